What follows belongs to an exercise in optimizing a design on an open flow for small area, a short achievable clock period and few clock cycles per item; a production flow would make more cautious choices. At most, simulation tests tie the RTL to the original design; equivalence was not proved. The runs stand in the order in which they began. Some may have run side by side, so a run need not build on the results above it, and the first need not be the original design. The series may have gaps, and a smaller design here may also do less where the tests do not look. Only the layout flow was run in runs 2 to 6, 11 to 16, 20 and 21; the RTL was not checked for function there. Power figures rest on the tool's default switching activity, not on a simulated workload.

==> design.v <==
module bit_population_counter #(
  parameter WIDTH = 128,
  parameter SLICE = 6
)(
  input                               clk_i,
  input                               srst_i,
  input        [(WIDTH-1):0]          data_i,
  input                               data_val_i,
  output logic [$clog2(WIDTH):0]      data_o,
  output logic                        data_val_o
);
  localparam                                          SLICE_CNT     = (WIDTH + SLICE - 1) / SLICE;
  localparam                                          LOG_SLICE_CNT = $clog2(SLICE_CNT);
  logic [WIDTH-1:0][$clog2(WIDTH):0]                  cnt_low_level;
  logic [LOG_SLICE_CNT:0][WIDTH-1:0][$clog2(WIDTH):0] cnt;
  logic [LOG_SLICE_CNT+1:0] valid_delay;
  assign data_val_o = valid_delay[LOG_SLICE_CNT+1];
  function automatic integer level_size( input integer level );
    integer size;
    size = SLICE_CNT;
    for( int top_level_ind = 1; top_level_ind <= level; top_level_ind++ )
      size = (size + 1) / 2;
    level_size = size;
  endfunction
  always_ff @( posedge clk_i )
    begin
      for( int top_level_ind = 1; top_level_ind <= LOG_SLICE_CNT; top_level_ind++ )
        begin
          for( int i = 0; i < level_size(top_level_ind); i++ )
            begin
              if( i * 2 + 1 < level_size(top_level_ind - 1) )
                cnt[top_level_ind][i] <= cnt[top_level_ind - 1][i * 2 + 1] + cnt[top_level_ind - 1][i * 2];
              else
                cnt[top_level_ind][i] <= cnt[top_level_ind - 1][i * 2];
            end
        end
    end
  always_ff @( posedge clk_i )
    begin
      cnt[0] <= cnt_low_level;
    end
  always_comb
    begin
      cnt_low_level = '0;
      for( int i = 0; i < SLICE_CNT; i++ )
      begin
        cnt_low_level[i] = '0;
        for( int j = 0; j < SLICE && i * SLICE + j < WIDTH; j++ )
          cnt_low_level[i] = cnt_low_level[i] + data_i[i * SLICE + j];
      end
    end
  always_ff @( posedge clk_i )
    data_o <= cnt[LOG_SLICE_CNT][0];
  always_ff @( posedge clk_i )
    if( srst_i )
      valid_delay <= '0;
    else
      valid_delay <= {valid_delay[LOG_SLICE_CNT:0],data_val_i};
endmodule
==> run.sh <==
#!/bin/bash
# synth_recipe.tcl (not shown) runs the flow's synth.tcl, then flattens the netlist and writes it again
# the make line also repeats each setting of config.mk as NAME=value (left out here)
make -C /OpenROAD-flow-scripts/flow DESIGN_CONFIG=/design/flow/config.mk WORK_HOME=/design/flow/orfs CLKGATE_MAP_FILE= SYNTH_SCRIPT=/design/flow/synth_recipe.tcl finish
==> config.mk <==
export PLATFORM = sky130hd
export DESIGN_NAME = bit_population_counter
export DESIGN_NICKNAME = bit_population_counter
export VERILOG_FILES = /design/flow/design.v
export SDC_FILE = /design/flow/constraint.sdc
export NUM_CORES = 4
export LEC_CHECK = 0
export CAP_MARGIN = 20
export CORE_MARGIN = 2
export CORE_UTILIZATION = 40
export SLEW_MARGIN = 20
==> constraint.sdc <==
create_clock -name core_clock -period 2.5 [get_ports {clk_i}]
set_input_delay 0.5000 -clock core_clock [delete_from_list [all_inputs] [get_ports {clk_i}]]
set_output_delay 0.5000 -clock core_clock [all_outputs]
set_load 0.01 [all_outputs]
==> metrics.md, run 1 <==
| Metric | Value |
|---|---|
| Final setup vio count | 0 |
| Drt drc | 0 |
| Share of cells above drive strength 1 | ~3.7% |
| Post-route cell area | 10840 um^2 |
| Grt ovf | 0 |
| Ant diodes | 0 |
| Mapped Cells | 702 |
| Seq/Total Area, Yosys | between 40% and 50% |
| Instance count on the critical path | 7 |
| H-tree levels | 4 |
| Chip height | 149.4 um |
| DR WL met2 | a little over 5000 um |
| Hold_buf cts | 0 |
| Root Buffer | clkbuf_16 |
| FMAX | between 400 and 500 MHz |
| Internal reg-to-reg setup slack | 0.76 ns |
| Final period util | between 90% and 100% |
| Final Hold Vio Count | 0 |
| Most frequent cell on the critical path | fa_1 |
| CP cell instances | clkdlybuf4s50_1, fa_1, inv_1, fa_1, inv_1, ha_1, fa_1 |
| Cts repair resizes | 0 |
| Area Overhead vs Synth | 28.23% |
| RSZ-0062 raised after global routing | false |
| Startpoint Class | input port |
| Die Area | 22320 um^2 |
| Post-synth top area share | 45.45% |
| Starting Density | 40.49% |
| Worst EP required | 2.79 ns |
| Nets@finish | roughly 1200 |
| Worst-margin pin slew | 0.2500 ns |
| Hpwl dp | 8971 um |
| I/O pin cnt | 140 |
| M1 WL | between 5000 and 6000 um |
| Detailed-route via count | 4677 |
| Worst skew pair latency | 0.41 ns |
| Fin crit period | roughly 2.4 ns |
| Critical Path End | cnt[113]$_DFF_P_ |
| Synth cell types | 20 |
| Placed Area | between 10000 and 15000 um^2 |
| Pwr Total | 12310 uW |
| Status | complete, no violations |
| CTS tree | yes |
| Path depth of the worst reg2reg path | 6 |
| Pin count of the biggest net entering global routing | 18 |
| Max incr delay on CP | about 0.55 ns |
| PortBufs | 139 |
| Skew final | ~0.006 ns |
| Mean Syn Cell Area | 12.05 um^2 |
| Die Wd | roughly 150 um |
| Worst hold-check path type | register to register |
| Pre-antenna DRT Iters | 4 |
| Crit path max fanout | 1 |
| Met3 wire length | 547 um |
| Max-cap violation count | 0 |
| Rel. slew slack | a little over four fifths |
| Reg2reg end | cnt[5126]$_DFF_P_ |
| Critical Path AT | 2.67 ns |
| Core box area | 20890 um^2 |
| Slowest stage cell, crit path | fa_1 |
| P per Cell Area | 1135 nW/um^2 |
| First-pass GRT wire length | 20010 um |
| Reg clk slew, reported paths | 0.07 ns |
| Yosys reg bits | 192 |
| Yosys top cell by area | dfxtp_1 |
| CTS Buf Count | 17 |
| GRT Overall Usage | 11.23% |
| Vias in the first global route | 4911 |
| CP Capture Type | register |
| TritonCTS Sinks | approximately 190 |
| Final wirelength | 10820 um |
| Yosys warns | 1 |
| Initial drt markers | 82 |
| Placer's final routability congestion estimate | 0.7596 |
| Crit path kind | input port to register |
| Top cells by area, synth | dfxtp_1 (45%), fa_1 (20%), ha_1 (15%) |
| Max layer used | met4 |
| RR Startpoint | cnt[4096]$_DFF_P_ |
| DR WL/cell | roughly 9.4 um |
| Top delay family on crit path | adder cells |
| Post-CTS Setup Bufs | 0 |
| Worst Setup SP | data_i[84] |
| DRT antenna net count | 0 |
| WP buf/inv | 3 |
| WHS | 0.3264 ns |
| FP Rows | 53 |
| Max clock buf depth | 2 |
| Vias/cell | 4.074 |
| Lkg Pwr | 0.005381 uW |
| Post-synth net total | 1017 |
| Worst VDD drop | 0.4903 mV |
| Count of pins over their slew limit | 0 |
| Mapped cell area | 8457 um^2 |
| Antenna violations before repair | 0 |
-- worst min path at each step --
stage	from	endpoint	slack, ns	depth (start not counted)
detailed placement	cnt[3089]$_DFF_P_	cnt[4105]$_DFF_P_	0.31	0
CTS	cnt[3089]$_DFF_P_	cnt[4105]$_DFF_P_	0.33	0
global placement	cnt[5127]$_DFF_P_	data_o[7]$_DFF_P_	0.31	0
global route	cnt[5122]$_DFF_P_	data_o[2]$_DFF_P_	0.33	0
finish	cnt[5127]$_DFF_P_	data_o[7]$_DFF_P_	0.33	0
floorplan	cnt[1104]$_DFF_P_	cnt[2088]$_DFF_P_	0.31	0
-- layout by cell type, fill, tap and decap left out, types with 2 or more instances in the layout --
cell / synthesis / layout
dfxtp_1: 192 / 192
inv_1: 182 / 182
clkdlybuf4s50_1: 0 / 139
ha_1: 100 / 100
fa_1: 84 / 84
a21o_1: 35 / 35
xnor2_1: 26 / 26
a21oi_1: 17 / 17
clkbuf_16: 0 / 17
nor2b_1: 15 / 15
o21ai_0: 13 / 13
xor2_1: 10 / 10
nand2b_1: 7 / 7
nor2_1: 6 / 6
a211oi_1: 6 / 6
inv_6: 0 / 4
bufinv_16: 0 / 4
o21bai_1: 2 / 2
nand2_1: 2 / 2
clkinv_4: 0 / 2
clkbuf_8: 0 / 2
clkinvlp_4: 0 / 2
-- state kept, by name (all words and copies together), names as in the netlist --
register / count
cnt: 177
data_o: 8
valid_delay: 7
-- worst reg2reg max path: stages (launching register included) --
cell	delay, ns
dfxtp_1	0.30
ha_1	0.21
fa_1	0.43
a211oi_1	0.29
o21bai_1	0.13
a21oi_1	0.18
xnor2_1	0.13
-- final cells by class --
cell class | count | area [um^2]
clock buffer | 19 | 452.9
inverter | 182 | 683.2
sequential | 192 | 3844
timing repair buffer | 139 | 1391
multi-input combinational | 328 | 3930
clock inverter | 13 | 198.9
fill | 1894 | 10040
tap | 275 | 344.1
-- through the flow --
| step | setup WS, ns | setup TNS (ns) | std cells | util [%] |
|---|---|---|---|---|
| floorplan | 0.2240 | 0 | 702 | - |
| global placement | -0.2756 | -9.209 | 1116 | 48.79 |
| detailed placement | -0.3383 | -10.21 | 1116 | 48.79 |
| CTS | 0.1206 | 0 | 1148 | 51.91 |
| global route | 0.07600 | 0 | 1148 | 51.91 |
| finish | 0.1182 | 0 | 1148 | 51.91 |
-- kinds of logic after synthesis --
logic type      count (synthesis)  synth area share [%]
compound gates                 77                 6.007
xor+xnor                       36                 3.728
fa+ha+maj                     184                 34.68
buf+inv                       182                 8.078
flops                         192                 45.45
simple gates                   31                 2.057
-- where the power goes --
group	leakage [uW]	switching (uW)	total, uW	internal (uW)
registers	0.00161	511	4960	4450
logic	0.00345	2090	4460	2370
clock network	0.000313	1140	2890	1750
-- cell usage after synthesis --
| master | count |
|---|---|
| nor2b_1 | 15 |
| dfxtp_1 | 192 |
| a21oi_1 | 17 |
| fa_1 | 84 |
| inv_1 | 182 |
| o21bai_1 | 2 |
| and2_1 | 1 |
| xor2_1 | 10 |
| o21a_1 | 1 |
| a22o_1 | 1 |
| xnor2_1 | 26 |
| a21o_1 | 35 |
| a311o_1 | 1 |
| o21ai_0 | 13 |
| o31a_1 | 1 |
| nor2_1 | 6 |
| a211oi_1 | 6 |
| ha_1 | 100 |
| nand2_1 | 2 |
| nand2b_1 | 7 |
-- routing by layer --
metal | GRT usage, % | up-vias
met5 | 0 | -
met4 | 2.857 | 0
met3 | 4.343 | 4
met2 | 18.65 | 82
met1 | 13.71 | 2140
li1 | - | 2451
Testbench counts, summed over its fixed seeds: cycles 8,056, items 8,000.
==> run 2: changes to the inputs <==
==> design.v (replaced) <==
module pc_fa ( input a, input b, input c, output s, output co );
  assign s  = a ^ b ^ c;
  assign co = (a & b) | (a & c) | (b & c);
endmodule
module pc_ha ( input a, input b, output s, output co );
  assign s  = a ^ b;
  assign co = a & b;
endmodule
module bit_population_counter #(
  parameter WIDTH = 128,
  parameter SLICE = 6
)(
  input                               clk_i,
  input                               srst_i,
  input        [(WIDTH-1):0]          data_i,
  input                               data_val_i,
  output logic [$clog2(WIDTH):0]      data_o,
  output logic                        data_val_o
);
  logic s1;
  logic c2;
  logic s3;
  logic c4;
  logic s5;
  logic c6;
  logic s7;
  logic c8;
  logic s9;
  logic c10;
  logic s11;
  logic c12;
  logic s13;
  logic c14;
  logic s15;
  logic c16;
  logic s17;
  logic c18;
  logic s19;
  logic c20;
  logic s21;
  logic c22;
  logic s23;
  logic c24;
  logic s25;
  logic c26;
  logic s27;
  logic c28;
  logic s29;
  logic c30;
  logic s31;
  logic c32;
  logic s33;
  logic c34;
  logic s35;
  logic c36;
  logic s37;
  logic c38;
  logic s39;
  logic c40;
  logic s41;
  logic c42;
  logic s43;
  logic c44;
  logic s45;
  logic c46;
  logic s47;
  logic c48;
  logic s49;
  logic c50;
  logic s51;
  logic c52;
  logic s53;
  logic c54;
  logic s55;
  logic c56;
  logic s57;
  logic c58;
  logic s59;
  logic c60;
  logic s61;
  logic c62;
  logic s63;
  logic c64;
  logic s65;
  logic c66;
  logic s67;
  logic c68;
  logic s69;
  logic c70;
  logic s71;
  logic c72;
  logic s73;
  logic c74;
  logic s75;
  logic c76;
  logic s77;
  logic c78;
  logic s79;
  logic c80;
  logic s81;
  logic c82;
  logic s83;
  logic c84;
  logic s85;
  logic c86;
  logic s87;
  logic c88;
  logic s89;
  logic c90;
  logic s91;
  logic c92;
  logic s93;
  logic c94;
  logic s95;
  logic c96;
  logic s97;
  logic c98;
  logic s99;
  logic c100;
  logic s101;
  logic c102;
  logic s103;
  logic c104;
  logic s105;
  logic c106;
  logic s107;
  logic c108;
  logic s109;
  logic c110;
  logic s111;
  logic c112;
  logic s113;
  logic c114;
  logic s115;
  logic c116;
  logic s117;
  logic c118;
  logic s119;
  logic c120;
  logic s121;
  logic c122;
  logic s123;
  logic c124;
  logic s125;
  logic c126;
  logic s127;
  logic c128;
  logic s129;
  logic c130;
  logic s131;
  logic c132;
  logic s133;
  logic c134;
  logic s135;
  logic c136;
  logic s137;
  logic c138;
  logic s139;
  logic c140;
  logic s141;
  logic c142;
  logic s143;
  logic c144;
  logic s145;
  logic c146;
  logic s147;
  logic c148;
  logic s149;
  logic c150;
  logic s151;
  logic c152;
  logic s153;
  logic c154;
  logic s155;
  logic c156;
  logic s157;
  logic c158;
  logic s159;
  logic c160;
  logic s161;
  logic c162;
  logic s163;
  logic c164;
  logic s165;
  logic c166;
  logic s167;
  logic c168;
  logic s169;
  logic c170;
  logic s171;
  logic c172;
  logic s173;
  logic c174;
  logic s175;
  logic c176;
  logic s177;
  logic c178;
  logic s179;
  logic c180;
  logic s181;
  logic c182;
  logic s183;
  logic c184;
  logic s185;
  logic c186;
  logic s187;
  logic c188;
  logic s189;
  logic c190;
  logic s191;
  logic c192;
  logic s193;
  logic c194;
  logic s195;
  logic c196;
  logic s197;
  logic c198;
  logic s199;
  logic c200;
  logic s201;
  logic c202;
  logic s203;
  logic c204;
  logic s205;
  logic c206;
  logic s207;
  logic c208;
  logic s209;
  logic c210;
  logic s211;
  logic c212;
  logic s213;
  logic c214;
  logic s215;
  logic c216;
  logic s217;
  logic c218;
  logic s219;
  logic c220;
  logic s221;
  logic c222;
  logic s223;
  logic c224;
  logic s225;
  logic c226;
  logic s227;
  logic c228;
  logic s229;
  logic c230;
  logic s231;
  logic c232;
  logic s233;
  logic c234;
  logic s235;
  logic c236;
  logic s237;
  logic c238;
  logic s239;
  logic c240;
  logic s241;
  logic c242;
  logic s243;
  logic c244;
  logic s245;
  logic c246;
  logic s247;
  logic c248;
  logic s249;
  logic c250;
  logic s251;
  logic c252;
  logic s253;
  logic c254;
  logic r1_data_i_99;
  logic r1_data_i_9;
  logic r1_s1;
  logic r1_s11;
  logic r1_s13;
  logic r1_s15;
  logic r1_s17;
  logic r1_s19;
  logic r1_s21;
  logic r1_s23;
  logic r1_s25;
  logic r1_s27;
  logic r1_s29;
  logic r1_s3;
  logic r1_s31;
  logic r1_s33;
  logic r1_s35;
  logic r1_s37;
  logic r1_s39;
  logic r1_s41;
  logic r1_s43;
  logic r1_s45;
  logic r1_s47;
  logic r1_s49;
  logic r1_s5;
  logic r1_s51;
  logic r1_s53;
  logic r1_s55;
  logic r1_s57;
  logic r1_s59;
  logic r1_s61;
  logic r1_s63;
  logic r1_s65;
  logic r1_s67;
  logic r1_s69;
  logic r1_s7;
  logic r1_s71;
  logic r1_s73;
  logic r1_s75;
  logic r1_s77;
  logic r1_s79;
  logic r1_s81;
  logic r1_s83;
  logic r1_s9;
  logic r1_c10;
  logic r1_c12;
  logic r1_c14;
  logic r1_c16;
  logic r1_c18;
  logic r1_c2;
  logic r1_c20;
  logic r1_c22;
  logic r1_c24;
  logic r1_c26;
  logic r1_c28;
  logic r1_c30;
  logic r1_c32;
  logic r1_c34;
  logic r1_c36;
  logic r1_c38;
  logic r1_c4;
  logic r1_c40;
  logic r1_c42;
  logic r1_c44;
  logic r1_c46;
  logic r1_c48;
  logic r1_c50;
  logic r1_c52;
  logic r1_c54;
  logic r1_c56;
  logic r1_c58;
  logic r1_c6;
  logic r1_c60;
  logic r1_c62;
  logic r1_c64;
  logic r1_c66;
  logic r1_c68;
  logic r1_c70;
  logic r1_c72;
  logic r1_c74;
  logic r1_c76;
  logic r1_c78;
  logic r1_c8;
  logic r1_c80;
  logic r1_c82;
  logic r1_c84;
  logic r2_s99;
  logic r2_s113;
  logic r2_s115;
  logic r2_s117;
  logic r2_s119;
  logic r2_s121;
  logic r2_s149;
  logic r2_c114;
  logic r2_c116;
  logic r2_c118;
  logic r2_c120;
  logic r2_c122;
  logic r2_s151;
  logic r2_s153;
  logic r2_s155;
  logic r2_s157;
  logic r2_s159;
  logic r2_s161;
  logic r2_s163;
  logic r2_s165;
  logic r2_s167;
  logic r2_c148;
  logic r2_c150;
  logic r2_c152;
  logic r2_c154;
  logic r2_c156;
  logic r2_c158;
  logic r2_c160;
  logic r2_c162;
  logic r2_c164;
  logic r2_c166;
  logic r2_c168;
  logic r2_s169;
  logic r2_s171;
  logic r2_s173;
  logic r2_s175;
  logic r2_c170;
  logic r2_c172;
  logic r2_c174;
  logic r2_c176;
  logic r3_s181;
  logic r3_s191;
  logic r3_c182;
  logic r3_s193;
  logic r3_s195;
  logic r3_s205;
  logic r3_c194;
  logic r3_c196;
  logic r3_s207;
  logic r3_s209;
  logic r3_s211;
  logic r3_s213;
  logic r3_c208;
  logic r3_c210;
  logic r3_c212;
  logic r3_s215;
  logic r3_s217;
  logic r3_c214;
  logic r3_c216;
  logic r3_c218;
  logic r4_r3_s181;
  logic r4_s221;
  logic r4_c222;
  logic r4_s227;
  logic r4_s231;
  logic r4_c228;
  logic r4_s233;
  logic r4_c234;
  logic r4_s237;
  logic r4_c236;
  logic r4_c238;
  logic r5_r4_r3_s181;
  logic r5_r4_s221;
  logic r5_s239;
  logic r5_s243;
  logic r5_c244;
  logic r5_s245;
  logic r5_r4_c236;
  logic r5_r4_c238;
  logic r5_c246;
  logic r6_r5_r4_r3_s181;
  logic r6_r5_r4_s221;
  logic r6_r5_s239;
  logic r6_r5_s243;
  logic r6_s247;
  logic r6_s251;
  logic r6_c250;
  logic r6_c252;
  pc_fa u_s1 ( .a(data_i[0]), .b(data_i[100]), .c(data_i[101]), .s(s1), .co(c2) );
  pc_fa u_s3 ( .a(data_i[102]), .b(data_i[103]), .c(data_i[104]), .s(s3), .co(c4) );
  pc_fa u_s5 ( .a(data_i[105]), .b(data_i[106]), .c(data_i[107]), .s(s5), .co(c6) );
  pc_fa u_s7 ( .a(data_i[108]), .b(data_i[109]), .c(data_i[10]), .s(s7), .co(c8) );
  pc_fa u_s9 ( .a(data_i[110]), .b(data_i[111]), .c(data_i[112]), .s(s9), .co(c10) );
  pc_fa u_s11 ( .a(data_i[113]), .b(data_i[114]), .c(data_i[115]), .s(s11), .co(c12) );
  pc_fa u_s13 ( .a(data_i[116]), .b(data_i[117]), .c(data_i[118]), .s(s13), .co(c14) );
  pc_fa u_s15 ( .a(data_i[119]), .b(data_i[11]), .c(data_i[120]), .s(s15), .co(c16) );
  pc_fa u_s17 ( .a(data_i[121]), .b(data_i[122]), .c(data_i[123]), .s(s17), .co(c18) );
  pc_fa u_s19 ( .a(data_i[124]), .b(data_i[125]), .c(data_i[126]), .s(s19), .co(c20) );
  pc_fa u_s21 ( .a(data_i[127]), .b(data_i[12]), .c(data_i[13]), .s(s21), .co(c22) );
  pc_fa u_s23 ( .a(data_i[14]), .b(data_i[15]), .c(data_i[16]), .s(s23), .co(c24) );
  pc_fa u_s25 ( .a(data_i[17]), .b(data_i[18]), .c(data_i[19]), .s(s25), .co(c26) );
  pc_fa u_s27 ( .a(data_i[1]), .b(data_i[20]), .c(data_i[21]), .s(s27), .co(c28) );
  pc_fa u_s29 ( .a(data_i[22]), .b(data_i[23]), .c(data_i[24]), .s(s29), .co(c30) );
  pc_fa u_s31 ( .a(data_i[25]), .b(data_i[26]), .c(data_i[27]), .s(s31), .co(c32) );
  pc_fa u_s33 ( .a(data_i[28]), .b(data_i[29]), .c(data_i[2]), .s(s33), .co(c34) );
  pc_fa u_s35 ( .a(data_i[30]), .b(data_i[31]), .c(data_i[32]), .s(s35), .co(c36) );
  pc_fa u_s37 ( .a(data_i[33]), .b(data_i[34]), .c(data_i[35]), .s(s37), .co(c38) );
  pc_fa u_s39 ( .a(data_i[36]), .b(data_i[37]), .c(data_i[38]), .s(s39), .co(c40) );
  pc_fa u_s41 ( .a(data_i[39]), .b(data_i[3]), .c(data_i[40]), .s(s41), .co(c42) );
  pc_fa u_s43 ( .a(data_i[41]), .b(data_i[42]), .c(data_i[43]), .s(s43), .co(c44) );
  pc_fa u_s45 ( .a(data_i[44]), .b(data_i[45]), .c(data_i[46]), .s(s45), .co(c46) );
  pc_fa u_s47 ( .a(data_i[47]), .b(data_i[48]), .c(data_i[49]), .s(s47), .co(c48) );
  pc_fa u_s49 ( .a(data_i[4]), .b(data_i[50]), .c(data_i[51]), .s(s49), .co(c50) );
  pc_fa u_s51 ( .a(data_i[52]), .b(data_i[53]), .c(data_i[54]), .s(s51), .co(c52) );
  pc_fa u_s53 ( .a(data_i[55]), .b(data_i[56]), .c(data_i[57]), .s(s53), .co(c54) );
  pc_fa u_s55 ( .a(data_i[58]), .b(data_i[59]), .c(data_i[5]), .s(s55), .co(c56) );
  pc_fa u_s57 ( .a(data_i[60]), .b(data_i[61]), .c(data_i[62]), .s(s57), .co(c58) );
  pc_fa u_s59 ( .a(data_i[63]), .b(data_i[64]), .c(data_i[65]), .s(s59), .co(c60) );
  pc_fa u_s61 ( .a(data_i[66]), .b(data_i[67]), .c(data_i[68]), .s(s61), .co(c62) );
  pc_fa u_s63 ( .a(data_i[69]), .b(data_i[6]), .c(data_i[70]), .s(s63), .co(c64) );
  pc_fa u_s65 ( .a(data_i[71]), .b(data_i[72]), .c(data_i[73]), .s(s65), .co(c66) );
  pc_fa u_s67 ( .a(data_i[74]), .b(data_i[75]), .c(data_i[76]), .s(s67), .co(c68) );
  pc_fa u_s69 ( .a(data_i[77]), .b(data_i[78]), .c(data_i[79]), .s(s69), .co(c70) );
  pc_fa u_s71 ( .a(data_i[7]), .b(data_i[80]), .c(data_i[81]), .s(s71), .co(c72) );
  pc_fa u_s73 ( .a(data_i[82]), .b(data_i[83]), .c(data_i[84]), .s(s73), .co(c74) );
  pc_fa u_s75 ( .a(data_i[85]), .b(data_i[86]), .c(data_i[87]), .s(s75), .co(c76) );
  pc_fa u_s77 ( .a(data_i[88]), .b(data_i[89]), .c(data_i[8]), .s(s77), .co(c78) );
  pc_fa u_s79 ( .a(data_i[90]), .b(data_i[91]), .c(data_i[92]), .s(s79), .co(c80) );
  pc_fa u_s81 ( .a(data_i[93]), .b(data_i[94]), .c(data_i[95]), .s(s81), .co(c82) );
  pc_fa u_s83 ( .a(data_i[96]), .b(data_i[97]), .c(data_i[98]), .s(s83), .co(c84) );
  pc_fa u_s85 ( .a(r1_data_i_9), .b(r1_data_i_99), .c(r1_s1), .s(s85), .co(c86) );
  pc_fa u_s87 ( .a(r1_s11), .b(r1_s13), .c(r1_s15), .s(s87), .co(c88) );
  pc_fa u_s89 ( .a(r1_s17), .b(r1_s19), .c(r1_s21), .s(s89), .co(c90) );
  pc_fa u_s91 ( .a(r1_s23), .b(r1_s25), .c(r1_s27), .s(s91), .co(c92) );
  pc_fa u_s93 ( .a(r1_s29), .b(r1_s3), .c(r1_s31), .s(s93), .co(c94) );
  pc_fa u_s95 ( .a(r1_s33), .b(r1_s35), .c(r1_s37), .s(s95), .co(c96) );
  pc_fa u_s97 ( .a(r1_s39), .b(r1_s41), .c(r1_s43), .s(s97), .co(c98) );
  pc_fa u_s99 ( .a(r1_s45), .b(r1_s47), .c(r1_s49), .s(s99), .co(c100) );
  pc_fa u_s101 ( .a(r1_s5), .b(r1_s51), .c(r1_s53), .s(s101), .co(c102) );
  pc_fa u_s103 ( .a(r1_s55), .b(r1_s57), .c(r1_s59), .s(s103), .co(c104) );
  pc_fa u_s105 ( .a(r1_s61), .b(r1_s63), .c(r1_s65), .s(s105), .co(c106) );
  pc_fa u_s107 ( .a(r1_s67), .b(r1_s69), .c(r1_s7), .s(s107), .co(c108) );
  pc_fa u_s109 ( .a(r1_s71), .b(r1_s73), .c(r1_s75), .s(s109), .co(c110) );
  pc_fa u_s111 ( .a(r1_s77), .b(r1_s79), .c(r1_s81), .s(s111), .co(c112) );
  pc_fa u_s113 ( .a(r1_s83), .b(r1_s9), .c(s101), .s(s113), .co(c114) );
  pc_fa u_s115 ( .a(s103), .b(s105), .c(s107), .s(s115), .co(c116) );
  pc_fa u_s117 ( .a(s109), .b(s111), .c(s85), .s(s117), .co(c118) );
  pc_fa u_s119 ( .a(s87), .b(s89), .c(s91), .s(s119), .co(c120) );
  pc_fa u_s121 ( .a(s93), .b(s95), .c(s97), .s(s121), .co(c122) );
  pc_fa u_s123 ( .a(r1_c10), .b(r1_c12), .c(r1_c14), .s(s123), .co(c124) );
  pc_fa u_s125 ( .a(r1_c16), .b(r1_c18), .c(r1_c2), .s(s125), .co(c126) );
  pc_fa u_s127 ( .a(r1_c20), .b(r1_c22), .c(r1_c24), .s(s127), .co(c128) );
  pc_fa u_s129 ( .a(r1_c26), .b(r1_c28), .c(r1_c30), .s(s129), .co(c130) );
  pc_fa u_s131 ( .a(r1_c32), .b(r1_c34), .c(r1_c36), .s(s131), .co(c132) );
  pc_fa u_s133 ( .a(r1_c38), .b(r1_c4), .c(r1_c40), .s(s133), .co(c134) );
  pc_fa u_s135 ( .a(r1_c42), .b(r1_c44), .c(r1_c46), .s(s135), .co(c136) );
  pc_fa u_s137 ( .a(r1_c48), .b(r1_c50), .c(r1_c52), .s(s137), .co(c138) );
  pc_fa u_s139 ( .a(r1_c54), .b(r1_c56), .c(r1_c58), .s(s139), .co(c140) );
  pc_fa u_s141 ( .a(r1_c6), .b(r1_c60), .c(r1_c62), .s(s141), .co(c142) );
  pc_fa u_s143 ( .a(r1_c64), .b(r1_c66), .c(r1_c68), .s(s143), .co(c144) );
  pc_fa u_s145 ( .a(r1_c70), .b(r1_c72), .c(r1_c74), .s(s145), .co(c146) );
  pc_fa u_s147 ( .a(r1_c76), .b(r1_c78), .c(r1_c8), .s(s147), .co(c148) );
  pc_fa u_s149 ( .a(r1_c80), .b(r1_c82), .c(r1_c84), .s(s149), .co(c150) );
  pc_fa u_s151 ( .a(c100), .b(c102), .c(c104), .s(s151), .co(c152) );
  pc_fa u_s153 ( .a(c106), .b(c108), .c(c110), .s(s153), .co(c154) );
  pc_fa u_s155 ( .a(c112), .b(c86), .c(c88), .s(s155), .co(c156) );
  pc_fa u_s157 ( .a(c90), .b(c92), .c(c94), .s(s157), .co(c158) );
  pc_fa u_s159 ( .a(c96), .b(c98), .c(s123), .s(s159), .co(c160) );
  pc_fa u_s161 ( .a(s125), .b(s127), .c(s129), .s(s161), .co(c162) );
  pc_fa u_s163 ( .a(s131), .b(s133), .c(s135), .s(s163), .co(c164) );
  pc_fa u_s165 ( .a(s137), .b(s139), .c(s141), .s(s165), .co(c166) );
  pc_fa u_s167 ( .a(s143), .b(s145), .c(s147), .s(s167), .co(c168) );
  pc_fa u_s169 ( .a(c124), .b(c126), .c(c128), .s(s169), .co(c170) );
  pc_fa u_s171 ( .a(c130), .b(c132), .c(c134), .s(s171), .co(c172) );
  pc_fa u_s173 ( .a(c136), .b(c138), .c(c140), .s(s173), .co(c174) );
  pc_fa u_s175 ( .a(c142), .b(c144), .c(c146), .s(s175), .co(c176) );
  pc_fa u_s177 ( .a(r2_s113), .b(r2_s115), .c(r2_s117), .s(s177), .co(c178) );
  pc_fa u_s179 ( .a(r2_s119), .b(r2_s121), .c(r2_s99), .s(s179), .co(c180) );
  pc_ha u_s181 ( .a(s177), .b(s179), .s(s181), .co(c182) );
  pc_fa u_s183 ( .a(r2_c114), .b(r2_c116), .c(r2_c118), .s(s183), .co(c184) );
  pc_fa u_s185 ( .a(r2_c120), .b(r2_c122), .c(r2_s149), .s(s185), .co(c186) );
  pc_fa u_s187 ( .a(r2_s151), .b(r2_s153), .c(r2_s155), .s(s187), .co(c188) );
  pc_fa u_s189 ( .a(r2_s157), .b(r2_s159), .c(r2_s161), .s(s189), .co(c190) );
  pc_fa u_s191 ( .a(r2_s163), .b(r2_s165), .c(r2_s167), .s(s191), .co(c192) );
  pc_fa u_s193 ( .a(c178), .b(c180), .c(s183), .s(s193), .co(c194) );
  pc_fa u_s195 ( .a(s185), .b(s187), .c(s189), .s(s195), .co(c196) );
  pc_fa u_s197 ( .a(r2_c148), .b(r2_c150), .c(r2_c152), .s(s197), .co(c198) );
  pc_fa u_s199 ( .a(r2_c154), .b(r2_c156), .c(r2_c158), .s(s199), .co(c200) );
  pc_fa u_s201 ( .a(r2_c160), .b(r2_c162), .c(r2_c164), .s(s201), .co(c202) );
  pc_fa u_s203 ( .a(r2_c166), .b(r2_c168), .c(r2_s169), .s(s203), .co(c204) );
  pc_fa u_s205 ( .a(r2_s171), .b(r2_s173), .c(r2_s175), .s(s205), .co(c206) );
  pc_fa u_s207 ( .a(c184), .b(c186), .c(c188), .s(s207), .co(c208) );
  pc_fa u_s209 ( .a(c190), .b(c192), .c(s197), .s(s209), .co(c210) );
  pc_fa u_s211 ( .a(s199), .b(s201), .c(s203), .s(s211), .co(c212) );
  pc_fa u_s213 ( .a(r2_c170), .b(r2_c172), .c(r2_c174), .s(s213), .co(c214) );
  pc_fa u_s215 ( .a(r2_c176), .b(c198), .c(c200), .s(s215), .co(c216) );
  pc_fa u_s217 ( .a(c202), .b(c204), .c(c206), .s(s217), .co(c218) );
  pc_fa u_s219 ( .a(r3_c182), .b(r3_s191), .c(r3_s193), .s(s219), .co(c220) );
  pc_ha u_s221 ( .a(r3_s195), .b(s219), .s(s221), .co(c222) );
  pc_fa u_s223 ( .a(r3_c194), .b(r3_c196), .c(r3_s205), .s(s223), .co(c224) );
  pc_fa u_s225 ( .a(r3_s207), .b(r3_s209), .c(r3_s211), .s(s225), .co(c226) );
  pc_fa u_s227 ( .a(c220), .b(s223), .c(s225), .s(s227), .co(c228) );
  pc_fa u_s229 ( .a(r3_c208), .b(r3_c210), .c(r3_c212), .s(s229), .co(c230) );
  pc_fa u_s231 ( .a(r3_s213), .b(r3_s215), .c(r3_s217), .s(s231), .co(c232) );
  pc_fa u_s233 ( .a(c224), .b(c226), .c(s229), .s(s233), .co(c234) );
  pc_fa u_s235 ( .a(r3_c214), .b(r3_c216), .c(r3_c218), .s(s235), .co(c236) );
  pc_fa u_s237 ( .a(c230), .b(c232), .c(s235), .s(s237), .co(c238) );
  pc_ha u_s239 ( .a(r4_c222), .b(r4_s227), .s(s239), .co(c240) );
  pc_fa u_s241 ( .a(r4_c228), .b(r4_s231), .c(r4_s233), .s(s241), .co(c242) );
  pc_ha u_s243 ( .a(c240), .b(s241), .s(s243), .co(c244) );
  pc_fa u_s245 ( .a(r4_c234), .b(r4_s237), .c(c242), .s(s245), .co(c246) );
  pc_ha u_s247 ( .a(r5_c244), .b(r5_s245), .s(s247), .co(c248) );
  pc_fa u_s249 ( .a(r5_c246), .b(r5_r4_c236), .c(r5_r4_c238), .s(s249), .co(c250) );
  pc_ha u_s251 ( .a(c248), .b(s249), .s(s251), .co(c252) );
  pc_ha u_s253 ( .a(r6_c250), .b(r6_c252), .s(s253), .co(c254) );
  always_ff @( posedge clk_i )
    begin
      r1_data_i_99 <= data_i[99];
      r1_data_i_9 <= data_i[9];
      r1_s1 <= s1;
      r1_s11 <= s11;
      r1_s13 <= s13;
      r1_s15 <= s15;
      r1_s17 <= s17;
      r1_s19 <= s19;
      r1_s21 <= s21;
      r1_s23 <= s23;
      r1_s25 <= s25;
      r1_s27 <= s27;
      r1_s29 <= s29;
      r1_s3 <= s3;
      r1_s31 <= s31;
      r1_s33 <= s33;
      r1_s35 <= s35;
      r1_s37 <= s37;
      r1_s39 <= s39;
      r1_s41 <= s41;
      r1_s43 <= s43;
      r1_s45 <= s45;
      r1_s47 <= s47;
      r1_s49 <= s49;
      r1_s5 <= s5;
      r1_s51 <= s51;
      r1_s53 <= s53;
      r1_s55 <= s55;
      r1_s57 <= s57;
      r1_s59 <= s59;
      r1_s61 <= s61;
      r1_s63 <= s63;
      r1_s65 <= s65;
      r1_s67 <= s67;
      r1_s69 <= s69;
      r1_s7 <= s7;
      r1_s71 <= s71;
      r1_s73 <= s73;
      r1_s75 <= s75;
      r1_s77 <= s77;
      r1_s79 <= s79;
      r1_s81 <= s81;
      r1_s83 <= s83;
      r1_s9 <= s9;
      r1_c10 <= c10;
      r1_c12 <= c12;
      r1_c14 <= c14;
      r1_c16 <= c16;
      r1_c18 <= c18;
      r1_c2 <= c2;
      r1_c20 <= c20;
      r1_c22 <= c22;
      r1_c24 <= c24;
      r1_c26 <= c26;
      r1_c28 <= c28;
      r1_c30 <= c30;
      r1_c32 <= c32;
      r1_c34 <= c34;
      r1_c36 <= c36;
      r1_c38 <= c38;
      r1_c4 <= c4;
      r1_c40 <= c40;
      r1_c42 <= c42;
      r1_c44 <= c44;
      r1_c46 <= c46;
      r1_c48 <= c48;
      r1_c50 <= c50;
      r1_c52 <= c52;
      r1_c54 <= c54;
      r1_c56 <= c56;
      r1_c58 <= c58;
      r1_c6 <= c6;
      r1_c60 <= c60;
      r1_c62 <= c62;
      r1_c64 <= c64;
      r1_c66 <= c66;
      r1_c68 <= c68;
      r1_c70 <= c70;
      r1_c72 <= c72;
      r1_c74 <= c74;
      r1_c76 <= c76;
      r1_c78 <= c78;
      r1_c8 <= c8;
      r1_c80 <= c80;
      r1_c82 <= c82;
      r1_c84 <= c84;
    end
  always_ff @( posedge clk_i )
    begin
      r2_s99 <= s99;
      r2_s113 <= s113;
      r2_s115 <= s115;
      r2_s117 <= s117;
      r2_s119 <= s119;
      r2_s121 <= s121;
      r2_s149 <= s149;
      r2_c114 <= c114;
      r2_c116 <= c116;
      r2_c118 <= c118;
      r2_c120 <= c120;
      r2_c122 <= c122;
      r2_s151 <= s151;
      r2_s153 <= s153;
      r2_s155 <= s155;
      r2_s157 <= s157;
      r2_s159 <= s159;
      r2_s161 <= s161;
      r2_s163 <= s163;
      r2_s165 <= s165;
      r2_s167 <= s167;
      r2_c148 <= c148;
      r2_c150 <= c150;
      r2_c152 <= c152;
      r2_c154 <= c154;
      r2_c156 <= c156;
      r2_c158 <= c158;
      r2_c160 <= c160;
      r2_c162 <= c162;
      r2_c164 <= c164;
      r2_c166 <= c166;
      r2_c168 <= c168;
      r2_s169 <= s169;
      r2_s171 <= s171;
      r2_s173 <= s173;
      r2_s175 <= s175;
      r2_c170 <= c170;
      r2_c172 <= c172;
      r2_c174 <= c174;
      r2_c176 <= c176;
    end
  always_ff @( posedge clk_i )
    begin
      r3_s181 <= s181;
      r3_s191 <= s191;
      r3_c182 <= c182;
      r3_s193 <= s193;
      r3_s195 <= s195;
      r3_s205 <= s205;
      r3_c194 <= c194;
      r3_c196 <= c196;
      r3_s207 <= s207;
      r3_s209 <= s209;
      r3_s211 <= s211;
      r3_s213 <= s213;
      r3_c208 <= c208;
      r3_c210 <= c210;
      r3_c212 <= c212;
      r3_s215 <= s215;
      r3_s217 <= s217;
      r3_c214 <= c214;
      r3_c216 <= c216;
      r3_c218 <= c218;
    end
  always_ff @( posedge clk_i )
    begin
      r4_r3_s181 <= r3_s181;
      r4_s221 <= s221;
      r4_c222 <= c222;
      r4_s227 <= s227;
      r4_s231 <= s231;
      r4_c228 <= c228;
      r4_s233 <= s233;
      r4_c234 <= c234;
      r4_s237 <= s237;
      r4_c236 <= c236;
      r4_c238 <= c238;
    end
  always_ff @( posedge clk_i )
    begin
      r5_r4_r3_s181 <= r4_r3_s181;
      r5_r4_s221 <= r4_s221;
      r5_s239 <= s239;
      r5_s243 <= s243;
      r5_c244 <= c244;
      r5_s245 <= s245;
      r5_r4_c236 <= r4_c236;
      r5_r4_c238 <= r4_c238;
      r5_c246 <= c246;
    end
  always_ff @( posedge clk_i )
    begin
      r6_r5_r4_r3_s181 <= r5_r4_r3_s181;
      r6_r5_r4_s221 <= r5_r4_s221;
      r6_r5_s239 <= r5_s239;
      r6_r5_s243 <= r5_s243;
      r6_s247 <= s247;
      r6_s251 <= s251;
      r6_c250 <= c250;
      r6_c252 <= c252;
    end
  always_ff @( posedge clk_i )
    data_o <= {c254, s253, r6_s251, r6_s247, r6_r5_s243, r6_r5_s239, r6_r5_r4_s221, r6_r5_r4_r3_s181};
  logic [6:0] valid_delay;
  assign data_val_o = valid_delay[6];
  always_ff @( posedge clk_i )
    if( srst_i )
      valid_delay <= '0;
    else
      valid_delay <= {valid_delay[5:0], data_val_i};
endmodule
--- a/config.mk
+++ b/config.mk
@@ -10,2 +10,5 @@
 export CORE_UTILIZATION = 40
+export SETUP_SLACK_MARGIN = 1.1
 export SLEW_MARGIN = 20
+export SYNTH_HIERARCHICAL = 1
+export SYNTH_MINIMUM_KEEP_SIZE = 0
==> run 2 against run 1 <==
Still clean; synthesized area shrank 25%; critical path depth shrank 5; via count shrank 40%; sequential share of layout area grew 8.8 points; global-route usage grew 2.2 points; final cell count shrank 39%; largest power group unchanged.
==> metrics.md, run 2 <==
| Metric | Value |
|---|---|
| DP Cell Count | just under 700 |
| Pre-antenna DRT Iters | 3 |
| Drt drc | 0 |
| Core box area | 15310 um^2 |
| Area Overhead vs Synth | 36.17% |
| Yosys top cell by area | dfxtp_1 |
| Hold Startpoint | r5_r4_r3_s181$_DFF_P_ |
| RR Startpoint | r1_s37$_DFF_P_ |
| Ant diodes | 0 |
| Mapped Cells | 323 |
| Slowest stage cell, crit path | fa_2 |
| Status | complete, no violations |
| Non-filler cells, final | approximately 700 |
| Lkg Pwr | roughly 0.0034 uW |
| Rel. slew slack | 85.81% |
| Mean Syn Cell Area | 19.56 um^2 |
| Critical Path AT | between 1.5 and 2 ns |
| EDFF count, synth | 0 |
| Setup TNS | 0 ns |
| RSZ-0062 raised after global routing | true |
| Nets@finish | 739 |
| Worst skew pair latency | 0.42 ns |
| GRT Overall Usage | 13.42% |
| Most numerous cell in the Yosys netlist | dfxtp_1 |
| Post-synth top area share | between 50% and 60% |
| CP cell instances | fa_1, fa_2 |
| Worst hold-check path type | register to register |
| CP Capture Type | register |
| Hold_buf cts | 0 |
| FP Rows | 45 |
| Commonest cells after routing, fill and taps aside | dfxtp_1 (172), clkdlybuf4s50_1 (130), fa_1 (99), fa_2 (21) |
| Max clock buf depth | 2 |
| Worst VDD drop | between 0.7 and 0.8 mV |
| Antenna violations before repair | 0 |
| Detailed-route via count | between 2000 and 3000 |
| Final setup vio count | 0 |
| PortBufs | 139 |
| Synth cell types | 4 |
| H-tree levels | 4 |
| Crit path max fanout | 1 |
| Top flop regs | data_o x8, valid_delay x7 |
| Skew final | 0.005968 ns |
| Grt ovf | 0 |
| Main synth FF type | dfxtp_1 |
| Vias/cell | 3.965 |
| P per Cell Area | 1062 nW/um^2 |
| Placer's final routability congestion estimate | ~0.71 |
| Chip height | 129.7 um |
| Fin crit period | ~1.5 ns |
| Path depth of the worst reg2reg path | 2 |
| Final period util | 59.57% |
| Die Area | approximately 17000 um^2 |
| TritonCTS Sinks | 189 |
| Max-cap violation count | 0 |
| CTS tree | yes |
| Seq/Total Area, Yosys | about three fifths |
| Post-CTS Setup Bufs | 0 |
| Final Hold Vio Count | 0 |
| Startpoint Class | register |
| Top delay family on crit path | adder cells |
| Worst Setup SP | r1_s37$_DFF_P_ |
| I/O pin cnt | 140 |
| Pwr Total | 9136 uW |
| FMAX | 671.5 MHz |
| Worst EP required | 2.86 ns |
| Root Buffer | clkbuf_16 |
| Hold Path Depth | 0 |
| Hpwl dp | 8185 um |
| Top cells by count, synth | dfxtp_1 (189), fa_1 (120), ha_1 (7), nor2b_1 (7) |
| Pin count of the biggest net entering global routing | 17 |
| Crit path kind | register to register |
| Ys async rst share | 0% |
| Vias in the first global route | 3332 |
| DRT antenna net count | 0 |
| Share of cells above drive strength 1 | 15.18% |
| Final wirelength | 9768 um |
| Die Wd | 129.7 um |
| Top cells by area, synth | dfxtp_1 (60%), fa_1 (38%), ha_1 (1.4%) |
| Count of pins over their slew limit | 0 |
| Max incr delay on CP | 0.60 ns |
| Post-synth net total | 581 |
| Commonest non-fill, non-tap cell in the layout | dfxtp_1 |
| Reg clk slew, reported paths | around 0.06 ns |
| Final Core Density | 56.17% |
| Number of fill cells | 1222 |
| Yosys reg bits | approximately 190 |
| Yosys warns | 7 |
| DR WL/cell | around 14 um |
| WHS | 0.3234 ns |
| Initial drt markers | 61 |
| Instance count on the critical path | 2 |
| Max reg flops | 8 |
| Starting Density | 41.25% |
| WP buf/inv | 0 |
| CTS Buf Count | 17 |
| Most flops, register | data_o |
| Worst-margin pin slew | 0.2122 ns |
| First-pass GRT wire length | 15990 um |
| Mapped cell area | 6317 um^2 |
run 2: cell types whose count changed in the layout (fill, tap and decap cells not counted), sizes merged, moves of 9 or more:
cell           change
xor2              -10
a21oi             -17
buf                +9
xnor2             -26
a21o              -35
clkdlybuf4s50      -9
fa                +36
inv              -187
o21ai             -13
ha                -93
run 2: path summary, 6_finish.rpt:
path / slack, ns / end
setup / recovery: 1.01 / r2_s121$_DFF_P_
hold / removal: 0.32 / r6_r5_r4_r3_s181$_DFF_P_
setup reg to reg: 1.01 / r2_s121$_DFF_P_
hold reg to reg: 0.32 / r6_r5_r4_r3_s181$_DFF_P_
run 2: area by class of cell:
class	instances	area (um^2)	area share, %
clock inverters	5	77.57	0.9018
multi-input cells	134	2586	30.07
clock buffers	27	523.0	6.080
well taps	211	264.0	3.069
flip-flops and latches	189	3805	44.23
repair buffers	139	1346	15.65
run 2: cells by family (layout without fill, tap and decap cells):
group / count (synthesis) / count (layout) / synth area share (%)
simple gates: 7 / 7 / 0.6932
buf+inv: 0 / 171 / 0
fa+ha+maj: 127 / 127 / 39.41
flops: 189 / 189 / 59.89
run 2: per-module statistics from Yosys, one instance, submodules excluded:
module	cells	flip-flops and latches	times used	cell area [um^2]
bit_population_counter	196	189	1	3827
pc_fa	1	0	120	20.02
pc_ha	1	0	7	12.51
run 2: what timing repair did:
item,in CTS,in global routing
endpoints found under the setup margin,33,34
pin swaps,24,15
cloned,0,0
resized for setup,45,29
run 2: routing by layer:
layer / track usage (%) / up-vias / part of all wire (%)
li1: - / 1307 / -
met1: 16.02 / 1402 / 41
met2: 21.93 / 71 / 53
met3: 4.542 / 15 / 4.7
met4: 6.452 / 0 / 2.0
met5: 0 / - / 0
run 2: where the power goes:
part / switching [uW] / total, uW / internal, uW / leakage, uW
Sequential: 434 / 4450 / 4010 / 0.00159
Combinational: 929 / 2040 / 1110 / 0.00148
Clock: 1020 / 2650 / 1630 / 0.000294
run 2: per-stage QoR:
step           cell area (um^2)  setup slack [ns]
2_1_floorplan              6317             1.117
3_3_place_gp               7973            0.9244
4_1_cts                    8553             1.008
6_report                   8602             1.011
3_5_place_dp               7973            0.9132
5_1_grt                    8602            0.9693
==> run 3: changes to the inputs <==
==> design.v (replaced) <==
module pc_fa ( input a, input b, input c, output s, output co );
  assign s  = a ^ b ^ c;
  assign co = (a & b) | (a & c) | (b & c);
endmodule
module pc_ha ( input a, input b, output s, output co );
  assign s  = a ^ b;
  assign co = a & b;
endmodule
module bit_population_counter #(
  parameter WIDTH = 128,
  parameter SLICE = 6
)(
  input                               clk_i,
  input                               srst_i,
  input        [(WIDTH-1):0]          data_i,
  input                               data_val_i,
  output logic [$clog2(WIDTH):0]      data_o,
  output logic                        data_val_o
);
  logic s1;
  logic c2;
  logic s3;
  logic c4;
  logic s5;
  logic c6;
  logic s7;
  logic c8;
  logic s9;
  logic c10;
  logic s11;
  logic c12;
  logic s13;
  logic c14;
  logic s15;
  logic c16;
  logic s17;
  logic c18;
  logic s19;
  logic c20;
  logic s21;
  logic c22;
  logic s23;
  logic c24;
  logic s25;
  logic c26;
  logic s27;
  logic c28;
  logic s29;
  logic c30;
  logic s31;
  logic c32;
  logic s33;
  logic c34;
  logic s35;
  logic c36;
  logic s37;
  logic c38;
  logic s39;
  logic c40;
  logic s41;
  logic c42;
  logic s43;
  logic c44;
  logic s45;
  logic c46;
  logic s47;
  logic c48;
  logic s49;
  logic c50;
  logic s51;
  logic c52;
  logic s53;
  logic c54;
  logic s55;
  logic c56;
  logic s57;
  logic c58;
  logic s59;
  logic c60;
  logic s61;
  logic c62;
  logic s63;
  logic c64;
  logic s65;
  logic c66;
  logic s67;
  logic c68;
  logic s69;
  logic c70;
  logic s71;
  logic c72;
  logic s73;
  logic c74;
  logic s75;
  logic c76;
  logic s77;
  logic c78;
  logic s79;
  logic c80;
  logic s81;
  logic c82;
  logic s83;
  logic c84;
  logic s85;
  logic c86;
  logic s87;
  logic c88;
  logic s89;
  logic c90;
  logic s91;
  logic c92;
  logic s93;
  logic c94;
  logic s95;
  logic c96;
  logic s97;
  logic c98;
  logic s99;
  logic c100;
  logic s101;
  logic c102;
  logic s103;
  logic c104;
  logic s105;
  logic c106;
  logic s107;
  logic c108;
  logic s109;
  logic c110;
  logic s111;
  logic c112;
  logic s113;
  logic c114;
  logic s115;
  logic c116;
  logic s117;
  logic c118;
  logic s119;
  logic c120;
  logic s121;
  logic c122;
  logic s123;
  logic c124;
  logic s125;
  logic c126;
  logic s127;
  logic c128;
  logic s129;
  logic c130;
  logic s131;
  logic c132;
  logic s133;
  logic c134;
  logic s135;
  logic c136;
  logic s137;
  logic c138;
  logic s139;
  logic c140;
  logic s141;
  logic c142;
  logic s143;
  logic c144;
  logic s145;
  logic c146;
  logic s147;
  logic c148;
  logic s149;
  logic c150;
  logic s151;
  logic c152;
  logic s153;
  logic c154;
  logic s155;
  logic c156;
  logic s157;
  logic c158;
  logic s159;
  logic c160;
  logic s161;
  logic c162;
  logic s163;
  logic c164;
  logic s165;
  logic c166;
  logic s167;
  logic c168;
  logic s169;
  logic c170;
  logic s171;
  logic c172;
  logic s173;
  logic c174;
  logic s175;
  logic c176;
  logic s177;
  logic c178;
  logic s179;
  logic c180;
  logic s181;
  logic c182;
  logic s183;
  logic c184;
  logic s185;
  logic c186;
  logic s187;
  logic c188;
  logic s189;
  logic c190;
  logic s191;
  logic c192;
  logic s193;
  logic c194;
  logic s195;
  logic c196;
  logic s197;
  logic c198;
  logic s199;
  logic c200;
  logic s201;
  logic c202;
  logic s203;
  logic c204;
  logic s205;
  logic c206;
  logic s207;
  logic c208;
  logic s209;
  logic c210;
  logic s211;
  logic c212;
  logic s213;
  logic c214;
  logic s215;
  logic c216;
  logic s217;
  logic c218;
  logic s219;
  logic c220;
  logic s221;
  logic c222;
  logic s223;
  logic c224;
  logic s225;
  logic c226;
  logic s227;
  logic c228;
  logic s229;
  logic c230;
  logic s231;
  logic c232;
  logic s233;
  logic c234;
  logic s235;
  logic c236;
  logic s237;
  logic c238;
  logic s239;
  logic c240;
  logic s241;
  logic c242;
  logic s243;
  logic c244;
  logic s245;
  logic c246;
  logic s247;
  logic c248;
  logic s249;
  logic c250;
  logic s251;
  logic c252;
  logic s253;
  logic c254;
  logic r1_s99;
  logic r1_s113;
  logic r1_s115;
  logic r1_s117;
  logic r1_s119;
  logic r1_s121;
  logic r1_s149;
  logic r1_c114;
  logic r1_c116;
  logic r1_c118;
  logic r1_c120;
  logic r1_c122;
  logic r1_s151;
  logic r1_s153;
  logic r1_s155;
  logic r1_s157;
  logic r1_s159;
  logic r1_s161;
  logic r1_s163;
  logic r1_s165;
  logic r1_s167;
  logic r1_c148;
  logic r1_c150;
  logic r1_c152;
  logic r1_c154;
  logic r1_c156;
  logic r1_c158;
  logic r1_c160;
  logic r1_c162;
  logic r1_c164;
  logic r1_c166;
  logic r1_c168;
  logic r1_s169;
  logic r1_s171;
  logic r1_s173;
  logic r1_s175;
  logic r1_c170;
  logic r1_c172;
  logic r1_c174;
  logic r1_c176;
  logic r2_s181;
  logic r2_s199;
  logic r2_c198;
  logic r2_s217;
  logic r2_s219;
  logic r2_c200;
  logic r2_c218;
  logic r2_c220;
  logic r2_s227;
  logic r2_s229;
  logic r2_c228;
  logic r2_c230;
  logic r2_s231;
  logic r2_c232;
  logic r3_r2_s181;
  logic r3_r2_s199;
  logic r3_s235;
  logic r3_s241;
  logic r3_s247;
  logic r3_r2_c232;
  logic r3_c244;
  logic r3_c246;
  logic r3_c248;
  pc_fa u_s1 ( .a(data_i[0]), .b(data_i[100]), .c(data_i[101]), .s(s1), .co(c2) );
  pc_fa u_s3 ( .a(data_i[102]), .b(data_i[103]), .c(data_i[104]), .s(s3), .co(c4) );
  pc_fa u_s5 ( .a(data_i[105]), .b(data_i[106]), .c(data_i[107]), .s(s5), .co(c6) );
  pc_fa u_s7 ( .a(data_i[108]), .b(data_i[109]), .c(data_i[10]), .s(s7), .co(c8) );
  pc_fa u_s9 ( .a(data_i[110]), .b(data_i[111]), .c(data_i[112]), .s(s9), .co(c10) );
  pc_fa u_s11 ( .a(data_i[113]), .b(data_i[114]), .c(data_i[115]), .s(s11), .co(c12) );
  pc_fa u_s13 ( .a(data_i[116]), .b(data_i[117]), .c(data_i[118]), .s(s13), .co(c14) );
  pc_fa u_s15 ( .a(data_i[119]), .b(data_i[11]), .c(data_i[120]), .s(s15), .co(c16) );
  pc_fa u_s17 ( .a(data_i[121]), .b(data_i[122]), .c(data_i[123]), .s(s17), .co(c18) );
  pc_fa u_s19 ( .a(data_i[124]), .b(data_i[125]), .c(data_i[126]), .s(s19), .co(c20) );
  pc_fa u_s21 ( .a(data_i[127]), .b(data_i[12]), .c(data_i[13]), .s(s21), .co(c22) );
  pc_fa u_s23 ( .a(data_i[14]), .b(data_i[15]), .c(data_i[16]), .s(s23), .co(c24) );
  pc_fa u_s25 ( .a(data_i[17]), .b(data_i[18]), .c(data_i[19]), .s(s25), .co(c26) );
  pc_fa u_s27 ( .a(data_i[1]), .b(data_i[20]), .c(data_i[21]), .s(s27), .co(c28) );
  pc_fa u_s29 ( .a(data_i[22]), .b(data_i[23]), .c(data_i[24]), .s(s29), .co(c30) );
  pc_fa u_s31 ( .a(data_i[25]), .b(data_i[26]), .c(data_i[27]), .s(s31), .co(c32) );
  pc_fa u_s33 ( .a(data_i[28]), .b(data_i[29]), .c(data_i[2]), .s(s33), .co(c34) );
  pc_fa u_s35 ( .a(data_i[30]), .b(data_i[31]), .c(data_i[32]), .s(s35), .co(c36) );
  pc_fa u_s37 ( .a(data_i[33]), .b(data_i[34]), .c(data_i[35]), .s(s37), .co(c38) );
  pc_fa u_s39 ( .a(data_i[36]), .b(data_i[37]), .c(data_i[38]), .s(s39), .co(c40) );
  pc_fa u_s41 ( .a(data_i[39]), .b(data_i[3]), .c(data_i[40]), .s(s41), .co(c42) );
  pc_fa u_s43 ( .a(data_i[41]), .b(data_i[42]), .c(data_i[43]), .s(s43), .co(c44) );
  pc_fa u_s45 ( .a(data_i[44]), .b(data_i[45]), .c(data_i[46]), .s(s45), .co(c46) );
  pc_fa u_s47 ( .a(data_i[47]), .b(data_i[48]), .c(data_i[49]), .s(s47), .co(c48) );
  pc_fa u_s49 ( .a(data_i[4]), .b(data_i[50]), .c(data_i[51]), .s(s49), .co(c50) );
  pc_fa u_s51 ( .a(data_i[52]), .b(data_i[53]), .c(data_i[54]), .s(s51), .co(c52) );
  pc_fa u_s53 ( .a(data_i[55]), .b(data_i[56]), .c(data_i[57]), .s(s53), .co(c54) );
  pc_fa u_s55 ( .a(data_i[58]), .b(data_i[59]), .c(data_i[5]), .s(s55), .co(c56) );
  pc_fa u_s57 ( .a(data_i[60]), .b(data_i[61]), .c(data_i[62]), .s(s57), .co(c58) );
  pc_fa u_s59 ( .a(data_i[63]), .b(data_i[64]), .c(data_i[65]), .s(s59), .co(c60) );
  pc_fa u_s61 ( .a(data_i[66]), .b(data_i[67]), .c(data_i[68]), .s(s61), .co(c62) );
  pc_fa u_s63 ( .a(data_i[69]), .b(data_i[6]), .c(data_i[70]), .s(s63), .co(c64) );
  pc_fa u_s65 ( .a(data_i[71]), .b(data_i[72]), .c(data_i[73]), .s(s65), .co(c66) );
  pc_fa u_s67 ( .a(data_i[74]), .b(data_i[75]), .c(data_i[76]), .s(s67), .co(c68) );
  pc_fa u_s69 ( .a(data_i[77]), .b(data_i[78]), .c(data_i[79]), .s(s69), .co(c70) );
  pc_fa u_s71 ( .a(data_i[7]), .b(data_i[80]), .c(data_i[81]), .s(s71), .co(c72) );
  pc_fa u_s73 ( .a(data_i[82]), .b(data_i[83]), .c(data_i[84]), .s(s73), .co(c74) );
  pc_fa u_s75 ( .a(data_i[85]), .b(data_i[86]), .c(data_i[87]), .s(s75), .co(c76) );
  pc_fa u_s77 ( .a(data_i[88]), .b(data_i[89]), .c(data_i[8]), .s(s77), .co(c78) );
  pc_fa u_s79 ( .a(data_i[90]), .b(data_i[91]), .c(data_i[92]), .s(s79), .co(c80) );
  pc_fa u_s81 ( .a(data_i[93]), .b(data_i[94]), .c(data_i[95]), .s(s81), .co(c82) );
  pc_fa u_s83 ( .a(data_i[96]), .b(data_i[97]), .c(data_i[98]), .s(s83), .co(c84) );
  pc_fa u_s85 ( .a(data_i[99]), .b(data_i[9]), .c(s1), .s(s85), .co(c86) );
  pc_fa u_s87 ( .a(s11), .b(s13), .c(s15), .s(s87), .co(c88) );
  pc_fa u_s89 ( .a(s17), .b(s19), .c(s21), .s(s89), .co(c90) );
  pc_fa u_s91 ( .a(s23), .b(s25), .c(s27), .s(s91), .co(c92) );
  pc_fa u_s93 ( .a(s29), .b(s3), .c(s31), .s(s93), .co(c94) );
  pc_fa u_s95 ( .a(s33), .b(s35), .c(s37), .s(s95), .co(c96) );
  pc_fa u_s97 ( .a(s39), .b(s41), .c(s43), .s(s97), .co(c98) );
  pc_fa u_s99 ( .a(s45), .b(s47), .c(s49), .s(s99), .co(c100) );
  pc_fa u_s101 ( .a(s5), .b(s51), .c(s53), .s(s101), .co(c102) );
  pc_fa u_s103 ( .a(s55), .b(s57), .c(s59), .s(s103), .co(c104) );
  pc_fa u_s105 ( .a(s61), .b(s63), .c(s65), .s(s105), .co(c106) );
  pc_fa u_s107 ( .a(s67), .b(s69), .c(s7), .s(s107), .co(c108) );
  pc_fa u_s109 ( .a(s71), .b(s73), .c(s75), .s(s109), .co(c110) );
  pc_fa u_s111 ( .a(s77), .b(s79), .c(s81), .s(s111), .co(c112) );
  pc_fa u_s113 ( .a(s83), .b(s9), .c(s101), .s(s113), .co(c114) );
  pc_fa u_s115 ( .a(s103), .b(s105), .c(s107), .s(s115), .co(c116) );
  pc_fa u_s117 ( .a(s109), .b(s111), .c(s85), .s(s117), .co(c118) );
  pc_fa u_s119 ( .a(s87), .b(s89), .c(s91), .s(s119), .co(c120) );
  pc_fa u_s121 ( .a(s93), .b(s95), .c(s97), .s(s121), .co(c122) );
  pc_fa u_s123 ( .a(c10), .b(c12), .c(c14), .s(s123), .co(c124) );
  pc_fa u_s125 ( .a(c16), .b(c18), .c(c2), .s(s125), .co(c126) );
  pc_fa u_s127 ( .a(c20), .b(c22), .c(c24), .s(s127), .co(c128) );
  pc_fa u_s129 ( .a(c26), .b(c28), .c(c30), .s(s129), .co(c130) );
  pc_fa u_s131 ( .a(c32), .b(c34), .c(c36), .s(s131), .co(c132) );
  pc_fa u_s133 ( .a(c38), .b(c4), .c(c40), .s(s133), .co(c134) );
  pc_fa u_s135 ( .a(c42), .b(c44), .c(c46), .s(s135), .co(c136) );
  pc_fa u_s137 ( .a(c48), .b(c50), .c(c52), .s(s137), .co(c138) );
  pc_fa u_s139 ( .a(c54), .b(c56), .c(c58), .s(s139), .co(c140) );
  pc_fa u_s141 ( .a(c6), .b(c60), .c(c62), .s(s141), .co(c142) );
  pc_fa u_s143 ( .a(c64), .b(c66), .c(c68), .s(s143), .co(c144) );
  pc_fa u_s145 ( .a(c70), .b(c72), .c(c74), .s(s145), .co(c146) );
  pc_fa u_s147 ( .a(c76), .b(c78), .c(c8), .s(s147), .co(c148) );
  pc_fa u_s149 ( .a(c80), .b(c82), .c(c84), .s(s149), .co(c150) );
  pc_fa u_s151 ( .a(c100), .b(c102), .c(c104), .s(s151), .co(c152) );
  pc_fa u_s153 ( .a(c106), .b(c108), .c(c110), .s(s153), .co(c154) );
  pc_fa u_s155 ( .a(c112), .b(c86), .c(c88), .s(s155), .co(c156) );
  pc_fa u_s157 ( .a(c90), .b(c92), .c(c94), .s(s157), .co(c158) );
  pc_fa u_s159 ( .a(c96), .b(c98), .c(s123), .s(s159), .co(c160) );
  pc_fa u_s161 ( .a(s125), .b(s127), .c(s129), .s(s161), .co(c162) );
  pc_fa u_s163 ( .a(s131), .b(s133), .c(s135), .s(s163), .co(c164) );
  pc_fa u_s165 ( .a(s137), .b(s139), .c(s141), .s(s165), .co(c166) );
  pc_fa u_s167 ( .a(s143), .b(s145), .c(s147), .s(s167), .co(c168) );
  pc_fa u_s169 ( .a(c124), .b(c126), .c(c128), .s(s169), .co(c170) );
  pc_fa u_s171 ( .a(c130), .b(c132), .c(c134), .s(s171), .co(c172) );
  pc_fa u_s173 ( .a(c136), .b(c138), .c(c140), .s(s173), .co(c174) );
  pc_fa u_s175 ( .a(c142), .b(c144), .c(c146), .s(s175), .co(c176) );
  pc_fa u_s177 ( .a(r1_s113), .b(r1_s115), .c(r1_s117), .s(s177), .co(c178) );
  pc_fa u_s179 ( .a(r1_s119), .b(r1_s121), .c(r1_s99), .s(s179), .co(c180) );
  pc_ha u_s181 ( .a(s177), .b(s179), .s(s181), .co(c182) );
  pc_fa u_s183 ( .a(r1_c114), .b(r1_c116), .c(r1_c118), .s(s183), .co(c184) );
  pc_fa u_s185 ( .a(r1_c120), .b(r1_c122), .c(r1_s149), .s(s185), .co(c186) );
  pc_fa u_s187 ( .a(r1_s151), .b(r1_s153), .c(r1_s155), .s(s187), .co(c188) );
  pc_fa u_s189 ( .a(r1_s157), .b(r1_s159), .c(r1_s161), .s(s189), .co(c190) );
  pc_fa u_s191 ( .a(r1_s163), .b(r1_s165), .c(r1_s167), .s(s191), .co(c192) );
  pc_fa u_s193 ( .a(c178), .b(c180), .c(s183), .s(s193), .co(c194) );
  pc_fa u_s195 ( .a(s185), .b(s187), .c(s189), .s(s195), .co(c196) );
  pc_fa u_s197 ( .a(s191), .b(c182), .c(s193), .s(s197), .co(c198) );
  pc_ha u_s199 ( .a(s195), .b(s197), .s(s199), .co(c200) );
  pc_fa u_s201 ( .a(r1_c148), .b(r1_c150), .c(r1_c152), .s(s201), .co(c202) );
  pc_fa u_s203 ( .a(r1_c154), .b(r1_c156), .c(r1_c158), .s(s203), .co(c204) );
  pc_fa u_s205 ( .a(r1_c160), .b(r1_c162), .c(r1_c164), .s(s205), .co(c206) );
  pc_fa u_s207 ( .a(r1_c166), .b(r1_c168), .c(r1_s169), .s(s207), .co(c208) );
  pc_fa u_s209 ( .a(r1_s171), .b(r1_s173), .c(r1_s175), .s(s209), .co(c210) );
  pc_fa u_s211 ( .a(c184), .b(c186), .c(c188), .s(s211), .co(c212) );
  pc_fa u_s213 ( .a(c190), .b(c192), .c(s201), .s(s213), .co(c214) );
  pc_fa u_s215 ( .a(s203), .b(s205), .c(s207), .s(s215), .co(c216) );
  pc_fa u_s217 ( .a(s209), .b(c194), .c(c196), .s(s217), .co(c218) );
  pc_fa u_s219 ( .a(s211), .b(s213), .c(s215), .s(s219), .co(c220) );
  pc_fa u_s221 ( .a(r1_c170), .b(r1_c172), .c(r1_c174), .s(s221), .co(c222) );
  pc_fa u_s223 ( .a(r1_c176), .b(c202), .c(c204), .s(s223), .co(c224) );
  pc_fa u_s225 ( .a(c206), .b(c208), .c(c210), .s(s225), .co(c226) );
  pc_fa u_s227 ( .a(s221), .b(c212), .c(c214), .s(s227), .co(c228) );
  pc_fa u_s229 ( .a(c216), .b(s223), .c(s225), .s(s229), .co(c230) );
  pc_fa u_s231 ( .a(c222), .b(c224), .c(c226), .s(s231), .co(c232) );
  pc_fa u_s233 ( .a(r2_c198), .b(r2_c200), .c(r2_s217), .s(s233), .co(c234) );
  pc_ha u_s235 ( .a(r2_s219), .b(s233), .s(s235), .co(c236) );
  pc_fa u_s237 ( .a(r2_c218), .b(r2_c220), .c(r2_s227), .s(s237), .co(c238) );
  pc_fa u_s239 ( .a(r2_s229), .b(c234), .c(s237), .s(s239), .co(c240) );
  pc_ha u_s241 ( .a(c236), .b(s239), .s(s241), .co(c242) );
  pc_fa u_s243 ( .a(r2_c228), .b(r2_c230), .c(r2_s231), .s(s243), .co(c244) );
  pc_fa u_s245 ( .a(c238), .b(s243), .c(c240), .s(s245), .co(c246) );
  pc_ha u_s247 ( .a(c242), .b(s245), .s(s247), .co(c248) );
  pc_fa u_s249 ( .a(r3_c244), .b(r3_c246), .c(r3_c248), .s(s249), .co(c250) );
  pc_ha u_s251 ( .a(r3_r2_c232), .b(s249), .s(s251), .co(c252) );
  pc_ha u_s253 ( .a(c250), .b(c252), .s(s253), .co(c254) );
  always_ff @( posedge clk_i )
    begin
      r1_s99 <= s99;
      r1_s113 <= s113;
      r1_s115 <= s115;
      r1_s117 <= s117;
      r1_s119 <= s119;
      r1_s121 <= s121;
      r1_s149 <= s149;
      r1_c114 <= c114;
      r1_c116 <= c116;
      r1_c118 <= c118;
      r1_c120 <= c120;
      r1_c122 <= c122;
      r1_s151 <= s151;
      r1_s153 <= s153;
      r1_s155 <= s155;
      r1_s157 <= s157;
      r1_s159 <= s159;
      r1_s161 <= s161;
      r1_s163 <= s163;
      r1_s165 <= s165;
      r1_s167 <= s167;
      r1_c148 <= c148;
      r1_c150 <= c150;
      r1_c152 <= c152;
      r1_c154 <= c154;
      r1_c156 <= c156;
      r1_c158 <= c158;
      r1_c160 <= c160;
      r1_c162 <= c162;
      r1_c164 <= c164;
      r1_c166 <= c166;
      r1_c168 <= c168;
      r1_s169 <= s169;
      r1_s171 <= s171;
      r1_s173 <= s173;
      r1_s175 <= s175;
      r1_c170 <= c170;
      r1_c172 <= c172;
      r1_c174 <= c174;
      r1_c176 <= c176;
    end
  always_ff @( posedge clk_i )
    begin
      r2_s181 <= s181;
      r2_s199 <= s199;
      r2_c198 <= c198;
      r2_s217 <= s217;
      r2_s219 <= s219;
      r2_c200 <= c200;
      r2_c218 <= c218;
      r2_c220 <= c220;
      r2_s227 <= s227;
      r2_s229 <= s229;
      r2_c228 <= c228;
      r2_c230 <= c230;
      r2_s231 <= s231;
      r2_c232 <= c232;
    end
  always_ff @( posedge clk_i )
    begin
      r3_r2_s181 <= r2_s181;
      r3_r2_s199 <= r2_s199;
      r3_s235 <= s235;
      r3_s241 <= s241;
      r3_s247 <= s247;
      r3_r2_c232 <= r2_c232;
      r3_c244 <= c244;
      r3_c246 <= c246;
      r3_c248 <= c248;
    end
  always_ff @( posedge clk_i )
    data_o <= {c254, s253, s251, r3_s247, r3_s241, r3_s235, r3_r2_s199, r3_r2_s181};
  logic [3:0] valid_delay;
  assign data_val_o = valid_delay[3];
  always_ff @( posedge clk_i )
    if( srst_i )
      valid_delay <= '0;
    else
      valid_delay <= {valid_delay[2:0], data_val_i};
endmodule
--- a/config.mk
+++ b/config.mk
@@ -10,3 +10,2 @@
 export CORE_UTILIZATION = 40
-export SETUP_SLACK_MARGIN = 1.1
 export SLEW_MARGIN = 20
==> run 3 against run 2 <==
Still clean; global-route usage rose by 2.5 points; final cell count fell by 30%; fmax fell by 35%; utilization rose by 3.2 points; flip-flop and latch count fell by 114; first-iteration DRC count fell by 13%; sequential share of layout area fell by 18 points; via count fell by 25%; clock-buffer cell count fell by 17; critical path type is now input port to register; critical endpoint is now r1_s115$_DFF_P_; highest routed layer unchanged.
==> metrics.md, run 3 <==
| Metric | Value |
|---|---|
| Status | complete, no violations |
| Max clock buf depth | 2 |
| H-tree levels | 3 |
| Mean Syn Cell Area | 19.50 um^2 |
| EDFF count, synth | 0 |
| Crit path max fanout | 1 |
| Pin count of the biggest net entering global routing | 15 |
| Ant diodes | 0 |
| FP Rows | 36 |
| TritonCTS Sinks | 75 |
| GRT Overall Usage | 15.94% |
| Area Overhead vs Synth | 44.58% |
| Startpoint Class | input port |
| Sequential Power Share | a little over a third |
| RSZ-0062 raised after global routing | false |
| Yosys warns | 7 |
| Most frequent cell on the critical path | fa_1 |
| DR WL/cell | 15.52 um |
| Commonest non-fill, non-tap cell in the layout | clkdlybuf4s50_1 |
| Rel. slew slack | between 80 and 90% |
| Top flop regs | data_o x8, valid_delay x4 |
| Hold_buf cts | 0 |
| Worst EP required | around 2.7 ns |
| Drt drc | 0 |
| Share of cells above drive strength 1 | 4.432% |
| Grt ovf | 0 |
| Combinational fraction of design power | 47.0% |
| Pwr Total | roughly 5900 uW |
| Crit path kind | input port to register |
| Placer's final routability congestion estimate | 0.7261 |
| Final wirelength | roughly 7700 um |
| Die Area | 10860 um^2 |
| Synth cell types | 4 |
| Max reg flops | 8 |
| Root Buffer | clkbuf_8 |
| Vias in the first global route | 2626 |
| Lkg Pwr | 0.002238 uW |
| Starting Density | 41.09% |
| First-pass GRT wire length | 12940 um |
| Internal reg-to-reg setup slack | approximately 0.36 ns |
| Worst-margin pin slew | between 0.2 and 0.25 ns |
| P per Cell Area | slightly above 1000 nW/um^2 |
| Critical Path AT | 2.50 ns |
| Max-cap violation count | 0 |
| Antenna violations before repair | 0 |
| Sw power | 2011 uW |
| Pre-antenna DRT Iters | 4 |
| Ys async rst share | 0% |
| Reg clk slew, reported paths | 0.08 ns |
| Final period util | 91.60% |
| Yosys top cell by area | fa_1 |
| CTS tree | yes |
| Mapped Cells | 206 |
| Clock share of power | 17.7% |
| I/O pin cnt | 140 |
| Top cells by count, synth | fa_1 (120), dfxtp_1 (75), ha_1 (7) |
| Post-synth top area share | 59.81% |
| Path depth of the worst reg2reg path | 4 |
| Most numerous cell in the Yosys netlist | fa_1 |
| Post-CTS Setup Bufs | 0 |
| Seq/Total Area, Yosys | 37.38% |
| PortBufs | around 140 |
| Die Wd | 104.2 um |
| Max incr delay on CP | 0.63 ns |
| Placed Area | ~5600 um^2 |
| Detailed-route via count | around 2100 |
| Hold Startpoint | r3_s247$_DFF_P_ |
| Worst VDD drop | 0.5626 mV |
| Core box area | between 9000 and 10000 um^2 |
| Critical Path End | r1_s115$_DFF_P_ |
| Post-synth net total | about 460 |
| Mapped cell area | about 4000 um^2 |
| Vias/cell | 4.247 |
| Chip height | ~100 um |
| Cts repair resizes | 0 |
| Reg2reg end | r2_s199$_DFF_P_ |
| Top cells by area, synth | fa_1 (60%), dfxtp_1 (37%), ha_1 (2.2%) |
| Hpwl dp | between 7000 and 8000 um |
| Yosys reg bits | between 70 and 80 |
| Worst hold-check path type | register to register |
| Setup TNS | 0 ns |
| Count of pins over their slew limit | 0 |
| CP Capture Type | register |
| Net Sw Frac | approximately 34% |
| Post-route cell area | ~5800 um^2 |
| CTS Buf Count | 9 |
| Commonest cells after routing, fill and taps aside | clkdlybuf4s50_1 (139), fa_1 (120), dfxtp_1 (75), clkbuf_8 (10), ha_1 (7) |
| RR Startpoint | r1_s113$_DFF_P_ |
| Main synth FF type | dfxtp_1 |
| Hold Path Depth | 0 |
| Skew final | 0.009089 ns |
| FMAX | about 440 MHz |
| Worst skew pair latency | 0.34 ns |
| CP cell instances | clkdlybuf4s50_1, fa_1, fa_1, fa_1 |
| Worst Setup SP | data_i[66] |
| Initial drt markers | 53 |
| Final Hold Vio Count | 0 |
| Nets@finish | 614 |
| P_int | ~3900 uW |
| Most flops, register | data_o |
| Slowest stage cell, crit path | fa_1 |
| DRT antenna net count | 0 |
| Final setup vio count | 0 |
| Fin crit period | 2.290 ns |
run 3: worst min-delay path by stage:
| stage | slack, ns | end |
|---|---|---|
| after floorplan | 0.31 | data_o[0]$_DFF_P_ |
| after global placement | 0.31 | r3_r2_s181$_DFF_P_ |
| after detailed placement | 0.31 | r3_r2_s199$_DFF_P_ |
| after CTS | 0.33 | data_o[1]$_DFF_P_ |
| after global routing | 0.34 | data_o[0]$_DFF_P_ |
| final | 0.33 | data_o[4]$_DFF_P_ |
run 3: metrics by stage:
step                      instances  worst slack, ns  utilization [%]  hold WS, ns
after floorplan                 206           0.4029                -       0.3096
after global placement          478          -0.1264            57.03       0.3115
after detailed placement        478          -0.1544            57.03       0.3121
after CTS                       494           0.2146            59.41       0.3291
after global routing            494           0.1850            59.41       0.3393
final                           494           0.2101            59.41       0.3263
run 3: power by group through the flow:
stage               logic, uW  clock network [uW]  registers (uW)
floorplan                1710                   0            2090
global placement         2800                   0            2130
detailed placement       2860                   0            2140
CTS                      2890                1080            2110
global route             3420                1130            2150
finish                   2780                1050            2100
run 3: area by class of cell:
cell class | instances | area [um^2]
fill | 797 | 3968
tap | 133 | 166.4
clock buffer | 10 | 137.6
clock inverter | 6 | 95.09
sequential | 75 | 1501
multi-input combinational | 131 | 2515
timing repair buffer | 139 | 1391
run 3: worst max-delay path: cells and delay by family:
family,cells,cell delay (ns)
fa+ha+maj,3,1.58
buf+inv,1,0.43
run 3: logic make-up after synthesis:
kind of cell,after synthesis,synth area share (%)
adder cells (fa/ha/maj),127,61.99
flip-flops,75,37.38
AND/OR/NAND/NOR,4,0.6230
run 3: modules after synthesis (local to each module, per instance):
| module | copies in the design | cells | area, um^2 |
|---|---|---|---|
| pc_fa | 120 | 1 | 20.02 |
| pc_ha | 7 | 1 | 12.51 |
| bit_population_counter | 1 | 79 | 1526 |
run 3: per-layer routing:
metal  vias up  share of wire (%)  track usage [%]
met3        10                4.2            2.820
met1      1090                 42            21.10
met5         -                  0                0
li1        930                  -                -
met2        68                 52            26.97
met4         0                1.2            4.923
==> run 4: changes to the inputs <==
==> design.v: back to that of run 2 <==
--- a/config.mk
+++ b/config.mk
@@ -10,2 +10,6 @@
 export CORE_UTILIZATION = 40
+export CTS_BUF_LIST = sky130_fd_sc_hd__clkbuf_4 sky130_fd_sc_hd__clkbuf_8
+export CTS_CLUSTER_DIAMETER = 100
+export CTS_CLUSTER_SIZE = 30
+export SETUP_SLACK_MARGIN = 1.1
 export SLEW_MARGIN = 20
==> run 4 against run 3 <==
Register-to-register slack better by 0.64 ns; largest power group is now registers; wire length grew 26%; critical path type is now register to register; non-clock buffer count is the same.
==> metrics.md, run 4 <==
| Metric | Value |
|---|---|
| Worst VDD drop | 0.4658 mV |
| TritonCTS Sinks | between 150 and 200 |
| Critical Path AT | 1.88 ns |
| Skew final | 0.006888 ns |
| WP buf/inv | 0 |
| PortBufs | 139 |
| FMAX | 668.3 MHz |
| Core box area | 15310 um^2 |
| Grt ovf | 0 |
| Die Area | 16810 um^2 |
| Post-CTS Setup Bufs | 0 |
| Synth cell types | 4 |
| Yosys reg bits | ~190 |
| CTS tree | yes |
| Ys async rst share | 0% |
| Antenna violations before repair | 0 |
| H-tree levels | 4 |
| Crit path max fanout | 1 |
| Worst EP required | 2.88 ns |
| RSZ-0062 raised after global routing | true |
| Setup TNS | 0 ns |
| Starting Density | 41.25% |
| Ant diodes | 0 |
| Commonest non-fill, non-tap cell in the layout | dfxtp_1 |
| Top delay family on crit path | adder cells |
| Nets@finish | around 740 |
| FP Rows | 45 |
| DR WL/cell | between 10 and 15 um |
| Top flop regs | data_o x8, valid_delay x7 |
| Lkg Pwr | 0.003298 uW |
| Max clock buf depth | 2 |
| Detailed-route via count | between 2000 and 3000 |
| Post-synth net total | between 500 and 600 |
| First-pass GRT wire length | 15930 um |
| Worst setup margin | between 1 and 1.5 ns |
| I/O pin cnt | 140 |
| Worst skew pair latency | roughly 0.45 ns |
| Commonest cells after routing, fill and taps aside | dfxtp_1 (168), clkdlybuf4s50_1 (130), fa_1 (100), clkbuf_8 (23), dfxtp_2 (21) |
| EDFF count, synth | 0 |
| GRT Overall Usage | 13.27% |
| Worst-margin pin slew | 0.2122 ns |
| Placer's final routability congestion estimate | around 0.71 |
| Root Buffer | clkbuf_8 |
| Chip height | 129.7 um |
| Number of fill cells | roughly 1200 |
| Main synth FF type | dfxtp_1 |
| Final period util | 59.85% |
| Max incr delay on CP | 0.60 ns |
| Mapped Cells | 323 |
| Mapped cell area | 6317 um^2 |
| Final setup vio count | 0 |
| Initial drt markers | 65 |
| Final Core Density | 55.11% |
| Most flops, register | data_o |
| CP Capture Type | register |
| Most numerous cell in the Yosys netlist | dfxtp_1 |
| Max-cap violation count | 0 |
| Yosys warns | 7 |
| Drt drc | 0 |
| CTS Buf Count | 17 |
| Pwr Total | 8527 uW |
| Die Wd | 129.7 um |
| Crit path kind | register to register |
| Slowest stage cell, crit path | fa_2 |
| Mean Syn Cell Area | 19.56 um^2 |
| Rel. slew slack | 85.81% |
| Yosys top cell by area | dfxtp_1 |
| Final wirelength | 9661 um |
| Reg clk slew, reported paths | 0.08 ns |
| Top cells by count, synth | dfxtp_1 (189), fa_1 (120), ha_1 (7), nor2b_1 (7) |
| Status | complete, no violations |
| Top cells by area, synth | dfxtp_1 (60%), fa_1 (38%), ha_1 (1.4%) |
| DRT antenna net count | 0 |
| Pre-CTS setup slack | approximately 0.91 ns |
| Post-synth top area share | 59.89% |
| Count of pins over their slew limit | 0 |
| Startpoint Class | register |
| Fin crit period | 1.496 ns |
| P per Cell Area | just over 1000 nW/um^2 |
| Vias in the first global route | 3311 |
| Pre-antenna DRT Iters | 4 |
| Area Overhead vs Synth | 33.61% |
| Vias/cell | slightly below 4 |
| Worst hold-check path type | register to register |
| Seq/Total Area, Yosys | 59.89% |
| Final Hold Vio Count | 0 |
| CP cell instances | fa_1, fa_2 |
| Pin count of the biggest net entering global routing | 17 |
| Max reg flops | 8 |
| Share of cells above drive strength 1 | 16.60% |
| Hpwl dp | 8185 um |
run 4: changes by cell type in the layout (fill, tap and decap cells not counted), moves of 3 or more:
| cell | delta |
|---|---|
| buf_2 | +7 |
| clkbuf_4 | +4 |
| clkbuf_8 | +13 |
| clkdlybuf4s50_1 | -9 |
| dfxtp_1 | +93 |
| dfxtp_2 | +21 |
| fa_1 | -20 |
| fa_2 | +20 |
| nor2b_1 | +3 |
run 4: final timing paths:
kind	start	endpoint	slack, ns	depth (start not counted)
worst max register to register	r1_s37$_DFF_P_	r2_s121$_DFF_P_	1.00	2
worst min register to register	r5_r4_r3_s181$_DFF_P_	r6_r5_r4_r3_s181$_DFF_P_	0.32	0
worst max-delay path	r1_s37$_DFF_P_	r2_s121$_DFF_P_	1.00	2
worst min-delay path	r5_r4_r3_s181$_DFF_P_	r6_r5_r4_r3_s181$_DFF_P_	0.32	0
run 4: routing by layer:
metal	global-route usage [%]	part of all wire, %
met4	5.503	1.6
met2	21.87	53
met1	16.03	40
met3	4.542	4.7
met5	0	0
run 4: cell families after synthesis:
logic type | after synthesis | synth area share, %
DFF | 189 | 59.89
adders and majority gates | 127 | 39.41
and+or+nand+nor | 7 | 0.6932
run 4: per-module statistics from Yosys, one instance, submodules excluded:
module,flops+latches,area (um^2),cells inside
bit_population_counter,189,3827,196
pc_ha,0,12.51,1
pc_fa,0,20.02,1
run 4: area by class of cell:
type	instances	area (um^2)	area share [%]
Timing Repair Buffer	139	1359	16.10
Clock inverter	5	77.57	0.9191
Sequential cell	189	3810	45.14
Clock buffer	27	346.6	4.106
Multi-Input combinational cell	134	2584	30.61
Tap cell	211	264.0	3.128
run 4: power breakdown:
group | switching (uW) | internal, uW
registers | 436 | 4010
clock network | 936 | 1090
logic | 932 | 1120
total | 2300 | 6220
run 4: metrics by stage:
stage,instance area (um^2),cells,hold slack (ns)
6_report,8441,705,0.3246
5_1_grt,8441,705,0.3278
4_1_cts,8379,705,0.3314
3_5_place_dp,7973,673,0.3154
3_3_place_gp,7973,673,0.3100
2_1_floorplan,6317,323,0.3096
run 4: timing repair:
item	CTS	global route
hold buffers	0	0
resized for setup	52	27
endpoints found under the setup margin	38	41
hold endpoints to repair	0	0
pin swaps	26	14
==> run 5: changes to the inputs <==
==> design.v (replaced) <==
module pc_fa ( input a, input b, input c, output s, output co );
  assign s  = a ^ b ^ c;
  assign co = (a & b) | (a & c) | (b & c);
endmodule
module pc_ha ( input a, input b, output s, output co );
  assign s  = a ^ b;
  assign co = a & b;
endmodule
module bit_population_counter #(
  parameter WIDTH = 128,
  parameter SLICE = 6
)(
  input                               clk_i,
  input                               srst_i,
  input        [(WIDTH-1):0]          data_i,
  input                               data_val_i,
  output logic [$clog2(WIDTH):0]      data_o,
  output logic                        data_val_o
);
  logic s1;
  logic c2;
  logic s3;
  logic c4;
  logic s5;
  logic c6;
  logic s7;
  logic c8;
  logic s9;
  logic c10;
  logic s11;
  logic c12;
  logic s13;
  logic c14;
  logic s15;
  logic c16;
  logic s17;
  logic c18;
  logic s19;
  logic c20;
  logic s21;
  logic c22;
  logic s23;
  logic c24;
  logic s25;
  logic c26;
  logic s27;
  logic c28;
  logic s29;
  logic c30;
  logic s31;
  logic c32;
  logic s33;
  logic c34;
  logic s35;
  logic c36;
  logic s37;
  logic c38;
  logic s39;
  logic c40;
  logic s41;
  logic c42;
  logic s43;
  logic c44;
  logic s45;
  logic c46;
  logic s47;
  logic c48;
  logic s49;
  logic c50;
  logic s51;
  logic c52;
  logic s53;
  logic c54;
  logic s55;
  logic c56;
  logic s57;
  logic c58;
  logic s59;
  logic c60;
  logic s61;
  logic c62;
  logic s63;
  logic c64;
  logic s65;
  logic c66;
  logic s67;
  logic c68;
  logic s69;
  logic c70;
  logic s71;
  logic c72;
  logic s73;
  logic c74;
  logic s75;
  logic c76;
  logic s77;
  logic c78;
  logic s79;
  logic c80;
  logic s81;
  logic c82;
  logic s83;
  logic c84;
  logic s85;
  logic c86;
  logic s87;
  logic c88;
  logic s89;
  logic c90;
  logic s91;
  logic c92;
  logic s93;
  logic c94;
  logic s95;
  logic c96;
  logic s97;
  logic c98;
  logic s99;
  logic c100;
  logic s101;
  logic c102;
  logic s103;
  logic c104;
  logic s105;
  logic c106;
  logic s107;
  logic c108;
  logic s109;
  logic c110;
  logic s111;
  logic c112;
  logic s113;
  logic c114;
  logic s115;
  logic c116;
  logic s117;
  logic c118;
  logic s119;
  logic c120;
  logic s121;
  logic c122;
  logic s123;
  logic c124;
  logic s125;
  logic c126;
  logic s127;
  logic c128;
  logic s129;
  logic c130;
  logic s131;
  logic c132;
  logic s133;
  logic c134;
  logic s135;
  logic c136;
  logic s137;
  logic c138;
  logic s139;
  logic c140;
  logic s141;
  logic c142;
  logic s143;
  logic c144;
  logic s145;
  logic c146;
  logic s147;
  logic c148;
  logic s149;
  logic c150;
  logic s151;
  logic c152;
  logic s153;
  logic c154;
  logic s155;
  logic c156;
  logic s157;
  logic c158;
  logic s159;
  logic c160;
  logic s161;
  logic c162;
  logic s163;
  logic c164;
  logic s165;
  logic c166;
  logic s167;
  logic c168;
  logic s169;
  logic c170;
  logic s171;
  logic c172;
  logic s173;
  logic c174;
  logic s175;
  logic c176;
  logic s177;
  logic c178;
  logic s179;
  logic c180;
  logic s181;
  logic c182;
  logic s183;
  logic c184;
  logic s185;
  logic c186;
  logic s187;
  logic c188;
  logic s189;
  logic c190;
  logic s191;
  logic c192;
  logic s193;
  logic c194;
  logic s195;
  logic c196;
  logic s197;
  logic c198;
  logic s199;
  logic c200;
  logic s201;
  logic c202;
  logic s203;
  logic c204;
  logic s205;
  logic c206;
  logic s207;
  logic c208;
  logic s209;
  logic c210;
  logic s211;
  logic c212;
  logic s213;
  logic c214;
  logic s215;
  logic c216;
  logic s217;
  logic c218;
  logic r1_s99;
  logic r1_s113;
  logic r1_s115;
  logic r1_s117;
  logic r1_s119;
  logic r1_s121;
  logic r1_s149;
  logic r1_c114;
  logic r1_c116;
  logic r1_c118;
  logic r1_c120;
  logic r1_c122;
  logic r1_s151;
  logic r1_s153;
  logic r1_s155;
  logic r1_s157;
  logic r1_s159;
  logic r1_s161;
  logic r1_s163;
  logic r1_s165;
  logic r1_s167;
  logic r1_c148;
  logic r1_c150;
  logic r1_c152;
  logic r1_c154;
  logic r1_c156;
  logic r1_c158;
  logic r1_c160;
  logic r1_c162;
  logic r1_c164;
  logic r1_c166;
  logic r1_c168;
  logic r1_s169;
  logic r1_s171;
  logic r1_s173;
  logic r1_s175;
  logic r1_c170;
  logic r1_c172;
  logic r1_c174;
  logic r1_c176;
  logic r2_s181;
  logic r2_s191;
  logic r2_c182;
  logic r2_s193;
  logic r2_s195;
  logic r2_s205;
  logic r2_c194;
  logic r2_c196;
  logic r2_s207;
  logic r2_s209;
  logic r2_s211;
  logic r2_s213;
  logic r2_c208;
  logic r2_c210;
  logic r2_c212;
  logic r2_s215;
  logic r2_s217;
  logic r2_c214;
  logic r2_c216;
  logic r2_c218;
  pc_fa u_s1 ( .a(data_i[0]), .b(data_i[100]), .c(data_i[101]), .s(s1), .co(c2) );
  pc_fa u_s3 ( .a(data_i[102]), .b(data_i[103]), .c(data_i[104]), .s(s3), .co(c4) );
  pc_fa u_s5 ( .a(data_i[105]), .b(data_i[106]), .c(data_i[107]), .s(s5), .co(c6) );
  pc_fa u_s7 ( .a(data_i[108]), .b(data_i[109]), .c(data_i[10]), .s(s7), .co(c8) );
  pc_fa u_s9 ( .a(data_i[110]), .b(data_i[111]), .c(data_i[112]), .s(s9), .co(c10) );
  pc_fa u_s11 ( .a(data_i[113]), .b(data_i[114]), .c(data_i[115]), .s(s11), .co(c12) );
  pc_fa u_s13 ( .a(data_i[116]), .b(data_i[117]), .c(data_i[118]), .s(s13), .co(c14) );
  pc_fa u_s15 ( .a(data_i[119]), .b(data_i[11]), .c(data_i[120]), .s(s15), .co(c16) );
  pc_fa u_s17 ( .a(data_i[121]), .b(data_i[122]), .c(data_i[123]), .s(s17), .co(c18) );
  pc_fa u_s19 ( .a(data_i[124]), .b(data_i[125]), .c(data_i[126]), .s(s19), .co(c20) );
  pc_fa u_s21 ( .a(data_i[127]), .b(data_i[12]), .c(data_i[13]), .s(s21), .co(c22) );
  pc_fa u_s23 ( .a(data_i[14]), .b(data_i[15]), .c(data_i[16]), .s(s23), .co(c24) );
  pc_fa u_s25 ( .a(data_i[17]), .b(data_i[18]), .c(data_i[19]), .s(s25), .co(c26) );
  pc_fa u_s27 ( .a(data_i[1]), .b(data_i[20]), .c(data_i[21]), .s(s27), .co(c28) );
  pc_fa u_s29 ( .a(data_i[22]), .b(data_i[23]), .c(data_i[24]), .s(s29), .co(c30) );
  pc_fa u_s31 ( .a(data_i[25]), .b(data_i[26]), .c(data_i[27]), .s(s31), .co(c32) );
  pc_fa u_s33 ( .a(data_i[28]), .b(data_i[29]), .c(data_i[2]), .s(s33), .co(c34) );
  pc_fa u_s35 ( .a(data_i[30]), .b(data_i[31]), .c(data_i[32]), .s(s35), .co(c36) );
  pc_fa u_s37 ( .a(data_i[33]), .b(data_i[34]), .c(data_i[35]), .s(s37), .co(c38) );
  pc_fa u_s39 ( .a(data_i[36]), .b(data_i[37]), .c(data_i[38]), .s(s39), .co(c40) );
  pc_fa u_s41 ( .a(data_i[39]), .b(data_i[3]), .c(data_i[40]), .s(s41), .co(c42) );
  pc_fa u_s43 ( .a(data_i[41]), .b(data_i[42]), .c(data_i[43]), .s(s43), .co(c44) );
  pc_fa u_s45 ( .a(data_i[44]), .b(data_i[45]), .c(data_i[46]), .s(s45), .co(c46) );
  pc_fa u_s47 ( .a(data_i[47]), .b(data_i[48]), .c(data_i[49]), .s(s47), .co(c48) );
  pc_fa u_s49 ( .a(data_i[4]), .b(data_i[50]), .c(data_i[51]), .s(s49), .co(c50) );
  pc_fa u_s51 ( .a(data_i[52]), .b(data_i[53]), .c(data_i[54]), .s(s51), .co(c52) );
  pc_fa u_s53 ( .a(data_i[55]), .b(data_i[56]), .c(data_i[57]), .s(s53), .co(c54) );
  pc_fa u_s55 ( .a(data_i[58]), .b(data_i[59]), .c(data_i[5]), .s(s55), .co(c56) );
  pc_fa u_s57 ( .a(data_i[60]), .b(data_i[61]), .c(data_i[62]), .s(s57), .co(c58) );
  pc_fa u_s59 ( .a(data_i[63]), .b(data_i[64]), .c(data_i[65]), .s(s59), .co(c60) );
  pc_fa u_s61 ( .a(data_i[66]), .b(data_i[67]), .c(data_i[68]), .s(s61), .co(c62) );
  pc_fa u_s63 ( .a(data_i[69]), .b(data_i[6]), .c(data_i[70]), .s(s63), .co(c64) );
  pc_fa u_s65 ( .a(data_i[71]), .b(data_i[72]), .c(data_i[73]), .s(s65), .co(c66) );
  pc_fa u_s67 ( .a(data_i[74]), .b(data_i[75]), .c(data_i[76]), .s(s67), .co(c68) );
  pc_fa u_s69 ( .a(data_i[77]), .b(data_i[78]), .c(data_i[79]), .s(s69), .co(c70) );
  pc_fa u_s71 ( .a(data_i[7]), .b(data_i[80]), .c(data_i[81]), .s(s71), .co(c72) );
  pc_fa u_s73 ( .a(data_i[82]), .b(data_i[83]), .c(data_i[84]), .s(s73), .co(c74) );
  pc_fa u_s75 ( .a(data_i[85]), .b(data_i[86]), .c(data_i[87]), .s(s75), .co(c76) );
  pc_fa u_s77 ( .a(data_i[88]), .b(data_i[89]), .c(data_i[8]), .s(s77), .co(c78) );
  pc_fa u_s79 ( .a(data_i[90]), .b(data_i[91]), .c(data_i[92]), .s(s79), .co(c80) );
  pc_fa u_s81 ( .a(data_i[93]), .b(data_i[94]), .c(data_i[95]), .s(s81), .co(c82) );
  pc_fa u_s83 ( .a(data_i[96]), .b(data_i[97]), .c(data_i[98]), .s(s83), .co(c84) );
  pc_fa u_s85 ( .a(data_i[99]), .b(data_i[9]), .c(s1), .s(s85), .co(c86) );
  pc_fa u_s87 ( .a(s11), .b(s13), .c(s15), .s(s87), .co(c88) );
  pc_fa u_s89 ( .a(s17), .b(s19), .c(s21), .s(s89), .co(c90) );
  pc_fa u_s91 ( .a(s23), .b(s25), .c(s27), .s(s91), .co(c92) );
  pc_fa u_s93 ( .a(s29), .b(s3), .c(s31), .s(s93), .co(c94) );
  pc_fa u_s95 ( .a(s33), .b(s35), .c(s37), .s(s95), .co(c96) );
  pc_fa u_s97 ( .a(s39), .b(s41), .c(s43), .s(s97), .co(c98) );
  pc_fa u_s99 ( .a(s45), .b(s47), .c(s49), .s(s99), .co(c100) );
  pc_fa u_s101 ( .a(s5), .b(s51), .c(s53), .s(s101), .co(c102) );
  pc_fa u_s103 ( .a(s55), .b(s57), .c(s59), .s(s103), .co(c104) );
  pc_fa u_s105 ( .a(s61), .b(s63), .c(s65), .s(s105), .co(c106) );
  pc_fa u_s107 ( .a(s67), .b(s69), .c(s7), .s(s107), .co(c108) );
  pc_fa u_s109 ( .a(s71), .b(s73), .c(s75), .s(s109), .co(c110) );
  pc_fa u_s111 ( .a(s77), .b(s79), .c(s81), .s(s111), .co(c112) );
  pc_fa u_s113 ( .a(s83), .b(s9), .c(s101), .s(s113), .co(c114) );
  pc_fa u_s115 ( .a(s103), .b(s105), .c(s107), .s(s115), .co(c116) );
  pc_fa u_s117 ( .a(s109), .b(s111), .c(s85), .s(s117), .co(c118) );
  pc_fa u_s119 ( .a(s87), .b(s89), .c(s91), .s(s119), .co(c120) );
  pc_fa u_s121 ( .a(s93), .b(s95), .c(s97), .s(s121), .co(c122) );
  pc_fa u_s123 ( .a(c10), .b(c12), .c(c14), .s(s123), .co(c124) );
  pc_fa u_s125 ( .a(c16), .b(c18), .c(c2), .s(s125), .co(c126) );
  pc_fa u_s127 ( .a(c20), .b(c22), .c(c24), .s(s127), .co(c128) );
  pc_fa u_s129 ( .a(c26), .b(c28), .c(c30), .s(s129), .co(c130) );
  pc_fa u_s131 ( .a(c32), .b(c34), .c(c36), .s(s131), .co(c132) );
  pc_fa u_s133 ( .a(c38), .b(c4), .c(c40), .s(s133), .co(c134) );
  pc_fa u_s135 ( .a(c42), .b(c44), .c(c46), .s(s135), .co(c136) );
  pc_fa u_s137 ( .a(c48), .b(c50), .c(c52), .s(s137), .co(c138) );
  pc_fa u_s139 ( .a(c54), .b(c56), .c(c58), .s(s139), .co(c140) );
  pc_fa u_s141 ( .a(c6), .b(c60), .c(c62), .s(s141), .co(c142) );
  pc_fa u_s143 ( .a(c64), .b(c66), .c(c68), .s(s143), .co(c144) );
  pc_fa u_s145 ( .a(c70), .b(c72), .c(c74), .s(s145), .co(c146) );
  pc_fa u_s147 ( .a(c76), .b(c78), .c(c8), .s(s147), .co(c148) );
  pc_fa u_s149 ( .a(c80), .b(c82), .c(c84), .s(s149), .co(c150) );
  pc_fa u_s151 ( .a(c100), .b(c102), .c(c104), .s(s151), .co(c152) );
  pc_fa u_s153 ( .a(c106), .b(c108), .c(c110), .s(s153), .co(c154) );
  pc_fa u_s155 ( .a(c112), .b(c86), .c(c88), .s(s155), .co(c156) );
  pc_fa u_s157 ( .a(c90), .b(c92), .c(c94), .s(s157), .co(c158) );
  pc_fa u_s159 ( .a(c96), .b(c98), .c(s123), .s(s159), .co(c160) );
  pc_fa u_s161 ( .a(s125), .b(s127), .c(s129), .s(s161), .co(c162) );
  pc_fa u_s163 ( .a(s131), .b(s133), .c(s135), .s(s163), .co(c164) );
  pc_fa u_s165 ( .a(s137), .b(s139), .c(s141), .s(s165), .co(c166) );
  pc_fa u_s167 ( .a(s143), .b(s145), .c(s147), .s(s167), .co(c168) );
  pc_fa u_s169 ( .a(c124), .b(c126), .c(c128), .s(s169), .co(c170) );
  pc_fa u_s171 ( .a(c130), .b(c132), .c(c134), .s(s171), .co(c172) );
  pc_fa u_s173 ( .a(c136), .b(c138), .c(c140), .s(s173), .co(c174) );
  pc_fa u_s175 ( .a(c142), .b(c144), .c(c146), .s(s175), .co(c176) );
  pc_fa u_s177 ( .a(r1_s113), .b(r1_s115), .c(r1_s117), .s(s177), .co(c178) );
  pc_fa u_s179 ( .a(r1_s119), .b(r1_s121), .c(r1_s99), .s(s179), .co(c180) );
  pc_ha u_s181 ( .a(s177), .b(s179), .s(s181), .co(c182) );
  pc_fa u_s183 ( .a(r1_c114), .b(r1_c116), .c(r1_c118), .s(s183), .co(c184) );
  pc_fa u_s185 ( .a(r1_c120), .b(r1_c122), .c(r1_s149), .s(s185), .co(c186) );
  pc_fa u_s187 ( .a(r1_s151), .b(r1_s153), .c(r1_s155), .s(s187), .co(c188) );
  pc_fa u_s189 ( .a(r1_s157), .b(r1_s159), .c(r1_s161), .s(s189), .co(c190) );
  pc_fa u_s191 ( .a(r1_s163), .b(r1_s165), .c(r1_s167), .s(s191), .co(c192) );
  pc_fa u_s193 ( .a(c178), .b(c180), .c(s183), .s(s193), .co(c194) );
  pc_fa u_s195 ( .a(s185), .b(s187), .c(s189), .s(s195), .co(c196) );
  pc_fa u_s197 ( .a(r1_c148), .b(r1_c150), .c(r1_c152), .s(s197), .co(c198) );
  pc_fa u_s199 ( .a(r1_c154), .b(r1_c156), .c(r1_c158), .s(s199), .co(c200) );
  pc_fa u_s201 ( .a(r1_c160), .b(r1_c162), .c(r1_c164), .s(s201), .co(c202) );
  pc_fa u_s203 ( .a(r1_c166), .b(r1_c168), .c(r1_s169), .s(s203), .co(c204) );
  pc_fa u_s205 ( .a(r1_s171), .b(r1_s173), .c(r1_s175), .s(s205), .co(c206) );
  pc_fa u_s207 ( .a(c184), .b(c186), .c(c188), .s(s207), .co(c208) );
  pc_fa u_s209 ( .a(c190), .b(c192), .c(s197), .s(s209), .co(c210) );
  pc_fa u_s211 ( .a(s199), .b(s201), .c(s203), .s(s211), .co(c212) );
  pc_fa u_s213 ( .a(r1_c170), .b(r1_c172), .c(r1_c174), .s(s213), .co(c214) );
  pc_fa u_s215 ( .a(r1_c176), .b(c198), .c(c200), .s(s215), .co(c216) );
  pc_fa u_s217 ( .a(c202), .b(c204), .c(c206), .s(s217), .co(c218) );
  logic [7:0] sum_last;
  assign sum_last = 8'(r2_s181)
                  + (8'(r2_s191) << 1)
                  + (8'(r2_c182) << 1)
                  + (8'(r2_s193) << 1)
                  + (8'(r2_s195) << 1)
                  + (8'(r2_s205) << 2)
                  + (8'(r2_c194) << 2)
                  + (8'(r2_c196) << 2)
                  + (8'(r2_s207) << 2)
                  + (8'(r2_s209) << 2)
                  + (8'(r2_s211) << 2)
                  + (8'(r2_s213) << 3)
                  + (8'(r2_c208) << 3)
                  + (8'(r2_c210) << 3)
                  + (8'(r2_c212) << 3)
                  + (8'(r2_s215) << 3)
                  + (8'(r2_s217) << 3)
                  + (8'(r2_c214) << 4)
                  + (8'(r2_c216) << 4)
                  + (8'(r2_c218) << 4);
  always_ff @( posedge clk_i )
    begin
      r1_s99 <= s99;
      r1_s113 <= s113;
      r1_s115 <= s115;
      r1_s117 <= s117;
      r1_s119 <= s119;
      r1_s121 <= s121;
      r1_s149 <= s149;
      r1_c114 <= c114;
      r1_c116 <= c116;
      r1_c118 <= c118;
      r1_c120 <= c120;
      r1_c122 <= c122;
      r1_s151 <= s151;
      r1_s153 <= s153;
      r1_s155 <= s155;
      r1_s157 <= s157;
      r1_s159 <= s159;
      r1_s161 <= s161;
      r1_s163 <= s163;
      r1_s165 <= s165;
      r1_s167 <= s167;
      r1_c148 <= c148;
      r1_c150 <= c150;
      r1_c152 <= c152;
      r1_c154 <= c154;
      r1_c156 <= c156;
      r1_c158 <= c158;
      r1_c160 <= c160;
      r1_c162 <= c162;
      r1_c164 <= c164;
      r1_c166 <= c166;
      r1_c168 <= c168;
      r1_s169 <= s169;
      r1_s171 <= s171;
      r1_s173 <= s173;
      r1_s175 <= s175;
      r1_c170 <= c170;
      r1_c172 <= c172;
      r1_c174 <= c174;
      r1_c176 <= c176;
    end
  always_ff @( posedge clk_i )
    begin
      r2_s181 <= s181;
      r2_s191 <= s191;
      r2_c182 <= c182;
      r2_s193 <= s193;
      r2_s195 <= s195;
      r2_s205 <= s205;
      r2_c194 <= c194;
      r2_c196 <= c196;
      r2_s207 <= s207;
      r2_s209 <= s209;
      r2_s211 <= s211;
      r2_s213 <= s213;
      r2_c208 <= c208;
      r2_c210 <= c210;
      r2_c212 <= c212;
      r2_s215 <= s215;
      r2_s217 <= s217;
      r2_c214 <= c214;
      r2_c216 <= c216;
      r2_c218 <= c218;
    end
  always_ff @( posedge clk_i )
    data_o <= {sum_last[7], sum_last[6], sum_last[5], sum_last[4], sum_last[3], sum_last[2], sum_last[1], sum_last[0]};
  logic [2:0] valid_delay;
  assign data_val_o = valid_delay[2];
  always_ff @( posedge clk_i )
    if( srst_i )
      valid_delay <= '0;
    else
      valid_delay <= {valid_delay[1:0], data_val_i};
endmodule
==> flow/run.sh (new file) <==
#!/bin/bash
# The standard layout (bash standard.sh), with the smallest buffer,
# sky130_fd_sc_hd__buf_1, on every input and output port; the resizer may
# still upsize it where timing needs. Each tool's output goes to its own log.
set -o pipefail
export BUFFER_PORTS_ARGS="-buffer_cell sky130_fd_sc_hd__buf_1"
bash standard.sh > standard.log 2>&1
==> standard.sh (new file) <==
#!/bin/bash
# synth_recipe.tcl (not shown) runs the flow's synth.tcl, then flattens the netlist and writes it again
# the make line also repeats each setting of config.mk as NAME=value (left out here)
make -C /OpenROAD-flow-scripts/flow DESIGN_CONFIG=/design/flow/config.mk WORK_HOME=/design/flow/orfs CLKGATE_MAP_FILE= SYNTH_SCRIPT=/design/flow/synth_recipe.tcl "${@:-finish}"
--- a/config.mk
+++ b/config.mk
@@ -10,6 +10,3 @@
 export CORE_UTILIZATION = 40
-export CTS_BUF_LIST = sky130_fd_sc_hd__clkbuf_4 sky130_fd_sc_hd__clkbuf_8
-export CTS_CLUSTER_DIAMETER = 100
-export CTS_CLUSTER_SIZE = 30
-export SETUP_SLACK_MARGIN = 1.1
+export SETUP_SLACK_MARGIN = 0.55
 export SLEW_MARGIN = 20
removed: run.sh
==> run 5 against run 4 <==
Now fails the layout checks on setup timing; via count is 22% lower; synthesized cell count fell by 28%; sequential share of layout area decreased by 17 points; flip-flop and latch count fell by 118; sequential power decreased by 55%; worst setup slack lost 1.2 ns; critical endpoint is now data_o[4]$_DFF_P_.
==> metrics.md, run 5 <==
| Metric | Value |
|---|---|
| Grt ovf | 0 |
| Final period util | 108.2% |
| Fin crit period | ~2.7 ns |
| Main synth FF type | dfxtp_1 |
| Most numerous cell in the Yosys netlist | fa_1 |
| H-tree levels | 3 |
| RR Startpoint | r2_c210$_DFF_P_ |
| CP cell instances | inv_2, fa_1, inv_1, fa_2, fa_1, ha_4, inv_2, fa_2, inv_1 |
| Final setup vio count | 4 |
| First-pass GRT wire length | 12230 um |
| CP Capture Type | register |
| P per Cell Area | 1308 nW/um^2 |
| Top flop regs | data_o x8, valid_delay x3 |
| DRT antenna net count | 0 |
| Rel. slew slack | ~89% |
| Lkg Pwr | roughly 0.0019 uW |
| WP buf/inv | 4 |
| DR WL/cell | 13.88 um |
| Placer's final routability congestion estimate | 0.7805 |
| Pre-antenna DRT Iters | 2 |
| CTS tree | yes |
| Post-synth net total | roughly 490 |
| Crit path max fanout | 2 |
| Starting Density | 41.42% |
| Reg clk slew, reported paths | 0.07 ns |
| GRT Overall Usage | 15.00% |
| Reg2reg end | data_o[4]$_DFF_P_ |
| Adder-Cell Fraction of Synth Area | 61.03% |
| Max reg flops | 8 |
| Crit path kind | register to register |
| TritonCTS Sinks | 71 |
| Top cells by area, synth | fa_1 (59%), dfxtp_1 (35%), ha_1 (2.5%) |
| Die Area | 10990 um^2 |
| Slowest stage cell, crit path | fa_1 |
| Instance count on the critical path | 9 |
| Most flops, register | data_o |
| Multi-input gate area | ~2700 um^2 |
| Critical Path End | data_o[4]$_DFF_P_ |
| Vias/cell | 4.155 |
| Simple-gate portion of the synthesized area | 0.6152% |
| Count of pins over their slew limit | 0 |
| Mean Syn Cell Area | 17.46 um^2 |
| Initial drt markers | 29 |
| Pwr Total | ~6700 uW |
| Detailed-route via count | roughly 2200 |
| RSZ-0062 raised after global routing | true |
| Startpoint Class | register |
| Worst EP required | 2.74 ns |
| Mux cell area share after synthesis | 0% |
| I/O pin cnt | 140 |
| Mapped cell area | 4068 um^2 |
| Final wirelength | between 7000 and 8000 um |
| Nets@finish | 642 |
| Vias in the first global route | between 2000 and 3000 |
| Chip height | 104.8 um |
| Worst Setup SP | r2_c210$_DFF_P_ |
| Layout Check Fails | setup timing |
| FMAX | 369.5 MHz |
| Root Buffer | clkbuf_8 |
| Pin count of the biggest net entering global routing | 11 |
| Die Wd | 104.8 um |
| Yosys top cell by area | fa_1 |
| Critical Path AT | 2.94 ns |
| Hold Path Depth | 0 |
| Synth cell types | 9 |
| Max incr delay on CP | roughly 0.55 ns |
| Largest family of logic cells by synthesized area | adder cells |
| Yosys reg bits | 71 |
| Hpwl dp | about 6700 um |
| Commonest cells after routing, fill and taps aside | buf_1 (136), fa_1 (72), dfxtp_1 (69), fa_2 (47), inv_1 (22) |
| Worst skew pair latency | roughly 0.33 ns |
| Max clock buf depth | 2 |
| Post-synth top area share | roughly three fifths |
| Synth Area in Compound Gates | less than 1% |
| Worst hold-check path type | register to register |
| Worst-margin pin slew | 0.1626 ns |
| Skew final | 0.006503 ns |
| PortBufs | 139 |
| Drt drc | 0 |
| Ant diodes | 0 |
| Final Core Density | 51.89% |
| Yosys warns | 7 |
| EDFF count, synth | 0 |
| Area Overhead vs Synth | 25.25% |
| Seq/Total Area, Yosys | 34.94% |
| Worst VDD drop | 0.8772 mV |
| Core box area | 9819 um^2 |
| Ys async rst share | 0% |
| Share of cells above drive strength 1 | 18.30% |
| Final Hold Vio Count | 0 |
| Antenna violations before repair | 0 |
| Reg area | approximately 1400 um^2 |
| Mapped Cells | 233 |
| Max-cap violation count | 0 |
| XOR/XNOR Fraction of Synth Area | less than 1% |
| Top delay family on crit path | adder cells |
| Commonest non-fill, non-tap cell in the layout | buf_1 |
| Status | finished with violations |
| Number of fill cells | 882 |
| CTS Buf Count | 9 |
| Path depth of the worst reg2reg path | 9 |
| Top cells by count, synth | fa_1 (119), dfxtp_1 (71), inv_1 (26) |
| FP Rows | 36 |
| Worst setup margin | -0.2060 ns |
| Internal reg-to-reg setup slack | -0.21 ns |
run 5: per-stage QoR:
stage	hold slack [ns]	cells	setup TNS, ns	cell area [um^2]	setup WS, ns
floorplan	0.3096	233	-0.5120	4193	-0.1952
global placement	0.3132	505	-0.6801	4881	-0.2232
detailed placement	0.3245	505	-0.8658	4881	-0.2607
CTS	0.3400	521	-0.7071	5074	-0.2105
global route	0.3481	521	-1.168	5095	-0.3216
finish	0.3336	521	-0.6618	5095	-0.2060
run 5: metal layers:
metal	track usage, %	vias to the layer above	share of wire [%]
met5	0	-	0
met4	3.143	0	0.75
met3	3.805	5	4.7
met2	28.20	64	56
met1	17.13	1107	39
li1	-	989	-
run 5: final cells by class:
| type | instances | share of cell area (%) |
|---|---|---|
| Clock buffer | 15 | 3.463 |
| Inverter | 26 | 1.916 |
| Multi-Input combinational cell | 136 | 52.58 |
| Sequential cell | 71 | 27.95 |
| Tap cell | 133 | 3.266 |
| Timing Repair Buffer | 140 | 10.83 |
run 5: modules after synthesis, one instance, submodules excluded:
module                  area [um^2]  cells  times used
pc_ha                         12.51      1           1
bit_population_counter         1893    124           1
pc_fa                         20.02      1         108
run 5: repair_timing:
action | CTS | global route
gates resized for setup | 4 | 9
pin swaps | 17 | 18
hold buffers | 0 | 0
endpoints found under the setup margin | 7 | 9
buffers inserted | 1 | 0
run 5: how the worst min path moves through the flow:
stage	start	end	slack [ns]
floorplan	r2_s181$_DFF_P_	data_o[0]$_DFF_P_	0.31
global placement	r2_s181$_DFF_P_	data_o[0]$_DFF_P_	0.31
detailed placement	r2_s181$_DFF_P_	data_o[0]$_DFF_P_	0.32
CTS	r2_s181$_DFF_P_	data_o[0]$_DFF_P_	0.34
finish	r2_s181$_DFF_P_	data_o[0]$_DFF_P_	0.33
global route	r2_s181$_DFF_P_	data_o[0]$_DFF_P_	0.35
run 5: power by group:
part           switching (uW)  internal [uW]
Sequential                247           1750
Clock                     368            438
Combinational            1950           1910
Total                    2560           4100
run 5: kinds of logic (layout without fill, tap and decap cells):
logic type      after synthesis  count (layout)
compound gates                3               3
fa+ha+maj                   127             127
flops                        71              71
buf+inv                      26             181
xor+xnor                      2               2
simple gates                  4               4
==> run 6: changes to the inputs <==
--- a/design.v
+++ b/design.v
@@ -237,3 +237,44 @@
   logic c218;
+  logic s219;
+  logic c220;
+  logic s221;
+  logic c222;
+  logic s223;
+  logic c224;
+  logic s225;
+  logic c226;
+  logic s227;
+  logic c228;
+  logic s229;
+  logic c230;
+  logic r1_s83;
+  logic r1_s9;
+  logic r1_s101;
+  logic r1_s103;
+  logic r1_s105;
+  logic r1_s107;
+  logic r1_s109;
+  logic r1_s111;
+  logic r1_s85;
+  logic r1_s87;
+  logic r1_s89;
+  logic r1_s91;
+  logic r1_s93;
+  logic r1_s95;
+  logic r1_s97;
   logic r1_s99;
+  logic r1_c100;
+  logic r1_c102;
+  logic r1_c104;
+  logic r1_c106;
+  logic r1_c108;
+  logic r1_c110;
+  logic r1_c112;
+  logic r1_c86;
+  logic r1_c88;
+  logic r1_c90;
+  logic r1_c92;
+  logic r1_c94;
+  logic r1_c96;
+  logic r1_c98;
   logic r1_s113;
@@ -243,3 +284,11 @@
   logic r1_s121;
-  logic r1_s149;
+  logic r1_s123;
+  logic r1_s125;
+  logic r1_s127;
+  logic r1_s129;
+  logic r1_s131;
+  logic r1_s133;
+  logic r1_s135;
+  logic r1_s137;
+  logic r1_s139;
   logic r1_c114;
@@ -249,50 +298,52 @@
   logic r1_c122;
-  logic r1_s151;
-  logic r1_s153;
-  logic r1_s155;
-  logic r1_s157;
-  logic r1_s159;
-  logic r1_s161;
-  logic r1_s163;
-  logic r1_s165;
-  logic r1_s167;
-  logic r1_c148;
-  logic r1_c150;
-  logic r1_c152;
-  logic r1_c154;
-  logic r1_c156;
-  logic r1_c158;
-  logic r1_c160;
-  logic r1_c162;
-  logic r1_c164;
-  logic r1_c166;
-  logic r1_c168;
-  logic r1_s169;
-  logic r1_s171;
-  logic r1_s173;
-  logic r1_s175;
-  logic r1_c170;
-  logic r1_c172;
-  logic r1_c174;
-  logic r1_c176;
+  logic r1_c124;
+  logic r1_c126;
+  logic r1_c128;
+  logic r1_c130;
+  logic r1_c132;
+  logic r1_c134;
+  logic r1_c136;
+  logic r1_c138;
+  logic r1_c140;
+  logic r2_s151;
+  logic r2_s153;
+  logic r2_c152;
+  logic r2_c154;
+  logic r2_s173;
+  logic r2_s175;
+  logic r2_s177;
+  logic r2_s179;
   logic r2_s181;
-  logic r2_s191;
+  logic r2_c174;
+  logic r2_c176;
+  logic r2_c178;
+  logic r2_c180;
   logic r2_c182;
+  logic r2_s191;
   logic r2_s193;
   logic r2_s195;
-  logic r2_s205;
+  logic r2_s197;
+  logic r2_s199;
+  logic r2_c190;
+  logic r2_c192;
   logic r2_c194;
   logic r2_c196;
-  logic r2_s207;
-  logic r2_s209;
-  logic r2_s211;
-  logic r2_s213;
-  logic r2_c208;
-  logic r2_c210;
-  logic r2_c212;
-  logic r2_s215;
-  logic r2_s217;
-  logic r2_c214;
-  logic r2_c216;
-  logic r2_c218;
+  logic r2_c198;
+  logic r2_c200;
+  logic r2_s201;
+  logic r2_c202;
+  logic r3_s203;
+  logic r3_s207;
+  logic r3_s209;
+  logic r3_c210;
+  logic r3_s217;
+  logic r3_s219;
+  logic r3_c218;
+  logic r3_c220;
+  logic r3_s225;
+  logic r3_s227;
+  logic r3_c226;
+  logic r3_c228;
+  logic r3_s229;
+  logic r3_c230;
   pc_fa u_s1 ( .a(data_i[0]), .b(data_i[100]), .c(data_i[101]), .s(s1), .co(c2) );
@@ -353,79 +404,108 @@
   pc_fa u_s111 ( .a(s77), .b(s79), .c(s81), .s(s111), .co(c112) );
-  pc_fa u_s113 ( .a(s83), .b(s9), .c(s101), .s(s113), .co(c114) );
-  pc_fa u_s115 ( .a(s103), .b(s105), .c(s107), .s(s115), .co(c116) );
-  pc_fa u_s117 ( .a(s109), .b(s111), .c(s85), .s(s117), .co(c118) );
-  pc_fa u_s119 ( .a(s87), .b(s89), .c(s91), .s(s119), .co(c120) );
-  pc_fa u_s121 ( .a(s93), .b(s95), .c(s97), .s(s121), .co(c122) );
-  pc_fa u_s123 ( .a(c10), .b(c12), .c(c14), .s(s123), .co(c124) );
-  pc_fa u_s125 ( .a(c16), .b(c18), .c(c2), .s(s125), .co(c126) );
-  pc_fa u_s127 ( .a(c20), .b(c22), .c(c24), .s(s127), .co(c128) );
-  pc_fa u_s129 ( .a(c26), .b(c28), .c(c30), .s(s129), .co(c130) );
-  pc_fa u_s131 ( .a(c32), .b(c34), .c(c36), .s(s131), .co(c132) );
-  pc_fa u_s133 ( .a(c38), .b(c4), .c(c40), .s(s133), .co(c134) );
-  pc_fa u_s135 ( .a(c42), .b(c44), .c(c46), .s(s135), .co(c136) );
-  pc_fa u_s137 ( .a(c48), .b(c50), .c(c52), .s(s137), .co(c138) );
-  pc_fa u_s139 ( .a(c54), .b(c56), .c(c58), .s(s139), .co(c140) );
-  pc_fa u_s141 ( .a(c6), .b(c60), .c(c62), .s(s141), .co(c142) );
-  pc_fa u_s143 ( .a(c64), .b(c66), .c(c68), .s(s143), .co(c144) );
-  pc_fa u_s145 ( .a(c70), .b(c72), .c(c74), .s(s145), .co(c146) );
-  pc_fa u_s147 ( .a(c76), .b(c78), .c(c8), .s(s147), .co(c148) );
-  pc_fa u_s149 ( .a(c80), .b(c82), .c(c84), .s(s149), .co(c150) );
-  pc_fa u_s151 ( .a(c100), .b(c102), .c(c104), .s(s151), .co(c152) );
-  pc_fa u_s153 ( .a(c106), .b(c108), .c(c110), .s(s153), .co(c154) );
-  pc_fa u_s155 ( .a(c112), .b(c86), .c(c88), .s(s155), .co(c156) );
-  pc_fa u_s157 ( .a(c90), .b(c92), .c(c94), .s(s157), .co(c158) );
-  pc_fa u_s159 ( .a(c96), .b(c98), .c(s123), .s(s159), .co(c160) );
-  pc_fa u_s161 ( .a(s125), .b(s127), .c(s129), .s(s161), .co(c162) );
-  pc_fa u_s163 ( .a(s131), .b(s133), .c(s135), .s(s163), .co(c164) );
-  pc_fa u_s165 ( .a(s137), .b(s139), .c(s141), .s(s165), .co(c166) );
-  pc_fa u_s167 ( .a(s143), .b(s145), .c(s147), .s(s167), .co(c168) );
-  pc_fa u_s169 ( .a(c124), .b(c126), .c(c128), .s(s169), .co(c170) );
-  pc_fa u_s171 ( .a(c130), .b(c132), .c(c134), .s(s171), .co(c172) );
-  pc_fa u_s173 ( .a(c136), .b(c138), .c(c140), .s(s173), .co(c174) );
-  pc_fa u_s175 ( .a(c142), .b(c144), .c(c146), .s(s175), .co(c176) );
-  pc_fa u_s177 ( .a(r1_s113), .b(r1_s115), .c(r1_s117), .s(s177), .co(c178) );
-  pc_fa u_s179 ( .a(r1_s119), .b(r1_s121), .c(r1_s99), .s(s179), .co(c180) );
-  pc_ha u_s181 ( .a(s177), .b(s179), .s(s181), .co(c182) );
+  pc_fa u_s113 ( .a(c10), .b(c12), .c(c14), .s(s113), .co(c114) );
+  pc_fa u_s115 ( .a(c16), .b(c18), .c(c2), .s(s115), .co(c116) );
+  pc_fa u_s117 ( .a(c20), .b(c22), .c(c24), .s(s117), .co(c118) );
+  pc_fa u_s119 ( .a(c26), .b(c28), .c(c30), .s(s119), .co(c120) );
+  pc_fa u_s121 ( .a(c32), .b(c34), .c(c36), .s(s121), .co(c122) );
+  pc_fa u_s123 ( .a(c38), .b(c4), .c(c40), .s(s123), .co(c124) );
+  pc_fa u_s125 ( .a(c42), .b(c44), .c(c46), .s(s125), .co(c126) );
+  pc_fa u_s127 ( .a(c48), .b(c50), .c(c52), .s(s127), .co(c128) );
+  pc_fa u_s129 ( .a(c54), .b(c56), .c(c58), .s(s129), .co(c130) );
+  pc_fa u_s131 ( .a(c6), .b(c60), .c(c62), .s(s131), .co(c132) );
+  pc_fa u_s133 ( .a(c64), .b(c66), .c(c68), .s(s133), .co(c134) );
+  pc_fa u_s135 ( .a(c70), .b(c72), .c(c74), .s(s135), .co(c136) );
+  pc_fa u_s137 ( .a(c76), .b(c78), .c(c8), .s(s137), .co(c138) );
+  pc_fa u_s139 ( .a(c80), .b(c82), .c(c84), .s(s139), .co(c140) );
+  pc_fa u_s141 ( .a(r1_s101), .b(r1_s103), .c(r1_s105), .s(s141), .co(c142) );
+  pc_fa u_s143 ( .a(r1_s107), .b(r1_s109), .c(r1_s111), .s(s143), .co(c144) );
+  pc_fa u_s145 ( .a(r1_s83), .b(r1_s85), .c(r1_s87), .s(s145), .co(c146) );
+  pc_fa u_s147 ( .a(r1_s89), .b(r1_s9), .c(r1_s91), .s(s147), .co(c148) );
+  pc_fa u_s149 ( .a(r1_s93), .b(r1_s95), .c(r1_s97), .s(s149), .co(c150) );
+  pc_fa u_s151 ( .a(r1_s99), .b(s141), .c(s143), .s(s151), .co(c152) );
+  pc_fa u_s153 ( .a(s145), .b(s147), .c(s149), .s(s153), .co(c154) );
+  pc_fa u_s155 ( .a(r1_c100), .b(r1_c102), .c(r1_c104), .s(s155), .co(c156) );
+  pc_fa u_s157 ( .a(r1_c106), .b(r1_c108), .c(r1_c110), .s(s157), .co(c158) );
+  pc_fa u_s159 ( .a(r1_c112), .b(r1_c86), .c(r1_c88), .s(s159), .co(c160) );
+  pc_fa u_s161 ( .a(r1_c90), .b(r1_c92), .c(r1_c94), .s(s161), .co(c162) );
+  pc_fa u_s163 ( .a(r1_c96), .b(r1_c98), .c(r1_s113), .s(s163), .co(c164) );
+  pc_fa u_s165 ( .a(r1_s115), .b(r1_s117), .c(r1_s119), .s(s165), .co(c166) );
+  pc_fa u_s167 ( .a(r1_s121), .b(r1_s123), .c(r1_s125), .s(s167), .co(c168) );
+  pc_fa u_s169 ( .a(r1_s127), .b(r1_s129), .c(r1_s131), .s(s169), .co(c170) );
+  pc_fa u_s171 ( .a(r1_s133), .b(r1_s135), .c(r1_s137), .s(s171), .co(c172) );
+  pc_fa u_s173 ( .a(r1_s139), .b(c142), .c(c144), .s(s173), .co(c174) );
+  pc_fa u_s175 ( .a(c146), .b(c148), .c(c150), .s(s175), .co(c176) );
+  pc_fa u_s177 ( .a(s155), .b(s157), .c(s159), .s(s177), .co(c178) );
+  pc_fa u_s179 ( .a(s161), .b(s163), .c(s165), .s(s179), .co(c180) );
+  pc_fa u_s181 ( .a(s167), .b(s169), .c(s171), .s(s181), .co(c182) );
   pc_fa u_s183 ( .a(r1_c114), .b(r1_c116), .c(r1_c118), .s(s183), .co(c184) );
-  pc_fa u_s185 ( .a(r1_c120), .b(r1_c122), .c(r1_s149), .s(s185), .co(c186) );
-  pc_fa u_s187 ( .a(r1_s151), .b(r1_s153), .c(r1_s155), .s(s187), .co(c188) );
-  pc_fa u_s189 ( .a(r1_s157), .b(r1_s159), .c(r1_s161), .s(s189), .co(c190) );
-  pc_fa u_s191 ( .a(r1_s163), .b(r1_s165), .c(r1_s167), .s(s191), .co(c192) );
-  pc_fa u_s193 ( .a(c178), .b(c180), .c(s183), .s(s193), .co(c194) );
-  pc_fa u_s195 ( .a(s185), .b(s187), .c(s189), .s(s195), .co(c196) );
-  pc_fa u_s197 ( .a(r1_c148), .b(r1_c150), .c(r1_c152), .s(s197), .co(c198) );
-  pc_fa u_s199 ( .a(r1_c154), .b(r1_c156), .c(r1_c158), .s(s199), .co(c200) );
-  pc_fa u_s201 ( .a(r1_c160), .b(r1_c162), .c(r1_c164), .s(s201), .co(c202) );
-  pc_fa u_s203 ( .a(r1_c166), .b(r1_c168), .c(r1_s169), .s(s203), .co(c204) );
-  pc_fa u_s205 ( .a(r1_s171), .b(r1_s173), .c(r1_s175), .s(s205), .co(c206) );
-  pc_fa u_s207 ( .a(c184), .b(c186), .c(c188), .s(s207), .co(c208) );
-  pc_fa u_s209 ( .a(c190), .b(c192), .c(s197), .s(s209), .co(c210) );
-  pc_fa u_s211 ( .a(s199), .b(s201), .c(s203), .s(s211), .co(c212) );
-  pc_fa u_s213 ( .a(r1_c170), .b(r1_c172), .c(r1_c174), .s(s213), .co(c214) );
-  pc_fa u_s215 ( .a(r1_c176), .b(c198), .c(c200), .s(s215), .co(c216) );
-  pc_fa u_s217 ( .a(c202), .b(c204), .c(c206), .s(s217), .co(c218) );
+  pc_fa u_s185 ( .a(r1_c120), .b(r1_c122), .c(r1_c124), .s(s185), .co(c186) );
+  pc_fa u_s187 ( .a(r1_c126), .b(r1_c128), .c(r1_c130), .s(s187), .co(c188) );
+  pc_fa u_s189 ( .a(r1_c132), .b(r1_c134), .c(r1_c136), .s(s189), .co(c190) );
+  pc_fa u_s191 ( .a(r1_c138), .b(r1_c140), .c(c156), .s(s191), .co(c192) );
+  pc_fa u_s193 ( .a(c158), .b(c160), .c(c162), .s(s193), .co(c194) );
+  pc_fa u_s195 ( .a(c164), .b(c166), .c(c168), .s(s195), .co(c196) );
+  pc_fa u_s197 ( .a(c170), .b(c172), .c(s183), .s(s197), .co(c198) );
+  pc_fa u_s199 ( .a(s185), .b(s187), .c(s189), .s(s199), .co(c200) );
+  pc_fa u_s201 ( .a(c184), .b(c186), .c(c188), .s(s201), .co(c202) );
+  pc_ha u_s203 ( .a(r2_s151), .b(r2_s153), .s(s203), .co(c204) );
+  pc_fa u_s205 ( .a(r2_c152), .b(r2_c154), .c(r2_s173), .s(s205), .co(c206) );
+  pc_fa u_s207 ( .a(r2_s175), .b(r2_s177), .c(r2_s179), .s(s207), .co(c208) );
+  pc_fa u_s209 ( .a(r2_s181), .b(c204), .c(s205), .s(s209), .co(c210) );
+  pc_fa u_s211 ( .a(r2_c174), .b(r2_c176), .c(r2_c178), .s(s211), .co(c212) );
+  pc_fa u_s213 ( .a(r2_c180), .b(r2_c182), .c(r2_s191), .s(s213), .co(c214) );
+  pc_fa u_s215 ( .a(r2_s193), .b(r2_s195), .c(r2_s197), .s(s215), .co(c216) );
+  pc_fa u_s217 ( .a(r2_s199), .b(c206), .c(c208), .s(s217), .co(c218) );
+  pc_fa u_s219 ( .a(s211), .b(s213), .c(s215), .s(s219), .co(c220) );
+  pc_fa u_s221 ( .a(r2_c190), .b(r2_c192), .c(r2_c194), .s(s221), .co(c222) );
+  pc_fa u_s223 ( .a(r2_c196), .b(r2_c198), .c(r2_c200), .s(s223), .co(c224) );
+  pc_fa u_s225 ( .a(r2_s201), .b(c212), .c(c214), .s(s225), .co(c226) );
+  pc_fa u_s227 ( .a(c216), .b(s221), .c(s223), .s(s227), .co(c228) );
+  pc_fa u_s229 ( .a(r2_c202), .b(c222), .c(c224), .s(s229), .co(c230) );
   logic [7:0] sum_last;
-  assign sum_last = 8'(r2_s181)
-                  + (8'(r2_s191) << 1)
-                  + (8'(r2_c182) << 1)
-                  + (8'(r2_s193) << 1)
-                  + (8'(r2_s195) << 1)
-                  + (8'(r2_s205) << 2)
-                  + (8'(r2_c194) << 2)
-                  + (8'(r2_c196) << 2)
-                  + (8'(r2_s207) << 2)
-                  + (8'(r2_s209) << 2)
-                  + (8'(r2_s211) << 2)
-                  + (8'(r2_s213) << 3)
-                  + (8'(r2_c208) << 3)
-                  + (8'(r2_c210) << 3)
-                  + (8'(r2_c212) << 3)
-                  + (8'(r2_s215) << 3)
-                  + (8'(r2_s217) << 3)
-                  + (8'(r2_c214) << 4)
-                  + (8'(r2_c216) << 4)
-                  + (8'(r2_c218) << 4);
+  assign sum_last = 8'(r3_s203)
+                  + (8'(r3_s207) << 1)
+                  + (8'(r3_s209) << 1)
+                  + (8'(r3_c210) << 2)
+                  + (8'(r3_s217) << 2)
+                  + (8'(r3_s219) << 2)
+                  + (8'(r3_c218) << 3)
+                  + (8'(r3_c220) << 3)
+                  + (8'(r3_s225) << 3)
+                  + (8'(r3_s227) << 3)
+                  + (8'(r3_c226) << 4)
+                  + (8'(r3_c228) << 4)
+                  + (8'(r3_s229) << 4)
+                  + (8'(r3_c230) << 5);
   always_ff @( posedge clk_i )
     begin
+      r1_s83 <= s83;
+      r1_s9 <= s9;
+      r1_s101 <= s101;
+      r1_s103 <= s103;
+      r1_s105 <= s105;
+      r1_s107 <= s107;
+      r1_s109 <= s109;
+      r1_s111 <= s111;
+      r1_s85 <= s85;
+      r1_s87 <= s87;
+      r1_s89 <= s89;
+      r1_s91 <= s91;
+      r1_s93 <= s93;
+      r1_s95 <= s95;
+      r1_s97 <= s97;
       r1_s99 <= s99;
+      r1_c100 <= c100;
+      r1_c102 <= c102;
+      r1_c104 <= c104;
+      r1_c106 <= c106;
+      r1_c108 <= c108;
+      r1_c110 <= c110;
+      r1_c112 <= c112;
+      r1_c86 <= c86;
+      r1_c88 <= c88;
+      r1_c90 <= c90;
+      r1_c92 <= c92;
+      r1_c94 <= c94;
+      r1_c96 <= c96;
+      r1_c98 <= c98;
       r1_s113 <= s113;
@@ -435,3 +515,11 @@
       r1_s121 <= s121;
-      r1_s149 <= s149;
+      r1_s123 <= s123;
+      r1_s125 <= s125;
+      r1_s127 <= s127;
+      r1_s129 <= s129;
+      r1_s131 <= s131;
+      r1_s133 <= s133;
+      r1_s135 <= s135;
+      r1_s137 <= s137;
+      r1_s139 <= s139;
       r1_c114 <= c114;
@@ -441,30 +529,11 @@
       r1_c122 <= c122;
-      r1_s151 <= s151;
-      r1_s153 <= s153;
-      r1_s155 <= s155;
-      r1_s157 <= s157;
-      r1_s159 <= s159;
-      r1_s161 <= s161;
-      r1_s163 <= s163;
-      r1_s165 <= s165;
-      r1_s167 <= s167;
-      r1_c148 <= c148;
-      r1_c150 <= c150;
-      r1_c152 <= c152;
-      r1_c154 <= c154;
-      r1_c156 <= c156;
-      r1_c158 <= c158;
-      r1_c160 <= c160;
-      r1_c162 <= c162;
-      r1_c164 <= c164;
-      r1_c166 <= c166;
-      r1_c168 <= c168;
-      r1_s169 <= s169;
-      r1_s171 <= s171;
-      r1_s173 <= s173;
-      r1_s175 <= s175;
-      r1_c170 <= c170;
-      r1_c172 <= c172;
-      r1_c174 <= c174;
-      r1_c176 <= c176;
+      r1_c124 <= c124;
+      r1_c126 <= c126;
+      r1_c128 <= c128;
+      r1_c130 <= c130;
+      r1_c132 <= c132;
+      r1_c134 <= c134;
+      r1_c136 <= c136;
+      r1_c138 <= c138;
+      r1_c140 <= c140;
     end
@@ -472,22 +541,46 @@
     begin
+      r2_s151 <= s151;
+      r2_s153 <= s153;
+      r2_c152 <= c152;
+      r2_c154 <= c154;
+      r2_s173 <= s173;
+      r2_s175 <= s175;
+      r2_s177 <= s177;
+      r2_s179 <= s179;
       r2_s181 <= s181;
-      r2_s191 <= s191;
+      r2_c174 <= c174;
+      r2_c176 <= c176;
+      r2_c178 <= c178;
+      r2_c180 <= c180;
       r2_c182 <= c182;
+      r2_s191 <= s191;
       r2_s193 <= s193;
       r2_s195 <= s195;
-      r2_s205 <= s205;
+      r2_s197 <= s197;
+      r2_s199 <= s199;
+      r2_c190 <= c190;
+      r2_c192 <= c192;
       r2_c194 <= c194;
       r2_c196 <= c196;
-      r2_s207 <= s207;
-      r2_s209 <= s209;
-      r2_s211 <= s211;
-      r2_s213 <= s213;
-      r2_c208 <= c208;
-      r2_c210 <= c210;
-      r2_c212 <= c212;
-      r2_s215 <= s215;
-      r2_s217 <= s217;
-      r2_c214 <= c214;
-      r2_c216 <= c216;
-      r2_c218 <= c218;
+      r2_c198 <= c198;
+      r2_c200 <= c200;
+      r2_s201 <= s201;
+      r2_c202 <= c202;
+    end
+  always_ff @( posedge clk_i )
+    begin
+      r3_s203 <= s203;
+      r3_s207 <= s207;
+      r3_s209 <= s209;
+      r3_c210 <= c210;
+      r3_s217 <= s217;
+      r3_s219 <= s219;
+      r3_c218 <= c218;
+      r3_c220 <= c220;
+      r3_s225 <= s225;
+      r3_s227 <= s227;
+      r3_c226 <= c226;
+      r3_c228 <= c228;
+      r3_s229 <= s229;
+      r3_c230 <= c230;
     end
@@ -495,4 +588,4 @@
     data_o <= {sum_last[7], sum_last[6], sum_last[5], sum_last[4], sum_last[3], sum_last[2], sum_last[1], sum_last[0]};
-  logic [2:0] valid_delay;
-  assign data_val_o = valid_delay[2];
+  logic [3:0] valid_delay;
+  assign data_val_o = valid_delay[3];
   always_ff @( posedge clk_i )
@@ -501,3 +594,3 @@
     else
-      valid_delay <= {valid_delay[1:0], data_val_i};
+      valid_delay <= {valid_delay[2:0], data_val_i};
 endmodule
--- a/config.mk
+++ b/config.mk
@@ -10,3 +10,3 @@
 export CORE_UTILIZATION = 40
-export SETUP_SLACK_MARGIN = 0.55
+export SETUP_SLACK_MARGIN = 1.0
 export SLEW_MARGIN = 20
==> run 6 against run 5 <==
The run now finishes clean; clock skew rose by 0.0043 ns; cell area rose by 17%; hold slack improved by 0.0038 ns; final cell count rose by 7.5%; worst setup slack improved by 0.53 ns; synthesized area rose by 18%; via count rose by 9.5%; largest cell class unchanged; highest routed layer unchanged.
==> metrics.md, run 6 <==
| Metric | Value |
|---|---|
| Share of cells above drive strength 1 | 14.04% |
| CTS Buf Count | 9 |
| H-tree levels | 3 |
| Vias/cell | 4.232 |
| Root Buffer | clkbuf_16 |
| Status | complete, no violations |
| Path depth of the worst reg2reg path | 8 |
| GRT Overall Usage | 12.88% |
| Initial drt markers | 52 |
| Lkg Pwr | about 0.0022 uW |
| Hold_buf cts | 0 |
| Final Core Density | 50.04% |
| CTS tree | yes |
| Skew final | between 0.01 and 0.015 ns |
| Crit path max fanout | 2 |
| PortBufs | 139 |
| RR Startpoint | r3_c218$_DFF_P_ |
| Final wirelength | 7372 um |
| EDFF count, synth | 0 |
| Most frequent cell on the critical path | fa_2 |
| Core box area | between 10000 and 15000 um^2 |
| Critical Path AT | 2.41 ns |
| DR WL/cell | between 10 and 15 um |
| Ant diodes | 0 |
| Post-CTS Setup Bufs | 0 |
| I/O pin cnt | 140 |
| CP Capture Type | register |
| Internal reg-to-reg setup slack | 0.32 ns |
| Max-cap violation count | 0 |
| Worst skew pair latency | ~0.34 ns |
| WHS | 0.3374 ns |
| Final Hold Vio Count | 0 |
| Commonest cells after routing, fill and taps aside | buf_1 (139), dfxtp_1 (110), fa_1 (83), fa_2 (36) |
| Ys async rst share | 0% |
| Count of pins over their slew limit | 0 |
| Setup TNS | 0 ns |
| Top cells by count, synth | fa_1 (119), dfxtp_1 (111), inv_1 (10) |
| Mapped cell area | slightly below 5000 um^2 |
| Max incr delay on CP | around 0.52 ns |
| FMAX | 459.4 MHz |
| DRT antenna net count | 0 |
| Commonest non-fill, non-tap cell in the layout | buf_1 |
| Hpwl dp | 6516 um |
| Post-synth net total | just over 500 |
| Rel. slew slack | 88.69% |
| Starting Density | 40.57% |
| Final setup vio count | 0 |
| Most flops, register | data_o |
| Chip height | between 100 and 150 um |
| Pin count of the biggest net entering global routing | 19 |
| Max reg flops | 8 |
| Startpoint Class | register |
| CP cell instances | inv_2, fa_1, inv_1, fa_2, ha_4, fa_2, a21oi_2, nor2b_1 |
| Non-filler cells, final | 560 |
| Area Overhead vs Synth | 23.35% |
| DP Cell Count | 544 |
| Crit path kind | register to register |
| FP Rows | 40 |
| Grt ovf | 0 |
| P per Cell Area | 1176 nW/um^2 |
| Placer's final routability congestion estimate | 0.7238 |
| Reg clk slew, reported paths | 0.07 ns |
| Fin crit period | 2.177 ns |
| Slowest stage cell, crit path | fa_1 |
| Yosys top cell by area | fa_1 |
| Mapped Cells | 258 |
| Max clock buf depth | 2 |
| Post-synth top area share | 49.51% |
| Final period util | 87.08% |
| Antenna violations before repair | 0 |
| Synth cell types | 10 |
| Seq/Total Area, Yosys | 46.18% |
| Vias in the first global route | about 2700 |
| Drt drc | 0 |
| Nets@finish | approximately 670 |
| Yosys warns | 7 |
| Mean Syn Cell Area | approximately 19 um^2 |
| RSZ-0062 raised after global routing | true |
| Worst Setup SP | r3_c218$_DFF_P_ |
| Most numerous cell in the Yosys netlist | fa_1 |
| Pre-antenna DRT Iters | 3 |
| Hold Startpoint | r3_s203$_DFF_P_ |
| Top flop regs | data_o x8, valid_delay x4 |
| Main synth FF type | dfxtp_1 |
| TritonCTS Sinks | 111 |
| Detailed-route via count | about 2400 |
| Die Area | 12920 um^2 |
| Yosys reg bits | 111 |
| Worst EP required | around 2.7 ns |
| Die Wd | approximately 110 um |
| Pwr Total | 6978 uW |
| Top cells by area, synth | fa_1 (50%), dfxtp_1 (46%), ha_1 (2.1%) |
| Worst hold-check path type | register to register |
| Worst-margin pin slew | 0.1697 ns |
| First-pass GRT wire length | ~12000 um |
| Critical Path End | data_o[7]$_DFF_P_ |
| Reg2reg end | data_o[7]$_DFF_P_ |
| Worst VDD drop | 0.5382 mV |
==> run 6: changes by cell type in the layout (fill, tap and decap cells not counted), moves of 3 or more <==
cell and delta:
clkbuf_8 -12, fa_1 +11, dfxtp_1 +41, clkbuf_16 +9
inv_1 -13, fa_2 -11, inv_6 +3, buf_6 -3
inv_2 -3, buf_1 +3
==> run 6: power by group <==
group	leakage, uW	internal (uW)	total, uW	switching, uW
sequential	0.000935	2530	2840	316
combinational	0.00115	1350	2730	1370
clock	0.000148	785	1410	625
==> run 6: modules after synthesis (local to each module, per instance) <==
module | area (um^2) | flip-flops and latches | copies in the design
bit_population_counter | 2517 | 111 | 1
pc_fa | 20.02 | 0 | 114
pc_ha | 12.51 | 0 | 1
==> run 6: timing repair <==
item | CTS | global route
resized for setup | 1 | 2
endpoints found under the setup margin | 6 | 8
pin swaps | 4 | 2
==> run 6: cell type report <==
cell class                 instances  area [um^2]
clock buffer                      10        229.0
clock inverter                     6        66.31
fill                            1025         5926
inverter                          10        37.54
multi-input combinational        137         2674
sequential                       111         2223
tap                              147        183.9
timing repair buffer             139        521.8
==> run 6: stage by stage <==
step	area (um^2)	worst slack [ns]
after floorplan	4931	0.3921
after global placement	5637	0.3711
after detailed placement	5637	0.3153
after CTS	5934	0.3040
after global routing	5936	0.2313
final	5936	0.3231
==> run 6: worst min path at each step <==
stage,endpoint,slack (ns),depth (start not counted)
finish,data_o[0]$_DFF_P_,0.34,0
global route,data_o[0]$_DFF_P_,0.36,0
floorplan,data_o[0]$_DFF_P_,0.31,0
detailed placement,data_o[0]$_DFF_P_,0.32,0
global placement,data_o[0]$_DFF_P_,0.32,0
CTS,data_o[0]$_DFF_P_,0.34,0
==> run 6: layer usage <==
layer | global-route usage [%] | vias up | share of wire (%)
li1 | - | 1081 | -
met1 | 15.50 | 1217 | 40
met2 | 22.59 | 65 | 55
met3 | 3.241 | 7 | 4.5
met4 | 4.634 | 0 | 1.3
met5 | 0 | - | 0
==> run 6: critical path: cells and delay by family (launching register included) <==
family / cells / cell delay (ns)
AOI/OAI and AO/OA: 1 / 0.13
buffers and inverters: 2 / 0.08
adders and majority gates: 4 / 1.49
DFF: 1 / 0.32
and+or+nand+nor: 1 / 0.05
==> run 6: cell families (layout without fill, tap and decap cells) <==
family / count (synthesis) / in the layout / synth area share (%)
adder cells (fa/ha/maj): 127 / 127 / 51.59
flip-flops: 111 / 111 / 46.18
buffers and inverters: 10 / 165 / 0.7801
AND/OR/NAND/NOR: 5 / 5 / 0.6500
AO/OA/AOI/OAI: 3 / 3 / 0.4420
XOR/XNOR: 2 / 2 / 0.3641
==> run 7: changes to the inputs <==
--- a/design.v
+++ b/design.v
@@ -249,2 +249,26 @@
   logic c230;
+  logic s231;
+  logic c232;
+  logic s233;
+  logic c234;
+  logic s235;
+  logic c236;
+  logic s237;
+  logic c238;
+  logic s239;
+  logic c240;
+  logic s241;
+  logic c242;
+  logic s243;
+  logic c244;
+  logic s245;
+  logic c246;
+  logic s247;
+  logic c248;
+  logic s249;
+  logic c250;
+  logic s251;
+  logic c252;
+  logic s253;
+  logic c254;
   logic r1_s83;
@@ -348,2 +372,20 @@
   logic r3_c230;
+  logic r4_r3_s203;
+  logic r4_s231;
+  logic r4_s235;
+  logic r4_c236;
+  logic r4_s239;
+  logic r4_c238;
+  logic r4_s241;
+  logic r4_c240;
+  logic r4_r3_c230;
+  logic r4_c242;
+  logic r5_r4_r3_s203;
+  logic r5_r4_s231;
+  logic r5_r4_s235;
+  logic r5_s243;
+  logic r5_s247;
+  logic r5_c248;
+  logic r5_s249;
+  logic r5_c250;
   pc_fa u_s1 ( .a(data_i[0]), .b(data_i[100]), .c(data_i[101]), .s(s1), .co(c2) );
@@ -463,17 +505,14 @@
   pc_fa u_s229 ( .a(r2_c202), .b(c222), .c(c224), .s(s229), .co(c230) );
-  logic [7:0] sum_last;
-  assign sum_last = 8'(r3_s203)
-                  + (8'(r3_s207) << 1)
-                  + (8'(r3_s209) << 1)
-                  + (8'(r3_c210) << 2)
-                  + (8'(r3_s217) << 2)
-                  + (8'(r3_s219) << 2)
-                  + (8'(r3_c218) << 3)
-                  + (8'(r3_c220) << 3)
-                  + (8'(r3_s225) << 3)
-                  + (8'(r3_s227) << 3)
-                  + (8'(r3_c226) << 4)
-                  + (8'(r3_c228) << 4)
-                  + (8'(r3_s229) << 4)
-                  + (8'(r3_c230) << 5);
+  pc_ha u_s231 ( .a(r3_s207), .b(r3_s209), .s(s231), .co(c232) );
+  pc_fa u_s233 ( .a(r3_c210), .b(r3_s217), .c(r3_s219), .s(s233), .co(c234) );
+  pc_ha u_s235 ( .a(c232), .b(s233), .s(s235), .co(c236) );
+  pc_fa u_s237 ( .a(r3_c218), .b(r3_c220), .c(r3_s225), .s(s237), .co(c238) );
+  pc_fa u_s239 ( .a(r3_s227), .b(c234), .c(s237), .s(s239), .co(c240) );
+  pc_fa u_s241 ( .a(r3_c226), .b(r3_c228), .c(r3_s229), .s(s241), .co(c242) );
+  pc_ha u_s243 ( .a(r4_c236), .b(r4_s239), .s(s243), .co(c244) );
+  pc_fa u_s245 ( .a(r4_c238), .b(r4_c240), .c(r4_s241), .s(s245), .co(c246) );
+  pc_ha u_s247 ( .a(c244), .b(s245), .s(s247), .co(c248) );
+  pc_fa u_s249 ( .a(r4_c242), .b(r4_r3_c230), .c(c246), .s(s249), .co(c250) );
+  pc_ha u_s251 ( .a(r5_c248), .b(r5_s249), .s(s251), .co(c252) );
+  pc_ha u_s253 ( .a(r5_c250), .b(c252), .s(s253), .co(c254) );
   always_ff @( posedge clk_i )
@@ -587,5 +626,29 @@
   always_ff @( posedge clk_i )
-    data_o <= {sum_last[7], sum_last[6], sum_last[5], sum_last[4], sum_last[3], sum_last[2], sum_last[1], sum_last[0]};
-  logic [3:0] valid_delay;
-  assign data_val_o = valid_delay[3];
+    begin
+      r4_r3_s203 <= r3_s203;
+      r4_s231 <= s231;
+      r4_s235 <= s235;
+      r4_c236 <= c236;
+      r4_s239 <= s239;
+      r4_c238 <= c238;
+      r4_s241 <= s241;
+      r4_c240 <= c240;
+      r4_r3_c230 <= r3_c230;
+      r4_c242 <= c242;
+    end
+  always_ff @( posedge clk_i )
+    begin
+      r5_r4_r3_s203 <= r4_r3_s203;
+      r5_r4_s231 <= r4_s231;
+      r5_r4_s235 <= r4_s235;
+      r5_s243 <= s243;
+      r5_s247 <= s247;
+      r5_c248 <= c248;
+      r5_s249 <= s249;
+      r5_c250 <= c250;
+    end
+  always_ff @( posedge clk_i )
+    data_o <= {c254, s253, s251, r5_s247, r5_s243, r5_r4_s235, r5_r4_s231, r5_r4_r3_s203};
+  logic [5:0] valid_delay;
+  assign data_val_o = valid_delay[5];
   always_ff @( posedge clk_i )
@@ -594,3 +657,3 @@
     else
-      valid_delay <= {valid_delay[2:0], data_val_i};
+      valid_delay <= {valid_delay[4:0], data_val_i};
 endmodule
--- a/config.mk
+++ b/config.mk
@@ -10,3 +10,3 @@
 export CORE_UTILIZATION = 40
-export SETUP_SLACK_MARGIN = 1.0
+export SETUP_SLACK_MARGIN = 1.1
 export SLEW_MARGIN = 20
==> run 7 against run 6 <==
Die area grew 6.8%; global-route usage is 0.30 points higher; highest routed layer unchanged; worst setup slack improved by 0.69 ns; critical endpoint is now r2_s153$_DFF_P_; combinational power fell by 25%.
==> metrics.md, run 7 <==
| Metric | Value |
|---|---|
| Status | complete, no violations |
| Ant diodes | 0 |
| Non-filler cells, final | 607 |
| Critical Path AT | 1.77 ns |
| Slowest stage cell, crit path | fa_2 |
| Vias in the first global route | 2986 |
| Fin crit period | ~1.5 ns |
| Root Buffer | clkbuf_16 |
| Final Hold Vio Count | 0 |
| GRT Overall Usage | 13.18% |
| WHS | around 0.32 ns |
| Pin count of the biggest net entering global routing | 17 |
| Pre-antenna DRT Iters | 4 |
| CP cell instances | fa_2, fa_2 |
| Most flops, register | data_o |
| Main synth FF type | dfxtp_1 |
| Max-cap violation count | 0 |
| Count of pins over their slew limit | 0 |
| Skew final | 0.006923 ns |
| Antenna violations before repair | 0 |
| Grt ovf | 0 |
| Rel. slew slack | 86.01% |
| Crit path max fanout | 1 |
| Die Wd | 117.5 um |
| Chip height | 117.5 um |
| TritonCTS Sinks | 131 |
| Max incr delay on CP | 0.61 ns |
| H-tree levels | 4 |
| Worst hold-check path type | register to register |
| Placer's final routability congestion estimate | 0.7354 |
| EDFF count, synth | 0 |
| Mapped cell area | 5150 um^2 |
| Top delay family on crit path | adder cells |
| Mapped Cells | 264 |
| RR Startpoint | r1_s95$_DFF_P_ |
| Reg clk slew, reported paths | 0.06 ns |
| First-pass GRT wire length | 13660 um |
| DRT antenna net count | 0 |
| Final wirelength | 7969 um |
| Worst EP required | 2.78 ns |
| Final period util | roughly three fifths |
| Die Area | 13800 um^2 |
| Hpwl dp | 6824 um |
| Worst-margin pin slew | 0.2098 ns |
| Initial drt markers | 65 |
| Seq/Total Area, Yosys | a little over 50% |
| Internal reg-to-reg setup slack | slightly above 1 ns |
| Startpoint Class | register |
| FP Rows | 41 |
| Core box area | 12620 um^2 |
| Starting Density | roughly 41% |
| Ys async rst share | 0% |
| Number of fill cells | ~1100 |
| Mean Syn Cell Area | 19.51 um^2 |
| FMAX | 671.9 MHz |
| Nets@finish | 680 |
| Crit path kind | register to register |
| Setup TNS | 0 ns |
| Worst skew pair latency | 0.40 ns |
| I/O pin cnt | 140 |
| Post-synth top area share | around 51% |
| Worst Setup SP | r1_s95$_DFF_P_ |
| Vias/cell | 4.064 |
| Top cells by count, synth | dfxtp_1 (131), fa_1 (120), ha_1 (7) |
| Most frequent cell on the critical path | fa_2 |
| CTS tree | yes |
| Yosys reg bits | ~130 |
| Max clock buf depth | 2 |
| DP Cell Count | 575 |
| Worst VDD drop | 0.6342 mV |
| CP Capture Type | register |
| Top flop regs | data_o x8, valid_delay x6 |
| Share of cells above drive strength 1 | 26.21% |
| Detailed-route via count | 2467 |
| Yosys warns | 7 |
| Final Core Density | 53.38% |
| Commonest cells after routing, fill and taps aside | buf_1 (137), dfxtp_1 (119), fa_2 (69), fa_1 (51), clkbuf_16 (17) |
| Final setup vio count | 0 |
| Drt drc | 0 |
| PortBufs | around 140 |
| WP buf/inv | 0 |
| Most numerous cell in the Yosys netlist | dfxtp_1 |
| Post-synth net total | 522 |
| Synth cell types | 4 |
| Yosys top cell by area | dfxtp_1 |
| CTS Buf Count | 17 |
| Lkg Pwr | between 0.002 and 0.0025 uW |
| DR WL/cell | 13.13 um |
| P per Cell Area | 1206 nW/um^2 |
| Max reg flops | 8 |
| RSZ-0062 raised after global routing | true |
| Commonest non-fill, non-tap cell in the layout | buf_1 |
| Hold_buf cts | 0 |
| Top cells by area, synth | dfxtp_1 (51%), fa_1 (47%), ha_1 (1.7%) |
| Area Overhead vs Synth | 30.81% |
| Post-CTS Setup Bufs | 0 |
| Hold Startpoint | r3_c230$_DFF_P_ |
## run 7: worst paths after layout
path	cells past startpoint	endpoint
setup / recovery	2	r2_s153$_DFF_P_
hold / removal	0	r4_r3_c230$_DFF_P_
setup reg to reg	2	r2_s153$_DFF_P_
hold reg to reg	0	r4_r3_c230$_DFF_P_
## run 7: layout make-up
| cell class | count | area, um^2 | share of cell area, % |
|---|---|---|---|
| Tap cell | 172 | 215.2 | 3.195 |
| Multi-Input combinational cell | 133 | 2700 | 40.08 |
| Timing Repair Buffer | 139 | 524.3 | 7.782 |
| Sequential cell | 131 | 2638 | 39.15 |
| Clock inverter | 12 | 202.7 | 3.009 |
| Clock buffer | 20 | 456.7 | 6.779 |
## run 7: Yosys stat by module, one instance, submodules excluded
module / cells / flops+latches
pc_fa: 1 / 0
pc_ha: 1 / 0
bit_population_counter: 137 / 131
## run 7: per-layer routing
metal / track usage [%] / share of wire [%]
met3: 4.651 / 5.0
met2: 23.10 / 55
met1: 14.74 / 39
met5: 0 / 0
met4: 5.120 / 1.3
## run 7: cells by family after synthesis
logic type / after synthesis / synth area share [%]
fa+ha+maj: 127 / 48.35
flops: 131 / 50.92
simple gates: 6 / 0.7289
## run 7: per-stage QoR
stage                     total power, uW  area, um^2  worst slack [ns]
final                                8124        6736             1.012
after global routing                 8842        6736            0.9812
after CTS                            8253        6694            0.9851
after detailed placement             5498        6027            0.7479
after global placement               5392        6027            0.7747
after floorplan                      4549        5290            0.9153
## run 7: where the power goes
part | leakage [uW] | total [uW] | internal, uW | switching (uW)
sequential | 0.00110 | 3390 | 3000 | 390
clock | 0.000309 | 2690 | 1820 | 863
combinational | 0.00106 | 2050 | 1040 | 1010
total | 0.00248 | 8120 | 5860 | 2260
## run 7: timing repair
action | CTS | global route
resized for setup | 5 | 22
hold endpoints to repair | 0 | 0
pin swaps | 16 | 21
setup endpoints to repair | 12 | 26
## run 7: worst register-to-register path: cells and delay by family, from the launching register on
family / cells / cell delay [ns]
adder cells (fa/ha/maj): 2 / 1.05
flip-flops: 1 / 0.32
Testbench counts for the RTL of run 7, summed over its fixed seeds: cycles 8,048, items 8,000.
==> run 8: changes to the inputs <==
--- a/config.mk
+++ b/config.mk
@@ -10,2 +10,5 @@
 export CORE_UTILIZATION = 40
+export CTS_BUF_LIST = sky130_fd_sc_hd__clkbuf_8
+export CTS_CLUSTER_DIAMETER = 60
+export CTS_CLUSTER_SIZE = 24
 export SETUP_SLACK_MARGIN = 1.1
==> run 8 against run 7 <==
Clock skew is 0.0044 ns higher; non-clock buffer count stayed put; clock power is 25% lower; flip-flop and latch count stayed put; via count is 0.41% lower; fmax is 0.17% lower; still clean on timing, DRC and antenna; clock-buffer cell count is 1 lower; critical endpoint is now r2_s181$_DFF_P_; sequential power hardly changed; die area stayed put; critical path type unchanged; global-route usage is 0.15 points lower; total power is 8.4% lower; largest cell class unchanged.
==> metrics.md, run 8 <==
| Metric | Value |
|---|---|
| Worst hold-check path type | input port to register |
| I/O pin cnt | 140 |
| H-tree levels | 4 |
| Vias in the first global route | 2955 |
| Top flop regs | data_o x8, valid_delay x6 |
| GRT Overall Usage | 13.03% |
| Die Area | about 14000 um^2 |
| Final Hold Vio Count | 0 |
| Largest family of logic cells by synthesized area | adder cells |
| Root Buffer | clkbuf_8 |
| Startpoint Class | register |
| Mapped cell area | 5150 um^2 |
| Most numerous cell in the Yosys netlist | dfxtp_1 |
| Yosys warns | 7 |
| XOR/XNOR Fraction of Synth Area | 0% |
| Simple-gate portion of the synthesized area | less than 1% |
| Clock share of power | 27.0% |
| First-pass GRT wire length | about 14000 um |
| Post-synth top area share | 50.92% |
| Reg clk slew, reported paths | 0.07 ns |
| WHS | 0.3132 ns |
| Final period util | 59.64% |
| P per Cell Area | about 1100 nW/um^2 |
| Top cells by count, synth | dfxtp_1 (131), fa_1 (120), ha_1 (7) |
| Worst EP required | 2.85 ns |
| Max-cap violation count | 0 |
| Ant diodes | 0 |
| Ys async rst share | 0% |
| Detailed-route via count | approximately 2500 |
| Skew final | approximately 0.011 ns |
| Worst VDD drop | 0.3992 mV |
| CP cell instances | fa_1, fa_2 |
| Mapped Cells | 264 |
| Crit path max fanout | 1 |
| Share of cells above drive strength 1 | between 20% and 30% |
| Yosys reg bits | 131 |
| Main synth FF type | dfxtp_1 |
| CTS Buf Count | 17 |
| Seq/Total Area, Yosys | 50.92% |
| Setup TNS | 0 ns |
| Critical Path AT | 1.85 ns |
| FMAX | 670.7 MHz |
| Reg2reg end | r2_s181$_DFF_P_ |
| Post-CTS Setup Bufs | 0 |
| Mean Syn Cell Area | 19.51 um^2 |
| Worst skew pair latency | approximately 0.42 ns |
| Top cells by area, synth | dfxtp_1 (51%), fa_1 (47%), ha_1 (1.7%) |
| Synth Area in Compound Gates | 0% |
| Slowest stage cell, crit path | fa_2 |
| Hold endpoint | valid_delay[0]$_SDFF_PP0_ |
| Grt ovf | 0 |
| Sw power | 2167 uW |
| Rel. slew slack | 86.01% |
| Synth cell types | 4 |
| Max incr delay on CP | 0.58 ns |
| TritonCTS Sinks | 131 |
| Hold Startpoint | data_val_i |
| Path depth of the worst reg2reg path | 2 |
| Antenna violations before repair | 0 |
| Count of pins over their slew limit | 0 |
| PortBufs | 139 |
| RR Startpoint | r1_s133$_DFF_P_ |
| Placer's final routability congestion estimate | 0.7354 |
| Core box area | 12620 um^2 |
| DRT antenna net count | 0 |
| Commonest cells after routing, fill and taps aside | buf_1 (130), dfxtp_1 (121), fa_2 (68), fa_1 (52), clkbuf_8 (19) |
| Yosys top cell by area | dfxtp_1 |
| Final Core Density | about half |
| Post-route cell area | ~6600 um^2 |
| Worst-margin pin slew | 0.2098 ns |
| Pin count of the biggest net entering global routing | 17 |
| CP Capture Type | register |
| Hold Path Depth | 2 |
| Sequential Power Share | about 46% |
| Drt drc | 0 |
| Post-synth net total | 522 |
| Pre-antenna DRT Iters | 4 |
| Die Wd | 117.5 um |
| Starting Density | 40.81% |
| DR WL/cell | 13.02 um |
| Number of fill cells | roughly 1100 |
| Hpwl dp | 6824 um |
| Adder-Cell Fraction of Synth Area | between 40% and 50% |
| Chip height | 117.5 um |
| Max reg flops | 8 |
| Hold_buf cts | 0 |
| Initial drt markers | 79 |
| Internal reg-to-reg setup slack | slightly above 1 ns |
| Status | complete, no violations |
| Lkg Pwr | 0.002418 uW |
| Crit path kind | register to register |
| Final setup vio count | 0 |
| P_int | 5277 uW |
| Most flops, register | data_o |
| Nets@finish | 680 |
| Mux cell area share after synthesis | 0% |
| Commonest non-fill, non-tap cell in the layout | buf_1 |
| FP Rows | 41 |
| Area Overhead vs Synth | 27.28% |
| Placed Area | approximately 6000 um^2 |
| RSZ-0062 raised after global routing | true |
| EDFF count, synth | 0 |
| Net Sw Frac | roughly 29% |
| Final wirelength | 7901 um |
| Max clock buf depth | 2 |
| Vias/cell | 4.048 |
| CTS tree | yes |
| Fin crit period | 1.491 ns |
| Combinational fraction of design power | 27.5% |
==> run 8: worst max-delay path by stage <==
stage                     from         endpoint  slack [ns]
2_1_floorplan       data_i[52]  r1_s101$_DFF_P_        0.92
3_3_place_gp        data_i[69]  r1_s105$_DFF_P_        0.77
3_5_place_dp        data_i[77]  r1_s107$_DFF_P_        0.75
4_1_cts        r1_s107$_DFF_P_  r2_s151$_DFF_P_        0.98
5_1_grt        r1_c102$_DFF_P_  r2_s177$_DFF_P_        0.98
6_report       r1_s133$_DFF_P_  r2_s181$_DFF_P_        1.01
==> run 8: kinds of logic after synthesis <==
| logic type | after synthesis |
|---|---|
| adders and majority gates | 127 |
| DFF | 131 |
| and+or+nand+nor | 6 |
==> run 8: metrics by stage <==
| step | setup WS [ns] | power (uW) | cells |
|---|---|---|---|
| floorplan | 0.9153 | 4549 | 264 |
| global placement | 0.7747 | 5392 | 575 |
| detailed placement | 0.7479 | 5498 | 575 |
| CTS | 0.9850 | 7554 | 607 |
| global route | 0.9774 | 8150 | 607 |
| finish | 1.009 | 7445 | 607 |
==> run 8: timing repair <==
action,CTS,global route
setup endpoints to repair,19,29
resized for setup,9,26
pin swaps,12,8
==> run 8: worst max-delay path, delay by kind of cell (launching register included) <==
| kind | cells | cell delay, ns |
|---|---|---|
| adder cells (fa/ha/maj) | 2 | 1.11 |
| flip-flops | 1 | 0.32 |
==> run 8: per-module statistics from Yosys (local to each module, per instance) <==
module / flip-flops and latches / cells inside
bit_population_counter: 131 / 137
pc_fa: 0 / 1
pc_ha: 0 / 1
==> run 8: layout make-up <==
type / instances / area [um^2] / area share [%]
multi-input cells: 133 / 2698 / 41.15
flip-flops and latches: 131 / 2635 / 40.20
repair buffers: 139 / 539.3 / 8.227
clock buffers: 19 / 261.5 / 3.989
well taps: 172 / 215.2 / 3.283
clock inverters: 13 / 206.4 / 3.149
==> run 8: routing by layer <==
metal | vias to the layer above | global-route usage (%) | routed length [um]
met4 | 0 | 7.154 | 106
met5 | - | 0 | 0
li1 | 1126 | - | -
met1 | 1242 | 14.63 | 3074
met3 | 11 | 3.198 | 417
met2 | 78 | 22.81 | 4303
==> run 8: power by group through the flow <==
stage	sequential [uW]	clock [uW]	combinational [uW]
floorplan	3360	0	1190
global placement	3410	0	1980
detailed placement	3420	0	2070
CTS	3390	2070	2100
global route	3480	2170	2500
finish	3380	2010	2050
==> run 9: changes to the inputs <==
==> flow/run.sh (replaced) <==
#!/bin/bash
# The standard layout (bash standard.sh), with the smallest buffer,
# sky130_fd_sc_hd__buf_1, on every input and output port (the resizer may
# still upsize it where timing needs), and clock tree synthesis without
# dummy loads. Each tool's output goes to its own log.
set -o pipefail
export BUFFER_PORTS_ARGS="-buffer_cell sky130_fd_sc_hd__buf_1"
export CTS_ARGS="-sink_clustering_enable -repair_clock_nets -dont_use_dummy_load -sink_clustering_size 24 -sink_clustering_max_diameter 60 -buf_list sky130_fd_sc_hd__clkbuf_8"
bash standard.sh > standard.log 2>&1
==> run 9 against run 8 <==
Highest routed layer unchanged; register-to-register slack is essentially flat; first-iteration DRC count is 14% lower; non-clock buffer count stayed put; wire length decreased by 1.1%; sequential share of layout area grew 1.5 points; die area unchanged; still clean on timing, DRC and antenna; synthesized cell count unchanged; largest cell class unchanged.
==> metrics.md, run 9 <==
| Metric | Value |
|---|---|
| First-pass GRT wire length | 13300 um |
| Fin crit period | 1.500 ns |
| Die Wd | 117.5 um |
| Synth cell types | 4 |
| FP Rows | 41 |
| Worst hold-check path type | register to register |
| Nets@finish | 680 |
| Vias in the first global route | 2898 |
| Worst VDD drop | approximately 0.42 mV |
| Crit path kind | register to register |
| Worst EP required | 2.76 ns |
| Worst setup margin | 1.000 ns |
| Yosys warns | 7 |
| Hold Startpoint | r3_c230$_DFF_P_ |
| Crit path max fanout | 1 |
| Ant diodes | 0 |
| Ys async rst share | 0% |
| Antenna violations before repair | 0 |
| Top cells by area, synth | dfxtp_1 (51%), fa_1 (47%), ha_1 (1.7%) |
| DR WL/cell | 13.19 um |
| Hold_buf cts | 0 |
| Worst Setup SP | r1_c104$_DFF_P_ |
| CP Capture Type | register |
| Number of fill cells | 1093 |
| Worst-margin pin slew | 0.2098 ns |
| Final wirelength | 7811 um |
| Count of pins over their slew limit | 0 |
| CTS Buf Count | 17 |
| Chip height | 117.5 um |
| TritonCTS Sinks | around 130 |
| Core box area | 12620 um^2 |
| Mean Syn Cell Area | between 15 and 20 um^2 |
| Top flop regs | data_o x8, valid_delay x6 |
| Startpoint Class | register |
| Max clock buf depth | 2 |
| Reg2reg end | r2_s177$_DFF_P_ |
| Internal reg-to-reg setup slack | 1.00 ns |
| Max reg flops | 8 |
| Worst skew pair latency | 0.41 ns |
| Multi-input gate area | 2700 um^2 |
| Skew final | 0.02347 ns |
| Lkg Pwr | 0.002307 uW |
| Post-synth top area share | 50.92% |
| Starting Density | 40.81% |
| Mapped cell area | 5150 um^2 |
| Reg area | between 2000 and 3000 um^2 |
| Commonest non-fill, non-tap cell in the layout | buf_1 |
| Pre-CTS setup slack | 0.7479 ns |
| Critical Path End | r2_s177$_DFF_P_ |
| Die Area | 13800 um^2 |
| Pre-antenna DRT Iters | 3 |
| Rel. slew slack | 86.01% |
| Pin count of the biggest net entering global routing | 17 |
| Commonest cells after routing, fill and taps aside | buf_1 (131), dfxtp_1 (120), fa_2 (69), fa_1 (51), clkbuf_8 (17) |
| Area Overhead vs Synth | 22.67% |
| Drt drc | 0 |
| Top cells by count, synth | dfxtp_1 (131), fa_1 (120), ha_1 (7) |
| Status | complete, no violations |
| Final Hold Vio Count | 0 |
| Yosys top cell by area | dfxtp_1 |
| RR Startpoint | r1_c104$_DFF_P_ |
| Placer's final routability congestion estimate | 0.7354 |
| Vias/cell | between 4 and 5 |
| P per Cell Area | 1052 nW/um^2 |
| RSZ-0062 raised after global routing | true |
| Path depth of the worst reg2reg path | 2 |
| EDFF count, synth | 0 |
| Seq/Total Area, Yosys | 50.92% |
| CTS tree | yes |
| Hpwl dp | 6824 um |
| I/O pin cnt | 140 |
| Detailed-route via count | 2430 |
| Mapped Cells | 264 |
| Most numerous cell in the Yosys netlist | dfxtp_1 |
| Share of cells above drive strength 1 | 25.00% |
| Setup TNS | 0 ns |
| Main synth FF type | dfxtp_1 |
| DRT antenna net count | 0 |
| Root Buffer | clkbuf_8 |
| Final setup vio count | 0 |
| Reg clk slew, reported paths | about 0.070 ns |
| Post-synth net total | 522 |
| Post-CTS Setup Bufs | 0 |
| Grt ovf | 0 |
| Critical Path AT | 1.76 ns |
| PortBufs | 139 |
| Final period util | between 50% and 60% |
| WHS | 0.3178 ns |
| Max-cap violation count | 0 |
| Most flops, register | data_o |
| FMAX | 666.8 MHz |
| GRT Overall Usage | between 10% and 20% |
| Initial drt markers | between 60 and 70 |
| Yosys reg bits | 131 |
| H-tree levels | 4 |
-- run 9: stage by stage --
step / power [uW] / area, um^2 / instances / utilization, %
finish: 6645 / 6317 / 592 / 50.06
detailed placement: 5498 / 6027 / 575 / 47.76
global placement: 5392 / 6027 / 575 / 47.76
floorplan: 4549 / 5290 / 264 / -
CTS: 6741 / 6269 / 592 / 49.67
global route: 7352 / 6317 / 592 / 50.06
-- run 9: layer usage --
layer | track usage (%) | wire length (um)
met5 | 0 | 0
met4 | 5.572 | 122
met3 | 4.360 | 409
met2 | 22.40 | 4218
met1 | 14.33 | 3060
-- run 9: logic make-up (layout without fill, tap and decap cells) --
kind of cell	count (synthesis)	after routing	synth area share (%)
simple gates	6	6	0.7289
fa+ha+maj	127	127	48.35
flops	131	131	50.92
buf+inv	0	156	0
-- run 9: Yosys stat by module (local to each module, per instance) --
module | copies in the design | area (um^2) | flip-flops and latches | cells inside
pc_fa | 120 | 20.02 | 0 | 1
bit_population_counter | 1 | 2660 | 131 | 137
pc_ha | 7 | 12.51 | 0 | 1
-- run 9: final cells by class --
| type | count | area share (%) |
|---|---|---|
| clock buffer | 17 | 3.704 |
| multi-input combinational | 133 | 42.74 |
| sequential | 131 | 41.73 |
| tap | 172 | 3.407 |
| timing repair buffer | 139 | 8.418 |
-- run 9: worst min-delay path by stage --
stage / cells after the start / slack [ns] / endpoint
6_report: 0 / 0.32 / r4_r3_c230$_DFF_P_
5_1_grt: 2 / 0.30 / valid_delay[0]$_SDFF_PP0_
4_1_cts: 2 / 0.29 / valid_delay[0]$_SDFF_PP0_
3_5_place_dp: 0 / 0.31 / r4_r3_c230$_DFF_P_
3_3_place_gp: 0 / 0.31 / r5_r4_s235$_DFF_P_
2_1_floorplan: 0 / 0.31 / data_o[0]$_DFF_P_
-- run 9: where the power goes --
part | leakage [uW] | switching [uW] | internal [uW]
logic | 0.00108 | 998 | 1050
registers | 0.00110 | 390 | 3000
clock network | 0.000122 | 618 | 597
total | 0.00231 | 2010 | 4640
-- run 9: critical path: stages, from the launching register on --
cell and delay (ns):
dfxtp_2 0.32, fa_1 0.58, fa_1 0.45
-- run 9: what timing repair did --
action	4_1_cts	5_1_grt
endpoints found under the hold margin	0	0
pin swaps	11	16
setup endpoints to repair	16	31
gates resized for setup	5	27
==> run 10: changes to the inputs <==
--- a/flow/run.sh
+++ b/flow/run.sh
@@ -7,3 +7,3 @@
 export BUFFER_PORTS_ARGS="-buffer_cell sky130_fd_sc_hd__buf_1"
-export CTS_ARGS="-sink_clustering_enable -repair_clock_nets -dont_use_dummy_load -sink_clustering_size 24 -sink_clustering_max_diameter 60 -buf_list sky130_fd_sc_hd__clkbuf_8"
+export CTS_ARGS="-sink_clustering_enable -repair_clock_nets -dont_use_dummy_load -sink_clustering_size 40 -sink_clustering_max_diameter 120 -buf_list sky130_fd_sc_hd__clkbuf_8"
 bash standard.sh > standard.log 2>&1
==> run 10 against run 9 <==
Die area did not move; combinational power barely moved; flip-flop and latch count did not move; hold slack did not move; worst setup slack did not move; critical endpoint unchanged; highest routed layer unchanged.
==> metrics.md, run 10 <==
| Metric | Value |
|---|---|
| Commonest cells after routing, fill and taps aside | buf_1 (131), dfxtp_1 (120), fa_2 (69), fa_1 (51), clkbuf_8 (17) |
| CP Capture Type | register |
| PortBufs | 139 |
| Mux cell area share after synthesis | 0% |
| Largest family of logic cells by synthesized area | adder cells |
| Pin count of the biggest net entering global routing | 17 |
| Combinational fraction of design power | around 31% |
| DR WL/cell | 13.19 um |
| Final Core Density | 50.06% |
| CP cell instances | fa_1, fa_1 |
| Detailed-route via count | 2430 |
| Worst setup margin | 1.000 ns |
| Vias/cell | 4.105 |
| Placer's final routability congestion estimate | 0.7354 |
| Adder-Cell Fraction of Synth Area | 48.35% |
| Non-filler cells, final | 592 |
| Net Sw Frac | 30.20% |
| Number of fill cells | approximately 1100 |
| Most numerous cell in the Yosys netlist | dfxtp_1 |
| Die Area | 13800 um^2 |
| Mean Syn Cell Area | 19.51 um^2 |
| Slowest stage cell, crit path | fa_1 |
| Area Overhead vs Synth | 22.67% |
| Critical Path AT | 1.76 ns |
| Synth cell types | 4 |
| TritonCTS Sinks | 131 |
| Ant diodes | 0 |
| Root Buffer | clkbuf_8 |
| CTS tree | yes |
| Placed Area | around 6000 um^2 |
| Skew final | 0.02347 ns |
| Seq/Total Area, Yosys | 50.92% |
| Core box area | 12620 um^2 |
| Drt drc | 0 |
| Simple-gate portion of the synthesized area | 0.7289% |
| Fin crit period | between 1 and 1.5 ns |
| FMAX | about 670 MHz |
| Chip height | about 120 um |
| Antenna violations before repair | 0 |
| Hold_buf cts | 0 |
| Final setup vio count | 0 |
| DP Cell Count | around 580 |
| GRT Overall Usage | between 10% and 20% |
| EDFF count, synth | 0 |
| Worst VDD drop | 0.4250 mV |
| Mapped cell area | 5150 um^2 |
| Post-synth net total | 522 |
| Yosys top cell by area | dfxtp_1 |
| Worst-margin pin slew | 0.2098 ns |
| Hold endpoint | r4_r3_c230$_DFF_P_ |
| Pre-CTS setup slack | between 0.7 and 0.8 ns |
| Setup TNS | 0 ns |
| Worst EP required | between 2 and 3 ns |
| Final Hold Vio Count | 0 |
| Lkg Pwr | 0.002307 uW |
| Grt ovf | 0 |
| Max incr delay on CP | 0.58 ns |
| Max reg flops | 8 |
| Reg2reg end | r2_s177$_DFF_P_ |
| Ys async rst share | 0% |
| Path depth of the worst reg2reg path | 2 |
| H-tree levels | 4 |
| FP Rows | between 40 and 50 |
| Post-route cell area | 6317 um^2 |
| Max clock buf depth | 2 |
| Yosys warns | 7 |
| Main synth FF type | dfxtp_1 |
| Hold Startpoint | r3_c230$_DFF_P_ |
| Mapped Cells | roughly 260 |
| Worst hold-check path type | register to register |
| Sequential Power Share | 50.9% |
| P_int | 4638 uW |
| Internal reg-to-reg setup slack | 1.00 ns |
| Vias in the first global route | 2898 |
| I/O pin cnt | 140 |
| Initial drt markers | 68 |
| Worst Setup SP | r1_c104$_DFF_P_ |
| Worst skew pair latency | approximately 0.41 ns |
| Reg clk slew, reported paths | 0.07 ns |
| Clock share of power | 18.3% |
| Nets@finish | 680 |
| Top cells by area, synth | dfxtp_1 (51%), fa_1 (47%), ha_1 (1.7%) |
| XOR/XNOR Fraction of Synth Area | 0% |
| Starting Density | 40.81% |
| Startpoint Class | register |
| Most frequent cell on the critical path | fa_1 |
| Hold Path Depth | 0 |
| Final wirelength | 7811 um |
| RSZ-0062 raised after global routing | true |
| Commonest non-fill, non-tap cell in the layout | buf_1 |
| First-pass GRT wire length | 13300 um |
| DRT antenna net count | 0 |
| Most flops, register | data_o |
| CTS Buf Count | 17 |
| Yosys reg bits | 131 |
| Multi-input gate area | 2700 um^2 |
| Max-cap violation count | 0 |
| Sw power | 2006 uW |
| P per Cell Area | roughly 1100 nW/um^2 |
| Top flop regs | data_o x8, valid_delay x6 |
| Crit path kind | register to register |
| Pre-antenna DRT Iters | 3 |
| Final period util | 59.99% |
| Synth Area in Compound Gates | 0% |
| Rel. slew slack | between 80% and 90% |
| Share of cells above drive strength 1 | 25.00% |
| Die Wd | approximately 120 um |
| Reg area | about 2600 um^2 |
| Hpwl dp | 6824 um |
| Count of pins over their slew limit | 0 |
| Post-synth top area share | 50.92% |
| RR Startpoint | r1_c104$_DFF_P_ |
| Status | complete, no violations |
| Top cells by count, synth | dfxtp_1 (131), fa_1 (120), ha_1 (7) |
| Crit path max fanout | 1 |
==> run 10: cell counts after synthesis <==
No cell type changed its count.
==> run 10: critical path: cells and delay by family (launching register included) <==
kind / cells / cell delay [ns]
flip-flops: 1 / 0.32
adder cells (fa/ha/maj): 2 / 1.03
==> run 10: stage by stage <==
step | hold WS [ns] | total power (uW)
finish | 0.3178 | 6645
global route | 0.3044 | 7352
CTS | 0.2947 | 6741
detailed placement | 0.3121 | 5498
global placement | 0.3106 | 5392
floorplan | 0.3096 | 4549
==> run 10: repair_timing <==
item,CTS,global route
pin swaps,11,16
setup buffers,0,0
gates resized for setup,5,27
endpoints found under the setup margin,16,31
==> run 10: logic make-up (layout without fill, tap and decap cells) <==
kind of cell,after synthesis,count (layout)
flops,131,131
buf+inv,0,156
fa+ha+maj,127,127
simple gates,6,6
==> run 10: per-module statistics from Yosys, one instance, submodules excluded <==
module,flip-flops and latches,cell area [um^2],cells inside
pc_fa,0,20.02,1
pc_ha,0,12.51,1
bit_population_counter,131,2660,137
==> run 10: metal layers <==
layer  up-vias  GRT usage, %  part of all wire [%]
met5         -             0                     0
met4         0         5.572                   1.6
met3        10         4.360                   5.2
met2        79         22.40                    54
met1      1229         14.33                    39
li1       1112             -                     -
==> run 10: worst max-delay path by stage <==
stage                            endpoint  slack (ns)  depth (start not counted)
after detailed placement  r1_s107$_DFF_P_        0.75                          3
final                     r2_s177$_DFF_P_        1.00                          2
after global placement    r1_s105$_DFF_P_        0.77                          3
after global routing      r2_s177$_DFF_P_        0.96                          2
after CTS                 r2_s177$_DFF_P_        0.98                          2
after floorplan           r1_s101$_DFF_P_        0.92                          2
==> run 10: power groups by stage <==
stage / combinational, uW / clock [uW] / sequential [uW]
2_1_floorplan: 1190 / 0 / 3360
3_5_place_dp: 2070 / 0 / 3420
5_1_grt: 2510 / 1360 / 3480
3_3_place_gp: 1980 / 0 / 3410
6_report: 2040 / 1220 / 3390
4_1_cts: 2090 / 1270 / 3390
==> run 10: area by class of cell <==
class	count	area share (%)
Clock buffer	17	3.704
Multi-Input combinational cell	133	42.74
Sequential cell	131	41.73
Tap cell	172	3.407
Timing Repair Buffer	139	8.418
==> run 11: changes to the inputs <==
--- a/design.v
+++ b/design.v
@@ -275,2 +275,3 @@
   logic r1_s9;
+  logic r1_s85;
   logic r1_s101;
@@ -281,3 +282,2 @@
   logic r1_s111;
-  logic r1_s85;
   logic r1_s87;
@@ -289,2 +289,3 @@
   logic r1_s99;
+  logic r1_c86;
   logic r1_c100;
@@ -296,3 +297,2 @@
   logic r1_c112;
-  logic r1_c86;
   logic r1_c88;
@@ -334,4 +334,4 @@
   logic r2_c152;
-  logic r2_c154;
   logic r2_s173;
+  logic r2_c154;
   logic r2_s175;
@@ -342,2 +342,3 @@
   logic r2_c176;
+  logic r2_s191;
   logic r2_c178;
@@ -345,3 +346,2 @@
   logic r2_c182;
-  logic r2_s191;
   logic r2_s193;
@@ -365,4 +365,4 @@
   logic r3_c218;
-  logic r3_c220;
   logic r3_s225;
+  logic r3_c220;
   logic r3_s227;
@@ -390,2 +390,10 @@
   logic r5_c250;
+  logic r6_r5_r4_r3_s203;
+  logic r6_r5_r4_s231;
+  logic r6_r5_r4_s235;
+  logic r6_r5_s243;
+  logic r6_r5_s247;
+  logic r6_s251;
+  logic r6_s253;
+  logic r6_c254;
   pc_fa u_s1 ( .a(data_i[0]), .b(data_i[100]), .c(data_i[101]), .s(s1), .co(c2) );
@@ -521,2 +529,3 @@
       r1_s9 <= s9;
+      r1_s85 <= s85;
       r1_s101 <= s101;
@@ -527,3 +536,2 @@
       r1_s111 <= s111;
-      r1_s85 <= s85;
       r1_s87 <= s87;
@@ -535,2 +543,3 @@
       r1_s99 <= s99;
+      r1_c86 <= c86;
       r1_c100 <= c100;
@@ -542,3 +551,2 @@
       r1_c112 <= c112;
-      r1_c86 <= c86;
       r1_c88 <= c88;
@@ -583,4 +591,4 @@
       r2_c152 <= c152;
-      r2_c154 <= c154;
       r2_s173 <= s173;
+      r2_c154 <= c154;
       r2_s175 <= s175;
@@ -591,2 +599,3 @@
       r2_c176 <= c176;
+      r2_s191 <= s191;
       r2_c178 <= c178;
@@ -594,3 +603,2 @@
       r2_c182 <= c182;
-      r2_s191 <= s191;
       r2_s193 <= s193;
@@ -617,4 +625,4 @@
       r3_c218 <= c218;
-      r3_c220 <= c220;
       r3_s225 <= s225;
+      r3_c220 <= c220;
       r3_s227 <= s227;
@@ -650,5 +658,16 @@
   always_ff @( posedge clk_i )
-    data_o <= {c254, s253, s251, r5_s247, r5_s243, r5_r4_s235, r5_r4_s231, r5_r4_r3_s203};
-  logic [5:0] valid_delay;
-  assign data_val_o = valid_delay[5];
+    begin
+      r6_r5_r4_r3_s203 <= r5_r4_r3_s203;
+      r6_r5_r4_s231 <= r5_r4_s231;
+      r6_r5_r4_s235 <= r5_r4_s235;
+      r6_r5_s243 <= r5_s243;
+      r6_r5_s247 <= r5_s247;
+      r6_s251 <= s251;
+      r6_s253 <= s253;
+      r6_c254 <= c254;
+    end
+  always_ff @( posedge clk_i )
+    data_o <= {r6_c254, r6_s253, r6_s251, r6_r5_s247, r6_r5_s243, r6_r5_r4_s235, r6_r5_r4_s231, r6_r5_r4_r3_s203};
+  logic [6:0] valid_delay;
+  assign data_val_o = valid_delay[6];
   always_ff @( posedge clk_i )
@@ -657,3 +676,3 @@
     else
-      valid_delay <= {valid_delay[4:0], data_val_i};
+      valid_delay <= {valid_delay[5:0], data_val_i};
 endmodule
--- a/flow/run.sh
+++ b/flow/run.sh
@@ -7,3 +7,3 @@
 export BUFFER_PORTS_ARGS="-buffer_cell sky130_fd_sc_hd__buf_1"
-export CTS_ARGS="-sink_clustering_enable -repair_clock_nets -dont_use_dummy_load -sink_clustering_size 40 -sink_clustering_max_diameter 120 -buf_list sky130_fd_sc_hd__clkbuf_8"
+export CTS_ARGS="-sink_clustering_enable -repair_clock_nets -dont_use_dummy_load -buf_list sky130_fd_sc_hd__clkbuf_8"
 bash standard.sh > standard.log 2>&1
--- a/config.mk
+++ b/config.mk
@@ -10,6 +10,3 @@
 export CORE_UTILIZATION = 40
-export CTS_BUF_LIST = sky130_fd_sc_hd__clkbuf_8
-export CTS_CLUSTER_DIAMETER = 60
-export CTS_CLUSTER_SIZE = 24
-export SETUP_SLACK_MARGIN = 1.1
+export SETUP_SLACK_MARGIN = 1.05
 export SLEW_MARGIN = 20
==> run 11 against run 10 <==
Still clean; worst setup slack better by 0.024 ns; synthesized area grew 3.6%; utilization fell by 1.1 points; cell area grew 1.9%; clock-buffer cell count unchanged; total power up 2.6%; sequential share of layout area is 2.0 points higher; clock skew is 0.00064 ns lower; first-iteration DRC count grew 29%; die area is 3.5% higher; global-route usage fell by 0.15 points; hold slack lost 0.022 ns; critical path type unchanged.
==> metrics.md, run 11 <==
| Metric | Value |
|---|---|
| Status | complete, no violations |
| Worst EP required | 2.78 ns |
| Worst VDD drop | 0.4463 mV |
| PortBufs | 139 |
| Mean Syn Cell Area | 19.48 um^2 |
| FMAX | 677.6 MHz |
| Synth cell types | 4 |
| Crit path kind | register to register |
| Hpwl dp | 6818 um |
| Antenna violations before repair | 0 |
| Nets@finish | 690 |
| Post-synth net total | 532 |
| Count of pins over their slew limit | 0 |
| CTS Buf Count | 17 |
| Final period util | about three fifths |
| Grt ovf | 0 |
| Post-synth top area share | 52.52% |
| RSZ-0062 raised after global routing | true |
| Worst-margin pin slew | 0.2692 ns |
| Lkg Pwr | 0.002383 uW |
| First-pass GRT wire length | 13310 um |
| Worst setup margin | just over 1 ns |
| Final Hold Vio Count | 0 |
| Area Overhead vs Synth | 20.61% |
| Initial drt markers | 88 |
| Non-filler cells, final | 606 |
| Placer's final routability congestion estimate | 0.7418 |
| Final Core Density | 48.99% |
| Worst skew pair latency | 0.43 ns |
| Top cells by area, synth | dfxtp_1 (53%), fa_1 (45%), ha_1 (1.6%) |
| Pre-antenna DRT Iters | 4 |
| Hold_buf cts | 0 |
| Top flop regs | data_o x8, valid_delay x7 |
| Share of cells above drive strength 1 | between 10% and 20% |
| Skew final | 0.02283 ns |
| Seq/Total Area, Yosys | 52.52% |
| FP Rows | 42 |
| Max reg flops | 8 |
| Fin crit period | around 1.5 ns |
| Reg clk slew, reported paths | 0.08 ns |
| Ys async rst share | 0% |
| EDFF count, synth | 0 |
| Chip height | between 100 and 150 um |
| Final wirelength | 7883 um |
| Setup TNS | 0 ns |
| Mapped cell area | 5336 um^2 |
| Commonest cells after routing, fill and taps aside | buf_1 (138), dfxtp_1 (132), fa_1 (75), fa_2 (45), clkbuf_8 (17) |
| Core box area | around 13000 um^2 |
| Most flops, register | data_o |
| Root Buffer | clkbuf_8 |
| Die Wd | 119.5 um |
| GRT Overall Usage | 12.70% |
| Yosys top cell by area | dfxtp_1 |
| Max clock buf depth | 2 |
| DP Cell Count | 589 |
| Rel. slew slack | 82.05% |
| Number of fill cells | approximately 1200 |
| Commonest non-fill, non-tap cell in the layout | buf_1 |
| Pwr Total | between 6000 and 7000 uW |
| Detailed-route via count | 2483 |
| Vias in the first global route | roughly 2900 |
| Starting Density | around two fifths |
| Crit path max fanout | 1 |
| Vias/cell | 4.097 |
| Yosys warns | 7 |
| CP Capture Type | register |
| H-tree levels | 4 |
| Yosys reg bits | 140 |
| Startpoint Class | register |
| Final setup vio count | 0 |
| Drt drc | 0 |
| P per Cell Area | between 1000 and 1500 nW/um^2 |
| Most numerous cell in the Yosys netlist | dfxtp_1 |
| Die Area | 14280 um^2 |
| DR WL/cell | 13.01 um |
| I/O pin cnt | 140 |
| Main synth FF type | dfxtp_1 |
| Pin count of the biggest net entering global routing | 17 |
| Ant diodes | 0 |
| Top cells by count, synth | dfxtp_1 (140), fa_1 (120), ha_1 (7), nor2b_1 (7) |
| CTS tree | yes |
| TritonCTS Sinks | 140 |
| Worst hold-check path type | input port to register |
| DRT antenna net count | 0 |
| Critical Path AT | 1.75 ns |
| Max-cap violation count | 0 |
| Mapped Cells | about 270 |
| Pre-CTS setup slack | 0.7411 ns |
[run 11: changes by cell type after synthesis]
| cell | delta |
|---|---|
| dfxtp_1 | +9 |
| nor2b_1 | +1 |
[run 11: cell families after synthesis]
family                     Yosys count  synth area share (%)
adders and majority gates          127                 46.66
and+or+nand+nor                      7                0.8206
DFF                                140                 52.52
[run 11: final timing paths]
kind	from	to	cells past startpoint	slack (ns)
setup / recovery	r1_c110$_DFF_P_	r2_s177$_DFF_P_	2	1.02
hold / removal	data_val_i	valid_delay[0]$_SDFF_PP0_	2	0.30
setup reg to reg	r1_c110$_DFF_P_	r2_s177$_DFF_P_	2	1.02
hold reg to reg	r6_r5_s243$_DFF_P_	data_o[3]$_DFF_P_	0	0.32
[run 11: routing by layer]
layer,GRT usage (%),up-vias,share of wire (%)
li1,-,1142,-
met1,14.16,1245,38
met2,22.04,80,55
met3,4.230,16,5.3
met4,5.809,0,2.2
met5,0,-,0
[run 11: repair_timing]
action	CTS	global route
gates resized for setup	4	8
setup endpoints to repair	6	11
setup buffers	0	0
pin swaps	11	10
[run 11: area by class of cell]
type                       count  area [um^2]  area share (%)
clock buffer                  17        234.0           3.635
multi-input combinational    134         2646           41.12
sequential                   140         2813           43.70
tap                          176        220.2           3.421
timing repair buffer         139        523.0           8.126
[run 11: worst max-delay path: stages, from the launching register on]
cell and delay (ns):
dfxtp_2 0.33, fa_1 0.56, fa_1 0.44
[run 11: metrics by stage]
step | hold slack [ns] | area [um^2]
6_report | 0.2953 | 6436
5_1_grt | 0.2773 | 6436
2_1_floorplan | 0.3096 | 5441
3_5_place_dp | 0.3128 | 6183
4_1_cts | 0.2703 | 6424
3_3_place_gp | 0.3102 | 6183
[run 11: per-module statistics from Yosys (local to each module, per instance)]
module / times used / flops+latches / area, um^2
bit_population_counter: 1 / 140 / 2846
pc_fa: 120 / 0 / 20.02
pc_ha: 7 / 0 / 12.51
[run 11: power by group]
part	leakage (uW)	switching, uW	internal [uW]
Combinational	0.00108	988	990
Sequential	0.00118	386	3190
Clock	0.000122	661	598
Total	0.00238	2030	4780
==> run 12: changes to the inputs <==
--- a/design.v
+++ b/design.v
@@ -331,8 +331,18 @@
   logic r1_c140;
+  logic r2_s145;
+  logic r2_s147;
+  logic r2_s149;
   logic r2_s151;
   logic r2_s153;
+  logic r2_s155;
+  logic r2_s157;
+  logic r2_s159;
+  logic r2_s161;
+  logic r2_s163;
+  logic r2_s165;
+  logic r2_s167;
+  logic r2_s169;
   logic r2_c152;
+  logic r2_s171;
   logic r2_s173;
-  logic r2_c154;
-  logic r2_s175;
   logic r2_s177;
@@ -340,60 +350,60 @@
   logic r2_s181;
+  logic r2_c172;
   logic r2_c174;
-  logic r2_c176;
-  logic r2_s191;
-  logic r2_c178;
-  logic r2_c180;
+  logic r2_s183;
+  logic r2_s185;
+  logic r2_s187;
+  logic r2_s189;
   logic r2_c182;
-  logic r2_s193;
-  logic r2_s195;
-  logic r2_s197;
-  logic r2_s199;
+  logic r2_c184;
+  logic r2_c186;
+  logic r2_c188;
   logic r2_c190;
+  logic r2_s191;
   logic r2_c192;
-  logic r2_c194;
-  logic r2_c196;
-  logic r2_c198;
-  logic r2_c200;
-  logic r2_s201;
-  logic r2_c202;
+  logic r3_s195;
+  logic r3_s201;
   logic r3_s203;
-  logic r3_s207;
-  logic r3_s209;
-  logic r3_c210;
+  logic r3_c196;
+  logic r3_s205;
+  logic r3_s211;
+  logic r3_c206;
+  logic r3_s213;
+  logic r3_s215;
   logic r3_s217;
   logic r3_s219;
-  logic r3_c218;
-  logic r3_s225;
-  logic r3_c220;
-  logic r3_s227;
-  logic r3_c226;
-  logic r3_c228;
-  logic r3_s229;
-  logic r3_c230;
-  logic r4_r3_s203;
+  logic r3_c214;
+  logic r3_c216;
+  logic r3_s221;
+  logic r3_c222;
+  logic r3_s223;
+  logic r3_c224;
+  logic r4_r3_s195;
+  logic r4_s227;
+  logic r4_c228;
   logic r4_s231;
+  logic r4_s233;
   logic r4_s235;
+  logic r4_c232;
   logic r4_c236;
-  logic r4_s239;
+  logic r4_s237;
+  logic r4_r3_c224;
   logic r4_c238;
-  logic r4_s241;
-  logic r4_c240;
-  logic r4_r3_c230;
-  logic r4_c242;
-  logic r5_r4_r3_s203;
-  logic r5_r4_s231;
-  logic r5_r4_s235;
+  logic r5_r4_r3_s195;
+  logic r5_r4_s227;
+  logic r5_s239;
   logic r5_s243;
-  logic r5_s247;
-  logic r5_c248;
-  logic r5_s249;
-  logic r5_c250;
-  logic r6_r5_r4_r3_s203;
-  logic r6_r5_r4_s231;
-  logic r6_r5_r4_s235;
+  logic r5_c244;
+  logic r5_s245;
+  logic r5_r4_c238;
+  logic r5_r4_r3_c224;
+  logic r5_c246;
+  logic r6_r5_r4_r3_s195;
+  logic r6_r5_r4_s227;
+  logic r6_r5_s239;
   logic r6_r5_s243;
-  logic r6_r5_s247;
+  logic r6_s247;
   logic r6_s251;
-  logic r6_s253;
-  logic r6_c254;
+  logic r6_c250;
+  logic r6_c252;
   pc_fa u_s1 ( .a(data_i[0]), .b(data_i[100]), .c(data_i[101]), .s(s1), .co(c2) );
@@ -474,53 +484,53 @@
   pc_fa u_s151 ( .a(r1_s99), .b(s141), .c(s143), .s(s151), .co(c152) );
-  pc_fa u_s153 ( .a(s145), .b(s147), .c(s149), .s(s153), .co(c154) );
-  pc_fa u_s155 ( .a(r1_c100), .b(r1_c102), .c(r1_c104), .s(s155), .co(c156) );
-  pc_fa u_s157 ( .a(r1_c106), .b(r1_c108), .c(r1_c110), .s(s157), .co(c158) );
-  pc_fa u_s159 ( .a(r1_c112), .b(r1_c86), .c(r1_c88), .s(s159), .co(c160) );
-  pc_fa u_s161 ( .a(r1_c90), .b(r1_c92), .c(r1_c94), .s(s161), .co(c162) );
-  pc_fa u_s163 ( .a(r1_c96), .b(r1_c98), .c(r1_s113), .s(s163), .co(c164) );
-  pc_fa u_s165 ( .a(r1_s115), .b(r1_s117), .c(r1_s119), .s(s165), .co(c166) );
-  pc_fa u_s167 ( .a(r1_s121), .b(r1_s123), .c(r1_s125), .s(s167), .co(c168) );
-  pc_fa u_s169 ( .a(r1_s127), .b(r1_s129), .c(r1_s131), .s(s169), .co(c170) );
-  pc_fa u_s171 ( .a(r1_s133), .b(r1_s135), .c(r1_s137), .s(s171), .co(c172) );
-  pc_fa u_s173 ( .a(r1_s139), .b(c142), .c(c144), .s(s173), .co(c174) );
-  pc_fa u_s175 ( .a(c146), .b(c148), .c(c150), .s(s175), .co(c176) );
-  pc_fa u_s177 ( .a(s155), .b(s157), .c(s159), .s(s177), .co(c178) );
-  pc_fa u_s179 ( .a(s161), .b(s163), .c(s165), .s(s179), .co(c180) );
-  pc_fa u_s181 ( .a(s167), .b(s169), .c(s171), .s(s181), .co(c182) );
-  pc_fa u_s183 ( .a(r1_c114), .b(r1_c116), .c(r1_c118), .s(s183), .co(c184) );
-  pc_fa u_s185 ( .a(r1_c120), .b(r1_c122), .c(r1_c124), .s(s185), .co(c186) );
-  pc_fa u_s187 ( .a(r1_c126), .b(r1_c128), .c(r1_c130), .s(s187), .co(c188) );
-  pc_fa u_s189 ( .a(r1_c132), .b(r1_c134), .c(r1_c136), .s(s189), .co(c190) );
-  pc_fa u_s191 ( .a(r1_c138), .b(r1_c140), .c(c156), .s(s191), .co(c192) );
-  pc_fa u_s193 ( .a(c158), .b(c160), .c(c162), .s(s193), .co(c194) );
-  pc_fa u_s195 ( .a(c164), .b(c166), .c(c168), .s(s195), .co(c196) );
-  pc_fa u_s197 ( .a(c170), .b(c172), .c(s183), .s(s197), .co(c198) );
-  pc_fa u_s199 ( .a(s185), .b(s187), .c(s189), .s(s199), .co(c200) );
-  pc_fa u_s201 ( .a(c184), .b(c186), .c(c188), .s(s201), .co(c202) );
-  pc_ha u_s203 ( .a(r2_s151), .b(r2_s153), .s(s203), .co(c204) );
-  pc_fa u_s205 ( .a(r2_c152), .b(r2_c154), .c(r2_s173), .s(s205), .co(c206) );
-  pc_fa u_s207 ( .a(r2_s175), .b(r2_s177), .c(r2_s179), .s(s207), .co(c208) );
-  pc_fa u_s209 ( .a(r2_s181), .b(c204), .c(s205), .s(s209), .co(c210) );
-  pc_fa u_s211 ( .a(r2_c174), .b(r2_c176), .c(r2_c178), .s(s211), .co(c212) );
-  pc_fa u_s213 ( .a(r2_c180), .b(r2_c182), .c(r2_s191), .s(s213), .co(c214) );
-  pc_fa u_s215 ( .a(r2_s193), .b(r2_s195), .c(r2_s197), .s(s215), .co(c216) );
-  pc_fa u_s217 ( .a(r2_s199), .b(c206), .c(c208), .s(s217), .co(c218) );
-  pc_fa u_s219 ( .a(s211), .b(s213), .c(s215), .s(s219), .co(c220) );
-  pc_fa u_s221 ( .a(r2_c190), .b(r2_c192), .c(r2_c194), .s(s221), .co(c222) );
-  pc_fa u_s223 ( .a(r2_c196), .b(r2_c198), .c(r2_c200), .s(s223), .co(c224) );
-  pc_fa u_s225 ( .a(r2_s201), .b(c212), .c(c214), .s(s225), .co(c226) );
-  pc_fa u_s227 ( .a(c216), .b(s221), .c(s223), .s(s227), .co(c228) );
-  pc_fa u_s229 ( .a(r2_c202), .b(c222), .c(c224), .s(s229), .co(c230) );
-  pc_ha u_s231 ( .a(r3_s207), .b(r3_s209), .s(s231), .co(c232) );
-  pc_fa u_s233 ( .a(r3_c210), .b(r3_s217), .c(r3_s219), .s(s233), .co(c234) );
-  pc_ha u_s235 ( .a(c232), .b(s233), .s(s235), .co(c236) );
-  pc_fa u_s237 ( .a(r3_c218), .b(r3_c220), .c(r3_s225), .s(s237), .co(c238) );
-  pc_fa u_s239 ( .a(r3_s227), .b(c234), .c(s237), .s(s239), .co(c240) );
-  pc_fa u_s241 ( .a(r3_c226), .b(r3_c228), .c(r3_s229), .s(s241), .co(c242) );
-  pc_ha u_s243 ( .a(r4_c236), .b(r4_s239), .s(s243), .co(c244) );
-  pc_fa u_s245 ( .a(r4_c238), .b(r4_c240), .c(r4_s241), .s(s245), .co(c246) );
-  pc_ha u_s247 ( .a(c244), .b(s245), .s(s247), .co(c248) );
-  pc_fa u_s249 ( .a(r4_c242), .b(r4_r3_c230), .c(c246), .s(s249), .co(c250) );
-  pc_ha u_s251 ( .a(r5_c248), .b(r5_s249), .s(s251), .co(c252) );
-  pc_ha u_s253 ( .a(r5_c250), .b(c252), .s(s253), .co(c254) );
+  pc_fa u_s153 ( .a(r1_c100), .b(r1_c102), .c(r1_c104), .s(s153), .co(c154) );
+  pc_fa u_s155 ( .a(r1_c106), .b(r1_c108), .c(r1_c110), .s(s155), .co(c156) );
+  pc_fa u_s157 ( .a(r1_c112), .b(r1_c86), .c(r1_c88), .s(s157), .co(c158) );
+  pc_fa u_s159 ( .a(r1_c90), .b(r1_c92), .c(r1_c94), .s(s159), .co(c160) );
+  pc_fa u_s161 ( .a(r1_c96), .b(r1_c98), .c(r1_s113), .s(s161), .co(c162) );
+  pc_fa u_s163 ( .a(r1_s115), .b(r1_s117), .c(r1_s119), .s(s163), .co(c164) );
+  pc_fa u_s165 ( .a(r1_s121), .b(r1_s123), .c(r1_s125), .s(s165), .co(c166) );
+  pc_fa u_s167 ( .a(r1_s127), .b(r1_s129), .c(r1_s131), .s(s167), .co(c168) );
+  pc_fa u_s169 ( .a(r1_s133), .b(r1_s135), .c(r1_s137), .s(s169), .co(c170) );
+  pc_fa u_s171 ( .a(r1_s139), .b(c142), .c(c144), .s(s171), .co(c172) );
+  pc_fa u_s173 ( .a(c146), .b(c148), .c(c150), .s(s173), .co(c174) );
+  pc_fa u_s175 ( .a(r1_c114), .b(r1_c116), .c(r1_c118), .s(s175), .co(c176) );
+  pc_fa u_s177 ( .a(r1_c120), .b(r1_c122), .c(r1_c124), .s(s177), .co(c178) );
+  pc_fa u_s179 ( .a(r1_c126), .b(r1_c128), .c(r1_c130), .s(s179), .co(c180) );
+  pc_fa u_s181 ( .a(r1_c132), .b(r1_c134), .c(r1_c136), .s(s181), .co(c182) );
+  pc_fa u_s183 ( .a(r1_c138), .b(r1_c140), .c(c154), .s(s183), .co(c184) );
+  pc_fa u_s185 ( .a(c156), .b(c158), .c(c160), .s(s185), .co(c186) );
+  pc_fa u_s187 ( .a(c162), .b(c164), .c(c166), .s(s187), .co(c188) );
+  pc_fa u_s189 ( .a(c168), .b(c170), .c(s175), .s(s189), .co(c190) );
+  pc_fa u_s191 ( .a(c176), .b(c178), .c(c180), .s(s191), .co(c192) );
+  pc_fa u_s193 ( .a(r2_s145), .b(r2_s147), .c(r2_s149), .s(s193), .co(c194) );
+  pc_ha u_s195 ( .a(r2_s151), .b(s193), .s(s195), .co(c196) );
+  pc_fa u_s197 ( .a(r2_c152), .b(r2_s153), .c(r2_s155), .s(s197), .co(c198) );
+  pc_fa u_s199 ( .a(r2_s157), .b(r2_s159), .c(r2_s161), .s(s199), .co(c200) );
+  pc_fa u_s201 ( .a(r2_s163), .b(r2_s165), .c(r2_s167), .s(s201), .co(c202) );
+  pc_fa u_s203 ( .a(r2_s169), .b(r2_s171), .c(r2_s173), .s(s203), .co(c204) );
+  pc_fa u_s205 ( .a(c194), .b(s197), .c(s199), .s(s205), .co(c206) );
+  pc_fa u_s207 ( .a(r2_c172), .b(r2_c174), .c(r2_s177), .s(s207), .co(c208) );
+  pc_fa u_s209 ( .a(r2_s179), .b(r2_s181), .c(r2_s183), .s(s209), .co(c210) );
+  pc_fa u_s211 ( .a(r2_s185), .b(r2_s187), .c(r2_s189), .s(s211), .co(c212) );
+  pc_fa u_s213 ( .a(c198), .b(c200), .c(c202), .s(s213), .co(c214) );
+  pc_fa u_s215 ( .a(c204), .b(s207), .c(s209), .s(s215), .co(c216) );
+  pc_fa u_s217 ( .a(r2_c182), .b(r2_c184), .c(r2_c186), .s(s217), .co(c218) );
+  pc_fa u_s219 ( .a(r2_c188), .b(r2_c190), .c(r2_s191), .s(s219), .co(c220) );
+  pc_fa u_s221 ( .a(c208), .b(c210), .c(c212), .s(s221), .co(c222) );
+  pc_fa u_s223 ( .a(r2_c192), .b(c218), .c(c220), .s(s223), .co(c224) );
+  pc_fa u_s225 ( .a(r3_c196), .b(r3_s201), .c(r3_s203), .s(s225), .co(c226) );
+  pc_ha u_s227 ( .a(r3_s205), .b(s225), .s(s227), .co(c228) );
+  pc_fa u_s229 ( .a(r3_c206), .b(r3_s211), .c(r3_s213), .s(s229), .co(c230) );
+  pc_fa u_s231 ( .a(r3_s215), .b(c226), .c(s229), .s(s231), .co(c232) );
+  pc_fa u_s233 ( .a(r3_c214), .b(r3_c216), .c(r3_s217), .s(s233), .co(c234) );
+  pc_fa u_s235 ( .a(r3_s219), .b(r3_s221), .c(c230), .s(s235), .co(c236) );
+  pc_fa u_s237 ( .a(r3_c222), .b(r3_s223), .c(c234), .s(s237), .co(c238) );
+  pc_ha u_s239 ( .a(r4_c228), .b(r4_s231), .s(s239), .co(c240) );
+  pc_fa u_s241 ( .a(r4_c232), .b(r4_s233), .c(r4_s235), .s(s241), .co(c242) );
+  pc_ha u_s243 ( .a(c240), .b(s241), .s(s243), .co(c244) );
+  pc_fa u_s245 ( .a(r4_c236), .b(r4_s237), .c(c242), .s(s245), .co(c246) );
+  pc_ha u_s247 ( .a(r5_c244), .b(r5_s245), .s(s247), .co(c248) );
+  pc_fa u_s249 ( .a(r5_c246), .b(r5_r4_c238), .c(r5_r4_r3_c224), .s(s249), .co(c250) );
+  pc_ha u_s251 ( .a(c248), .b(s249), .s(s251), .co(c252) );
+  pc_ha u_s253 ( .a(r6_c250), .b(r6_c252), .s(s253), .co(c254) );
   always_ff @( posedge clk_i )
@@ -588,8 +598,18 @@
     begin
+      r2_s145 <= s145;
+      r2_s147 <= s147;
+      r2_s149 <= s149;
       r2_s151 <= s151;
       r2_s153 <= s153;
+      r2_s155 <= s155;
+      r2_s157 <= s157;
+      r2_s159 <= s159;
+      r2_s161 <= s161;
+      r2_s163 <= s163;
+      r2_s165 <= s165;
+      r2_s167 <= s167;
+      r2_s169 <= s169;
       r2_c152 <= c152;
+      r2_s171 <= s171;
       r2_s173 <= s173;
-      r2_c154 <= c154;
-      r2_s175 <= s175;
       r2_s177 <= s177;
@@ -597,20 +617,15 @@
       r2_s181 <= s181;
+      r2_c172 <= c172;
       r2_c174 <= c174;
-      r2_c176 <= c176;
-      r2_s191 <= s191;
-      r2_c178 <= c178;
-      r2_c180 <= c180;
+      r2_s183 <= s183;
+      r2_s185 <= s185;
+      r2_s187 <= s187;
+      r2_s189 <= s189;
       r2_c182 <= c182;
-      r2_s193 <= s193;
-      r2_s195 <= s195;
-      r2_s197 <= s197;
-      r2_s199 <= s199;
+      r2_c184 <= c184;
+      r2_c186 <= c186;
+      r2_c188 <= c188;
       r2_c190 <= c190;
+      r2_s191 <= s191;
       r2_c192 <= c192;
-      r2_c194 <= c194;
-      r2_c196 <= c196;
-      r2_c198 <= c198;
-      r2_c200 <= c200;
-      r2_s201 <= s201;
-      r2_c202 <= c202;
     end
@@ -618,16 +633,19 @@
     begin
+      r3_s195 <= s195;
+      r3_s201 <= s201;
       r3_s203 <= s203;
-      r3_s207 <= s207;
-      r3_s209 <= s209;
-      r3_c210 <= c210;
+      r3_c196 <= c196;
+      r3_s205 <= s205;
+      r3_s211 <= s211;
+      r3_c206 <= c206;
+      r3_s213 <= s213;
+      r3_s215 <= s215;
       r3_s217 <= s217;
       r3_s219 <= s219;
-      r3_c218 <= c218;
-      r3_s225 <= s225;
-      r3_c220 <= c220;
-      r3_s227 <= s227;
-      r3_c226 <= c226;
-      r3_c228 <= c228;
-      r3_s229 <= s229;
-      r3_c230 <= c230;
+      r3_c214 <= c214;
+      r3_c216 <= c216;
+      r3_s221 <= s221;
+      r3_c222 <= c222;
+      r3_s223 <= s223;
+      r3_c224 <= c224;
     end
@@ -635,12 +653,13 @@
     begin
-      r4_r3_s203 <= r3_s203;
+      r4_r3_s195 <= r3_s195;
+      r4_s227 <= s227;
+      r4_c228 <= c228;
       r4_s231 <= s231;
+      r4_s233 <= s233;
       r4_s235 <= s235;
+      r4_c232 <= c232;
       r4_c236 <= c236;
-      r4_s239 <= s239;
+      r4_s237 <= s237;
+      r4_r3_c224 <= r3_c224;
       r4_c238 <= c238;
-      r4_s241 <= s241;
-      r4_c240 <= c240;
-      r4_r3_c230 <= r3_c230;
-      r4_c242 <= c242;
     end
@@ -648,10 +667,11 @@
     begin
-      r5_r4_r3_s203 <= r4_r3_s203;
-      r5_r4_s231 <= r4_s231;
-      r5_r4_s235 <= r4_s235;
+      r5_r4_r3_s195 <= r4_r3_s195;
+      r5_r4_s227 <= r4_s227;
+      r5_s239 <= s239;
       r5_s243 <= s243;
-      r5_s247 <= s247;
-      r5_c248 <= c248;
-      r5_s249 <= s249;
-      r5_c250 <= c250;
+      r5_c244 <= c244;
+      r5_s245 <= s245;
+      r5_r4_c238 <= r4_c238;
+      r5_r4_r3_c224 <= r4_r3_c224;
+      r5_c246 <= c246;
     end
@@ -659,13 +679,13 @@
     begin
-      r6_r5_r4_r3_s203 <= r5_r4_r3_s203;
-      r6_r5_r4_s231 <= r5_r4_s231;
-      r6_r5_r4_s235 <= r5_r4_s235;
+      r6_r5_r4_r3_s195 <= r5_r4_r3_s195;
+      r6_r5_r4_s227 <= r5_r4_s227;
+      r6_r5_s239 <= r5_s239;
       r6_r5_s243 <= r5_s243;
-      r6_r5_s247 <= r5_s247;
+      r6_s247 <= s247;
       r6_s251 <= s251;
-      r6_s253 <= s253;
-      r6_c254 <= c254;
+      r6_c250 <= c250;
+      r6_c252 <= c252;
     end
   always_ff @( posedge clk_i )
-    data_o <= {r6_c254, r6_s253, r6_s251, r6_r5_s247, r6_r5_s243, r6_r5_r4_s235, r6_r5_r4_s231, r6_r5_r4_r3_s203};
+    data_o <= {c254, s253, r6_s251, r6_s247, r6_r5_s243, r6_r5_s239, r6_r5_r4_s227, r6_r5_r4_r3_s195};
   logic [6:0] valid_delay;
--- a/config.mk
+++ b/config.mk
@@ -10,3 +10,3 @@
 export CORE_UTILIZATION = 40
-export SETUP_SLACK_MARGIN = 1.05
+export SETUP_SLACK_MARGIN = 1.1
 export SLEW_MARGIN = 20
==> run 12 against run 11 <==
Largest cell class unchanged; register-to-register slack gained 0.03 ns; critical path type unchanged; combinational power is 9% lower; critical endpoint is now r3_s205$_DFF_P_; global-route usage barely moved.
==> metrics.md, run 12 <==
| Metric | Value |
|---|---|
| WHS | 0.3190 ns |
| DP Cell Count | ~600 |
| DR WL met2 | about 4300 um |
| Post-synth top area share | 54.24% |
| Status | complete, no violations |
| Detailed-route via count | between 2000 and 3000 |
| Crit path kind | register to register |
| Vias in the first global route | 3004 |
| CTS tree | yes |
| Synth cell types | 4 |
| Worst-margin pin slew | around 0.26 ns |
| Root Buffer | clkbuf_8 |
| Top delay family on crit path | adder cells |
| Pre-CTS setup slack | 0.7240 ns |
| Worst skew pair latency | 0.42 ns |
| Worst Setup SP | r2_s157$_DFF_P_ |
| Max reg flops | 8 |
| Post-route cell area | 6696 um^2 |
| Worst hold-check path type | register to register |
| Placed Area | 6419 um^2 |
| Pre-antenna DRT Iters | 5 |
| Antenna violations before repair | 0 |
| Met3 wire length | 457 um |
| Post-synth net total | about 540 |
| DR WL/cell | 13.06 um |
| Area Overhead vs Synth | 20.95% |
| Drt drc | 0 |
| Slowest stage cell, crit path | fa_2 |
| Vias/cell | 4.065 |
| Count of pins over their slew limit | 0 |
| Reg clk slew, reported paths | 0.07 ns |
| Yosys reg bits | 150 |
| Worst setup margin | around 1.1 ns |
| TritonCTS Sinks | 150 |
| CTS Buf Count | 17 |
| Non-filler cells, final | 616 |
| Hold Startpoint | r6_s247$_DFF_P_ |
| GRT Overall Usage | 12.66% |
| H-tree levels | 4 |
| Max-cap violation count | 0 |
| Max layer used | met4 |
| Yosys warns | 7 |
| M1 WL | 3152 um |
| Worst VDD drop | 0.3728 mV |
| Starting Density | 41.32% |
| Rel. slew slack | 82.98% |
| Share of cells above drive strength 1 | 22.05% |
| Mean Syn Cell Area | between 15 and 20 um^2 |
| FMAX | around 690 MHz |
| Chip height | about 120 um |
| RSZ-0062 raised after global routing | true |
| Worst EP required | 2.79 ns |
| EDFF count, synth | 0 |
| Fin crit period | 1.448 ns |
| Most flops, register | data_o |
| Hpwl dp | 6946 um |
| Pin count of the biggest net entering global routing | 17 |
| Max clock buf depth | 2 |
| Seq/Total Area, Yosys | 54.24% |
| Nets@finish | 700 |
| I/O pin cnt | 140 |
| Ys async rst share | 0% |
| Max incr delay on CP | 0.59 ns |
| Mapped Cells | 284 |
| Yosys top cell by area | dfxtp_1 |
| PortBufs | 139 |
| Commonest cells after routing, fill and taps aside | dfxtp_1 (145), buf_1 (131), fa_2 (67), fa_1 (53), clkbuf_8 (17) |
| Final Hold Vio Count | 0 |
| Die Wd | 121.7 um |
| Commonest non-fill, non-tap cell in the layout | dfxtp_1 |
| Final setup vio count | 0 |
| Initial drt markers | 70 |
| DRT antenna net count | 0 |
| First-pass GRT wire length | 13730 um |
| RR Startpoint | r2_s157$_DFF_P_ |
| Post-CTS Setup Bufs | 0 |
| Final wirelength | a little over 8000 um |
| Mapped cell area | 5537 um^2 |
| Skew final | 0.01494 ns |
| Final period util | 57.93% |
| Top cells by count, synth | dfxtp_1 (150), fa_1 (120), ha_1 (7), nor2b_1 (7) |
| Placer's final routability congestion estimate | 0.7272 |
| Main synth FF type | dfxtp_1 |
| Die Area | 14800 um^2 |
| Setup TNS | 0 ns |
| CP Capture Type | register |
| Critical Path AT | 1.74 ns |
| Core box area | 13400 um^2 |
| Lkg Pwr | 0.002473 uW |
| WP buf/inv | 0 |
| CP cell instances | fa_2, fa_1 |
| Startpoint Class | register |
| P per Cell Area | 1043 nW/um^2 |
| Ant diodes | 0 |
| Top flop regs | data_o x8, valid_delay x7 |
| Grt ovf | 0 |
| Crit path max fanout | 1 |
| Top cells by area, synth | dfxtp_1 (54%), fa_1 (43%), ha_1 (1.6%) |
| FP Rows | 42 |
| Most numerous cell in the Yosys netlist | dfxtp_1 |
==> run 12: worst reg2reg max path, stage by stage (launching register included) <==
cell     delay, ns
dfxtp_2       0.33
fa_2          0.59
fa_1          0.41
==> run 12: layer usage <==
metal,vias up,GRT usage (%)
met5,-,0
met4,0,3.879
met3,8,4.494
met2,79,21.95
met1,1245,14.83
li1,1172,-
==> run 12: where the power goes <==
part	leakage (uW)	internal [uW]	switching [uW]
clock	0.000122	599	696
sequential	0.00126	3440	451
combinational	0.00109	926	877
total	0.00247	4960	2020
==> run 12: path summary, 6_finish.rpt <==
kind                            end  slack (ns)  depth (start not counted)
setup / recovery    r3_s205$_DFF_P_        1.05                          2
setup reg to reg    r3_s205$_DFF_P_        1.05                          2
hold / removal    data_o[4]$_DFF_P_        0.32                          0
hold reg to reg   data_o[4]$_DFF_P_        0.32                          0
==> run 12: modules after synthesis, one instance, submodules excluded <==
module | times used | cell area [um^2] | flip-flops and latches | cells
bit_population_counter | 1 | 3047 | 150 | 157
pc_fa | 120 | 20.02 | 0 | 1
pc_ha | 7 | 12.51 | 0 | 1
==> run 12: logic make-up after synthesis <==
family | Yosys count | share of synthesized area [%]
adder cells (fa/ha/maj) | 127 | 44.97
flip-flops | 150 | 54.24
AND/OR/NAND/NOR | 7 | 0.7909
==> run 12: layout make-up <==
| cell class | count | area, um^2 |
|---|---|---|
| Tap cell | 176 | 220.2 |
| Fill cell | 1156 | 6704 |
| Clock buffer | 17 | 234.0 |
| Timing Repair Buffer | 139 | 531.8 |
| Multi-Input combinational cell | 134 | 2701 |
| Sequential cell | 150 | 3009 |
==> run 12: repair_timing <==
action / CTS / global route
pin swaps: 6 / 4
endpoints found under the setup margin: 12 / 18
hold buffers: 0 / 0
gates resized for setup: 10 / 14
==> run 12: stage by stage <==
stage          total power (uW)  utilization [%]
5_1_grt                    7683            49.97
4_1_cts                    7110            49.78
2_1_floorplan              4941                -
6_report                   6984            49.97
3_3_place_gp               5749            47.90
3_5_place_dp               5790            47.90
==> run 13: changes to the inputs <==
==> design.v (replaced) <==
module pc_fa ( input a, input b, input c, output s, output co );
  assign s  = a ^ b ^ c;
  assign co = (a & b) | (a & c) | (b & c);
endmodule
module pc_ha ( input a, input b, output s, output co );
  assign s  = a ^ b;
  assign co = a & b;
endmodule
module bit_population_counter #(
  parameter WIDTH = 128,
  parameter SLICE = 6
)(
  input                               clk_i,
  input                               srst_i,
  input        [(WIDTH-1):0]          data_i,
  input                               data_val_i,
  output logic [$clog2(WIDTH):0]      data_o,
  output logic                        data_val_o
);
  logic s1;
  logic c2;
  logic s3;
  logic c4;
  logic s5;
  logic c6;
  logic s7;
  logic c8;
  logic s9;
  logic c10;
  logic s11;
  logic c12;
  logic s13;
  logic c14;
  logic s15;
  logic c16;
  logic s17;
  logic c18;
  logic s19;
  logic c20;
  logic s21;
  logic c22;
  logic s23;
  logic c24;
  logic s25;
  logic c26;
  logic s27;
  logic c28;
  logic s29;
  logic c30;
  logic s31;
  logic c32;
  logic s33;
  logic c34;
  logic s35;
  logic c36;
  logic s37;
  logic c38;
  logic s39;
  logic c40;
  logic s41;
  logic c42;
  logic s43;
  logic c44;
  logic s45;
  logic c46;
  logic s47;
  logic c48;
  logic s49;
  logic c50;
  logic s51;
  logic c52;
  logic s53;
  logic c54;
  logic s55;
  logic c56;
  logic s57;
  logic c58;
  logic s59;
  logic c60;
  logic s61;
  logic c62;
  logic s63;
  logic c64;
  logic s65;
  logic c66;
  logic s67;
  logic c68;
  logic s69;
  logic c70;
  logic s71;
  logic c72;
  logic s73;
  logic c74;
  logic s75;
  logic c76;
  logic s77;
  logic c78;
  logic s79;
  logic c80;
  logic s81;
  logic c82;
  logic s83;
  logic c84;
  logic s85;
  logic c86;
  logic s87;
  logic c88;
  logic s89;
  logic c90;
  logic s91;
  logic c92;
  logic s93;
  logic c94;
  logic s95;
  logic c96;
  logic s97;
  logic c98;
  logic s99;
  logic c100;
  logic s101;
  logic c102;
  logic s103;
  logic c104;
  logic s105;
  logic c106;
  logic s107;
  logic c108;
  logic s109;
  logic c110;
  logic s111;
  logic c112;
  logic s113;
  logic c114;
  logic s115;
  logic c116;
  logic s117;
  logic c118;
  logic s119;
  logic c120;
  logic s121;
  logic c122;
  logic s123;
  logic c124;
  logic s125;
  logic c126;
  logic s127;
  logic c128;
  logic s129;
  logic c130;
  logic s131;
  logic c132;
  logic s133;
  logic c134;
  logic s135;
  logic c136;
  logic s137;
  logic c138;
  logic s139;
  logic c140;
  logic s141;
  logic c142;
  logic s143;
  logic c144;
  logic s145;
  logic c146;
  logic s147;
  logic c148;
  logic s149;
  logic c150;
  logic s151;
  logic c152;
  logic s153;
  logic c154;
  logic s155;
  logic c156;
  logic s157;
  logic c158;
  logic s159;
  logic c160;
  logic s161;
  logic c162;
  logic s163;
  logic c164;
  logic s165;
  logic c166;
  logic s167;
  logic c168;
  logic s169;
  logic c170;
  logic s171;
  logic c172;
  logic s173;
  logic c174;
  logic s175;
  logic c176;
  logic s177;
  logic c178;
  logic s179;
  logic c180;
  logic s181;
  logic c182;
  logic s183;
  logic c184;
  logic s185;
  logic c186;
  logic s187;
  logic c188;
  logic s189;
  logic c190;
  logic s191;
  logic c192;
  logic s193;
  logic c194;
  logic s195;
  logic c196;
  logic s197;
  logic c198;
  logic s199;
  logic c200;
  logic s201;
  logic c202;
  logic s203;
  logic c204;
  logic s205;
  logic c206;
  logic s207;
  logic c208;
  logic s209;
  logic c210;
  logic s211;
  logic c212;
  logic s213;
  logic c214;
  logic s215;
  logic c216;
  logic s217;
  logic c218;
  logic s219;
  logic c220;
  logic s221;
  logic c222;
  logic s223;
  logic c224;
  logic s225;
  logic c226;
  logic s227;
  logic c228;
  logic s229;
  logic c230;
  logic s231;
  logic c232;
  logic s233;
  logic c234;
  logic s235;
  logic c236;
  logic s237;
  logic c238;
  logic s239;
  logic c240;
  logic s241;
  logic c242;
  logic s243;
  logic c244;
  logic s245;
  logic c246;
  logic s247;
  logic c248;
  logic s249;
  logic c250;
  logic s251;
  logic c252;
  logic s253;
  logic c254;
  logic r1_s99;
  logic r1_s113;
  logic r1_s115;
  logic r1_s117;
  logic r1_s119;
  logic r1_s121;
  logic r1_s149;
  logic r1_c114;
  logic r1_s151;
  logic r1_c116;
  logic r1_c118;
  logic r1_c120;
  logic r1_c122;
  logic r1_s153;
  logic r1_s155;
  logic r1_s157;
  logic r1_s159;
  logic r1_s161;
  logic r1_s163;
  logic r1_s165;
  logic r1_s167;
  logic r1_c148;
  logic r1_c150;
  logic r1_c152;
  logic r1_c154;
  logic r1_c156;
  logic r1_c158;
  logic r1_c160;
  logic r1_c162;
  logic r1_c164;
  logic r1_c166;
  logic r1_c168;
  logic r1_s169;
  logic r1_s171;
  logic r1_s173;
  logic r1_s175;
  logic r1_c170;
  logic r1_c172;
  logic r1_c174;
  logic r1_c176;
  logic r2_s181;
  logic r2_s195;
  logic r2_s197;
  logic r2_c198;
  logic r2_s215;
  logic r2_s217;
  logic r2_c216;
  logic r2_s225;
  logic r2_c218;
  logic r2_s227;
  logic r2_c226;
  logic r2_s229;
  logic r2_c228;
  logic r2_c230;
  logic r3_r2_s181;
  logic r3_s231;
  logic r3_s235;
  logic r3_s241;
  logic r3_c242;
  logic r3_s245;
  logic r3_r2_c230;
  logic r3_c244;
  logic r3_c246;
  logic r4_r3_r2_s181;
  logic r4_r3_s231;
  logic r4_r3_s235;
  logic r4_r3_s241;
  logic r4_s247;
  logic r4_s251;
  logic r4_s253;
  logic r4_c254;
  pc_fa u_s1 ( .a(data_i[0]), .b(data_i[100]), .c(data_i[101]), .s(s1), .co(c2) );
  pc_fa u_s3 ( .a(data_i[102]), .b(data_i[103]), .c(data_i[104]), .s(s3), .co(c4) );
  pc_fa u_s5 ( .a(data_i[105]), .b(data_i[106]), .c(data_i[107]), .s(s5), .co(c6) );
  pc_fa u_s7 ( .a(data_i[108]), .b(data_i[109]), .c(data_i[10]), .s(s7), .co(c8) );
  pc_fa u_s9 ( .a(data_i[110]), .b(data_i[111]), .c(data_i[112]), .s(s9), .co(c10) );
  pc_fa u_s11 ( .a(data_i[113]), .b(data_i[114]), .c(data_i[115]), .s(s11), .co(c12) );
  pc_fa u_s13 ( .a(data_i[116]), .b(data_i[117]), .c(data_i[118]), .s(s13), .co(c14) );
  pc_fa u_s15 ( .a(data_i[119]), .b(data_i[11]), .c(data_i[120]), .s(s15), .co(c16) );
  pc_fa u_s17 ( .a(data_i[121]), .b(data_i[122]), .c(data_i[123]), .s(s17), .co(c18) );
  pc_fa u_s19 ( .a(data_i[124]), .b(data_i[125]), .c(data_i[126]), .s(s19), .co(c20) );
  pc_fa u_s21 ( .a(data_i[127]), .b(data_i[12]), .c(data_i[13]), .s(s21), .co(c22) );
  pc_fa u_s23 ( .a(data_i[14]), .b(data_i[15]), .c(data_i[16]), .s(s23), .co(c24) );
  pc_fa u_s25 ( .a(data_i[17]), .b(data_i[18]), .c(data_i[19]), .s(s25), .co(c26) );
  pc_fa u_s27 ( .a(data_i[1]), .b(data_i[20]), .c(data_i[21]), .s(s27), .co(c28) );
  pc_fa u_s29 ( .a(data_i[22]), .b(data_i[23]), .c(data_i[24]), .s(s29), .co(c30) );
  pc_fa u_s31 ( .a(data_i[25]), .b(data_i[26]), .c(data_i[27]), .s(s31), .co(c32) );
  pc_fa u_s33 ( .a(data_i[28]), .b(data_i[29]), .c(data_i[2]), .s(s33), .co(c34) );
  pc_fa u_s35 ( .a(data_i[30]), .b(data_i[31]), .c(data_i[32]), .s(s35), .co(c36) );
  pc_fa u_s37 ( .a(data_i[33]), .b(data_i[34]), .c(data_i[35]), .s(s37), .co(c38) );
  pc_fa u_s39 ( .a(data_i[36]), .b(data_i[37]), .c(data_i[38]), .s(s39), .co(c40) );
  pc_fa u_s41 ( .a(data_i[39]), .b(data_i[3]), .c(data_i[40]), .s(s41), .co(c42) );
  pc_fa u_s43 ( .a(data_i[41]), .b(data_i[42]), .c(data_i[43]), .s(s43), .co(c44) );
  pc_fa u_s45 ( .a(data_i[44]), .b(data_i[45]), .c(data_i[46]), .s(s45), .co(c46) );
  pc_fa u_s47 ( .a(data_i[47]), .b(data_i[48]), .c(data_i[49]), .s(s47), .co(c48) );
  pc_fa u_s49 ( .a(data_i[4]), .b(data_i[50]), .c(data_i[51]), .s(s49), .co(c50) );
  pc_fa u_s51 ( .a(data_i[52]), .b(data_i[53]), .c(data_i[54]), .s(s51), .co(c52) );
  pc_fa u_s53 ( .a(data_i[55]), .b(data_i[56]), .c(data_i[57]), .s(s53), .co(c54) );
  pc_fa u_s55 ( .a(data_i[58]), .b(data_i[59]), .c(data_i[5]), .s(s55), .co(c56) );
  pc_fa u_s57 ( .a(data_i[60]), .b(data_i[61]), .c(data_i[62]), .s(s57), .co(c58) );
  pc_fa u_s59 ( .a(data_i[63]), .b(data_i[64]), .c(data_i[65]), .s(s59), .co(c60) );
  pc_fa u_s61 ( .a(data_i[66]), .b(data_i[67]), .c(data_i[68]), .s(s61), .co(c62) );
  pc_fa u_s63 ( .a(data_i[69]), .b(data_i[6]), .c(data_i[70]), .s(s63), .co(c64) );
  pc_fa u_s65 ( .a(data_i[71]), .b(data_i[72]), .c(data_i[73]), .s(s65), .co(c66) );
  pc_fa u_s67 ( .a(data_i[74]), .b(data_i[75]), .c(data_i[76]), .s(s67), .co(c68) );
  pc_fa u_s69 ( .a(data_i[77]), .b(data_i[78]), .c(data_i[79]), .s(s69), .co(c70) );
  pc_fa u_s71 ( .a(data_i[7]), .b(data_i[80]), .c(data_i[81]), .s(s71), .co(c72) );
  pc_fa u_s73 ( .a(data_i[82]), .b(data_i[83]), .c(data_i[84]), .s(s73), .co(c74) );
  pc_fa u_s75 ( .a(data_i[85]), .b(data_i[86]), .c(data_i[87]), .s(s75), .co(c76) );
  pc_fa u_s77 ( .a(data_i[88]), .b(data_i[89]), .c(data_i[8]), .s(s77), .co(c78) );
  pc_fa u_s79 ( .a(data_i[90]), .b(data_i[91]), .c(data_i[92]), .s(s79), .co(c80) );
  pc_fa u_s81 ( .a(data_i[93]), .b(data_i[94]), .c(data_i[95]), .s(s81), .co(c82) );
  pc_fa u_s83 ( .a(data_i[96]), .b(data_i[97]), .c(data_i[98]), .s(s83), .co(c84) );
  pc_fa u_s85 ( .a(data_i[99]), .b(data_i[9]), .c(s1), .s(s85), .co(c86) );
  pc_fa u_s87 ( .a(s11), .b(s13), .c(s15), .s(s87), .co(c88) );
  pc_fa u_s89 ( .a(s17), .b(s19), .c(s21), .s(s89), .co(c90) );
  pc_fa u_s91 ( .a(s23), .b(s25), .c(s27), .s(s91), .co(c92) );
  pc_fa u_s93 ( .a(s29), .b(s3), .c(s31), .s(s93), .co(c94) );
  pc_fa u_s95 ( .a(s33), .b(s35), .c(s37), .s(s95), .co(c96) );
  pc_fa u_s97 ( .a(s39), .b(s41), .c(s43), .s(s97), .co(c98) );
  pc_fa u_s99 ( .a(s45), .b(s47), .c(s49), .s(s99), .co(c100) );
  pc_fa u_s101 ( .a(s5), .b(s51), .c(s53), .s(s101), .co(c102) );
  pc_fa u_s103 ( .a(s55), .b(s57), .c(s59), .s(s103), .co(c104) );
  pc_fa u_s105 ( .a(s61), .b(s63), .c(s65), .s(s105), .co(c106) );
  pc_fa u_s107 ( .a(s67), .b(s69), .c(s7), .s(s107), .co(c108) );
  pc_fa u_s109 ( .a(s71), .b(s73), .c(s75), .s(s109), .co(c110) );
  pc_fa u_s111 ( .a(s77), .b(s79), .c(s81), .s(s111), .co(c112) );
  pc_fa u_s113 ( .a(s83), .b(s9), .c(s85), .s(s113), .co(c114) );
  pc_fa u_s115 ( .a(s101), .b(s103), .c(s105), .s(s115), .co(c116) );
  pc_fa u_s117 ( .a(s107), .b(s109), .c(s111), .s(s117), .co(c118) );
  pc_fa u_s119 ( .a(s87), .b(s89), .c(s91), .s(s119), .co(c120) );
  pc_fa u_s121 ( .a(s93), .b(s95), .c(s97), .s(s121), .co(c122) );
  pc_fa u_s123 ( .a(c10), .b(c12), .c(c14), .s(s123), .co(c124) );
  pc_fa u_s125 ( .a(c16), .b(c18), .c(c2), .s(s125), .co(c126) );
  pc_fa u_s127 ( .a(c20), .b(c22), .c(c24), .s(s127), .co(c128) );
  pc_fa u_s129 ( .a(c26), .b(c28), .c(c30), .s(s129), .co(c130) );
  pc_fa u_s131 ( .a(c32), .b(c34), .c(c36), .s(s131), .co(c132) );
  pc_fa u_s133 ( .a(c38), .b(c4), .c(c40), .s(s133), .co(c134) );
  pc_fa u_s135 ( .a(c42), .b(c44), .c(c46), .s(s135), .co(c136) );
  pc_fa u_s137 ( .a(c48), .b(c50), .c(c52), .s(s137), .co(c138) );
  pc_fa u_s139 ( .a(c54), .b(c56), .c(c58), .s(s139), .co(c140) );
  pc_fa u_s141 ( .a(c6), .b(c60), .c(c62), .s(s141), .co(c142) );
  pc_fa u_s143 ( .a(c64), .b(c66), .c(c68), .s(s143), .co(c144) );
  pc_fa u_s145 ( .a(c70), .b(c72), .c(c74), .s(s145), .co(c146) );
  pc_fa u_s147 ( .a(c76), .b(c78), .c(c8), .s(s147), .co(c148) );
  pc_fa u_s149 ( .a(c80), .b(c82), .c(c84), .s(s149), .co(c150) );
  pc_fa u_s151 ( .a(c86), .b(c100), .c(c102), .s(s151), .co(c152) );
  pc_fa u_s153 ( .a(c104), .b(c106), .c(c108), .s(s153), .co(c154) );
  pc_fa u_s155 ( .a(c110), .b(c112), .c(c88), .s(s155), .co(c156) );
  pc_fa u_s157 ( .a(c90), .b(c92), .c(c94), .s(s157), .co(c158) );
  pc_fa u_s159 ( .a(c96), .b(c98), .c(s123), .s(s159), .co(c160) );
  pc_fa u_s161 ( .a(s125), .b(s127), .c(s129), .s(s161), .co(c162) );
  pc_fa u_s163 ( .a(s131), .b(s133), .c(s135), .s(s163), .co(c164) );
  pc_fa u_s165 ( .a(s137), .b(s139), .c(s141), .s(s165), .co(c166) );
  pc_fa u_s167 ( .a(s143), .b(s145), .c(s147), .s(s167), .co(c168) );
  pc_fa u_s169 ( .a(c124), .b(c126), .c(c128), .s(s169), .co(c170) );
  pc_fa u_s171 ( .a(c130), .b(c132), .c(c134), .s(s171), .co(c172) );
  pc_fa u_s173 ( .a(c136), .b(c138), .c(c140), .s(s173), .co(c174) );
  pc_fa u_s175 ( .a(c142), .b(c144), .c(c146), .s(s175), .co(c176) );
  pc_fa u_s177 ( .a(r1_s113), .b(r1_s115), .c(r1_s117), .s(s177), .co(c178) );
  pc_fa u_s179 ( .a(r1_s119), .b(r1_s121), .c(r1_s99), .s(s179), .co(c180) );
  pc_ha u_s181 ( .a(s177), .b(s179), .s(s181), .co(c182) );
  pc_fa u_s183 ( .a(r1_c114), .b(r1_c116), .c(r1_c118), .s(s183), .co(c184) );
  pc_fa u_s185 ( .a(r1_c120), .b(r1_c122), .c(r1_s149), .s(s185), .co(c186) );
  pc_fa u_s187 ( .a(r1_s151), .b(r1_s153), .c(r1_s155), .s(s187), .co(c188) );
  pc_fa u_s189 ( .a(r1_s157), .b(r1_s159), .c(r1_s161), .s(s189), .co(c190) );
  pc_fa u_s191 ( .a(r1_s163), .b(r1_s165), .c(r1_s167), .s(s191), .co(c192) );
  pc_fa u_s193 ( .a(c178), .b(c180), .c(s183), .s(s193), .co(c194) );
  pc_fa u_s195 ( .a(s185), .b(s187), .c(s189), .s(s195), .co(c196) );
  pc_fa u_s197 ( .a(s191), .b(c182), .c(s193), .s(s197), .co(c198) );
  pc_fa u_s199 ( .a(r1_c148), .b(r1_c150), .c(r1_c152), .s(s199), .co(c200) );
  pc_fa u_s201 ( .a(r1_c154), .b(r1_c156), .c(r1_c158), .s(s201), .co(c202) );
  pc_fa u_s203 ( .a(r1_c160), .b(r1_c162), .c(r1_c164), .s(s203), .co(c204) );
  pc_fa u_s205 ( .a(r1_c166), .b(r1_c168), .c(r1_s169), .s(s205), .co(c206) );
  pc_fa u_s207 ( .a(r1_s171), .b(r1_s173), .c(r1_s175), .s(s207), .co(c208) );
  pc_fa u_s209 ( .a(c184), .b(c186), .c(c188), .s(s209), .co(c210) );
  pc_fa u_s211 ( .a(c190), .b(c192), .c(s199), .s(s211), .co(c212) );
  pc_fa u_s213 ( .a(s201), .b(s203), .c(s205), .s(s213), .co(c214) );
  pc_fa u_s215 ( .a(s207), .b(c194), .c(c196), .s(s215), .co(c216) );
  pc_fa u_s217 ( .a(s209), .b(s211), .c(s213), .s(s217), .co(c218) );
  pc_fa u_s219 ( .a(r1_c170), .b(r1_c172), .c(r1_c174), .s(s219), .co(c220) );
  pc_fa u_s221 ( .a(r1_c176), .b(c200), .c(c202), .s(s221), .co(c222) );
  pc_fa u_s223 ( .a(c204), .b(c206), .c(c208), .s(s223), .co(c224) );
  pc_fa u_s225 ( .a(s219), .b(c210), .c(c212), .s(s225), .co(c226) );
  pc_fa u_s227 ( .a(s221), .b(c214), .c(s223), .s(s227), .co(c228) );
  pc_fa u_s229 ( .a(c220), .b(c222), .c(c224), .s(s229), .co(c230) );
  pc_ha u_s231 ( .a(r2_s195), .b(r2_s197), .s(s231), .co(c232) );
  pc_fa u_s233 ( .a(r2_c198), .b(r2_s215), .c(r2_s217), .s(s233), .co(c234) );
  pc_ha u_s235 ( .a(c232), .b(s233), .s(s235), .co(c236) );
  pc_fa u_s237 ( .a(r2_c216), .b(r2_c218), .c(r2_s225), .s(s237), .co(c238) );
  pc_fa u_s239 ( .a(r2_s227), .b(c234), .c(s237), .s(s239), .co(c240) );
  pc_ha u_s241 ( .a(c236), .b(s239), .s(s241), .co(c242) );
  pc_fa u_s243 ( .a(r2_c226), .b(r2_c228), .c(r2_s229), .s(s243), .co(c244) );
  pc_fa u_s245 ( .a(c238), .b(s243), .c(c240), .s(s245), .co(c246) );
  pc_ha u_s247 ( .a(r3_c242), .b(r3_s245), .s(s247), .co(c248) );
  pc_fa u_s249 ( .a(r3_c244), .b(r3_c246), .c(r3_r2_c230), .s(s249), .co(c250) );
  pc_ha u_s251 ( .a(c248), .b(s249), .s(s251), .co(c252) );
  pc_ha u_s253 ( .a(c250), .b(c252), .s(s253), .co(c254) );
  always_ff @( posedge clk_i )
    begin
      r1_s99 <= s99;
      r1_s113 <= s113;
      r1_s115 <= s115;
      r1_s117 <= s117;
      r1_s119 <= s119;
      r1_s121 <= s121;
      r1_s149 <= s149;
      r1_c114 <= c114;
      r1_s151 <= s151;
      r1_c116 <= c116;
      r1_c118 <= c118;
      r1_c120 <= c120;
      r1_c122 <= c122;
      r1_s153 <= s153;
      r1_s155 <= s155;
      r1_s157 <= s157;
      r1_s159 <= s159;
      r1_s161 <= s161;
      r1_s163 <= s163;
      r1_s165 <= s165;
      r1_s167 <= s167;
      r1_c148 <= c148;
      r1_c150 <= c150;
      r1_c152 <= c152;
      r1_c154 <= c154;
      r1_c156 <= c156;
      r1_c158 <= c158;
      r1_c160 <= c160;
      r1_c162 <= c162;
      r1_c164 <= c164;
      r1_c166 <= c166;
      r1_c168 <= c168;
      r1_s169 <= s169;
      r1_s171 <= s171;
      r1_s173 <= s173;
      r1_s175 <= s175;
      r1_c170 <= c170;
      r1_c172 <= c172;
      r1_c174 <= c174;
      r1_c176 <= c176;
    end
  always_ff @( posedge clk_i )
    begin
      r2_s181 <= s181;
      r2_s195 <= s195;
      r2_s197 <= s197;
      r2_c198 <= c198;
      r2_s215 <= s215;
      r2_s217 <= s217;
      r2_c216 <= c216;
      r2_s225 <= s225;
      r2_c218 <= c218;
      r2_s227 <= s227;
      r2_c226 <= c226;
      r2_s229 <= s229;
      r2_c228 <= c228;
      r2_c230 <= c230;
    end
  always_ff @( posedge clk_i )
    begin
      r3_r2_s181 <= r2_s181;
      r3_s231 <= s231;
      r3_s235 <= s235;
      r3_s241 <= s241;
      r3_c242 <= c242;
      r3_s245 <= s245;
      r3_r2_c230 <= r2_c230;
      r3_c244 <= c244;
      r3_c246 <= c246;
    end
  always_ff @( posedge clk_i )
    begin
      r4_r3_r2_s181 <= r3_r2_s181;
      r4_r3_s231 <= r3_s231;
      r4_r3_s235 <= r3_s235;
      r4_r3_s241 <= r3_s241;
      r4_s247 <= s247;
      r4_s251 <= s251;
      r4_s253 <= s253;
      r4_c254 <= c254;
    end
  always_ff @( posedge clk_i )
    data_o <= {r4_c254, r4_s253, r4_s251, r4_s247, r4_r3_s241, r4_r3_s235, r4_r3_s231, r4_r3_r2_s181};
  logic [4:0] valid_delay;
  assign data_val_o = valid_delay[4];
  always_ff @( posedge clk_i )
    if( srst_i )
      valid_delay <= '0;
    else
      valid_delay <= {valid_delay[3:0], data_val_i};
endmodule
--- a/config.mk
+++ b/config.mk
@@ -10,3 +10,3 @@
 export CORE_UTILIZATION = 40
-export SETUP_SLACK_MARGIN = 1.1
+export SETUP_SLACK_MARGIN = 0.6
 export SLEW_MARGIN = 20
==> run 13 against run 12 <==
Combinational power grew 29%; final cell count fell by 19%; global-route usage up 0.64 points; total power decreased by 24%; worst setup slack worse by 0.48 ns; first-iteration DRC count down 19%; fmax down 25%; sequential power down 41%; register-to-register slack lost 0.48 ns; non-clock buffer count stayed put; die area is 23% lower; clock-buffer cell count is 8 lower.
==> metrics.md, run 13 <==
| Metric | Value |
|---|---|
| Status | complete, no violations |
| Mux cell area share after synthesis | 0% |
| Final Core Density | 50.32% |
| Hold Path Depth | 0 |
| TritonCTS Sinks | 84 |
| Final wirelength | 6623 um |
| Max-cap violation count | 0 |
| Pin count of the biggest net entering global routing | 14 |
| RSZ-0062 raised after global routing | true |
| Mean Syn Cell Area | 19.46 um^2 |
| Area Overhead vs Synth | 23.04% |
| Chip height | about 110 um |
| Core box area | 10280 um^2 |
| Non-filler cells, final | 500 |
| Placer's final routability congestion estimate | about 0.75 |
| CTS Buf Count | 9 |
| Largest family of logic cells by synthesized area | adder cells |
| Die Area | roughly 11000 um^2 |
| Final period util | 77.15% |
| Commonest cells after routing, fill and taps aside | buf_1 (134), dfxtp_1 (83), fa_1 (72), fa_2 (48), clkbuf_8 (9) |
| Placed Area | approximately 5000 um^2 |
| Simple-gate portion of the synthesized area | 0.7443% |
| Post-synth net total | between 400 and 500 |
| EDFF count, synth | 0 |
| Setup TNS | 0 ns |
| Worst VDD drop | 0.4109 mV |
| Vias/cell | 4.220 |
| RR Startpoint | r1_c166$_DFF_P_ |
| Crit path max fanout | 1 |
| Pre-antenna DRT Iters | 4 |
| Worst-margin pin slew | 0.1847 ns |
| Ant diodes | 0 |
| Top cells by count, synth | fa_1 (120), dfxtp_1 (84), ha_1 (7) |
| Post-CTS Setup Bufs | 0 |
| Starting Density | roughly two fifths |
| Synth cell types | 4 |
| Path depth of the worst reg2reg path | 3 |
| Hold_buf cts | 0 |
| Yosys top cell by area | fa_1 |
| DR WL/cell | 13.25 um |
| Crit path kind | register to register |
| Count of pins over their slew limit | 0 |
| Nets@finish | 624 |
| Internal reg-to-reg setup slack | 0.57 ns |
| P per Cell Area | 1032 nW/um^2 |
| FP Rows | 37 |
| Max reg flops | 8 |
| Reg2reg end | r2_s217$_DFF_P_ |
| Mapped Cells | 216 |
| FMAX | 518.4 MHz |
| Post-route cell area | 5171 um^2 |
| First-pass GRT wire length | 11290 um |
| Final setup vio count | 0 |
| Final Hold Vio Count | 0 |
| Initial drt markers | 57 |
| Hold Startpoint | r3_r2_s181$_DFF_P_ |
| Main synth FF type | dfxtp_1 |
| PortBufs | 139 |
| Skew final | 0.01362 ns |
| Commonest non-fill, non-tap cell in the layout | buf_1 |
| Reg clk slew, reported paths | 0.07 ns |
| CP Capture Type | register |
| DRT antenna net count | 0 |
| WHS | 0.3145 ns |
| GRT Overall Usage | 13.30% |
| Worst skew pair latency | 0.34 ns |
| Antenna violations before repair | 0 |
| Most flops, register | data_o |
| Grt ovf | 0 |
| DP Cell Count | 491 |
| Die Wd | approximately 110 um |
| Adder-Cell Fraction of Synth Area | 59.24% |
| XOR/XNOR Fraction of Synth Area | 0% |
| Most numerous cell in the Yosys netlist | fa_1 |
| Mapped cell area | 4203 um^2 |
| Share of cells above drive strength 1 | 17.31% |
| Drt drc | 0 |
| Worst EP required | 2.71 ns |
| Critical Path AT | 2.14 ns |
| H-tree levels | 3 |
| Ys async rst share | 0% |
| Vias in the first global route | 2487 |
| Post-synth top area share | a little under three fifths |
| Top cells by area, synth | fa_1 (57%), dfxtp_1 (40%), ha_1 (2.1%) |
| Seq/Total Area, Yosys | 40.01% |
| Detailed-route via count | 2110 |
| Yosys warns | 7 |
| Max clock buf depth | 2 |
| Fin crit period | 1.929 ns |
| I/O pin cnt | between 100 and 150 |
| Top flop regs | data_o x8, valid_delay x5 |
| Root Buffer | clkbuf_8 |
| Synth Area in Compound Gates | 0% |
| Hold endpoint | r4_r3_r2_s181$_DFF_P_ |
| Lkg Pwr | 0.001866 uW |
| Startpoint Class | register |
| Yosys reg bits | 84 |
| Worst hold-check path type | register to register |
| CTS tree | yes |
| Rel. slew slack | 87.69% |
-- run 13: cell types whose count changed in the layout (fill, tap and decap cells not counted), sizes merged --
cell,delta
dfxtp,-66
clkbuf,-12
buf,+4
nor2b,-2
-- run 13: worst max path at each step --
stage | from | endpoint | slack, ns
detailed placement | data_i[29] | r1_s121$_DFF_P_ | 0.25
CTS | r1_c154$_DFF_P_ | r2_s217$_DFF_P_ | 0.56
global route | r1_c166$_DFF_P_ | r2_s217$_DFF_P_ | 0.52
global placement | data_i[113] | r1_s119$_DFF_P_ | 0.28
floorplan | data_i[113] | r1_s119$_DFF_P_ | 0.40
finish | r1_c166$_DFF_P_ | r2_s217$_DFF_P_ | 0.57
-- run 13: modules after synthesis, one instance, submodules excluded --
module / copies in the design / cells / cell area [um^2] / flops+latches
pc_fa: 120 / 1 / 20.02 / 0
bit_population_counter: 1 / 89 / 1713 / 84
pc_ha: 7 / 1 / 12.51 / 0
-- run 13: where the power goes --
group          switching (uW)  internal [uW]  leakage [uW]  total (uW)
clock                     378            321     0.0000647         699
combinational            1160           1180       0.00110        2330
sequential                276           2030      0.000706        2300
total                    1810           3530       0.00187        5340
-- run 13: critical path, stage by stage (launching register included) --
cell,delay [ns]
dfxtp_1,0.32
fa_1,0.50
fa_1,0.57
fa_1,0.41
-- run 13: cell type report --
type                       instances  area [um^2]
fill                             899         5106
multi-input combinational        132         2641
sequential                        84         1683
timing repair buffer             139        553.0
tap                              136        170.2
clock buffer                       9        123.9
-- run 13: cells by family (layout without fill, tap and decap cells) --
kind of cell | Yosys count | after routing
fa+ha+maj | 127 | 127
buf+inv | 0 | 148
flops | 84 | 84
simple gates | 5 | 5
-- run 13: timing repair --
| action | 4_1_cts | 5_1_grt |
|---|---|---|
| cloned | 0 | 0 |
| pin swaps | 0 | 18 |
| endpoints found under the hold margin | 0 | 0 |
| endpoints found under the setup margin | 1 | 6 |
| gates resized for setup | 0 | 15 |
-- run 13: per-layer routing --
metal | wire length (um) | global-route usage [%] | up-vias
li1 | - | - | 953
met2 | 3643 | 23.40 | 76
met1 | 2513 | 15.81 | 1072
met5 | 0 | 0 | -
met4 | 86 | 3.618 | 0
met3 | 380 | 4.169 | 9
-- run 13: stage by stage --
step                      total power [uW]  worst slack, ns
after floorplan                       3888           0.4029
after global placement                4680           0.2765
after detailed placement              4756           0.2483
after CTS                             5470           0.5636
after global routing                  6048           0.5174
final                                 5339           0.5712
==> run 14: changes to the inputs <==
==> design.v: back to that of run 11 <==
--- a/config.mk
+++ b/config.mk
@@ -10,3 +10,3 @@
 export CORE_UTILIZATION = 40
-export SETUP_SLACK_MARGIN = 0.6
+export SETUP_SLACK_MARGIN = 1.15
 export SLEW_MARGIN = 20
==> run 14 against run 13 <==
Utilization shrank 0.42 points; sequential share of layout area up 11 points; total power is 30% higher; die area grew 26%; cell area up 27%; register-to-register slack gained 0.46 ns; synthesized cell count grew 27%; largest cell class is now registers; combinational power shrank 12%; flip-flop and latch count grew 56; highest routed layer unchanged; first-iteration DRC count rose by 67%; still clean; clock power rose by 82%; hold slack got worse by 0.015 ns.
==> metrics.md, run 14 <==
| Metric | Value |
|---|---|
| Status | complete, no violations |
| Ys async rst share | 0% |
| Startpoint Class | register |
| Share of cells above drive strength 1 | 28.84% |
| Number of fill cells | 1121 |
| Top cells by area, synth | dfxtp_1 (53%), fa_1 (45%), ha_1 (1.6%) |
| DRT antenna net count | 0 |
| Combinational fraction of design power | 29.7% |
| Top cells by count, synth | dfxtp_1 (140), fa_1 (120), ha_1 (7), nor2b_1 (7) |
| Core box area | 13140 um^2 |
| Post-CTS Setup Bufs | 0 |
| XOR/XNOR Fraction of Synth Area | 0% |
| Top flop regs | data_o x8, valid_delay x7 |
| Top delay family on crit path | adder cells |
| Seq/Total Area, Yosys | 52.52% |
| Instance count on the critical path | 2 |
| FP Rows | 42 |
| H-tree levels | 4 |
| CP Capture Type | register |
| Mapped cell area | roughly 5300 um^2 |
| Initial drt markers | 95 |
| Worst VDD drop | 0.4565 mV |
| Mapped Cells | 274 |
| Critical Path AT | around 1.8 ns |
| Antenna violations before repair | 0 |
| Max clock buf depth | 2 |
| Mean Syn Cell Area | 19.48 um^2 |
| RSZ-0062 raised after global routing | true |
| Die Wd | 119.5 um |
| Post-synth net total | around 530 |
| WP buf/inv | 0 |
| Reg2reg end | r2_s177$_DFF_P_ |
| Count of pins over their slew limit | 0 |
| Nets@finish | 690 |
| Chip height | 119.5 um |
| P_int | 4878 uW |
| Detailed-route via count | 2454 |
| Largest family of logic cells by synthesized area | adder cells |
| Yosys warns | 7 |
| Synth Area in Compound Gates | 0% |
| TritonCTS Sinks | between 100 and 150 |
| Final setup vio count | 0 |
| P per Cell Area | 1059 nW/um^2 |
| Sw power | 2062 uW |
| EDFF count, synth | 0 |
| Root Buffer | clkbuf_8 |
| Commonest cells after routing, fill and taps aside | buf_1 (130), dfxtp_1 (119), fa_2 (77), fa_1 (43), dfxtp_2 (21) |
| Drt drc | 0 |
| Post-synth top area share | 52.52% |
| Commonest non-fill, non-tap cell in the layout | buf_1 |
| DR WL/cell | roughly 13 um |
| Grt ovf | 0 |
| Sequential Power Share | 52.1% |
| Vias/cell | 4.050 |
| Worst-margin pin slew | 0.2649 ns |
| Slowest stage cell, crit path | fa_2 |
| Final Hold Vio Count | 0 |
| Yosys reg bits | 140 |
| PortBufs | approximately 140 |
| GRT Overall Usage | 13.02% |
| Max-cap violation count | 0 |
| Worst Setup SP | r1_c108$_DFF_P_ |
| Reg clk slew, reported paths | 0.08 ns |
| Worst hold-check path type | input port to register |
| Yosys top cell by area | dfxtp_1 |
| Ant diodes | 0 |
| Most flops, register | data_o |
| Mux cell area share after synthesis | 0% |
| Synth cell types | 4 |
| Max reg flops | 8 |
| Worst EP required | 2.78 ns |
| CTS tree | yes |
| Die Area | ~14000 um^2 |
| Net Sw Frac | between 20% and 30% |
| Max incr delay on CP | 0.57 ns |
| Final period util | 58.93% |
| Hpwl dp | 6891 um |
| I/O pin cnt | 140 |
| Skew final | 0.02306 ns |
| Path depth of the worst reg2reg path | 2 |
| Critical Path End | r2_s177$_DFF_P_ |
| RR Startpoint | r1_c108$_DFF_P_ |
| Final Core Density | between 40% and 50% |
| Worst skew pair latency | 0.42 ns |
| Clock share of power | 18.2% |
| Most numerous cell in the Yosys netlist | dfxtp_1 |
| Area Overhead vs Synth | 22.84% |
| First-pass GRT wire length | 13580 um |
| Vias in the first global route | 2949 |
| Rel. slew slack | 82.34% |
| Final wirelength | 8045 um |
| Pre-antenna DRT Iters | 4 |
| Internal reg-to-reg setup slack | 1.03 ns |
| Starting Density | 40.62% |
| Simple-gate portion of the synthesized area | less than 1% |
| CP cell instances | fa_2, fa_1 |
| FMAX | 678.8 MHz |
| Main synth FF type | dfxtp_1 |
| Hold_buf cts | 0 |
| Fin crit period | 1.473 ns |
| Lkg Pwr | between 0.002 and 0.0025 uW |
| Crit path kind | register to register |
| Placer's final routability congestion estimate | 0.7685 |
| Crit path max fanout | 1 |
| CTS Buf Count | 17 |
| Setup TNS | 0 ns |
| Adder-Cell Fraction of Synth Area | between 40% and 50% |
| Pin count of the biggest net entering global routing | 17 |
==> run 14: cell types whose count changed in the layout (fill, tap and decap cells not counted), sizes merged <==
cell	before	now
clkbuf	10	17
buf	138	139
nor2b	5	7
dfxtp	84	140
==> run 14: per-module statistics from Yosys (local to each module, per instance) <==
module	times used	cell area [um^2]	cells
bit_population_counter	1	2846	147
pc_fa	120	20.02	1
pc_ha	7	12.51	1
==> run 14: cell families after synthesis <==
group | count (synthesis)
simple gates | 7
flops | 140
fa+ha+maj | 127
==> run 14: how the worst min path moves through the flow <==
| stage | start | cells past startpoint | slack (ns) | to |
|---|---|---|---|---|
| detailed placement | r6_s251$_DFF_P_ | 0 | 0.31 | data_o[5]$_DFF_P_ |
| CTS | data_val_i | 2 | 0.28 | valid_delay[0]$_SDFF_PP0_ |
| global placement | r6_r5_s247$_DFF_P_ | 0 | 0.31 | data_o[4]$_DFF_P_ |
| global route | data_val_i | 2 | 0.29 | valid_delay[0]$_SDFF_PP0_ |
| floorplan | r6_r5_r4_r3_s203$_DFF_P_ | 0 | 0.31 | data_o[0]$_DFF_P_ |
| finish | data_val_i | 2 | 0.30 | valid_delay[0]$_SDFF_PP0_ |
==> run 14: power groups by stage <==
stage          Sequential, uW  Clock (uW)  Combinational (uW)
6_report                 3620        1270                2060
5_1_grt                  3720        1410                2500
4_1_cts                  3620        1310                2120
3_5_place_dp             3640           0                2050
3_3_place_gp             3620           0                1980
2_1_floorplan            3570           0                1190
==> run 14: area by class of cell <==
class                   count  area (um^2)  area share (%)
flip-flops and latches    140         2829           43.16
multi-input cells         134         2726           41.59
repair buffers            139        545.5           8.322
clock buffers              17        234.0           3.569
well taps                 176        220.2           3.359
==> run 14: worst reg2reg max path: stages, from the launching register on <==
cell	delay (ns)
dfxtp_2	0.33
fa_2	0.57
fa_1	0.43
==> run 14: per-layer routing <==
layer	up-vias	global-route usage (%)	routed length, um
met2	88	22.29	4281
li1	1142	-	-
met3	19	4.753	460
met1	1205	14.55	3086
met4	0	5.882	217
met5	-	0	0
==> run 14: what timing repair did <==
item                       CTS  global route
setup endpoints to repair   37            35
pin swaps                   16            13
gates resized for setup     32            21
==> run 14: per-stage QoR <==
step / total power [uW] / cell area, um^2 / setup slack (ns) / hold WS (ns) / std cells
after floorplan: 4764 / 5477 / 0.9153 / 0.3096 / 274
after global placement: 5598 / 6218 / 0.7655 / 0.3100 / 589
after detailed placement: 5692 / 6218 / 0.7468 / 0.3121 / 589
after CTS: 7047 / 6506 / 1.005 / 0.2841 / 606
after global routing: 7629 / 6555 / 0.9973 / 0.2876 / 606
final: 6940 / 6555 / 1.027 / 0.2998 / 606
==> run 15: changes to the inputs <==
--- a/design.v
+++ b/design.v
@@ -382,18 +382,2 @@
   logic r4_c242;
-  logic r5_r4_r3_s203;
-  logic r5_r4_s231;
-  logic r5_r4_s235;
-  logic r5_s243;
-  logic r5_s247;
-  logic r5_c248;
-  logic r5_s249;
-  logic r5_c250;
-  logic r6_r5_r4_r3_s203;
-  logic r6_r5_r4_s231;
-  logic r6_r5_r4_s235;
-  logic r6_r5_s243;
-  logic r6_r5_s247;
-  logic r6_s251;
-  logic r6_s253;
-  logic r6_c254;
   pc_fa u_s1 ( .a(data_i[0]), .b(data_i[100]), .c(data_i[101]), .s(s1), .co(c2) );
@@ -523,4 +507,4 @@
   pc_fa u_s249 ( .a(r4_c242), .b(r4_r3_c230), .c(c246), .s(s249), .co(c250) );
-  pc_ha u_s251 ( .a(r5_c248), .b(r5_s249), .s(s251), .co(c252) );
-  pc_ha u_s253 ( .a(r5_c250), .b(c252), .s(s253), .co(c254) );
+  pc_ha u_s251 ( .a(c248), .b(s249), .s(s251), .co(c252) );
+  pc_ha u_s253 ( .a(c250), .b(c252), .s(s253), .co(c254) );
   always_ff @( posedge clk_i )
@@ -647,27 +631,5 @@
   always_ff @( posedge clk_i )
-    begin
-      r5_r4_r3_s203 <= r4_r3_s203;
-      r5_r4_s231 <= r4_s231;
-      r5_r4_s235 <= r4_s235;
-      r5_s243 <= s243;
-      r5_s247 <= s247;
-      r5_c248 <= c248;
-      r5_s249 <= s249;
-      r5_c250 <= c250;
-    end
-  always_ff @( posedge clk_i )
-    begin
-      r6_r5_r4_r3_s203 <= r5_r4_r3_s203;
-      r6_r5_r4_s231 <= r5_r4_s231;
-      r6_r5_r4_s235 <= r5_r4_s235;
-      r6_r5_s243 <= r5_s243;
-      r6_r5_s247 <= r5_s247;
-      r6_s251 <= s251;
-      r6_s253 <= s253;
-      r6_c254 <= c254;
-    end
-  always_ff @( posedge clk_i )
-    data_o <= {r6_c254, r6_s253, r6_s251, r6_r5_s247, r6_r5_s243, r6_r5_r4_s235, r6_r5_r4_s231, r6_r5_r4_r3_s203};
-  logic [6:0] valid_delay;
-  assign data_val_o = valid_delay[6];
+    data_o <= {c254, s253, s251, s247, s243, r4_s235, r4_s231, r4_r3_s203};
+  logic [4:0] valid_delay;
+  assign data_val_o = valid_delay[4];
   always_ff @( posedge clk_i )
@@ -676,3 +638,3 @@
     else
-      valid_delay <= {valid_delay[5:0], data_val_i};
+      valid_delay <= {valid_delay[3:0], data_val_i};
 endmodule
--- a/config.mk
+++ b/config.mk
@@ -10,3 +10,3 @@
 export CORE_UTILIZATION = 40
-export SETUP_SLACK_MARGIN = 1.15
+export SETUP_SLACK_MARGIN = 1.1
 export SLEW_MARGIN = 20
==> run 15 against run 14 <==
Still clean; combinational power fell by 2%; sequential power fell by 12%; synthesized cell count fell by 7.3%; die area fell by 6.8%.
==> metrics.md, run 15 <==
| Metric | Value |
|---|---|
| Post-CTS Setup Bufs | 0 |
| Core box area | 12060 um^2 |
| Area Overhead vs Synth | 24.40% |
| Die Area | 13320 um^2 |
| Post-synth top area share | about half |
| Worst EP required | 2.80 ns |
| Starting Density | a little over 40% |
| Initial drt markers | between 50 and 60 |
| Final wirelength | 7579 um |
| Synth cell types | 4 |
| Yosys warns | 7 |
| Root Buffer | clkbuf_8 |
| GR Layer Usage met2 | 22.11% |
| Top flop regs | data_o x8, valid_delay x5 |
| Fin crit period | 1.654 ns |
| Nets@finish | 670 |
| First-pass GRT wire length | 12550 um |
| PortBufs | 139 |
| Mean Syn Cell Area | between 15 and 20 um^2 |
| Die Wd | around 120 um |
| Worst hold-check path type | input port to register |
| Drt drc | 0 |
| Detailed-route via count | 2343 |
| Met1 usage | 15.04% |
| Max incr delay on CP | 0.48 ns |
| H-tree levels | 4 |
| Reg2reg end | data_o[6]$_DFF_P_ |
| Most flops, register | data_o |
| Startpoint Class | register |
| Reg clk slew, reported paths | 0.07 ns |
| Hold_buf cts | 0 |
| Main synth FF type | dfxtp_1 |
| Count of pins over their slew limit | 0 |
| Path depth of the worst reg2reg path | 4 |
| Yosys reg bits | 122 |
| Global-route met3 utilization | 4.217% |
| Placer's final routability congestion estimate | 0.7806 |
| P per Cell Area | approximately 1000 nW/um^2 |
| RSZ-0062 raised after global routing | true |
| Grt ovf | 0 |
| Crit path max fanout | 1 |
| Yosys top cell by area | dfxtp_1 |
| EDFF count, synth | 0 |
| FP Rows | 40 |
| RR Startpoint | r4_c238$_DFF_P_ |
| Pin count of the biggest net entering global routing | 17 |
| Final setup vio count | 0 |
| Hold Path Depth | 2 |
| Most numerous cell in the Yosys netlist | dfxtp_1 |
| Hold endpoint | valid_delay[0]$_SDFF_PP0_ |
| Max reg flops | 8 |
| Antenna violations before repair | 0 |
| Multi-input gate area | 2736 um^2 |
| Rel. slew slack | around 88% |
| Lkg Pwr | 0.002221 uW |
| Hold Startpoint | data_val_i |
| Max-cap violation count | 0 |
| Top cells by count, synth | dfxtp_1 (122), fa_1 (120), ha_1 (7) |
| Post-route cell area | 6175 um^2 |
| Worst skew pair latency | 0.41 ns |
| Chip height | 115.4 um |
| Post-synth net total | just over 500 |
| Mapped Cells | 254 |
| Reg area | ~2500 um^2 |
| Mapped cell area | 4964 um^2 |
| Ant diodes | 0 |
| Status | complete, no violations |
| Ys async rst share | 0% |
| Global routing's busiest layer | met2 |
| CTS tree | yes |
| FMAX | 604.5 MHz |
| TritonCTS Sinks | roughly 120 |
| CP cell instances | fa_2, fa_1, ha_4, ha_4 |
| Pre-antenna DRT Iters | 4 |
| Vias in the first global route | 2811 |
| Slowest stage cell, crit path | fa_1 |
| Worst VDD drop | approximately 0.44 mV |
| Commonest non-fill, non-tap cell in the layout | buf_1 |
| Placed Area | between 5000 and 6000 um^2 |
| Vias/cell | 4.054 |
| Share of cells above drive strength 1 | between 20% and 30% |
| Commonest cells after routing, fill and taps aside | buf_1 (132), dfxtp_1 (110), fa_2 (76), fa_1 (44), clkbuf_8 (17) |
| Final Hold Vio Count | 0 |
| Skew final | roughly 0.018 ns |
| CTS Buf Count | 17 |
| Internal reg-to-reg setup slack | between 0.8 and 0.9 ns |
| CP Capture Type | register |
| DRT antenna net count | 0 |
| I/O pin cnt | 140 |
| Worst-margin pin slew | between 0.15 and 0.2 ns |
| Most frequent cell on the critical path | ha_4 |
| Max clock buf depth | 2 |
| Top cells by area, synth | dfxtp_1 (49%), fa_1 (48%), ha_1 (1.8%) |
| Seq/Total Area, Yosys | about half |
| Critical Path AT | 1.95 ns |
| Setup TNS | 0 ns |
| DR WL/cell | around 13 um |
| Hpwl dp | around 6600 um |
| GRT Overall Usage | 13.03% |
| Final period util | 66.17% |
| Pwr Total | 6367 uW |
| Number of fill cells | 1033 |
| Crit path kind | register to register |
==> run 15: stage by stage <==
step | setup slack [ns] | instances | hold slack (ns) | utilization, %
after floorplan | 0.8473 | 254 | 0.3096 | -
after global placement | 0.7129 | 561 | 0.3104 | 48.71
after detailed placement | 0.7126 | 561 | 0.3143 | 48.71
after CTS | 0.8100 | 578 | 0.2919 | 50.72
after global routing | 0.8214 | 578 | 0.2830 | 51.19
final | 0.8458 | 578 | 0.3211 | 51.19
==> run 15: routing by layer <==
| metal | part of all wire (%) | vias up |
|---|---|---|
| met5 | 0 | - |
| met4 | 1.1 | 0 |
| met3 | 5.0 | 4 |
| met2 | 55 | 72 |
| met1 | 39 | 1185 |
| li1 | - | 1082 |
==> run 15: cell families (layout without fill, tap and decap cells) <==
group | count (synthesis) | count (layout) | share of synthesized area (%)
fa+ha+maj | 127 | 127 | 50.16
flops | 122 | 122 | 49.21
simple gates | 5 | 5 | 0.6302
buf+inv | 0 | 156 | 0
==> run 15: how the worst max path moves through the flow <==
stage                          from                end  slack, ns  depth (start not counted)
finish              r4_c238$_DFF_P_  data_o[6]$_DFF_P_       0.85                          4
global route        r4_c238$_DFF_P_  data_o[6]$_DFF_P_       0.82                          4
CTS                 r4_c238$_DFF_P_  data_o[6]$_DFF_P_       0.81                          4
detailed placement       data_i[47]     r1_s99$_DFF_P_       0.71                          3
global placement         data_i[47]     r1_s99$_DFF_P_       0.71                          3
floorplan           r4_c238$_DFF_P_  data_o[6]$_DFF_P_       0.85                          4
==> run 15: per-module statistics from Yosys (local to each module, per instance) <==
module                  times used  cell area [um^2]  cells inside
bit_population_counter           1              2474           127
pc_fa                          120             20.02             1
pc_ha                            7             12.51             1
==> run 15: cell type report <==
class	instances	area share (%)
clock buffers	17	3.789
multi-input cells	132	44.32
flip-flops and latches	122	39.80
well taps	168	3.404
repair buffers	139	8.693
==> run 15: critical path: cells and delay by family (launching register included) <==
family	cells	cell delay [ns]
DFF	1	0.32
adders and majority gates	4	1.24
==> run 15: power by group <==
group | leakage, uW | internal, uW | switching [uW]
registers | 0.00103 | 2790 | 374
logic | 0.00107 | 1030 | 995
clock network | 0.000122 | 595 | 585
==> run 15: repair_timing <==
action,4_1_cts,5_1_grt
pin swaps,20,12
setup endpoints to repair,18,27
resized for setup,6,25
==> run 16: changes to the inputs <==
==> design.v (replaced) <==
module pc_fa ( input a, input b, input c, output s, output co );
  assign s  = a ^ b ^ c;
  assign co = (a & b) | (a & c) | (b & c);
endmodule
module pc_ha ( input a, input b, output s, output co );
  assign s  = a ^ b;
  assign co = a & b;
endmodule
module bit_population_counter #(
  parameter WIDTH = 128,
  parameter SLICE = 6
)(
  input                               clk_i,
  input                               srst_i,
  input        [(WIDTH-1):0]          data_i,
  input                               data_val_i,
  output logic [$clog2(WIDTH):0]      data_o,
  output logic                        data_val_o
);
  logic s1;
  logic c2;
  logic s3;
  logic c4;
  logic s5;
  logic c6;
  logic s7;
  logic c8;
  logic s9;
  logic c10;
  logic s11;
  logic c12;
  logic s13;
  logic c14;
  logic s15;
  logic c16;
  logic s17;
  logic c18;
  logic s19;
  logic c20;
  logic s21;
  logic c22;
  logic s23;
  logic c24;
  logic s25;
  logic c26;
  logic s27;
  logic c28;
  logic s29;
  logic c30;
  logic s31;
  logic c32;
  logic s33;
  logic c34;
  logic s35;
  logic c36;
  logic s37;
  logic c38;
  logic s39;
  logic c40;
  logic s41;
  logic c42;
  logic s43;
  logic c44;
  logic s45;
  logic c46;
  logic s47;
  logic c48;
  logic s49;
  logic c50;
  logic s51;
  logic c52;
  logic s53;
  logic c54;
  logic s55;
  logic c56;
  logic s57;
  logic c58;
  logic s59;
  logic c60;
  logic s61;
  logic c62;
  logic s63;
  logic c64;
  logic s65;
  logic c66;
  logic s67;
  logic c68;
  logic s69;
  logic c70;
  logic s71;
  logic c72;
  logic s73;
  logic c74;
  logic s75;
  logic c76;
  logic s77;
  logic c78;
  logic s79;
  logic c80;
  logic s81;
  logic c82;
  logic s83;
  logic c84;
  logic s85;
  logic c86;
  logic s87;
  logic c88;
  logic s89;
  logic c90;
  logic s91;
  logic c92;
  logic s93;
  logic c94;
  logic s95;
  logic c96;
  logic s97;
  logic c98;
  logic s99;
  logic c100;
  logic s101;
  logic c102;
  logic s103;
  logic c104;
  logic s105;
  logic c106;
  logic s107;
  logic c108;
  logic s109;
  logic c110;
  logic s111;
  logic c112;
  logic s113;
  logic c114;
  logic s115;
  logic c116;
  logic s117;
  logic c118;
  logic s119;
  logic c120;
  logic s121;
  logic c122;
  logic s123;
  logic c124;
  logic s125;
  logic c126;
  logic s127;
  logic c128;
  logic s129;
  logic c130;
  logic s131;
  logic c132;
  logic s133;
  logic c134;
  logic s135;
  logic c136;
  logic s137;
  logic c138;
  logic s139;
  logic c140;
  logic s141;
  logic c142;
  logic s143;
  logic c144;
  logic s145;
  logic c146;
  logic s147;
  logic c148;
  logic s149;
  logic c150;
  logic s151;
  logic c152;
  logic s153;
  logic c154;
  logic s155;
  logic c156;
  logic s157;
  logic c158;
  logic s159;
  logic c160;
  logic s161;
  logic c162;
  logic s163;
  logic c164;
  logic s165;
  logic c166;
  logic s167;
  logic c168;
  logic s169;
  logic c170;
  logic s171;
  logic c172;
  logic s173;
  logic c174;
  logic s175;
  logic c176;
  logic s177;
  logic c178;
  logic s179;
  logic c180;
  logic s181;
  logic c182;
  logic s183;
  logic c184;
  logic s185;
  logic c186;
  logic s187;
  logic c188;
  logic s189;
  logic c190;
  logic s191;
  logic c192;
  logic s193;
  logic c194;
  logic s195;
  logic c196;
  logic s197;
  logic c198;
  logic s199;
  logic c200;
  logic s201;
  logic c202;
  logic s203;
  logic c204;
  logic s205;
  logic c206;
  logic s207;
  logic c208;
  logic s209;
  logic c210;
  logic s211;
  logic c212;
  logic s213;
  logic c214;
  logic s215;
  logic c216;
  logic s217;
  logic c218;
  logic s219;
  logic c220;
  logic s221;
  logic c222;
  logic s223;
  logic c224;
  logic s225;
  logic c226;
  logic s227;
  logic c228;
  logic s229;
  logic c230;
  logic s231;
  logic c232;
  logic s233;
  logic c234;
  logic s235;
  logic c236;
  logic s237;
  logic c238;
  logic s239;
  logic c240;
  logic s241;
  logic c242;
  logic s243;
  logic c244;
  logic s245;
  logic c246;
  logic s247;
  logic c248;
  logic s249;
  logic c250;
  logic s251;
  logic c252;
  logic s253;
  logic c254;
  logic r1_s99;
  logic r1_s113;
  logic r1_s115;
  logic r1_s117;
  logic r1_s119;
  logic r1_s121;
  logic r1_s149;
  logic r1_c114;
  logic r1_s151;
  logic r1_c116;
  logic r1_c118;
  logic r1_c120;
  logic r1_c122;
  logic r1_s153;
  logic r1_s155;
  logic r1_s157;
  logic r1_s159;
  logic r1_s161;
  logic r1_s163;
  logic r1_s165;
  logic r1_s167;
  logic r1_c148;
  logic r1_c150;
  logic r1_c152;
  logic r1_c154;
  logic r1_c156;
  logic r1_c158;
  logic r1_c160;
  logic r1_c162;
  logic r1_c164;
  logic r1_c166;
  logic r1_c168;
  logic r1_s169;
  logic r1_s171;
  logic r1_s173;
  logic r1_s175;
  logic r1_c170;
  logic r1_c172;
  logic r1_c174;
  logic r1_c176;
  logic r2_s181;
  logic r2_s195;
  logic r2_s197;
  logic r2_c198;
  logic r2_s215;
  logic r2_s217;
  logic r2_c216;
  logic r2_s225;
  logic r2_c218;
  logic r2_s227;
  logic r2_c226;
  logic r2_s229;
  logic r2_c228;
  logic r2_c230;
  logic r3_r2_s181;
  logic r3_s231;
  logic r3_s235;
  logic r3_s241;
  logic r3_c242;
  logic r3_s245;
  logic r3_r2_c230;
  logic r3_c244;
  logic r3_c246;
  pc_fa u_s1 ( .a(data_i[0]), .b(data_i[100]), .c(data_i[101]), .s(s1), .co(c2) );
  pc_fa u_s3 ( .a(data_i[102]), .b(data_i[103]), .c(data_i[104]), .s(s3), .co(c4) );
  pc_fa u_s5 ( .a(data_i[105]), .b(data_i[106]), .c(data_i[107]), .s(s5), .co(c6) );
  pc_fa u_s7 ( .a(data_i[108]), .b(data_i[109]), .c(data_i[10]), .s(s7), .co(c8) );
  pc_fa u_s9 ( .a(data_i[110]), .b(data_i[111]), .c(data_i[112]), .s(s9), .co(c10) );
  pc_fa u_s11 ( .a(data_i[113]), .b(data_i[114]), .c(data_i[115]), .s(s11), .co(c12) );
  pc_fa u_s13 ( .a(data_i[116]), .b(data_i[117]), .c(data_i[118]), .s(s13), .co(c14) );
  pc_fa u_s15 ( .a(data_i[119]), .b(data_i[11]), .c(data_i[120]), .s(s15), .co(c16) );
  pc_fa u_s17 ( .a(data_i[121]), .b(data_i[122]), .c(data_i[123]), .s(s17), .co(c18) );
  pc_fa u_s19 ( .a(data_i[124]), .b(data_i[125]), .c(data_i[126]), .s(s19), .co(c20) );
  pc_fa u_s21 ( .a(data_i[127]), .b(data_i[12]), .c(data_i[13]), .s(s21), .co(c22) );
  pc_fa u_s23 ( .a(data_i[14]), .b(data_i[15]), .c(data_i[16]), .s(s23), .co(c24) );
  pc_fa u_s25 ( .a(data_i[17]), .b(data_i[18]), .c(data_i[19]), .s(s25), .co(c26) );
  pc_fa u_s27 ( .a(data_i[1]), .b(data_i[20]), .c(data_i[21]), .s(s27), .co(c28) );
  pc_fa u_s29 ( .a(data_i[22]), .b(data_i[23]), .c(data_i[24]), .s(s29), .co(c30) );
  pc_fa u_s31 ( .a(data_i[25]), .b(data_i[26]), .c(data_i[27]), .s(s31), .co(c32) );
  pc_fa u_s33 ( .a(data_i[28]), .b(data_i[29]), .c(data_i[2]), .s(s33), .co(c34) );
  pc_fa u_s35 ( .a(data_i[30]), .b(data_i[31]), .c(data_i[32]), .s(s35), .co(c36) );
  pc_fa u_s37 ( .a(data_i[33]), .b(data_i[34]), .c(data_i[35]), .s(s37), .co(c38) );
  pc_fa u_s39 ( .a(data_i[36]), .b(data_i[37]), .c(data_i[38]), .s(s39), .co(c40) );
  pc_fa u_s41 ( .a(data_i[39]), .b(data_i[3]), .c(data_i[40]), .s(s41), .co(c42) );
  pc_fa u_s43 ( .a(data_i[41]), .b(data_i[42]), .c(data_i[43]), .s(s43), .co(c44) );
  pc_fa u_s45 ( .a(data_i[44]), .b(data_i[45]), .c(data_i[46]), .s(s45), .co(c46) );
  pc_fa u_s47 ( .a(data_i[47]), .b(data_i[48]), .c(data_i[49]), .s(s47), .co(c48) );
  pc_fa u_s49 ( .a(data_i[4]), .b(data_i[50]), .c(data_i[51]), .s(s49), .co(c50) );
  pc_fa u_s51 ( .a(data_i[52]), .b(data_i[53]), .c(data_i[54]), .s(s51), .co(c52) );
  pc_fa u_s53 ( .a(data_i[55]), .b(data_i[56]), .c(data_i[57]), .s(s53), .co(c54) );
  pc_fa u_s55 ( .a(data_i[58]), .b(data_i[59]), .c(data_i[5]), .s(s55), .co(c56) );
  pc_fa u_s57 ( .a(data_i[60]), .b(data_i[61]), .c(data_i[62]), .s(s57), .co(c58) );
  pc_fa u_s59 ( .a(data_i[63]), .b(data_i[64]), .c(data_i[65]), .s(s59), .co(c60) );
  pc_fa u_s61 ( .a(data_i[66]), .b(data_i[67]), .c(data_i[68]), .s(s61), .co(c62) );
  pc_fa u_s63 ( .a(data_i[69]), .b(data_i[6]), .c(data_i[70]), .s(s63), .co(c64) );
  pc_fa u_s65 ( .a(data_i[71]), .b(data_i[72]), .c(data_i[73]), .s(s65), .co(c66) );
  pc_fa u_s67 ( .a(data_i[74]), .b(data_i[75]), .c(data_i[76]), .s(s67), .co(c68) );
  pc_fa u_s69 ( .a(data_i[77]), .b(data_i[78]), .c(data_i[79]), .s(s69), .co(c70) );
  pc_fa u_s71 ( .a(data_i[7]), .b(data_i[80]), .c(data_i[81]), .s(s71), .co(c72) );
  pc_fa u_s73 ( .a(data_i[82]), .b(data_i[83]), .c(data_i[84]), .s(s73), .co(c74) );
  pc_fa u_s75 ( .a(data_i[85]), .b(data_i[86]), .c(data_i[87]), .s(s75), .co(c76) );
  pc_fa u_s77 ( .a(data_i[88]), .b(data_i[89]), .c(data_i[8]), .s(s77), .co(c78) );
  pc_fa u_s79 ( .a(data_i[90]), .b(data_i[91]), .c(data_i[92]), .s(s79), .co(c80) );
  pc_fa u_s81 ( .a(data_i[93]), .b(data_i[94]), .c(data_i[95]), .s(s81), .co(c82) );
  pc_fa u_s83 ( .a(data_i[96]), .b(data_i[97]), .c(data_i[98]), .s(s83), .co(c84) );
  pc_fa u_s85 ( .a(data_i[99]), .b(data_i[9]), .c(s1), .s(s85), .co(c86) );
  pc_fa u_s87 ( .a(s11), .b(s13), .c(s15), .s(s87), .co(c88) );
  pc_fa u_s89 ( .a(s17), .b(s19), .c(s21), .s(s89), .co(c90) );
  pc_fa u_s91 ( .a(s23), .b(s25), .c(s27), .s(s91), .co(c92) );
  pc_fa u_s93 ( .a(s29), .b(s3), .c(s31), .s(s93), .co(c94) );
  pc_fa u_s95 ( .a(s33), .b(s35), .c(s37), .s(s95), .co(c96) );
  pc_fa u_s97 ( .a(s39), .b(s41), .c(s43), .s(s97), .co(c98) );
  pc_fa u_s99 ( .a(s45), .b(s47), .c(s49), .s(s99), .co(c100) );
  pc_fa u_s101 ( .a(s5), .b(s51), .c(s53), .s(s101), .co(c102) );
  pc_fa u_s103 ( .a(s55), .b(s57), .c(s59), .s(s103), .co(c104) );
  pc_fa u_s105 ( .a(s61), .b(s63), .c(s65), .s(s105), .co(c106) );
  pc_fa u_s107 ( .a(s67), .b(s69), .c(s7), .s(s107), .co(c108) );
  pc_fa u_s109 ( .a(s71), .b(s73), .c(s75), .s(s109), .co(c110) );
  pc_fa u_s111 ( .a(s77), .b(s79), .c(s81), .s(s111), .co(c112) );
  pc_fa u_s113 ( .a(s83), .b(s9), .c(s85), .s(s113), .co(c114) );
  pc_fa u_s115 ( .a(s101), .b(s103), .c(s105), .s(s115), .co(c116) );
  pc_fa u_s117 ( .a(s107), .b(s109), .c(s111), .s(s117), .co(c118) );
  pc_fa u_s119 ( .a(s87), .b(s89), .c(s91), .s(s119), .co(c120) );
  pc_fa u_s121 ( .a(s93), .b(s95), .c(s97), .s(s121), .co(c122) );
  pc_fa u_s123 ( .a(c10), .b(c12), .c(c14), .s(s123), .co(c124) );
  pc_fa u_s125 ( .a(c16), .b(c18), .c(c2), .s(s125), .co(c126) );
  pc_fa u_s127 ( .a(c20), .b(c22), .c(c24), .s(s127), .co(c128) );
  pc_fa u_s129 ( .a(c26), .b(c28), .c(c30), .s(s129), .co(c130) );
  pc_fa u_s131 ( .a(c32), .b(c34), .c(c36), .s(s131), .co(c132) );
  pc_fa u_s133 ( .a(c38), .b(c4), .c(c40), .s(s133), .co(c134) );
  pc_fa u_s135 ( .a(c42), .b(c44), .c(c46), .s(s135), .co(c136) );
  pc_fa u_s137 ( .a(c48), .b(c50), .c(c52), .s(s137), .co(c138) );
  pc_fa u_s139 ( .a(c54), .b(c56), .c(c58), .s(s139), .co(c140) );
  pc_fa u_s141 ( .a(c6), .b(c60), .c(c62), .s(s141), .co(c142) );
  pc_fa u_s143 ( .a(c64), .b(c66), .c(c68), .s(s143), .co(c144) );
  pc_fa u_s145 ( .a(c70), .b(c72), .c(c74), .s(s145), .co(c146) );
  pc_fa u_s147 ( .a(c76), .b(c78), .c(c8), .s(s147), .co(c148) );
  pc_fa u_s149 ( .a(c80), .b(c82), .c(c84), .s(s149), .co(c150) );
  pc_fa u_s151 ( .a(c86), .b(c100), .c(c102), .s(s151), .co(c152) );
  pc_fa u_s153 ( .a(c104), .b(c106), .c(c108), .s(s153), .co(c154) );
  pc_fa u_s155 ( .a(c110), .b(c112), .c(c88), .s(s155), .co(c156) );
  pc_fa u_s157 ( .a(c90), .b(c92), .c(c94), .s(s157), .co(c158) );
  pc_fa u_s159 ( .a(c96), .b(c98), .c(s123), .s(s159), .co(c160) );
  pc_fa u_s161 ( .a(s125), .b(s127), .c(s129), .s(s161), .co(c162) );
  pc_fa u_s163 ( .a(s131), .b(s133), .c(s135), .s(s163), .co(c164) );
  pc_fa u_s165 ( .a(s137), .b(s139), .c(s141), .s(s165), .co(c166) );
  pc_fa u_s167 ( .a(s143), .b(s145), .c(s147), .s(s167), .co(c168) );
  pc_fa u_s169 ( .a(c124), .b(c126), .c(c128), .s(s169), .co(c170) );
  pc_fa u_s171 ( .a(c130), .b(c132), .c(c134), .s(s171), .co(c172) );
  pc_fa u_s173 ( .a(c136), .b(c138), .c(c140), .s(s173), .co(c174) );
  pc_fa u_s175 ( .a(c142), .b(c144), .c(c146), .s(s175), .co(c176) );
  pc_fa u_s177 ( .a(r1_s113), .b(r1_s115), .c(r1_s117), .s(s177), .co(c178) );
  pc_fa u_s179 ( .a(r1_s119), .b(r1_s121), .c(r1_s99), .s(s179), .co(c180) );
  pc_ha u_s181 ( .a(s177), .b(s179), .s(s181), .co(c182) );
  pc_fa u_s183 ( .a(r1_c114), .b(r1_c116), .c(r1_c118), .s(s183), .co(c184) );
  pc_fa u_s185 ( .a(r1_c120), .b(r1_c122), .c(r1_s149), .s(s185), .co(c186) );
  pc_fa u_s187 ( .a(r1_s151), .b(r1_s153), .c(r1_s155), .s(s187), .co(c188) );
  pc_fa u_s189 ( .a(r1_s157), .b(r1_s159), .c(r1_s161), .s(s189), .co(c190) );
  pc_fa u_s191 ( .a(r1_s163), .b(r1_s165), .c(r1_s167), .s(s191), .co(c192) );
  pc_fa u_s193 ( .a(c178), .b(c180), .c(s183), .s(s193), .co(c194) );
  pc_fa u_s195 ( .a(s185), .b(s187), .c(s189), .s(s195), .co(c196) );
  pc_fa u_s197 ( .a(s191), .b(c182), .c(s193), .s(s197), .co(c198) );
  pc_fa u_s199 ( .a(r1_c148), .b(r1_c150), .c(r1_c152), .s(s199), .co(c200) );
  pc_fa u_s201 ( .a(r1_c154), .b(r1_c156), .c(r1_c158), .s(s201), .co(c202) );
  pc_fa u_s203 ( .a(r1_c160), .b(r1_c162), .c(r1_c164), .s(s203), .co(c204) );
  pc_fa u_s205 ( .a(r1_c166), .b(r1_c168), .c(r1_s169), .s(s205), .co(c206) );
  pc_fa u_s207 ( .a(r1_s171), .b(r1_s173), .c(r1_s175), .s(s207), .co(c208) );
  pc_fa u_s209 ( .a(c184), .b(c186), .c(c188), .s(s209), .co(c210) );
  pc_fa u_s211 ( .a(c190), .b(c192), .c(s199), .s(s211), .co(c212) );
  pc_fa u_s213 ( .a(s201), .b(s203), .c(s205), .s(s213), .co(c214) );
  pc_fa u_s215 ( .a(s207), .b(c194), .c(c196), .s(s215), .co(c216) );
  pc_fa u_s217 ( .a(s209), .b(s211), .c(s213), .s(s217), .co(c218) );
  pc_fa u_s219 ( .a(r1_c170), .b(r1_c172), .c(r1_c174), .s(s219), .co(c220) );
  pc_fa u_s221 ( .a(r1_c176), .b(c200), .c(c202), .s(s221), .co(c222) );
  pc_fa u_s223 ( .a(c204), .b(c206), .c(c208), .s(s223), .co(c224) );
  pc_fa u_s225 ( .a(s219), .b(c210), .c(c212), .s(s225), .co(c226) );
  pc_fa u_s227 ( .a(s221), .b(c214), .c(s223), .s(s227), .co(c228) );
  pc_fa u_s229 ( .a(c220), .b(c222), .c(c224), .s(s229), .co(c230) );
  pc_ha u_s231 ( .a(r2_s195), .b(r2_s197), .s(s231), .co(c232) );
  pc_fa u_s233 ( .a(r2_c198), .b(r2_s215), .c(r2_s217), .s(s233), .co(c234) );
  pc_ha u_s235 ( .a(c232), .b(s233), .s(s235), .co(c236) );
  pc_fa u_s237 ( .a(r2_c216), .b(r2_c218), .c(r2_s225), .s(s237), .co(c238) );
  pc_fa u_s239 ( .a(r2_s227), .b(c234), .c(s237), .s(s239), .co(c240) );
  pc_ha u_s241 ( .a(c236), .b(s239), .s(s241), .co(c242) );
  pc_fa u_s243 ( .a(r2_c226), .b(r2_c228), .c(r2_s229), .s(s243), .co(c244) );
  pc_fa u_s245 ( .a(c238), .b(s243), .c(c240), .s(s245), .co(c246) );
  pc_ha u_s247 ( .a(r3_c242), .b(r3_s245), .s(s247), .co(c248) );
  pc_fa u_s249 ( .a(r3_c244), .b(r3_c246), .c(r3_r2_c230), .s(s249), .co(c250) );
  pc_ha u_s251 ( .a(c248), .b(s249), .s(s251), .co(c252) );
  pc_ha u_s253 ( .a(c250), .b(c252), .s(s253), .co(c254) );
  always_ff @( posedge clk_i )
    begin
      r1_s99 <= s99;
      r1_s113 <= s113;
      r1_s115 <= s115;
      r1_s117 <= s117;
      r1_s119 <= s119;
      r1_s121 <= s121;
      r1_s149 <= s149;
      r1_c114 <= c114;
      r1_s151 <= s151;
      r1_c116 <= c116;
      r1_c118 <= c118;
      r1_c120 <= c120;
      r1_c122 <= c122;
      r1_s153 <= s153;
      r1_s155 <= s155;
      r1_s157 <= s157;
      r1_s159 <= s159;
      r1_s161 <= s161;
      r1_s163 <= s163;
      r1_s165 <= s165;
      r1_s167 <= s167;
      r1_c148 <= c148;
      r1_c150 <= c150;
      r1_c152 <= c152;
      r1_c154 <= c154;
      r1_c156 <= c156;
      r1_c158 <= c158;
      r1_c160 <= c160;
      r1_c162 <= c162;
      r1_c164 <= c164;
      r1_c166 <= c166;
      r1_c168 <= c168;
      r1_s169 <= s169;
      r1_s171 <= s171;
      r1_s173 <= s173;
      r1_s175 <= s175;
      r1_c170 <= c170;
      r1_c172 <= c172;
      r1_c174 <= c174;
      r1_c176 <= c176;
    end
  always_ff @( posedge clk_i )
    begin
      r2_s181 <= s181;
      r2_s195 <= s195;
      r2_s197 <= s197;
      r2_c198 <= c198;
      r2_s215 <= s215;
      r2_s217 <= s217;
      r2_c216 <= c216;
      r2_s225 <= s225;
      r2_c218 <= c218;
      r2_s227 <= s227;
      r2_c226 <= c226;
      r2_s229 <= s229;
      r2_c228 <= c228;
      r2_c230 <= c230;
    end
  always_ff @( posedge clk_i )
    begin
      r3_r2_s181 <= r2_s181;
      r3_s231 <= s231;
      r3_s235 <= s235;
      r3_s241 <= s241;
      r3_c242 <= c242;
      r3_s245 <= s245;
      r3_r2_c230 <= r2_c230;
      r3_c244 <= c244;
      r3_c246 <= c246;
    end
  always_ff @( posedge clk_i )
    data_o <= {c254, s253, s251, s247, r3_s241, r3_s235, r3_s231, r3_r2_s181};
  logic [3:0] valid_delay;
  assign data_val_o = valid_delay[3];
  always_ff @( posedge clk_i )
    if( srst_i )
      valid_delay <= '0;
    else
      valid_delay <= {valid_delay[2:0], data_val_i};
endmodule
--- a/config.mk
+++ b/config.mk
@@ -10,3 +10,3 @@
 export CORE_UTILIZATION = 40
-export SETUP_SLACK_MARGIN = 1.1
+export SETUP_SLACK_MARGIN = 0.6
 export SLEW_MARGIN = 20
==> run 16 against run 15 <==
Still clean; total power decreased by 19%; synthesized cell count decreased by 19%; worst setup slack got worse by 0.29 ns; clock-buffer cell count is 8 lower; flip-flop and latch count is 47 lower; final cell count is 16% lower; critical path depth down 1; first-iteration DRC count down 9.8%; wire length is 13% lower; critical path type unchanged; critical endpoint is now r2_s217$_DFF_P_; highest routed layer unchanged.
==> metrics.md, run 16 <==
| Metric | Value |
|---|---|
| Status | complete, no violations |
| Post-synth top area share | 59.81% |
| Core box area | between 9000 and 10000 um^2 |
| Non-filler cells, final | 487 |
| P per Cell Area | between 1000 and 1500 nW/um^2 |
| Initial drt markers | 46 |
| Final setup vio count | 0 |
| Mapped cell area | 4016 um^2 |
| Hpwl dp | 6208 um |
| Ys async rst share | 0% |
| Die Wd | 104.2 um |
| Starting Density | 41.09% |
| Main synth FF type | dfxtp_1 |
| Hold Startpoint | r2_s181$_DFF_P_ |
| Share of cells above drive strength 1 | 17.51% |
| CTS Buf Count | 9 |
| Critical Path End | r2_s217$_DFF_P_ |
| Worst EP required | 2.70 ns |
| Reg2reg end | r2_s217$_DFF_P_ |
| Post-CTS Setup Bufs | 0 |
| RSZ-0062 raised after global routing | true |
| Post-synth net total | 464 |
| Yosys warns | 7 |
| Internal reg-to-reg setup slack | about 0.55 ns |
| Reg clk slew, reported paths | roughly 0.070 ns |
| EDFF count, synth | 0 |
| TritonCTS Sinks | 75 |
| Final Hold Vio Count | 0 |
| Seq/Total Area, Yosys | 37.38% |
| Final period util | 77.90% |
| CP cell instances | fa_2, fa_2, fa_1 |
| Worst-margin pin slew | 0.1555 ns |
| Chip height | 104.2 um |
| Top delay family on crit path | adder cells |
| Area Overhead vs Synth | 23.58% |
| Detailed-route via count | 2047 |
| Slowest stage cell, crit path | fa_2 |
| CP Capture Type | register |
| Ant diodes | 0 |
| Max clock buf depth | 2 |
| Commonest cells after routing, fill and taps aside | buf_1 (137), dfxtp_1 (74), fa_1 (70), fa_2 (50), clkbuf_8 (9) |
| FMAX | 513.5 MHz |
| Drt drc | 0 |
| Crit path kind | register to register |
| Most numerous cell in the Yosys netlist | fa_1 |
| I/O pin cnt | 140 |
| DRT antenna net count | 0 |
| Worst hold-check path type | register to register |
| Hold_buf cts | 0 |
| Critical Path AT | 2.15 ns |
| Lkg Pwr | 0.001773 uW |
| First-pass GRT wire length | between 10000 and 15000 um |
| Most frequent cell on the critical path | fa_2 |
| Top cells by count, synth | fa_1 (120), dfxtp_1 (75), ha_1 (7) |
| Worst VDD drop | 0.4418 mV |
| Vias in the first global route | 2478 |
| Fin crit period | 1.948 ns |
| Vias/cell | 4.203 |
| Max reg flops | 8 |
| Pin count of the biggest net entering global routing | 13 |
| H-tree levels | 3 |
| RR Startpoint | r1_c158$_DFF_P_ |
| Pre-antenna DRT Iters | 4 |
| Synth cell types | 4 |
| Rel. slew slack | 89.60% |
| Antenna violations before repair | 0 |
| Placer's final routability congestion estimate | around 0.75 |
| Commonest non-fill, non-tap cell in the layout | buf_1 |
| Instance count on the critical path | 3 |
| Path depth of the worst reg2reg path | 3 |
| Yosys reg bits | 75 |
| DR WL/cell | 13.61 um |
| Worst skew pair latency | about 0.34 ns |
| Die Area | 10860 um^2 |
| Grt ovf | 0 |
| Final wirelength | roughly 6600 um |
| Startpoint Class | register |
| CTS tree | yes |
| Yosys top cell by area | fa_1 |
| GRT Overall Usage | 13.84% |
| Max-cap violation count | 0 |
| WHS | 0.3167 ns |
| Top flop regs | data_o x8, valid_delay x4 |
| Skew final | 0.01675 ns |
| Mapped Cells | 206 |
| Worst Setup SP | r1_c158$_DFF_P_ |
| PortBufs | 139 |
| Count of pins over their slew limit | 0 |
| Crit path max fanout | 1 |
| FP Rows | 36 |
| Top cells by area, synth | fa_1 (60%), dfxtp_1 (37%), ha_1 (2.2%) |
| WP buf/inv | 0 |
| Mean Syn Cell Area | 19.50 um^2 |
| Root Buffer | clkbuf_8 |
| Max incr delay on CP | a little under 0.6 ns |
| Number of fill cells | 854 |
| Nets@finish | 614 |
| Most flops, register | data_o |
| Setup TNS | 0 ns |
| DP Cell Count | ~480 |
-- run 16: cell count changes in the layout (fill, tap and decap cells not counted), sizes merged --
cell,before,now
buf,135,138
dfxtp,122,75
clkbuf,21,10
nor2b,5,4
-- run 16: Yosys stat by module, one instance, submodules excluded --
module | copies in the design | cell area, um^2
pc_fa | 120 | 20.02
bit_population_counter | 1 | 1526
pc_ha | 7 | 12.51
-- run 16: power by group --
part           internal (uW)  switching [uW]
Sequential              1820             262
Combinational           1200            1180
Clock                    320             350
Total                   3340            1790
-- run 16: per-layer routing --
| layer | vias up | GRT usage (%) | wire length, um |
|---|---|---|---|
| met3 | 8 | 3.697 | 334 |
| met5 | - | 0 | 0 |
| met1 | 1051 | 15.95 | 2520 |
| met4 | 0 | 4.923 | 94 |
| met2 | 67 | 24.81 | 3677 |
| li1 | 921 | - | - |
-- run 16: cell type report --
| class | count | area [um^2] | share of cell area (%) |
|---|---|---|---|
| tap | 133 | 166.4 | 3.353 |
| multi-input combinational | 131 | 2640 | 53.19 |
| sequential | 75 | 1503 | 30.27 |
| clock buffer | 9 | 123.9 | 2.496 |
| timing repair buffer | 139 | 530.5 | 10.69 |
-- run 16: worst min-delay path by stage --
stage                     cells past startpoint  slack [ns]                  to
after global routing                          0        0.33  r3_r2_s181$_DFF_P_
after global placement                        0        0.31   data_o[0]$_DFF_P_
after CTS                                     0        0.31  r3_r2_s181$_DFF_P_
after detailed placement                      0        0.31   data_o[3]$_DFF_P_
after floorplan                               0        0.31   data_o[0]$_DFF_P_
final                                         0        0.32  r3_r2_s181$_DFF_P_
-- run 16: worst reg2reg max path, stage by stage, from the launching register on --
cell and delay [ns]:
dfxtp_1 0.35, fa_2 0.46, fa_2 0.58, fa_1 0.42
-- run 16: cell families (layout without fill, tap and decap cells) --
group         after synthesis  in the layout  share of synthesized area [%]
buf+inv                     0            148                              0
flops                      75             75                          37.38
simple gates                4              4                         0.6230
fa+ha+maj                 127            127                          61.99
-- run 16: through the flow --
| stage | cell area (um^2) | util (%) | setup slack (ns) | power [uW] |
|---|---|---|---|---|
| finish | 4964 | 50.78 | 0.5525 | 5137 |
| global route | 4964 | 50.78 | 0.5023 | 5754 |
| CTS | 4943 | 50.58 | 0.5518 | 5249 |
| detailed placement | 4817 | 49.28 | 0.2397 | 4571 |
| global placement | 4817 | 49.28 | 0.2764 | 4484 |
| floorplan | 4129 | - | 0.4029 | 3672 |
-- run 16: what timing repair did --
action | 4_1_cts | 5_1_grt
pin swaps | 1 | 10
resized for setup | 1 | 8
endpoints found under the setup margin | 2 | 6
==> run 17: changes to the inputs <==
--- a/design.v
+++ b/design.v
@@ -273,3 +273,32 @@
   logic c254;
+  logic r1_s83;
+  logic r1_s9;
+  logic r1_s85;
+  logic r1_s101;
+  logic r1_s103;
+  logic r1_s105;
+  logic r1_s107;
+  logic r1_s109;
+  logic r1_s111;
+  logic r1_s87;
+  logic r1_s89;
+  logic r1_s91;
+  logic r1_s93;
+  logic r1_s95;
+  logic r1_s97;
   logic r1_s99;
+  logic r1_c86;
+  logic r1_c100;
+  logic r1_c102;
+  logic r1_c104;
+  logic r1_c106;
+  logic r1_c108;
+  logic r1_c110;
+  logic r1_c112;
+  logic r1_c88;
+  logic r1_c90;
+  logic r1_c92;
+  logic r1_c94;
+  logic r1_c96;
+  logic r1_c98;
   logic r1_s113;
@@ -279,5 +308,12 @@
   logic r1_s121;
-  logic r1_s149;
+  logic r1_s123;
+  logic r1_s125;
+  logic r1_s127;
+  logic r1_s129;
+  logic r1_s131;
+  logic r1_s133;
+  logic r1_s135;
+  logic r1_s137;
+  logic r1_s139;
   logic r1_c114;
-  logic r1_s151;
   logic r1_c116;
@@ -286,52 +322,70 @@
   logic r1_c122;
-  logic r1_s153;
-  logic r1_s155;
-  logic r1_s157;
-  logic r1_s159;
-  logic r1_s161;
-  logic r1_s163;
-  logic r1_s165;
-  logic r1_s167;
-  logic r1_c148;
-  logic r1_c150;
-  logic r1_c152;
-  logic r1_c154;
-  logic r1_c156;
-  logic r1_c158;
-  logic r1_c160;
-  logic r1_c162;
-  logic r1_c164;
-  logic r1_c166;
-  logic r1_c168;
-  logic r1_s169;
-  logic r1_s171;
-  logic r1_s173;
-  logic r1_s175;
-  logic r1_c170;
-  logic r1_c172;
-  logic r1_c174;
-  logic r1_c176;
+  logic r1_c124;
+  logic r1_c126;
+  logic r1_c128;
+  logic r1_c130;
+  logic r1_c132;
+  logic r1_c134;
+  logic r1_c136;
+  logic r1_c138;
+  logic r1_c140;
+  logic r2_s151;
+  logic r2_s153;
+  logic r2_c152;
+  logic r2_s173;
+  logic r2_c154;
+  logic r2_s175;
+  logic r2_s177;
+  logic r2_s179;
   logic r2_s181;
+  logic r2_c174;
+  logic r2_c176;
+  logic r2_s191;
+  logic r2_c178;
+  logic r2_c180;
+  logic r2_c182;
+  logic r2_s193;
   logic r2_s195;
   logic r2_s197;
+  logic r2_s199;
+  logic r2_c190;
+  logic r2_c192;
+  logic r2_c194;
+  logic r2_c196;
   logic r2_c198;
-  logic r2_s215;
-  logic r2_s217;
-  logic r2_c216;
-  logic r2_s225;
-  logic r2_c218;
-  logic r2_s227;
-  logic r2_c226;
-  logic r2_s229;
-  logic r2_c228;
-  logic r2_c230;
-  logic r3_r2_s181;
-  logic r3_s231;
-  logic r3_s235;
-  logic r3_s241;
-  logic r3_c242;
-  logic r3_s245;
-  logic r3_r2_c230;
-  logic r3_c244;
-  logic r3_c246;
+  logic r2_c200;
+  logic r2_s201;
+  logic r2_c202;
+  logic r3_s203;
+  logic r3_s207;
+  logic r3_s209;
+  logic r3_c210;
+  logic r3_s217;
+  logic r3_s219;
+  logic r3_c218;
+  logic r3_s225;
+  logic r3_c220;
+  logic r3_s227;
+  logic r3_c226;
+  logic r3_c228;
+  logic r3_s229;
+  logic r3_c230;
+  logic r4_r3_s203;
+  logic r4_s231;
+  logic r4_s235;
+  logic r4_c236;
+  logic r4_s239;
+  logic r4_c238;
+  logic r4_s241;
+  logic r4_c240;
+  logic r4_r3_c230;
+  logic r4_c242;
+  logic r5_r4_r3_s203;
+  logic r5_r4_s231;
+  logic r5_r4_s235;
+  logic r5_s243;
+  logic r5_s247;
+  logic r5_c248;
+  logic r5_s249;
+  logic r5_c250;
   pc_fa u_s1 ( .a(data_i[0]), .b(data_i[100]), .c(data_i[101]), .s(s1), .co(c2) );
@@ -392,76 +446,105 @@
   pc_fa u_s111 ( .a(s77), .b(s79), .c(s81), .s(s111), .co(c112) );
-  pc_fa u_s113 ( .a(s83), .b(s9), .c(s85), .s(s113), .co(c114) );
-  pc_fa u_s115 ( .a(s101), .b(s103), .c(s105), .s(s115), .co(c116) );
-  pc_fa u_s117 ( .a(s107), .b(s109), .c(s111), .s(s117), .co(c118) );
-  pc_fa u_s119 ( .a(s87), .b(s89), .c(s91), .s(s119), .co(c120) );
-  pc_fa u_s121 ( .a(s93), .b(s95), .c(s97), .s(s121), .co(c122) );
-  pc_fa u_s123 ( .a(c10), .b(c12), .c(c14), .s(s123), .co(c124) );
-  pc_fa u_s125 ( .a(c16), .b(c18), .c(c2), .s(s125), .co(c126) );
-  pc_fa u_s127 ( .a(c20), .b(c22), .c(c24), .s(s127), .co(c128) );
-  pc_fa u_s129 ( .a(c26), .b(c28), .c(c30), .s(s129), .co(c130) );
-  pc_fa u_s131 ( .a(c32), .b(c34), .c(c36), .s(s131), .co(c132) );
-  pc_fa u_s133 ( .a(c38), .b(c4), .c(c40), .s(s133), .co(c134) );
-  pc_fa u_s135 ( .a(c42), .b(c44), .c(c46), .s(s135), .co(c136) );
-  pc_fa u_s137 ( .a(c48), .b(c50), .c(c52), .s(s137), .co(c138) );
-  pc_fa u_s139 ( .a(c54), .b(c56), .c(c58), .s(s139), .co(c140) );
-  pc_fa u_s141 ( .a(c6), .b(c60), .c(c62), .s(s141), .co(c142) );
-  pc_fa u_s143 ( .a(c64), .b(c66), .c(c68), .s(s143), .co(c144) );
-  pc_fa u_s145 ( .a(c70), .b(c72), .c(c74), .s(s145), .co(c146) );
-  pc_fa u_s147 ( .a(c76), .b(c78), .c(c8), .s(s147), .co(c148) );
-  pc_fa u_s149 ( .a(c80), .b(c82), .c(c84), .s(s149), .co(c150) );
-  pc_fa u_s151 ( .a(c86), .b(c100), .c(c102), .s(s151), .co(c152) );
-  pc_fa u_s153 ( .a(c104), .b(c106), .c(c108), .s(s153), .co(c154) );
-  pc_fa u_s155 ( .a(c110), .b(c112), .c(c88), .s(s155), .co(c156) );
-  pc_fa u_s157 ( .a(c90), .b(c92), .c(c94), .s(s157), .co(c158) );
-  pc_fa u_s159 ( .a(c96), .b(c98), .c(s123), .s(s159), .co(c160) );
-  pc_fa u_s161 ( .a(s125), .b(s127), .c(s129), .s(s161), .co(c162) );
-  pc_fa u_s163 ( .a(s131), .b(s133), .c(s135), .s(s163), .co(c164) );
-  pc_fa u_s165 ( .a(s137), .b(s139), .c(s141), .s(s165), .co(c166) );
-  pc_fa u_s167 ( .a(s143), .b(s145), .c(s147), .s(s167), .co(c168) );
-  pc_fa u_s169 ( .a(c124), .b(c126), .c(c128), .s(s169), .co(c170) );
-  pc_fa u_s171 ( .a(c130), .b(c132), .c(c134), .s(s171), .co(c172) );
-  pc_fa u_s173 ( .a(c136), .b(c138), .c(c140), .s(s173), .co(c174) );
-  pc_fa u_s175 ( .a(c142), .b(c144), .c(c146), .s(s175), .co(c176) );
-  pc_fa u_s177 ( .a(r1_s113), .b(r1_s115), .c(r1_s117), .s(s177), .co(c178) );
-  pc_fa u_s179 ( .a(r1_s119), .b(r1_s121), .c(r1_s99), .s(s179), .co(c180) );
-  pc_ha u_s181 ( .a(s177), .b(s179), .s(s181), .co(c182) );
+  pc_fa u_s113 ( .a(c10), .b(c12), .c(c14), .s(s113), .co(c114) );
+  pc_fa u_s115 ( .a(c16), .b(c18), .c(c2), .s(s115), .co(c116) );
+  pc_fa u_s117 ( .a(c20), .b(c22), .c(c24), .s(s117), .co(c118) );
+  pc_fa u_s119 ( .a(c26), .b(c28), .c(c30), .s(s119), .co(c120) );
+  pc_fa u_s121 ( .a(c32), .b(c34), .c(c36), .s(s121), .co(c122) );
+  pc_fa u_s123 ( .a(c38), .b(c4), .c(c40), .s(s123), .co(c124) );
+  pc_fa u_s125 ( .a(c42), .b(c44), .c(c46), .s(s125), .co(c126) );
+  pc_fa u_s127 ( .a(c48), .b(c50), .c(c52), .s(s127), .co(c128) );
+  pc_fa u_s129 ( .a(c54), .b(c56), .c(c58), .s(s129), .co(c130) );
+  pc_fa u_s131 ( .a(c6), .b(c60), .c(c62), .s(s131), .co(c132) );
+  pc_fa u_s133 ( .a(c64), .b(c66), .c(c68), .s(s133), .co(c134) );
+  pc_fa u_s135 ( .a(c70), .b(c72), .c(c74), .s(s135), .co(c136) );
+  pc_fa u_s137 ( .a(c76), .b(c78), .c(c8), .s(s137), .co(c138) );
+  pc_fa u_s139 ( .a(c80), .b(c82), .c(c84), .s(s139), .co(c140) );
+  pc_fa u_s141 ( .a(r1_s101), .b(r1_s103), .c(r1_s105), .s(s141), .co(c142) );
+  pc_fa u_s143 ( .a(r1_s107), .b(r1_s109), .c(r1_s111), .s(s143), .co(c144) );
+  pc_fa u_s145 ( .a(r1_s83), .b(r1_s85), .c(r1_s87), .s(s145), .co(c146) );
+  pc_fa u_s147 ( .a(r1_s89), .b(r1_s9), .c(r1_s91), .s(s147), .co(c148) );
+  pc_fa u_s149 ( .a(r1_s93), .b(r1_s95), .c(r1_s97), .s(s149), .co(c150) );
+  pc_fa u_s151 ( .a(r1_s99), .b(s141), .c(s143), .s(s151), .co(c152) );
+  pc_fa u_s153 ( .a(s145), .b(s147), .c(s149), .s(s153), .co(c154) );
+  pc_fa u_s155 ( .a(r1_c100), .b(r1_c102), .c(r1_c104), .s(s155), .co(c156) );
+  pc_fa u_s157 ( .a(r1_c106), .b(r1_c108), .c(r1_c110), .s(s157), .co(c158) );
+  pc_fa u_s159 ( .a(r1_c112), .b(r1_c86), .c(r1_c88), .s(s159), .co(c160) );
+  pc_fa u_s161 ( .a(r1_c90), .b(r1_c92), .c(r1_c94), .s(s161), .co(c162) );
+  pc_fa u_s163 ( .a(r1_c96), .b(r1_c98), .c(r1_s113), .s(s163), .co(c164) );
+  pc_fa u_s165 ( .a(r1_s115), .b(r1_s117), .c(r1_s119), .s(s165), .co(c166) );
+  pc_fa u_s167 ( .a(r1_s121), .b(r1_s123), .c(r1_s125), .s(s167), .co(c168) );
+  pc_fa u_s169 ( .a(r1_s127), .b(r1_s129), .c(r1_s131), .s(s169), .co(c170) );
+  pc_fa u_s171 ( .a(r1_s133), .b(r1_s135), .c(r1_s137), .s(s171), .co(c172) );
+  pc_fa u_s173 ( .a(r1_s139), .b(c142), .c(c144), .s(s173), .co(c174) );
+  pc_fa u_s175 ( .a(c146), .b(c148), .c(c150), .s(s175), .co(c176) );
+  pc_fa u_s177 ( .a(s155), .b(s157), .c(s159), .s(s177), .co(c178) );
+  pc_fa u_s179 ( .a(s161), .b(s163), .c(s165), .s(s179), .co(c180) );
+  pc_fa u_s181 ( .a(s167), .b(s169), .c(s171), .s(s181), .co(c182) );
   pc_fa u_s183 ( .a(r1_c114), .b(r1_c116), .c(r1_c118), .s(s183), .co(c184) );
-  pc_fa u_s185 ( .a(r1_c120), .b(r1_c122), .c(r1_s149), .s(s185), .co(c186) );
-  pc_fa u_s187 ( .a(r1_s151), .b(r1_s153), .c(r1_s155), .s(s187), .co(c188) );
-  pc_fa u_s189 ( .a(r1_s157), .b(r1_s159), .c(r1_s161), .s(s189), .co(c190) );
-  pc_fa u_s191 ( .a(r1_s163), .b(r1_s165), .c(r1_s167), .s(s191), .co(c192) );
-  pc_fa u_s193 ( .a(c178), .b(c180), .c(s183), .s(s193), .co(c194) );
-  pc_fa u_s195 ( .a(s185), .b(s187), .c(s189), .s(s195), .co(c196) );
-  pc_fa u_s197 ( .a(s191), .b(c182), .c(s193), .s(s197), .co(c198) );
-  pc_fa u_s199 ( .a(r1_c148), .b(r1_c150), .c(r1_c152), .s(s199), .co(c200) );
-  pc_fa u_s201 ( .a(r1_c154), .b(r1_c156), .c(r1_c158), .s(s201), .co(c202) );
-  pc_fa u_s203 ( .a(r1_c160), .b(r1_c162), .c(r1_c164), .s(s203), .co(c204) );
-  pc_fa u_s205 ( .a(r1_c166), .b(r1_c168), .c(r1_s169), .s(s205), .co(c206) );
-  pc_fa u_s207 ( .a(r1_s171), .b(r1_s173), .c(r1_s175), .s(s207), .co(c208) );
-  pc_fa u_s209 ( .a(c184), .b(c186), .c(c188), .s(s209), .co(c210) );
-  pc_fa u_s211 ( .a(c190), .b(c192), .c(s199), .s(s211), .co(c212) );
-  pc_fa u_s213 ( .a(s201), .b(s203), .c(s205), .s(s213), .co(c214) );
-  pc_fa u_s215 ( .a(s207), .b(c194), .c(c196), .s(s215), .co(c216) );
-  pc_fa u_s217 ( .a(s209), .b(s211), .c(s213), .s(s217), .co(c218) );
-  pc_fa u_s219 ( .a(r1_c170), .b(r1_c172), .c(r1_c174), .s(s219), .co(c220) );
-  pc_fa u_s221 ( .a(r1_c176), .b(c200), .c(c202), .s(s221), .co(c222) );
-  pc_fa u_s223 ( .a(c204), .b(c206), .c(c208), .s(s223), .co(c224) );
-  pc_fa u_s225 ( .a(s219), .b(c210), .c(c212), .s(s225), .co(c226) );
-  pc_fa u_s227 ( .a(s221), .b(c214), .c(s223), .s(s227), .co(c228) );
-  pc_fa u_s229 ( .a(c220), .b(c222), .c(c224), .s(s229), .co(c230) );
-  pc_ha u_s231 ( .a(r2_s195), .b(r2_s197), .s(s231), .co(c232) );
-  pc_fa u_s233 ( .a(r2_c198), .b(r2_s215), .c(r2_s217), .s(s233), .co(c234) );
+  pc_fa u_s185 ( .a(r1_c120), .b(r1_c122), .c(r1_c124), .s(s185), .co(c186) );
+  pc_fa u_s187 ( .a(r1_c126), .b(r1_c128), .c(r1_c130), .s(s187), .co(c188) );
+  pc_fa u_s189 ( .a(r1_c132), .b(r1_c134), .c(r1_c136), .s(s189), .co(c190) );
+  pc_fa u_s191 ( .a(r1_c138), .b(r1_c140), .c(c156), .s(s191), .co(c192) );
+  pc_fa u_s193 ( .a(c158), .b(c160), .c(c162), .s(s193), .co(c194) );
+  pc_fa u_s195 ( .a(c164), .b(c166), .c(c168), .s(s195), .co(c196) );
+  pc_fa u_s197 ( .a(c170), .b(c172), .c(s183), .s(s197), .co(c198) );
+  pc_fa u_s199 ( .a(s185), .b(s187), .c(s189), .s(s199), .co(c200) );
+  pc_fa u_s201 ( .a(c184), .b(c186), .c(c188), .s(s201), .co(c202) );
+  pc_ha u_s203 ( .a(r2_s151), .b(r2_s153), .s(s203), .co(c204) );
+  pc_fa u_s205 ( .a(r2_c152), .b(r2_c154), .c(r2_s173), .s(s205), .co(c206) );
+  pc_fa u_s207 ( .a(r2_s175), .b(r2_s177), .c(r2_s179), .s(s207), .co(c208) );
+  pc_fa u_s209 ( .a(r2_s181), .b(c204), .c(s205), .s(s209), .co(c210) );
+  pc_fa u_s211 ( .a(r2_c174), .b(r2_c176), .c(r2_c178), .s(s211), .co(c212) );
+  pc_fa u_s213 ( .a(r2_c180), .b(r2_c182), .c(r2_s191), .s(s213), .co(c214) );
+  pc_fa u_s215 ( .a(r2_s193), .b(r2_s195), .c(r2_s197), .s(s215), .co(c216) );
+  pc_fa u_s217 ( .a(r2_s199), .b(c206), .c(c208), .s(s217), .co(c218) );
+  pc_fa u_s219 ( .a(s211), .b(s213), .c(s215), .s(s219), .co(c220) );
+  pc_fa u_s221 ( .a(r2_c190), .b(r2_c192), .c(r2_c194), .s(s221), .co(c222) );
+  pc_fa u_s223 ( .a(r2_c196), .b(r2_c198), .c(r2_c200), .s(s223), .co(c224) );
+  pc_fa u_s225 ( .a(r2_s201), .b(c212), .c(c214), .s(s225), .co(c226) );
+  pc_fa u_s227 ( .a(c216), .b(s221), .c(s223), .s(s227), .co(c228) );
+  pc_fa u_s229 ( .a(r2_c202), .b(c222), .c(c224), .s(s229), .co(c230) );
+  pc_ha u_s231 ( .a(r3_s207), .b(r3_s209), .s(s231), .co(c232) );
+  pc_fa u_s233 ( .a(r3_c210), .b(r3_s217), .c(r3_s219), .s(s233), .co(c234) );
   pc_ha u_s235 ( .a(c232), .b(s233), .s(s235), .co(c236) );
-  pc_fa u_s237 ( .a(r2_c216), .b(r2_c218), .c(r2_s225), .s(s237), .co(c238) );
-  pc_fa u_s239 ( .a(r2_s227), .b(c234), .c(s237), .s(s239), .co(c240) );
-  pc_ha u_s241 ( .a(c236), .b(s239), .s(s241), .co(c242) );
-  pc_fa u_s243 ( .a(r2_c226), .b(r2_c228), .c(r2_s229), .s(s243), .co(c244) );
-  pc_fa u_s245 ( .a(c238), .b(s243), .c(c240), .s(s245), .co(c246) );
-  pc_ha u_s247 ( .a(r3_c242), .b(r3_s245), .s(s247), .co(c248) );
-  pc_fa u_s249 ( .a(r3_c244), .b(r3_c246), .c(r3_r2_c230), .s(s249), .co(c250) );
-  pc_ha u_s251 ( .a(c248), .b(s249), .s(s251), .co(c252) );
-  pc_ha u_s253 ( .a(c250), .b(c252), .s(s253), .co(c254) );
+  pc_fa u_s237 ( .a(r3_c218), .b(r3_c220), .c(r3_s225), .s(s237), .co(c238) );
+  pc_fa u_s239 ( .a(r3_s227), .b(c234), .c(s237), .s(s239), .co(c240) );
+  pc_fa u_s241 ( .a(r3_c226), .b(r3_c228), .c(r3_s229), .s(s241), .co(c242) );
+  pc_ha u_s243 ( .a(r4_c236), .b(r4_s239), .s(s243), .co(c244) );
+  pc_fa u_s245 ( .a(r4_c238), .b(r4_c240), .c(r4_s241), .s(s245), .co(c246) );
+  pc_ha u_s247 ( .a(c244), .b(s245), .s(s247), .co(c248) );
+  pc_fa u_s249 ( .a(r4_c242), .b(r4_r3_c230), .c(c246), .s(s249), .co(c250) );
+  pc_ha u_s251 ( .a(r5_c248), .b(r5_s249), .s(s251), .co(c252) );
+  pc_ha u_s253 ( .a(r5_c250), .b(c252), .s(s253), .co(c254) );
   always_ff @( posedge clk_i )
     begin
+      r1_s83 <= s83;
+      r1_s9 <= s9;
+      r1_s85 <= s85;
+      r1_s101 <= s101;
+      r1_s103 <= s103;
+      r1_s105 <= s105;
+      r1_s107 <= s107;
+      r1_s109 <= s109;
+      r1_s111 <= s111;
+      r1_s87 <= s87;
+      r1_s89 <= s89;
+      r1_s91 <= s91;
+      r1_s93 <= s93;
+      r1_s95 <= s95;
+      r1_s97 <= s97;
       r1_s99 <= s99;
+      r1_c86 <= c86;
+      r1_c100 <= c100;
+      r1_c102 <= c102;
+      r1_c104 <= c104;
+      r1_c106 <= c106;
+      r1_c108 <= c108;
+      r1_c110 <= c110;
+      r1_c112 <= c112;
+      r1_c88 <= c88;
+      r1_c90 <= c90;
+      r1_c92 <= c92;
+      r1_c94 <= c94;
+      r1_c96 <= c96;
+      r1_c98 <= c98;
       r1_s113 <= s113;
@@ -471,5 +554,12 @@
       r1_s121 <= s121;
-      r1_s149 <= s149;
+      r1_s123 <= s123;
+      r1_s125 <= s125;
+      r1_s127 <= s127;
+      r1_s129 <= s129;
+      r1_s131 <= s131;
+      r1_s133 <= s133;
+      r1_s135 <= s135;
+      r1_s137 <= s137;
+      r1_s139 <= s139;
       r1_c114 <= c114;
-      r1_s151 <= s151;
       r1_c116 <= c116;
@@ -478,29 +568,11 @@
       r1_c122 <= c122;
-      r1_s153 <= s153;
-      r1_s155 <= s155;
-      r1_s157 <= s157;
-      r1_s159 <= s159;
-      r1_s161 <= s161;
-      r1_s163 <= s163;
-      r1_s165 <= s165;
-      r1_s167 <= s167;
-      r1_c148 <= c148;
-      r1_c150 <= c150;
-      r1_c152 <= c152;
-      r1_c154 <= c154;
-      r1_c156 <= c156;
-      r1_c158 <= c158;
-      r1_c160 <= c160;
-      r1_c162 <= c162;
-      r1_c164 <= c164;
-      r1_c166 <= c166;
-      r1_c168 <= c168;
-      r1_s169 <= s169;
-      r1_s171 <= s171;
-      r1_s173 <= s173;
-      r1_s175 <= s175;
-      r1_c170 <= c170;
-      r1_c172 <= c172;
-      r1_c174 <= c174;
-      r1_c176 <= c176;
+      r1_c124 <= c124;
+      r1_c126 <= c126;
+      r1_c128 <= c128;
+      r1_c130 <= c130;
+      r1_c132 <= c132;
+      r1_c134 <= c134;
+      r1_c136 <= c136;
+      r1_c138 <= c138;
+      r1_c140 <= c140;
     end
@@ -508,16 +580,29 @@
     begin
+      r2_s151 <= s151;
+      r2_s153 <= s153;
+      r2_c152 <= c152;
+      r2_s173 <= s173;
+      r2_c154 <= c154;
+      r2_s175 <= s175;
+      r2_s177 <= s177;
+      r2_s179 <= s179;
       r2_s181 <= s181;
+      r2_c174 <= c174;
+      r2_c176 <= c176;
+      r2_s191 <= s191;
+      r2_c178 <= c178;
+      r2_c180 <= c180;
+      r2_c182 <= c182;
+      r2_s193 <= s193;
       r2_s195 <= s195;
       r2_s197 <= s197;
+      r2_s199 <= s199;
+      r2_c190 <= c190;
+      r2_c192 <= c192;
+      r2_c194 <= c194;
+      r2_c196 <= c196;
       r2_c198 <= c198;
-      r2_s215 <= s215;
-      r2_s217 <= s217;
-      r2_c216 <= c216;
-      r2_s225 <= s225;
-      r2_c218 <= c218;
-      r2_s227 <= s227;
-      r2_c226 <= c226;
-      r2_s229 <= s229;
-      r2_c228 <= c228;
-      r2_c230 <= c230;
+      r2_c200 <= c200;
+      r2_s201 <= s201;
+      r2_c202 <= c202;
     end
@@ -525,16 +610,45 @@
     begin
-      r3_r2_s181 <= r2_s181;
-      r3_s231 <= s231;
-      r3_s235 <= s235;
-      r3_s241 <= s241;
-      r3_c242 <= c242;
-      r3_s245 <= s245;
-      r3_r2_c230 <= r2_c230;
-      r3_c244 <= c244;
-      r3_c246 <= c246;
+      r3_s203 <= s203;
+      r3_s207 <= s207;
+      r3_s209 <= s209;
+      r3_c210 <= c210;
+      r3_s217 <= s217;
+      r3_s219 <= s219;
+      r3_c218 <= c218;
+      r3_s225 <= s225;
+      r3_c220 <= c220;
+      r3_s227 <= s227;
+      r3_c226 <= c226;
+      r3_c228 <= c228;
+      r3_s229 <= s229;
+      r3_c230 <= c230;
     end
   always_ff @( posedge clk_i )
-    data_o <= {c254, s253, s251, s247, r3_s241, r3_s235, r3_s231, r3_r2_s181};
-  logic [3:0] valid_delay;
-  assign data_val_o = valid_delay[3];
+    begin
+      r4_r3_s203 <= r3_s203;
+      r4_s231 <= s231;
+      r4_s235 <= s235;
+      r4_c236 <= c236;
+      r4_s239 <= s239;
+      r4_c238 <= c238;
+      r4_s241 <= s241;
+      r4_c240 <= c240;
+      r4_r3_c230 <= r3_c230;
+      r4_c242 <= c242;
+    end
+  always_ff @( posedge clk_i )
+    begin
+      r5_r4_r3_s203 <= r4_r3_s203;
+      r5_r4_s231 <= r4_s231;
+      r5_r4_s235 <= r4_s235;
+      r5_s243 <= s243;
+      r5_s247 <= s247;
+      r5_c248 <= c248;
+      r5_s249 <= s249;
+      r5_c250 <= c250;
+    end
+  always_ff @( posedge clk_i )
+    data_o <= {c254, s253, s251, r5_s247, r5_s243, r5_r4_s235, r5_r4_s231, r5_r4_r3_s203};
+  logic [5:0] valid_delay;
+  assign data_val_o = valid_delay[5];
   always_ff @( posedge clk_i )
@@ -543,3 +657,3 @@
     else
-      valid_delay <= {valid_delay[2:0], data_val_i};
+      valid_delay <= {valid_delay[4:0], data_val_i};
 endmodule
--- a/config.mk
+++ b/config.mk
@@ -10,3 +10,3 @@
 export CORE_UTILIZATION = 40
-export SETUP_SLACK_MARGIN = 0.6
+export SETUP_SLACK_MARGIN = 1.05
 export SLEW_MARGIN = 20
==> run 17 against run 16 <==
Still clean; critical path depth shrank 1; critical endpoint is now r2_s151$_DFF_P_; clock power increased by about 80%; sequential share of layout area up 12 points; register-to-register slack improved by 0.43 ns; total power is 27% higher; hold slack got worse by 0.0092 ns; cell area up 26%.
==> metrics.md, run 17 <==
| Metric | Value |
|---|---|
| TritonCTS Sinks | around 130 |
| Seq/Total Area, Yosys | 50.92% |
| Critical Path AT | 1.78 ns |
| Root Buffer | clkbuf_8 |
| Synth cell types | 4 |
| Vias in the first global route | 2932 |
| Commonest non-fill, non-tap cell in the layout | buf_1 |
| Mean Syn Cell Area | 19.51 um^2 |
| Detailed-route via count | approximately 2400 |
| Combinational fraction of design power | around 30% |
| Worst EP required | 2.77 ns |
| Most numerous cell in the Yosys netlist | dfxtp_1 |
| Reg2reg end | r2_s151$_DFF_P_ |
| Post-synth net total | 522 |
| P_int | 4542 uW |
| Core box area | 12620 um^2 |
| DP Cell Count | between 500 and 600 |
| Hold Startpoint | data_val_i |
| Final wirelength | approximately 7700 um |
| Final period util | 60.54% |
| CP Capture Type | register |
| Starting Density | between 40% and 50% |
| Multi-input gate area | 2638 um^2 |
| Final setup vio count | 0 |
| Hold endpoint | valid_delay[0]$_SDFF_PP0_ |
| CTS Buf Count | 17 |
| Mapped Cells | 264 |
| GRT Overall Usage | between 10% and 20% |
| Commonest cells after routing, fill and taps aside | buf_1 (139), dfxtp_1 (127), fa_1 (76), fa_2 (44), clkbuf_8 (17) |
| Crit path max fanout | 1 |
| DRT antenna net count | 0 |
| Startpoint Class | register |
| Sw power | 1959 uW |
| Top delay family on crit path | adder cells |
| FP Rows | 41 |
| I/O pin cnt | 140 |
| Main synth FF type | dfxtp_1 |
| Top cells by area, synth | dfxtp_1 (51%), fa_1 (47%), ha_1 (1.7%) |
| EDFF count, synth | 0 |
| Hpwl dp | around 6800 um |
| WHS | 0.3075 ns |
| FMAX | 660.7 MHz |
| Clock share of power | 18.6% |
| H-tree levels | 4 |
| Hold Path Depth | 2 |
| Path depth of the worst reg2reg path | 2 |
| Share of cells above drive strength 1 | 15.48% |
| Reg area | roughly 2600 um^2 |
| Max clock buf depth | 2 |
| Internal reg-to-reg setup slack | 0.99 ns |
| Sequential Power Share | 51.8% |
| RR Startpoint | r1_s105$_DFF_P_ |
| Final Hold Vio Count | 0 |
| Top flop regs | data_o x8, valid_delay x6 |
| Skew final | 0.02564 ns |
| Post-CTS Setup Bufs | 0 |
| Die Area | 13800 um^2 |
| Rel. slew slack | 85.43% |
| Placer's final routability congestion estimate | 0.7485 |
| Drt drc | 0 |
| Yosys reg bits | 131 |
| Worst Setup SP | r1_s105$_DFF_P_ |
| Chip height | 117.5 um |
| Pre-antenna DRT Iters | 4 |
| Most frequent cell on the critical path | fa_1 |
| Number of fill cells | 1095 |
| Net Sw Frac | 30.14% |
| Yosys top cell by area | dfxtp_1 |
| Die Wd | ~120 um |
| Slowest stage cell, crit path | fa_1 |
| Worst-margin pin slew | 0.2186 ns |
| Max incr delay on CP | 0.61 ns |
| First-pass GRT wire length | 13250 um |
| Max reg flops | 8 |
| CTS tree | yes |
| Max-cap violation count | 0 |
| P per Cell Area | 1043 nW/um^2 |
| Worst VDD drop | between 0.4 and 0.5 mV |
| Post-synth top area share | between 50% and 60% |
| Setup TNS | 0 ns |
| RSZ-0062 raised after global routing | true |
| Pin count of the biggest net entering global routing | 17 |
| Status | complete, no violations |
| Initial drt markers | 53 |
| Fin crit period | 1.514 ns |
| Mapped cell area | 5150 um^2 |
| Most flops, register | data_o |
| Grt ovf | 0 |
| Top cells by count, synth | dfxtp_1 (131), fa_1 (120), ha_1 (7) |
| Vias/cell | slightly above 4 |
| Lkg Pwr | around 0.0023 uW |
| Non-filler cells, final | 592 |
| DR WL/cell | 13.01 um |
| Area Overhead vs Synth | 21.09% |
| Worst skew pair latency | 0.41 ns |
| Count of pins over their slew limit | 0 |
| Crit path kind | register to register |
| Ys async rst share | 0% |
| PortBufs | 139 |
| Reg clk slew, reported paths | 0.07 ns |
| Ant diodes | 0 |
| Yosys warns | 7 |
| Antenna violations before repair | 0 |
| WP buf/inv | 0 |
| Nets@finish | 680 |
| CP cell instances | fa_1, fa_1 |
| Worst hold-check path type | input port to register |
-- run 17: per-module statistics from Yosys, one instance, submodules excluded --
| module | area, um^2 | copies in the design |
|---|---|---|
| pc_ha | 12.51 | 7 |
| pc_fa | 20.02 | 120 |
| bit_population_counter | 2660 | 1 |
-- run 17: power groups by stage --
stage                     Sequential, uW  Clock (uW)  Combinational (uW)
after CTS                           3390        1260                2020
final                               3370        1210                1930
after global routing                3460        1360                2370
after detailed placement            3430           0                2020
after global placement              3410           0                1960
after floorplan                     3360           0                1180
-- run 17: logic make-up after synthesis --
group         count (synthesis)  share of synthesized area, %
flops                       131                         50.92
simple gates                  6                        0.7289
fa+ha+maj                   127                         48.35
-- run 17: area by class of cell --
cell class | count | area share [%]
clock buffer | 17 | 3.752
multi-input combinational | 133 | 42.30
timing repair buffer | 139 | 8.367
sequential | 131 | 42.13
tap | 172 | 3.451
-- run 17: timing repair --
action | CTS | global route
gates cloned | 0 | 0
hold endpoints to repair | 0 | 0
pin swaps | 13 | 10
gates resized for setup | 2 | 4
endpoints found under the setup margin | 8 | 11
hold buffers | 0 | 0
-- run 17: worst max path at each step --
stage	to	slack, ns	cells after the start
after floorplan	r1_s101$_DFF_P_	0.92	2
after global placement	r1_s105$_DFF_P_	0.78	3
after detailed placement	r1_s101$_DFF_P_	0.74	3
after CTS	r2_s151$_DFF_P_	0.99	2
after global routing	r2_s151$_DFF_P_	0.97	2
final	r2_s151$_DFF_P_	0.99	2
-- run 17: metrics by stage --
stage / worst slack, ns / cell area, um^2 / power, uW / utilization [%]
finish: 0.9864 / 6236 / 6501 / 49.42
global route: 0.9686 / 6236 / 7182 / 49.42
CTS: 0.9866 / 6228 / 6670 / 49.36
detailed placement: 0.7426 / 5992 / 5447 / 47.48
global placement: 0.7830 / 5992 / 5373 / 47.48
floorplan: 0.9153 / 5255 / 4541 / -
-- run 17: per-layer routing --
| metal | share of wire, % | GRT usage (%) | vias up |
|---|---|---|---|
| met5 | 0 | 0 | - |
| met4 | 1.6 | 5.422 | 0 |
| met3 | 5.5 | 4.409 | 4 |
| met2 | 54 | 22.55 | 79 |
| met1 | 39 | 14.15 | 1183 |
| li1 | - | - | 1114 |
Testbench counts for the RTL of run 17, summed over its fixed seeds: cycles 8,048, items 8,000.
==> run 18: changes to the inputs <==
--- a/config.mk
+++ b/config.mk
@@ -10,3 +10,3 @@
 export CORE_UTILIZATION = 40
-export SETUP_SLACK_MARGIN = 1.05
+export SETUP_SLACK_MARGIN = 1.15
 export SLEW_MARGIN = 20
==> run 18 against run 17 <==
Combinational power up 9%; critical endpoint is now r2_s177$_DFF_P_; still clean; clock-buffer cell count unchanged; non-clock buffer count unchanged.
==> metrics.md, run 18 <==
| Metric | Value |
|---|---|
| Pre-antenna DRT Iters | 4 |
| Top cells by area, synth | dfxtp_1 (51%), fa_1 (47%), ha_1 (1.7%) |
| Mapped Cells | 264 |
| Lkg Pwr | ~0.0023 uW |
| Skew final | 0.02436 ns |
| Max clock buf depth | 2 |
| Fin crit period | 1.503 ns |
| Final setup vio count | 0 |
| Grt ovf | 0 |
| WP buf/inv | 0 |
| CTS Buf Count | 17 |
| GRT Overall Usage | 12.78% |
| Vias/cell | 4.101 |
| Main synth FF type | dfxtp_1 |
| Worst hold-check path type | register to register |
| EDFF count, synth | 0 |
| Yosys warns | 7 |
| Pin count of the biggest net entering global routing | 17 |
| Count of pins over their slew limit | 0 |
| Hold_buf cts | 0 |
| Yosys reg bits | 131 |
| Post-synth top area share | 50.92% |
| Path depth of the worst reg2reg path | 2 |
| Mapped cell area | 5150 um^2 |
| Most numerous cell in the Yosys netlist | dfxtp_1 |
| Initial drt markers | 62 |
| Yosys top cell by area | dfxtp_1 |
| RSZ-0062 raised after global routing | true |
| Area Overhead vs Synth | 24.00% |
| DP Cell Count | 575 |
| Placed Area | 6027 um^2 |
| Placer's final routability congestion estimate | around 0.74 |
| Core box area | 12620 um^2 |
| Top cells by count, synth | dfxtp_1 (131), fa_1 (120), ha_1 (7) |
| Status | complete, no violations |
| DR WL/cell | 13.22 um |
| Final Hold Vio Count | 0 |
| Starting Density | 40.81% |
| Pwr Total | 6743 uW |
| Mean Syn Cell Area | 19.51 um^2 |
| Hpwl dp | 6824 um |
| PortBufs | 139 |
| Worst skew pair latency | approximately 0.4 ns |
| Most flops, register | data_o |
| Startpoint Class | register |
| Antenna violations before repair | 0 |
| P per Cell Area | approximately 1100 nW/um^2 |
| Worst EP required | 2.76 ns |
| Die Wd | ~120 um |
| Detailed-route via count | 2428 |
| Seq/Total Area, Yosys | 50.92% |
| Chip height | 117.5 um |
| Instance count on the critical path | 2 |
| TritonCTS Sinks | between 100 and 150 |
| FMAX | 665.4 MHz |
| Synth cell types | 4 |
| Rel. slew slack | 86.02% |
| Final wirelength | 7826 um |
| Top delay family on crit path | adder cells |
| Commonest non-fill, non-tap cell in the layout | buf_1 |
| I/O pin cnt | 140 |
| First-pass GRT wire length | 13190 um |
| Ant diodes | 0 |
| DRT antenna net count | 0 |
| Non-filler cells, final | 592 |
| Nets@finish | 680 |
| Share of cells above drive strength 1 | 31.90% |
| Ys async rst share | 0% |
| Max-cap violation count | 0 |
| Crit path kind | register to register |
| Top flop regs | data_o x8, valid_delay x6 |
| H-tree levels | 4 |
| Worst VDD drop | ~0.43 mV |
| Drt drc | 0 |
| Root Buffer | clkbuf_8 |
| Vias in the first global route | 2885 |
| Post-CTS Setup Bufs | 0 |
| CTS tree | yes |
| Max reg flops | 8 |
| CP Capture Type | register |
| Die Area | 13800 um^2 |
| Setup TNS | 0 ns |
| Hold Path Depth | 0 |
| Critical Path AT | 1.76 ns |
| Crit path max fanout | 1 |
| Post-synth net total | 522 |
| Slowest stage cell, crit path | fa_2 |
| FP Rows | 41 |
| Commonest cells after routing, fill and taps aside | buf_1 (130), dfxtp_1 (108), fa_2 (85), fa_1 (35), dfxtp_2 (23) |
| Final period util | between 60% and 70% |
| Reg clk slew, reported paths | 0.07 ns |
| Max incr delay on CP | 0.57 ns |
| CP cell instances | fa_2, fa_1 |
| Post-route cell area | 6386 um^2 |
| Worst-margin pin slew | ~0.21 ns |
## run 18: power breakdown
group          switching [uW]  internal (uW)
clock network             619            597
registers                 406           3010
logic                    1000           1110
## run 18: modules after synthesis, one instance, submodules excluded
| module | times used | cell area, um^2 | flip-flops and latches |
|---|---|---|---|
| bit_population_counter | 1 | 2660 | 131 |
| pc_fa | 120 | 20.02 | 0 |
| pc_ha | 7 | 12.51 | 0 |
## run 18: metrics by stage
| stage | hold slack [ns] | util, % | setup slack, ns |
|---|---|---|---|
| finish | 0.3181 | 50.60 | 0.9970 |
| CTS | 0.2947 | 50.17 | 0.9752 |
| floorplan | 0.3096 | - | 0.9153 |
| global route | 0.3044 | 50.60 | 0.9604 |
| global placement | 0.3106 | 47.76 | 0.7747 |
| detailed placement | 0.3121 | 47.76 | 0.7479 |
## run 18: metal layers
| metal | GRT usage [%] | vias to the layer above | wire, um |
|---|---|---|---|
| met5 | 0 | - | 0 |
| met3 | 4.360 | 11 | 413 |
| met2 | 22.33 | 79 | 4237 |
| met4 | 5.572 | 0 | 131 |
| met1 | 14.19 | 1225 | 3043 |
| li1 | - | 1113 | - |
## run 18: cell type report
| class | instances | area, um^2 |
|---|---|---|
| multi-input combinational | 133 | 2740 |
| clock buffer | 17 | 234.0 |
| timing repair buffer | 139 | 545.5 |
| tap | 172 | 215.2 |
| fill | 1086 | 6233 |
| sequential | 131 | 2651 |
## run 18: final timing paths
kind                   startpoint                  to  slack (ns)
setup reg to reg  r1_c106$_DFF_P_     r2_s177$_DFF_P_         1.0
setup / recovery  r1_c106$_DFF_P_     r2_s177$_DFF_P_         1.0
hold / removal    r3_c230$_DFF_P_  r4_r3_c230$_DFF_P_        0.32
hold reg to reg   r3_c230$_DFF_P_  r4_r3_c230$_DFF_P_        0.32
## run 18: what timing repair did
action,CTS,global route
resized for setup,37,26
setup endpoints to repair,36,37
pin swaps,14,13
hold endpoints to repair,0,0
## run 18: logic make-up (layout without fill, tap and decap cells)
logic type	Yosys count	count (layout)	synth area share (%)
adder cells (fa/ha/maj)	127	127	48.35
AND/OR/NAND/NOR	6	6	0.7289
flip-flops	131	131	50.92
buffers and inverters	0	156	0
==> run 19: changes to the inputs <==
--- a/config.mk
+++ b/config.mk
@@ -9,4 +9,4 @@
 export CORE_MARGIN = 2
-export CORE_UTILIZATION = 40
-export SETUP_SLACK_MARGIN = 1.15
+export CORE_UTILIZATION = 75
+export SETUP_SLACK_MARGIN = 1.05
 export SLEW_MARGIN = 20
==> run 19 against run 18 <==
The flow now stops in detailed placement; synthesized area unchanged; synthesized cell count unchanged.
==> metrics.md, run 19 <==
| Metric | Value |
|---|---|
| Yosys reg bits | 131 |
| Top cells by area, synth | dfxtp_1 (51%), fa_1 (47%), ha_1 (1.7%) |
| Status | stopped before the end |
| Ys async rst share | 0% |
| Chip height | between 80 and 90 um |
| Seq/Total Area, Yosys | 50.92% |
| Largest family of logic cells by synthesized area | adder cells |
| Placer's final routability congestion estimate | 0.8441 |
| Yosys warns | 7 |
| Starting Density | between 70% and 80% |
| Mapped cell area | 5150 um^2 |
| Failing step | detailed placement |
| Tool error | [ERROR DPL-0033] detailed placement checks failed during check placement. |
| Adder-Cell Fraction of Synth Area | 48.35% |
| Synth Area in Compound Gates | 0% |
| Main synth FF type | dfxtp_1 |
| Mean Syn Cell Area | 19.51 um^2 |
| XOR/XNOR Fraction of Synth Area | 0% |
| Synth cell types | 4 |
| Hpwl dp | 9570 um |
| Mux cell area share after synthesis | 0% |
| PortBufs | 139 |
| Post-synth net total | between 500 and 600 |
| Top cells by count, synth | dfxtp_1 (131), fa_1 (120), ha_1 (7) |
| Die Wd | 86.87 um |
| Mapped Cells | 264 |
| EDFF count, synth | 0 |
| I/O pin cnt | 140 |
| FP Rows | 30 |
| Most numerous cell in the Yosys netlist | dfxtp_1 |
| Yosys top cell by area | dfxtp_1 |
| Simple-gate portion of the synthesized area | less than 1% |
| Post-synth top area share | 50.92% |
==> run 19: cell counts after synthesis <==
No cell type changed its count.
==> run 19: worst min-delay path by stage <==
stage,end,cells past startpoint
3_3_place_gp,data_o[4]$_DFF_P_,0
2_1_floorplan,data_o[0]$_DFF_P_,0
==> run 19: power groups by stage <==
stage             clock (uW)  sequential, uW  combinational (uW)
global placement           0            3400                1880
floorplan                  0            3360                1180
==> run 19: cells by family after synthesis <==
logic type                 count (synthesis)
DFF                                      131
adders and majority gates                127
and+or+nand+nor                            6
==> run 19: metrics by stage <==
stage	cell area, um^2	hold WS [ns]	setup WS, ns	total power, uW	cells
2_1_floorplan	5255	0.3096	0.9153	4541	264
3_3_place_gp	5877	0.3137	0.7728	5273	483
==> run 19: per-module statistics from Yosys, one instance, submodules excluded <==
module,area (um^2),cells
bit_population_counter,2660,137
pc_ha,12.51,1
pc_fa,20.02,1
==> run 20: changes to the inputs <==
==> design.v (replaced) <==
module pc_fa ( input a, input b, input c, output s, output co );
  assign s  = a ^ b ^ c;
  assign co = (a & b) | (a & c) | (b & c);
endmodule
module pc_ha ( input a, input b, output s, output co );
  assign s  = a ^ b;
  assign co = a & b;
endmodule
module bit_population_counter #(
  parameter WIDTH = 128,
  parameter SLICE = 6
)(
  input                               clk_i,
  input                               srst_i,
  input        [(WIDTH-1):0]          data_i,
  input                               data_val_i,
  output logic [$clog2(WIDTH):0]      data_o,
  output logic                        data_val_o
);
  logic s1;
  logic c2;
  logic s3;
  logic c4;
  logic s5;
  logic c6;
  logic s7;
  logic c8;
  logic s9;
  logic c10;
  logic s11;
  logic c12;
  logic s13;
  logic c14;
  logic s15;
  logic c16;
  logic s17;
  logic c18;
  logic s19;
  logic c20;
  logic s21;
  logic c22;
  logic s23;
  logic c24;
  logic s25;
  logic c26;
  logic s27;
  logic c28;
  logic s29;
  logic c30;
  logic s31;
  logic c32;
  logic s33;
  logic c34;
  logic s35;
  logic c36;
  logic s37;
  logic c38;
  logic s39;
  logic c40;
  logic s41;
  logic c42;
  logic s43;
  logic c44;
  logic s45;
  logic c46;
  logic s47;
  logic c48;
  logic s49;
  logic c50;
  logic s51;
  logic c52;
  logic s53;
  logic c54;
  logic s55;
  logic c56;
  logic s57;
  logic c58;
  logic s59;
  logic c60;
  logic s61;
  logic c62;
  logic s63;
  logic c64;
  logic s65;
  logic c66;
  logic s67;
  logic c68;
  logic s69;
  logic c70;
  logic s71;
  logic c72;
  logic s73;
  logic c74;
  logic s75;
  logic c76;
  logic s77;
  logic c78;
  logic s79;
  logic c80;
  logic s81;
  logic c82;
  logic s83;
  logic c84;
  logic s85;
  logic c86;
  logic s87;
  logic c88;
  logic s89;
  logic c90;
  logic s91;
  logic c92;
  logic s93;
  logic c94;
  logic s95;
  logic c96;
  logic s97;
  logic c98;
  logic s99;
  logic c100;
  logic s101;
  logic c102;
  logic s103;
  logic c104;
  logic s105;
  logic c106;
  logic s107;
  logic c108;
  logic s109;
  logic c110;
  logic s111;
  logic c112;
  logic s113;
  logic c114;
  logic s115;
  logic c116;
  logic s117;
  logic c118;
  logic s119;
  logic c120;
  logic s121;
  logic c122;
  logic s123;
  logic c124;
  logic s125;
  logic c126;
  logic s127;
  logic c128;
  logic s129;
  logic c130;
  logic s131;
  logic c132;
  logic s133;
  logic c134;
  logic s135;
  logic c136;
  logic s137;
  logic c138;
  logic s139;
  logic c140;
  logic s141;
  logic c142;
  logic s143;
  logic c144;
  logic s145;
  logic c146;
  logic s147;
  logic c148;
  logic s149;
  logic c150;
  logic s151;
  logic c152;
  logic s153;
  logic c154;
  logic s155;
  logic c156;
  logic s157;
  logic c158;
  logic s159;
  logic c160;
  logic s161;
  logic c162;
  logic s163;
  logic c164;
  logic s165;
  logic c166;
  logic s167;
  logic c168;
  logic s169;
  logic c170;
  logic s171;
  logic c172;
  logic s173;
  logic c174;
  logic s175;
  logic c176;
  logic s177;
  logic c178;
  logic s179;
  logic c180;
  logic s181;
  logic c182;
  logic s183;
  logic c184;
  logic s185;
  logic c186;
  logic s187;
  logic c188;
  logic s189;
  logic c190;
  logic s191;
  logic c192;
  logic s193;
  logic c194;
  logic s195;
  logic c196;
  logic s197;
  logic c198;
  logic s199;
  logic c200;
  logic s201;
  logic c202;
  logic s203;
  logic c204;
  logic s205;
  logic c206;
  logic s207;
  logic c208;
  logic s209;
  logic c210;
  logic s211;
  logic c212;
  logic s213;
  logic c214;
  logic s215;
  logic c216;
  logic s217;
  logic c218;
  logic s219;
  logic c220;
  logic s221;
  logic c222;
  logic s223;
  logic c224;
  logic s225;
  logic c226;
  logic s227;
  logic c228;
  logic s229;
  logic c230;
  logic s231;
  logic c232;
  logic s233;
  logic c234;
  logic s235;
  logic c236;
  logic s237;
  logic c238;
  logic s239;
  logic c240;
  logic s241;
  logic c242;
  logic s243;
  logic c244;
  logic s245;
  logic c246;
  logic s247;
  logic c248;
  logic s249;
  logic c250;
  logic s251;
  logic c252;
  logic s253;
  logic c254;
  logic r1_s101;
  logic r1_s103;
  logic r1_s105;
  logic r1_s107;
  logic r1_s109;
  logic r1_s111;
  logic r1_s87;
  logic r1_s89;
  logic r1_s91;
  logic r1_s93;
  logic r1_s95;
  logic r1_s97;
  logic r1_s99;
  logic r1_s113;
  logic r1_s141;
  logic r1_c114;
  logic r1_s143;
  logic r1_s145;
  logic r1_s147;
  logic r1_s149;
  logic r1_s151;
  logic r1_s153;
  logic r1_s155;
  logic r1_s157;
  logic r1_s159;
  logic r1_c140;
  logic r1_c142;
  logic r1_c144;
  logic r1_c146;
  logic r1_c148;
  logic r1_c150;
  logic r1_c152;
  logic r1_c154;
  logic r1_c156;
  logic r1_c158;
  logic r1_c160;
  logic r1_s161;
  logic r1_s163;
  logic r1_s165;
  logic r1_s167;
  logic r1_c162;
  logic r1_c164;
  logic r1_c166;
  logic r1_c168;
  logic r2_s177;
  logic r2_s179;
  logic r2_s189;
  logic r2_s191;
  logic r2_s193;
  logic r2_c190;
  logic r2_c192;
  logic r2_s205;
  logic r2_s207;
  logic r2_s209;
  logic r2_c194;
  logic r2_c208;
  logic r2_s215;
  logic r2_c210;
  logic r2_s217;
  logic r2_c218;
  logic r2_s219;
  logic r2_c220;
  logic r3_s221;
  logic r3_s225;
  logic r3_s233;
  logic r3_s235;
  logic r3_c232;
  logic r3_s237;
  logic r3_c234;
  logic r3_c238;
  logic r3_s239;
  logic r3_r2_c220;
  logic r3_c240;
  logic r4_r3_s221;
  logic r4_r3_s225;
  logic r4_r3_s233;
  logic r4_s243;
  logic r4_s247;
  logic r4_c248;
  logic r4_s249;
  logic r4_c250;
  pc_fa u_s1 ( .a(data_i[0]), .b(data_i[100]), .c(data_i[101]), .s(s1), .co(c2) );
  pc_fa u_s3 ( .a(data_i[102]), .b(data_i[103]), .c(data_i[104]), .s(s3), .co(c4) );
  pc_fa u_s5 ( .a(data_i[105]), .b(data_i[106]), .c(data_i[107]), .s(s5), .co(c6) );
  pc_fa u_s7 ( .a(data_i[108]), .b(data_i[109]), .c(data_i[10]), .s(s7), .co(c8) );
  pc_fa u_s9 ( .a(data_i[110]), .b(data_i[111]), .c(data_i[112]), .s(s9), .co(c10) );
  pc_fa u_s11 ( .a(data_i[113]), .b(data_i[114]), .c(data_i[115]), .s(s11), .co(c12) );
  pc_fa u_s13 ( .a(data_i[116]), .b(data_i[117]), .c(data_i[118]), .s(s13), .co(c14) );
  pc_fa u_s15 ( .a(data_i[119]), .b(data_i[11]), .c(data_i[120]), .s(s15), .co(c16) );
  pc_fa u_s17 ( .a(data_i[121]), .b(data_i[122]), .c(data_i[123]), .s(s17), .co(c18) );
  pc_fa u_s19 ( .a(data_i[124]), .b(data_i[125]), .c(data_i[126]), .s(s19), .co(c20) );
  pc_fa u_s21 ( .a(data_i[127]), .b(data_i[12]), .c(data_i[13]), .s(s21), .co(c22) );
  pc_fa u_s23 ( .a(data_i[14]), .b(data_i[15]), .c(data_i[16]), .s(s23), .co(c24) );
  pc_fa u_s25 ( .a(data_i[17]), .b(data_i[18]), .c(data_i[19]), .s(s25), .co(c26) );
  pc_fa u_s27 ( .a(data_i[1]), .b(data_i[20]), .c(data_i[21]), .s(s27), .co(c28) );
  pc_fa u_s29 ( .a(data_i[22]), .b(data_i[23]), .c(data_i[24]), .s(s29), .co(c30) );
  pc_fa u_s31 ( .a(data_i[25]), .b(data_i[26]), .c(data_i[27]), .s(s31), .co(c32) );
  pc_fa u_s33 ( .a(data_i[28]), .b(data_i[29]), .c(data_i[2]), .s(s33), .co(c34) );
  pc_fa u_s35 ( .a(data_i[30]), .b(data_i[31]), .c(data_i[32]), .s(s35), .co(c36) );
  pc_fa u_s37 ( .a(data_i[33]), .b(data_i[34]), .c(data_i[35]), .s(s37), .co(c38) );
  pc_fa u_s39 ( .a(data_i[36]), .b(data_i[37]), .c(data_i[38]), .s(s39), .co(c40) );
  pc_fa u_s41 ( .a(data_i[39]), .b(data_i[3]), .c(data_i[40]), .s(s41), .co(c42) );
  pc_fa u_s43 ( .a(data_i[41]), .b(data_i[42]), .c(data_i[43]), .s(s43), .co(c44) );
  pc_fa u_s45 ( .a(data_i[44]), .b(data_i[45]), .c(data_i[46]), .s(s45), .co(c46) );
  pc_fa u_s47 ( .a(data_i[47]), .b(data_i[48]), .c(data_i[49]), .s(s47), .co(c48) );
  pc_fa u_s49 ( .a(data_i[4]), .b(data_i[50]), .c(data_i[51]), .s(s49), .co(c50) );
  pc_fa u_s51 ( .a(data_i[52]), .b(data_i[53]), .c(data_i[54]), .s(s51), .co(c52) );
  pc_fa u_s53 ( .a(data_i[55]), .b(data_i[56]), .c(data_i[57]), .s(s53), .co(c54) );
  pc_fa u_s55 ( .a(data_i[58]), .b(data_i[59]), .c(data_i[5]), .s(s55), .co(c56) );
  pc_fa u_s57 ( .a(data_i[60]), .b(data_i[61]), .c(data_i[62]), .s(s57), .co(c58) );
  pc_fa u_s59 ( .a(data_i[63]), .b(data_i[64]), .c(data_i[65]), .s(s59), .co(c60) );
  pc_fa u_s61 ( .a(data_i[66]), .b(data_i[67]), .c(data_i[68]), .s(s61), .co(c62) );
  pc_fa u_s63 ( .a(data_i[69]), .b(data_i[6]), .c(data_i[70]), .s(s63), .co(c64) );
  pc_fa u_s65 ( .a(data_i[71]), .b(data_i[72]), .c(data_i[73]), .s(s65), .co(c66) );
  pc_fa u_s67 ( .a(data_i[74]), .b(data_i[75]), .c(data_i[76]), .s(s67), .co(c68) );
  pc_fa u_s69 ( .a(data_i[77]), .b(data_i[78]), .c(data_i[79]), .s(s69), .co(c70) );
  pc_fa u_s71 ( .a(data_i[7]), .b(data_i[80]), .c(data_i[81]), .s(s71), .co(c72) );
  pc_fa u_s73 ( .a(data_i[82]), .b(data_i[83]), .c(data_i[84]), .s(s73), .co(c74) );
  pc_fa u_s75 ( .a(data_i[85]), .b(data_i[86]), .c(data_i[87]), .s(s75), .co(c76) );
  pc_fa u_s77 ( .a(data_i[88]), .b(data_i[89]), .c(data_i[8]), .s(s77), .co(c78) );
  pc_fa u_s79 ( .a(data_i[90]), .b(data_i[91]), .c(data_i[92]), .s(s79), .co(c80) );
  pc_fa u_s81 ( .a(data_i[93]), .b(data_i[94]), .c(data_i[95]), .s(s81), .co(c82) );
  pc_fa u_s83 ( .a(data_i[96]), .b(data_i[97]), .c(data_i[98]), .s(s83), .co(c84) );
  pc_fa u_s85 ( .a(data_i[99]), .b(data_i[9]), .c(s1), .s(s85), .co(c86) );
  pc_fa u_s87 ( .a(s11), .b(s13), .c(s15), .s(s87), .co(c88) );
  pc_fa u_s89 ( .a(s17), .b(s19), .c(s21), .s(s89), .co(c90) );
  pc_fa u_s91 ( .a(s23), .b(s25), .c(s27), .s(s91), .co(c92) );
  pc_fa u_s93 ( .a(s29), .b(s3), .c(s31), .s(s93), .co(c94) );
  pc_fa u_s95 ( .a(s33), .b(s35), .c(s37), .s(s95), .co(c96) );
  pc_fa u_s97 ( .a(s39), .b(s41), .c(s43), .s(s97), .co(c98) );
  pc_fa u_s99 ( .a(s45), .b(s47), .c(s49), .s(s99), .co(c100) );
  pc_fa u_s101 ( .a(s5), .b(s51), .c(s53), .s(s101), .co(c102) );
  pc_fa u_s103 ( .a(s55), .b(s57), .c(s59), .s(s103), .co(c104) );
  pc_fa u_s105 ( .a(s61), .b(s63), .c(s65), .s(s105), .co(c106) );
  pc_fa u_s107 ( .a(s67), .b(s69), .c(s7), .s(s107), .co(c108) );
  pc_fa u_s109 ( .a(s71), .b(s73), .c(s75), .s(s109), .co(c110) );
  pc_fa u_s111 ( .a(s77), .b(s79), .c(s81), .s(s111), .co(c112) );
  pc_fa u_s113 ( .a(s83), .b(s9), .c(s85), .s(s113), .co(c114) );
  pc_fa u_s115 ( .a(c10), .b(c12), .c(c14), .s(s115), .co(c116) );
  pc_fa u_s117 ( .a(c16), .b(c18), .c(c2), .s(s117), .co(c118) );
  pc_fa u_s119 ( .a(c20), .b(c22), .c(c24), .s(s119), .co(c120) );
  pc_fa u_s121 ( .a(c26), .b(c28), .c(c30), .s(s121), .co(c122) );
  pc_fa u_s123 ( .a(c32), .b(c34), .c(c36), .s(s123), .co(c124) );
  pc_fa u_s125 ( .a(c38), .b(c4), .c(c40), .s(s125), .co(c126) );
  pc_fa u_s127 ( .a(c42), .b(c44), .c(c46), .s(s127), .co(c128) );
  pc_fa u_s129 ( .a(c48), .b(c50), .c(c52), .s(s129), .co(c130) );
  pc_fa u_s131 ( .a(c54), .b(c56), .c(c58), .s(s131), .co(c132) );
  pc_fa u_s133 ( .a(c6), .b(c60), .c(c62), .s(s133), .co(c134) );
  pc_fa u_s135 ( .a(c64), .b(c66), .c(c68), .s(s135), .co(c136) );
  pc_fa u_s137 ( .a(c70), .b(c72), .c(c74), .s(s137), .co(c138) );
  pc_fa u_s139 ( .a(c76), .b(c78), .c(c8), .s(s139), .co(c140) );
  pc_fa u_s141 ( .a(c80), .b(c82), .c(c84), .s(s141), .co(c142) );
  pc_fa u_s143 ( .a(c86), .b(c100), .c(c102), .s(s143), .co(c144) );
  pc_fa u_s145 ( .a(c104), .b(c106), .c(c108), .s(s145), .co(c146) );
  pc_fa u_s147 ( .a(c110), .b(c112), .c(c88), .s(s147), .co(c148) );
  pc_fa u_s149 ( .a(c90), .b(c92), .c(c94), .s(s149), .co(c150) );
  pc_fa u_s151 ( .a(c96), .b(c98), .c(s115), .s(s151), .co(c152) );
  pc_fa u_s153 ( .a(s117), .b(s119), .c(s121), .s(s153), .co(c154) );
  pc_fa u_s155 ( .a(s123), .b(s125), .c(s127), .s(s155), .co(c156) );
  pc_fa u_s157 ( .a(s129), .b(s131), .c(s133), .s(s157), .co(c158) );
  pc_fa u_s159 ( .a(s135), .b(s137), .c(s139), .s(s159), .co(c160) );
  pc_fa u_s161 ( .a(c116), .b(c118), .c(c120), .s(s161), .co(c162) );
  pc_fa u_s163 ( .a(c122), .b(c124), .c(c126), .s(s163), .co(c164) );
  pc_fa u_s165 ( .a(c128), .b(c130), .c(c132), .s(s165), .co(c166) );
  pc_fa u_s167 ( .a(c134), .b(c136), .c(c138), .s(s167), .co(c168) );
  pc_fa u_s169 ( .a(r1_s101), .b(r1_s103), .c(r1_s105), .s(s169), .co(c170) );
  pc_fa u_s171 ( .a(r1_s107), .b(r1_s109), .c(r1_s111), .s(s171), .co(c172) );
  pc_fa u_s173 ( .a(r1_s113), .b(r1_s87), .c(r1_s89), .s(s173), .co(c174) );
  pc_fa u_s175 ( .a(r1_s91), .b(r1_s93), .c(r1_s95), .s(s175), .co(c176) );
  pc_fa u_s177 ( .a(r1_s97), .b(r1_s99), .c(s169), .s(s177), .co(c178) );
  pc_fa u_s179 ( .a(s171), .b(s173), .c(s175), .s(s179), .co(c180) );
  pc_fa u_s181 ( .a(r1_c114), .b(r1_s141), .c(r1_s143), .s(s181), .co(c182) );
  pc_fa u_s183 ( .a(r1_s145), .b(r1_s147), .c(r1_s149), .s(s183), .co(c184) );
  pc_fa u_s185 ( .a(r1_s151), .b(r1_s153), .c(r1_s155), .s(s185), .co(c186) );
  pc_fa u_s187 ( .a(r1_s157), .b(r1_s159), .c(c170), .s(s187), .co(c188) );
  pc_fa u_s189 ( .a(c172), .b(c174), .c(c176), .s(s189), .co(c190) );
  pc_fa u_s191 ( .a(s181), .b(s183), .c(s185), .s(s191), .co(c192) );
  pc_fa u_s193 ( .a(s187), .b(c178), .c(c180), .s(s193), .co(c194) );
  pc_fa u_s195 ( .a(r1_c140), .b(r1_c142), .c(r1_c144), .s(s195), .co(c196) );
  pc_fa u_s197 ( .a(r1_c146), .b(r1_c148), .c(r1_c150), .s(s197), .co(c198) );
  pc_fa u_s199 ( .a(r1_c152), .b(r1_c154), .c(r1_c156), .s(s199), .co(c200) );
  pc_fa u_s201 ( .a(r1_c158), .b(r1_c160), .c(r1_s161), .s(s201), .co(c202) );
  pc_fa u_s203 ( .a(r1_s163), .b(r1_s165), .c(r1_s167), .s(s203), .co(c204) );
  pc_fa u_s205 ( .a(c182), .b(c184), .c(c186), .s(s205), .co(c206) );
  pc_fa u_s207 ( .a(s195), .b(s197), .c(s199), .s(s207), .co(c208) );
  pc_fa u_s209 ( .a(s201), .b(s203), .c(c188), .s(s209), .co(c210) );
  pc_fa u_s211 ( .a(r1_c162), .b(r1_c164), .c(r1_c166), .s(s211), .co(c212) );
  pc_fa u_s213 ( .a(r1_c168), .b(c196), .c(c198), .s(s213), .co(c214) );
  pc_fa u_s215 ( .a(c200), .b(c202), .c(c204), .s(s215), .co(c216) );
  pc_fa u_s217 ( .a(s211), .b(c206), .c(s213), .s(s217), .co(c218) );
  pc_fa u_s219 ( .a(c212), .b(c214), .c(c216), .s(s219), .co(c220) );
  pc_ha u_s221 ( .a(r2_s177), .b(r2_s179), .s(s221), .co(c222) );
  pc_fa u_s223 ( .a(r2_s189), .b(r2_s191), .c(r2_s193), .s(s223), .co(c224) );
  pc_ha u_s225 ( .a(c222), .b(s223), .s(s225), .co(c226) );
  pc_fa u_s227 ( .a(r2_c190), .b(r2_c192), .c(r2_c194), .s(s227), .co(c228) );
  pc_fa u_s229 ( .a(r2_s205), .b(r2_s207), .c(r2_s209), .s(s229), .co(c230) );
  pc_fa u_s231 ( .a(c224), .b(s227), .c(s229), .s(s231), .co(c232) );
  pc_ha u_s233 ( .a(c226), .b(s231), .s(s233), .co(c234) );
  pc_fa u_s235 ( .a(r2_c208), .b(r2_c210), .c(r2_s215), .s(s235), .co(c236) );
  pc_fa u_s237 ( .a(r2_s217), .b(c228), .c(c230), .s(s237), .co(c238) );
  pc_fa u_s239 ( .a(r2_c218), .b(r2_s219), .c(c236), .s(s239), .co(c240) );
  pc_fa u_s241 ( .a(r3_c232), .b(r3_c234), .c(r3_s235), .s(s241), .co(c242) );
  pc_ha u_s243 ( .a(r3_s237), .b(s241), .s(s243), .co(c244) );
  pc_fa u_s245 ( .a(r3_c238), .b(r3_s239), .c(c242), .s(s245), .co(c246) );
  pc_ha u_s247 ( .a(c244), .b(s245), .s(s247), .co(c248) );
  pc_fa u_s249 ( .a(r3_c240), .b(r3_r2_c220), .c(c246), .s(s249), .co(c250) );
  pc_ha u_s251 ( .a(r4_c248), .b(r4_s249), .s(s251), .co(c252) );
  pc_ha u_s253 ( .a(r4_c250), .b(c252), .s(s253), .co(c254) );
  always_ff @( posedge clk_i )
    begin
      r1_s101 <= s101;
      r1_s103 <= s103;
      r1_s105 <= s105;
      r1_s107 <= s107;
      r1_s109 <= s109;
      r1_s111 <= s111;
      r1_s87 <= s87;
      r1_s89 <= s89;
      r1_s91 <= s91;
      r1_s93 <= s93;
      r1_s95 <= s95;
      r1_s97 <= s97;
      r1_s99 <= s99;
      r1_s113 <= s113;
      r1_s141 <= s141;
      r1_c114 <= c114;
      r1_s143 <= s143;
      r1_s145 <= s145;
      r1_s147 <= s147;
      r1_s149 <= s149;
      r1_s151 <= s151;
      r1_s153 <= s153;
      r1_s155 <= s155;
      r1_s157 <= s157;
      r1_s159 <= s159;
      r1_c140 <= c140;
      r1_c142 <= c142;
      r1_c144 <= c144;
      r1_c146 <= c146;
      r1_c148 <= c148;
      r1_c150 <= c150;
      r1_c152 <= c152;
      r1_c154 <= c154;
      r1_c156 <= c156;
      r1_c158 <= c158;
      r1_c160 <= c160;
      r1_s161 <= s161;
      r1_s163 <= s163;
      r1_s165 <= s165;
      r1_s167 <= s167;
      r1_c162 <= c162;
      r1_c164 <= c164;
      r1_c166 <= c166;
      r1_c168 <= c168;
    end
  always_ff @( posedge clk_i )
    begin
      r2_s177 <= s177;
      r2_s179 <= s179;
      r2_s189 <= s189;
      r2_s191 <= s191;
      r2_s193 <= s193;
      r2_c190 <= c190;
      r2_c192 <= c192;
      r2_s205 <= s205;
      r2_s207 <= s207;
      r2_s209 <= s209;
      r2_c194 <= c194;
      r2_c208 <= c208;
      r2_s215 <= s215;
      r2_c210 <= c210;
      r2_s217 <= s217;
      r2_c218 <= c218;
      r2_s219 <= s219;
      r2_c220 <= c220;
    end
  always_ff @( posedge clk_i )
    begin
      r3_s221 <= s221;
      r3_s225 <= s225;
      r3_s233 <= s233;
      r3_s235 <= s235;
      r3_c232 <= c232;
      r3_s237 <= s237;
      r3_c234 <= c234;
      r3_c238 <= c238;
      r3_s239 <= s239;
      r3_r2_c220 <= r2_c220;
      r3_c240 <= c240;
    end
  always_ff @( posedge clk_i )
    begin
      r4_r3_s221 <= r3_s221;
      r4_r3_s225 <= r3_s225;
      r4_r3_s233 <= r3_s233;
      r4_s243 <= s243;
      r4_s247 <= s247;
      r4_c248 <= c248;
      r4_s249 <= s249;
      r4_c250 <= c250;
    end
  always_ff @( posedge clk_i )
    data_o <= {c254, s253, s251, r4_s247, r4_s243, r4_r3_s233, r4_r3_s225, r4_r3_s221};
  logic [4:0] valid_delay;
  assign data_val_o = valid_delay[4];
  always_ff @( posedge clk_i )
    if( srst_i )
      valid_delay <= '0;
    else
      valid_delay <= {valid_delay[3:0], data_val_i};
endmodule
--- a/config.mk
+++ b/config.mk
@@ -9,4 +9,4 @@
 export CORE_MARGIN = 2
-export CORE_UTILIZATION = 75
-export SETUP_SLACK_MARGIN = 1.05
+export CORE_UTILIZATION = 60
+export SETUP_SLACK_MARGIN = 0.8
 export SLEW_MARGIN = 20
==> run 20 against run 19 <==
Now clean on timing, DRC and antenna; synthesized cell count down 14%; synthesized area is 15% lower.
==> metrics.md, run 20 <==
| Metric | Value |
|---|---|
| H-tree levels | 3 |
| I/O pin cnt | 140 |
| Final Hold Vio Count | 0 |
| Drt drc | 0 |
| Non-filler cells, final | approximately 470 |
| Share of cells above drive strength 1 | 36.10% |
| Skew final | 0.02904 ns |
| Commonest cells after routing, fill and taps aside | buf_1 (115), fa_2 (95), dfxtp_1 (87), fa_1 (25), buf_6 (11) |
| PortBufs | approximately 140 |
| Area Overhead vs Synth | 25.32% |
| Reg2reg end | r2_s193$_DFF_P_ |
| Mapped Cells | 226 |
| First-pass GRT wire length | 11580 um |
| GRT Overall Usage | between 20% and 30% |
| XOR/XNOR Fraction of Synth Area | 0% |
| Hold Path Depth | 0 |
| Initial drt markers | 23 |
| Startpoint Class | input port |
| Crit path max fanout | 1 |
| FP Rows | 31 |
| Fin crit period | 1.822 ns |
| Reg clk slew, reported paths | 0.08 ns |
| Max incr delay on CP | 0.56 ns |
| Die Wd | roughly 90 um |
| Antenna violations before repair | 0 |
| Largest family of logic cells by synthesized area | adder cells |
| Ant diodes | 0 |
| CP Capture Type | register |
| Final Core Density | around three quarters |
| Seq/Total Area, Yosys | ~43% |
| Rel. slew slack | 86.74% |
| Synth cell types | 4 |
| TritonCTS Sinks | between 90 and 100 |
| Root Buffer | clkbuf_8 |
| Ys async rst share | 0% |
| Max clock buf depth | 2 |
| DR WL/cell | 15.36 um |
| Critical Path AT | 2.11 ns |
| WP buf/inv | 1 |
| Most frequent cell on the critical path | fa_2 |
| Slowest stage cell, crit path | fa_2 |
| Mux cell area share after synthesis | 0% |
| Post-CTS Setup Bufs | 0 |
| Worst skew pair latency | 0.35 ns |
| FMAX | 548.8 MHz |
| Yosys warns | 7 |
| Grt ovf | 0 |
| P per Cell Area | 1034 nW/um^2 |
| Setup TNS | 0 ns |
| Detailed-route via count | 2155 |
| RSZ-0062 raised after global routing | true |
| Core box area | 7176 um^2 |
| Vias/cell | 4.556 |
| Commonest non-fill, non-tap cell in the layout | buf_1 |
| Hpwl dp | between 6000 and 7000 um |
| Worst hold-check path type | register to register |
| Mean Syn Cell Area | 19.48 um^2 |
| Top flop regs | data_o x8, valid_delay x5 |
| DRT antenna net count | 0 |
| Die Area | 8040 um^2 |
| Status | complete, no violations |
| Final period util | 72.88% |
| Adder-Cell Fraction of Synth Area | 56.55% |
| Final wirelength | 7267 um |
| Hold Startpoint | r4_s247$_DFF_P_ |
| CTS tree | yes |
| Chip height | 89.67 um |
| Simple-gate portion of the synthesized area | 0.7104% |
| Top delay family on crit path | adder cells |
| Synth Area in Compound Gates | 0% |
| Path depth of the worst reg2reg path | 3 |
| DP Cell Count | between 400 and 500 |
| Post-synth net total | about 480 |
| Count of pins over their slew limit | 0 |
| Top cells by area, synth | fa_1 (55%), dfxtp_1 (43%), ha_1 (2.0%) |
| Yosys reg bits | between 90 and 100 |
| CTS Buf Count | 9 |
| Pin count of the biggest net entering global routing | 18 |
| Worst-margin pin slew | 0.1989 ns |
| Crit path kind | input port to register |
| Hold endpoint | data_o[4]$_DFF_P_ |
| Final setup vio count | 0 |
| Starting Density | 61.36% |
| Most numerous cell in the Yosys netlist | fa_1 |
| Placer's final routability congestion estimate | 0.7741 |
| EDFF count, synth | 0 |
| Internal reg-to-reg setup slack | 0.69 ns |
| Mapped cell area | 4403 um^2 |
| Post-synth top area share | 54.56% |
| Main synth FF type | dfxtp_1 |
| RR Startpoint | r1_s101$_DFF_P_ |
| Worst VDD drop | 0.3989 mV |
| CP cell instances | buf_6, fa_2, fa_2, fa_2 |
| Worst EP required | 2.79 ns |
| Pre-antenna DRT Iters | 4 |
| Max reg flops | 8 |
| Max-cap violation count | 0 |
| Hold_buf cts | 0 |
| Pwr Total | 5703 uW |
| Lkg Pwr | a little under 0.002 uW |
| Yosys top cell by area | fa_1 |
| Most flops, register | data_o |
| Top cells by count, synth | fa_1 (120), dfxtp_1 (94), ha_1 (7) |
| Nets@finish | 634 |
| Vias in the first global route | 2502 |
-- run 20: Yosys stat by module, one instance, submodules excluded --
module | flip-flops and latches | cell area [um^2] | times used
pc_fa | 0 | 20.02 | 120
bit_population_counter | 94 | 1913 | 1
pc_ha | 0 | 12.51 | 7
-- run 20: cell families after synthesis --
group,after synthesis
flops,94
simple gates,5
fa+ha+maj,127
-- run 20: report_power, final --
part | switching [uW] | internal [uW] | total (uW)
Clock | 421 | 323 | 743
Sequential | 335 | 2270 | 2600
Combinational | 1150 | 1210 | 2360
-- run 20: routing by layer --
layer	global-route usage, %	up-vias	share of wire, %
li1	-	982	-
met1	26.42	1102	38
met2	35.90	62	57
met3	3.565	9	3.4
met4	6.106	0	1.2
met5	0	-	0
-- run 20: final cells by class --
| type | count | area, um^2 |
|---|---|---|
| Multi-Input combinational cell | 132 | 2759 |
| Sequential cell | 94 | 1891 |
| Fill cell | 451 | 1658 |
| Timing Repair Buffer | 139 | 620.6 |
| Clock buffer | 9 | 123.9 |
| Tap cell | 99 | 123.9 |
-- run 20: worst register-to-register path, delay by kind of cell (launching register included) --
family,cells,cell delay (ns)
flip-flops,1,0.33
adder cells (fa/ha/maj),3,1.35
-- run 20: worst max path at each step --
stage	end	start	depth (start not counted)
3_3_place_gp	r1_s147$_DFF_P_	data_i[113]	4
5_1_grt	r2_s193$_DFF_P_	r1_s101$_DFF_P_	3
2_1_floorplan	r1_s113$_DFF_P_	data_i[0]	3
3_5_place_dp	r1_s147$_DFF_P_	data_i[114]	4
6_report	r1_s113$_DFF_P_	data_i[0]	4
4_1_cts	r2_s193$_DFF_P_	r1_s101$_DFF_P_	3
-- run 20: repair_timing --
action | in CTS | in global routing
setup endpoints to repair | 24 | 22
resized for setup | 37 | 36
pin swaps | 32 | 40
-- run 20: stage by stage --
step / hold slack, ns / instance area (um^2) / worst slack (ns)
6_report: 0.3305 / 5518 / 0.6780
3_3_place_gp: 0.3108 / 5219 / 0.3139
3_5_place_dp: 0.3121 / 5219 / 0.3025
2_1_floorplan: 0.3096 / 4573 / 0.4863
4_1_cts: 0.3293 / 5441 / 0.6708
5_1_grt: 0.3367 / 5518 / 0.6562
==> run 21: changes to the inputs <==
--- a/design.v
+++ b/design.v
@@ -273,23 +273,15 @@
   logic c254;
-  logic r1_s101;
-  logic r1_s103;
-  logic r1_s105;
-  logic r1_s107;
-  logic r1_s109;
-  logic r1_s111;
-  logic r1_s87;
-  logic r1_s89;
-  logic r1_s91;
-  logic r1_s93;
-  logic r1_s95;
-  logic r1_s97;
   logic r1_s99;
   logic r1_s113;
-  logic r1_s141;
-  logic r1_c114;
-  logic r1_s143;
-  logic r1_s145;
-  logic r1_s147;
+  logic r1_s115;
+  logic r1_s117;
+  logic r1_s119;
+  logic r1_s121;
   logic r1_s149;
+  logic r1_c114;
   logic r1_s151;
+  logic r1_c116;
+  logic r1_c118;
+  logic r1_c120;
+  logic r1_c122;
   logic r1_s153;
@@ -298,6 +290,6 @@
   logic r1_s159;
-  logic r1_c140;
-  logic r1_c142;
-  logic r1_c144;
-  logic r1_c146;
+  logic r1_s161;
+  logic r1_s163;
+  logic r1_s165;
+  logic r1_s167;
   logic r1_c148;
@@ -309,6 +301,2 @@
   logic r1_c160;
-  logic r1_s161;
-  logic r1_s163;
-  logic r1_s165;
-  logic r1_s167;
   logic r1_c162;
@@ -317,39 +305,43 @@
   logic r1_c168;
-  logic r2_s177;
-  logic r2_s179;
-  logic r2_s189;
-  logic r2_s191;
-  logic r2_s193;
-  logic r2_c190;
-  logic r2_c192;
-  logic r2_s205;
-  logic r2_s207;
+  logic r1_s169;
+  logic r1_s171;
+  logic r1_s173;
+  logic r1_s175;
+  logic r1_c170;
+  logic r1_c172;
+  logic r1_c174;
+  logic r1_c176;
+  logic r2_s181;
+  logic r2_s195;
+  logic r2_s197;
   logic r2_s209;
-  logic r2_c194;
-  logic r2_c208;
+  logic r2_s211;
+  logic r2_s213;
+  logic r2_c198;
   logic r2_s215;
-  logic r2_c210;
-  logic r2_s217;
-  logic r2_c218;
-  logic r2_s219;
-  logic r2_c220;
-  logic r3_s221;
-  logic r3_s225;
-  logic r3_s233;
+  logic r2_c216;
+  logic r2_s223;
+  logic r2_s225;
+  logic r2_c224;
+  logic r2_s227;
+  logic r2_c226;
+  logic r2_c228;
+  logic r3_r2_s181;
+  logic r3_s229;
   logic r3_s235;
-  logic r3_c232;
-  logic r3_s237;
-  logic r3_c234;
-  logic r3_c238;
+  logic r3_c236;
   logic r3_s239;
-  logic r3_r2_c220;
+  logic r3_c238;
+  logic r3_s241;
   logic r3_c240;
-  logic r4_r3_s221;
-  logic r4_r3_s225;
-  logic r4_r3_s233;
+  logic r3_r2_c228;
+  logic r3_c242;
+  logic r4_r3_r2_s181;
+  logic r4_r3_s229;
+  logic r4_r3_s235;
   logic r4_s243;
   logic r4_s247;
-  logic r4_c248;
-  logic r4_s249;
+  logic r4_s251;
   logic r4_c250;
+  logic r4_c252;
   pc_fa u_s1 ( .a(data_i[0]), .b(data_i[100]), .c(data_i[101]), .s(s1), .co(c2) );
@@ -411,95 +403,87 @@
   pc_fa u_s113 ( .a(s83), .b(s9), .c(s85), .s(s113), .co(c114) );
-  pc_fa u_s115 ( .a(c10), .b(c12), .c(c14), .s(s115), .co(c116) );
-  pc_fa u_s117 ( .a(c16), .b(c18), .c(c2), .s(s117), .co(c118) );
-  pc_fa u_s119 ( .a(c20), .b(c22), .c(c24), .s(s119), .co(c120) );
-  pc_fa u_s121 ( .a(c26), .b(c28), .c(c30), .s(s121), .co(c122) );
-  pc_fa u_s123 ( .a(c32), .b(c34), .c(c36), .s(s123), .co(c124) );
-  pc_fa u_s125 ( .a(c38), .b(c4), .c(c40), .s(s125), .co(c126) );
-  pc_fa u_s127 ( .a(c42), .b(c44), .c(c46), .s(s127), .co(c128) );
-  pc_fa u_s129 ( .a(c48), .b(c50), .c(c52), .s(s129), .co(c130) );
-  pc_fa u_s131 ( .a(c54), .b(c56), .c(c58), .s(s131), .co(c132) );
-  pc_fa u_s133 ( .a(c6), .b(c60), .c(c62), .s(s133), .co(c134) );
-  pc_fa u_s135 ( .a(c64), .b(c66), .c(c68), .s(s135), .co(c136) );
-  pc_fa u_s137 ( .a(c70), .b(c72), .c(c74), .s(s137), .co(c138) );
-  pc_fa u_s139 ( .a(c76), .b(c78), .c(c8), .s(s139), .co(c140) );
-  pc_fa u_s141 ( .a(c80), .b(c82), .c(c84), .s(s141), .co(c142) );
-  pc_fa u_s143 ( .a(c86), .b(c100), .c(c102), .s(s143), .co(c144) );
-  pc_fa u_s145 ( .a(c104), .b(c106), .c(c108), .s(s145), .co(c146) );
-  pc_fa u_s147 ( .a(c110), .b(c112), .c(c88), .s(s147), .co(c148) );
-  pc_fa u_s149 ( .a(c90), .b(c92), .c(c94), .s(s149), .co(c150) );
-  pc_fa u_s151 ( .a(c96), .b(c98), .c(s115), .s(s151), .co(c152) );
-  pc_fa u_s153 ( .a(s117), .b(s119), .c(s121), .s(s153), .co(c154) );
-  pc_fa u_s155 ( .a(s123), .b(s125), .c(s127), .s(s155), .co(c156) );
-  pc_fa u_s157 ( .a(s129), .b(s131), .c(s133), .s(s157), .co(c158) );
-  pc_fa u_s159 ( .a(s135), .b(s137), .c(s139), .s(s159), .co(c160) );
-  pc_fa u_s161 ( .a(c116), .b(c118), .c(c120), .s(s161), .co(c162) );
-  pc_fa u_s163 ( .a(c122), .b(c124), .c(c126), .s(s163), .co(c164) );
-  pc_fa u_s165 ( .a(c128), .b(c130), .c(c132), .s(s165), .co(c166) );
-  pc_fa u_s167 ( .a(c134), .b(c136), .c(c138), .s(s167), .co(c168) );
-  pc_fa u_s169 ( .a(r1_s101), .b(r1_s103), .c(r1_s105), .s(s169), .co(c170) );
-  pc_fa u_s171 ( .a(r1_s107), .b(r1_s109), .c(r1_s111), .s(s171), .co(c172) );
-  pc_fa u_s173 ( .a(r1_s113), .b(r1_s87), .c(r1_s89), .s(s173), .co(c174) );
-  pc_fa u_s175 ( .a(r1_s91), .b(r1_s93), .c(r1_s95), .s(s175), .co(c176) );
-  pc_fa u_s177 ( .a(r1_s97), .b(r1_s99), .c(s169), .s(s177), .co(c178) );
-  pc_fa u_s179 ( .a(s171), .b(s173), .c(s175), .s(s179), .co(c180) );
-  pc_fa u_s181 ( .a(r1_c114), .b(r1_s141), .c(r1_s143), .s(s181), .co(c182) );
-  pc_fa u_s183 ( .a(r1_s145), .b(r1_s147), .c(r1_s149), .s(s183), .co(c184) );
-  pc_fa u_s185 ( .a(r1_s151), .b(r1_s153), .c(r1_s155), .s(s185), .co(c186) );
-  pc_fa u_s187 ( .a(r1_s157), .b(r1_s159), .c(c170), .s(s187), .co(c188) );
-  pc_fa u_s189 ( .a(c172), .b(c174), .c(c176), .s(s189), .co(c190) );
-  pc_fa u_s191 ( .a(s181), .b(s183), .c(s185), .s(s191), .co(c192) );
-  pc_fa u_s193 ( .a(s187), .b(c178), .c(c180), .s(s193), .co(c194) );
-  pc_fa u_s195 ( .a(r1_c140), .b(r1_c142), .c(r1_c144), .s(s195), .co(c196) );
-  pc_fa u_s197 ( .a(r1_c146), .b(r1_c148), .c(r1_c150), .s(s197), .co(c198) );
-  pc_fa u_s199 ( .a(r1_c152), .b(r1_c154), .c(r1_c156), .s(s199), .co(c200) );
-  pc_fa u_s201 ( .a(r1_c158), .b(r1_c160), .c(r1_s161), .s(s201), .co(c202) );
-  pc_fa u_s203 ( .a(r1_s163), .b(r1_s165), .c(r1_s167), .s(s203), .co(c204) );
-  pc_fa u_s205 ( .a(c182), .b(c184), .c(c186), .s(s205), .co(c206) );
-  pc_fa u_s207 ( .a(s195), .b(s197), .c(s199), .s(s207), .co(c208) );
-  pc_fa u_s209 ( .a(s201), .b(s203), .c(c188), .s(s209), .co(c210) );
-  pc_fa u_s211 ( .a(r1_c162), .b(r1_c164), .c(r1_c166), .s(s211), .co(c212) );
-  pc_fa u_s213 ( .a(r1_c168), .b(c196), .c(c198), .s(s213), .co(c214) );
-  pc_fa u_s215 ( .a(c200), .b(c202), .c(c204), .s(s215), .co(c216) );
-  pc_fa u_s217 ( .a(s211), .b(c206), .c(s213), .s(s217), .co(c218) );
-  pc_fa u_s219 ( .a(c212), .b(c214), .c(c216), .s(s219), .co(c220) );
-  pc_ha u_s221 ( .a(r2_s177), .b(r2_s179), .s(s221), .co(c222) );
-  pc_fa u_s223 ( .a(r2_s189), .b(r2_s191), .c(r2_s193), .s(s223), .co(c224) );
-  pc_ha u_s225 ( .a(c222), .b(s223), .s(s225), .co(c226) );
-  pc_fa u_s227 ( .a(r2_c190), .b(r2_c192), .c(r2_c194), .s(s227), .co(c228) );
-  pc_fa u_s229 ( .a(r2_s205), .b(r2_s207), .c(r2_s209), .s(s229), .co(c230) );
-  pc_fa u_s231 ( .a(c224), .b(s227), .c(s229), .s(s231), .co(c232) );
-  pc_ha u_s233 ( .a(c226), .b(s231), .s(s233), .co(c234) );
-  pc_fa u_s235 ( .a(r2_c208), .b(r2_c210), .c(r2_s215), .s(s235), .co(c236) );
-  pc_fa u_s237 ( .a(r2_s217), .b(c228), .c(c230), .s(s237), .co(c238) );
-  pc_fa u_s239 ( .a(r2_c218), .b(r2_s219), .c(c236), .s(s239), .co(c240) );
-  pc_fa u_s241 ( .a(r3_c232), .b(r3_c234), .c(r3_s235), .s(s241), .co(c242) );
-  pc_ha u_s243 ( .a(r3_s237), .b(s241), .s(s243), .co(c244) );
-  pc_fa u_s245 ( .a(r3_c238), .b(r3_s239), .c(c242), .s(s245), .co(c246) );
+  pc_fa u_s115 ( .a(s101), .b(s103), .c(s105), .s(s115), .co(c116) );
+  pc_fa u_s117 ( .a(s107), .b(s109), .c(s111), .s(s117), .co(c118) );
+  pc_fa u_s119 ( .a(s87), .b(s89), .c(s91), .s(s119), .co(c120) );
+  pc_fa u_s121 ( .a(s93), .b(s95), .c(s97), .s(s121), .co(c122) );
+  pc_fa u_s123 ( .a(c10), .b(c12), .c(c14), .s(s123), .co(c124) );
+  pc_fa u_s125 ( .a(c16), .b(c18), .c(c2), .s(s125), .co(c126) );
+  pc_fa u_s127 ( .a(c20), .b(c22), .c(c24), .s(s127), .co(c128) );
+  pc_fa u_s129 ( .a(c26), .b(c28), .c(c30), .s(s129), .co(c130) );
+  pc_fa u_s131 ( .a(c32), .b(c34), .c(c36), .s(s131), .co(c132) );
+  pc_fa u_s133 ( .a(c38), .b(c4), .c(c40), .s(s133), .co(c134) );
+  pc_fa u_s135 ( .a(c42), .b(c44), .c(c46), .s(s135), .co(c136) );
+  pc_fa u_s137 ( .a(c48), .b(c50), .c(c52), .s(s137), .co(c138) );
+  pc_fa u_s139 ( .a(c54), .b(c56), .c(c58), .s(s139), .co(c140) );
+  pc_fa u_s141 ( .a(c6), .b(c60), .c(c62), .s(s141), .co(c142) );
+  pc_fa u_s143 ( .a(c64), .b(c66), .c(c68), .s(s143), .co(c144) );
+  pc_fa u_s145 ( .a(c70), .b(c72), .c(c74), .s(s145), .co(c146) );
+  pc_fa u_s147 ( .a(c76), .b(c78), .c(c8), .s(s147), .co(c148) );
+  pc_fa u_s149 ( .a(c80), .b(c82), .c(c84), .s(s149), .co(c150) );
+  pc_fa u_s151 ( .a(c86), .b(c100), .c(c102), .s(s151), .co(c152) );
+  pc_fa u_s153 ( .a(c104), .b(c106), .c(c108), .s(s153), .co(c154) );
+  pc_fa u_s155 ( .a(c110), .b(c112), .c(c88), .s(s155), .co(c156) );
+  pc_fa u_s157 ( .a(c90), .b(c92), .c(c94), .s(s157), .co(c158) );
+  pc_fa u_s159 ( .a(c96), .b(c98), .c(s123), .s(s159), .co(c160) );
+  pc_fa u_s161 ( .a(s125), .b(s127), .c(s129), .s(s161), .co(c162) );
+  pc_fa u_s163 ( .a(s131), .b(s133), .c(s135), .s(s163), .co(c164) );
+  pc_fa u_s165 ( .a(s137), .b(s139), .c(s141), .s(s165), .co(c166) );
+  pc_fa u_s167 ( .a(s143), .b(s145), .c(s147), .s(s167), .co(c168) );
+  pc_fa u_s169 ( .a(c124), .b(c126), .c(c128), .s(s169), .co(c170) );
+  pc_fa u_s171 ( .a(c130), .b(c132), .c(c134), .s(s171), .co(c172) );
+  pc_fa u_s173 ( .a(c136), .b(c138), .c(c140), .s(s173), .co(c174) );
+  pc_fa u_s175 ( .a(c142), .b(c144), .c(c146), .s(s175), .co(c176) );
+  pc_fa u_s177 ( .a(r1_s113), .b(r1_s115), .c(r1_s117), .s(s177), .co(c178) );
+  pc_fa u_s179 ( .a(r1_s119), .b(r1_s121), .c(r1_s99), .s(s179), .co(c180) );
+  pc_ha u_s181 ( .a(s177), .b(s179), .s(s181), .co(c182) );
+  pc_fa u_s183 ( .a(r1_c114), .b(r1_c116), .c(r1_c118), .s(s183), .co(c184) );
+  pc_fa u_s185 ( .a(r1_c120), .b(r1_c122), .c(r1_s149), .s(s185), .co(c186) );
+  pc_fa u_s187 ( .a(r1_s151), .b(r1_s153), .c(r1_s155), .s(s187), .co(c188) );
+  pc_fa u_s189 ( .a(r1_s157), .b(r1_s159), .c(r1_s161), .s(s189), .co(c190) );
+  pc_fa u_s191 ( .a(r1_s163), .b(r1_s165), .c(r1_s167), .s(s191), .co(c192) );
+  pc_fa u_s193 ( .a(c178), .b(c180), .c(s183), .s(s193), .co(c194) );
+  pc_fa u_s195 ( .a(s185), .b(s187), .c(s189), .s(s195), .co(c196) );
+  pc_fa u_s197 ( .a(s191), .b(c182), .c(s193), .s(s197), .co(c198) );
+  pc_fa u_s199 ( .a(r1_c148), .b(r1_c150), .c(r1_c152), .s(s199), .co(c200) );
+  pc_fa u_s201 ( .a(r1_c154), .b(r1_c156), .c(r1_c158), .s(s201), .co(c202) );
+  pc_fa u_s203 ( .a(r1_c160), .b(r1_c162), .c(r1_c164), .s(s203), .co(c204) );
+  pc_fa u_s205 ( .a(r1_c166), .b(r1_c168), .c(r1_s169), .s(s205), .co(c206) );
+  pc_fa u_s207 ( .a(r1_s171), .b(r1_s173), .c(r1_s175), .s(s207), .co(c208) );
+  pc_fa u_s209 ( .a(c184), .b(c186), .c(c188), .s(s209), .co(c210) );
+  pc_fa u_s211 ( .a(c190), .b(c192), .c(s199), .s(s211), .co(c212) );
+  pc_fa u_s213 ( .a(s201), .b(s203), .c(s205), .s(s213), .co(c214) );
+  pc_fa u_s215 ( .a(s207), .b(c194), .c(c196), .s(s215), .co(c216) );
+  pc_fa u_s217 ( .a(r1_c170), .b(r1_c172), .c(r1_c174), .s(s217), .co(c218) );
+  pc_fa u_s219 ( .a(r1_c176), .b(c200), .c(c202), .s(s219), .co(c220) );
+  pc_fa u_s221 ( .a(c204), .b(c206), .c(c208), .s(s221), .co(c222) );
+  pc_fa u_s223 ( .a(s217), .b(c210), .c(c212), .s(s223), .co(c224) );
+  pc_fa u_s225 ( .a(s219), .b(c214), .c(s221), .s(s225), .co(c226) );
+  pc_fa u_s227 ( .a(c218), .b(c220), .c(c222), .s(s227), .co(c228) );
+  pc_ha u_s229 ( .a(r2_s195), .b(r2_s197), .s(s229), .co(c230) );
+  pc_fa u_s231 ( .a(r2_c198), .b(r2_s209), .c(r2_s211), .s(s231), .co(c232) );
+  pc_fa u_s233 ( .a(r2_s213), .b(r2_s215), .c(c230), .s(s233), .co(c234) );
+  pc_ha u_s235 ( .a(s231), .b(s233), .s(s235), .co(c236) );
+  pc_fa u_s237 ( .a(r2_c216), .b(r2_s223), .c(r2_s225), .s(s237), .co(c238) );
+  pc_fa u_s239 ( .a(c232), .b(s237), .c(c234), .s(s239), .co(c240) );
+  pc_fa u_s241 ( .a(r2_c224), .b(r2_c226), .c(r2_s227), .s(s241), .co(c242) );
+  pc_ha u_s243 ( .a(r3_c236), .b(r3_s239), .s(s243), .co(c244) );
+  pc_fa u_s245 ( .a(r3_c238), .b(r3_c240), .c(r3_s241), .s(s245), .co(c246) );
   pc_ha u_s247 ( .a(c244), .b(s245), .s(s247), .co(c248) );
-  pc_fa u_s249 ( .a(r3_c240), .b(r3_r2_c220), .c(c246), .s(s249), .co(c250) );
-  pc_ha u_s251 ( .a(r4_c248), .b(r4_s249), .s(s251), .co(c252) );
-  pc_ha u_s253 ( .a(r4_c250), .b(c252), .s(s253), .co(c254) );
+  pc_fa u_s249 ( .a(r3_c242), .b(r3_r2_c228), .c(c246), .s(s249), .co(c250) );
+  pc_ha u_s251 ( .a(c248), .b(s249), .s(s251), .co(c252) );
+  pc_ha u_s253 ( .a(r4_c250), .b(r4_c252), .s(s253), .co(c254) );
   always_ff @( posedge clk_i )
     begin
-      r1_s101 <= s101;
-      r1_s103 <= s103;
-      r1_s105 <= s105;
-      r1_s107 <= s107;
-      r1_s109 <= s109;
-      r1_s111 <= s111;
-      r1_s87 <= s87;
-      r1_s89 <= s89;
-      r1_s91 <= s91;
-      r1_s93 <= s93;
-      r1_s95 <= s95;
-      r1_s97 <= s97;
       r1_s99 <= s99;
       r1_s113 <= s113;
-      r1_s141 <= s141;
-      r1_c114 <= c114;
-      r1_s143 <= s143;
-      r1_s145 <= s145;
-      r1_s147 <= s147;
+      r1_s115 <= s115;
+      r1_s117 <= s117;
+      r1_s119 <= s119;
+      r1_s121 <= s121;
       r1_s149 <= s149;
+      r1_c114 <= c114;
       r1_s151 <= s151;
+      r1_c116 <= c116;
+      r1_c118 <= c118;
+      r1_c120 <= c120;
+      r1_c122 <= c122;
       r1_s153 <= s153;
@@ -508,6 +492,6 @@
       r1_s159 <= s159;
-      r1_c140 <= c140;
-      r1_c142 <= c142;
-      r1_c144 <= c144;
-      r1_c146 <= c146;
+      r1_s161 <= s161;
+      r1_s163 <= s163;
+      r1_s165 <= s165;
+      r1_s167 <= s167;
       r1_c148 <= c148;
@@ -519,6 +503,2 @@
       r1_c160 <= c160;
-      r1_s161 <= s161;
-      r1_s163 <= s163;
-      r1_s165 <= s165;
-      r1_s167 <= s167;
       r1_c162 <= c162;
@@ -527,2 +507,10 @@
       r1_c168 <= c168;
+      r1_s169 <= s169;
+      r1_s171 <= s171;
+      r1_s173 <= s173;
+      r1_s175 <= s175;
+      r1_c170 <= c170;
+      r1_c172 <= c172;
+      r1_c174 <= c174;
+      r1_c176 <= c176;
     end
@@ -530,20 +518,17 @@
     begin
-      r2_s177 <= s177;
-      r2_s179 <= s179;
-      r2_s189 <= s189;
-      r2_s191 <= s191;
-      r2_s193 <= s193;
-      r2_c190 <= c190;
-      r2_c192 <= c192;
-      r2_s205 <= s205;
-      r2_s207 <= s207;
+      r2_s181 <= s181;
+      r2_s195 <= s195;
+      r2_s197 <= s197;
       r2_s209 <= s209;
-      r2_c194 <= c194;
-      r2_c208 <= c208;
+      r2_s211 <= s211;
+      r2_s213 <= s213;
+      r2_c198 <= c198;
       r2_s215 <= s215;
-      r2_c210 <= c210;
-      r2_s217 <= s217;
-      r2_c218 <= c218;
-      r2_s219 <= s219;
-      r2_c220 <= c220;
+      r2_c216 <= c216;
+      r2_s223 <= s223;
+      r2_s225 <= s225;
+      r2_c224 <= c224;
+      r2_s227 <= s227;
+      r2_c226 <= c226;
+      r2_c228 <= c228;
     end
@@ -551,13 +536,12 @@
     begin
-      r3_s221 <= s221;
-      r3_s225 <= s225;
-      r3_s233 <= s233;
+      r3_r2_s181 <= r2_s181;
+      r3_s229 <= s229;
       r3_s235 <= s235;
-      r3_c232 <= c232;
-      r3_s237 <= s237;
-      r3_c234 <= c234;
-      r3_c238 <= c238;
+      r3_c236 <= c236;
       r3_s239 <= s239;
-      r3_r2_c220 <= r2_c220;
+      r3_c238 <= c238;
+      r3_s241 <= s241;
       r3_c240 <= c240;
+      r3_r2_c228 <= r2_c228;
+      r3_c242 <= c242;
     end
@@ -565,13 +549,13 @@
     begin
-      r4_r3_s221 <= r3_s221;
-      r4_r3_s225 <= r3_s225;
-      r4_r3_s233 <= r3_s233;
+      r4_r3_r2_s181 <= r3_r2_s181;
+      r4_r3_s229 <= r3_s229;
+      r4_r3_s235 <= r3_s235;
       r4_s243 <= s243;
       r4_s247 <= s247;
-      r4_c248 <= c248;
-      r4_s249 <= s249;
+      r4_s251 <= s251;
       r4_c250 <= c250;
+      r4_c252 <= c252;
     end
   always_ff @( posedge clk_i )
-    data_o <= {c254, s253, s251, r4_s247, r4_s243, r4_r3_s233, r4_r3_s225, r4_r3_s221};
+    data_o <= {c254, s253, r4_s251, r4_s247, r4_s243, r4_r3_s235, r4_r3_s229, r4_r3_r2_s181};
   logic [4:0] valid_delay;
--- a/config.mk
+++ b/config.mk
@@ -10,3 +10,3 @@
 export CORE_UTILIZATION = 60
-export SETUP_SLACK_MARGIN = 0.8
+export SETUP_SLACK_MARGIN = 0.75
 export SLEW_MARGIN = 20
==> run 21 against run 20 <==
Still clean; clock-buffer cell count unchanged; combinational power up 6%; first-iteration DRC count down 13%; synthesized area down 3.6%; critical path type unchanged; largest cell class unchanged; highest routed layer unchanged.
==> metrics.md, run 21 <==
| Metric | Value |
|---|---|
| Synth cell types | 4 |
| Ant diodes | 0 |
| Final Hold Vio Count | 0 |
| First-pass GRT wire length | 12030 um |
| Detailed-route via count | 2162 |
| Placer's final routability congestion estimate | 0.7509 |
| Setup TNS | 0 ns |
| Non-filler cells, final | 462 |
| Crit path kind | input port to register |
| DR WL/cell | approximately 16 um |
| Grt ovf | 0 |
| Nets@finish | 626 |
| DRT antenna net count | 0 |
| Antenna violations before repair | 0 |
| CTS Buf Count | 9 |
| Yosys warns | 7 |
| Worst EP required | 2.78 ns |
| RSZ-0062 raised after global routing | true |
| Pre-antenna DRT Iters | 4 |
| Share of cells above drive strength 1 | 39.62% |
| Final period util | about three quarters |
| Startpoint Class | input port |
| Top flop regs | data_o x8, valid_delay x5 |
| Post-synth top area share | between 50% and 60% |
| Max clock buf depth | 2 |
| Die Wd | 88.09 um |
| Vias in the first global route | 2614 |
| Top cells by area, synth | fa_1 (57%), dfxtp_1 (41%), ha_1 (2.1%) |
| Max reg flops | 8 |
| Fin crit period | 1.911 ns |
| Ys async rst share | 0% |
| Hold_buf cts | 0 |
| Count of pins over their slew limit | 0 |
| Mapped cell area | 4243 um^2 |
| Hpwl dp | ~6400 um |
| Root Buffer | clkbuf_8 |
| Seq/Total Area, Yosys | 40.58% |
| Initial drt markers | 20 |
| I/O pin cnt | 140 |
| Most frequent cell on the critical path | fa_2 |
| PortBufs | ~140 |
| Pre-CTS setup slack | 0.2512 ns |
| TritonCTS Sinks | 86 |
| Status | complete, no violations |
| Drt drc | 0 |
| Mean Syn Cell Area | 19.46 um^2 |
| Main synth FF type | dfxtp_1 |
| FMAX | between 500 and 600 MHz |
| Worst-margin pin slew | about 0.19 ns |
| GRT Overall Usage | roughly 22% |
| Yosys top cell by area | fa_1 |
| Rel. slew slack | 87.62% |
| WP buf/inv | 1 |
| Worst setup margin | a little under 0.6 ns |
| Vias/cell | 4.680 |
| CTS tree | yes |
| Top delay family on crit path | adder cells |
| Worst skew pair latency | about 0.35 ns |
| DP Cell Count | roughly 450 |
| Starting Density | 62.11% |
| Core box area | roughly 7000 um^2 |
| Skew final | 0.02885 ns |
| Crit path max fanout | 1 |
| Final wirelength | 7285 um |
| Lkg Pwr | 0.001976 uW |
| Post-CTS Setup Bufs | 0 |
| Most flops, register | data_o |
| Slowest stage cell, crit path | fa_2 |
| Worst VDD drop | 0.4684 mV |
| Top cells by count, synth | fa_1 (120), dfxtp_1 (86), ha_1 (7) |
| Post-synth net total | 476 |
| EDFF count, synth | 0 |
| Max-cap violation count | 0 |
| CP cell instances | clkbuf_2, fa_2, fa_2, fa_2 |
| FP Rows | 30 |
| Most numerous cell in the Yosys netlist | fa_1 |
| Number of fill cells | 412 |
| Area Overhead vs Synth | 28.34% |
| P per Cell Area | 1028 nW/um^2 |
| Critical Path AT | between 2 and 2.5 ns |
| Worst hold-check path type | register to register |
| Reg clk slew, reported paths | 0.08 ns |
| CP Capture Type | register |
| Die Area | 7760 um^2 |
| Yosys reg bits | 86 |
| H-tree levels | 3 |
| Commonest non-fill, non-tap cell in the layout | buf_1 |
| Mapped Cells | 218 |
| Final setup vio count | 0 |
| Max incr delay on CP | 0.57 ns |
| Commonest cells after routing, fill and taps aside | buf_1 (103), fa_2 (93), dfxtp_1 (79), fa_1 (27), buf_6 (24) |
| Pin count of the biggest net entering global routing | 16 |
| Chip height | between 80 and 90 um |
[run 21: cell count changes after synthesis, sizes merged]
cell and delta:
dfxtp -8
[run 21: logic make-up after synthesis]
group | count (synthesis) | share of synthesized area (%)
flops | 86 | 40.58
simple gates | 5 | 0.7372
fa+ha+maj | 127 | 58.68
[run 21: per-module statistics from Yosys, one instance, submodules excluded]
| module | flip-flops and latches | cells inside | times used | cell area [um^2] |
|---|---|---|---|---|
| pc_ha | 0 | 1 | 7 | 12.51 |
| bit_population_counter | 86 | 91 | 1 | 1753 |
| pc_fa | 0 | 1 | 120 | 20.02 |
[run 21: worst paths after layout]
kind	end	startpoint	cells past startpoint	slack [ns]
worst max-delay path	r1_s115$_DFF_P_	data_i[70]	4	0.59
worst min-delay path	r3_r2_c228$_DFF_P_	r2_c228$_DFF_P_	0	0.31
worst max register to register	r2_s197$_DFF_P_	r1_c114$_DFF_P_	3	0.61
worst min register to register	r3_r2_c228$_DFF_P_	r2_c228$_DFF_P_	0	0.31
[run 21: routing by layer]
layer | vias up | GRT usage (%) | wire length (um)
met5 | - | 0 | 0
met4 | 0 | 9.642 | 187
met3 | 15 | 3.864 | 288
met2 | 81 | 38.57 | 4173
met1 | 1109 | 27.48 | 2636
li1 | 957 | - | -
[run 21: cell type report]
cell class / count / area (um^2) / share of cell area, %
sequential: 86 / 1730 / 31.78
tap: 96 / 120.1 / 2.206
multi-input combinational: 132 / 2754 / 50.57
clock buffer: 9 / 123.9 / 2.275
timing repair buffer: 139 / 716.9 / 13.17
[run 21: metrics by stage]
stage	cell area [um^2]	utilization, %	total power (uW)	hold WS, ns
finish	5445	79.71	5596	0.3066
global route	5445	79.71	6283	0.3040
CTS	5310	77.73	5615	0.3033
detailed placement	5050	73.92	4817	0.3121
global placement	5050	73.92	4633	0.3109
floorplan	4408	-	3880	0.3096
[run 21: what timing repair did]
item / in CTS / in global routing
resized for setup: 47 / 57
setup endpoints to repair: 28 / 29
pin swaps: 43 / 48
[run 21: report_power, final]
part,switching (uW),total [uW],leakage [uW],internal (uW)
sequential,302,2390,0.000724,2090
clock,389,711,0.0000647,322
combinational,1200,2490,0.00119,1290
==> run 22: changes to the inputs <==
==> design.v: back to that of run 17 <==
--- a/config.mk
+++ b/config.mk
@@ -10,3 +10,3 @@
 export CORE_UTILIZATION = 60
-export SETUP_SLACK_MARGIN = 0.75
+export SETUP_SLACK_MARGIN = 1.05
 export SLEW_MARGIN = 20
==> run 22 against run 21 <==
Clock power up about 70%; clock-buffer cell count up 8; die area up 20%; synthesized area up 21%; sequential share of layout area up 11 points; worst setup slack better by 0.42 ns; fmax up 28%; via count up 12%; synthesized cell count up 21%.
==> metrics.md, run 22 <==
| Metric | Value |
|---|---|
| Yosys reg bits | 131 |
| DR WL/cell | 14.16 um |
| Max clock buf depth | 2 |
| Top cells by area, synth | dfxtp_1 (51%), fa_1 (47%), ha_1 (1.7%) |
| CTS Buf Count | 17 |
| Die Area | 9340 um^2 |
| Grt ovf | 0 |
| Crit path kind | register to register |
| Pin count of the biggest net entering global routing | 17 |
| Simple-gate portion of the synthesized area | 0.7289% |
| Initial drt markers | 30 |
| Core box area | around 8300 um^2 |
| Reg2reg end | r2_s153$_DFF_P_ |
| Antenna violations before repair | 0 |
| Worst hold-check path type | input port to register |
| Final period util | between 50% and 60% |
| Status | complete, no violations |
| FP Rows | 33 |
| Ant diodes | 0 |
| Crit path max fanout | 1 |
| Worst skew pair latency | ~0.42 ns |
| Lkg Pwr | 0.002303 uW |
| First-pass GRT wire length | 13360 um |
| Worst EP required | 2.78 ns |
| Mean Syn Cell Area | roughly 20 um^2 |
| Commonest cells after routing, fill and taps aside | buf_1 (139), dfxtp_1 (127), fa_1 (76), fa_2 (44), clkbuf_8 (17) |
| Hold Startpoint | data_val_i |
| Share of cells above drive strength 1 | around 15% |
| Seq/Total Area, Yosys | 50.92% |
| Worst-margin pin slew | roughly 0.21 ns |
| Final setup vio count | 0 |
| Main synth FF type | dfxtp_1 |
| Hold_buf cts | 0 |
| Adder-Cell Fraction of Synth Area | 48.35% |
| Reg clk slew, reported paths | roughly 0.070 ns |
| Chip height | 96.65 um |
| Largest family of logic cells by synthesized area | adder cells |
| Root Buffer | clkbuf_8 |
| Mapped cell area | 5150 um^2 |
| Met3 wire length | about 370 um |
| Starting Density | 62.36% |
| Yosys warns | 7 |
| Skew final | 0.02094 ns |
| Detailed-route via count | 2420 |
| Nets@finish | slightly below 700 |
| Final wirelength | 7435 um |
| Pre-CTS setup slack | 0.7593 ns |
| DR WL met2 | between 4000 and 5000 um |
| TritonCTS Sinks | 131 |
| Setup TNS | 0 ns |
| Hold endpoint | valid_delay[0]$_SDFF_PP0_ |
| H-tree levels | 4 |
| Vias in the first global route | 2988 |
| Synth cell types | 4 |
| FMAX | 669.9 MHz |
| Die Wd | 96.65 um |
| PortBufs | around 140 |
| CTS tree | yes |
| M1 WL | 2911 um |
| Vias/cell | 4.610 |
| DRT antenna net count | 0 |
| Post-synth net total | around 520 |
| Commonest non-fill, non-tap cell in the layout | buf_1 |
| Max layer used | met4 |
| Hpwl dp | 6547 um |
| Path depth of the worst reg2reg path | 2 |
| Mux cell area share after synthesis | 0% |
| I/O pin cnt | 140 |
| Final Hold Vio Count | 0 |
| Critical Path AT | 1.78 ns |
| Top flop regs | data_o x8, valid_delay x6 |
| Post-synth top area share | 50.92% |
| Most numerous cell in the Yosys netlist | dfxtp_1 |
| Worst VDD drop | 0.4113 mV |
| Internal reg-to-reg setup slack | 1.01 ns |
| Pre-antenna DRT Iters | 4 |
| Ys async rst share | 0% |
| Drt drc | 0 |
| Count of pins over their slew limit | 0 |
| Max-cap violation count | 0 |
| Rel. slew slack | 85.68% |
| Most flops, register | data_o |
| Placer's final routability congestion estimate | 0.7559 |
| Max reg flops | 8 |
| Fin crit period | 1.493 ns |
| Yosys top cell by area | dfxtp_1 |
| Synth Area in Compound Gates | 0% |
| XOR/XNOR Fraction of Synth Area | 0% |
| EDFF count, synth | 0 |
| CP Capture Type | register |
| Worst setup margin | 1.007 ns |
| RR Startpoint | r1_s97$_DFF_P_ |
| GRT Overall Usage | 19.19% |
| Area Overhead vs Synth | 19.46% |
| Mapped Cells | between 200 and 300 |
| RSZ-0062 raised after global routing | true |
| Top cells by count, synth | dfxtp_1 (131), fa_1 (120), ha_1 (7) |
| Post-CTS Setup Bufs | 0 |
| Startpoint Class | register |
| Hold Path Depth | 2 |
| P per Cell Area | about 1100 nW/um^2 |
==> run 22: cell types whose count changed after synthesis <==
cell     previous run  this run
nor2b_1             5         6
dfxtp_1            86       131
==> run 22: modules after synthesis, one instance, submodules excluded <==
module,area [um^2],flops+latches
bit_population_counter,2660,131
pc_fa,20.02,0
pc_ha,12.51,0
==> run 22: worst max-delay path by stage <==
| stage | start | endpoint | slack (ns) | cells past startpoint |
|---|---|---|---|---|
| 3_3_place_gp | data_i[47] | r1_s99$_DFF_P_ | 0.78 | 3 |
| 6_report | r1_s97$_DFF_P_ | r2_s153$_DFF_P_ | 1.01 | 2 |
| 2_1_floorplan | data_i[52] | r1_s101$_DFF_P_ | 0.92 | 2 |
| 3_5_place_dp | data_i[47] | r1_s99$_DFF_P_ | 0.76 | 3 |
| 4_1_cts | r1_s105$_DFF_P_ | r2_s151$_DFF_P_ | 0.99 | 2 |
| 5_1_grt | r1_s135$_DFF_P_ | r2_s181$_DFF_P_ | 0.98 | 2 |
==> run 22: final cells by class <==
class | count | area (um^2)
clock buffer | 17 | 234.0
fill | 531 | 2106
multi-input combinational | 133 | 2638
sequential | 131 | 2628
tap | 105 | 131.4
timing repair buffer | 139 | 521.8
==> run 22: cells by family after synthesis <==
kind of cell,Yosys count
fa+ha+maj,127
flops,131
simple gates,6
==> run 22: timing repair <==
action | 4_1_cts | 5_1_grt
endpoints found under the setup margin | 7 | 10
resized for setup | 3 | 3
pin swaps | 7 | 10
==> run 22: per-stage QoR <==
step	hold slack, ns	util (%)	power [uW]	instances	instance area, um^2
after detailed placement	0.3121	71.55	5492	508	5908
after floorplan	0.3096	-	4541	264	5255
after CTS	0.2607	74.44	6722	525	6147
after global placement	0.3124	71.55	5376	508	5908
after global routing	0.2789	74.50	7226	525	6152
final	0.2786	74.50	6585	525	6152
==> run 22: layer usage <==
metal,up-vias,global-route usage (%)
met3,11,5.925
met1,1213,23.30
met5,-,0
li1,1114,-
met2,82,32.00
met4,0,8.342
==> run 22: where the power goes <==
| part | internal [uW] | switching (uW) |
|---|---|---|
| registers | 2990 | 380 |
| logic | 1000 | 1010 |
| clock network | 595 | 611 |
==> run 22: worst max-delay path: stages (launching register included) <==
cell	delay (ns)
dfxtp_2	0.33
fa_2	0.61
fa_1	0.42
Testbench counts for the RTL of run 22, summed over its fixed seeds: cycles 8,048, items 8,000.

## re-timing with driven ports
In the flow no input, the clock included, has a driving cell. The finished layouts below were timed again as built, in two steps.
Step 1 sets driving cells, clkbuf_16 on the clock port and buf_2 on the other inputs (assumed; they add their load-dependent delay and slew).
Step 2, shift: input delay + t, output delay - t, t = (earliest + latest rising clock arrival at the registers) / 2. This alone moves slack from input paths to output paths.
Three values: no drivers, after step 1, after step 2; two values: the first two.
run | t, ns | setup WS [ns] | worst data-port slew with drivers (ns)
run 1 | 0.453 | 0.118 / 0.140 / -0.313 | 0.05
run 2 | 0.459 | 1.011 / 1.011 / 0.905 | 0.04
run 3 | 0.365 | 0.210 / 0.211 / -0.154 | 0.05
run 4 | 0.477 | 1.004 / 1.004 / 0.906 | 0.04
run 5 | 0.357 | -0.206 / -0.206 / -0.206 | 0.05
run 6 | 0.376 | 0.323 / 0.323 / 0.323 | 0.03
run 7 | 0.435 | 1.012 / 1.012 / 0.747 | 0.04
run 8 | 0.446 | 1.009 / 1.009 / 0.750 | 0.04
run 9 | 0.438 | 1.000 / 1.000 / 0.751 | 0.04
run 10 | 0.438 | 1.000 / 1.000 / 0.751 | 0.04
run 11 | 0.449 | 1.024 / 1.024 / 0.736 | 0.04
run 12 | 0.448 | 1.052 / 1.052 / 0.737 | 0.04
run 13 | 0.363 | 0.571 / 0.571 / 0.245 | 0.05
run 14 | 0.448 | 1.027 / 1.027 / 0.749 | 0.04
run 15 | 0.430 | 0.846 / 0.846 / 0.722 | 0.04
run 16 | 0.362 | 0.552 / 0.552 / 0.236 | 0.05
run 17 | 0.430 | 0.986 / 0.986 / 0.755 | 0.04
run 18 | 0.438 | 0.997 / 0.997 / 0.746 | 0.04
run 20 | 0.361 | 0.678 / 0.666 / 0.304 | 0.06
run 21 | 0.365 | 0.589 / 0.587 / 0.222 | 0.05
run 22 | 0.441 | 1.007 / 1.007 / 0.758 | 0.04
With both steps, setup timing fails in run 1 and run 3, where it was met with ideal ports. For run 1, which loses most, drivers alone change the setup slack by +0.022 ns; drivers and shift together by -0.431 ns.
